Context: an optimization exercise on an open-source flow, tuned for small area, a short achievable clock period and few clock cycles. The choices shown serve that exercise and are no tape-out recipe. RTL that was checked went through simulation tests only; none was proved equivalent to the original. Runs are listed by start time; runs that overlapped did not see each other's results, and the first one shown may already differ from the original design. Some runs may be left out. An edit can pass the tests and still lose a function that they never use. No functional check of the RTL was part of runs 4 to 9, 17, 18, 20 and 27. Power and IR drop assume default switching activity.

## flow/run.sh

```bash
#!/bin/bash
# synth_recipe.tcl (not shown) runs the flow's synth.tcl, then flattens the netlist and writes it again
# the make line also repeats each setting of config.mk as NAME=value (left out here)
make -C /OpenROAD-flow-scripts/flow DESIGN_CONFIG=/design/flow/config.mk WORK_HOME=/design/flow/orfs CLKGATE_MAP_FILE= SYNTH_SCRIPT=/design/flow/synth_recipe.tcl finish
```

## flow/config.mk

```make
export PLATFORM = sky130hd
export DESIGN_NAME = cpu
export DESIGN_NICKNAME = cpu
export VERILOG_FILES = /design/flow/design.v
export SDC_FILE = /design/flow/constraint.sdc
export NUM_CORES = 4
export LEC_CHECK = 0
export CAP_MARGIN = 20
export CORE_MARGIN = 2
export CORE_UTILIZATION = 40
export PLACE_DENSITY = 0.6
export SLEW_MARGIN = 20
```

## flow/constraint.sdc

```tcl
create_clock -name core_clock -period 8.0 [get_ports {CLK}]
set_input_delay 1.6000 -clock core_clock [delete_from_list [all_inputs] [get_ports {CLK}]]
set_output_delay 1.6000 -clock core_clock [all_outputs]
set_load 0.01 [all_outputs]
```

## flow/design.v

```verilog
module sm(
  output reg [3:0] q,
  input start,
  input stop,
  input CLK,
  input RSTN
  );
  always @(posedge CLK or negedge RSTN)
  begin
    if (!RSTN) begin
      q <= 4'b0000;
    end
    else begin
      casex ({q,start,stop})
      6'b0000_1_x: q <= 4'b0001;
      6'b0001_x_x: q <= 4'b0010;
      6'b0010_x_x: q <= 4'b0100;
      6'b0100_x_x: q <= 4'b1000;
      6'b1000_x_0: q <= 4'b0001;
      6'b1000_x_1: q <= 4'b0000;
      endcase
    end
  end
endmodule
module count16rle(
  output reg [15:0] q,
  input [15:0] d,
  input load,
  input inc,
  input CLK,
  input RSTN
  );
  always @(posedge CLK or negedge RSTN)
  begin
    if (!RSTN) begin
      q <= 0;
    end
    else begin
      if (load) begin
        q <= d;
      end
      else if (inc) begin
        q <= q+1;
      end
    end
  end
endmodule
module reg16(
  output reg [15:0] q,
  input [15:0] d,
  input load,
  input CLK,
  input RSTN
  );
  always @(posedge CLK or negedge RSTN)
  begin
    if (!RSTN) begin
      q <= 0;
    end
    else begin
      if (load) begin
        q <= d;
      end
    end
  end
endmodule
module regfile (
  output reg [15:0] q0,
  output reg [15:0] q1,
  output reg [15:0] q2,
  output reg [15:0] q3,
  output reg [15:0] q4,
  output reg [15:0] q5,
  output reg [15:0] q6,
  output reg [15:0] q7,
  input [15:0] d,
  input load,
  input [2:0] wsel,
  input CLK,
  input RSTN
  );
  always @(posedge CLK or negedge RSTN)
  begin
    if (!RSTN) begin
      {q0,q1,q2,q3,q4,q5,q6,q7} <= 128'b0;
    end
    else if (load) begin
      case (wsel)
      3'b000 : q0 <= d;
      3'b001 : q1 <= d;
      3'b010 : q2 <= d;
      3'b011 : q3 <= d;
      3'b100 : q4 <= d;
      3'b101 : q5 <= d;
      3'b110 : q6 <= d;
      3'b111 : q7 <= d;
      endcase
    end
  end
endmodule
module muxreg16 (
  output reg [15:0] q,
  input [15:0] d0,
  input [15:0] d1,
  input [15:0] d2,
  input [15:0] d3,
  input [15:0] d4,
  input [15:0] d5,
  input [15:0] d6,
  input [15:0] d7,
  input load,
  input [2:0] sel,
  input CLK,
  input RSTN
  );
  always @(posedge CLK or negedge RSTN)
  begin
    if (!RSTN) begin
      q <= 0;
    end
    else if (load) begin
      case (sel)
      3'b000 : q <= d0;
      3'b001 : q <= d1;
      3'b010 : q <= d2;
      3'b011 : q <= d3;
      3'b100 : q <= d4;
      3'b101 : q <= d5;
      3'b110 : q <= d6;
      3'b111 : q <= d7;
      endcase
    end	
  end
endmodule
module alu (
  output reg [15:0] q,
  input [15:0] sr1,
  input [15:0] sr2,
  input [15:0] pc,
  input [15:0] ir,
  input [3:0] ph,
  input CLK,
  input RSTN
  );
  wire [15:0] imm8 = {{8{ir[7]}},ir[7:0]};
  always @(posedge CLK or negedge RSTN)
  begin
    if (!RSTN)
    begin
      q <= 0;
    end
    else
    begin
      casex ({ph,ir})
      {4'bx1xx,16'b00_xxx_xxx_xxx_00010}: q <= sr1 + sr2;
      {4'bx1xx,16'b01_xxx_000_xxxxxxxx}:  q <= imm8;
      {4'bx1xx,16'b10_000_000_xxxxxxxx}:   q <= pc + imm8;
      {4'bx1xx,16'b10_001_xxx_xxxxxxxx}: q <= sr1 != 0 ? pc + imm8 : pc;
      {4'bx1xx,16'b10_010_xxx_xxxxxxxx}:  q <= sr1 == 0 ? pc + imm8 : pc;
      {4'bx1xx,16'b00_xxx_xxx_xxx_00100}: q <= sr1 > sr2 ? 'hffff : 'h0000;
      {4'bx1xx,16'b00_xxx_xxx_xxx_00101}: q <= sr1 * sr2;
      endcase
    end
  end
endmodule
module cpu (
  output [15:0] imem_addr,
  input  [15:0] imem_rdata,
  output [15:0] dmem_addr,
  input  [15:0] dmem_rdata,
  output [15:0] dmem_wdata,
  output reg    dmem_write,
  input         start,
  input         stop,
  input         CLK,
  input         RSTN
  );
  wire [3:0] ph;
  wire [15:0] w_pc, w_ir, w_sr1, w_sr2, w_alu, w_dr;
  wire [15:0] r0, r1, r2, r3, r4, r5, r6, r7;
  reg [15:0] regfile_wdata;
  reg pc_write, dr_write, regfile_write;
  assign imem_addr = w_pc;
  assign dmem_addr = w_sr1;
  assign dmem_wdata = w_sr2;
  always @*
  begin
    casex ({ph,w_ir})
    {4'b1xxx,16'b10_000_000_xxxxxxxx}:   pc_write = 1'b1;  
    {4'b1xxx,16'b10_001_xxx_xxxxxxxx}: pc_write = 1'b1;  
    {4'b1xxx,16'b10_010_xxx_xxxxxxxx}:  pc_write = 1'b1;  
    default:     pc_write = 1'b0;
    endcase
  end
  always @*
  begin
    casex ({ph,w_ir})
    {4'b1xxx,16'b00_xxx_xxx_000_00001}:  regfile_write = 1'b1;
    {4'b1xxx,16'b00_xxx_xxx_xxx_00010}: regfile_write = 1'b1;
    {4'b1xxx,16'b01_xxx_000_xxxxxxxx}:  regfile_write = 1'b1;
    {4'b1xxx,16'b00_xxx_xxx_xxx_00101}: regfile_write = 1'b1;
    {4'b1xxx,16'b00_xxx_xxx_xxx_00100}: regfile_write = 1'b1;
    default:     regfile_write = 1'b0;
    endcase
  end
  always @*
  begin
    casex ({ph,w_ir})
    {4'bx1xx,16'b00_000_xxx_xxx_00000}:  dmem_write = 1'b1;
    default:    dmem_write = 1'b0;
    endcase
  end
  always @*
  begin
    casex ({ph,w_ir})
    {4'bx1xx,16'b00_xxx_xxx_000_00001}: dr_write = 1'b1;
    default:    dr_write = 1'b0;
    endcase
  end
  always @*
  begin
    casex (w_ir)
    16'b00_xxx_xxx_000_00001:     regfile_wdata = w_dr;
    default: regfile_wdata = w_alu;
    endcase
  end
  sm sm (
    .q(ph),
    .start(start),
    .stop(stop),
    .CLK(CLK),
    .RSTN(RSTN)
  );
  count16rle pc (
    .q(w_pc),
    .load(pc_write),
    .inc(ph[0]),
    .d(w_alu),
    .CLK(CLK),
    .RSTN(RSTN)
  );
  reg16 ir (
    .q(w_ir),
    .load(ph[0]),
    .d(imem_rdata),
    .CLK(CLK),
    .RSTN(RSTN)
  );
  regfile regfile (
    .q0(r0),
    .q1(r1),
    .q2(r2),
    .q3(r3),
    .q4(r4),
    .q5(r5),
    .q6(r6),
    .q7(r7),
    .load(regfile_write),
    .wsel(w_ir[13:11]),
    .d(regfile_wdata),
    .CLK(CLK),
    .RSTN(RSTN)
  );
  muxreg16 sr1 (
    .q(w_sr1),
    .load(ph[1]),
    .d0(r0),
    .d1(r1),
    .d2(r2),
    .d3(r3),
    .d4(r4),
    .d5(r5),
    .d6(r6),
    .d7(r7),
    .sel(w_ir[10:8]),
    .CLK(CLK),
    .RSTN(RSTN)
  );
  muxreg16 sr2 (
    .q(w_sr2),
    .load(ph[1]),
    .d0(r0),
    .d1(r1),
    .d2(r2),
    .d3(r3),
    .d4(r4),
    .d5(r5),
    .d6(r6),
    .d7(r7),
    .sel(w_ir[7:5]),
    .CLK(CLK),
    .RSTN(RSTN)
  );
  alu alu (
    .q(w_alu),
    .sr1(w_sr1),
    .sr2(w_sr2),
    .pc(w_pc),
    .ir(w_ir),
    .ph(ph),
    .CLK(CLK),
    .RSTN(RSTN)
  );
  reg16 dr (
    .q(w_dr),
    .load(dr_write),
    .d(dmem_rdata),
    .CLK(CLK),
    .RSTN(RSTN)
  );
endmodule
```

==> impl_metrics.py, run 1 <==
metrics = {
    "power_and_ir_drop": {
        "combPwrFrac_pct": 54.9,
        "p_clk_share_pct": 15.7,
        "seq_power_share_pct": 29.4,
        "power_switching_mw": 3.64,
        "p_int_mw": 3.98,
        "p_leak_nw": 8.25,
        "p_per_area_nw_per_um2": 402,
        "switching_share_pct": 47.8,
        "peakVddDrop_v": 0.000241,
    },
    "final_layout": {
        "final_common_cell": "nand2_1",
        "layout.nets": 2087,
        "final_cell_mix": "271 x nand2_1, 224 x dfrtp_1, 171 x inv_1",
        "instances_no_fill": 2430,
        "nFillCells": 4079,
        "fin_util_pct": 45.4,
        "area_delta_synth_final_pct": 12.5,
        "diodes": 0,
        "drive_gt1_share_pct": 8.83,
    },
    "detailed_routing": {
        "vias_per_cell": 5.63,
        "wl_um": 53000,
        "final_antenna_net_count": 0,
        "drt_iter0_drc": 1017,
        "wl_per_cell_um": 21.8,
        "via_count": 13700,
        "first_pass_iters": 5,
        "drc": 0,
    },
    "logic_synthesis": {
        "synth-seq-cells": 228,
        "syn-mean-instance-area_um2": 9.20,
        "synth_warnings": 7,
        "synth_xor_area_share_pct": 4.18,
        "synth_adder_area_share_pct": 16.9,
        "synth_compound_area_share_pct": 17.0,
        "ys.flop_type": "dfrtp_1",
        "syn_area_um2": 16900,
        "yosys.area_share.simple_pct": 13.8,
        "synthMuxAreaShare_pct": 8.03,
        "synthesis.nets": 2047,
        "synth_enable_flop_cells": 0,
        "seq_area_frac_synth_pct": 33.8,
        "synth_cell_types": 82,
        "async_flop_share_pct": 100,
        "synth_top_family_by_area": "compound AO/OA/AOI/OAI gates",
        "syn_inst": 1833,
    },
    "clock_tree": {
        "htree_levels": 1,
        "cts.repair.resized": 0,
        "insertion_delay_ns": 0.55,
        "cts.path.max_buffers": 3,
        "numCtsBuffers": 26,
        "cts-root-buf": "clkbuf_16",
        "holdBufCountCts": 0,
        "clock_sinks": 228,
        "cts_tree": "built",
        "postCtsSetupBuffers": 0,
        "clkTransAtPathRegs_ns": 0.06,
    },
    "worst_hold_path": {
        "min_path_type": "flop to flop",
    },
    "timing": {
        "finalHoldViolCount": 0,
        "fin_crit_ns": 6.09,
        "fmax_mhz": 164,
        "setup_tns_ns": 0,
        "rsz0062_at_grt": "no",
        "tightest_slew_ns": 1.12,
        "slew_viol_final": 0,
        "skew_ns": 0.0111,
        "period_share_pct": 76.1,
        "setup_viol": 0,
        "slew_headroom_pct": 23.1,
    },
    "critical_path": {
        "worst_ep_required_time_ns": 8.40,
        "end_kind": "flop",
        "worst_ep_arrival_time_ns": 6.49,
        "cp_max_fo": 11,
        "path_class": "flop to flop",
        "startpoint_type": "flop",
        "reg2reg_setup_slack_ns": 1.91,
    },
    "floorplan": {
        "pin_count": 85,
        "die_w_um": 209,
        "rows": 75,
        "die_area_um2": 43800,
        "initial_core_util_pct": 40.4,
        "die_y_um": 209,
        "core_um2": 41800,
    },
    "grt": {
        "grt_max_degree": 127,
        "grt_usage_pct": 24.5,
        "overflow": 0,
        "grt_pass1_wl_um": 83100,
        "first_global_vias": 13800,
        "antenna_found_initial": 1,
    },
    "place": {
        "port_buffers": 84,
        "place_inst": 2383,
        "gp_congestion": 0.921,
        "dpl.hpwl_um": 38800,
    },
    "run": {
        "cap_violations": 0,
    },
    "outcome": {
        "outcome": "no timing/DRC/antenna violations",
    },
}
## cell type report
type	instances	area (um2)	share of cell area (%)
Tap cell	539	674	3.55
Sequential cell	228	5710	30.1
Timing Repair Buffer	104	996	5.25
Clock buffer	37	732	3.86
Multi-Input combinational cell	1339	10100	53.2
Inverter	174	653	3.44
Clock inverter	9	111	0.587
## worst max-delay path, cell delays in order (launching register included)
cell and delay (ns):
dfrtp_1 0.64, clkinv_1 0.49, nor2_1 0.25, fa_1 0.44
ha_1 0.20, fa_1 0.48, inv_1 0.05, fa_1 0.52
inv_1 0.05, fa_1 0.47, inv_1 0.05, fa_1 0.49
inv_1 0.05, ha_1 0.32, a21o_1 0.19, a21o_1 0.19
a21oi_1 0.16, o21ai_0 0.16, xor2_1 0.18, a221o_2 0.34
a21oi_1 0.13, a211oi_1 0.06
## routing by layer
metal / vias up / share of wire, % / GRT usage [%]
met4: 2 / 3.3 / 8.08
met1: 6784 / 43 / 33.0
met5: - / 0.025 / 0
li1: 6367 / - / -
met2: 433 / 47 / 40.7
met3: 90 / 6.1 / 3.70
## cells in the mapped netlist (all sizes together), types with 3 or more instances
cell    count  area share (%)
xor2       29             1.5
nand3      17            0.58
xnor2      49             2.5
mux4       17             2.3
a21oi      88             2.6
inv       172             3.8
nand2b      8            0.30
a22oi       9            0.40
o21a        3            0.13
o31ai       6            0.27
clkbuf     42            0.93
a31oi      11            0.41
nor4        6            0.26
o41ai       3            0.31
fa         82             9.7
nand4       8            0.30
dfrtp     228              34
nor3       15            0.51
buf        50             1.6
a22o        6            0.31
nor2      129             3.2
nor2b      15            0.56
o211ai     22             1.0
ha         96             7.1
a211oi     14            0.68
nand2     272             6.1
o21ai     205             6.1
o221ai     15            0.78
and3       12            0.44
a221oi     18             1.0
o22ai      12            0.44
mux2i      42             2.5
a221o       8            0.50
and2       19            0.71
nor3b       5            0.25
a222oi      4            0.24
a211o       8            0.42
a21o       11            0.49
mux2       49             3.3
or3         3            0.11
## cells by family after synthesis
kind of cell	Yosys count
AOI/OAI and AO/OA	455
adders and majority gates	178
buffers and inverters	266
xor gates and xnor gates	79
DFF	228
muxes	108
and+or+nand+nor	519
## path summary, 6_finish.rpt
| kind | cells after the start | to | startpoint |
|---|---|---|---|
| worst max-delay path | 21 | alu.q[13] | sr1.q[1] |
| worst min-delay path | 2 | regfile.q2[6] | regfile.q2[6] |
| worst max register to register | 21 | alu.q[13] | sr1.q[1] |
| worst min register to register | 2 | regfile.q2[6] | regfile.q2[6] |
| max in group asynchronous | 2 | ir.q[7] | RSTN |
| min in group asynchronous | 1 | regfile.q3[7] | RSTN |
## stage by stage
stage / hold slack (ns) / worst slack [ns] / cell area [um2] / total power [mW]
CTS: 0.487 / 1.86 / 19000 / 7.65
detailed placement: 0.475 / 1.88 / 18100 / 6.42
floorplan: 0.450 / 2.34 / 16900 / 4.90
global route: 0.513 / 1.59 / 19000 / 8.21
global placement: 0.467 / 2.03 / 18100 / 6.34
finish: 0.486 / 1.91 / 19000 / 7.62
## power groups by stage
stage	clock, mW	sequential, mW	combinational (mW)
finish	1.20	2.24	4.18
global route	1.28	2.31	4.62
CTS	1.22	2.23	4.20
detailed placement	0	2.25	4.18
global placement	0	2.23	4.11
floorplan	0	1.99	2.91
Testbench counts, summed over its fixed seeds: cycles 105,216.
==> run 2: changes to the inputs <==
==> flow/design.v (replaced) <==
module cpu (
  output [15:0] imem_addr,
  input  [15:0] imem_rdata,
  output [15:0] dmem_addr,
  input  [15:0] dmem_rdata,
  output [15:0] dmem_wdata,
  output        dmem_write,
  input         start,
  input         stop,
  input         CLK,
  input         RSTN
  );
  reg  [15:0] pc;         
  reg         run;        
  reg  [15:0] ir;         
  reg         rv;         
  reg  [15:0] ra, rb;     
  reg         e_st;       
  reg         e_wen;      
  reg         e_mlt;      
  reg         e_ld, e_sgt, e_li;
  reg  [2:0]  e_dst;
  reg  [1:0]  mcnt;       
  reg         bprev;      
  reg  [15:0] acc;        
  reg  [127:0] rf;        
  wire [1:0] op = ir[15:14];
  wire [2:0] fd = ir[13:11];
  wire [2:0] fs = ir[10:8];
  wire [2:0] ft = ir[7:5];
  wire [4:0] fn = ir[4:0];
  wire [15:0] imm = {{8{ir[7]}}, ir[7:0]};
  wire op0   = (op == 2'b00);
  wire d_st  = op0 & (fd == 3'b000) & (fn == 5'b00000);
  wire d_ld  = op0 & (ft == 3'b000) & (fn == 5'b00001);
  wire d_add = op0 & (fn == 5'b00010);
  wire d_sgt = op0 & (fn == 5'b00100);
  wire d_mlt = op0 & (fn == 5'b00101);
  wire d_li  = (op == 2'b01) & (fs == 3'b000);
  wire d_b   = (op == 2'b10) & (fd == 3'b000) & (fs == 3'b000);
  wire d_bnz = (op == 2'b10) & (fd == 3'b001);
  wire d_bz  = (op == 2'b10) & (fd == 3'b010);
  wire last  = (mcnt == 2'd3);
  wire mbusy = e_mlt & ~last;
  wire wen   = e_wen | (e_mlt & last);
  wire one0 = e_mlt ? (rb[0] ^ bprev) : 1'b1;
  wire two0 = e_mlt & ((rb[1] & ~rb[0] & ~bprev) | (~rb[1] & rb[0] & bprev));
  wire neg0 = e_mlt & rb[1];
  wire one1 = e_mlt & (rb[2] ^ rb[1]);
  wire two1 = e_mlt & ((rb[3] & ~rb[2] & ~rb[1]) | (~rb[3] & rb[2] & rb[1]));
  wire neg1 = e_mlt & rb[3];
  wire [15:0] ra1 = {ra[14:0], 1'b0};
  wire [15:0] pp0 = ({16{one0}} & ra | {16{two0}} & ra1) ^ {16{neg0}};
  wire [15:0] pp1 = {(({14{one1}} & ra[13:0] | {14{two1}} & ra1[13:0]) ^ {14{neg1}}), {2{neg1}}};
  wire [15:0] x0  = e_mlt ? (mcnt == 2'd0 ? 16'h0000 : acc) : rb;
  wire [15:0] cs_s = x0 ^ pp0 ^ pp1;
  wire [15:0] cs_c = {(x0[14:0] & pp0[14:0]) | (x0[14:0] & pp1[14:0]) | (pp0[14:0] & pp1[14:0]), neg0};
  wire [16:0] sum17 = {cs_s, neg1} + {cs_c, neg1};
  wire [15:0] sum = sum17[16:1];
  wire gt = ra > rb;
  wire [15:0] res = e_ld  ? dmem_rdata :
                    e_sgt ? {16{gt}} :
                    e_li  ? rb : sum;
  wire [15:0] zx = ra ^ rb;
  wire [15:0] zo = {ra[14:0] | rb[14:0], 1'b0};
  wire z_add = (zx == zo);
  wire z_ex  = e_sgt ? ~gt : e_li ? (rb == 16'h0000) : z_add;
  wire [15:0] rf_s = rf[{fs, 4'b0000} +: 16];
  wire [15:0] rf_t = rf[{ft, 4'b0000} +: 16];
  wire fwd_s = wen & (e_dst == fs);
  wire fwd_t = wen & (e_dst == ft);
  wire [15:0] vs = fwd_s ? res : rf_s;
  wire [15:0] vt = fwd_t ? res : rf_t;
  wire zs = fwd_s ? z_ex : (rf_s == 16'h0000);
  wire is_bc  = d_bnz | d_bz;
  wire hazard = is_bc & (e_dst == fs) & ((e_wen & e_ld) | e_mlt);
  wire taken  = d_b | (d_bnz & ~zs) | (d_bz & zs);
  wire issue  = rv & run & ~mbusy & ~hazard;
  wire fetch  = ~rv | issue;
  always @(posedge CLK or negedge RSTN) begin
    if (!RSTN) begin
      pc    <= 16'h0000;
      run   <= 1'b0;
      rv    <= 1'b0;
      e_st  <= 1'b0;
      e_wen <= 1'b0;
      e_mlt <= 1'b0;
      mcnt  <= 2'd0;
    end else begin
      if (start)
        run <= 1'b1;
      else if (stop)
        run <= 1'b0;
      if (issue & taken) begin
        pc <= pc + imm;
        rv <= 1'b0;
      end else if (fetch) begin
        pc <= pc + 16'd1;
        rv <= 1'b1;
      end
      e_st  <= issue & d_st;
      e_wen <= issue & (d_ld | d_add | d_sgt | d_li);
      e_mlt <= mbusy | (issue & d_mlt);
      mcnt  <= mbusy ? mcnt + 2'd1 : 2'd0;
    end
  end
  always @(posedge CLK) begin
    if (fetch)
      ir <= imem_rdata;
    if (mbusy) begin
      ra    <= {ra[11:0], 4'b0000};
      rb    <= {4'b0000, rb[15:4]};
      bprev <= rb[3];
    end else begin
      ra    <= vs;
      rb    <= d_li ? imm : vt;
      bprev <= 1'b0;
      e_ld  <= d_ld;
      e_sgt <= d_sgt;
      e_li  <= d_li;
      e_dst <= fd;
    end
    acc <= sum;
  end
  genvar i;
  generate
    for (i = 0; i < 8; i = i + 1) begin : g_rf
      always @(posedge CLK or negedge RSTN) begin
        if (!RSTN)
          rf[16*i +: 16] <= 16'h0000;
        else if (wen && e_dst == i)
          rf[16*i +: 16] <= res;
      end
    end
  endgenerate
  assign imem_addr  = pc;
  assign dmem_addr  = ra;
  assign dmem_wdata = rb;
  assign dmem_write = e_st;
endmodule
==> run 2 against run 1 <==
  * Largest cell class unchanged
  * Via count down 6.4%
  * Die area down 12%
  * Count of clock-buffer cells in the layout up 2
  * Synthesized cell count down 13%
  * Critical endpoint is now ra[10]
  * Core utilization up 0.95 points
  * Still clean
  * Setup slack worse by 0.015 ns
==> impl_metrics.py, run 2 <==
metrics = {
    "run": {
        "cap_violations": 0,
    },
    "critical_path": {
        "end_kind": "flop",
        "worst_ep_arrival_time_ns": 6.54,
        "worst_ep_required_time_ns": 8.44,
        "cp_max_fo": 25,
        "startpoint_type": "flop",
        "path_class": "flop to flop",
    },
    "final_layout": {
        "fin_util_pct": 46.4,
        "diodes": 0,
        "layout.nets": 1741,
        "area_delta_synth_final_pct": 14.4,
        "final_common_cell": "nand2_1",
        "instances_no_fill": 2113,
        "nFillCells": 3415,
        "largest_reg_flops": 128,
        "final_cell_mix": "258 x nand2_1, 151 x dfrtp_1, 106 x o21ai_0",
        "drive_gt1_share_pct": 11.2,
        "largest_register": "rf",
    },
    "timing": {
        "finalHoldViolCount": 0,
        "period_share_pct": 76.3,
        "slew_headroom_pct": 22.4,
        "holdWs_ns": 0.473,
        "fmax_mhz": 164,
        "skew_ns": 0.0281,
        "setup_viol": 0,
        "setup_tns_ns": 0,
        "slew_viol_final": 0,
        "fin_crit_ns": 6.10,
        "tightest_slew_ns": 1.16,
        "rsz0062_at_grt": "no",
    },
    "place": {
        "dpl.hpwl_um": 35500,
        "place_inst": 2065,
        "port_buffers": 84,
        "gp_congestion": 0.923,
    },
    "logic_synthesis": {
        "ys.flop_type": "dfrtp_1",
        "syn-mean-instance-area_um2": 9.30,
        "yosysTopAreaCellShare_pct": 25.5,
        "synthTopCellsByCount": "258 x nand2_1, 151 x dfrtp_1, 106 x o21ai_0",
        "synth_warnings": 1,
        "seq_area_frac_synth_pct": 36.6,
        "synthesis.nets": 1708,
        "synth-seq-cells": 222,
        "synth.most_common_cell": "nand2_1",
        "syn_area_um2": 14800,
        "yosysTopAreaCell": "dfrtp_1",
        "synth_area_leaders": "dfrtp_1 26%, mux4_2 8.7%, dfxtp_1 6.6%",
        "synth_cell_types": 80,
        "syn_inst": 1592,
        "synth_enable_flop_cells": 22,
        "async_flop_share_pct": 68.0,
    },
    "clock_tree": {
        "numCtsBuffers": 26,
        "postCtsSetupBuffers": 0,
        "cts.path.max_buffers": 3,
        "cts.repair.resized": 0,
        "insertion_delay_ns": 0.55,
        "cts_tree": "built",
        "clock_sinks": 222,
        "clkTransAtPathRegs_ns": 0.06,
        "cts-root-buf": "clkbuf_16",
        "htree_levels": 1,
        "holdBufCountCts": 0,
    },
    "floorplan": {
        "die_y_um": 196,
        "die_area_um2": 38600,
        "rows": 70,
        "initial_core_util_pct": 40.6,
        "core_um2": 36500,
        "die_w_um": 196,
        "pin_count": 85,
    },
    "detailed_routing": {
        "drt_iter0_drc": 1258,
        "wl_um": 49600,
        "final_antenna_net_count": 0,
        "vias_per_cell": 6.06,
        "first_pass_iters": 7,
        "drc": 0,
        "wl_per_cell_um": 23.5,
        "via_count": 12800,
    },
    "outcome": {
        "outcome": "no timing/DRC/antenna violations",
    },
    "worst_hold_path": {
        "min_path_type": "flop to flop",
    },
    "grt": {
        "first_global_vias": 12300,
        "antenna_found_initial": 1,
        "grt_pass1_wl_um": 75100,
        "grt_max_degree": 91,
        "grt_usage_pct": 25.5,
        "overflow": 0,
    },
}
[run 2: cell count changes after synthesis, sizes merged, moves of 35 or more]
cell and change:
o21ai -95, inv -84, dfrtp -77, fa -66, dfxtp +49, clkbuf +45, mux4 +40, nor2 -35
[run 2: layer usage]
metal / GRT usage [%] / part of all wire, %
met5: 0 / 0.020
met2: 41.0 / 47
met3: 2.94 / 5.9
met4: 11.3 / 4.5
met1: 34.7 / 43
[run 2: cell type report]
type	count	area (um2)	area share [%]
well taps	468	586	3.46
clock inverters	9	141	0.834
multi-input cells	1170	8600	50.8
inverters	91	342	2.02
flip-flops and latches	222	5420	32.0
repair buffers	114	1070	6.34
clock buffers	39	781	4.61
[run 2: worst paths after layout]
check | startpoint | end | depth (start not counted) | slack (ns)
setup / recovery | rb[2] | ra[10] | 16 | 1.90
hold / removal | mcnt[0] | mcnt[0] | 1 | 0.47
setup reg to reg | rb[2] | ra[10] | 16 | 1.90
hold reg to reg | mcnt[0] | mcnt[0] | 1 | 0.47
max in group asynchronous | RSTN | rf[30] | 2 | 5.50
min in group asynchronous | RSTN | rf[32] | 1 | 1.17
[run 2: worst max-delay path, cell delays in order, from the launching register on]
cell and delay [ns]:
dfxtp_1 0.88, inv_2 0.34, nor2_1 0.62, a211oi_1 0.18, o22ai_1 0.36, nand2_1 0.16, fa_1 0.55, inv_1 0.04
ha_1 0.20, or4_1 0.53, nor3_1 0.31, o31ai_2 0.15, xor2_1 0.24, nor2_1 0.11, a2111oi_4 0.76, o21ai_0 0.36
o21ai_0 0.20
[run 2: cell families (layout without fill, tap and decap cells)]
| family | count (synthesis) | in the layout | share of synthesized area (%) |
|---|---|---|---|
| simple gates | 502 | 502 | 15.3 |
| compound gates | 409 | 409 | 18.4 |
| flops | 222 | 222 | 36.6 |
| buf+inv | 200 | 253 | 5.37 |
| mux | 123 | 123 | 13.4 |
| fa+ha+maj | 88 | 88 | 8.11 |
| xor+xnor | 48 | 48 | 2.84 |
[run 2: metrics by stage]
stage / worst slack (ns) / area [um2]
floorplan: 2.87 / 14800
global placement: 2.16 / 16000
detailed placement: 2.04 / 16000
CTS: 2.02 / 16900
global route: 1.42 / 16900
finish: 1.90 / 16900
Testbench counts for the RTL of run 2, summed over its fixed seeds: cycles 35,342.
Power of run 2 is not shown: the default activity estimate is doubtful for this run.
==> run 3: changes to the inputs <==
--- a/flow/config.mk
+++ b/flow/config.mk
@@ -6,7 +6,9 @@
 export NUM_CORES = 4
 export LEC_CHECK = 0
+export ABC_CLOCK_PERIOD_IN_PS = 2500
 export CAP_MARGIN = 20
 export CORE_MARGIN = 2
 export CORE_UTILIZATION = 40
 export PLACE_DENSITY = 0.6
+export SETUP_SLACK_MARGIN = 5
 export SLEW_MARGIN = 20
==> run 3 against run 2 <==
  * Still clean on timing, DRC and antenna
  * Wire length rose by 17%
  * Register-to-register slack improved by 1.4 ns
  * Synthesized area unchanged
  * Via count increased by 9.4%
  * Count of clock-buffer cells in the layout is the same
  * Fmax increased by 30%
  * Sequential cell count did not move
  * Non-clock buffer count increased by 144
  * Final cell count grew 7.0%
  * First-iteration DRC count up 9.4%
  * Clock skew increased by 0.0095 ns
  * Largest cell class unchanged
==> impl_metrics.py, run 3 <==
metrics = {
    "outcome": {
        "outcome": "no timing/DRC/antenna violations",
    },
    "detailed_routing": {
        "wl_per_cell_um": 25.8,
        "first_pass_iters": 6,
        "via_count": 14000,
        "wl_um": 58200,
        "final_antenna_net_count": 0,
        "drc": 0,
        "drt_iter0_drc": 1376,
        "vias_per_cell": 6.19,
    },
    "grt": {
        "antenna_found_initial": 1,
        "first_global_vias": 13500,
        "grt_pass1_wl_um": 85500,
        "grt_usage_pct": 29.3,
        "grt_max_degree": 101,
        "overflow": 0,
    },
    "timing": {
        "skew_ns": 0.0376,
        "rsz0062_at_grt": "yes",
        "period_share_pct": 58.8,
        "setup_viol": 0,
        "slew_headroom_pct": 17.5,
        "finalHoldViolCount": 0,
        "fin_crit_ns": 4.70,
        "tightest_slew_ns": 1.23,
        "slew_viol_final": 0,
        "setup_tns_ns": 0,
        "fmax_mhz": 213,
    },
    "clock_tree": {
        "clkTransAtPathRegs_ns": 0.06,
        "insertion_delay_ns": 0.58,
        "htree_levels": 1,
        "clock_sinks": 222,
        "cts_tree": "built",
        "cts.path.max_buffers": 3,
        "holdBufCountCts": 0,
        "cts-root-buf": "clkbuf_16",
        "numCtsBuffers": 26,
    },
    "final_layout": {
        "final_cell_mix": "229 x nand2_1, 144 x dfrtp_1, 96 x buf_4",
        "nFillCells": 3072,
        "area_delta_synth_final_pct": 38.7,
        "drive_gt1_share_pct": 36.8,
        "final_common_cell": "nand2_1",
        "layout.nets": 1888,
        "largest_reg_flops": 128,
        "largest_register": "rf",
    },
    "critical_path": {
        "end_kind": "flop",
        "cp_max_fo": 4,
        "crit_slowest_cell": "or4_1",
        "path_class": "flop to flop",
        "critPathMaxStageDelay_ns": 0.48,
        "path_cells": "inv_2, ha_4, or4_1, o221ai_1, a32oi_1, buf_4, a32oi_4, mux2i_1, nand2_1, or3_4, ha_4, inv_2, fa_2, nor2b_2, o21ai_2, a21boi_2, o21ai_2, a21oi_2, o2111ai_2, a311oi_2, or3_1, nand3_1",
        "startpoint_type": "flop",
        "cp_top_family": "compound AO/OA/AOI/OAI gates",
        "worst_ep_arrival_time_ns": 5.19,
        "cp_num_buf_inv": 3,
        "worst_ep_required_time_ns": 8.49,
    },
    "logic_synthesis": {
        "yosysTopAreaCell": "dfrtp_1",
        "seq_area_frac_synth_pct": 36.6,
        "yosysTopAreaCellShare_pct": 25.5,
        "synth_cell_types": 80,
        "syn_area_um2": 14800,
        "synth-seq-cells": 222,
        "synthTopCellsByCount": "258 x nand2_1, 151 x dfrtp_1, 106 x o21ai_0",
        "synth_area_leaders": "dfrtp_1 26%, mux4_2 8.7%, dfxtp_1 6.6%",
        "synth_warnings": 1,
        "ys.flop_type": "dfrtp_1",
        "synthesis.nets": 1708,
        "syn_inst": 1592,
        "synth_enable_flop_cells": 22,
        "syn-mean-instance-area_um2": 9.30,
        "async_flop_share_pct": 68.0,
        "synth.most_common_cell": "nand2_1",
    },
    "floorplan": {
        "rows": 70,
        "initial_core_util_pct": 40.6,
        "die_area_um2": 38600,
        "pin_count": 85,
        "core_um2": 36500,
        "die_w_um": 196,
        "die_y_um": 196,
    },
    "run": {
        "cap_violations": 0,
    },
    "place": {
        "dpl.hpwl_um": 36900,
        "gp_congestion": 0.941,
        "port_buffers": 84,
    },
    "worst_hold_path": {
        "min_path_type": "flop to flop",
    },
}
==> run 3: through the flow <==
step	std cells	area, um2	setup WS (ns)	util [%]	hold slack (ns)
2_1_floorplan	1592	15400	3.64	-	0.432
6_report	2260	20500	3.30	56.2	0.474
5_1_grt	2259	20500	3.14	56.2	0.492
4_1_cts	2216	19300	3.29	52.8	0.479
3_3_place_gp	2061	16400	2.35	44.8	0.458
3_5_place_dp	2061	16400	2.21	44.8	0.474
==> run 3: logic make-up (layout without fill, tap and decap cells) <==
kind of cell	Yosys count	count (layout)	share of synthesized area [%]
AND/OR/NAND/NOR	502	502	15.3
AO/OA/AOI/OAI	409	412	18.4
flip-flops	222	222	36.6
buffers and inverters	200	396	5.37
multiplexers	123	123	13.4
adder cells (fa/ha/maj)	88	88	8.11
XOR/XNOR	48	48	2.84
other	0	1	0
==> run 3: area by class of cell <==
class | instances | area (um2) | area share (%)
Antenna cell | 1 | 2.50 | 0.0122
Clock buffer | 39 | 719 | 3.50
Clock inverter | 8 | 114 | 0.554
Inverter | 91 | 362 | 1.76
Multi-Input combinational cell | 1173 | 10600 | 51.5
Sequential cell | 222 | 5530 | 26.9
Tap cell | 468 | 586 | 2.85
Timing Repair Buffer | 258 | 2640 | 12.8
==> run 3: path summary, 6_finish.rpt <==
check | cells after the start | from | endpoint | slack, ns
worst min-delay path | 1 | mcnt[0] | mcnt[0] | 0.47
worst min register to register | 1 | mcnt[0] | mcnt[0] | 0.47
min in group asynchronous | 1 | RSTN | rf[50] | 1.13
max in group asynchronous | 2 | RSTN | pc[8] | 5.46
worst max register to register | 22 | rb[7] | pc[14] | 3.30
worst max-delay path | 22 | rb[7] | pc[14] | 3.30
==> run 3: per-layer routing <==
| metal | global-route usage (%) | wire length (um) | vias to the layer above |
|---|---|---|---|
| met4 | 14.8 | 3400 | 0 |
| met3 | 4.12 | 4240 | 159 |
| met2 | 46.4 | 26800 | 645 |
| met5 | 0 | 0 | - |
| li1 | - | - | 6178 |
| met1 | 39.3 | 23800 | 7013 |
==> run 3: repair_timing <==
item	in CTS	in global routing
pin swaps	77	76
setup buffers	104	37
gates cloned	4	5
gates resized for setup	360	205
endpoints found under the setup margin	257	217
==> run 3: worst register-to-register path: stages (launching register included) <==
cell and delay, ns:
dfxtp_2 0.41, inv_2 0.13, ha_4 0.26, or4_1 0.48
o221ai_1 0.22, a32oi_1 0.11, buf_4 0.18, a32oi_4 0.24
mux2i_1 0.26, nand2_1 0.13, or3_4 0.39, ha_4 0.17
inv_2 0.05, fa_2 0.21, nor2b_2 0.05, o21ai_2 0.16
a21boi_2 0.10, o21ai_2 0.15, a21oi_2 0.09, o2111ai_2 0.24
a311oi_2 0.18, or3_1 0.34, nand3_1 0.08
Power of run 3 is left out: the tool's default activity adds up to more than one toggle a clock period on the data nets, which glitch-free logic cannot reach.
==> run 4: changes to the inputs <==
==> flow/design.v (replaced) <==
module cpu (
  output [15:0] imem_addr,
  input  [15:0] imem_rdata,
  output [15:0] dmem_addr,
  input  [15:0] dmem_rdata,
  output [15:0] dmem_wdata,
  output        dmem_write,
  input         start,
  input         stop,
  input         CLK,
  input         RSTN
  );
  reg  [15:0] pc;         
  reg         run;        
  reg  [15:0] ir;         
  reg         rv;         
  reg  [15:0] ra, rb;     
  reg         e_st;       
  reg         e_wen;      
  reg         e_mlt;      
  reg         e_ld, e_sgt;
  reg  [2:0]  e_dst;
  reg  [1:0]  mcnt;       
  reg         bprev;      
  reg  [15:0] acc_s, acc_c;   
  reg  [127:0] rf;        
  reg  [7:0]  rvld;       
  wire [1:0] op = ir[15:14];
  wire [2:0] fd = ir[13:11];
  wire [2:0] fs = ir[10:8];
  wire [2:0] ft = ir[7:5];
  wire [4:0] fn = ir[4:0];
  wire [15:0] imm = {{8{ir[7]}}, ir[7:0]};
  wire op0   = (op == 2'b00);
  wire d_st  = op0 & (fd == 3'b000) & (fn == 5'b00000);
  wire d_ld  = op0 & (ft == 3'b000) & (fn == 5'b00001);
  wire d_add = op0 & (fn == 5'b00010);
  wire d_sgt = op0 & (fn == 5'b00100);
  wire d_mlt = op0 & (fn == 5'b00101);
  wire d_li  = (op == 2'b01) & (fs == 3'b000);
  wire d_b   = (op == 2'b10) & (fd == 3'b000) & (fs == 3'b000);
  wire d_bnz = (op == 2'b10) & (fd == 3'b001);
  wire d_bz  = (op == 2'b10) & (fd == 3'b010);
  wire last = (mcnt == 2'd3);
  wire [15:0] sum = ra + rb;
  wire gt = ra > rb;
  wire [15:0] res = e_ld  ? dmem_rdata :
                    e_sgt ? {16{gt}} : sum;
  wire z_add = ((ra ^ rb) == {ra[14:0] | rb[14:0], 1'b0});
  wire z_ex  = e_sgt ? ~gt : z_add;
  wire one0 = rb[0] ^ bprev;
  wire two0 = (rb[1] & ~rb[0] & ~bprev) | (~rb[1] & rb[0] & bprev);
  wire neg0 = rb[1];
  wire one1 = rb[2] ^ rb[1];
  wire two1 = (rb[3] & ~rb[2] & ~rb[1]) | (~rb[3] & rb[2] & rb[1]);
  wire neg1 = rb[3];
  wire [15:0] ra1 = {ra[14:0], 1'b0};
  wire [15:0] pp0 = ({16{one0}} & ra | {16{two0}} & ra1) ^ {16{neg0}};
  wire [15:0] pp1 = {(({14{one1}} & ra[13:0] | {14{two1}} & ra1[13:0]) ^ {14{neg1}}), {2{neg1}}};
  wire first = (mcnt == 2'd0);
  wire [15:0] as = acc_s & {16{~first}};
  wire [15:0] ac = acc_c & {16{~first}};
  wire [15:0] s1 = as ^ ac ^ pp0;
  wire [15:0] c1 = {(as[14:0] & ac[14:0]) | (as[14:0] & pp0[14:0]) | (ac[14:0] & pp0[14:0]), neg0};
  wire [15:0] s2 = s1 ^ c1 ^ pp1;
  wire [15:0] c2 = {(s1[14:0] & c1[14:0]) | (s1[14:0] & pp1[14:0]) | (c1[14:0] & pp1[14:0]), neg1};
  wire [15:0] rf_s = rf[{fs, 4'b0000} +: 16] & {16{rvld[fs]}};
  wire [15:0] rf_t = rf[{ft, 4'b0000} +: 16] & {16{rvld[ft]}};
  wire fwd_s = e_wen & (e_dst == fs);
  wire fwd_t = e_wen & (e_dst == ft);
  wire [15:0] vs = fwd_s ? res : rf_s;
  wire [15:0] vt = fwd_t ? res : rf_t;
  wire zs = fwd_s ? z_ex : (rf_s == 16'h0000);
  wire hazard = (d_bnz | d_bz) & e_wen & e_ld & (e_dst == fs);
  wire taken  = d_b | (d_bnz & ~zs) | (d_bz & zs);
  wire issue  = rv & run & ~e_mlt & ~hazard;
  wire fetch  = ~rv | issue;
  wire [8:0]  lo_t   = {1'b0, pc[7:0]} + {1'b0, ir[7:0]};
  wire [8:0]  lo_i   = {1'b0, pc[7:0]} + 9'd1;
  wire [7:0]  hi_inc = pc[15:8] + 8'd1;
  wire [7:0]  hi_dec = pc[15:8] - 8'd1;
  wire [15:0] pc_inc = {lo_i[8] ? hi_inc : pc[15:8], lo_i[7:0]};
  wire [15:0] target = {(lo_t[8] & ~ir[7]) ? hi_inc :
                        (~lo_t[8] & ir[7]) ? hi_dec : pc[15:8], lo_t[7:0]};
  always @(posedge CLK or negedge RSTN) begin
    if (!RSTN) begin
      pc    <= 16'h0000;
      run   <= 1'b0;
      rv    <= 1'b0;
      e_st  <= 1'b0;
      e_wen <= 1'b0;
      e_mlt <= 1'b0;
      mcnt  <= 2'd0;
      rvld  <= 8'h00;
    end else begin
      if (start)
        run <= 1'b1;
      else if (stop)
        run <= 1'b0;
      if (issue & taken) begin
        pc <= target;
        rv <= 1'b0;
      end else if (fetch) begin
        pc <= pc_inc;
        rv <= 1'b1;
      end
      e_st  <= issue & d_st;
      e_wen <= (issue & (d_ld | d_add | d_sgt | d_li)) | (e_mlt & last);
      e_mlt <= (e_mlt & ~last) | (issue & d_mlt);
      mcnt  <= e_mlt ? mcnt + 2'd1 : 2'd0;
      if (e_wen)
        rvld[e_dst] <= 1'b1;
    end
  end
  always @(posedge CLK) begin
    if (fetch)
      ir <= imem_rdata;
    if (e_mlt) begin
      if (last) begin
        ra <= s2;
        rb <= c2;
      end else begin
        ra <= {ra[11:0], 4'b0000};
        rb <= {4'b0000, rb[15:4]};
      end
      bprev <= rb[3];
      e_ld  <= 1'b0;
      e_sgt <= 1'b0;
    end else begin
      ra    <= d_li ? 16'h0000 : vs;
      rb    <= d_li ? imm : vt;
      bprev <= 1'b0;
      e_ld  <= d_ld;
      e_sgt <= d_sgt;
      e_dst <= fd;
    end
    acc_s <= s2;
    acc_c <= c2;
  end
  genvar i;
  generate
    for (i = 0; i < 8; i = i + 1) begin : g_rf
      always @(posedge CLK) begin
        if (e_wen && e_dst == i)
          rf[16*i +: 16] <= res;
      end
    end
  endgenerate
  assign imem_addr  = pc;
  assign dmem_addr  = ra;
  assign dmem_wdata = rb;
  assign dmem_write = e_st;
endmodule
--- a/flow/config.mk
+++ b/flow/config.mk
@@ -6,5 +6,4 @@
 export NUM_CORES = 4
 export LEC_CHECK = 0
-export ABC_CLOCK_PERIOD_IN_PS = 2500
 export CAP_MARGIN = 20
 export CORE_MARGIN = 2
==> run 4 against run 3 <==
  * Sequential share of layout area grew 6.3 points
  * Still clean on timing, DRC and antenna
  * Sequential cell count rose by 23
  * Global-route usage is 3.0 points lower
  * Non-clock buffer count down 16
  * Critical path depth is 10 lower
  * Synthesized cell count fell by 11%
  * Core utilization shrank 3.1 points
  * Clock skew down 0.023 ns
  * Worst hold slack lost 0.023 ns
  * Final cell count shrank 6.2%
==> impl_metrics.py, run 4 <==
metrics = {
    "outcome": {
        "outcome": "no timing/DRC/antenna violations",
    },
    "logic_synthesis": {
        "synth_compound_area_share_pct": 14.7,
        "synthTopCellsByCount": "147 x edfxtp_1, 139 x a21oi_1, 113 x nand2_1",
        "synth_enable_flop_cells": 147,
        "syn_area_um2": 15100,
        "yosys.area_share.simple_pct": 10.9,
        "ys.flop_type": "edfxtp_1",
        "synthMuxAreaShare_pct": 13.3,
        "yosysTopAreaCell": "edfxtp_1",
        "synth_top_family_by_area": "compound AO/OA/AOI/OAI gates",
        "syn-mean-instance-area_um2": 10.7,
        "seq_area_frac_synth_pct": 43.2,
        "synth_warnings": 1,
        "synth_adder_area_share_pct": 9.78,
        "synth_area_leaders": "edfxtp_1 29%, mux4_2 9.7%, dfxtp_1 8.9%",
        "synthesis.nets": 1545,
        "synth.most_common_cell": "edfxtp_1",
        "yosysTopAreaCellShare_pct": 29.2,
        "async_flop_share_pct": 12.7,
        "synth_cell_types": 75,
        "syn_inst": 1410,
        "synth_xor_area_share_pct": 3.30,
        "synth-seq-cells": 245,
    },
    "place": {
        "place_inst": 1922,
        "gp_congestion": 0.887,
        "placed_area_um2": 16500,
        "dpl.hpwl_um": 32400,
        "port_buffers": 84,
    },
    "critical_path": {
        "path_cells": "buf_6, buf_12, mux4_2, nor4_4, nand4_1, nand2_2, a41oi_4, nand2_8, mux2i_4, mux2_4, o21ai_2, xnor2_1",
        "worst_ep_arrival_time_ns": 3.67,
        "startpoint_type": "flop",
        "crit_slowest_cell": "mux4_2",
        "cp_max_fo": 6,
        "end_kind": "flop",
        "cp_top_family": "multiplexers",
        "cp_num_buf_inv": 2,
        "worst_ep_required_time_ns": 8.48,
        "critPathMaxStageDelay_ns": 0.58,
        "path_class": "flop to flop",
    },
    "clock_tree": {
        "cts.path.max_buffers": 3,
        "cts-root-buf": "clkbuf_16",
        "holdBufCountCts": 0,
        "cts_tree": "built",
        "numCtsBuffers": 28,
        "htree_levels": 1,
        "clkTransAtPathRegs_ns": 0.07,
        "clock_sinks": 245,
        "insertion_delay_ns": 0.56,
    },
    "detailed_routing": {
        "wl_per_cell_um": 24.8,
        "wl_um": 52500,
        "first_pass_iters": 10,
        "drc": 0,
        "via_count": 12700,
        "final_antenna_net_count": 0,
        "drt_iter0_drc": 1222,
        "vias_per_cell": 6.00,
    },
    "timing": {
        "skew_ns": 0.0145,
        "slew_viol_final": 0,
        "setup_viol": 0,
        "setup_tns_ns": 0,
        "fin_crit_ns": 3.19,
        "slew_headroom_pct": 26.1,
        "period_share_pct": 39.8,
        "fmax_mhz": 314,
        "finalHoldViolCount": 0,
        "tightest_slew_ns": 1.11,
        "rsz0062_at_grt": "yes",
    },
    "final_layout": {
        "drive_gt1_share_pct": 29.8,
        "area_delta_synth_final_pct": 31.7,
        "fin_util_pct": 53.2,
        "largest_register": "rf",
        "largest_reg_flops": 128,
        "final_cell_mix": "147 x edfxtp_1, 117 x a21oi_1, 113 x buf_4",
        "fin_area_um2": 19900,
        "layout.nets": 1721,
        "final_common_cell": "edfxtp_1",
        "nFillCells": 3216,
        "instances_no_fill": 2120,
    },
    "grt": {
        "first_global_vias": 12400,
        "gr-usage-met2_pct": 43.6,
        "grt_max_degree": 46,
        "overflow": 0,
        "antenna_found_initial": 0,
        "grt.met3_usage_pct": 3.58,
        "grt_pass1_wl_um": 77800,
        "use_met1_pct": 34.3,
        "grt_usage_pct": 26.3,
        "busiest_layer": "met2",
    },
    "floorplan": {
        "die_area_um2": 39400,
        "rows": 71,
        "die_y_um": 198,
        "core_um2": 37500,
        "initial_core_util_pct": 40.4,
        "pin_count": 85,
        "die_w_um": 198,
    },
    "run": {
        "cap_violations": 0,
    },
    "power_and_ir_drop": {
        "power.total_mw": 8.01,
        "peakVddDrop_v": 0.000199,
        "p_leak_nw": 7.53,
        "p_per_area_nw_per_um2": 402,
    },
    "worst_hold_path": {
        "min_path_type": "flop to flop",
    },
}
[run 4: power by group]
group / internal, mW / leakage (nW) / switching, mW / total [mW]
Clock: 0.809 / 0.485 / 0.550 / 1.36
Sequential: 1.76 / 2.31 / 0.246 / 2.01
Combinational: 2.06 / 4.73 / 2.59 / 4.65
[run 4: timing repair]
item                                    4_1_cts  5_1_grt
setup buffers                                90       39
cloned                                       15        1
pin swaps                                    22       47
resized for setup                           253      104
endpoints found under the hold margin         0        0
endpoints found under the setup margin      264      130
[run 4: routing by layer]
| metal | routed length, um | vias to the layer above |
|---|---|---|
| li1 | - | 5587 |
| met1 | 20300 | 6246 |
| met5 | 0 | - |
| met3 | 4280 | 197 |
| met4 | 3090 | 0 |
| met2 | 24900 | 691 |
[run 4: final cells by class]
type                    instances  area [um2]  area share (%)
well taps                     511         639            3.21
clock inverters                23         278            1.39
diodes                          1        2.50          0.0126
multi-input cells             986        8790            44.1
flip-flops and latches        245        6630            33.3
repair buffers                242        2440            12.3
repair inverters                1        11.3          0.0565
inverters                      82         430            2.16
clock buffers                  29         704            3.53
[run 4: through the flow]
stage,setup WS (ns),hold WS (ns)
4_1_cts,4.82,0.453
3_3_place_gp,3.56,0.440
2_1_floorplan,4.89,0.386
5_1_grt,4.69,0.513
6_report,4.81,0.452
3_5_place_dp,3.38,0.445
[run 4: path summary, 6_finish.rpt]
path,startpoint,slack [ns],endpoint,depth (start not counted)
worst max-delay path,ir[8],4.81,pc[14],12
worst min-delay path,mcnt[0],0.45,mcnt[0],1
worst max register to register,ir[8],4.81,pc[14],12
worst min register to register,mcnt[0],0.45,mcnt[0],1
max in group asynchronous,RSTN,6.22,pc[4],2
min in group asynchronous,RSTN,1.45,pc[14],2
[run 4: kinds of logic (layout without fill, tap and decap cells)]
logic type,count (synthesis),in the layout
AND/OR/NAND/NOR,337,338
flip-flops,245,245
other,0,1
XOR/XNOR,57,57
adder cells (fa/ha/maj),99,99
multiplexers,118,119
AO/OA/AOI/OAI,372,373
buffers and inverters,182,377
==> run 5: changes to the inputs <==
--- a/flow/design.v
+++ b/flow/design.v
@@ -21,7 +21,4 @@
   reg         e_ld, e_sgt;
   reg  [2:0]  e_dst;
-  reg  [1:0]  mcnt;       
-  reg         bprev;      
-  reg  [15:0] acc_s, acc_c;   
   reg  [127:0] rf;        
   reg  [7:0]  rvld;       
@@ -42,5 +39,4 @@
   wire d_bnz = (op == 2'b10) & (fd == 3'b001);
   wire d_bz  = (op == 2'b10) & (fd == 3'b010);
-  wire last = (mcnt == 2'd3);
   wire [15:0] sum = ra + rb;
   wire gt = ra > rb;
@@ -49,20 +45,36 @@
   wire z_add = ((ra ^ rb) == {ra[14:0] | rb[14:0], 1'b0});
   wire z_ex  = e_sgt ? ~gt : z_add;
-  wire one0 = rb[0] ^ bprev;
-  wire two0 = (rb[1] & ~rb[0] & ~bprev) | (~rb[1] & rb[0] & bprev);
-  wire neg0 = rb[1];
-  wire one1 = rb[2] ^ rb[1];
-  wire two1 = (rb[3] & ~rb[2] & ~rb[1]) | (~rb[3] & rb[2] & rb[1]);
-  wire neg1 = rb[3];
+  wire [16:0] bx = {rb, 1'b0};
   wire [15:0] ra1 = {ra[14:0], 1'b0};
-  wire [15:0] pp0 = ({16{one0}} & ra | {16{two0}} & ra1) ^ {16{neg0}};
-  wire [15:0] pp1 = {(({14{one1}} & ra[13:0] | {14{two1}} & ra1[13:0]) ^ {14{neg1}}), {2{neg1}}};
-  wire first = (mcnt == 2'd0);
-  wire [15:0] as = acc_s & {16{~first}};
-  wire [15:0] ac = acc_c & {16{~first}};
-  wire [15:0] s1 = as ^ ac ^ pp0;
-  wire [15:0] c1 = {(as[14:0] & ac[14:0]) | (as[14:0] & pp0[14:0]) | (ac[14:0] & pp0[14:0]), neg0};
-  wire [15:0] s2 = s1 ^ c1 ^ pp1;
-  wire [15:0] c2 = {(s1[14:0] & c1[14:0]) | (s1[14:0] & pp1[14:0]) | (c1[14:0] & pp1[14:0]), neg1};
+  reg  [15:0] pp [0:7];
+  reg  [15:0] nb;
+  reg  [15:0] row;
+  reg         one, two, neg;
+  integer j;
+  always @* begin
+    nb = 16'h0000;
+    for (j = 0; j < 8; j = j + 1) begin
+      one = bx[2*j+1] ^ bx[2*j];
+      two = (bx[2*j+2] & ~bx[2*j+1] & ~bx[2*j]) | (~bx[2*j+2] & bx[2*j+1] & bx[2*j]);
+      neg = bx[2*j+2];
+      row = ({16{one}} & ra | {16{two}} & ra1) ^ {16{neg}};
+      pp[j] = row << (2*j);
+      nb[2*j] = neg;
+    end
+  end
+  function [31:0] csa;    
+    input [15:0] x, y, z;
+    begin
+      csa[15:0]  = x ^ y ^ z;
+      csa[31:16] = {(x[14:0] & y[14:0]) | (x[14:0] & z[14:0]) | (y[14:0] & z[14:0]), 1'b0};
+    end
+  endfunction
+  wire [31:0] l1a = csa(pp[0], pp[1], pp[2]);
+  wire [31:0] l1b = csa(pp[3], pp[4], pp[5]);
+  wire [31:0] l1c = csa(pp[6], pp[7], nb);
+  wire [31:0] l2a = csa(l1a[15:0], l1a[31:16], l1b[15:0]);
+  wire [31:0] l2b = csa(l1b[31:16], l1c[15:0], l1c[31:16]);
+  wire [31:0] l3  = csa(l2a[15:0], l2a[31:16], l2b[15:0]);
+  wire [31:0] l4  = csa(l3[15:0], l3[31:16], l2b[31:16]);
   wire [15:0] rf_s = rf[{fs, 4'b0000} +: 16] & {16{rvld[fs]}};
   wire [15:0] rf_t = rf[{ft, 4'b0000} +: 16] & {16{rvld[ft]}};
@@ -91,5 +103,4 @@
       e_wen <= 1'b0;
       e_mlt <= 1'b0;
-      mcnt  <= 2'd0;
       rvld  <= 8'h00;
     end else begin
@@ -106,7 +117,6 @@
       end
       e_st  <= issue & d_st;
-      e_wen <= (issue & (d_ld | d_add | d_sgt | d_li)) | (e_mlt & last);
-      e_mlt <= (e_mlt & ~last) | (issue & d_mlt);
-      mcnt  <= e_mlt ? mcnt + 2'd1 : 2'd0;
+      e_wen <= (issue & (d_ld | d_add | d_sgt | d_li)) | e_mlt;
+      e_mlt <= issue & d_mlt;
       if (e_wen)
         rvld[e_dst] <= 1'b1;
@@ -117,12 +127,6 @@
       ir <= imem_rdata;
     if (e_mlt) begin
-      if (last) begin
-        ra <= s2;
-        rb <= c2;
-      end else begin
-        ra <= {ra[11:0], 4'b0000};
-        rb <= {4'b0000, rb[15:4]};
-      end
-      bprev <= rb[3];
+      ra    <= l4[15:0];
+      rb    <= l4[31:16];
       e_ld  <= 1'b0;
       e_sgt <= 1'b0;
@@ -130,11 +134,8 @@
       ra    <= d_li ? 16'h0000 : vs;
       rb    <= d_li ? imm : vt;
-      bprev <= 1'b0;
       e_ld  <= d_ld;
       e_sgt <= d_sgt;
       e_dst <= fd;
     end
-    acc_s <= s2;
-    acc_c <= c2;
   end
   genvar i;
==> run 5 against run 4 <==
  * Fmax decreased by 17%
  * Clock skew is 0.0016 ns lower
  * Count of clock-buffer cells in the layout fell by 2
  * Setup slack worse by 0.66 ns
  * Combinational power fell by 9.9%
  * Non-clock buffer count grew 137
  * Design area is 13% higher
  * Die area increased by 6.7%
  * Clock power shrank 27%
  * Via count rose by 23%
  * Total power down 16%
  * Largest cell class unchanged
  * Largest power group unchanged
==> impl_metrics.py, run 5 <==
metrics = {
    "final_layout": {
        "fin_util_pct": 56.6,
        "instances_no_fill": 2479,
        "largest_reg_flops": 128,
        "largest_register": "rf",
        "final_cell_mix": "177 x buf_4, 147 x edfxtp_1, 124 x nand2_1",
        "fin_area_um2": 22600,
        "final_common_cell": "buf_4",
        "drive_gt1_share_pct": 37.9,
        "area_delta_synth_final_pct": 39.5,
        "layout.nets": 2098,
    },
    "timing": {
        "finalHoldViolCount": 0,
        "rsz0062_at_grt": "yes",
        "slew_viol_final": 0,
        "period_share_pct": 48.1,
        "holdWs_ns": 0.486,
        "fin_crit_ns": 3.85,
        "skew_ns": 0.0128,
        "slew_headroom_pct": 29.0,
        "tightest_slew_ns": 1.07,
        "setup_tns_ns": 0,
        "fmax_mhz": 260,
        "setup_viol": 0,
    },
    "worst_hold_path": {
        "hold_path_startpoint": "pc[15]",
        "hold_depth": 1,
        "min_to": "pc[15]",
        "min_path_type": "flop to flop",
    },
    "detailed_routing": {
        "wl_um": 65400,
        "via_count": 15700,
        "drt_iter0_drc": 2070,
        "vias_per_cell": 6.31,
        "first_pass_iters": 9,
        "wl_per_cell_um": 26.4,
        "final_antenna_net_count": 0,
        "drc": 0,
    },
    "critical_path": {
        "cpMostUsedCell": "xnor2_1",
        "cp_top_family": "adder cells",
        "reg2reg_setup_slack_ns": 4.15,
        "critPathMaxStageDelay_ns": 0.44,
        "r2r_cells": 16,
        "path_class": "flop to flop",
        "cp_max_fo": 6,
        "startpoint_type": "flop",
        "r2r-start": "rb[4]",
        "cp_num_buf_inv": 2,
        "worst_ep_arrival_time_ns": 4.21,
        "worst_ep_required_time_ns": 8.37,
        "crit_slowest_cell": "fa_1",
        "path_cells": "clkinvlp_4, o311ai_1, o21ai_1, o21ai_2, fa_1, inv_2, fa_1, fa_2, xnor2_2, xnor2_2, xnor2_1, xnor2_1, xnor2_1, xnor2_1, nand2_1, o221ai_1",
        "startpoint": "rb[4]",
        "r2r-end": "ra[15]",
        "end_kind": "flop",
    },
    "power_and_ir_drop": {
        "peakVddDrop_v": 0.000144,
        "p_per_area_nw_per_um2": 298,
        "p_leak_nw": 8.73,
    },
    "logic_synthesis": {
        "yosysTopAreaCell": "edfxtp_1",
        "synth-seq-cells": 210,
        "seq_area_frac_synth_pct": 36.0,
        "synth_area_leaders": "edfxtp_1 27%, mux4_2 9.2%, ha_1 6.8%",
        "syn_inst": 1662,
        "synth.most_common_cell": "a21oi_1",
        "async_flop_share_pct": 13.8,
        "syn-mean-instance-area_um2": 9.73,
        "synth_cell_types": 73,
        "synthTopCellsByCount": "182 x a21oi_1, 147 x edfxtp_1, 132 x nand2_1",
        "syn_area_um2": 16200,
        "synth_enable_flop_cells": 147,
        "yosysTopAreaCellShare_pct": 27.3,
        "synthesis.nets": 1826,
        "ys.flop_type": "edfxtp_1",
        "synth_warnings": 2,
    },
    "clock_tree": {
        "htree_levels": 1,
        "insertion_delay_ns": 0.51,
        "holdBufCountCts": 0,
        "cts.path.max_buffers": 3,
        "clock_sinks": 210,
        "clkTransAtPathRegs_ns": 0.07,
        "cts-root-buf": "clkbuf_16",
        "cts_tree": "built",
        "numCtsBuffers": 23,
    },
    "grt": {
        "grt_max_degree": 40,
        "first_global_vias": 14700,
        "antenna_found_initial": 2,
        "grt_usage_pct": 29.3,
        "grt_pass1_wl_um": 92200,
        "overflow": 0,
    },
    "place": {
        "place_inst": 2155,
        "port_buffers": 84,
        "placed_area_um2": 17400,
        "dpl.hpwl_um": 35600,
        "gp_congestion": 0.895,
    },
    "run": {
        "cap_violations": 0,
    },
    "floorplan": {
        "die_area_um2": 42000,
        "initial_core_util_pct": 40.6,
        "core_um2": 39800,
        "die_w_um": 205,
        "pin_count": 85,
        "rows": 73,
        "die_y_um": 205,
    },
    "outcome": {
        "outcome": "no timing/DRC/antenna violations",
    },
}
-- run 5: cell types whose count changed after synthesis, moves of 21 or more --
cell	previous run	this run
a21oi_1	139	182
clkbuf_1	67	96
dfxtp_1	67	34
nor2b_1	34	7
xor2_1	8	36
inv_1	77	112
nand3_1	35	63
o21ai_0	98	124
nor2_1	55	102
ha_1	67	88
-- run 5: cell families after synthesis --
| logic type | after synthesis | share of synthesized area, % |
|---|---|---|
| buffers and inverters | 251 | 6.09 |
| DFF | 210 | 36.0 |
| AOI/OAI and AO/OA | 478 | 17.8 |
| adders and majority gates | 128 | 11.8 |
| muxes | 116 | 12.5 |
| and+or+nand+nor | 385 | 10.8 |
| xor gates and xnor gates | 94 | 5.09 |
-- run 5: layout make-up --
| cell class | count | area [um2] |
|---|---|---|
| Inverter | 119 | 563 |
| Clock inverter | 14 | 97.6 |
| Antenna cell | 4 | 10.0 |
| Multi-Input combinational cell | 1201 | 10700 |
| Sequential cell | 210 | 5950 |
| Tap cell | 525 | 657 |
| Clock buffer | 27 | 591 |
| Fill cell | 3257 | 17300 |
| Timing Repair Buffer | 379 | 3970 |
-- run 5: stage by stage --
step | setup WS, ns | power, mW
5_1_grt | 4.02 | 7.03
4_1_cts | 4.36 | 6.12
6_report | 4.15 | 6.73
2_1_floorplan | 4.45 | 3.44
3_5_place_dp | 3.35 | 4.24
3_3_place_gp | 3.42 | 4.22
-- run 5: timing repair --
action / in CTS / in global routing
setup endpoints to repair: 241 / 210
cloned: 9 / 2
resized for setup: 410 / 202
buffers inserted: 206 / 60
pin swaps: 82 / 89
-- run 5: worst max path at each step --
stage | endpoint | slack, ns | cells past startpoint
floorplan | ra[15] | 4.45 | 17
global placement | pc[10] | 3.42 | 11
detailed placement | pc[14] | 3.35 | 11
CTS | ra[15] | 4.36 | 16
global route | ra[15] | 4.02 | 16
finish | ra[15] | 4.15 | 16
-- run 5: where the power goes --
group | switching [mW] | internal [mW]
logic | 2.30 | 1.89
registers | 0.179 | 1.36
clock network | 0.434 | 0.560
total | 2.91 | 3.81
-- run 5: layer usage --
layer  vias to the layer above  wire length [um]  part of all wire, %  track usage [%]
li1                       6660                 -                    -                -
met1                      7569             24200                   37             37.4
met2                      1078             29000                   44             45.6
met3                       344              7240                   11             6.12
met4                         2              5030                  7.7             17.6
met5                         -                10                0.015                0
==> run 6: changes to the inputs <==
--- a/flow/design.v
+++ b/flow/design.v
@@ -23,4 +23,6 @@
   reg  [127:0] rf;        
   reg  [7:0]  rvld;       
+  reg  [7:0]  zf;         
+  reg         e_add;      
   wire [1:0] op = ir[15:14];
   wire [2:0] fd = ir[13:11];
@@ -41,47 +43,234 @@
   wire [15:0] sum = ra + rb;
   wire gt = ra > rb;
-  wire [15:0] res = e_ld  ? dmem_rdata :
-                    e_sgt ? {16{gt}} : sum;
+  wire [15:0] res = ({16{e_ld}} & dmem_rdata) | {16{e_sgt & gt}} | ({16{e_add}} & sum);
   wire z_add = ((ra ^ rb) == {ra[14:0] | rb[14:0], 1'b0});
   wire z_ex  = e_sgt ? ~gt : z_add;
   wire [16:0] bx = {rb, 1'b0};
-  wire [15:0] ra1 = {ra[14:0], 1'b0};
-  reg  [15:0] pp [0:7];
-  reg  [15:0] nb;
-  reg  [15:0] row;
-  reg         one, two, neg;
-  integer j;
-  always @* begin
-    nb = 16'h0000;
-    for (j = 0; j < 8; j = j + 1) begin
-      one = bx[2*j+1] ^ bx[2*j];
-      two = (bx[2*j+2] & ~bx[2*j+1] & ~bx[2*j]) | (~bx[2*j+2] & bx[2*j+1] & bx[2*j]);
-      neg = bx[2*j+2];
-      row = ({16{one}} & ra | {16{two}} & ra1) ^ {16{neg}};
-      pp[j] = row << (2*j);
-      nb[2*j] = neg;
-    end
-  end
-  function [31:0] csa;    
-    input [15:0] x, y, z;
-    begin
-      csa[15:0]  = x ^ y ^ z;
-      csa[31:16] = {(x[14:0] & y[14:0]) | (x[14:0] & z[14:0]) | (y[14:0] & z[14:0]), 1'b0};
-    end
-  endfunction
-  wire [31:0] l1a = csa(pp[0], pp[1], pp[2]);
-  wire [31:0] l1b = csa(pp[3], pp[4], pp[5]);
-  wire [31:0] l1c = csa(pp[6], pp[7], nb);
-  wire [31:0] l2a = csa(l1a[15:0], l1a[31:16], l1b[15:0]);
-  wire [31:0] l2b = csa(l1b[31:16], l1c[15:0], l1c[31:16]);
-  wire [31:0] l3  = csa(l2a[15:0], l2a[31:16], l2b[15:0]);
-  wire [31:0] l4  = csa(l3[15:0], l3[31:16], l2b[31:16]);
-  wire [15:0] rf_s = rf[{fs, 4'b0000} +: 16] & {16{rvld[fs]}};
-  wire [15:0] rf_t = rf[{ft, 4'b0000} +: 16] & {16{rvld[ft]}};
+  wire [15:0] mul_s, mul_c;
+  wire s1 = (rb[0] & ra[13]) ^ (rb[1] & ra[12]);
+  wire c2 = (rb[0] & ra[13]) & (rb[1] & ra[12]);
+  wire s3 = (rb[0] & ra[14]) ^ (rb[1] & ra[13]) ^ (rb[2] & ra[12]);
+  wire c4 = ((rb[0] & ra[14]) & (rb[1] & ra[13])) | ((rb[0] & ra[14]) & (rb[2] & ra[12])) | ((rb[1] & ra[13]) & (rb[2] & ra[12]));
+  wire s5 = (rb[3] & ra[11]) ^ (rb[4] & ra[10]);
+  wire c6 = (rb[3] & ra[11]) & (rb[4] & ra[10]);
+  wire s7 = (rb[0] & ra[15]) ^ (rb[1] & ra[14]) ^ (rb[2] & ra[13]);
+  wire c8 = ((rb[0] & ra[15]) & (rb[1] & ra[14])) | ((rb[0] & ra[15]) & (rb[2] & ra[13])) | ((rb[1] & ra[14]) & (rb[2] & ra[13]));
+  wire s9 = (rb[3] & ra[12]) ^ (rb[4] & ra[11]) ^ (rb[5] & ra[10]);
+  wire c10 = ((rb[3] & ra[12]) & (rb[4] & ra[11])) | ((rb[3] & ra[12]) & (rb[5] & ra[10])) | ((rb[4] & ra[11]) & (rb[5] & ra[10]));
+  wire s11 = (rb[6] & ra[9]) ^ (rb[7] & ra[8]);
+  wire c12 = (rb[6] & ra[9]) & (rb[7] & ra[8]);
+  wire s13 = (rb[0] & ra[9]) ^ (rb[1] & ra[8]);
+  wire c14 = (rb[0] & ra[9]) & (rb[1] & ra[8]);
+  wire s15 = (rb[0] & ra[10]) ^ (rb[1] & ra[9]) ^ (rb[2] & ra[8]);
+  wire c16 = ((rb[0] & ra[10]) & (rb[1] & ra[9])) | ((rb[0] & ra[10]) & (rb[2] & ra[8])) | ((rb[1] & ra[9]) & (rb[2] & ra[8]));
+  wire s17 = (rb[3] & ra[7]) ^ (rb[4] & ra[6]);
+  wire c18 = (rb[3] & ra[7]) & (rb[4] & ra[6]);
+  wire s19 = (rb[0] & ra[11]) ^ (rb[1] & ra[10]) ^ (rb[2] & ra[9]);
+  wire c20 = ((rb[0] & ra[11]) & (rb[1] & ra[10])) | ((rb[0] & ra[11]) & (rb[2] & ra[9])) | ((rb[1] & ra[10]) & (rb[2] & ra[9]));
+  wire s21 = (rb[3] & ra[8]) ^ (rb[4] & ra[7]) ^ (rb[5] & ra[6]);
+  wire c22 = ((rb[3] & ra[8]) & (rb[4] & ra[7])) | ((rb[3] & ra[8]) & (rb[5] & ra[6])) | ((rb[4] & ra[7]) & (rb[5] & ra[6]));
+  wire s23 = (rb[6] & ra[5]) ^ (rb[7] & ra[4]);
+  wire c24 = (rb[6] & ra[5]) & (rb[7] & ra[4]);
+  wire s25 = (rb[0] & ra[12]) ^ (rb[1] & ra[11]) ^ (rb[2] & ra[10]);
+  wire c26 = ((rb[0] & ra[12]) & (rb[1] & ra[11])) | ((rb[0] & ra[12]) & (rb[2] & ra[10])) | ((rb[1] & ra[11]) & (rb[2] & ra[10]));
+  wire s27 = (rb[3] & ra[9]) ^ (rb[4] & ra[8]) ^ (rb[5] & ra[7]);
+  wire c28 = ((rb[3] & ra[9]) & (rb[4] & ra[8])) | ((rb[3] & ra[9]) & (rb[5] & ra[7])) | ((rb[4] & ra[8]) & (rb[5] & ra[7]));
+  wire s29 = (rb[6] & ra[6]) ^ (rb[7] & ra[5]) ^ (rb[8] & ra[4]);
+  wire c30 = ((rb[6] & ra[6]) & (rb[7] & ra[5])) | ((rb[6] & ra[6]) & (rb[8] & ra[4])) | ((rb[7] & ra[5]) & (rb[8] & ra[4]));
+  wire s31 = (rb[9] & ra[3]) ^ (rb[10] & ra[2]);
+  wire c32 = (rb[9] & ra[3]) & (rb[10] & ra[2]);
+  wire s33 = (rb[2] & ra[11]) ^ (rb[3] & ra[10]) ^ (rb[4] & ra[9]);
+  wire c34 = ((rb[2] & ra[11]) & (rb[3] & ra[10])) | ((rb[2] & ra[11]) & (rb[4] & ra[9])) | ((rb[3] & ra[10]) & (rb[4] & ra[9]));
+  wire s35 = (rb[5] & ra[8]) ^ (rb[6] & ra[7]) ^ (rb[7] & ra[6]);
+  wire c36 = ((rb[5] & ra[8]) & (rb[6] & ra[7])) | ((rb[5] & ra[8]) & (rb[7] & ra[6])) | ((rb[6] & ra[7]) & (rb[7] & ra[6]));
+  wire s37 = (rb[8] & ra[5]) ^ (rb[9] & ra[4]) ^ (rb[10] & ra[3]);
+  wire c38 = ((rb[8] & ra[5]) & (rb[9] & ra[4])) | ((rb[8] & ra[5]) & (rb[10] & ra[3])) | ((rb[9] & ra[4]) & (rb[10] & ra[3]));
+  wire s39 = (rb[11] & ra[2]) ^ (rb[12] & ra[1]) ^ (rb[13] & ra[0]);
+  wire c40 = ((rb[11] & ra[2]) & (rb[12] & ra[1])) | ((rb[11] & ra[2]) & (rb[13] & ra[0])) | ((rb[12] & ra[1]) & (rb[13] & ra[0]));
+  wire s41 = (rb[5] & ra[9]) ^ (rb[6] & ra[8]) ^ (rb[7] & ra[7]);
+  wire c42 = ((rb[5] & ra[9]) & (rb[6] & ra[8])) | ((rb[5] & ra[9]) & (rb[7] & ra[7])) | ((rb[6] & ra[8]) & (rb[7] & ra[7]));
+  wire s43 = (rb[8] & ra[6]) ^ (rb[9] & ra[5]) ^ (rb[10] & ra[4]);
+  wire c44 = ((rb[8] & ra[6]) & (rb[9] & ra[5])) | ((rb[8] & ra[6]) & (rb[10] & ra[4])) | ((rb[9] & ra[5]) & (rb[10] & ra[4]));
+  wire s45 = (rb[11] & ra[3]) ^ (rb[12] & ra[2]) ^ (rb[13] & ra[1]);
+  wire c46 = ((rb[11] & ra[3]) & (rb[12] & ra[2])) | ((rb[11] & ra[3]) & (rb[13] & ra[1])) | ((rb[12] & ra[2]) & (rb[13] & ra[1]));
+  wire s47 = (rb[14] & ra[0]) ^ s3 ^ s5;
+  wire c48 = ((rb[14] & ra[0]) & s3) | ((rb[14] & ra[0]) & s5) | (s3 & s5);
+  wire s49 = (rb[8] & ra[7]) ^ (rb[9] & ra[6]) ^ (rb[10] & ra[5]);
+  wire c50 = ((rb[8] & ra[7]) & (rb[9] & ra[6])) | ((rb[8] & ra[7]) & (rb[10] & ra[5])) | ((rb[9] & ra[6]) & (rb[10] & ra[5]));
+  wire s51 = (rb[11] & ra[4]) ^ (rb[12] & ra[3]) ^ (rb[13] & ra[2]);
+  wire c52 = ((rb[11] & ra[4]) & (rb[12] & ra[3])) | ((rb[11] & ra[4]) & (rb[13] & ra[2])) | ((rb[12] & ra[3]) & (rb[13] & ra[2]));
+  wire s53 = (rb[14] & ra[1]) ^ (rb[15] & ra[0]) ^ s7;
+  wire c54 = ((rb[14] & ra[1]) & (rb[15] & ra[0])) | ((rb[14] & ra[1]) & s7) | ((rb[15] & ra[0]) & s7);
+  wire s55 = s9 ^ s11 ^ c4;
+  wire c56 = (s9 & s11) | (s9 & c4) | (s11 & c4);
+  wire s57 = (rb[0] & ra[6]) ^ (rb[1] & ra[5]);
+  wire c58 = (rb[0] & ra[6]) & (rb[1] & ra[5]);
+  wire s59 = (rb[0] & ra[7]) ^ (rb[1] & ra[6]) ^ (rb[2] & ra[5]);
+  wire c60 = ((rb[0] & ra[7]) & (rb[1] & ra[6])) | ((rb[0] & ra[7]) & (rb[2] & ra[5])) | ((rb[1] & ra[6]) & (rb[2] & ra[5]));
+  wire s61 = (rb[3] & ra[4]) ^ (rb[4] & ra[3]);
+  wire c62 = (rb[3] & ra[4]) & (rb[4] & ra[3]);
+  wire s63 = (rb[0] & ra[8]) ^ (rb[1] & ra[7]) ^ (rb[2] & ra[6]);
+  wire c64 = ((rb[0] & ra[8]) & (rb[1] & ra[7])) | ((rb[0] & ra[8]) & (rb[2] & ra[6])) | ((rb[1] & ra[7]) & (rb[2] & ra[6]));
+  wire s65 = (rb[3] & ra[5]) ^ (rb[4] & ra[4]) ^ (rb[5] & ra[3]);
+  wire c66 = ((rb[3] & ra[5]) & (rb[4] & ra[4])) | ((rb[3] & ra[5]) & (rb[5] & ra[3])) | ((rb[4] & ra[4]) & (rb[5] & ra[3]));
+  wire s67 = (rb[6] & ra[2]) ^ (rb[7] & ra[1]);
+  wire c68 = (rb[6] & ra[2]) & (rb[7] & ra[1]);
+  wire s69 = (rb[2] & ra[7]) ^ (rb[3] & ra[6]) ^ (rb[4] & ra[5]);
+  wire c70 = ((rb[2] & ra[7]) & (rb[3] & ra[6])) | ((rb[2] & ra[7]) & (rb[4] & ra[5])) | ((rb[3] & ra[6]) & (rb[4] & ra[5]));
+  wire s71 = (rb[5] & ra[4]) ^ (rb[6] & ra[3]) ^ (rb[7] & ra[2]);
+  wire c72 = ((rb[5] & ra[4]) & (rb[6] & ra[3])) | ((rb[5] & ra[4]) & (rb[7] & ra[2])) | ((rb[6] & ra[3]) & (rb[7] & ra[2]));
+  wire s73 = (rb[8] & ra[1]) ^ (rb[9] & ra[0]) ^ s13;
+  wire c74 = ((rb[8] & ra[1]) & (rb[9] & ra[0])) | ((rb[8] & ra[1]) & s13) | ((rb[9] & ra[0]) & s13);
+  wire s75 = (rb[5] & ra[5]) ^ (rb[6] & ra[4]) ^ (rb[7] & ra[3]);
+  wire c76 = ((rb[5] & ra[5]) & (rb[6] & ra[4])) | ((rb[5] & ra[5]) & (rb[7] & ra[3])) | ((rb[6] & ra[4]) & (rb[7] & ra[3]));
+  wire s77 = (rb[8] & ra[2]) ^ (rb[9] & ra[1]) ^ (rb[10] & ra[0]);
+  wire c78 = ((rb[8] & ra[2]) & (rb[9] & ra[1])) | ((rb[8] & ra[2]) & (rb[10] & ra[0])) | ((rb[9] & ra[1]) & (rb[10] & ra[0]));
+  wire s79 = s15 ^ s17 ^ c14;
+  wire c80 = (s15 & s17) | (s15 & c14) | (s17 & c14);
+  wire s81 = (rb[8] & ra[3]) ^ (rb[9] & ra[2]) ^ (rb[10] & ra[1]);
+  wire c82 = ((rb[8] & ra[3]) & (rb[9] & ra[2])) | ((rb[8] & ra[3]) & (rb[10] & ra[1])) | ((rb[9] & ra[2]) & (rb[10] & ra[1]));
+  wire s83 = (rb[11] & ra[0]) ^ s19 ^ s21;
+  wire c84 = ((rb[11] & ra[0]) & s19) | ((rb[11] & ra[0]) & s21) | (s19 & s21);
+  wire s85 = s23 ^ c16 ^ c18;
+  wire c86 = (s23 & c16) | (s23 & c18) | (c16 & c18);
+  wire s87 = (rb[11] & ra[1]) ^ (rb[12] & ra[0]) ^ s25;
+  wire c88 = ((rb[11] & ra[1]) & (rb[12] & ra[0])) | ((rb[11] & ra[1]) & s25) | ((rb[12] & ra[0]) & s25);
+  wire s89 = s27 ^ s29 ^ s31;
+  wire c90 = (s27 & s29) | (s27 & s31) | (s29 & s31);
+  wire s91 = c20 ^ c22 ^ c24;
+  wire c92 = (c20 & c22) | (c20 & c24) | (c22 & c24);
+  wire s93 = s1 ^ s33 ^ s35;
+  wire c94 = (s1 & s33) | (s1 & s35) | (s33 & s35);
+  wire s95 = s37 ^ s39 ^ c26;
+  wire c96 = (s37 & s39) | (s37 & c26) | (s39 & c26);
+  wire s97 = c28 ^ c30 ^ c32;
+  wire c98 = (c28 & c30) | (c28 & c32) | (c30 & c32);
+  wire s99 = c2 ^ s41 ^ s43;
+  wire c100 = (c2 & s41) | (c2 & s43) | (s41 & s43);
+  wire s101 = s45 ^ s47 ^ c34;
+  wire c102 = (s45 & s47) | (s45 & c34) | (s47 & c34);
+  wire s103 = c36 ^ c38 ^ c40;
+  wire c104 = (c36 & c38) | (c36 & c40) | (c38 & c40);
+  wire s105 = c6 ^ s49 ^ s51;
+  wire c106 = (c6 & s49) | (c6 & s51) | (s49 & s51);
+  wire s107 = s53 ^ s55 ^ c42;
+  wire c108 = (s53 & s55) | (s53 & c42) | (s55 & c42);
+  wire s109 = c44 ^ c46 ^ c48;
+  wire c110 = (c44 & c46) | (c44 & c48) | (c46 & c48);
+  wire s111 = (rb[0] & ra[4]) ^ (rb[1] & ra[3]);
+  wire c112 = (rb[0] & ra[4]) & (rb[1] & ra[3]);
+  wire s113 = (rb[0] & ra[5]) ^ (rb[1] & ra[4]) ^ (rb[2] & ra[3]);
+  wire c114 = ((rb[0] & ra[5]) & (rb[1] & ra[4])) | ((rb[0] & ra[5]) & (rb[2] & ra[3])) | ((rb[1] & ra[4]) & (rb[2] & ra[3]));
+  wire s115 = (rb[3] & ra[2]) ^ (rb[4] & ra[1]);
+  wire c116 = (rb[3] & ra[2]) & (rb[4] & ra[1]);
+  wire s117 = (rb[2] & ra[4]) ^ (rb[3] & ra[3]) ^ (rb[4] & ra[2]);
+  wire c118 = ((rb[2] & ra[4]) & (rb[3] & ra[3])) | ((rb[2] & ra[4]) & (rb[4] & ra[2])) | ((rb[3] & ra[3]) & (rb[4] & ra[2]));
+  wire s119 = (rb[5] & ra[1]) ^ (rb[6] & ra[0]) ^ s57;
+  wire c120 = ((rb[5] & ra[1]) & (rb[6] & ra[0])) | ((rb[5] & ra[1]) & s57) | ((rb[6] & ra[0]) & s57);
+  wire s121 = (rb[5] & ra[2]) ^ (rb[6] & ra[1]) ^ (rb[7] & ra[0]);
+  wire c122 = ((rb[5] & ra[2]) & (rb[6] & ra[1])) | ((rb[5] & ra[2]) & (rb[7] & ra[0])) | ((rb[6] & ra[1]) & (rb[7] & ra[0]));
+  wire s123 = s59 ^ s61 ^ c58;
+  wire c124 = (s59 & s61) | (s59 & c58) | (s61 & c58);
+  wire s125 = (rb[8] & ra[0]) ^ s63 ^ s65;
+  wire c126 = ((rb[8] & ra[0]) & s63) | ((rb[8] & ra[0]) & s65) | (s63 & s65);
+  wire s127 = s67 ^ c60 ^ c62;
+  wire c128 = (s67 & c60) | (s67 & c62) | (c60 & c62);
+  wire s129 = s69 ^ s71 ^ s73;
+  wire c130 = (s69 & s71) | (s69 & s73) | (s71 & s73);
+  wire s131 = c64 ^ c66 ^ c68;
+  wire c132 = (c64 & c66) | (c64 & c68) | (c66 & c68);
+  wire s133 = s75 ^ s77 ^ s79;
+  wire c134 = (s75 & s77) | (s75 & s79) | (s77 & s79);
+  wire s135 = c70 ^ c72 ^ c74;
+  wire c136 = (c70 & c72) | (c70 & c74) | (c72 & c74);
+  wire s137 = s81 ^ s83 ^ s85;
+  wire c138 = (s81 & s83) | (s81 & s85) | (s83 & s85);
+  wire s139 = c76 ^ c78 ^ c80;
+  wire c140 = (c76 & c78) | (c76 & c80) | (c78 & c80);
+  wire s141 = s87 ^ s89 ^ s91;
+  wire c142 = (s87 & s89) | (s87 & s91) | (s89 & s91);
+  wire s143 = c82 ^ c84 ^ c86;
+  wire c144 = (c82 & c84) | (c82 & c86) | (c84 & c86);
+  wire s145 = s93 ^ s95 ^ s97;
+  wire c146 = (s93 & s95) | (s93 & s97) | (s95 & s97);
+  wire s147 = c88 ^ c90 ^ c92;
+  wire c148 = (c88 & c90) | (c88 & c92) | (c90 & c92);
+  wire s149 = s99 ^ s101 ^ s103;
+  wire c150 = (s99 & s101) | (s99 & s103) | (s101 & s103);
+  wire s151 = c94 ^ c96 ^ c98;
+  wire c152 = (c94 & c96) | (c94 & c98) | (c96 & c98);
+  wire s153 = s105 ^ s107 ^ s109;
+  wire c154 = (s105 & s107) | (s105 & s109) | (s107 & s109);
+  wire s155 = c100 ^ c102 ^ c104;
+  wire c156 = (c100 & c102) | (c100 & c104) | (c102 & c104);
+  wire s157 = (rb[0] & ra[3]) ^ (rb[1] & ra[2]);
+  wire c158 = (rb[0] & ra[3]) & (rb[1] & ra[2]);
+  wire s159 = (rb[2] & ra[2]) ^ (rb[3] & ra[1]) ^ (rb[4] & ra[0]);
+  wire c160 = ((rb[2] & ra[2]) & (rb[3] & ra[1])) | ((rb[2] & ra[2]) & (rb[4] & ra[0])) | ((rb[3] & ra[1]) & (rb[4] & ra[0]));
+  wire s161 = (rb[5] & ra[0]) ^ s113 ^ s115;
+  wire c162 = ((rb[5] & ra[0]) & s113) | ((rb[5] & ra[0]) & s115) | (s113 & s115);
+  wire s163 = s117 ^ s119 ^ c114;
+  wire c164 = (s117 & s119) | (s117 & c114) | (s119 & c114);
+  wire s165 = s121 ^ s123 ^ c118;
+  wire c166 = (s121 & s123) | (s121 & c118) | (s123 & c118);
+  wire s167 = s125 ^ s127 ^ c122;
+  wire c168 = (s125 & s127) | (s125 & c122) | (s127 & c122);
+  wire s169 = s129 ^ s131 ^ c126;
+  wire c170 = (s129 & s131) | (s129 & c126) | (s131 & c126);
+  wire s171 = s133 ^ s135 ^ c130;
+  wire c172 = (s133 & s135) | (s133 & c130) | (s135 & c130);
+  wire s173 = s137 ^ s139 ^ c134;
+  wire c174 = (s137 & s139) | (s137 & c134) | (s139 & c134);
+  wire s175 = s141 ^ s143 ^ c138;
+  wire c176 = (s141 & s143) | (s141 & c138) | (s143 & c138);
+  wire s177 = s145 ^ s147 ^ c142;
+  wire c178 = (s145 & s147) | (s145 & c142) | (s147 & c142);
+  wire s179 = s149 ^ s151 ^ c146;
+  wire c180 = (s149 & s151) | (s149 & c146) | (s151 & c146);
+  wire s181 = s153 ^ s155 ^ c150;
+  wire c182 = (s153 & s155) | (s153 & c150) | (s155 & c150);
+  wire s183 = (rb[0] & ra[2]) ^ (rb[1] & ra[1]);
+  wire c184 = (rb[0] & ra[2]) & (rb[1] & ra[1]);
+  wire s185 = (rb[2] & ra[1]) ^ (rb[3] & ra[0]) ^ s157;
+  wire c186 = ((rb[2] & ra[1]) & (rb[3] & ra[0])) | ((rb[2] & ra[1]) & s157) | ((rb[3] & ra[0]) & s157);
+  wire s187 = s111 ^ s159 ^ c158;
+  wire c188 = (s111 & s159) | (s111 & c158) | (s159 & c158);
+  wire s189 = c112 ^ s161 ^ c160;
+  wire c190 = (c112 & s161) | (c112 & c160) | (s161 & c160);
+  wire s191 = c116 ^ s163 ^ c162;
+  wire c192 = (c116 & s163) | (c116 & c162) | (s163 & c162);
+  wire s193 = c120 ^ s165 ^ c164;
+  wire c194 = (c120 & s165) | (c120 & c164) | (s165 & c164);
+  wire s195 = c124 ^ s167 ^ c166;
+  wire c196 = (c124 & s167) | (c124 & c166) | (s167 & c166);
+  wire s197 = c128 ^ s169 ^ c168;
+  wire c198 = (c128 & s169) | (c128 & c168) | (s169 & c168);
+  wire s199 = c132 ^ s171 ^ c170;
+  wire c200 = (c132 & s171) | (c132 & c170) | (s171 & c170);
+  wire s201 = c136 ^ s173 ^ c172;
+  wire c202 = (c136 & s173) | (c136 & c172) | (s173 & c172);
+  wire s203 = c140 ^ s175 ^ c174;
+  wire c204 = (c140 & s175) | (c140 & c174) | (s175 & c174);
+  wire s205 = c144 ^ s177 ^ c176;
+  wire c206 = (c144 & s177) | (c144 & c176) | (s177 & c176);
+  wire s207 = c148 ^ s179 ^ c178;
+  wire c208 = (c148 & s179) | (c148 & c178) | (s179 & c178);
+  wire s209 = c152 ^ s181 ^ c180;
+  wire c210 = (c152 & s181) | (c152 & c180) | (s181 & c180);
+  assign mul_s = {s209, s207, s205, s203, s201, s199, s197, s195, s193, s191, s189, s187, s185, (rb[2] & ra[0]), (rb[0] & ra[1]), (rb[0] & ra[0])};
+  assign mul_c = {c208, c206, c204, c202, c200, c198, c196, c194, c192, c190, c188, c186, c184, s183, (rb[1] & ra[0]), 1'b0};
+  wire [15:0] rf_s = rf[{fs, 4'b0000} +: 16];
+  wire [15:0] rf_t = rf[{ft, 4'b0000} +: 16];
   wire fwd_s = e_wen & (e_dst == fs);
   wire fwd_t = e_wen & (e_dst == ft);
-  wire [15:0] vs = fwd_s ? res : rf_s;
-  wire [15:0] vt = fwd_t ? res : rf_t;
-  wire zs = fwd_s ? z_ex : (rf_s == 16'h0000);
+  wire sa_f = ~e_mlt & ~d_li & fwd_s;
+  wire sa_r = ~e_mlt & ~d_li & ~fwd_s & rvld[fs];
+  wire sb_i = ~e_mlt & d_li;
+  wire sb_f = ~e_mlt & ~d_li & fwd_t;
+  wire sb_r = ~e_mlt & ~d_li & ~fwd_t & rvld[ft];
+  wire [15:0] ra_d = ({16{e_mlt}} & mul_s) | ({16{sa_f}} & res) | ({16{sa_r}} & rf_s);
+  wire [15:0] rb_d = ({16{e_mlt}} & mul_c) | ({16{sb_f}} & res) | ({16{sb_r}} & rf_t) |
+                     ({16{sb_i}} & imm);
+  wire zs = fwd_s ? z_ex : zf[fs];
   wire hazard = (d_bnz | d_bz) & e_wen & e_ld & (e_dst == fs);
   wire taken  = d_b | (d_bnz & ~zs) | (d_bz & zs);
@@ -104,4 +293,5 @@
       e_mlt <= 1'b0;
       rvld  <= 8'h00;
+      zf    <= 8'hff;
     end else begin
       if (start)
@@ -119,6 +309,8 @@
       e_wen <= (issue & (d_ld | d_add | d_sgt | d_li)) | e_mlt;
       e_mlt <= issue & d_mlt;
-      if (e_wen)
+      if (e_wen) begin
         rvld[e_dst] <= 1'b1;
+        zf[e_dst]   <= e_ld ? (dmem_rdata == 16'h0000) : z_ex;
+      end
     end
   end
@@ -126,14 +318,14 @@
     if (fetch)
       ir <= imem_rdata;
+    ra <= ra_d;
+    rb <= rb_d;
     if (e_mlt) begin
-      ra    <= l4[15:0];
-      rb    <= l4[31:16];
       e_ld  <= 1'b0;
       e_sgt <= 1'b0;
+      e_add <= 1'b1;
     end else begin
-      ra    <= d_li ? 16'h0000 : vs;
-      rb    <= d_li ? imm : vt;
       e_ld  <= d_ld;
       e_sgt <= d_sgt;
+      e_add <= ~d_ld & ~d_sgt;
       e_dst <= fd;
     end
==> run 6 against run 5 <==
  * Clock skew shrank 0.0018 ns
  * Wire length shrank 27%
  * Design area shrank 16%
  * Total power shrank 37%
  * Die area shrank 9.1%
  * Critical path type unchanged
  * Worst hold slack lost 0.010 ns
  * Sequential power is essentially flat
  * Synthesized area shrank 9.2%
  * Global-route usage shrank 4.6 points
  * Non-clock buffer count shrank 150
  * Synthesized cell count shrank 25%
  * Count of clock-buffer cells in the layout is the same
  * Still clean on timing, DRC and antenna
==> impl_metrics.py, run 6 <==
metrics = {
    "outcome": {
        "outcome": "no timing/DRC/antenna violations",
    },
    "timing": {
        "skew_ns": 0.0110,
        "setup_viol": 0,
        "setup_tns_ns": 0,
        "fmax_mhz": 252,
        "finalHoldViolCount": 0,
        "slew_headroom_pct": 30.1,
        "period_share_pct": 49.6,
        "tightest_slew_ns": 1.05,
        "slew_viol_final": 0,
        "rsz0062_at_grt": "yes",
        "fin_crit_ns": 3.97,
    },
    "final_layout": {
        "largest_reg_flops": 128,
        "final_cell_mix": "147 x edfxtp_1, 112 x nand2_1, 109 x buf_4",
        "area_delta_synth_final_pct": 29.5,
        "layout.nets": 1628,
        "diodes": 0,
        "drive_gt1_share_pct": 35.5,
        "largest_register": "rf",
        "final_common_cell": "edfxtp_1",
        "nFillCells": 3061,
    },
    "detailed_routing": {
        "wl_met2_um": 22800,
        "wl_um": 47900,
        "wl_per_cell_um": 25.0,
        "met1Wirelength_um": 18800,
        "drc": 0,
        "final_antenna_net_count": 0,
        "drt_iter0_drc": 1048,
        "vias_per_cell": 5.87,
        "wl_met3_um": 3700,
        "first_pass_iters": 5,
        "via_count": 11200,
        "top_layer": "met4",
    },
    "clock_tree": {
        "clock_sinks": 219,
        "insertion_delay_ns": 0.51,
        "cts.path.max_buffers": 3,
        "cts_tree": "built",
        "numCtsBuffers": 23,
        "cts-root-buf": "clkbuf_16",
        "holdBufCountCts": 0,
        "clkTransAtPathRegs_ns": 0.06,
        "htree_levels": 1,
    },
    "place": {
        "gp_congestion": 0.989,
        "port_buffers": 84,
        "dpl.hpwl_um": 31400,
    },
    "logic_synthesis": {
        "synth_area_leaders": "edfxtp_1 30%, fa_1 11%, mux4_2 11%",
        "synthTopCellsByCount": "147 x edfxtp_1, 139 x inv_1, 119 x nand2_1",
        "yosysTopAreaCellShare_pct": 30.1,
        "async_flop_share_pct": 16.9,
        "syn_area_um2": 14700,
        "synth.most_common_cell": "edfxtp_1",
        "synth_enable_flop_cells": 147,
        "seq_area_frac_synth_pct": 41.2,
        "synth_warnings": 1,
        "syn_inst": 1239,
        "synth_cell_types": 70,
        "synthesis.nets": 1432,
        "yosysTopAreaCell": "edfxtp_1",
        "synth-seq-cells": 219,
        "syn-mean-instance-area_um2": 11.8,
        "ys.flop_type": "edfxtp_1",
    },
    "floorplan": {
        "die_w_um": 196,
        "initial_core_util_pct": 40.4,
        "die_y_um": 196,
        "rows": 70,
        "core_um2": 36300,
        "die_area_um2": 38200,
        "pin_count": 85,
    },
    "grt": {
        "grt_pass1_wl_um": 70400,
        "overflow": 0,
        "grt_usage_pct": 24.6,
        "antenna_found_initial": 0,
        "grt_max_degree": 39,
        "first_global_vias": 11200,
    },
    "critical_path": {
        "path_cells": "inv_8, nor2_4, fa_1, inv_1, fa_1, fa_1, fa_1, fa_2, xnor2_2, xnor2_1, xnor2_1, xnor2_1, xnor2_1, a21oi_1, o21ai_1",
        "crit_slowest_cell": "fa_1",
        "worst_ep_arrival_time_ns": 4.34,
        "cp_max_fo": 2,
        "path_class": "flop to flop",
        "critPathMaxStageDelay_ns": 0.53,
        "end_kind": "flop",
        "r2r_cells": 15,
        "worst_ep_required_time_ns": 8.38,
        "r2r-start": "rb[2]",
        "startpoint_type": "flop",
        "startpoint": "rb[2]",
    },
    "power_and_ir_drop": {
        "p_per_area_nw_per_um2": 224,
        "power.total_mw": 4.26,
        "p_leak_nw": 7.17,
        "peakVddDrop_v": 0.000134,
    },
    "worst_hold_path": {
        "hold_depth": 2,
        "hold_path_startpoint": "zf[5]",
        "min_path_type": "flop to flop",
    },
    "run": {
        "cap_violations": 0,
    },
}
==> run 6: what timing repair did <==
item                                    4_1_cts  5_1_grt
gates resized for setup                     268      129
cloned                                        1        3
endpoints found under the setup margin      250      205
buffers inserted                            103       32
pin swaps                                    37       53
==> run 6: worst max-delay path: cells and delay by family (launching register included) <==
family | cells | cell delay (ns)
adder cells (fa/ha/maj) | 5 | 2.32
XOR/XNOR | 5 | 0.80
flip-flops | 1 | 0.38
AO/OA/AOI/OAI | 2 | 0.20
buffers and inverters | 2 | 0.11
AND/OR/NAND/NOR | 1 | 0.03
==> run 6: final timing paths <==
check,end,slack (ns)
worst max-delay path,ra[15],4.03
min in group asynchronous,rvld[7],1.23
worst min-delay path,zf[5],0.48
worst min register to register,zf[5],0.48
worst max register to register,ra[15],4.03
max in group asynchronous,e_mlt,6.14
==> run 6: through the flow <==
stage                     utilization (%)  setup slack (ns)  instance area [um2]  hold slack [ns]  instances
after detailed placement             44.3              3.79                16100            0.470       1739
after CTS                            50.3              4.05                18300            0.485       1882
final                                52.3              4.03                19000            0.476       1917
after global routing                 52.3              3.90                19000            0.493       1917
after floorplan                         -              4.15                15000            0.446       1239
after global placement               44.3              3.83                16100            0.465       1739
==> run 6: kinds of logic after synthesis <==
logic type	after synthesis	synth area share (%)
buf+inv	203	5.29
compound gates	170	8.00
fa+ha+maj	157	17.5
xor+xnor	74	4.42
flops	219	41.2
simple gates	303	9.63
mux	113	13.9
==> run 6: cell type report <==
class                   instances  area, um2  area share, %
inverters                     143        639           3.37
flip-flops and latches        219       6170           32.5
clock inverters                12        121          0.639
clock buffers                  27        591           3.11
repair buffers                229       2030           10.7
well taps                     468        586           3.08
multi-input cells             819       8860           46.6
==> run 6: where the power goes <==
part | leakage (nW) | internal [mW] | switching, mW | total, mW
logic | 4.72 | 0.752 | 0.959 | 1.71
registers | 2.12 | 1.39 | 0.137 | 1.52
clock network | 0.336 | 0.591 | 0.429 | 1.02
total | 7.17 | 2.73 | 1.53 | 4.26
==> run 6: metal layers <==
layer | vias to the layer above | GRT usage (%)
li1 | 4802 | -
met5 | - | 0
met3 | 157 | 4.25
met4 | 0 | 10.9
met1 | 5720 | 32.1
met2 | 569 | 40.5
==> run 7: changes to the inputs <==
==> flow/design.v (replaced) <==
module cpu (
  output [15:0] imem_addr,
  input  [15:0] imem_rdata,
  output [15:0] dmem_addr,
  input  [15:0] dmem_rdata,
  output [15:0] dmem_wdata,
  output        dmem_write,
  input         start,
  input         stop,
  input         CLK,
  input         RSTN
  );
  reg  [15:0] pc;         
  reg         run;        
  reg  [15:0] ir;         
  reg         rv;         
  reg  [15:0] ra, rb;     
  reg         e_st;       
  reg         e_wen;      
  reg         e_mlt;      
  reg         e_ml2;      
  reg  [15:0] mq;         
  reg         e_ld, e_sgt;
  reg  [2:0]  e_dst;
  reg  [127:0] rf;        
  reg  [7:0]  rvld;       
  reg  [7:0]  zf;         
  reg         e_add;      
  wire [1:0] op = ir[15:14];
  wire [2:0] fd = ir[13:11];
  wire [2:0] fs = ir[10:8];
  wire [2:0] ft = ir[7:5];
  wire [4:0] fn = ir[4:0];
  wire [15:0] imm = {{8{ir[7]}}, ir[7:0]};
  wire op0   = (op == 2'b00);
  wire d_st  = op0 & (fd == 3'b000) & (fn == 5'b00000);
  wire d_ld  = op0 & (ft == 3'b000) & (fn == 5'b00001);
  wire d_add = op0 & (fn == 5'b00010);
  wire d_sgt = op0 & (fn == 5'b00100);
  wire d_mlt = op0 & (fn == 5'b00101);
  wire d_li  = (op == 2'b01) & (fs == 3'b000);
  wire d_b   = (op == 2'b10) & (fd == 3'b000) & (fs == 3'b000);
  wire d_bnz = (op == 2'b10) & (fd == 3'b001);
  wire d_bz  = (op == 2'b10) & (fd == 3'b010);
  wire [15:0] sum = ra + rb;
  wire gt = ra > rb;
  wire [15:0] res = ({16{e_ld}} & dmem_rdata) | {16{e_sgt & gt}} | ({16{e_add}} & sum);
  wire z_add = ((ra ^ rb) == {ra[14:0] | rb[14:0], 1'b0});
  wire z_ex  = e_sgt ? ~gt : z_add;
  wire [15:0] m1_s, m1_c, m2_s, m2_c;
  wire as1 = (rb[0] & ra[6]) ^ (rb[1] & ra[5]);
  wire ac2 = (rb[0] & ra[6]) & (rb[1] & ra[5]);
  wire as3 = (rb[0] & ra[7]) ^ (rb[1] & ra[6]) ^ (rb[2] & ra[5]);
  wire ac4 = ((rb[0] & ra[7]) & (rb[1] & ra[6])) | ((rb[0] & ra[7]) & (rb[2] & ra[5])) | ((rb[1] & ra[6]) & (rb[2] & ra[5]));
  wire as5 = (rb[3] & ra[4]) ^ (rb[4] & ra[3]);
  wire ac6 = (rb[3] & ra[4]) & (rb[4] & ra[3]);
  wire as7 = (rb[0] & ra[8]) ^ (rb[1] & ra[7]) ^ (rb[2] & ra[6]);
  wire ac8 = ((rb[0] & ra[8]) & (rb[1] & ra[7])) | ((rb[0] & ra[8]) & (rb[2] & ra[6])) | ((rb[1] & ra[7]) & (rb[2] & ra[6]));
  wire as9 = (rb[3] & ra[5]) ^ (rb[4] & ra[4]) ^ (rb[5] & ra[3]);
  wire ac10 = ((rb[3] & ra[5]) & (rb[4] & ra[4])) | ((rb[3] & ra[5]) & (rb[5] & ra[3])) | ((rb[4] & ra[4]) & (rb[5] & ra[3]));
  wire as11 = (rb[0] & ra[9]) ^ (rb[1] & ra[8]) ^ (rb[2] & ra[7]);
  wire ac12 = ((rb[0] & ra[9]) & (rb[1] & ra[8])) | ((rb[0] & ra[9]) & (rb[2] & ra[7])) | ((rb[1] & ra[8]) & (rb[2] & ra[7]));
  wire as13 = (rb[3] & ra[6]) ^ (rb[4] & ra[5]) ^ (rb[5] & ra[4]);
  wire ac14 = ((rb[3] & ra[6]) & (rb[4] & ra[5])) | ((rb[3] & ra[6]) & (rb[5] & ra[4])) | ((rb[4] & ra[5]) & (rb[5] & ra[4]));
  wire as15 = (rb[0] & ra[10]) ^ (rb[1] & ra[9]) ^ (rb[2] & ra[8]);
  wire ac16 = ((rb[0] & ra[10]) & (rb[1] & ra[9])) | ((rb[0] & ra[10]) & (rb[2] & ra[8])) | ((rb[1] & ra[9]) & (rb[2] & ra[8]));
  wire as17 = (rb[3] & ra[7]) ^ (rb[4] & ra[6]) ^ (rb[5] & ra[5]);
  wire ac18 = ((rb[3] & ra[7]) & (rb[4] & ra[6])) | ((rb[3] & ra[7]) & (rb[5] & ra[5])) | ((rb[4] & ra[6]) & (rb[5] & ra[5]));
  wire as19 = (rb[0] & ra[11]) ^ (rb[1] & ra[10]) ^ (rb[2] & ra[9]);
  wire ac20 = ((rb[0] & ra[11]) & (rb[1] & ra[10])) | ((rb[0] & ra[11]) & (rb[2] & ra[9])) | ((rb[1] & ra[10]) & (rb[2] & ra[9]));
  wire as21 = (rb[3] & ra[8]) ^ (rb[4] & ra[7]) ^ (rb[5] & ra[6]);
  wire ac22 = ((rb[3] & ra[8]) & (rb[4] & ra[7])) | ((rb[3] & ra[8]) & (rb[5] & ra[6])) | ((rb[4] & ra[7]) & (rb[5] & ra[6]));
  wire as23 = (rb[0] & ra[12]) ^ (rb[1] & ra[11]) ^ (rb[2] & ra[10]);
  wire ac24 = ((rb[0] & ra[12]) & (rb[1] & ra[11])) | ((rb[0] & ra[12]) & (rb[2] & ra[10])) | ((rb[1] & ra[11]) & (rb[2] & ra[10]));
  wire as25 = (rb[3] & ra[9]) ^ (rb[4] & ra[8]) ^ (rb[5] & ra[7]);
  wire ac26 = ((rb[3] & ra[9]) & (rb[4] & ra[8])) | ((rb[3] & ra[9]) & (rb[5] & ra[7])) | ((rb[4] & ra[8]) & (rb[5] & ra[7]));
  wire as27 = (rb[0] & ra[13]) ^ (rb[1] & ra[12]) ^ (rb[2] & ra[11]);
  wire ac28 = ((rb[0] & ra[13]) & (rb[1] & ra[12])) | ((rb[0] & ra[13]) & (rb[2] & ra[11])) | ((rb[1] & ra[12]) & (rb[2] & ra[11]));
  wire as29 = (rb[3] & ra[10]) ^ (rb[4] & ra[9]) ^ (rb[5] & ra[8]);
  wire ac30 = ((rb[3] & ra[10]) & (rb[4] & ra[9])) | ((rb[3] & ra[10]) & (rb[5] & ra[8])) | ((rb[4] & ra[9]) & (rb[5] & ra[8]));
  wire as31 = (rb[0] & ra[14]) ^ (rb[1] & ra[13]) ^ (rb[2] & ra[12]);
  wire ac32 = ((rb[0] & ra[14]) & (rb[1] & ra[13])) | ((rb[0] & ra[14]) & (rb[2] & ra[12])) | ((rb[1] & ra[13]) & (rb[2] & ra[12]));
  wire as33 = (rb[3] & ra[11]) ^ (rb[4] & ra[10]) ^ (rb[5] & ra[9]);
  wire ac34 = ((rb[3] & ra[11]) & (rb[4] & ra[10])) | ((rb[3] & ra[11]) & (rb[5] & ra[9])) | ((rb[4] & ra[10]) & (rb[5] & ra[9]));
  wire as35 = (rb[0] & ra[15]) ^ (rb[1] & ra[14]) ^ (rb[2] & ra[13]);
  wire as37 = (rb[3] & ra[12]) ^ (rb[4] & ra[11]) ^ (rb[5] & ra[10]);
  wire as39 = (rb[0] & ra[4]) ^ (rb[1] & ra[3]);
  wire ac40 = (rb[0] & ra[4]) & (rb[1] & ra[3]);
  wire as41 = (rb[0] & ra[5]) ^ (rb[1] & ra[4]) ^ (rb[2] & ra[3]);
  wire ac42 = ((rb[0] & ra[5]) & (rb[1] & ra[4])) | ((rb[0] & ra[5]) & (rb[2] & ra[3])) | ((rb[1] & ra[4]) & (rb[2] & ra[3]));
  wire as43 = (rb[3] & ra[2]) ^ (rb[4] & ra[1]);
  wire ac44 = (rb[3] & ra[2]) & (rb[4] & ra[1]);
  wire as45 = (rb[2] & ra[4]) ^ (rb[3] & ra[3]) ^ (rb[4] & ra[2]);
  wire ac46 = ((rb[2] & ra[4]) & (rb[3] & ra[3])) | ((rb[2] & ra[4]) & (rb[4] & ra[2])) | ((rb[3] & ra[3]) & (rb[4] & ra[2]));
  wire as47 = (rb[5] & ra[1]) ^ (rb[6] & ra[0]) ^ as1;
  wire ac48 = ((rb[5] & ra[1]) & (rb[6] & ra[0])) | ((rb[5] & ra[1]) & as1) | ((rb[6] & ra[0]) & as1);
  wire as49 = (rb[5] & ra[2]) ^ (rb[6] & ra[1]) ^ (rb[7] & ra[0]);
  wire ac50 = ((rb[5] & ra[2]) & (rb[6] & ra[1])) | ((rb[5] & ra[2]) & (rb[7] & ra[0])) | ((rb[6] & ra[1]) & (rb[7] & ra[0]));
  wire as51 = as3 ^ as5 ^ ac2;
  wire ac52 = (as3 & as5) | (as3 & ac2) | (as5 & ac2);
  wire as53 = (rb[6] & ra[2]) ^ (rb[7] & ra[1]) ^ as7;
  wire ac54 = ((rb[6] & ra[2]) & (rb[7] & ra[1])) | ((rb[6] & ra[2]) & as7) | ((rb[7] & ra[1]) & as7);
  wire as55 = as9 ^ ac4 ^ ac6;
  wire ac56 = (as9 & ac4) | (as9 & ac6) | (ac4 & ac6);
  wire as57 = (rb[6] & ra[3]) ^ (rb[7] & ra[2]) ^ as11;
  wire ac58 = ((rb[6] & ra[3]) & (rb[7] & ra[2])) | ((rb[6] & ra[3]) & as11) | ((rb[7] & ra[2]) & as11);
  wire as59 = as13 ^ ac8 ^ ac10;
  wire ac60 = (as13 & ac8) | (as13 & ac10) | (ac8 & ac10);
  wire as61 = (rb[6] & ra[4]) ^ (rb[7] & ra[3]) ^ as15;
  wire ac62 = ((rb[6] & ra[4]) & (rb[7] & ra[3])) | ((rb[6] & ra[4]) & as15) | ((rb[7] & ra[3]) & as15);
  wire as63 = as17 ^ ac12 ^ ac14;
  wire ac64 = (as17 & ac12) | (as17 & ac14) | (ac12 & ac14);
  wire as65 = (rb[6] & ra[5]) ^ (rb[7] & ra[4]) ^ as19;
  wire ac66 = ((rb[6] & ra[5]) & (rb[7] & ra[4])) | ((rb[6] & ra[5]) & as19) | ((rb[7] & ra[4]) & as19);
  wire as67 = as21 ^ ac16 ^ ac18;
  wire ac68 = (as21 & ac16) | (as21 & ac18) | (ac16 & ac18);
  wire as69 = (rb[6] & ra[6]) ^ (rb[7] & ra[5]) ^ as23;
  wire ac70 = ((rb[6] & ra[6]) & (rb[7] & ra[5])) | ((rb[6] & ra[6]) & as23) | ((rb[7] & ra[5]) & as23);
  wire as71 = as25 ^ ac20 ^ ac22;
  wire ac72 = (as25 & ac20) | (as25 & ac22) | (ac20 & ac22);
  wire as73 = (rb[6] & ra[7]) ^ (rb[7] & ra[6]) ^ as27;
  wire ac74 = ((rb[6] & ra[7]) & (rb[7] & ra[6])) | ((rb[6] & ra[7]) & as27) | ((rb[7] & ra[6]) & as27);
  wire as75 = as29 ^ ac24 ^ ac26;
  wire ac76 = (as29 & ac24) | (as29 & ac26) | (ac24 & ac26);
  wire as77 = (rb[6] & ra[8]) ^ (rb[7] & ra[7]) ^ as31;
  wire ac78 = ((rb[6] & ra[8]) & (rb[7] & ra[7])) | ((rb[6] & ra[8]) & as31) | ((rb[7] & ra[7]) & as31);
  wire as79 = as33 ^ ac28 ^ ac30;
  wire ac80 = (as33 & ac28) | (as33 & ac30) | (ac28 & ac30);
  wire as81 = (rb[6] & ra[9]) ^ (rb[7] & ra[8]) ^ as35;
  wire as83 = as37 ^ ac32 ^ ac34;
  wire as85 = (rb[0] & ra[3]) ^ (rb[1] & ra[2]);
  wire ac86 = (rb[0] & ra[3]) & (rb[1] & ra[2]);
  wire as87 = (rb[2] & ra[2]) ^ (rb[3] & ra[1]) ^ (rb[4] & ra[0]);
  wire ac88 = ((rb[2] & ra[2]) & (rb[3] & ra[1])) | ((rb[2] & ra[2]) & (rb[4] & ra[0])) | ((rb[3] & ra[1]) & (rb[4] & ra[0]));
  wire as89 = (rb[5] & ra[0]) ^ as41 ^ as43;
  wire ac90 = ((rb[5] & ra[0]) & as41) | ((rb[5] & ra[0]) & as43) | (as41 & as43);
  wire as91 = as45 ^ as47 ^ ac42;
  wire ac92 = (as45 & as47) | (as45 & ac42) | (as47 & ac42);
  wire as93 = as49 ^ as51 ^ ac46;
  wire ac94 = (as49 & as51) | (as49 & ac46) | (as51 & ac46);
  wire as95 = as53 ^ as55 ^ ac50;
  wire ac96 = (as53 & as55) | (as53 & ac50) | (as55 & ac50);
  wire as97 = as57 ^ as59 ^ ac54;
  wire ac98 = (as57 & as59) | (as57 & ac54) | (as59 & ac54);
  wire as99 = as61 ^ as63 ^ ac58;
  wire ac100 = (as61 & as63) | (as61 & ac58) | (as63 & ac58);
  wire as101 = as65 ^ as67 ^ ac62;
  wire ac102 = (as65 & as67) | (as65 & ac62) | (as67 & ac62);
  wire as103 = as69 ^ as71 ^ ac66;
  wire ac104 = (as69 & as71) | (as69 & ac66) | (as71 & ac66);
  wire as105 = as73 ^ as75 ^ ac70;
  wire ac106 = (as73 & as75) | (as73 & ac70) | (as75 & ac70);
  wire as107 = as77 ^ as79 ^ ac74;
  wire ac108 = (as77 & as79) | (as77 & ac74) | (as79 & ac74);
  wire as109 = as81 ^ as83 ^ ac78;
  wire as111 = (rb[0] & ra[2]) ^ (rb[1] & ra[1]);
  wire ac112 = (rb[0] & ra[2]) & (rb[1] & ra[1]);
  wire as113 = (rb[2] & ra[1]) ^ (rb[3] & ra[0]) ^ as85;
  wire ac114 = ((rb[2] & ra[1]) & (rb[3] & ra[0])) | ((rb[2] & ra[1]) & as85) | ((rb[3] & ra[0]) & as85);
  wire as115 = as39 ^ as87 ^ ac86;
  wire ac116 = (as39 & as87) | (as39 & ac86) | (as87 & ac86);
  wire as117 = ac40 ^ as89 ^ ac88;
  wire ac118 = (ac40 & as89) | (ac40 & ac88) | (as89 & ac88);
  wire as119 = ac44 ^ as91 ^ ac90;
  wire ac120 = (ac44 & as91) | (ac44 & ac90) | (as91 & ac90);
  wire as121 = ac48 ^ as93 ^ ac92;
  wire ac122 = (ac48 & as93) | (ac48 & ac92) | (as93 & ac92);
  wire as123 = ac52 ^ as95 ^ ac94;
  wire ac124 = (ac52 & as95) | (ac52 & ac94) | (as95 & ac94);
  wire as125 = ac56 ^ as97 ^ ac96;
  wire ac126 = (ac56 & as97) | (ac56 & ac96) | (as97 & ac96);
  wire as127 = ac60 ^ as99 ^ ac98;
  wire ac128 = (ac60 & as99) | (ac60 & ac98) | (as99 & ac98);
  wire as129 = ac64 ^ as101 ^ ac100;
  wire ac130 = (ac64 & as101) | (ac64 & ac100) | (as101 & ac100);
  wire as131 = ac68 ^ as103 ^ ac102;
  wire ac132 = (ac68 & as103) | (ac68 & ac102) | (as103 & ac102);
  wire as133 = ac72 ^ as105 ^ ac104;
  wire ac134 = (ac72 & as105) | (ac72 & ac104) | (as105 & ac104);
  wire as135 = ac76 ^ as107 ^ ac106;
  wire ac136 = (ac76 & as107) | (ac76 & ac106) | (as107 & ac106);
  wire as137 = ac80 ^ as109 ^ ac108;
  assign m1_s = {as137, as135, as133, as131, as129, as127, as125, as123, as121, as119, as117, as115, as113, (rb[2] & ra[0]), (rb[0] & ra[1]), (rb[0] & ra[0])};
  assign m1_c = {ac136, ac134, ac132, ac130, ac128, ac126, ac124, ac122, ac120, ac118, ac116, ac114, ac112, as111, (rb[1] & ra[0]), 1'b0};
  wire bs139 = ra[15] ^ rb[15];
  wire bs141 = ra[12] ^ rb[12];
  wire bc142 = ra[12] & rb[12];
  wire bs143 = ra[13] ^ rb[13] ^ (mq[0] & mq[13]);
  wire bc144 = (ra[13] & rb[13]) | (ra[13] & (mq[0] & mq[13])) | (rb[13] & (mq[0] & mq[13]));
  wire bs145 = (mq[1] & mq[12]) ^ (mq[2] & mq[11]);
  wire bc146 = (mq[1] & mq[12]) & (mq[2] & mq[11]);
  wire bs147 = ra[14] ^ rb[14] ^ (mq[0] & mq[14]);
  wire bc148 = (ra[14] & rb[14]) | (ra[14] & (mq[0] & mq[14])) | (rb[14] & (mq[0] & mq[14]));
  wire bs149 = (mq[1] & mq[13]) ^ (mq[2] & mq[12]) ^ (mq[3] & mq[11]);
  wire bc150 = ((mq[1] & mq[13]) & (mq[2] & mq[12])) | ((mq[1] & mq[13]) & (mq[3] & mq[11])) | ((mq[2] & mq[12]) & (mq[3] & mq[11]));
  wire bs151 = (mq[4] & mq[10]) ^ (mq[5] & mq[9]);
  wire bc152 = (mq[4] & mq[10]) & (mq[5] & mq[9]);
  wire bs153 = (mq[0] & mq[15]) ^ (mq[1] & mq[14]) ^ (mq[2] & mq[13]);
  wire bs155 = (mq[3] & mq[12]) ^ (mq[4] & mq[11]) ^ (mq[5] & mq[10]);
  wire bs157 = (mq[6] & mq[9]) ^ (mq[7] & mq[8]) ^ bs139;
  wire bs159 = ra[10] ^ rb[10];
  wire bc160 = ra[10] & rb[10];
  wire bs161 = ra[11] ^ rb[11] ^ (mq[0] & mq[11]);
  wire bc162 = (ra[11] & rb[11]) | (ra[11] & (mq[0] & mq[11])) | (rb[11] & (mq[0] & mq[11]));
  wire bs163 = (mq[1] & mq[10]) ^ (mq[2] & mq[9]);
  wire bc164 = (mq[1] & mq[10]) & (mq[2] & mq[9]);
  wire bs165 = (mq[0] & mq[12]) ^ (mq[1] & mq[11]) ^ (mq[2] & mq[10]);
  wire bc166 = ((mq[0] & mq[12]) & (mq[1] & mq[11])) | ((mq[0] & mq[12]) & (mq[2] & mq[10])) | ((mq[1] & mq[11]) & (mq[2] & mq[10]));
  wire bs167 = (mq[3] & mq[9]) ^ (mq[4] & mq[8]) ^ bs141;
  wire bc168 = ((mq[3] & mq[9]) & (mq[4] & mq[8])) | ((mq[3] & mq[9]) & bs141) | ((mq[4] & mq[8]) & bs141);
  wire bs169 = (mq[3] & mq[10]) ^ (mq[4] & mq[9]) ^ (mq[5] & mq[8]);
  wire bc170 = ((mq[3] & mq[10]) & (mq[4] & mq[9])) | ((mq[3] & mq[10]) & (mq[5] & mq[8])) | ((mq[4] & mq[9]) & (mq[5] & mq[8]));
  wire bs171 = bs143 ^ bs145 ^ bc142;
  wire bc172 = (bs143 & bs145) | (bs143 & bc142) | (bs145 & bc142);
  wire bs173 = (mq[6] & mq[8]) ^ bs147 ^ bs149;
  wire bc174 = ((mq[6] & mq[8]) & bs147) | ((mq[6] & mq[8]) & bs149) | (bs147 & bs149);
  wire bs175 = bs151 ^ bc144 ^ bc146;
  wire bc176 = (bs151 & bc144) | (bs151 & bc146) | (bc144 & bc146);
  wire bs177 = bs153 ^ bs155 ^ bs157;
  wire bs179 = bc148 ^ bc150 ^ bc152;
  wire bs181 = ra[9] ^ rb[9];
  wire bc182 = ra[9] & rb[9];
  wire bs183 = (mq[0] & mq[10]) ^ (mq[1] & mq[9]) ^ (mq[2] & mq[8]);
  wire bc184 = ((mq[0] & mq[10]) & (mq[1] & mq[9])) | ((mq[0] & mq[10]) & (mq[2] & mq[8])) | ((mq[1] & mq[9]) & (mq[2] & mq[8]));
  wire bs185 = (mq[3] & mq[8]) ^ bs161 ^ bs163;
  wire bc186 = ((mq[3] & mq[8]) & bs161) | ((mq[3] & mq[8]) & bs163) | (bs161 & bs163);
  wire bs187 = bs165 ^ bs167 ^ bc162;
  wire bc188 = (bs165 & bs167) | (bs165 & bc162) | (bs167 & bc162);
  wire bs189 = bs169 ^ bs171 ^ bc166;
  wire bc190 = (bs169 & bs171) | (bs169 & bc166) | (bs171 & bc166);
  wire bs191 = bs173 ^ bs175 ^ bc170;
  wire bc192 = (bs173 & bs175) | (bs173 & bc170) | (bs175 & bc170);
  wire bs193 = bs177 ^ bs179 ^ bc174;
  wire bs195 = ra[8] ^ rb[8];
  wire bc196 = ra[8] & rb[8];
  wire bs197 = (mq[0] & mq[9]) ^ (mq[1] & mq[8]) ^ bs181;
  wire bc198 = ((mq[0] & mq[9]) & (mq[1] & mq[8])) | ((mq[0] & mq[9]) & bs181) | ((mq[1] & mq[8]) & bs181);
  wire bs199 = bs159 ^ bs183 ^ bc182;
  wire bc200 = (bs159 & bs183) | (bs159 & bc182) | (bs183 & bc182);
  wire bs201 = bc160 ^ bs185 ^ bc184;
  wire bc202 = (bc160 & bs185) | (bc160 & bc184) | (bs185 & bc184);
  wire bs203 = bc164 ^ bs187 ^ bc186;
  wire bc204 = (bc164 & bs187) | (bc164 & bc186) | (bs187 & bc186);
  wire bs205 = bc168 ^ bs189 ^ bc188;
  wire bc206 = (bc168 & bs189) | (bc168 & bc188) | (bs189 & bc188);
  wire bs207 = bc172 ^ bs191 ^ bc190;
  wire bc208 = (bc172 & bs191) | (bc172 & bc190) | (bs191 & bc190);
  wire bs209 = bc176 ^ bs193 ^ bc192;
  assign m2_s = {bs209, bs207, bs205, bs203, bs201, bs199, bs197, (mq[0] & mq[8]), ra[7], ra[6], ra[5], ra[4], ra[3], ra[2], ra[1], ra[0]};
  assign m2_c = {bc208, bc206, bc204, bc202, bc200, bc198, bc196, bs195, rb[7], rb[6], rb[5], rb[4], rb[3], rb[2], rb[1], rb[0]};
  wire [15:0] rf_s = rf[{fs, 4'b0000} +: 16];
  wire [15:0] rf_t = rf[{ft, 4'b0000} +: 16];
  wire fwd_s = e_wen & (e_dst == fs);
  wire fwd_t = e_wen & (e_dst == ft);
  wire busy = e_mlt | e_ml2;
  wire sa_f = ~busy & ~d_li & fwd_s;
  wire sa_r = ~busy & ~d_li & ~fwd_s & rvld[fs];
  wire sb_i = ~busy & d_li;
  wire sb_f = ~busy & ~d_li & fwd_t;
  wire sb_r = ~busy & ~d_li & ~fwd_t & rvld[ft];
  wire [15:0] ra_d = ({16{e_mlt}} & m1_s) | ({16{e_ml2}} & m2_s) |
                     ({16{sa_f}} & res) | ({16{sa_r}} & rf_s);
  wire [15:0] rb_d = ({16{e_mlt}} & m1_c) | ({16{e_ml2}} & m2_c) |
                     ({16{sb_f}} & res) | ({16{sb_r}} & rf_t) | ({16{sb_i}} & imm);
  wire zs = fwd_s ? z_ex : zf[fs];
  wire hazard = (d_bnz | d_bz) & e_wen & e_ld & (e_dst == fs);
  wire taken  = d_b | (d_bnz & ~zs) | (d_bz & zs);
  wire issue  = rv & run & ~busy & ~hazard;
  wire fetch  = ~rv | issue;
  wire [8:0]  lo_t   = {1'b0, pc[7:0]} + {1'b0, ir[7:0]};
  wire [8:0]  lo_i   = {1'b0, pc[7:0]} + 9'd1;
  wire [7:0]  hi_inc = pc[15:8] + 8'd1;
  wire [7:0]  hi_dec = pc[15:8] - 8'd1;
  wire [15:0] pc_inc = {lo_i[8] ? hi_inc : pc[15:8], lo_i[7:0]};
  wire [15:0] target = {(lo_t[8] & ~ir[7]) ? hi_inc :
                        (~lo_t[8] & ir[7]) ? hi_dec : pc[15:8], lo_t[7:0]};
  always @(posedge CLK or negedge RSTN) begin
    if (!RSTN) begin
      pc    <= 16'h0000;
      run   <= 1'b0;
      rv    <= 1'b0;
      e_st  <= 1'b0;
      e_wen <= 1'b0;
      e_mlt <= 1'b0;
      e_ml2 <= 1'b0;
      rvld  <= 8'h00;
      zf    <= 8'hff;
    end else begin
      if (start)
        run <= 1'b1;
      else if (stop)
        run <= 1'b0;
      if (issue & taken) begin
        pc <= target;
        rv <= 1'b0;
      end else if (fetch) begin
        pc <= pc_inc;
        rv <= 1'b1;
      end
      e_st  <= issue & d_st;
      e_wen <= (issue & (d_ld | d_add | d_sgt | d_li)) | e_ml2;
      e_mlt <= issue & d_mlt;
      e_ml2 <= e_mlt;
      if (e_wen) begin
        rvld[e_dst] <= 1'b1;
        zf[e_dst]   <= e_ld ? (dmem_rdata == 16'h0000) : z_ex;
      end
    end
  end
  always @(posedge CLK) begin
    if (fetch)
      ir <= imem_rdata;
    ra <= ra_d;
    rb <= rb_d;
    mq <= {ra[7:0], rb[15:8]};
    if (busy) begin
      e_ld  <= 1'b0;
      e_sgt <= 1'b0;
      e_add <= 1'b1;
    end else begin
      e_ld  <= d_ld;
      e_sgt <= d_sgt;
      e_add <= ~d_ld & ~d_sgt;
      e_dst <= fd;
    end
  end
  genvar i;
  generate
    for (i = 0; i < 8; i = i + 1) begin : g_rf
      always @(posedge CLK) begin
        if (e_wen && e_dst == i)
          rf[16*i +: 16] <= res;
      end
    end
  endgenerate
  assign imem_addr  = pc;
  assign dmem_addr  = ra;
  assign dmem_wdata = rb;
  assign dmem_write = e_st;
endmodule
==> run 7 against run 6 <==
  * Sequential cell count is 17 higher
  * Critical path depth increased by 2
  * Setup slack gained 0.58 ns
  * Non-clock buffer count increased by 27
  * Critical path type unchanged
  * Clock skew increased by 0.011 ns
  * Highest routed layer unchanged
  * Register-to-register slack improved by 0.58 ns
  * Synthesized cell count increased by 4.0%
  * Sequential power increased by 12%
  * Combinational power is about 20% higher
  * First-iteration DRC count decreased by 4.7%
  * Core utilization increased by 1.8 points
==> impl_metrics.py, run 7 <==
metrics = {
    "floorplan": {
        "initial_core_util_pct": 40.4,
        "core_um2": 37500,
        "pin_count": 85,
        "die_w_um": 198,
        "rows": 71,
        "die_y_um": 198,
        "die_area_um2": 39400,
    },
    "logic_synthesis": {
        "synth-seq-cells": 236,
        "syn_inst": 1288,
        "yosysTopAreaCell": "edfxtp_1",
        "synth_warnings": 1,
        "ys.flop_type": "edfxtp_1",
        "syn-mean-instance-area_um2": 11.7,
        "synth_adder_area_share_pct": 16.6,
        "synth_cell_types": 73,
        "synth_enable_flop_cells": 147,
        "seq_area_frac_synth_pct": 42.3,
        "yosysTopAreaCellShare_pct": 29.2,
        "yosys.area_share.simple_pct": 10.8,
        "synth_xor_area_share_pct": 4.34,
        "synthesis.nets": 1477,
        "synthTopCellsByCount": "147 x edfxtp_1, 142 x nand2_1, 126 x inv_1",
        "synth_compound_area_share_pct": 8.66,
        "synth_top_family_by_area": "adder cells",
        "synthMuxAreaShare_pct": 12.4,
        "synth.most_common_cell": "edfxtp_1",
        "async_flop_share_pct": 16.1,
        "synth_area_leaders": "edfxtp_1 29%, fa_1 11%, mux4_2 10%",
        "syn_area_um2": 15100,
    },
    "detailed_routing": {
        "via_count": 11500,
        "wl_um": 47100,
        "final_antenna_net_count": 0,
        "drt_iter0_drc": 999,
        "drc": 0,
        "wl_per_cell_um": 23.1,
        "first_pass_iters": 5,
        "vias_per_cell": 5.66,
    },
    "clock_tree": {
        "cts-root-buf": "clkbuf_16",
        "holdBufCountCts": 0,
        "cts_tree": "built",
        "numCtsBuffers": 25,
        "htree_levels": 1,
        "clock_sinks": 236,
        "clkTransAtPathRegs_ns": 0.06,
        "insertion_delay_ns": 0.54,
        "cts.path.max_buffers": 3,
    },
    "critical_path": {
        "worst_ep_required_time_ns": 8.46,
        "cp_max_fo": 4,
        "startpoint_type": "flop",
        "end_kind": "flop",
        "reg2reg_setup_slack_ns": 4.61,
        "path_class": "flop to flop",
        "worst_ep_arrival_time_ns": 3.84,
    },
    "place": {
        "gp_congestion": 0.921,
        "port_buffers": 84,
        "dpl.hpwl_um": 30300,
    },
    "timing": {
        "finalHoldViolCount": 0,
        "fmax_mhz": 295,
        "period_share_pct": 42.3,
        "setup_viol": 0,
        "tightest_slew_ns": 1.19,
        "skew_ns": 0.0216,
        "slew_headroom_pct": 20.0,
        "rsz0062_at_grt": "yes",
        "setup_tns_ns": 0,
        "slew_viol_final": 0,
        "fin_crit_ns": 3.39,
    },
    "final_layout": {
        "fin_util_pct": 54.1,
        "final_common_cell": "edfxtp_1",
        "nFillCells": 3095,
        "drive_gt1_share_pct": 38.1,
        "final_cell_mix": "147 x edfxtp_1, 126 x nand2_1, 125 x buf_4",
        "area_delta_synth_final_pct": 34.0,
        "largest_register": "rf",
        "layout.nets": 1701,
        "diodes": 0,
        "largest_reg_flops": 128,
    },
    "outcome": {
        "outcome": "no timing/DRC/antenna violations",
    },
    "run": {
        "cap_violations": 0,
    },
    "grt": {
        "grt_usage_pct": 23.2,
        "grt_max_degree": 39,
        "overflow": 0,
        "grt_pass1_wl_um": 68700,
        "antenna_found_initial": 0,
        "first_global_vias": 11400,
    },
    "power_and_ir_drop": {
        "peakVddDrop_v": 0.000159,
        "p_per_area_nw_per_um2": 245,
        "p_leak_nw": 7.62,
    },
    "worst_hold_path": {
        "min_path_type": "flop to flop",
    },
}
-- run 7: final timing paths --
check | cells after the start | startpoint | endpoint
worst max register to register | 17 | ir[0] | pc[11]
min in group asynchronous | 1 | RSTN | pc[14]
worst min-delay path | 0 | rb[15] | mq[7]
worst max-delay path | 17 | ir[0] | pc[11]
worst min register to register | 0 | rb[15] | mq[7]
max in group asynchronous | 1 | RSTN | pc[1]
-- run 7: area by class of cell --
type,instances,area [um2],share of cell area (%)
clock buffer,31,668,3.30
clock inverter,14,174,0.858
inverter,129,552,2.72
multi-input combinational,864,9320,46.0
sequential,236,6540,32.3
tap,511,639,3.16
timing repair buffer,256,2380,11.7
-- run 7: per-layer routing --
layer	vias up	GRT usage [%]	wire length [um]
met5	-	0	0
met4	0	6.69	1420
met3	91	4.19	3740
met2	506	37.3	22400
met1	5868	32.2	19500
li1	5077	-	-
-- run 7: critical path, stage by stage, from the launching register on --
cell,delay [ns]
edfxtp_1,0.40
ha_2,0.20
inv_2,0.05
fa_2,0.19
inv_2,0.04
a21oi_2,0.12
o21ai_2,0.08
a21o_1,0.16
a21o_1,0.16
a21o_1,0.18
a21o_1,0.21
ha_4,0.19
nor4_4,0.32
mux2i_4,0.14
buf_4,0.15
or4_4,0.41
a21oi_2,0.14
xor2_1,0.17
-- run 7: power breakdown --
part	internal, mW	switching [mW]	total [mW]
sequential	1.52	0.180	1.70
clock	0.720	0.483	1.20
combinational	0.966	1.09	2.06
total	3.21	1.76	4.96
-- run 7: logic make-up (layout without fill, tap and decap cells) --
| group | Yosys count | count (layout) |
|---|---|---|
| xor gates and xnor gates | 75 | 75 |
| muxes | 99 | 102 |
| adders and majority gates | 153 | 153 |
| and+or+nand+nor | 339 | 339 |
| DFF | 236 | 236 |
| AOI/OAI and AO/OA | 195 | 195 |
| buffers and inverters | 191 | 430 |
-- run 7: through the flow --
step	power, mW	std cells	hold WS, ns	setup slack (ns)	instance area, um2
after floorplan	2.66	1288	0.352	4.81	15500
after global placement	3.14	1833	0.366	4.26	16700
after detailed placement	3.16	1833	0.375	4.17	16700
after CTS	4.70	1986	0.379	4.62	19200
after global routing	5.19	2041	0.397	4.49	20300
final	4.96	2041	0.375	4.61	20300
-- run 7: what timing repair did --
item | 4_1_cts | 5_1_grt
gates cloned | 3 | 2
endpoints found under the setup margin | 234 | 180
resized for setup | 251 | 168
setup buffers | 105 | 53
pin swaps | 54 | 101
==> run 8: changes to the inputs <==
--- a/flow/design.v
+++ b/flow/design.v
@@ -44,5 +44,17 @@
   wire d_bz  = (op == 2'b10) & (fd == 3'b010);
   wire [15:0] sum = ra + rb;
-  wire gt = ra > rb;
+  reg [15:0] cg, cl;
+  integer q, r;
+  always @* begin
+    cg = ra & ~rb;
+    cl = ~ra & rb;
+    for (q = 1; q < 16; q = q * 2)
+      for (r = 15; r >= 0; r = r - 1)
+        if ((r % (2 * q)) == (2 * q - 1)) begin
+          cg[r] = cg[r] | (~cl[r] & cg[r - q]);
+          cl[r] = cl[r] | (~cg[r] & cl[r - q]);
+        end
+  end
+  wire gt = cg[15];
   wire [15:0] res = ({16{e_ld}} & dmem_rdata) | {16{e_sgt & gt}} | ({16{e_add}} & sum);
   wire z_add = ((ra ^ rb) == {ra[14:0] | rb[14:0], 1'b0});
@@ -263,9 +275,9 @@
   wire [15:0] rb_d = ({16{e_mlt}} & m1_c) | ({16{e_ml2}} & m2_c) |
                      ({16{sb_f}} & res) | ({16{sb_r}} & rf_t) | ({16{sb_i}} & imm);
-  wire zs = fwd_s ? z_ex : zf[fs];
   wire hazard = (d_bnz | d_bz) & e_wen & e_ld & (e_dst == fs);
-  wire taken  = d_b | (d_bnz & ~zs) | (d_bz & zs);
   wire issue  = rv & run & ~busy & ~hazard;
   wire fetch  = ~rv | issue;
+  wire tk1 = issue & (d_b | d_bz);
+  wire tk0 = issue & (d_b | d_bnz);
   wire [8:0]  lo_t   = {1'b0, pc[7:0]} + {1'b0, ir[7:0]};
   wire [8:0]  lo_i   = {1'b0, pc[7:0]} + 9'd1;
@@ -275,4 +287,13 @@
   wire [15:0] target = {(lo_t[8] & ~ir[7]) ? hi_inc :
                         (~lo_t[8] & ir[7]) ? hi_dec : pc[15:8], lo_t[7:0]};
+  wire [15:0] pc_n  = fetch ? pc_inc : pc;
+  wire [15:0] pc_z1 = tk1 ? target : pc_n;
+  wire [15:0] pc_z0 = tk0 ? target : pc_n;
+  wire        rv_z1 = ~tk1 & (rv | fetch);
+  wire        rv_z0 = ~tk0 & (rv | fetch);
+  wire [15:0] pc_r  = zf[fs] ? pc_z1 : pc_z0;
+  wire        rv_r  = zf[fs] ? rv_z1 : rv_z0;
+  wire [15:0] pc_d  = ~fwd_s ? pc_r : z_ex ? pc_z1 : pc_z0;
+  wire        rv_d  = ~fwd_s ? rv_r : z_ex ? rv_z1 : rv_z0;
   always @(posedge CLK or negedge RSTN) begin
     if (!RSTN) begin
@@ -291,11 +312,6 @@
       else if (stop)
         run <= 1'b0;
-      if (issue & taken) begin
-        pc <= target;
-        rv <= 1'b0;
-      end else if (fetch) begin
-        pc <= pc_inc;
-        rv <= 1'b1;
-      end
+      pc <= pc_d;
+      rv <= rv_d;
       e_st  <= issue & d_st;
       e_wen <= (issue & (d_ld | d_add | d_sgt | d_li)) | e_ml2;
==> run 8 against run 7 <==
  * Combinational power fell by 17%
  * First-iteration DRC count is 8.5% higher
  * Non-clock buffer count decreased by 53
  * Setup slack better by 0.035 ns
  * Die area rose by 2.7%
  * Critical path type unchanged
  * Critical endpoint is now rb[12]
==> impl_metrics.py, run 8 <==
metrics = {
    "final_layout": {
        "layout.nets": 1687,
        "final_cell_mix": "147 x edfxtp_1, 98 x inv_1, 90 x buf_4",
        "final_common_cell": "edfxtp_1",
        "fin_util_pct": 51.1,
        "fin_area_um2": 19600,
        "largest_register": "rf",
        "diodes": 0,
        "nFillCells": 3341,
        "area_delta_synth_final_pct": 26.4,
        "largest_reg_flops": 128,
        "drive_gt1_share_pct": 30.3,
    },
    "grt": {
        "grt_pass1_wl_um": 72800,
        "overflow": 0,
        "first_global_vias": 11800,
        "grt_usage_pct": 23.6,
        "grt_max_degree": 39,
        "antenna_found_initial": 0,
    },
    "logic_synthesis": {
        "synth_warnings": 1,
        "yosysTopAreaCell": "edfxtp_1",
        "synth-seq-cells": 236,
        "async_flop_share_pct": 16.1,
        "syn_inst": 1311,
        "yosysTopAreaCellShare_pct": 28.4,
        "synth_cell_types": 70,
        "seq_area_frac_synth_pct": 41.1,
        "synth_area_leaders": "edfxtp_1 28%, fa_1 10%, mux4_2 10%",
        "synthesis.nets": 1515,
        "syn_area_um2": 15500,
        "ys.flop_type": "edfxtp_1",
        "synth_enable_flop_cells": 147,
        "synth.most_common_cell": "edfxtp_1",
        "synthTopCellsByCount": "147 x edfxtp_1, 137 x inv_1, 101 x nor2_1",
        "syn-mean-instance-area_um2": 11.9,
    },
    "detailed_routing": {
        "vias_per_cell": 5.67,
        "via_count": 11500,
        "final_antenna_net_count": 0,
        "first_pass_iters": 5,
        "wl_per_cell_um": 23.6,
        "wl_um": 47600,
        "drc": 0,
        "drt_iter0_drc": 1084,
    },
    "timing": {
        "slew_headroom_pct": 18.0,
        "setup_tns_ns": 0,
        "tightest_slew_ns": 1.23,
        "setup_ws_ns": 4.65,
        "finalHoldViolCount": 0,
        "setup_viol": 0,
        "slew_viol_final": 0,
        "fin_crit_ns": 3.35,
        "period_share_pct": 41.9,
        "rsz0062_at_grt": "yes",
        "skew_ns": 0.0254,
        "fmax_mhz": 298,
    },
    "clock_tree": {
        "insertion_delay_ns": 0.56,
        "clock_sinks": 236,
        "cts_tree": "built",
        "htree_levels": 1,
        "cts.path.max_buffers": 3,
        "cts-root-buf": "clkbuf_16",
        "numCtsBuffers": 27,
        "clkTransAtPathRegs_ns": 0.08,
    },
    "critical_path": {
        "startpoint_type": "flop",
        "worst_ep_arrival_time_ns": 3.68,
        "worst_ep_required_time_ns": 8.33,
        "end_kind": "flop",
        "r2r-start": "ra[6]",
        "path_class": "flop to flop",
        "startpoint": "ra[6]",
        "cp_max_fo": 7,
    },
    "place": {
        "port_buffers": 84,
        "post-place-ws_ns": 3.84,
        "placed_area_um2": 17000,
        "dpl.hpwl_um": 32500,
        "gp_congestion": 0.963,
    },
    "power_and_ir_drop": {
        "p_per_area_nw_per_um2": 234,
        "p_leak_nw": 7.63,
        "power.total_mw": 4.60,
        "peakVddDrop_v": 0.000133,
    },
    "floorplan": {
        "pin_count": 85,
        "die_w_um": 201,
        "initial_core_util_pct": 40.4,
        "rows": 72,
        "die_area_um2": 40500,
        "core_um2": 38500,
        "die_y_um": 201,
    },
    "run": {
        "cap_violations": 0,
    },
    "outcome": {
        "outcome": "no timing/DRC/antenna violations",
    },
    "worst_hold_path": {
        "hold_path_startpoint": "rb[12]",
        "min_path_type": "flop to flop",
    },
}
[run 8: changes by cell type after synthesis, sizes merged, moves of 10 or more]
cell	before	now
o21ai	51	25
inv	127	137
and2	22	32
nor2	68	101
mux2i	22	35
ha	73	88
nand2	142	92
[run 8: path summary, 6_finish.rpt]
path	cells after the start	end	slack (ns)
worst max-delay path	10	rb[12]	4.65
worst min-delay path	0	mq[4]	0.39
worst max register to register	10	rb[12]	4.65
worst min register to register	0	mq[4]	0.39
max in group asynchronous	1	pc[10]	6.12
min in group asynchronous	1	rvld[3]	1.21
[run 8: layout make-up]
cell class | instances | area [um2] | area share, %
sequential | 236 | 6520 | 33.2
tap | 518 | 648 | 3.30
inverter | 139 | 612 | 3.11
clock inverter | 13 | 154 | 0.783
clock buffer | 36 | 719 | 3.66
multi-input combinational | 876 | 9090 | 46.3
timing repair buffer | 203 | 1910 | 9.72
[run 8: repair_timing]
action	in CTS	in global routing
hold endpoints to repair	0	0
endpoints found under the setup margin	234	166
hold buffers	0	0
resized for setup	229	81
setup buffers	78	26
pin swaps	38	33
cloned	1	1
[run 8: cells by family (layout without fill, tap and decap cells)]
logic type               after synthesis  count (layout)  synth area share, %
adder cells (fa/ha/maj)              168             168                 17.4
multiplexers                         118             118                 13.3
flip-flops                           236             236                 41.1
AND/OR/NAND/NOR                      330             330                 10.3
XOR/XNOR                              77              77                 4.34
buffers and inverters                200             391                 4.95
AO/OA/AOI/OAI                        182             183                 8.59
[run 8: stage by stage]
stage / hold WS (ns) / std cells
5_1_grt: 0.400 / 2021
3_3_place_gp: 0.390 / 1866
6_report: 0.388 / 2021
4_1_cts: 0.399 / 1994
3_5_place_dp: 0.406 / 1866
2_1_floorplan: 0.352 / 1311
[run 8: worst max-delay path: stages, from the launching register on]
cell and delay [ns]:
dfxtp_4 0.39, clkinvlp_4 0.24, nor2_4 0.18, fa_1 0.41, fa_1 0.50, inv_1 0.06
fa_2 0.54, fa_2 0.22, inv_2 0.03, a222oi_1 0.29, o211ai_1 0.28
[run 8: power by group]
part           internal [mW]  total, mW  switching, mW  leakage (nW)
logic                  0.734       1.71          0.975          4.96
clock network          0.730       1.25          0.517         0.411
registers               1.49       1.65          0.155          2.26
total                   2.96       4.60           1.65          7.63
[run 8: metal layers]
metal	track usage [%]	vias to the layer above	wire length [um]	share of wire (%)
li1	-	5035	-	-
met1	33.1	5848	20800	44
met2	37.4	489	21800	46
met3	3.29	92	3260	6.8
met4	9.21	0	1830	3.8
met5	0	-	0	0
==> run 9: changes to the inputs <==
--- a/flow/design.v
+++ b/flow/design.v
@@ -44,17 +44,5 @@
   wire d_bz  = (op == 2'b10) & (fd == 3'b010);
   wire [15:0] sum = ra + rb;
-  reg [15:0] cg, cl;
-  integer q, r;
-  always @* begin
-    cg = ra & ~rb;
-    cl = ~ra & rb;
-    for (q = 1; q < 16; q = q * 2)
-      for (r = 15; r >= 0; r = r - 1)
-        if ((r % (2 * q)) == (2 * q - 1)) begin
-          cg[r] = cg[r] | (~cl[r] & cg[r - q]);
-          cl[r] = cl[r] | (~cg[r] & cl[r - q]);
-        end
-  end
-  wire gt = cg[15];
+  wire gt = ra > rb;
   wire [15:0] res = ({16{e_ld}} & dmem_rdata) | {16{e_sgt & gt}} | ({16{e_add}} & sum);
   wire z_add = ((ra ^ rb) == {ra[14:0] | rb[14:0], 1'b0});
@@ -275,9 +263,9 @@
   wire [15:0] rb_d = ({16{e_mlt}} & m1_c) | ({16{e_ml2}} & m2_c) |
                      ({16{sb_f}} & res) | ({16{sb_r}} & rf_t) | ({16{sb_i}} & imm);
+  wire zs = fwd_s ? z_ex : zf[fs];
   wire hazard = (d_bnz | d_bz) & e_wen & e_ld & (e_dst == fs);
+  wire taken  = d_b | (d_bnz & ~zs) | (d_bz & zs);
   wire issue  = rv & run & ~busy & ~hazard;
   wire fetch  = ~rv | issue;
-  wire tk1 = issue & (d_b | d_bz);
-  wire tk0 = issue & (d_b | d_bnz);
   wire [8:0]  lo_t   = {1'b0, pc[7:0]} + {1'b0, ir[7:0]};
   wire [8:0]  lo_i   = {1'b0, pc[7:0]} + 9'd1;
@@ -287,13 +275,4 @@
   wire [15:0] target = {(lo_t[8] & ~ir[7]) ? hi_inc :
                         (~lo_t[8] & ir[7]) ? hi_dec : pc[15:8], lo_t[7:0]};
-  wire [15:0] pc_n  = fetch ? pc_inc : pc;
-  wire [15:0] pc_z1 = tk1 ? target : pc_n;
-  wire [15:0] pc_z0 = tk0 ? target : pc_n;
-  wire        rv_z1 = ~tk1 & (rv | fetch);
-  wire        rv_z0 = ~tk0 & (rv | fetch);
-  wire [15:0] pc_r  = zf[fs] ? pc_z1 : pc_z0;
-  wire        rv_r  = zf[fs] ? rv_z1 : rv_z0;
-  wire [15:0] pc_d  = ~fwd_s ? pc_r : z_ex ? pc_z1 : pc_z0;
-  wire        rv_d  = ~fwd_s ? rv_r : z_ex ? rv_z1 : rv_z0;
   always @(posedge CLK or negedge RSTN) begin
     if (!RSTN) begin
@@ -312,6 +291,11 @@
       else if (stop)
         run <= 1'b0;
-      pc <= pc_d;
-      rv <= rv_d;
+      if (issue & taken) begin
+        pc <= target;
+        rv <= 1'b0;
+      end else if (fetch) begin
+        pc <= pc_inc;
+        rv <= 1'b1;
+      end
       e_st  <= issue & d_st;
       e_wen <= (issue & (d_ld | d_add | d_sgt | d_li)) | e_ml2;
--- a/flow/config.mk
+++ b/flow/config.mk
@@ -10,4 +10,4 @@
 export CORE_UTILIZATION = 40
 export PLACE_DENSITY = 0.6
-export SETUP_SLACK_MARGIN = 5
+export SETUP_SLACK_MARGIN = 4.4
 export SLEW_MARGIN = 20
==> run 9 against run 8 <==
  * Still clean on timing, DRC and antenna
  * Sequential power rose by 4%
  * Synthesized area is 2.7% lower
  * First-iteration DRC count is 36% lower
  * Fmax shrank 5.2%
  * Die area down 2.7%
  * Sequential cell count unchanged
  * Wire length shrank 8.2%
  * Critical endpoint is now pc[15]
==> impl_metrics.py, run 9 <==
metrics = {
    "logic_synthesis": {
        "yosysTopAreaCellShare_pct": 29.2,
        "synth_warnings": 1,
        "synth.most_common_cell": "edfxtp_1",
        "syn_inst": 1288,
        "synth_cell_types": 73,
        "synthTopCellsByCount": "147 x edfxtp_1, 142 x nand2_1, 126 x inv_1",
        "synth_enable_flop_cells": 147,
        "syn-mean-instance-area_um2": 11.7,
        "synth_area_leaders": "edfxtp_1 29%, fa_1 11%, mux4_2 10%",
        "synth-seq-cells": 236,
        "seq_area_frac_synth_pct": 42.3,
        "ys.flop_type": "edfxtp_1",
        "async_flop_share_pct": 16.1,
        "yosysTopAreaCell": "edfxtp_1",
        "synthesis.nets": 1477,
        "syn_area_um2": 15100,
    },
    "grt": {
        "first_global_vias": 10500,
        "antenna_found_initial": 1,
        "grt_max_degree": 39,
        "grt_pass1_wl_um": 65300,
        "grt_usage_pct": 22.3,
        "overflow": 0,
    },
    "clock_tree": {
        "holdBufCountCts": 0,
        "clock_sinks": 236,
        "htree_levels": 1,
        "cts.path.max_buffers": 3,
        "numCtsBuffers": 26,
        "clkTransAtPathRegs_ns": 0.06,
        "cts-root-buf": "clkbuf_16",
        "insertion_delay_ns": 0.55,
        "cts_tree": "built",
    },
    "floorplan": {
        "initial_core_util_pct": 40.4,
        "core_um2": 37500,
        "die_w_um": 198,
        "rows": 71,
        "die_area_um2": 39400,
        "pin_count": 85,
        "die_y_um": 198,
    },
    "final_layout": {
        "diodes": 0,
        "layout.nets": 1573,
        "instances_no_fill": 1915,
        "final-seq-area_um2": 6470,
        "largest_register": "rf",
        "fin_area_um2": 18100,
        "drive_gt1_share_pct": 19.5,
        "multi_input_area_um2": 8330,
        "final_common_cell": "edfxtp_1",
        "area_delta_synth_final_pct": 19.7,
        "fin_util_pct": 48.3,
        "largest_reg_flops": 128,
        "final_cell_mix": "147 x edfxtp_1, 142 x nand2_1, 118 x inv_1",
        "nFillCells": 3378,
    },
    "place": {
        "gp_congestion": 0.924,
        "place_inst": 1835,
        "placed_area_um2": 16500,
        "dpl.hpwl_um": 31100,
        "port_buffers": 84,
        "post-place-ws_ns": 3.63,
    },
    "detailed_routing": {
        "via_count": 10700,
        "vias_per_cell": 5.58,
        "wl_um": 43700,
        "drc": 0,
        "first_pass_iters": 5,
        "drt_iter0_drc": 697,
        "final_antenna_net_count": 0,
        "wl_per_cell_um": 22.8,
    },
    "timing": {
        "finalHoldViolCount": 0,
        "fin_crit_ns": 3.54,
        "setup_viol": 0,
        "period_share_pct": 44.2,
        "slew_headroom_pct": 26.0,
        "setup_tns_ns": 0,
        "slew_viol_final": 0,
        "setup_ws_ns": 4.46,
        "skew_ns": 0.0176,
        "fmax_mhz": 283,
        "tightest_slew_ns": 1.11,
        "rsz0062_at_grt": "no",
        "holdWs_ns": 0.412,
    },
    "outcome": {
        "outcome": "no timing/DRC/antenna violations",
    },
    "critical_path": {
        "end_kind": "flop",
        "critPathMaxStageDelay_ns": 0.53,
        "r2r-start": "ra[6]",
        "path_class": "flop to flop",
        "reg2reg_setup_slack_ns": 4.46,
        "path_cells": "inv_2, ha_2, xnor2_1, or4_4, nor4_4, o31a_1, o21a_4, mux2i_2, buf_6, mux2_4, a21oi_1, xor2_1",
        "cp_max_fo": 9,
        "startpoint_type": "flop",
        "startpoint": "ra[6]",
        "setup.worst_path.end": "pc[15]",
        "crit_slowest_cell": "or4_4",
        "r2r-end": "pc[15]",
        "worst_ep_required_time_ns": 8.46,
        "worst_ep_arrival_time_ns": 4.00,
        "r2r_cells": 12,
    },
    "run": {
        "cap_violations": 0,
    },
    "worst_hold_path": {
        "min_path_type": "flop to flop",
    },
    "power_and_ir_drop": {
        "power.total_mw": 4.60,
        "peakVddDrop_v": 0.000146,
        "p_per_area_nw_per_um2": 254,
        "p_leak_nw": 6.54,
    },
}
==> run 9: cell types whose count changed after synthesis, moves of 7 or more <==
| cell | change |
|---|---|
| a221oi_1 | -8 |
| and2_1 | -10 |
| o211ai_1 | -7 |
| mux2i_1 | -13 |
| a21oi_1 | +7 |
| nand3_1 | +9 |
| nand2_1 | +50 |
| ha_1 | -15 |
| o21ai_0 | +22 |
| nor2_1 | -34 |
| inv_1 | -11 |
==> run 9: what timing repair did <==
item / in CTS / in global routing
pin swaps: 2 / 12
setup endpoints to repair: 155 / 85
setup buffers: 8 / 23
cloned: 1 / 0
gates resized for setup: 65 / 54
==> run 9: power breakdown <==
group	switching, mW	total (mW)	internal [mW]
registers	0.206	1.72	1.51
clock network	0.517	1.36	0.845
logic	0.846	1.52	0.672
==> run 9: worst min-delay path by stage <==
stage | start | slack, ns | depth (start not counted) | to
2_1_floorplan | e_mlt | 0.35 | 0 | e_ml2
5_1_grt | rb[13] | 0.42 | 0 | mq[5]
3_3_place_gp | rb[13] | 0.39 | 0 | mq[5]
6_report | rb[13] | 0.41 | 0 | mq[5]
3_5_place_dp | rb[13] | 0.40 | 0 | mq[5]
4_1_cts | rb[13] | 0.40 | 0 | mq[5]
==> run 9: worst max-delay path, delay by kind of cell (launching register included) <==
family	cells	cell delay, ns
AOI/OAI and AO/OA	3	0.61
xor gates and xnor gates	2	0.31
adders and majority gates	1	0.33
and+or+nand+nor	2	0.95
buffers and inverters	2	0.21
DFF	1	0.41
muxes	2	0.62
==> run 9: metal layers <==
metal | global-route usage (%) | part of all wire, % | vias to the layer above
met5 | 0 | 0.018 | -
met4 | 7.27 | 3.2 | 2
met3 | 3.59 | 7.3 | 80
met2 | 35.6 | 47 | 373
met1 | 31.3 | 43 | 5425
li1 | - | - | 4808
==> run 9: cells by family after synthesis <==
group | share of synthesized area (%)
AO/OA/AOI/OAI | 8.66
buffers and inverters | 4.87
flip-flops | 42.3
AND/OR/NAND/NOR | 10.8
multiplexers | 12.4
adder cells (fa/ha/maj) | 16.6
XOR/XNOR | 4.34
==> run 9: area by class of cell <==
| class | count | area share (%) |
|---|---|---|
| Clock inverter | 19 | 1.60 |
| Tap cell | 511 | 3.53 |
| Timing Repair Buffer | 130 | 6.56 |
| Clock buffer | 29 | 3.77 |
| Sequential cell | 236 | 35.7 |
| Multi-Input combinational cell | 861 | 46.0 |
| Inverter | 129 | 2.78 |
==> run 10: changes to the inputs <==
--- a/flow/design.v
+++ b/flow/design.v
@@ -24,5 +24,4 @@
   reg  [2:0]  e_dst;
   reg  [127:0] rf;        
-  reg  [7:0]  rvld;       
   reg  [7:0]  zf;         
   reg         e_add;      
@@ -44,5 +43,17 @@
   wire d_bz  = (op == 2'b10) & (fd == 3'b010);
   wire [15:0] sum = ra + rb;
-  wire gt = ra > rb;
+  reg [15:0] cg, cl;
+  integer q, r;
+  always @* begin
+    cg = ra & ~rb;
+    cl = ~ra & rb;
+    for (q = 1; q < 16; q = q * 2)
+      for (r = 15; r >= 0; r = r - 1)
+        if ((r % (2 * q)) == (2 * q - 1)) begin
+          cg[r] = cg[r] | (~cl[r] & cg[r - q]);
+          cl[r] = cl[r] | (~cg[r] & cl[r - q]);
+        end
+  end
+  wire gt = cg[15];
   wire [15:0] res = ({16{e_ld}} & dmem_rdata) | {16{e_sgt & gt}} | ({16{e_add}} & sum);
   wire z_add = ((ra ^ rb) == {ra[14:0] | rb[14:0], 1'b0});
@@ -255,17 +266,17 @@
   wire busy = e_mlt | e_ml2;
   wire sa_f = ~busy & ~d_li & fwd_s;
-  wire sa_r = ~busy & ~d_li & ~fwd_s & rvld[fs];
+  wire sa_r = ~busy & ~d_li & ~fwd_s & ~zf[fs];
   wire sb_i = ~busy & d_li;
   wire sb_f = ~busy & ~d_li & fwd_t;
-  wire sb_r = ~busy & ~d_li & ~fwd_t & rvld[ft];
+  wire sb_r = ~busy & ~d_li & ~fwd_t & ~zf[ft];
   wire [15:0] ra_d = ({16{e_mlt}} & m1_s) | ({16{e_ml2}} & m2_s) |
                      ({16{sa_f}} & res) | ({16{sa_r}} & rf_s);
   wire [15:0] rb_d = ({16{e_mlt}} & m1_c) | ({16{e_ml2}} & m2_c) |
                      ({16{sb_f}} & res) | ({16{sb_r}} & rf_t) | ({16{sb_i}} & imm);
-  wire zs = fwd_s ? z_ex : zf[fs];
   wire hazard = (d_bnz | d_bz) & e_wen & e_ld & (e_dst == fs);
-  wire taken  = d_b | (d_bnz & ~zs) | (d_bz & zs);
   wire issue  = rv & run & ~busy & ~hazard;
   wire fetch  = ~rv | issue;
+  wire tk1 = issue & (d_b | d_bz);
+  wire tk0 = issue & (d_b | d_bnz);
   wire [8:0]  lo_t   = {1'b0, pc[7:0]} + {1'b0, ir[7:0]};
   wire [8:0]  lo_i   = {1'b0, pc[7:0]} + 9'd1;
@@ -275,4 +286,13 @@
   wire [15:0] target = {(lo_t[8] & ~ir[7]) ? hi_inc :
                         (~lo_t[8] & ir[7]) ? hi_dec : pc[15:8], lo_t[7:0]};
+  wire [15:0] pc_n  = fetch ? pc_inc : pc;
+  wire [15:0] pc_z1 = tk1 ? target : pc_n;
+  wire [15:0] pc_z0 = tk0 ? target : pc_n;
+  wire        rv_z1 = ~tk1 & (rv | fetch);
+  wire        rv_z0 = ~tk0 & (rv | fetch);
+  wire [15:0] pc_r  = zf[fs] ? pc_z1 : pc_z0;
+  wire        rv_r  = zf[fs] ? rv_z1 : rv_z0;
+  wire [15:0] pc_d  = ~fwd_s ? pc_r : z_ex ? pc_z1 : pc_z0;
+  wire        rv_d  = ~fwd_s ? rv_r : z_ex ? rv_z1 : rv_z0;
   always @(posedge CLK or negedge RSTN) begin
     if (!RSTN) begin
@@ -284,5 +304,4 @@
       e_mlt <= 1'b0;
       e_ml2 <= 1'b0;
-      rvld  <= 8'h00;
       zf    <= 8'hff;
     end else begin
@@ -291,11 +310,6 @@
       else if (stop)
         run <= 1'b0;
-      if (issue & taken) begin
-        pc <= target;
-        rv <= 1'b0;
-      end else if (fetch) begin
-        pc <= pc_inc;
-        rv <= 1'b1;
-      end
+      pc <= pc_d;
+      rv <= rv_d;
       e_st  <= issue & d_st;
       e_wen <= (issue & (d_ld | d_add | d_sgt | d_li)) | e_ml2;
@@ -303,5 +317,4 @@
       e_ml2 <= e_mlt;
       if (e_wen) begin
-        rvld[e_dst] <= 1'b1;
         zf[e_dst]   <= e_ld ? (dmem_rdata == 16'h0000) : z_ex;
       end
--- a/flow/config.mk
+++ b/flow/config.mk
@@ -10,4 +10,4 @@
 export CORE_UTILIZATION = 40
 export PLACE_DENSITY = 0.6
-export SETUP_SLACK_MARGIN = 4.4
+export SETUP_SLACK_MARGIN = 5
 export SLEW_MARGIN = 20
==> run 10 against run 9 <==
  * Synthesized cell count is 1.1% lower
  * Fmax is 6.7% higher
  * Critical endpoint is now ra[9]
  * Count of clock-buffer cells in the layout is 3 lower
  * Total power is 1.0% lower
  * Synthesized area is 0.55% lower
  * Critical path type unchanged
==> impl_metrics.py, run 10 <==
metrics = {
    "outcome": {
        "outcome": "no timing/DRC/antenna violations",
    },
    "place": {
        "post-place-ws_ns": 4.02,
        "place_inst": 1789,
        "gp_congestion": 0.897,
        "port_buffers": 84,
        "dpl.hpwl_um": 30600,
    },
    "detailed_routing": {
        "wl_um": 45100,
        "met1Wirelength_um": 19000,
        "top_layer": "met4",
        "final_antenna_net_count": 0,
        "wl_per_cell_um": 23.3,
        "vias_per_cell": 5.69,
        "first_pass_iters": 5,
        "drc": 0,
        "wl_met2_um": 21500,
        "via_count": 11000,
        "drt_iter0_drc": 963,
        "wl_met3_um": 2760,
    },
    "power_and_ir_drop": {
        "p_leak_nw": 7.40,
        "p_per_area_nw_per_um2": 235,
        "peakVddDrop_v": 0.000125,
    },
    "timing": {
        "slew_viol_final": 0,
        "setup_ws_ns": 4.69,
        "rsz0062_at_grt": "yes",
        "setup_tns_ns": 0,
        "skew_ns": 0.0137,
        "fmax_mhz": 302,
        "finalHoldViolCount": 0,
        "slew_headroom_pct": 25.6,
        "fin_crit_ns": 3.31,
        "tightest_slew_ns": 1.12,
        "setup_viol": 0,
        "period_share_pct": 41.4,
    },
    "clock_tree": {
        "clock_sinks": 228,
        "cts_tree": "built",
        "numCtsBuffers": 25,
        "insertion_delay_ns": 0.53,
        "cts-root-buf": "clkbuf_16",
        "htree_levels": 1,
        "holdBufCountCts": 0,
        "clkTransAtPathRegs_ns": 0.06,
        "cts.path.max_buffers": 3,
    },
    "critical_path": {
        "worst_ep_arrival_time_ns": 3.70,
        "path_class": "flop to flop",
        "cp_max_fo": 7,
        "worst_ep_required_time_ns": 8.39,
        "end_kind": "flop",
        "startpoint_type": "flop",
    },
    "logic_synthesis": {
        "synth_enable_flop_cells": 147,
        "seq_area_frac_synth_pct": 41.2,
        "yosysTopAreaCell": "edfxtp_1",
        "syn-mean-instance-area_um2": 11.8,
        "synth.most_common_cell": "edfxtp_1",
        "syn_area_um2": 15000,
        "synthTopCellsByCount": "147 x edfxtp_1, 118 x inv_1, 112 x nand2_1",
        "syn_inst": 1274,
        "synth-seq-cells": 228,
        "synthesis.nets": 1477,
        "yosysTopAreaCellShare_pct": 29.3,
        "synth_warnings": 1,
        "async_flop_share_pct": 13.2,
        "ys.flop_type": "edfxtp_1",
        "synth_cell_types": 74,
        "synth_area_leaders": "edfxtp_1 29%, fa_1 11%, mux4_2 10%",
    },
    "floorplan": {
        "die_w_um": 198,
        "initial_core_util_pct": 40.3,
        "die_y_um": 198,
        "core_um2": 37300,
        "pin_count": 85,
        "die_area_um2": 39200,
        "rows": 71,
    },
    "final_layout": {
        "final_cell_mix": "147 x edfxtp_1, 106 x nand2_1, 88 x buf_4",
        "diodes": 0,
        "final_common_cell": "edfxtp_1",
        "largest_reg_flops": 128,
        "drive_gt1_share_pct": 32.7,
        "instances_no_fill": 1938,
        "layout.nets": 1651,
        "area_delta_synth_final_pct": 28.8,
        "nFillCells": 3161,
        "largest_register": "rf",
    },
    "grt": {
        "grt_usage_pct": 22.9,
        "overflow": 0,
        "grt_pass1_wl_um": 67200,
        "antenna_found_initial": 0,
        "first_global_vias": 11200,
        "grt_max_degree": 39,
    },
    "run": {
        "cap_violations": 0,
    },
    "worst_hold_path": {
        "min_path_type": "flop to flop",
    },
}
run 10: cell count changes after synthesis, sizes merged, moves of 11 or more:
cell and change:
o21ai -17, nand2 -29, nor2 +43, a21oi -12, clkbuf -11, ha +14
run 10: metal layers:
layer,global-route usage (%),up-vias
met1,31.5,5590
li1,-,4919
met3,2.45,109
met2,37.7,409
met5,0,-
met4,8.44,0
run 10: cells by family after synthesis:
logic type | Yosys count | share of synthesized area (%)
and+or+nand+nor | 336 | 10.3
DFF | 228 | 41.2
AOI/OAI and AO/OA | 183 | 8.80
buffers and inverters | 178 | 4.66
adders and majority gates | 167 | 17.9
muxes | 101 | 12.4
xor gates and xnor gates | 81 | 4.77
run 10: final timing paths:
path | from | to | slack, ns | depth (start not counted)
hold reg to reg | rb[15] | mq[7] | 0.40 | 0
setup reg to reg | ra[6] | ra[9] | 4.69 | 9
min in group asynchronous | RSTN | e_wen | 1.50 | 2
hold / removal | rb[15] | mq[7] | 0.40 | 0
max in group asynchronous | RSTN | pc[6] | 6.16 | 2
setup / recovery | ra[6] | ra[9] | 4.69 | 9
run 10: report_power, final:
group / leakage [nW] / internal [mW] / switching [mW]
Combinational: 4.88 / 0.821 / 1.02
Clock: 0.374 / 0.632 / 0.472
Sequential: 2.14 / 1.44 / 0.157
run 10: layout make-up:
class                           instances  area (um2)  area share, %
Inverter                              123         558           2.88
Clock inverter                         17         136          0.704
Tap cell                              474         593           3.06
Timing Repair Buffer                  200        1850           9.56
Multi-Input combinational cell        870        9290           48.0
Sequential cell                       228        6310           32.6
Clock buffer                           26         629           3.25
run 10: worst max-delay path: stages, from the launching register on:
cell,delay [ns]
dfxtp_4,0.39
clkinvlp_4,0.22
nor2_4,0.18
fa_1,0.42
fa_1,0.56
inv_2,0.04
fa_2,0.45
fa_2,0.65
o221a_4,0.20
o21ai_0,0.07
run 10: stage by stage:
step                      total power [mW]  util (%)  hold slack, ns  instance area [um2]
final                                 4.55      51.9           0.398                19400
after global placement                3.04      44.1           0.411                16500
after detailed placement              3.05      44.1           0.416                16500
after global routing                  4.79      51.9           0.405                19400
after CTS                             4.33      48.9           0.400                18200
after floorplan                       2.52         -           0.349                15200
run 10: timing repair:
item | CTS | global route
gates resized for setup | 195 | 175
buffers inserted | 68 | 34
pin swaps | 23 | 47
cloned | 0 | 3
endpoints found under the setup margin | 230 | 174
Testbench counts for the RTL of run 10, summed over its fixed seeds: cycles 33,795.
==> run 11: changes to the inputs <==
--- a/flow/config.mk
+++ b/flow/config.mk
@@ -8,6 +8,7 @@
 export CAP_MARGIN = 20
 export CORE_MARGIN = 2
-export CORE_UTILIZATION = 40
-export PLACE_DENSITY = 0.6
+export CORE_UTILIZATION = 60
+export PLACE_DENSITY = 0.75
 export SETUP_SLACK_MARGIN = 5
 export SLEW_MARGIN = 20
+export TNS_END_PERCENT = 0
==> run 11 against run 10 <==
  * Still clean on timing, DRC and antenna
  * First-iteration DRC count increased by 50%
  * Final cell count fell by 12%
  * Sequential cell count unchanged
  * Clock skew is 0.0021 ns lower
  * Critical endpoint is now rb[12]
==> impl_metrics.py, run 11 <==
metrics = {
    "final_layout": {
        "largest_reg_flops": 128,
        "layout.nets": 1576,
        "area_delta_synth_final_pct": 17.0,
        "final_cell_mix": "147 x edfxtp_1, 112 x nand2_1, 103 x nor2_1",
        "largest_register": "rf",
        "final_common_cell": "edfxtp_1",
        "nFillCells": 1677,
        "drive_gt1_share_pct": 18.6,
        "diodes": 0,
        "fin_util_pct": 72.0,
    },
    "outcome": {
        "outcome": "no timing/DRC/antenna violations",
    },
    "logic_synthesis": {
        "ys.flop_type": "edfxtp_1",
        "synth_cell_types": 74,
        "synth_area_leaders": "edfxtp_1 29%, fa_1 11%, mux4_2 10%",
        "synth_compound_area_share_pct": 8.80,
        "synth_adder_area_share_pct": 17.9,
        "synth-seq-cells": 228,
        "yosysTopAreaCell": "edfxtp_1",
        "synth_warnings": 1,
        "async_flop_share_pct": 13.2,
        "synthesis.nets": 1477,
        "synth_enable_flop_cells": 147,
        "syn_inst": 1274,
        "seq_area_frac_synth_pct": 41.2,
        "yosysTopAreaCellShare_pct": 29.3,
        "yosys.area_share.simple_pct": 10.3,
        "synth_xor_area_share_pct": 4.77,
        "synthMuxAreaShare_pct": 12.4,
        "synth_top_family_by_area": "adder cells",
        "syn-mean-instance-area_um2": 11.8,
        "synthTopCellsByCount": "147 x edfxtp_1, 118 x inv_1, 112 x nand2_1",
        "synth.most_common_cell": "edfxtp_1",
        "syn_area_um2": 15000,
    },
    "grt": {
        "first_global_vias": 10800,
        "antenna_found_initial": 1,
        "overflow": 0,
        "grt_pass1_wl_um": 63500,
        "grt_usage_pct": 32.0,
        "grt_max_degree": 39,
    },
    "detailed_routing": {
        "via_count": 11000,
        "first_pass_iters": 7,
        "vias_per_cell": 6.39,
        "final_antenna_net_count": 0,
        "drt_iter0_drc": 1445,
        "wl_per_cell_um": 24.2,
        "wl_um": 41400,
        "drc": 0,
    },
    "floorplan": {
        "pin_count": 85,
        "die_w_um": 162,
        "rows": 57,
        "initial_core_util_pct": 61.5,
        "die_area_um2": 26400,
        "core_um2": 24500,
        "die_y_um": 162,
    },
    "timing": {
        "fmax_mhz": 298,
        "fin_crit_ns": 3.36,
        "slew_headroom_pct": 26.0,
        "period_share_pct": 42.0,
        "slew_viol_final": 0,
        "rsz0062_at_grt": "yes",
        "setup_viol": 0,
        "skew_ns": 0.0116,
        "setup_tns_ns": 0,
        "tightest_slew_ns": 1.11,
        "finalHoldViolCount": 0,
    },
    "critical_path": {
        "cpMostUsedCell": "fa_1",
        "path_class": "flop to flop",
        "end_kind": "flop",
        "critPathMaxStageDelay_ns": 0.50,
        "startpoint_type": "flop",
        "worst_ep_arrival_time_ns": 3.83,
        "worst_ep_required_time_ns": 8.47,
        "cp_num_buf_inv": 2,
        "cp_top_family": "adder cells",
        "crit_cells": 10,
        "crit_slowest_cell": "fa_1",
        "path_cells": "inv_2, nor2_1, fa_1, fa_1, inv_1, fa_1, fa_1, o21ai_1, a311oi_1, o21ai_0",
        "cp_max_fo": 8,
        "r2r_cells": 10,
    },
    "power_and_ir_drop": {
        "p_leak_nw": 6.73,
        "peakVddDrop_v": 0.000207,
        "p_per_area_nw_per_um2": 245,
    },
    "place": {
        "dpl.hpwl_um": 28600,
        "gp_congestion": 0.986,
        "port_buffers": 84,
    },
    "worst_hold_path": {
        "hold_depth": 0,
        "min_path_type": "flop to flop",
    },
    "clock_tree": {
        "htree_levels": 1,
        "clock_sinks": 228,
        "numCtsBuffers": 25,
        "cts.path.max_buffers": 3,
        "cts_tree": "built",
        "holdBufCountCts": 0,
        "clkTransAtPathRegs_ns": 0.07,
        "cts-root-buf": "clkbuf_16",
        "insertion_delay_ns": 0.55,
    },
    "run": {
        "cap_violations": 0,
    },
}
-- run 11: cell counts after synthesis --
No cell type changed its count.
-- run 11: routing by layer --
metal | share of wire, % | vias to the layer above | track usage (%)
li1 | - | 4769 | -
met5 | 0 | - | 0
met4 | 3.8 | 0 | 11.5
met1 | 41 | 5499 | 45.6
met3 | 9.2 | 106 | 5.17
met2 | 46 | 581 | 50.3
-- run 11: worst paths after layout --
| path | start | endpoint | slack (ns) |
|---|---|---|---|
| worst min register to register | rb[15] | mq[7] | 0.39 |
| min in group asynchronous | RSTN | e_st | 1.48 |
| max in group asynchronous | RSTN | zf[0] | 6.18 |
| worst min-delay path | rb[15] | mq[7] | 0.39 |
| worst max register to register | ra[8] | rb[12] | 4.64 |
| worst max-delay path | ra[8] | rb[12] | 4.64 |
-- run 11: timing repair --
item	CTS	global route
setup endpoints to repair	246	234
gates resized for setup	74	14
setup buffers	32	0
pin swaps	11	4
-- run 11: cell families (layout without fill, tap and decap cells) --
| kind of cell | after synthesis | in the layout |
|---|---|---|
| buffers and inverters | 178 | 294 |
| muxes | 101 | 101 |
| and+or+nand+nor | 336 | 336 |
| xor gates and xnor gates | 81 | 81 |
| DFF | 228 | 228 |
| adders and majority gates | 167 | 167 |
| AOI/OAI and AO/OA | 183 | 183 |
-- run 11: final cells by class --
type / count / area [um2] / share of cell area [%]
inverters: 123 / 529 / 3.01
clock inverters: 16 / 193 / 1.09
clock buffers: 28 / 637 / 3.62
well taps: 324 / 405 / 2.30
repair buffers: 127 / 1200 / 6.84
multi-input cells: 868 / 8370 / 47.5
flip-flops and latches: 228 / 6270 / 35.6
-- run 11: where the power goes --
| part | switching (mW) | total, mW | internal (mW) |
|---|---|---|---|
| clock | 0.485 | 1.19 | 0.702 |
| combinational | 0.853 | 1.52 | 0.666 |
| sequential | 0.177 | 1.62 | 1.44 |
-- run 11: per-stage QoR --
stage	area, um2	worst slack (ns)	power [mW]	hold WS (ns)	cells
6_report	17600	4.64	4.32	0.393	1714
5_1_grt	17600	4.52	4.53	0.424	1714
4_1_cts	17500	4.71	4.29	0.402	1714
3_5_place_dp	16200	4.06	3.02	0.399	1638
3_3_place_gp	16200	4.11	2.99	0.401	1638
2_1_floorplan	15100	4.90	2.52	0.349	1274
-- run 11: worst register-to-register path: cells and delay by family (launching register included) --
family	cells	cell delay [ns]
AO/OA/AOI/OAI	3	0.62
adder cells (fa/ha/maj)	4	1.83
buffers and inverters	2	0.21
flip-flops	1	0.49
AND/OR/NAND/NOR	1	0.14
==> run 12: changes to the inputs <==
--- a/flow/config.mk
+++ b/flow/config.mk
@@ -8,7 +8,7 @@
 export CAP_MARGIN = 20
 export CORE_MARGIN = 2
-export CORE_UTILIZATION = 60
-export PLACE_DENSITY = 0.75
-export SETUP_SLACK_MARGIN = 5
+export CORE_UTILIZATION = 40
+export PLACE_DENSITY = 0.6
+export SETUP_SLACK_MARGIN = 4.6
 export SLEW_MARGIN = 20
 export TNS_END_PERCENT = 0
==> run 12 against run 11 <==
  * Setup slack lost 0.28 ns
  * Design area shrank 0.97%
  * Fmax shrank 7.7%
  * Global-route usage shrank 9.6 points
  * Still clean
  * Count of clock-buffer cells in the layout grew 5
  * Combinational power shrank 4%
  * Wire length grew 4.8%
  * Total power shrank 1.1%
  * Synthesized area is the same
  * Die area grew 49%
  * Register-to-register slack lost 0.21 ns
  * Highest routed layer unchanged
==> impl_metrics.py, run 12 <==
metrics = {
    "grt": {
        "antenna_found_initial": 0,
        "overflow": 0,
        "first_global_vias": 10800,
        "grt_pass1_wl_um": 66100,
        "grt_max_degree": 39,
        "grt_usage_pct": 22.4,
    },
    "logic_synthesis": {
        "synthTopCellsByCount": "147 x edfxtp_1, 118 x inv_1, 112 x nand2_1",
        "synth_warnings": 1,
        "yosysTopAreaCell": "edfxtp_1",
        "async_flop_share_pct": 13.2,
        "synth_enable_flop_cells": 147,
        "synth_cell_types": 74,
        "synthesis.nets": 1477,
        "syn-mean-instance-area_um2": 11.8,
        "seq_area_frac_synth_pct": 41.2,
        "yosysTopAreaCellShare_pct": 29.3,
        "synth.most_common_cell": "edfxtp_1",
        "synth_area_leaders": "edfxtp_1 29%, fa_1 11%, mux4_2 10%",
        "syn_inst": 1274,
        "syn_area_um2": 15000,
        "ys.flop_type": "edfxtp_1",
        "synth-seq-cells": 228,
    },
    "clock_tree": {
        "holdBufCountCts": 0,
        "cts-root-buf": "clkbuf_16",
        "htree_levels": 1,
        "cts_tree": "built",
        "insertion_delay_ns": 0.54,
        "numCtsBuffers": 26,
        "clock_sinks": 228,
        "clkTransAtPathRegs_ns": 0.07,
        "cts.path.max_buffers": 3,
    },
    "final_layout": {
        "fin_util_pct": 46.7,
        "area_delta_synth_final_pct": 15.9,
        "layout.nets": 1556,
        "diodes": 0,
        "fin_area_um2": 17400,
        "final_common_cell": "edfxtp_1",
        "largest_reg_flops": 128,
        "largest_register": "rf",
        "final_cell_mix": "147 x edfxtp_1, 112 x nand2_1, 110 x inv_1",
        "instances_no_fill": 1846,
        "drive_gt1_share_pct": 14.9,
    },
    "outcome": {
        "outcome": "no timing/DRC/antenna violations",
    },
    "timing": {
        "fmax_mhz": 275,
        "slew_viol_final": 0,
        "setup_tns_ns": 0,
        "slew_headroom_pct": 26.1,
        "tightest_slew_ns": 1.11,
        "setup_ws_ns": 4.36,
        "skew_ns": 0.0143,
        "rsz0062_at_grt": "yes",
        "fin_crit_ns": 3.64,
        "finalHoldViolCount": 0,
        "holdWs_ns": 0.455,
        "period_share_pct": 45.5,
        "setup_viol": 0,
    },
    "place": {
        "dpl.hpwl_um": 31100,
        "placed_area_um2": 16300,
        "port_buffers": 84,
        "place_inst": 1788,
        "gp_congestion": 0.928,
        "post-place-ws_ns": 3.58,
    },
    "critical_path": {
        "end_kind": "flop",
        "startpoint_type": "input port",
        "startpoint": "dmem_rdata[5]",
        "worst_ep_required_time_ns": 8.45,
        "r2r-start": "ra[4]",
        "worst_ep_arrival_time_ns": 4.08,
        "cp_max_fo": 5,
        "path_class": "input port to flop",
    },
    "detailed_routing": {
        "wl_um": 43400,
        "drc": 0,
        "vias_per_cell": 5.72,
        "drt_iter0_drc": 1043,
        "via_count": 10600,
        "final_antenna_net_count": 0,
        "first_pass_iters": 5,
        "wl_per_cell_um": 23.5,
    },
    "power_and_ir_drop": {
        "switching_share_pct": 35.4,
        "seq_power_share_pct": 37.9,
        "peakVddDrop_v": 0.000165,
        "power.total_mw": 4.28,
        "combPwrFrac_pct": 34.1,
        "p_int_mw": 2.76,
        "p_leak_nw": 6.58,
        "p_clk_share_pct": 28.0,
        "power_switching_mw": 1.51,
        "p_per_area_nw_per_um2": 245,
    },
    "floorplan": {
        "rows": 71,
        "die_area_um2": 39200,
        "die_w_um": 198,
        "die_y_um": 198,
        "core_um2": 37300,
        "initial_core_util_pct": 40.3,
        "pin_count": 85,
    },
    "run": {
        "cap_violations": 0,
    },
    "worst_hold_path": {
        "min_path_type": "flop to flop",
        "hold_path_startpoint": "ra[5]",
    },
}
## run 12: cell count changes in the layout (fill, tap and decap cells not counted), moves of 6 or more
cell / previous run / this run
a221oi_1: 5 / 11
inv_1: 101 / 110
dfxtp_1: 25 / 33
buf_4: 39 / 19
nor2_1: 103 / 109
a221oi_2: 14 / 8
dfxtp_4: 17 / 7
## run 12: worst paths after layout
check / slack, ns / depth (start not counted) / to
max in group asynchronous: 6.20 / 2 / zf[6]
worst min-delay path: 0.46 / 0 / mq[13]
worst min register to register: 0.46 / 0 / mq[13]
worst max register to register: 4.43 / 10 / rb[11]
worst max-delay path: 4.36 / 6 / zf[3]
min in group asynchronous: 1.48 / 2 / e_wen
## run 12: timing repair
action,4_1_cts,5_1_grt
pin swaps,6,3
setup endpoints to repair,182,152
setup buffers,8,3
gates resized for setup,48,12
hold endpoints to repair,0,0
## run 12: routing by layer
layer	GRT usage, %	vias to the layer above	wire, um
li1	-	4718	-
met1	31.0	5423	18900
met2	36.4	334	20400
met3	3.19	82	2640
met4	7.46	0	1470
met5	0	-	0
## run 12: final cells by class
| class | count | area [um2] |
|---|---|---|
| clock inverter | 14 | 126 |
| timing repair buffer | 106 | 1020 |
| sequential | 228 | 6240 |
| clock buffer | 33 | 718 |
| tap | 474 | 593 |
| inverter | 123 | 482 |
| multi-input combinational | 868 | 8260 |
| fill | 3354 | 19900 |
## run 12: worst max-delay path, cell delays in order
cell and delay, ns:
clkdlybuf4s50_1 0.54, nor4_1 0.65, a41oi_1 0.40, a31oi_2 0.44, nand2_1 0.18, o31ai_1 0.27
## run 12: kinds of logic after synthesis
family / Yosys count / share of synthesized area (%)
DFF: 228 / 41.2
muxes: 101 / 12.4
AOI/OAI and AO/OA: 183 / 8.80
and+or+nand+nor: 336 / 10.3
xor gates and xnor gates: 81 / 4.77
buffers and inverters: 178 / 4.66
adders and majority gates: 167 / 17.9
## run 12: power by group through the flow
stage                     clock, mW  sequential [mW]  combinational, mW
final                          1.20             1.62               1.46
after global routing           1.26             1.64               1.61
after CTS                      1.21             1.62               1.44
after detailed placement          0             1.64               1.40
after global placement            0             1.64               1.38
after floorplan                   0             1.59              0.915
==> run 13: changes to the inputs <==
--- a/flow/config.mk
+++ b/flow/config.mk
@@ -10,5 +10,5 @@
 export CORE_UTILIZATION = 40
 export PLACE_DENSITY = 0.6
-export SETUP_SLACK_MARGIN = 4.6
+export SETUP_SLACK_MARGIN = 5
 export SLEW_MARGIN = 20
 export TNS_END_PERCENT = 0
==> run 13 against run 12 <==
  * Still clean on timing, DRC and antenna
  * Die area unchanged
  * Via count increased by 0.63%
  * Sequential cell count unchanged
  * Register-to-register slack improved by 0.25 ns
  * Clock power increased by 6%
  * Sequential share of layout area decreased by 1.2 points
  * Sequential power about the same
  * Clock skew increased by 0.0093 ns
  * Total power increased by 4.8%
  * Final cell count increased by 1.8%
  * Setup slack improved by 0.31 ns
  * Critical path type is now flop to flop
  * Largest cell class unchanged
  * Highest routed layer unchanged
==> impl_metrics.py, run 13 <==
metrics = {
    "outcome": {
        "outcome": "no timing/DRC/antenna violations",
    },
    "final_layout": {
        "area_delta_synth_final_pct": 20.8,
        "final_cell_mix": "147 x edfxtp_1, 112 x nand2_1, 98 x nor2_1",
        "fin_util_pct": 48.7,
        "final_common_cell": "edfxtp_1",
        "diodes": 0,
        "largest_register": "rf",
        "layout.nets": 1590,
        "nFillCells": 3256,
        "largest_reg_flops": 128,
        "instances_no_fill": 1880,
        "drive_gt1_share_pct": 22.3,
        "fin_area_um2": 18200,
    },
    "logic_synthesis": {
        "synthTopCellsByCount": "147 x edfxtp_1, 118 x inv_1, 112 x nand2_1",
        "yosysTopAreaCell": "edfxtp_1",
        "syn-mean-instance-area_um2": 11.8,
        "ys.flop_type": "edfxtp_1",
        "synth-seq-cells": 228,
        "seq_area_frac_synth_pct": 41.2,
        "async_flop_share_pct": 13.2,
        "syn_inst": 1274,
        "synth_cell_types": 74,
        "synth_enable_flop_cells": 147,
        "synth_area_leaders": "edfxtp_1 29%, fa_1 11%, mux4_2 10%",
        "syn_area_um2": 15000,
        "synth_warnings": 1,
        "yosysTopAreaCellShare_pct": 29.3,
        "synthesis.nets": 1477,
        "synth.most_common_cell": "edfxtp_1",
    },
    "place": {
        "place_inst": 1790,
        "post-place-ws_ns": 4.10,
        "gp_congestion": 0.895,
        "placed_area_um2": 16400,
        "dpl.hpwl_um": 30700,
        "port_buffers": 84,
    },
    "critical_path": {
        "end_kind": "flop",
        "worst_ep_arrival_time_ns": 3.71,
        "worst_ep_required_time_ns": 8.38,
        "cp_max_fo": 8,
        "startpoint_type": "flop",
        "path_class": "flop to flop",
    },
    "detailed_routing": {
        "drc": 0,
        "wl_um": 43400,
        "vias_per_cell": 5.65,
        "final_antenna_net_count": 0,
        "drt_iter0_drc": 802,
        "first_pass_iters": 5,
        "wl_per_cell_um": 23.1,
        "via_count": 10600,
    },
    "grt": {
        "first_global_vias": 10800,
        "antenna_found_initial": 0,
        "overflow": 0,
        "grt_pass1_wl_um": 66000,
        "grt_usage_pct": 22.5,
        "grt_max_degree": 39,
    },
    "timing": {
        "skew_ns": 0.0236,
        "fmax_mhz": 301,
        "slew_headroom_pct": 21.2,
        "period_share_pct": 41.5,
        "fin_crit_ns": 3.32,
        "finalHoldViolCount": 0,
        "setup_tns_ns": 0,
        "tightest_slew_ns": 1.18,
        "setup_ws_ns": 4.68,
        "rsz0062_at_grt": "yes",
        "setup_viol": 0,
        "slew_viol_final": 0,
    },
    "clock_tree": {
        "insertion_delay_ns": 0.54,
        "cts-root-buf": "clkbuf_16",
        "clkTransAtPathRegs_ns": 0.07,
        "clock_sinks": 228,
        "cts.path.max_buffers": 3,
        "cts_tree": "built",
        "numCtsBuffers": 25,
        "htree_levels": 1,
    },
    "floorplan": {
        "die_y_um": 198,
        "die_area_um2": 39200,
        "core_um2": 37300,
        "initial_core_util_pct": 40.3,
        "pin_count": 85,
        "die_w_um": 198,
        "rows": 71,
    },
    "worst_hold_path": {
        "min_path_type": "flop to flop",
    },
    "power_and_ir_drop": {
        "p_per_area_nw_per_um2": 247,
        "peakVddDrop_v": 0.000142,
        "p_leak_nw": 6.86,
    },
    "run": {
        "cap_violations": 0,
    },
}
-- run 13: cell counts after synthesis --
Identical to the previous run, type by type.
-- run 13: power breakdown --
| group | internal, mW | leakage [nW] | switching [mW] |
|---|---|---|---|
| Combinational | 0.704 | 4.28 | 0.890 |
| Clock | 0.769 | 0.435 | 0.500 |
| Sequential | 1.44 | 2.14 | 0.178 |
-- run 13: worst paths after layout --
check                      cells past startpoint  startpoint  slack, ns     to
max reg2reg                                    8       ra[4]       4.68  ra[9]
max                                            8       ra[4]       4.68  ra[9]
min reg2reg                                    0      rb[15]       0.40  mq[7]
min in group asynchronous                      2        RSTN       1.49    run
max in group asynchronous                      2        RSTN       6.16  zf[0]
min                                            0      rb[15]       0.40  mq[7]
-- run 13: layout make-up --
cell class              count  area, um2  area share (%)
repair inverters            1       6.26          0.0344
clock inverters            21        274            1.51
clock buffers              25        626            3.44
repair buffers            140       1330            7.32
flip-flops and latches    228       6280            34.6
multi-input cells         868       8530            46.9
inverters                 123        532            2.93
well taps                 474        593            3.26
-- run 13: timing repair --
item                                    4_1_cts  5_1_grt
endpoints found under the setup margin      233      233
hold buffers                                  0        0
gates resized for setup                     105       34
buffers inserted                             43        0
pin swaps                                    24       13
gates cloned                                  1        0
-- run 13: logic make-up after synthesis --
family	after synthesis	synth area share, %
adder cells (fa/ha/maj)	167	17.9
AND/OR/NAND/NOR	336	10.3
XOR/XNOR	81	4.77
AO/OA/AOI/OAI	183	8.80
flip-flops	228	41.2
multiplexers	101	12.4
buffers and inverters	178	4.66
-- run 13: stage by stage --
| step | hold slack (ns) | power (mW) |
|---|---|---|
| finish | 0.399 | 4.48 |
| global route | 0.413 | 4.72 |
| CTS | 0.398 | 4.45 |
| detailed placement | 0.407 | 3.05 |
| global placement | 0.407 | 3.04 |
| floorplan | 0.349 | 2.52 |
-- run 13: critical path, stage by stage, from the launching register on --
cell and delay [ns]:
dfxtp_2 0.44, ha_1 0.38, fa_1 0.47, inv_1 0.07, fa_1 0.43, fa_1 0.44, fa_1 0.66, o221a_2 0.21
o21ai_0 0.07
-- run 13: metal layers --
metal	up-vias	GRT usage (%)	share of wire [%]
li1	4800	-	-
met1	5367	29.7	41
met4	0	9.05	3.9
met3	86	3.56	6.8
met2	371	37.3	48
met5	-	0	0
==> run 14: changes to the inputs <==
==> flow/flow/run.sh (new file) <==
#!/bin/bash
# Standard layout, with plain buf_1 cells as the port buffers.
cp standard.sh standard_sh_copy.txt
export BUFFER_PORTS_ARGS="-buffer_cell sky130_fd_sc_hd__buf_1"
bash standard.sh > standard.log 2>&1
==> flow/standard.sh (new file) <==
#!/bin/bash
# synth_recipe.tcl (not shown) runs the flow's synth.tcl, then flattens the netlist and writes it again
# the make line also repeats each setting of config.mk as NAME=value (left out here)
make -C /OpenROAD-flow-scripts/flow DESIGN_CONFIG=/design/flow/config.mk WORK_HOME=/design/flow/orfs CLKGATE_MAP_FILE= SYNTH_SCRIPT=/design/flow/synth_recipe.tcl "${@:-finish}"
removed: flow/run.sh
==> run 14 against run 13 <==
  * Still clean
  * Die area did not move
  * Core utilization is 0.99 points lower
  * Combinational power decreased by 4%
  * Worst hold slack better by 0.0026 ns
  * First-iteration DRC count grew 7.2%
  * Wire length about the same
  * Register-to-register slack gained 0.02 ns
  * Critical path depth rose by 2
  * Clock power about the same
  * Count of clock-buffer cells in the layout up 8
==> impl_metrics.py, run 14 <==
metrics = {
    "logic_synthesis": {
        "synth_warnings": 1,
        "syn-mean-instance-area_um2": 11.8,
        "seq_area_frac_synth_pct": 41.2,
        "async_flop_share_pct": 13.2,
        "synth_enable_flop_cells": 147,
        "yosysTopAreaCellShare_pct": 29.3,
        "synthesis.nets": 1477,
        "synth-seq-cells": 228,
        "synth_cell_types": 74,
        "synth_area_leaders": "edfxtp_1 29%, fa_1 11%, mux4_2 10%",
        "syn_inst": 1274,
        "syn_area_um2": 15000,
        "synthTopCellsByCount": "147 x edfxtp_1, 118 x inv_1, 112 x nand2_1",
        "yosysTopAreaCell": "edfxtp_1",
        "ys.flop_type": "edfxtp_1",
        "synth.most_common_cell": "edfxtp_1",
    },
    "timing": {
        "skew_ns": 0.0165,
        "period_share_pct": 41.3,
        "setup_tns_ns": 0,
        "slew_viol_final": 0,
        "rsz0062_at_grt": "yes",
        "setup_viol": 0,
        "setup_ws_ns": 4.70,
        "finalHoldViolCount": 0,
        "tightest_slew_ns": 1.27,
        "fin_crit_ns": 3.30,
        "slew_headroom_pct": 15.4,
        "fmax_mhz": 303,
    },
    "critical_path": {
        "cp_top_family": "adder cells",
        "worst_ep_required_time_ns": 8.42,
        "startpoint_type": "flop",
        "cpMostUsedCell": "fa_1",
        "path_cells": "buf_6, nand2_1, fa_2, inv_1, fa_1, inv_1, fa_1, fa_1, o22ai_1, or3_1",
        "cp_num_buf_inv": 3,
        "crit_cells": 10,
        "cp_max_fo": 7,
        "end_kind": "flop",
        "r2r-start": "rb[3]",
        "critPathMaxStageDelay_ns": 0.52,
        "path_class": "flop to flop",
        "r2r_cells": 10,
        "worst_ep_arrival_time_ns": 3.72,
        "r2r-end": "ra[13]",
        "crit_slowest_cell": "fa_2",
        "reg2reg_setup_slack_ns": 4.70,
    },
    "clock_tree": {
        "numCtsBuffers": 26,
        "clkTransAtPathRegs_ns": 0.07,
        "htree_levels": 1,
        "clock_sinks": 228,
        "insertion_delay_ns": 0.54,
        "cts.path.max_buffers": 3,
        "cts-root-buf": "clkbuf_16",
        "cts_tree": "built",
    },
    "power_and_ir_drop": {
        "power_switching_mw": 1.57,
        "p_leak_nw": 6.72,
        "p_clk_share_pct": 28.9,
        "peakVddDrop_v": 0.000125,
        "switching_share_pct": 35.6,
        "combPwrFrac_pct": 34.4,
        "p_int_mw": 2.84,
        "power.total_mw": 4.41,
        "seq_power_share_pct": 36.7,
        "p_per_area_nw_per_um2": 247,
    },
    "final_layout": {
        "drive_gt1_share_pct": 22.9,
        "nFillCells": 3338,
        "final_common_cell": "edfxtp_1",
        "layout.nets": 1605,
        "area_delta_synth_final_pct": 18.3,
        "largest_reg_flops": 128,
        "final_cell_mix": "147 x edfxtp_1, 111 x nand2_1, 99 x nor2_1",
        "instances_no_fill": 1896,
        "diodes": 0,
        "final-seq-area_um2": 6280,
        "multi_input_area_um2": 8590,
        "fin_util_pct": 47.7,
        "largest_register": "rf",
    },
    "place": {
        "dpl.hpwl_um": 30400,
        "post-place-ws_ns": 3.83,
        "place_inst": 1788,
        "port_buffers": 84,
        "gp_congestion": 0.911,
    },
    "grt": {
        "first_global_vias": 10900,
        "grt_max_degree": 39,
        "overflow": 0,
        "antenna_found_initial": 0,
        "grt_usage_pct": 22.1,
        "grt_pass1_wl_um": 65500,
    },
    "detailed_routing": {
        "drt_iter0_drc": 860,
        "drc": 0,
        "first_pass_iters": 5,
        "vias_per_cell": 5.70,
        "wl_um": 43400,
        "wl_per_cell_um": 22.9,
        "final_antenna_net_count": 0,
        "via_count": 10800,
    },
    "run": {
        "cap_violations": 0,
    },
    "floorplan": {
        "die_area_um2": 39200,
        "die_y_um": 198,
        "die_w_um": 198,
        "initial_core_util_pct": 40.3,
        "pin_count": 85,
        "core_um2": 37300,
        "rows": 71,
    },
    "outcome": {
        "outcome": "no timing/DRC/antenna violations",
    },
    "worst_hold_path": {
        "min_to": "mq[7]",
        "hold_path_startpoint": "rb[15]",
        "hold_depth": 0,
        "min_path_type": "flop to flop",
    },
}
run 14: cell type report:
class                   instances  share of cell area (%)
multi-input cells             869                    48.2
flip-flops and latches        228                    35.3
repair buffers                154                    4.94
clock buffers                  33                    4.03
well taps                     474                    3.33
inverters                     123                    3.12
clock inverters                15                    1.07
run 14: worst max path at each step:
| stage | start | endpoint | slack, ns |
|---|---|---|---|
| floorplan | rb[0] | ra[13] | 4.90 |
| global placement | dmem_rdata[4] | zf[3] | 3.82 |
| detailed placement | dmem_rdata[4] | zf[3] | 3.83 |
| CTS | rb[3] | ra[15] | 4.70 |
| global route | ra[1] | rf[9] | 4.60 |
| finish | rb[3] | ra[13] | 4.70 |
run 14: metrics by stage:
step / hold slack, ns / area, um2
after floorplan: 0.349 / 15100
after global placement: 0.397 / 15900
after detailed placement: 0.405 / 15900
after CTS: 0.405 / 17400
after global routing: 0.417 / 17800
final: 0.402 / 17800
run 14: power by group through the flow:
stage	clock, mW	combinational [mW]	sequential (mW)
3_3_place_gp	0	1.29	1.64
2_1_floorplan	0	0.925	1.59
4_1_cts	1.29	1.43	1.61
5_1_grt	1.34	1.66	1.63
6_report	1.27	1.52	1.62
3_5_place_dp	0	1.31	1.64
run 14: cell families after synthesis:
| logic type | Yosys count | share of synthesized area (%) |
|---|---|---|
| and+or+nand+nor | 336 | 10.3 |
| xor gates and xnor gates | 81 | 4.77 |
| adders and majority gates | 167 | 17.9 |
| AOI/OAI and AO/OA | 183 | 8.80 |
| muxes | 101 | 12.4 |
| buffers and inverters | 178 | 4.66 |
| DFF | 228 | 41.2 |
run 14: per-layer routing:
metal / GRT usage [%] / vias up / routed length (um) / share of wire [%]
li1: - / 4833 / - / -
met1: 29.7 / 5484 / 18300 / 42
met2: 36.4 / 406 / 20600 / 48
met3: 3.27 / 93 / 2740 / 6.3
met4: 8.38 / 0 / 1720 / 4.0
met5: 0 / - / 0 / 0
run 14: what timing repair did:
item                                    4_1_cts  5_1_grt
buffers inserted                             39       20
resized for setup                            85       59
gates cloned                                  0        1
endpoints found under the setup margin      187      184
hold buffers                                  0        0
pin swaps                                    16       24
==> run 15: changes to the inputs <==
--- a/flow/config.mk
+++ b/flow/config.mk
@@ -9,4 +9,5 @@
 export CORE_MARGIN = 2
 export CORE_UTILIZATION = 40
+export CTS_BUF_LIST = sky130_fd_sc_hd__clkbuf_4 sky130_fd_sc_hd__clkbuf_8
 export PLACE_DENSITY = 0.6
 export SETUP_SLACK_MARGIN = 5
==> run 15 against run 14 <==
  * Still clean on timing, DRC and antenna
  * Sequential cell count unchanged
  * Die area unchanged
  * Synthesized cell count unchanged
  * Design area decreased by 2.4%
  * Sequential power about the same
  * Register-to-register slack about the same
  * Clock power decreased by 11%
  * Non-clock buffer count decreased by 24
==> impl_metrics.py, run 15 <==
metrics = {
    "outcome": {
        "outcome": "no timing/DRC/antenna violations",
    },
    "worst_hold_path": {
        "hold_depth": 0,
        "min_path_type": "flop to flop",
        "min_to": "mq[0]",
        "hold_path_startpoint": "rb[8]",
    },
    "logic_synthesis": {
        "async_flop_share_pct": 13.2,
        "synthesis.nets": 1477,
        "yosysTopAreaCell": "edfxtp_1",
        "synth_cell_types": 74,
        "syn_inst": 1274,
        "synth-seq-cells": 228,
        "syn_area_um2": 15000,
        "yosysTopAreaCellShare_pct": 29.3,
        "synth_enable_flop_cells": 147,
        "synth_area_leaders": "edfxtp_1 29%, fa_1 11%, mux4_2 10%",
        "seq_area_frac_synth_pct": 41.2,
        "syn-mean-instance-area_um2": 11.8,
        "synth_warnings": 1,
        "ys.flop_type": "edfxtp_1",
        "synth.most_common_cell": "edfxtp_1",
        "synthTopCellsByCount": "147 x edfxtp_1, 118 x inv_1, 112 x nand2_1",
    },
    "detailed_routing": {
        "final_antenna_net_count": 0,
        "wl_per_cell_um": 22.5,
        "wl_um": 42600,
        "drc": 0,
        "drt_iter0_drc": 847,
        "first_pass_iters": 5,
        "vias_per_cell": 5.64,
        "via_count": 10700,
    },
    "critical_path": {
        "cp_max_fo": 11,
        "critPathMaxStageDelay_ns": 0.51,
        "startpoint_type": "flop",
        "cp_top_family": "adder cells",
        "path_cells": "inv_6, nor2_2, fa_1, inv_1, fa_1, fa_2, xor2_2, xnor2_2, xnor2_1, xnor2_1, xnor2_1, a221oi_2, o21ai_1",
        "path_class": "flop to flop",
        "crit_cells": 13,
        "reg2reg_setup_slack_ns": 4.70,
        "end_kind": "flop",
        "worst_ep_required_time_ns": 8.44,
        "worst_ep_arrival_time_ns": 3.75,
        "r2r-end": "ra[15]",
        "cp_num_buf_inv": 2,
        "crit_slowest_cell": "fa_1",
        "cpMostUsedCell": "xnor2_1",
        "r2r_cells": 13,
        "r2r-start": "rb[4]",
    },
    "place": {
        "dpl.hpwl_um": 30400,
        "gp_congestion": 0.911,
        "place_inst": 1788,
        "post-place-ws_ns": 3.83,
        "port_buffers": 84,
    },
    "floorplan": {
        "core_um2": 37300,
        "initial_core_util_pct": 40.3,
        "die_w_um": 198,
        "die_y_um": 198,
        "rows": 71,
        "die_area_um2": 39200,
        "pin_count": 85,
    },
    "timing": {
        "rsz0062_at_grt": "yes",
        "skew_ns": 0.0445,
        "fmax_mhz": 303,
        "slew_viol_final": 0,
        "tightest_slew_ns": 1.11,
        "finalHoldViolCount": 0,
        "setup_ws_ns": 4.70,
        "period_share_pct": 41.3,
        "slew_headroom_pct": 25.9,
        "setup_tns_ns": 0,
        "setup_viol": 0,
        "fin_crit_ns": 3.30,
    },
    "clock_tree": {
        "htree_levels": 2,
        "insertion_delay_ns": 0.58,
        "numCtsBuffers": 40,
        "cts-root-buf": "clkbuf_8",
        "cts_tree": "built",
        "clkTransAtPathRegs_ns": 0.06,
        "clock_sinks": 228,
        "cts.path.max_buffers": 3,
        "holdBufCountCts": 0,
    },
    "power_and_ir_drop": {
        "p_leak_nw": 6.54,
        "p_per_area_nw_per_um2": 241,
        "power.total_mw": 4.19,
        "peakVddDrop_v": 0.000106,
    },
    "grt": {
        "antenna_found_initial": 0,
        "overflow": 0,
        "grt_max_degree": 39,
        "first_global_vias": 10900,
        "grt_usage_pct": 22.2,
        "grt_pass1_wl_um": 65200,
    },
    "final_layout": {
        "final-seq-area_um2": 6280,
        "final_cell_mix": "147 x edfxtp_1, 112 x nand2_1, 102 x nor2_1",
        "area_delta_synth_final_pct": 15.5,
        "multi_input_area_um2": 8450,
        "largest_reg_flops": 128,
        "diodes": 0,
        "layout.nets": 1594,
        "instances_no_fill": 1894,
        "final_common_cell": "edfxtp_1",
        "fin_util_pct": 46.6,
        "largest_register": "rf",
        "drive_gt1_share_pct": 21.7,
        "nFillCells": 3409,
    },
    "run": {
        "cap_violations": 0,
    },
}
-- run 15: cell count changes in the layout (fill, tap and decap cells not counted), sizes merged --
cell,before,now
mux2,8,7
clkinvlp,3,10
clkinv,14,13
buf,153,129
bufinv,4,3
clkbuf,34,52
-- run 15: power breakdown --
group          leakage (nW)  total (mW)  internal, mW  switching, mW
Clock                 0.421        1.13         0.632          0.498
Combinational          3.97        1.44         0.587          0.855
Sequential             2.14        1.62          1.44          0.176
-- run 15: worst max-delay path by stage --
stage	startpoint	to	slack, ns
floorplan	rb[0]	ra[13]	4.90
global placement	dmem_rdata[4]	zf[3]	3.82
detailed placement	dmem_rdata[4]	zf[3]	3.83
CTS	rb[5]	ra[15]	4.71
global route	rb[4]	ra[15]	4.61
finish	rb[4]	ra[15]	4.70
-- run 15: cell type report --
class                           count  share of cell area (%)
Clock buffer                       51                    3.71
Clock inverter                     20                    1.08
Inverter                          123                    3.04
Multi-Input combinational cell    868                    48.6
Sequential cell                   228                    36.1
Tap cell                          474                    3.41
Timing Repair Buffer              130                    4.02
-- run 15: timing repair --
item,CTS,global route
pin swaps,11,5
resized for setup,80,29
setup buffers,29,6
endpoints found under the setup margin,189,185
-- run 15: metal layers --
layer  share of wire (%)  routed length, um  GRT usage [%]  vias up
met1                  43              18200           29.7     5453
met3                 5.9               2510           3.51       88
met4                 3.4               1470           8.58        0
met2                  48              20500           36.6      322
li1                    -                  -              -     4818
met5                   0                  0              0        -
-- run 15: worst register-to-register path, cell delays in order, from the launching register on --
cell      delay, ns
dfxtp_4        0.39
inv_6          0.13
nor2_2         0.06
fa_1           0.51
inv_1          0.06
fa_1           0.47
fa_2           0.40
xor2_2         0.20
xnor2_2        0.14
xnor2_1        0.18
xnor2_1        0.16
xnor2_1        0.11
a221oi_2       0.29
o21ai_1        0.10
-- run 15: kinds of logic after synthesis --
logic type      count (synthesis)  synth area share (%)
simple gates                  336                  10.3
flops                         228                  41.2
compound gates                183                  8.80
buf+inv                       178                  4.66
fa+ha+maj                     167                  17.9
mux                           101                  12.4
xor+xnor                       81                  4.77
-- run 15: metrics by stage --
| stage | instance area [um2] | hold slack, ns |
|---|---|---|
| 2_1_floorplan | 15100 | 0.349 |
| 3_3_place_gp | 15900 | 0.397 |
| 3_5_place_dp | 15900 | 0.405 |
| 4_1_cts | 17200 | 0.417 |
| 5_1_grt | 17400 | 0.421 |
| 6_report | 17400 | 0.413 |
==> run 16: changes to the inputs <==
--- a/flow/config.mk
+++ b/flow/config.mk
@@ -8,7 +8,7 @@
 export CAP_MARGIN = 20
 export CORE_MARGIN = 2
-export CORE_UTILIZATION = 40
+export CORE_UTILIZATION = 60
 export CTS_BUF_LIST = sky130_fd_sc_hd__clkbuf_4 sky130_fd_sc_hd__clkbuf_8
-export PLACE_DENSITY = 0.6
+export PLACE_DENSITY = 0.75
 export SETUP_SLACK_MARGIN = 5
 export SLEW_MARGIN = 20
==> run 16 against run 15 <==
  * Sequential cell count did not move
  * Worst hold slack improved by 0.018 ns
  * Count of clock-buffer cells in the layout grew 2
  * Largest cell class unchanged
  * Clock power shrank 9.7%
==> impl_metrics.py, run 16 <==
metrics = {
    "power_and_ir_drop": {
        "p_clk_share_pct": 24.9,
        "power.total_mw": 4.11,
        "switching_share_pct": 37.4,
        "p_leak_nw": 6.50,
        "peakVddDrop_v": 0.000160,
        "combPwrFrac_pct": 35.7,
        "p_int_mw": 2.57,
        "power_switching_mw": 1.54,
        "seq_power_share_pct": 39.4,
        "p_per_area_nw_per_um2": 240,
    },
    "final_layout": {
        "largest_register": "rf",
        "final_common_cell": "edfxtp_1",
        "drive_gt1_share_pct": 21.2,
        "area_delta_synth_final_pct": 13.5,
        "largest_reg_flops": 128,
        "layout.nets": 1591,
        "final_cell_mix": "147 x edfxtp_1, 112 x nand2_1, 102 x nor2_1",
        "diodes": 0,
        "fin_util_pct": 69.8,
    },
    "place": {
        "dpl.hpwl_um": 28500,
        "post-place-ws_ns": 3.99,
        "port_buffers": 84,
        "gp_congestion": 1.01,
    },
    "critical_path": {
        "worst_ep_arrival_time_ns": 3.84,
        "path_class": "input port to flop",
        "startpoint_type": "input port",
        "path_cells": "buf_1, nor4_1, a41oi_1, a31oi_2, nand2_1, o31ai_1",
        "worst_ep_required_time_ns": 8.47,
        "end_kind": "flop",
        "critPathMaxStageDelay_ns": 0.67,
        "crit_slowest_cell": "nor4_1",
        "cp_max_fo": 5,
    },
    "grt": {
        "grt_usage_pct": 31.7,
        "grt_pass1_wl_um": 62300,
        "antenna_found_initial": 0,
        "first_global_vias": 10800,
        "grt_max_degree": 39,
        "overflow": 0,
    },
    "timing": {
        "finalHoldViolCount": 0,
        "setup_tns_ns": 0,
        "setup_viol": 0,
        "setup_ws_ns": 4.62,
        "slew_headroom_pct": 26.9,
        "slew_viol_final": 0,
        "tightest_slew_ns": 1.10,
        "fin_crit_ns": 3.38,
        "fmax_mhz": 296,
        "skew_ns": 0.0211,
        "rsz0062_at_grt": "yes",
        "period_share_pct": 42.2,
    },
    "clock_tree": {
        "insertion_delay_ns": 0.56,
        "cts.path.max_buffers": 3,
        "clock_sinks": 228,
        "clkTransAtPathRegs_ns": 0.06,
        "holdBufCountCts": 0,
        "numCtsBuffers": 40,
        "htree_levels": 2,
        "cts_tree": "built",
        "cts-root-buf": "clkbuf_8",
    },
    "worst_hold_path": {
        "min_path_type": "flop to flop",
    },
    "floorplan": {
        "rows": 57,
        "initial_core_util_pct": 61.5,
        "die_w_um": 162,
        "die_area_um2": 26400,
        "core_um2": 24500,
        "pin_count": 85,
        "die_y_um": 162,
    },
    "detailed_routing": {
        "wl_um": 41000,
        "wl_per_cell_um": 23.6,
        "drt_iter0_drc": 1449,
        "vias_per_cell": 6.32,
        "drc": 0,
        "first_pass_iters": 6,
        "final_antenna_net_count": 0,
        "via_count": 11000,
    },
    "logic_synthesis": {
        "synth-seq-cells": 228,
        "synth_warnings": 1,
        "syn_area_um2": 15000,
        "synth_cell_types": 74,
        "synthesis.nets": 1477,
        "syn_inst": 1274,
        "seq_area_frac_synth_pct": 41.2,
        "async_flop_share_pct": 13.2,
        "synth_area_leaders": "edfxtp_1 29%, fa_1 11%, mux4_2 10%",
        "synth_enable_flop_cells": 147,
        "syn-mean-instance-area_um2": 11.8,
        "synthTopCellsByCount": "147 x edfxtp_1, 118 x inv_1, 112 x nand2_1",
        "ys.flop_type": "edfxtp_1",
        "yosysTopAreaCellShare_pct": 29.3,
        "synth.most_common_cell": "edfxtp_1",
        "yosysTopAreaCell": "edfxtp_1",
    },
    "run": {
        "cap_violations": 0,
    },
    "outcome": {
        "outcome": "no timing/DRC/antenna violations",
    },
}
run 16: worst max-delay path, delay by kind of cell:
kind	cells	cell delay, ns
AND/OR/NAND/NOR	2	0.86
AO/OA/AOI/OAI	3	1.20
buffers and inverters	1	0.16
run 16: stage by stage:
| step | area [um2] | cells | hold WS (ns) |
|---|---|---|---|
| finish | 17100 | 1739 | 0.431 |
| global route | 17100 | 1739 | 0.439 |
| CTS | 16900 | 1735 | 0.435 |
| detailed placement | 15700 | 1637 | 0.407 |
| global placement | 15700 | 1637 | 0.401 |
| floorplan | 15100 | 1274 | 0.349 |
run 16: power by group through the flow:
| stage | logic [mW] | clock network, mW | registers, mW |
|---|---|---|---|
| floorplan | 0.925 | 0 | 1.59 |
| global placement | 1.29 | 0 | 1.63 |
| detailed placement | 1.31 | 0 | 1.64 |
| CTS | 1.41 | 1.03 | 1.61 |
| global route | 1.61 | 1.09 | 1.63 |
| finish | 1.47 | 1.02 | 1.62 |
run 16: final timing paths:
check | cells past startpoint | slack, ns | to | start
min reg2reg | 0 | 0.43 | mq[6] | rb[14]
min | 0 | 0.43 | mq[6] | rb[14]
max reg2reg | 10 | 4.67 | ra[13] | rb[2]
max in group asynchronous | 1 | 6.34 | e_ml2 | RSTN
min in group asynchronous | 1 | 1.13 | e_wen | RSTN
max | 6 | 4.62 | zf[3] | dmem_rdata[6]
run 16: timing repair:
item	4_1_cts	5_1_grt
gates resized for setup	64	40
pin swaps	14	8
setup endpoints to repair	187	181
buffers inserted	29	4
run 16: cell families after synthesis:
group           after synthesis  share of synthesized area, %
compound gates              183                          8.80
buf+inv                     178                          4.66
xor+xnor                     81                          4.77
flops                       228                          41.2
mux                         101                          12.4
simple gates                336                          10.3
fa+ha+maj                   167                          17.9
run 16: final cells by class:
type / count / area, um2
clock buffer: 53 / 648
timing repair buffer: 127 / 691
tap: 324 / 405
inverter: 123 / 527
fill: 1759 / 7380
clock inverter: 16 / 95.1
multi-input combinational: 868 / 8440
sequential: 228 / 6270
run 16: per-layer routing:
layer	GRT usage [%]	routed length, um
met1	45.0	16600
met2	50.3	19300
met3	5.02	3530
met4	11.0	1570
met5	0	0
==> run 17: changes to the inputs <==
--- a/flow/design.v
+++ b/flow/design.v
@@ -15,4 +15,5 @@
   reg  [15:0] ir;         
   reg         rv;         
+  reg         ir_pred;    
   reg  [15:0] ra, rb;     
   reg         e_st;       
@@ -58,5 +59,6 @@
   wire [15:0] res = ({16{e_ld}} & dmem_rdata) | {16{e_sgt & gt}} | ({16{e_add}} & sum);
   wire z_add = ((ra ^ rb) == {ra[14:0] | rb[14:0], 1'b0});
-  wire z_ex  = e_sgt ? ~gt : z_add;
+  wire z_ld  = (dmem_rdata == 16'h0000);
+  wire z_ex  = e_ld ? z_ld : e_sgt ? ~gt : z_add;
   wire [15:0] m1_s, m1_c, m2_s, m2_c;
   wire as1 = (rb[0] & ra[6]) ^ (rb[1] & ra[5]);
@@ -274,10 +276,12 @@
   wire [15:0] rb_d = ({16{e_mlt}} & m1_c) | ({16{e_ml2}} & m2_c) |
                      ({16{sb_f}} & res) | ({16{sb_r}} & rf_t) | ({16{sb_i}} & imm);
-  wire hazard = (d_bnz | d_bz) & e_wen & e_ld & (e_dst == fs);
-  wire issue  = rv & run & ~busy & ~hazard;
+  wire issue  = rv & run & ~busy;
   wire fetch  = ~rv | issue;
-  wire tk1 = issue & (d_b | d_bz);
-  wire tk0 = issue & (d_b | d_bnz);
+  wire tk1 = d_b | d_bz;
+  wire tk0 = d_b | d_bnz;
+  wire rd1 = issue & (ir_pred ? ~tk1 : tk1);
+  wire rd0 = issue & (ir_pred ? ~tk0 : tk0);
   wire [8:0]  lo_t   = {1'b0, pc[7:0]} + {1'b0, ir[7:0]};
+  wire [8:0]  lo_f   = {1'b0, pc[7:0]} - {1'b0, ir[7:0]};
   wire [8:0]  lo_i   = {1'b0, pc[7:0]} + 9'd1;
   wire [7:0]  hi_inc = pc[15:8] + 8'd1;
@@ -286,13 +290,17 @@
   wire [15:0] target = {(lo_t[8] & ~ir[7]) ? hi_inc :
                         (~lo_t[8] & ir[7]) ? hi_dec : pc[15:8], lo_t[7:0]};
-  wire [15:0] pc_n  = fetch ? pc_inc : pc;
-  wire [15:0] pc_z1 = tk1 ? target : pc_n;
-  wire [15:0] pc_z0 = tk0 ? target : pc_n;
-  wire        rv_z1 = ~tk1 & (rv | fetch);
-  wire        rv_z0 = ~tk0 & (rv | fetch);
-  wire [15:0] pc_r  = zf[fs] ? pc_z1 : pc_z0;
-  wire        rv_r  = zf[fs] ? rv_z1 : rv_z0;
-  wire [15:0] pc_d  = ~fwd_s ? pc_r : z_ex ? pc_z1 : pc_z0;
-  wire        rv_d  = ~fwd_s ? rv_r : z_ex ? rv_z1 : rv_z0;
+  wire [15:0] fall   = {(~lo_f[8] & ir[7]) ? hi_inc :
+                        (lo_f[8] & ~ir[7]) ? hi_dec : pc[15:8], lo_f[7:0]};
+  wire [15:0] raddr  = ir_pred ? fall : target;
+  wire [15:0] iw     = imem_rdata;
+  wire        i_pred = (iw[15:14] == 2'b10) & ((iw[13:8] == 6'b000000) |
+                       (iw[7] & ((iw[13:11] == 3'b001) | (iw[13:11] == 3'b010))));
+  wire [8:0]  lo_p   = {1'b0, pc[7:0]} + {1'b0, iw[7:0]} + 9'd1;
+  wire [15:0] ptgt   = {(lo_p[8] & ~iw[7]) ? hi_inc :
+                        (~lo_p[8] & iw[7]) ? hi_dec : pc[15:8], lo_p[7:0]};
+  wire [15:0] pc_n  = ~fetch ? pc : i_pred ? ptgt : pc_inc;
+  wire        redir = ~fwd_s ? (zf[fs] ? rd1 : rd0) : (z_ex ? rd1 : rd0);
+  wire [15:0] pc_d  = redir ? raddr : pc_n;
+  wire        rv_d  = ~redir & (rv | fetch);
   always @(posedge CLK or negedge RSTN) begin
     if (!RSTN) begin
@@ -317,11 +325,13 @@
       e_ml2 <= e_mlt;
       if (e_wen) begin
-        zf[e_dst]   <= e_ld ? (dmem_rdata == 16'h0000) : z_ex;
+        zf[e_dst] <= z_ex;
       end
     end
   end
   always @(posedge CLK) begin
-    if (fetch)
-      ir <= imem_rdata;
+    if (fetch) begin
+      ir      <= imem_rdata;
+      ir_pred <= i_pred;
+    end
     ra <= ra_d;
     rb <= rb_d;
--- a/flow/config.mk
+++ b/flow/config.mk
@@ -8,7 +8,7 @@
 export CAP_MARGIN = 20
 export CORE_MARGIN = 2
-export CORE_UTILIZATION = 60
+export CORE_UTILIZATION = 40
 export CTS_BUF_LIST = sky130_fd_sc_hd__clkbuf_4 sky130_fd_sc_hd__clkbuf_8
-export PLACE_DENSITY = 0.75
+export PLACE_DENSITY = 0.6
 export SETUP_SLACK_MARGIN = 5
 export SLEW_MARGIN = 20
==> run 17 against run 16 <==
  * First-iteration DRC count shrank 23%
  * Via count grew 3.9%
  * Worst hold slack gained 0.020 ns
  * Die area grew 55%
  * Fmax shrank 12%
  * Still clean
  * Critical path depth grew 6
  * Global-route usage shrank 9.2 points
  * Non-clock buffer count shrank 12
  * Total power grew 13%
  * Setup slack lost 0.46 ns
==> impl_metrics.py, run 17 <==
metrics = {
    "outcome": {
        "outcome": "no timing/DRC/antenna violations",
    },
    "final_layout": {
        "final_cell_mix": "148 x edfxtp_1, 119 x inv_1, 115 x nand2_1",
        "layout.nets": 1709,
        "largest_reg_flops": 128,
        "diodes": 0,
        "final_common_cell": "edfxtp_1",
        "largest_register": "rf",
        "instances_no_fill": 2036,
        "drive_gt1_share_pct": 18.1,
        "area_delta_synth_final_pct": 13.8,
    },
    "clock_tree": {
        "clock_sinks": 229,
        "insertion_delay_ns": 0.56,
        "cts.path.max_buffers": 3,
        "htree_levels": 2,
        "cts-root-buf": "clkbuf_8",
        "numCtsBuffers": 41,
        "cts_tree": "built",
        "clkTransAtPathRegs_ns": 0.06,
        "holdBufCountCts": 0,
    },
    "power_and_ir_drop": {
        "p_clk_share_pct": 24.8,
        "power_switching_mw": 1.81,
        "combPwrFrac_pct": 38.5,
        "seq_power_share_pct": 36.7,
        "p_per_area_nw_per_um2": 259,
        "switching_share_pct": 38.8,
        "p_int_mw": 2.85,
        "peakVddDrop_v": 0.000100,
        "p_leak_nw": 6.78,
    },
    "timing": {
        "skew_ns": 0.0200,
        "holdWs_ns": 0.451,
        "period_share_pct": 47.9,
        "setup_viol": 0,
        "slew_viol_final": 0,
        "tightest_slew_ns": 1.11,
        "slew_headroom_pct": 26.0,
        "setup_tns_ns": 0,
        "fmax_mhz": 261,
        "finalHoldViolCount": 0,
        "fin_crit_ns": 3.83,
        "rsz0062_at_grt": "yes",
    },
    "critical_path": {
        "startpoint_type": "input port",
        "reg2reg_setup_slack_ns": 4.21,
        "end_kind": "flop",
        "r2r_cells": 13,
        "r2r-end": "pc[10]",
        "worst_ep_arrival_time_ns": 4.32,
        "r2r-start": "ra[0]",
        "cp_max_fo": 9,
        "path_class": "input port to flop",
        "worst_ep_required_time_ns": 8.49,
    },
    "grt": {
        "antenna_found_initial": 0,
        "grt_usage_pct": 22.5,
        "grt_pass1_wl_um": 70100,
        "overflow": 0,
        "first_global_vias": 11700,
        "grt_max_degree": 40,
    },
    "detailed_routing": {
        "drt_iter0_drc": 1114,
        "wl_per_cell_um": 22.5,
        "first_pass_iters": 7,
        "final_antenna_net_count": 0,
        "vias_per_cell": 5.61,
        "wl_um": 45800,
        "via_count": 11400,
        "drc": 0,
    },
    "place": {
        "port_buffers": 84,
        "gp_congestion": 0.957,
        "dpl.hpwl_um": 32900,
        "place_inst": 1940,
    },
    "logic_synthesis": {
        "syn_area_um2": 15800,
        "synth_enable_flop_cells": 148,
        "syn-mean-instance-area_um2": 11.4,
        "syn_inst": 1385,
        "synth_area_leaders": "edfxtp_1 28%, fa_1 10%, mux4_2 9.7%",
        "synthesis.nets": 1609,
        "async_flop_share_pct": 13.1,
        "seq_area_frac_synth_pct": 39.5,
        "synth_cell_types": 68,
        "synth-seq-cells": 229,
        "synthTopCellsByCount": "148 x edfxtp_1, 131 x inv_1, 115 x nand2_1",
        "yosysTopAreaCell": "edfxtp_1",
        "synth_warnings": 1,
        "ys.flop_type": "edfxtp_1",
        "yosysTopAreaCellShare_pct": 28.2,
        "synth.most_common_cell": "edfxtp_1",
    },
    "floorplan": {
        "die_y_um": 202,
        "pin_count": 85,
        "rows": 72,
        "die_w_um": 202,
        "initial_core_util_pct": 40.7,
        "core_um2": 38700,
        "die_area_um2": 41000,
    },
    "worst_hold_path": {
        "hold_path_startpoint": "rb[15]",
        "min_to": "mq[7]",
        "min_path_type": "flop to flop",
        "hold_depth": 0,
    },
    "run": {
        "cap_violations": 0,
    },
}
==> run 17: power by group through the flow <==
stage               sequential [mW]  combinational, mW  clock (mW)
finish                         1.71               1.79        1.15
global route                   1.72               1.99        1.23
CTS                            1.70               1.72        1.18
detailed placement             1.71               1.68           0
global placement               1.71               1.67           0
floorplan                      1.63               1.18           0
==> run 17: worst max-delay path by stage <==
stage                   startpoint  endpoint  slack (ns)
floorplan            imem_rdata[0]    pc[13]        3.87
finish               dmem_rdata[7]    pc[10]        4.17
global route         imem_rdata[0]    pc[15]        4.08
CTS                  imem_rdata[0]    pc[15]        4.11
detailed placement  dmem_rdata[11]     pc[0]        2.89
global placement     dmem_rdata[7]     pc[0]        3.06
==> run 17: area by class of cell <==
cell class                      count  area [um2]
Fill cell                        3589       20800
Clock buffer                       58         717
Sequential cell                   229        6280
Timing Repair Buffer              115         561
Tap cell                          518         648
Inverter                          136         547
Multi-Input combinational cell    962        9030
Clock inverter                     18         145
==> run 17: cells by family (layout without fill, tap and decap cells) <==
logic type	after synthesis	in the layout	synth area share (%)
fa+ha+maj	188	188	18.8
simple gates	373	373	11.0
buf+inv	194	327	4.69
compound gates	218	218	9.53
xor+xnor	86	86	4.78
flops	229	229	39.5
mux	97	97	11.6
==> run 17: through the flow <==
stage          total power, mW  utilization [%]  area (um2)  worst slack [ns]
6_report                  4.65             46.3       17900              4.17
5_1_grt                   4.94             46.3       17900              4.08
4_1_cts                   4.59             45.5       17600              4.11
3_5_place_dp              3.39             42.8       16600              2.89
3_3_place_gp              3.38             42.8       16600              3.06
2_1_floorplan             2.81                -       15800              3.87
==> run 17: worst max-delay path: stages <==
cell	delay, ns
buf_1	0.21
nor4_4	0.38
nand3_1	0.17
nor4_4	0.25
buf_4	0.19
or3_1	0.12
mux2i_2	0.10
or3_4	0.42
and3_4	0.22
or3b_1	0.36
a21oi_2	0.14
xor2_1	0.14
==> run 17: layer usage <==
layer	track usage, %	vias up	routed length [um]	share of wire [%]
met1	30.5	5731	19100	42
met2	35.8	457	21300	47
met5	0	-	0	0
li1	-	5147	-	-
met4	8.63	0	1620	3.5
met3	4.32	89	3720	8.1
==> run 17: what timing repair did <==
action	4_1_cts	5_1_grt
resized for setup	42	54
setup buffers	5	15
pin swaps	3	16
setup endpoints to repair	193	189
==> run 18: changes to the inputs <==
--- a/flow/design.v
+++ b/flow/design.v
@@ -15,5 +15,4 @@
   reg  [15:0] ir;         
   reg         rv;         
-  reg         ir_pred;    
   reg  [15:0] ra, rb;     
   reg         e_st;       
@@ -278,10 +277,7 @@
   wire issue  = rv & run & ~busy;
   wire fetch  = ~rv | issue;
-  wire tk1 = d_b | d_bz;
-  wire tk0 = d_b | d_bnz;
-  wire rd1 = issue & (ir_pred ? ~tk1 : tk1);
-  wire rd0 = issue & (ir_pred ? ~tk0 : tk0);
+  wire tk1 = issue & (d_b | d_bz);
+  wire tk0 = issue & (d_b | d_bnz);
   wire [8:0]  lo_t   = {1'b0, pc[7:0]} + {1'b0, ir[7:0]};
-  wire [8:0]  lo_f   = {1'b0, pc[7:0]} - {1'b0, ir[7:0]};
   wire [8:0]  lo_i   = {1'b0, pc[7:0]} + 9'd1;
   wire [7:0]  hi_inc = pc[15:8] + 8'd1;
@@ -290,16 +286,7 @@
   wire [15:0] target = {(lo_t[8] & ~ir[7]) ? hi_inc :
                         (~lo_t[8] & ir[7]) ? hi_dec : pc[15:8], lo_t[7:0]};
-  wire [15:0] fall   = {(~lo_f[8] & ir[7]) ? hi_inc :
-                        (lo_f[8] & ~ir[7]) ? hi_dec : pc[15:8], lo_f[7:0]};
-  wire [15:0] raddr  = ir_pred ? fall : target;
-  wire [15:0] iw     = imem_rdata;
-  wire        i_pred = (iw[15:14] == 2'b10) & ((iw[13:8] == 6'b000000) |
-                       (iw[7] & ((iw[13:11] == 3'b001) | (iw[13:11] == 3'b010))));
-  wire [8:0]  lo_p   = {1'b0, pc[7:0]} + {1'b0, iw[7:0]} + 9'd1;
-  wire [15:0] ptgt   = {(lo_p[8] & ~iw[7]) ? hi_inc :
-                        (~lo_p[8] & iw[7]) ? hi_dec : pc[15:8], lo_p[7:0]};
-  wire [15:0] pc_n  = ~fetch ? pc : i_pred ? ptgt : pc_inc;
-  wire        redir = ~fwd_s ? (zf[fs] ? rd1 : rd0) : (z_ex ? rd1 : rd0);
-  wire [15:0] pc_d  = redir ? raddr : pc_n;
+  wire [15:0] pc_n  = fetch ? pc_inc : pc;
+  wire        redir = ~fwd_s ? (zf[fs] ? tk1 : tk0) : (z_ex ? tk1 : tk0);
+  wire [15:0] pc_d  = redir ? target : pc_n;
   wire        rv_d  = ~redir & (rv | fetch);
   always @(posedge CLK or negedge RSTN) begin
@@ -330,8 +317,6 @@
   end
   always @(posedge CLK) begin
-    if (fetch) begin
-      ir      <= imem_rdata;
-      ir_pred <= i_pred;
-    end
+    if (fetch)
+      ir <= imem_rdata;
     ra <= ra_d;
     rb <= rb_d;
==> run 18 against run 17 <==
  * Critical path depth unchanged
  * Setup slack improved by 0.35 ns
  * Core utilization rose by 1.2 points
  * Register-to-register slack improved by 0.32 ns
  * Wire length shrank 2.3%
  * Clock power down 3%
  * Fmax rose by 10%
  * Total power decreased by 8.5%
  * Design area fell by 1.2%
  * Sequential power down 4%
  * Clock skew increased by 0.0017 ns
  * Sequential share of layout area rose by 0.35 points
  * Critical endpoint unchanged
  * Largest cell class unchanged
  * Largest power group is now sequential cells
  * Highest routed layer is now met5
==> impl_metrics.py, run 18 <==
metrics = {
    "logic_synthesis": {
        "ys.flop_type": "edfxtp_1",
        "seq_area_frac_synth_pct": 41.2,
        "synthesis.nets": 1485,
        "async_flop_share_pct": 13.2,
        "synth_warnings": 1,
        "synth.most_common_cell": "edfxtp_1",
        "synth_area_leaders": "edfxtp_1 29%, fa_1 11%, mux4_2 10%",
        "synthTopCellsByCount": "147 x edfxtp_1, 117 x inv_1, 110 x nor2_1",
        "syn_inst": 1282,
        "synth_cell_types": 75,
        "yosysTopAreaCell": "edfxtp_1",
        "syn_area_um2": 15000,
        "yosysTopAreaCellShare_pct": 29.4,
        "syn-mean-instance-area_um2": 11.7,
        "synth_enable_flop_cells": 147,
        "synth-seq-cells": 228,
    },
    "place": {
        "post-place-ws_ns": 3.55,
        "port_buffers": 84,
        "gp_congestion": 0.981,
        "placed_area_um2": 15900,
        "dpl.hpwl_um": 31400,
    },
    "power_and_ir_drop": {
        "peakVddDrop_v": 0.000114,
        "seq_power_share_pct": 38.5,
        "combPwrFrac_pct": 35.4,
        "p_leak_nw": 6.60,
        "p_clk_share_pct": 26.1,
        "p_int_mw": 2.68,
        "power_switching_mw": 1.58,
        "p_per_area_nw_per_um2": 240,
        "switching_share_pct": 37.1,
    },
    "clock_tree": {
        "holdBufCountCts": 0,
        "insertion_delay_ns": 0.57,
        "cts-root-buf": "clkbuf_8",
        "numCtsBuffers": 38,
        "clock_sinks": 228,
        "cts.path.max_buffers": 3,
        "cts_tree": "built",
        "htree_levels": 2,
        "clkTransAtPathRegs_ns": 0.07,
    },
    "detailed_routing": {
        "wl_met3_um": 3640,
        "wl_um": 44700,
        "drt_iter0_drc": 988,
        "vias_per_cell": 5.77,
        "wl_met2_um": 20700,
        "wl_per_cell_um": 23.3,
        "top_layer": "met5",
        "first_pass_iters": 5,
        "via_count": 11100,
        "final_antenna_net_count": 0,
        "drc": 0,
        "met1Wirelength_um": 17700,
    },
    "worst_hold_path": {
        "hold_depth": 0,
        "min_to": "mq[5]",
        "hold_path_startpoint": "rb[13]",
        "min_path_type": "flop to flop",
    },
    "critical_path": {
        "cp_num_buf_inv": 4,
        "cpMostUsedCell": "buf_8",
        "r2r-start": "rb[2]",
        "path_cells": "buf_8, nor4b_4, nand4_1, o41ai_4, a221oi_2, a31o_1, buf_12, buf_8, buf_4, nor3b_1, o21bai_1, xnor2_1",
        "path_class": "input port to flop",
        "worst_ep_required_time_ns": 8.45,
        "cp_top_family": "compound AO/OA/AOI/OAI gates",
        "crit_slowest_cell": "nor4b_4",
        "reg2reg_setup_slack_ns": 4.53,
        "cp_max_fo": 7,
        "end_kind": "flop",
        "r2r_cells": 11,
        "r2r-end": "ra[9]",
        "worst_ep_arrival_time_ns": 3.94,
        "critPathMaxStageDelay_ns": 0.40,
        "startpoint_type": "input port",
    },
    "grt": {
        "first_global_vias": 11200,
        "antenna_found_initial": 1,
        "grt_usage_pct": 23.3,
        "grt_pass1_wl_um": 68100,
        "overflow": 0,
        "grt_max_degree": 39,
    },
    "final_layout": {
        "layout.nets": 1620,
        "final_common_cell": "edfxtp_1",
        "diodes": 0,
        "fin_area_um2": 17700,
        "area_delta_synth_final_pct": 17.8,
        "drive_gt1_share_pct": 22.8,
        "largest_reg_flops": 128,
        "fin_util_pct": 47.5,
        "final_cell_mix": "147 x edfxtp_1, 103 x inv_1, 98 x nor2_1",
        "largest_register": "rf",
        "nFillCells": 3332,
    },
    "floorplan": {
        "initial_core_util_pct": 40.3,
        "rows": 71,
        "core_um2": 37300,
        "die_y_um": 198,
        "pin_count": 85,
        "die_w_um": 198,
        "die_area_um2": 39200,
    },
    "timing": {
        "finalHoldViolCount": 0,
        "holdWs_ns": 0.434,
        "slew_viol_final": 0,
        "setup_viol": 0,
        "skew_ns": 0.0217,
        "tightest_slew_ns": 1.05,
        "fmax_mhz": 287,
        "setup_ws_ns": 4.52,
        "setup_tns_ns": 0,
        "period_share_pct": 43.5,
        "rsz0062_at_grt": "yes",
        "slew_headroom_pct": 30.3,
        "fin_crit_ns": 3.48,
    },
    "run": {
        "cap_violations": 0,
    },
    "outcome": {
        "outcome": "no timing/DRC/antenna violations",
    },
}
## run 18: how the worst max path moves through the flow
| stage | endpoint | depth (start not counted) | from |
|---|---|---|---|
| after detailed placement | pc[11] | 10 | dmem_rdata[14] |
| after floorplan | pc[10] | 9 | dmem_rdata[7] |
| after global placement | pc[11] | 10 | dmem_rdata[14] |
| after CTS | pc[11] | 10 | dmem_rdata[14] |
| final | pc[10] | 12 | dmem_rdata[14] |
| after global routing | ra[13] | 11 | rb[1] |
## run 18: layer usage
metal	track usage, %	vias to the layer above
met1	30.1	5506
met5	0	-
met2	36.6	522
li1	-	4886
met3	4.84	155
met4	13.6	2
## run 18: cells by family after synthesis
family / after synthesis / share of synthesized area, %
simple gates: 352 / 11.2
compound gates: 196 / 9.18
buf+inv: 177 / 4.55
mux: 90 / 11.7
xor+xnor: 72 / 4.19
flops: 228 / 41.2
fa+ha+maj: 167 / 17.9
## run 18: per-stage QoR
stage / power, mW / cells
6_report: 4.26 / 1920
5_1_grt: 4.48 / 1920
4_1_cts: 4.20 / 1912
3_5_place_dp: 2.93 / 1797
3_3_place_gp: 2.92 / 1797
2_1_floorplan: 2.48 / 1282
## run 18: repair_timing
item	CTS	global route
gates cloned	1	0
pin swaps	22	22
buffers inserted	45	8
setup endpoints to repair	194	182
gates resized for setup	121	46
## run 18: final cells by class
type / count / area (um2) / share of cell area, %
Clock buffer: 50 / 632 / 3.57
Clock inverter: 19 / 179 / 1.01
Inverter: 122 / 515 / 2.91
Multi-Input combinational cell: 877 / 8610 / 48.6
Sequential cell: 228 / 6270 / 35.4
Tap cell: 474 / 593 / 3.35
Timing Repair Buffer: 150 / 923 / 5.21
## run 18: power groups by stage
stage / registers (mW) / clock network (mW) / logic [mW]
6_report: 1.64 / 1.11 / 1.50
5_1_grt: 1.65 / 1.19 / 1.64
4_1_cts: 1.63 / 1.14 / 1.43
3_5_place_dp: 1.65 / 0 / 1.29
3_3_place_gp: 1.64 / 0 / 1.27
2_1_floorplan: 1.59 / 0 / 0.885
## run 18: worst reg2reg max path, stage by stage, from the launching register on
cell and delay (ns):
dfxtp_4 0.38, clkinvlp_4 0.12, buf_4 0.14, buf_4 0.11, nor2_2 0.04, fa_1 0.53
inv_1 0.06, fa_1 0.47, fa_1 0.55, fa_1 0.55, a2bb2oi_2 0.22, o221ai_1 0.15
==> run 19: changes to the inputs <==
--- a/flow/design.v
+++ b/flow/design.v
@@ -58,6 +58,5 @@
   wire [15:0] res = ({16{e_ld}} & dmem_rdata) | {16{e_sgt & gt}} | ({16{e_add}} & sum);
   wire z_add = ((ra ^ rb) == {ra[14:0] | rb[14:0], 1'b0});
-  wire z_ld  = (dmem_rdata == 16'h0000);
-  wire z_ex  = e_ld ? z_ld : e_sgt ? ~gt : z_add;
+  wire z_ex  = e_sgt ? ~gt : z_add;
   wire [15:0] m1_s, m1_c, m2_s, m2_c;
   wire as1 = (rb[0] & ra[6]) ^ (rb[1] & ra[5]);
@@ -275,5 +274,6 @@
   wire [15:0] rb_d = ({16{e_mlt}} & m1_c) | ({16{e_ml2}} & m2_c) |
                      ({16{sb_f}} & res) | ({16{sb_r}} & rf_t) | ({16{sb_i}} & imm);
-  wire issue  = rv & run & ~busy;
+  wire hazard = (d_bnz | d_bz) & e_wen & e_ld & (e_dst == fs);
+  wire issue  = rv & run & ~busy & ~hazard;
   wire fetch  = ~rv | issue;
   wire tk1 = issue & (d_b | d_bz);
@@ -287,7 +287,12 @@
                         (~lo_t[8] & ir[7]) ? hi_dec : pc[15:8], lo_t[7:0]};
   wire [15:0] pc_n  = fetch ? pc_inc : pc;
-  wire        redir = ~fwd_s ? (zf[fs] ? tk1 : tk0) : (z_ex ? tk1 : tk0);
-  wire [15:0] pc_d  = redir ? target : pc_n;
-  wire        rv_d  = ~redir & (rv | fetch);
+  wire [15:0] pc_z1 = tk1 ? target : pc_n;
+  wire [15:0] pc_z0 = tk0 ? target : pc_n;
+  wire        rv_z1 = ~tk1 & (rv | fetch);
+  wire        rv_z0 = ~tk0 & (rv | fetch);
+  wire [15:0] pc_r  = zf[fs] ? pc_z1 : pc_z0;
+  wire        rv_r  = zf[fs] ? rv_z1 : rv_z0;
+  wire [15:0] pc_d  = ~fwd_s ? pc_r : z_ex ? pc_z1 : pc_z0;
+  wire        rv_d  = ~fwd_s ? rv_r : z_ex ? rv_z1 : rv_z0;
   always @(posedge CLK or negedge RSTN) begin
     if (!RSTN) begin
@@ -312,5 +317,5 @@
       e_ml2 <= e_mlt;
       if (e_wen) begin
-        zf[e_dst] <= z_ex;
+        zf[e_dst]   <= e_ld ? (dmem_rdata == 16'h0000) : z_ex;
       end
     end
==> flow/flow/run.sh (replaced) <==
#!/bin/bash
# The standard layout (standard.sh), except that the port buffers are
# plain buf_1 cells rather than the delay buffers buffer_ports picks itself.
set -euo pipefail
export BUFFER_PORTS_ARGS="-buffer_cell sky130_fd_sc_hd__buf_1"
bash standard.sh > standard.log 2>&1
==> run 19 against run 18 <==
  * Sequential power about the same
  * Combinational power down 4%
  * Sequential cell count unchanged
  * Setup slack better by 0.18 ns
  * Wire length shrank 4.7%
  * Worst hold slack got worse by 0.021 ns
  * Non-clock buffer count fell by 20
  * Design area is 1.9% lower
  * Clock skew is 0.023 ns higher
  * Fmax grew 5.4%
==> impl_metrics.py, run 19 <==
metrics = {
    "outcome": {
        "outcome": "no timing/DRC/antenna violations",
    },
    "place": {
        "port_buffers": 84,
        "gp_congestion": 0.911,
        "dpl.hpwl_um": 30400,
    },
    "logic_synthesis": {
        "syn_inst": 1274,
        "ys.flop_type": "edfxtp_1",
        "synth_cell_types": 74,
        "synth_area_leaders": "edfxtp_1 29%, fa_1 11%, mux4_2 10%",
        "syn-mean-instance-area_um2": 11.8,
        "yosysTopAreaCellShare_pct": 29.3,
        "syn_area_um2": 15000,
        "synth_warnings": 1,
        "yosysTopAreaCell": "edfxtp_1",
        "synthesis.nets": 1477,
        "synth.most_common_cell": "edfxtp_1",
        "async_flop_share_pct": 13.2,
        "seq_area_frac_synth_pct": 41.2,
        "synthTopCellsByCount": "147 x edfxtp_1, 118 x inv_1, 112 x nand2_1",
        "synth_enable_flop_cells": 147,
        "synth-seq-cells": 228,
    },
    "grt": {
        "grt_pass1_wl_um": 65200,
        "grt_max_degree": 39,
        "first_global_vias": 10900,
        "grt_usage_pct": 22.2,
        "overflow": 0,
        "antenna_found_initial": 0,
    },
    "final_layout": {
        "final_cell_mix": "147 x edfxtp_1, 112 x nand2_1, 102 x nor2_1",
        "final_common_cell": "edfxtp_1",
        "largest_register": "rf",
        "final-seq-area_um2": 6280,
        "multi_input_area_um2": 8450,
        "layout.nets": 1594,
        "drive_gt1_share_pct": 21.7,
        "fin_util_pct": 46.6,
        "diodes": 0,
        "largest_reg_flops": 128,
        "area_delta_synth_final_pct": 15.5,
        "nFillCells": 3409,
    },
    "critical_path": {
        "worst_ep_arrival_time_ns": 3.75,
        "crit_slowest_cell": "fa_1",
        "cp_max_fo": 11,
        "path_cells": "inv_6, nor2_2, fa_1, inv_1, fa_1, fa_2, xor2_2, xnor2_2, xnor2_1, xnor2_1, xnor2_1, a221oi_2, o21ai_1",
        "critPathMaxStageDelay_ns": 0.51,
        "cpMostUsedCell": "xnor2_1",
        "cp_num_buf_inv": 2,
        "cp_top_family": "adder cells",
        "path_class": "flop to flop",
        "worst_ep_required_time_ns": 8.44,
        "end_kind": "flop",
        "startpoint_type": "flop",
    },
    "clock_tree": {
        "holdBufCountCts": 0,
        "clock_sinks": 228,
        "insertion_delay_ns": 0.58,
        "cts_tree": "built",
        "clkTransAtPathRegs_ns": 0.06,
        "numCtsBuffers": 40,
        "htree_levels": 2,
        "cts-root-buf": "clkbuf_8",
        "cts.path.max_buffers": 3,
    },
    "power_and_ir_drop": {
        "p_per_area_nw_per_um2": 241,
        "p_leak_nw": 6.54,
        "peakVddDrop_v": 0.000106,
        "p_int_mw": 2.66,
        "p_clk_share_pct": 27.0,
        "power_switching_mw": 1.53,
        "switching_share_pct": 36.5,
        "seq_power_share_pct": 38.6,
        "power.total_mw": 4.19,
        "combPwrFrac_pct": 34.4,
    },
    "timing": {
        "setup_tns_ns": 0,
        "setup_viol": 0,
        "slew_viol_final": 0,
        "finalHoldViolCount": 0,
        "tightest_slew_ns": 1.11,
        "fin_crit_ns": 3.30,
        "slew_headroom_pct": 25.9,
        "fmax_mhz": 303,
        "period_share_pct": 41.3,
        "skew_ns": 0.0445,
        "rsz0062_at_grt": "yes",
        "holdWs_ns": 0.413,
    },
    "floorplan": {
        "die_w_um": 198,
        "die_area_um2": 39200,
        "die_y_um": 198,
        "pin_count": 85,
        "core_um2": 37300,
        "rows": 71,
        "initial_core_util_pct": 40.3,
    },
    "detailed_routing": {
        "final_antenna_net_count": 0,
        "via_count": 10700,
        "wl_per_cell_um": 22.5,
        "drt_iter0_drc": 847,
        "vias_per_cell": 5.64,
        "first_pass_iters": 5,
        "wl_um": 42600,
        "drc": 0,
    },
    "run": {
        "cap_violations": 0,
    },
    "worst_hold_path": {
        "min_path_type": "flop to flop",
    },
}
==> run 19: changes by cell type in the layout (fill, tap and decap cells not counted), moves of 5 or more <==
cell     change
and3_1       -6
o21a_1       -5
or3_1        -5
nand2_1     +15
buf_6        -6
mux2i_1      +8
xor2_1       +8
buf_4       -13
==> run 19: area by class of cell <==
class	instances	share of cell area (%)
repair buffers	130	4.02
inverters	123	3.04
flip-flops and latches	228	36.1
well taps	474	3.41
clock buffers	51	3.71
clock inverters	20	1.08
multi-input cells	868	48.6
==> run 19: worst paths after layout <==
path,startpoint,to,slack (ns),depth (start not counted)
max in group asynchronous,RSTN,pc[15],6.32,1
min,rb[8],mq[0],0.41,0
min reg2reg,rb[8],mq[0],0.41,0
min in group asynchronous,RSTN,e_st,1.15,1
max reg2reg,rb[4],ra[15],4.70,13
max,rb[4],ra[15],4.70,13
==> run 19: per-stage QoR <==
stage               cells  instance area (um2)  setup slack [ns]
finish               1894                17400              4.70
global route         1894                17400              4.61
CTS                  1888                17200              4.71
global placement     1788                15900              3.82
floorplan            1274                15100              4.90
detailed placement   1788                15900              3.83
==> run 19: repair_timing <==
action	4_1_cts	5_1_grt
endpoints found under the hold margin	0	0
setup buffers	29	6
gates resized for setup	80	29
pin swaps	11	5
endpoints found under the setup margin	189	185
==> run 19: power by group through the flow <==
| stage | Clock (mW) | Combinational [mW] | Sequential [mW] |
|---|---|---|---|
| 2_1_floorplan | 0 | 0.925 | 1.59 |
| 3_3_place_gp | 0 | 1.29 | 1.64 |
| 3_5_place_dp | 0 | 1.31 | 1.64 |
| 4_1_cts | 1.16 | 1.41 | 1.62 |
| 5_1_grt | 1.21 | 1.59 | 1.63 |
| 6_report | 1.13 | 1.44 | 1.62 |
==> run 19: kinds of logic after synthesis <==
group / share of synthesized area [%]
XOR/XNOR: 4.77
AO/OA/AOI/OAI: 8.80
AND/OR/NAND/NOR: 10.3
multiplexers: 12.4
flip-flops: 41.2
adder cells (fa/ha/maj): 17.9
buffers and inverters: 4.66
==> run 19: routing by layer <==
layer  up-vias  wire length, um  global-route usage, %  share of wire [%]
met5         -                0                      0                  0
met4         0             1470                   8.58                3.4
met3        88             2510                   3.51                5.9
met2       322            20500                   36.6                 48
met1      5453            18200                   29.7                 43
li1       4818                -                      -                  -
==> run 19: worst reg2reg max path: stages (launching register included) <==
cell and delay (ns):
dfxtp_4 0.39, inv_6 0.13, nor2_2 0.06, fa_1 0.51, inv_1 0.06, fa_1 0.47, fa_2 0.40, xor2_2 0.20
xnor2_2 0.14, xnor2_1 0.18, xnor2_1 0.16, xnor2_1 0.11, a221oi_2 0.29, o21ai_1 0.10
Testbench counts for the RTL of run 19, summed over its fixed seeds: cycles 33,795.
==> run 20: changes to the inputs <==
--- a/flow/design.v
+++ b/flow/design.v
@@ -15,4 +15,7 @@
   reg  [15:0] ir;         
   reg         rv;         
+  reg  [15:0] tgt;        
+  reg         ir_pred;    
+  reg         use_tgt;    
   reg  [15:0] ra, rb;     
   reg         e_st;       
@@ -277,18 +280,25 @@
   wire issue  = rv & run & ~busy & ~hazard;
   wire fetch  = ~rv | issue;
-  wire tk1 = issue & (d_b | d_bz);
-  wire tk0 = issue & (d_b | d_bnz);
-  wire [8:0]  lo_t   = {1'b0, pc[7:0]} + {1'b0, ir[7:0]};
-  wire [8:0]  lo_i   = {1'b0, pc[7:0]} + 9'd1;
-  wire [7:0]  hi_inc = pc[15:8] + 8'd1;
-  wire [7:0]  hi_dec = pc[15:8] - 8'd1;
-  wire [15:0] pc_inc = {lo_i[8] ? hi_inc : pc[15:8], lo_i[7:0]};
-  wire [15:0] target = {(lo_t[8] & ~ir[7]) ? hi_inc :
-                        (~lo_t[8] & ir[7]) ? hi_dec : pc[15:8], lo_t[7:0]};
-  wire [15:0] pc_n  = fetch ? pc_inc : pc;
-  wire [15:0] pc_z1 = tk1 ? target : pc_n;
-  wire [15:0] pc_z0 = tk0 ? target : pc_n;
-  wire        rv_z1 = ~tk1 & (rv | fetch);
-  wire        rv_z0 = ~tk0 & (rv | fetch);
+  wire tk1 = d_b | d_bz;
+  wire tk0 = d_b | d_bnz;
+  wire rd1 = issue & (ir_pred ? ~tk1 : tk1);
+  wire rd0 = issue & (ir_pred ? ~tk0 : tk0);
+  wire [15:0] fa     = use_tgt ? tgt : pc;
+  wire [15:0] iw     = imem_rdata;
+  wire        i_pred = (iw[15:14] == 2'b10) & ((iw[13:8] == 6'b000000) |
+                       (iw[7] & ((iw[13:11] == 3'b001) | (iw[13:11] == 3'b010))));
+  wire [8:0]  lo_i   = {1'b0, fa[7:0]} + 9'd1;
+  wire [8:0]  lo_t   = {1'b0, fa[7:0]} + {1'b0, iw[7:0]} + 9'd1;
+  wire [7:0]  hi_inc = fa[15:8] + 8'd1;
+  wire [7:0]  hi_dec = fa[15:8] - 8'd1;
+  wire [15:0] fa_inc = {lo_i[8] ? hi_inc : fa[15:8], lo_i[7:0]};
+  wire [15:0] i_tgt  = {(lo_t[8] & ~iw[7]) ? hi_inc :
+                        (~lo_t[8] & iw[7]) ? hi_dec : fa[15:8], lo_t[7:0]};
+  wire [15:0] raddr = ir_pred ? pc : tgt;
+  wire [15:0] pc_n  = fetch ? fa_inc : pc;
+  wire [15:0] pc_z1 = rd1 ? raddr : pc_n;
+  wire [15:0] pc_z0 = rd0 ? raddr : pc_n;
+  wire        rv_z1 = ~rd1 & (rv | fetch);
+  wire        rv_z0 = ~rd0 & (rv | fetch);
   wire [15:0] pc_r  = zf[fs] ? pc_z1 : pc_z0;
   wire        rv_r  = zf[fs] ? rv_z1 : rv_z0;
@@ -300,4 +310,5 @@
       run   <= 1'b0;
       rv    <= 1'b0;
+      use_tgt <= 1'b0;
       e_st  <= 1'b0;
       e_wen <= 1'b0;
@@ -312,4 +323,5 @@
       pc <= pc_d;
       rv <= rv_d;
+      use_tgt <= rv_d & (fetch ? i_pred : ir_pred);
       e_st  <= issue & d_st;
       e_wen <= (issue & (d_ld | d_add | d_sgt | d_li)) | e_ml2;
@@ -322,6 +334,9 @@
   end
   always @(posedge CLK) begin
-    if (fetch)
-      ir <= imem_rdata;
+    if (fetch) begin
+      ir      <= iw;
+      ir_pred <= i_pred;
+      tgt     <= i_tgt;
+    end
     ra <= ra_d;
     rb <= rb_d;
@@ -347,5 +362,5 @@
     end
   endgenerate
-  assign imem_addr  = pc;
+  assign imem_addr  = fa;
   assign dmem_addr  = ra;
   assign dmem_wdata = rb;
==> run 20 against run 19 <==
  * Count of clock-buffer cells in the layout grew 6
  * Wire length grew 12%
  * Global-route usage grew 0.58 points
  * Sequential cell count grew 18
  * Combinational power grew 85%
  * Worst hold slack gained 0.026 ns
  * Clock power is essentially flat
  * Sequential power grew 19%
  * Total power grew 36%
  * Critical endpoint is now tgt[15]
==> impl_metrics.py, run 20 <==
metrics = {
    "clock_tree": {
        "htree_levels": 2,
        "holdBufCountCts": 0,
        "cts.path.max_buffers": 3,
        "numCtsBuffers": 43,
        "insertion_delay_ns": 0.57,
        "clkTransAtPathRegs_ns": 0.06,
        "cts_tree": "built",
        "cts-root-buf": "clkbuf_8",
        "clock_sinks": 246,
    },
    "timing": {
        "slew_viol_final": 0,
        "period_share_pct": 44.0,
        "skew_ns": 0.0304,
        "finalHoldViolCount": 0,
        "fin_crit_ns": 3.52,
        "slew_headroom_pct": 24.6,
        "fmax_mhz": 284,
        "holdWs_ns": 0.438,
        "setup_tns_ns": 0,
        "rsz0062_at_grt": "yes",
        "setup_viol": 0,
        "tightest_slew_ns": 1.13,
    },
    "place": {
        "gp_congestion": 0.933,
        "port_buffers": 84,
        "dpl.hpwl_um": 33600,
    },
    "detailed_routing": {
        "wl_um": 47800,
        "vias_per_cell": 5.72,
        "drc": 0,
        "wl_per_cell_um": 22.8,
        "first_pass_iters": 6,
        "drt_iter0_drc": 978,
        "final_antenna_net_count": 0,
        "via_count": 12000,
    },
    "grt": {
        "grt.met3_usage_pct": 4.45,
        "antenna_found_initial": 1,
        "first_global_vias": 12100,
        "grt_max_degree": 39,
        "grt_usage_pct": 22.8,
        "busiest_layer": "met2",
        "gr-usage-met2_pct": 37.9,
        "use_met1_pct": 29.8,
        "overflow": 0,
        "grt_pass1_wl_um": 72500,
    },
    "final_layout": {
        "final_cell_mix": "163 x edfxtp_1, 123 x inv_1, 112 x nand2_1",
        "diodes": 0,
        "largest_reg_flops": 128,
        "area_delta_synth_final_pct": 16.7,
        "final_common_cell": "edfxtp_1",
        "drive_gt1_share_pct": 21.5,
        "largest_register": "rf",
        "layout.nets": 1745,
    },
    "logic_synthesis": {
        "seq_area_frac_synth_pct": 41.4,
        "synth_cell_types": 78,
        "syn-mean-instance-area_um2": 11.7,
        "yosysTopAreaCell": "edfxtp_1",
        "synthesis.nets": 1595,
        "yosysTopAreaCellShare_pct": 30.2,
        "synth.most_common_cell": "edfxtp_1",
        "syn_inst": 1391,
        "async_flop_share_pct": 12.6,
        "synth_area_leaders": "edfxtp_1 30%, fa_1 9.9%, mux4_2 9.4%",
        "synthTopCellsByCount": "163 x edfxtp_1, 142 x inv_1, 113 x nand2_1",
        "synth_warnings": 1,
        "ys.flop_type": "edfxtp_1",
        "synth-seq-cells": 246,
        "synth_enable_flop_cells": 163,
        "syn_area_um2": 16200,
    },
    "power_and_ir_drop": {
        "p_clk_share_pct": 19.6,
        "p_int_mw": 3.44,
        "p_leak_nw": 7.17,
        "peakVddDrop_v": 0.000103,
        "combPwrFrac_pct": 46.6,
        "power_switching_mw": 2.27,
        "seq_power_share_pct": 33.8,
        "switching_share_pct": 39.8,
        "p_per_area_nw_per_um2": 302,
    },
    "critical_path": {
        "crit_slowest_cell": "fa_2",
        "end_kind": "flop",
        "startpoint_type": "input port",
        "worst_ep_required_time_ns": 8.33,
        "critPathMaxStageDelay_ns": 0.38,
        "path_cells": "buf_8, inv_12, ha_4, inv_2, fa_2, a21o_1, a21oi_2, nor2b_1, o21a_1, o41ai_4, buf_4, nand2_4, o41ai_4, xnor2_1",
        "r2r_cells": 11,
        "reg2reg_setup_slack_ns": 4.54,
        "cp_max_fo": 4,
        "r2r-end": "rf[84]",
        "cpMostUsedCell": "o41ai_4",
        "worst_ep_arrival_time_ns": 3.85,
        "r2r-start": "rb[7]",
        "startpoint": "imem_rdata[0]",
        "path_class": "input port to flop",
    },
    "worst_hold_path": {
        "hold_depth": 0,
        "min_path_type": "flop to flop",
        "min_to": "mq[7]",
        "hold_path_startpoint": "rb[15]",
    },
    "floorplan": {
        "die_area_um2": 42200,
        "die_y_um": 205,
        "pin_count": 85,
        "initial_core_util_pct": 40.7,
        "die_w_um": 205,
        "rows": 73,
        "core_um2": 39900,
    },
    "run": {
        "cap_violations": 0,
    },
    "outcome": {
        "outcome": "no timing/DRC/antenna violations",
    },
}
[run 20: cell types whose count changed after synthesis, moves of 7 or more]
cell      change
inv_1        +24
edfxtp_1     +16
clkbuf_1      +7
a221oi_2     +11
xor2_1       -11
nor2b_1       +7
nor3_1       +16
o21ai_0       +9
xnor2_1      +17
nor2_1        -9
[run 20: critical path, delay by kind of cell]
kind            cells  cell delay (ns)
compound gates      5             1.11
fa+ha+maj           2             0.50
buf+inv             4             0.39
simple gates        2             0.15
xor+xnor            1             0.11
[run 20: routing by layer]
layer	vias up	routed length, um	part of all wire [%]
met4	0	1610	3.4
met3	99	3650	7.6
met5	-	0	0
li1	5312	-	-
met1	6129	19600	41
met2	454	23000	48
[run 20: worst max path at each step]
stage	to	slack, ns	cells past startpoint
after floorplan	tgt[15]	4.10	12
after global placement	tgt[15]	3.64	13
after detailed placement	tgt[15]	3.56	13
after CTS	tgt[15]	4.57	14
after global routing	tgt[15]	4.41	14
final	tgt[15]	4.48	14
[run 20: metrics by stage]
stage	setup WS (ns)	util, %	total power, mW	std cells	area (um2)
global placement	3.64	42.9	4.21	1956	17100
finish	4.48	47.4	5.71	2096	18900
CTS	4.57	47.2	5.68	2087	18800
floorplan	4.10	-	3.53	1391	16300
detailed placement	3.56	42.9	4.24	1956	17100
global route	4.41	47.4	6.08	2096	18900
[run 20: what timing repair did]
action,4_1_cts,5_1_grt
cloned,2,0
pin swaps,17,1
resized for setup,121,10
setup endpoints to repair,220,211
buffers inserted,54,9
hold endpoints to repair,0,0
[run 20: cell families after synthesis]
group                      share of synthesized area, %
DFF                                                41.4
adders and majority gates                          16.8
and+or+nand+nor                                    10.4
xor gates and xnor gates                           4.64
muxes                                              11.4
AOI/OAI and AO/OA                                  10.5
buffers and inverters                              4.90
[run 20: final cells by class]
class | count | area [um2]
clock buffer | 57 | 734
clock inverter | 18 | 85.1
fill | 3584 | 21000
inverter | 146 | 601
multi-input combinational | 940 | 9050
sequential | 246 | 6780
tap | 525 | 657
timing repair buffer | 163 | 1020
timing repair inverter | 1 | 5.00
[run 20: power groups by stage]
stage,logic (mW),clock network (mW),registers [mW]
6_report,2.66,1.12,1.93
5_1_grt,2.94,1.20,1.94
4_1_cts,2.61,1.14,1.92
3_5_place_dp,2.32,0,1.92
3_3_place_gp,2.29,0,1.92
2_1_floorplan,1.71,0,1.83
==> run 21: changes to the inputs <==
==> flow/design.v: back to that of run 10 <==
--- a/flow/config.mk
+++ b/flow/config.mk
@@ -8,7 +8,7 @@
 export CAP_MARGIN = 20
 export CORE_MARGIN = 2
-export CORE_UTILIZATION = 40
+export CORE_UTILIZATION = 55
 export CTS_BUF_LIST = sky130_fd_sc_hd__clkbuf_4 sky130_fd_sc_hd__clkbuf_8
-export PLACE_DENSITY = 0.6
+export PLACE_DENSITY = 0.7
 export SETUP_SLACK_MARGIN = 5
 export SLEW_MARGIN = 20
==> run 21 against run 20 <==
  * Still clean
  * Setup slack improved by 0.18 ns
  * Wire length down 12%
  * Via count shrank 8.0%
  * Global-route usage is 7.0 points higher
  * Synthesized cell count is 8.4% lower
  * Critical path type is now flop to flop
  * Largest cell class unchanged
  * Highest routed layer unchanged
==> impl_metrics.py, run 21 <==
metrics = {
    "outcome": {
        "outcome": "no timing/DRC/antenna violations",
    },
    "logic_synthesis": {
        "synthMuxAreaShare_pct": 12.4,
        "syn_inst": 1274,
        "syn-mean-instance-area_um2": 11.8,
        "yosysTopAreaCellShare_pct": 29.3,
        "synth_adder_area_share_pct": 17.9,
        "async_flop_share_pct": 13.2,
        "synth.most_common_cell": "edfxtp_1",
        "synth-seq-cells": 228,
        "synth_xor_area_share_pct": 4.77,
        "synthesis.nets": 1477,
        "syn_area_um2": 15000,
        "synth_cell_types": 74,
        "seq_area_frac_synth_pct": 41.2,
        "synthTopCellsByCount": "147 x edfxtp_1, 118 x inv_1, 112 x nand2_1",
        "yosys.area_share.simple_pct": 10.3,
        "synth_compound_area_share_pct": 8.80,
        "yosysTopAreaCell": "edfxtp_1",
        "synth_enable_flop_cells": 147,
        "synth_area_leaders": "edfxtp_1 29%, fa_1 11%, mux4_2 10%",
        "synth_warnings": 1,
        "synth_top_family_by_area": "adder cells",
        "ys.flop_type": "edfxtp_1",
    },
    "detailed_routing": {
        "via_count": 11000,
        "final_antenna_net_count": 0,
        "vias_per_cell": 6.23,
        "drc": 0,
        "first_pass_iters": 7,
        "wl_um": 42000,
        "drt_iter0_drc": 1371,
        "wl_per_cell_um": 23.7,
    },
    "grt": {
        "antenna_found_initial": 0,
        "grt_max_degree": 39,
        "first_global_vias": 11000,
        "grt_usage_pct": 29.9,
        "overflow": 0,
        "grt_pass1_wl_um": 64800,
    },
    "floorplan": {
        "rows": 60,
        "initial_core_util_pct": 56.0,
        "core_um2": 26900,
        "die_area_um2": 28700,
        "die_w_um": 169,
        "pin_count": 85,
        "die_y_um": 169,
    },
    "timing": {
        "setup_ws_ns": 4.66,
        "holdWs_ns": 0.402,
        "setup_tns_ns": 0,
        "slew_headroom_pct": 28.0,
        "fin_crit_ns": 3.34,
        "fmax_mhz": 299,
        "finalHoldViolCount": 0,
        "rsz0062_at_grt": "yes",
        "skew_ns": 0.0179,
        "setup_viol": 0,
        "slew_viol_final": 0,
        "period_share_pct": 41.8,
        "tightest_slew_ns": 1.08,
    },
    "place": {
        "dpl.hpwl_um": 28900,
        "placed_area_um2": 15700,
        "gp_congestion": 0.940,
        "place_inst": 1653,
        "post-place-ws_ns": 3.88,
        "port_buffers": 84,
    },
    "worst_hold_path": {
        "min_to": "mq[6]",
        "hold_depth": 0,
        "hold_path_startpoint": "rb[14]",
        "min_path_type": "flop to flop",
    },
    "critical_path": {
        "end_kind": "flop",
        "r2r_cells": 10,
        "reg2reg_setup_slack_ns": 4.66,
        "r2r-end": "pc[14]",
        "startpoint_type": "flop",
        "r2r-start": "ra[7]",
        "path_class": "flop to flop",
        "worst_ep_required_time_ns": 8.41,
        "cp_max_fo": 7,
        "worst_ep_arrival_time_ns": 3.75,
    },
    "final_layout": {
        "instances_no_fill": 1772,
        "diodes": 0,
        "fin_util_pct": 64.1,
        "final_common_cell": "edfxtp_1",
        "largest_register": "rf",
        "final_cell_mix": "147 x edfxtp_1, 112 x nand2_1, 100 x inv_1",
        "area_delta_synth_final_pct": 14.6,
        "largest_reg_flops": 128,
        "nFillCells": 2038,
        "layout.nets": 1603,
        "drive_gt1_share_pct": 22.1,
        "fin_area_um2": 17200,
    },
    "clock_tree": {
        "insertion_delay_ns": 0.56,
        "holdBufCountCts": 0,
        "cts_tree": "built",
        "clkTransAtPathRegs_ns": 0.06,
        "cts.path.max_buffers": 3,
        "cts-root-buf": "clkbuf_8",
        "numCtsBuffers": 40,
        "clock_sinks": 228,
        "htree_levels": 2,
    },
    "run": {
        "cap_violations": 0,
    },
    "power_and_ir_drop": {
        "p_leak_nw": 6.60,
        "power.total_mw": 4.23,
        "p_per_area_nw_per_um2": 245,
        "peakVddDrop_v": 0.000111,
    },
}
## run 21: metal layers
metal	wire length [um]	vias to the layer above	part of all wire, %	global-route usage [%]
met5	0	-	0	0
met4	1440	0	3.4	10.7
met3	3640	115	8.7	5.74
met2	19700	558	47	47.3
met1	17200	5530	41	41.5
li1	-	4836	-	-
## run 21: power breakdown
part,total (mW),switching (mW),internal (mW)
sequential,1.61,0.174,1.44
clock,1.16,0.512,0.652
combinational,1.45,0.860,0.591
total,4.23,1.55,2.68
## run 21: repair_timing
item | 4_1_cts | 5_1_grt
cloned | 1 | 0
gates resized for setup | 100 | 8
pin swaps | 18 | 0
endpoints found under the setup margin | 189 | 185
buffers inserted | 45 | 0
## run 21: cell families (layout without fill, tap and decap cells)
kind of cell / count (synthesis) / in the layout
AND/OR/NAND/NOR: 336 / 336
flip-flops: 228 / 228
AO/OA/AOI/OAI: 183 / 183
buffers and inverters: 178 / 335
adder cells (fa/ha/maj): 167 / 167
multiplexers: 101 / 101
XOR/XNOR: 81 / 81
## run 21: worst max path at each step
stage                   from     end  slack, ns  depth (start not counted)
6_report               ra[7]  pc[14]       4.66                         10
5_1_grt                rb[3]  ra[15]       4.56                         13
4_1_cts                rb[2]  ra[15]       4.75                         13
3_5_place_dp   dmem_rdata[4]   zf[3]       3.88                          6
3_3_place_gp   dmem_rdata[4]   zf[3]       3.93                          6
2_1_floorplan          rb[0]  ra[13]       4.90                         10
## run 21: critical path, stage by stage (launching register included)
cell and delay, ns:
dfxtp_4 0.40, clkinvlp_4 0.22, ha_2 0.46, xor2_1 0.19
nand4_1 0.14, or4_1 0.62, mux2i_1 0.28, nor3b_1 0.13
o31ai_1 0.38, a2bb2oi_1 0.25, o21ai_0 0.12
## run 21: layout make-up
cell class,instances,area (um2),area share [%]
well taps,341,427,2.48
repair buffers,138,753,4.37
multi-input cells,868,8390,48.7
clock buffers,48,623,3.61
flip-flops and latches,228,6280,36.4
clock inverters,25,230,1.34
repair inverters,1,6.26,0.0363
inverters,123,532,3.08
Testbench counts for the RTL of run 21, summed over its fixed seeds: cycles 33,795.
==> run 22: changes to the inputs <==
--- a/flow/config.mk
+++ b/flow/config.mk
@@ -8,7 +8,8 @@
 export CAP_MARGIN = 20
 export CORE_MARGIN = 2
-export CORE_UTILIZATION = 55
+export CORE_UTILIZATION = 40
 export CTS_BUF_LIST = sky130_fd_sc_hd__clkbuf_4 sky130_fd_sc_hd__clkbuf_8
-export PLACE_DENSITY = 0.7
+export CTS_CLUSTER_SIZE = 30
+export PLACE_DENSITY = 0.6
 export SETUP_SLACK_MARGIN = 5
 export SLEW_MARGIN = 20
==> run 22 against run 21 <==
  * Still clean on timing, DRC and antenna
  * Sequential share of layout area decreased by 0.29 points
  * Count of clock-buffer cells in the layout increased by 3
  * Sequential power about the same
  * Worst hold slack improved by 0.010 ns
  * Setup slack improved by 0.037 ns
  * Clock power about the same
  * Fmax increased by 1.1%
  * Clock skew increased by 0.027 ns
  * Critical path depth increased by 3
  * Sequential cell count unchanged
  * Synthesized cell count unchanged
  * Non-clock buffer count decreased by 8
  * Critical path type unchanged
  * Highest routed layer unchanged
==> impl_metrics.py, run 22 <==
metrics = {
    "critical_path": {
        "r2r-end": "ra[15]",
        "reg2reg_setup_slack_ns": 4.70,
        "end_kind": "flop",
        "startpoint_type": "flop",
        "worst_ep_required_time_ns": 8.44,
        "r2r_cells": 13,
        "r2r-start": "rb[4]",
        "cp_max_fo": 11,
        "worst_ep_arrival_time_ns": 3.75,
        "path_class": "flop to flop",
    },
    "logic_synthesis": {
        "synth_xor_area_share_pct": 4.77,
        "synthMuxAreaShare_pct": 12.4,
        "synth_area_leaders": "edfxtp_1 29%, fa_1 11%, mux4_2 10%",
        "syn-mean-instance-area_um2": 11.8,
        "synth_adder_area_share_pct": 17.9,
        "synth.most_common_cell": "edfxtp_1",
        "synth-seq-cells": 228,
        "synthTopCellsByCount": "147 x edfxtp_1, 118 x inv_1, 112 x nand2_1",
        "synthesis.nets": 1477,
        "synth_cell_types": 74,
        "seq_area_frac_synth_pct": 41.2,
        "synth_top_family_by_area": "adder cells",
        "synth_enable_flop_cells": 147,
        "syn_inst": 1274,
        "yosys.area_share.simple_pct": 10.3,
        "syn_area_um2": 15000,
        "yosysTopAreaCell": "edfxtp_1",
        "yosysTopAreaCellShare_pct": 29.3,
        "ys.flop_type": "edfxtp_1",
        "synth_compound_area_share_pct": 8.80,
        "async_flop_share_pct": 13.2,
        "synth_warnings": 1,
    },
    "grt": {
        "grt_usage_pct": 22.2,
        "grt_pass1_wl_um": 65200,
        "overflow": 0,
        "grt_max_degree": 39,
        "antenna_found_initial": 0,
        "first_global_vias": 10900,
    },
    "clock_tree": {
        "insertion_delay_ns": 0.58,
        "cts.path.max_buffers": 3,
        "htree_levels": 2,
        "cts-root-buf": "clkbuf_8",
        "numCtsBuffers": 40,
        "clock_sinks": 228,
        "cts_tree": "built",
        "holdBufCountCts": 0,
        "clkTransAtPathRegs_ns": 0.06,
    },
    "worst_hold_path": {
        "min_path_type": "flop to flop",
        "hold_path_startpoint": "rb[8]",
        "min_to": "mq[0]",
        "hold_depth": 0,
    },
    "place": {
        "gp_congestion": 0.911,
        "place_inst": 1788,
        "port_buffers": 84,
        "dpl.hpwl_um": 30400,
    },
    "power_and_ir_drop": {
        "p_per_area_nw_per_um2": 241,
        "p_leak_nw": 6.54,
        "peakVddDrop_v": 0.000106,
        "power.total_mw": 4.19,
    },
    "floorplan": {
        "rows": 71,
        "core_um2": 37300,
        "die_y_um": 198,
        "pin_count": 85,
        "die_area_um2": 39200,
        "die_w_um": 198,
        "initial_core_util_pct": 40.3,
    },
    "timing": {
        "slew_headroom_pct": 25.9,
        "fmax_mhz": 303,
        "period_share_pct": 41.3,
        "tightest_slew_ns": 1.11,
        "slew_viol_final": 0,
        "setup_viol": 0,
        "holdWs_ns": 0.413,
        "rsz0062_at_grt": "yes",
        "setup_tns_ns": 0,
        "finalHoldViolCount": 0,
        "fin_crit_ns": 3.30,
        "skew_ns": 0.0445,
    },
    "final_layout": {
        "layout.nets": 1594,
        "instances_no_fill": 1894,
        "final_cell_mix": "147 x edfxtp_1, 112 x nand2_1, 102 x nor2_1",
        "area_delta_synth_final_pct": 15.5,
        "diodes": 0,
        "largest_register": "rf",
        "final_common_cell": "edfxtp_1",
        "drive_gt1_share_pct": 21.7,
        "largest_reg_flops": 128,
    },
    "detailed_routing": {
        "wl_um": 42600,
        "drt_iter0_drc": 847,
        "via_count": 10700,
        "drc": 0,
        "vias_per_cell": 5.64,
        "first_pass_iters": 5,
        "final_antenna_net_count": 0,
        "wl_per_cell_um": 22.5,
    },
    "run": {
        "cap_violations": 0,
    },
    "outcome": {
        "outcome": "no timing/DRC/antenna violations",
    },
}
[run 22: cell counts after synthesis]
Identical to the previous run, type by type.
[run 22: cells by family (layout without fill, tap and decap cells)]
family | after synthesis | in the layout
compound gates | 183 | 183
xor+xnor | 81 | 81
fa+ha+maj | 167 | 167
buf+inv | 178 | 324
flops | 228 | 228
mux | 101 | 101
simple gates | 336 | 336
[run 22: routing by layer]
layer | GRT usage, % | vias to the layer above | routed length (um)
met5 | 0 | - | 0
met4 | 8.58 | 0 | 1470
met3 | 3.51 | 88 | 2510
met2 | 36.6 | 322 | 20500
met1 | 29.7 | 5453 | 18200
li1 | - | 4818 | -
[run 22: how the worst max path moves through the flow]
stage	end	slack, ns	startpoint
after detailed placement	zf[3]	3.83	dmem_rdata[4]
after CTS	ra[15]	4.71	rb[5]
after global routing	ra[15]	4.61	rb[4]
after floorplan	ra[13]	4.90	rb[0]
after global placement	zf[3]	3.82	dmem_rdata[4]
final	ra[15]	4.70	rb[4]
[run 22: cell type report]
class	instances	area, um2
Fill cell	3409	19900
Multi-Input combinational cell	868	8450
Sequential cell	228	6280
Timing Repair Buffer	130	698
Clock buffer	51	646
Tap cell	474	593
Inverter	123	528
Clock inverter	20	188
[run 22: critical path, cell delays in order, from the launching register on]
cell and delay (ns):
dfxtp_4 0.39, inv_6 0.13, nor2_2 0.06, fa_1 0.51, inv_1 0.06, fa_1 0.47
fa_2 0.40, xor2_2 0.20, xnor2_2 0.14, xnor2_1 0.18, xnor2_1 0.16, xnor2_1 0.11
a221oi_2 0.29, o21ai_1 0.10
[run 22: timing repair]
item | CTS | global route
setup endpoints to repair | 189 | 185
buffers inserted | 29 | 6
pin swaps | 11 | 5
gates resized for setup | 80 | 29
cloned | 0 | 0
[run 22: per-stage QoR]
stage	utilization, %	area [um2]	setup slack, ns
6_report	46.6	17400	4.70
3_5_place_dp	42.6	15900	3.83
2_1_floorplan	-	15100	4.90
4_1_cts	46.2	17200	4.71
3_3_place_gp	42.6	15900	3.82
5_1_grt	46.6	17400	4.61
[run 22: report_power, final]
part           switching (mW)  internal (mW)  total (mW)
Combinational           0.855          0.587        1.44
Clock                   0.498          0.632        1.13
Sequential              0.176           1.44        1.62
Total                    1.53           2.66        4.19
==> run 23: changes to the inputs <==
--- a/flow/config.mk
+++ b/flow/config.mk
@@ -9,6 +9,6 @@
 export CORE_MARGIN = 2
 export CORE_UTILIZATION = 40
-export CTS_BUF_LIST = sky130_fd_sc_hd__clkbuf_4 sky130_fd_sc_hd__clkbuf_8
-export CTS_CLUSTER_SIZE = 30
+export CTS_BUF_LIST = sky130_fd_sc_hd__clkbuf_8
+export CTS_CLUSTER_SIZE = 40
 export PLACE_DENSITY = 0.6
 export SETUP_SLACK_MARGIN = 5
==> run 23 against run 22 <==
  * Still clean on timing, DRC and antenna
  * Clock skew up 0.0042 ns
  * Die area unchanged
  * Count of clock-buffer cells in the layout is 9 lower
  * Core utilization down 0.084 points
  * Synthesized area did not move
  * Setup slack got worse by 0.0027 ns
  * Critical path depth unchanged
  * Sequential share of layout area up 0.080 points
==> impl_metrics.py, run 23 <==
metrics = {
    "power_and_ir_drop": {
        "p_per_area_nw_per_um2": 239,
        "p_leak_nw": 6.54,
        "peakVddDrop_v": 0.000106,
        "power.total_mw": 4.15,
    },
    "grt": {
        "grt_usage_pct": 22.2,
        "antenna_found_initial": 0,
        "grt_pass1_wl_um": 65200,
        "grt_max_degree": 39,
        "overflow": 0,
        "first_global_vias": 10900,
    },
    "clock_tree": {
        "insertion_delay_ns": 0.58,
        "clock_sinks": 228,
        "cts-root-buf": "clkbuf_8",
        "numCtsBuffers": 40,
        "cts.path.max_buffers": 3,
        "clkTransAtPathRegs_ns": 0.06,
        "holdBufCountCts": 0,
        "cts_tree": "built",
        "htree_levels": 2,
    },
    "final_layout": {
        "largest_reg_flops": 128,
        "final_cell_mix": "147 x edfxtp_1, 112 x nand2_1, 108 x inv_1",
        "instances_no_fill": 1894,
        "largest_register": "rf",
        "fin_area_um2": 17300,
        "diodes": 0,
        "final_common_cell": "edfxtp_1",
        "drive_gt1_share_pct": 21.1,
        "area_delta_synth_final_pct": 15.3,
        "layout.nets": 1594,
        "fin_util_pct": 46.5,
        "nFillCells": 3417,
    },
    "timing": {
        "fmax_mhz": 302,
        "tightest_slew_ns": 1.12,
        "slew_headroom_pct": 25.0,
        "slew_viol_final": 0,
        "finalHoldViolCount": 0,
        "setup_ws_ns": 4.69,
        "rsz0062_at_grt": "yes",
        "period_share_pct": 41.3,
        "setup_viol": 0,
        "holdWs_ns": 0.410,
        "fin_crit_ns": 3.31,
        "setup_tns_ns": 0,
        "skew_ns": 0.0487,
    },
    "logic_synthesis": {
        "yosysTopAreaCellShare_pct": 29.3,
        "seq_area_frac_synth_pct": 41.2,
        "synth.most_common_cell": "edfxtp_1",
        "syn_area_um2": 15000,
        "syn_inst": 1274,
        "synth-seq-cells": 228,
        "yosysTopAreaCell": "edfxtp_1",
        "synth_cell_types": 74,
        "synthesis.nets": 1477,
        "synth_area_leaders": "edfxtp_1 29%, fa_1 11%, mux4_2 10%",
        "ys.flop_type": "edfxtp_1",
        "synth_warnings": 1,
        "async_flop_share_pct": 13.2,
        "synthTopCellsByCount": "147 x edfxtp_1, 118 x inv_1, 112 x nand2_1",
        "syn-mean-instance-area_um2": 11.8,
        "synth_enable_flop_cells": 147,
    },
    "floorplan": {
        "rows": 71,
        "die_w_um": 198,
        "die_y_um": 198,
        "pin_count": 85,
        "die_area_um2": 39200,
        "core_um2": 37300,
        "initial_core_util_pct": 40.3,
    },
    "critical_path": {
        "worst_ep_required_time_ns": 8.44,
        "end_kind": "flop",
        "r2r-start": "rb[4]",
        "r2r_cells": 13,
        "crit_slowest_cell": "fa_1",
        "reg2reg_setup_slack_ns": 4.69,
        "cp_top_family": "adder cells",
        "startpoint_type": "flop",
        "path_cells": "inv_6, nor2_2, fa_1, inv_1, fa_1, fa_2, xor2_2, xnor2_2, xnor2_1, xnor2_1, xnor2_1, a221oi_2, o21ai_1",
        "path_class": "flop to flop",
        "cp_max_fo": 11,
        "cpMostUsedCell": "xnor2_1",
        "cp_num_buf_inv": 2,
        "critPathMaxStageDelay_ns": 0.51,
        "r2r-end": "ra[15]",
        "worst_ep_arrival_time_ns": 3.75,
    },
    "place": {
        "dpl.hpwl_um": 30400,
        "placed_area_um2": 15900,
        "post-place-ws_ns": 3.83,
        "gp_congestion": 0.911,
        "port_buffers": 84,
        "place_inst": 1788,
    },
    "run": {
        "cap_violations": 0,
    },
    "worst_hold_path": {
        "min_path_type": "flop to flop",
        "hold_path_startpoint": "rb[8]",
        "min_to": "mq[0]",
        "hold_depth": 0,
    },
    "detailed_routing": {
        "drc": 0,
        "wl_um": 42600,
        "first_pass_iters": 5,
        "vias_per_cell": 5.63,
        "wl_per_cell_um": 22.5,
        "drt_iter0_drc": 839,
        "via_count": 10700,
        "final_antenna_net_count": 0,
    },
    "outcome": {
        "outcome": "no timing/DRC/antenna violations",
    },
}
run 23: how the worst max path moves through the flow:
stage             startpoint      to  depth (start not counted)
5_1_grt                rb[4]  ra[15]                         13
3_5_place_dp   dmem_rdata[4]   zf[3]                          6
3_3_place_gp   dmem_rdata[4]   zf[3]                          6
4_1_cts                rb[5]  ra[15]                         13
2_1_floorplan          rb[0]  ra[13]                         10
6_report               rb[4]  ra[15]                         13
run 23: cell families (layout without fill, tap and decap cells):
logic type / after synthesis / in the layout / share of synthesized area (%)
compound gates: 183 / 183 / 8.80
flops: 228 / 228 / 41.2
fa+ha+maj: 167 / 167 / 17.9
xor+xnor: 81 / 81 / 4.77
buf+inv: 178 / 324 / 4.66
mux: 101 / 101 / 12.4
simple gates: 336 / 336 / 10.3
run 23: timing repair:
action                                  CTS  global route
hold endpoints to repair                  0             0
buffers inserted                         29             6
resized for setup                        81            29
pin swaps                                11             5
endpoints found under the setup margin  189           185
run 23: area by class of cell:
cell class | instances | area (um2) | share of cell area (%)
clock buffer | 42 | 578 | 3.33
multi-input combinational | 868 | 8450 | 48.7
clock inverter | 29 | 221 | 1.28
inverter | 123 | 528 | 3.04
tap | 474 | 593 | 3.42
timing repair buffer | 130 | 698 | 4.02
sequential | 228 | 6280 | 36.2
run 23: power breakdown:
group          total (mW)  internal (mW)  switching, mW  leakage [nW]
Sequential           1.62           1.44          0.177          2.14
Combinational        1.44          0.587          0.856          3.97
Clock                1.09          0.590          0.499         0.427
Total                4.15           2.62           1.53          6.54
run 23: metal layers:
metal	global-route usage (%)	vias up	share of wire, %
met1	29.7	5433	43
met5	0	-	0
met3	3.51	84	5.6
met2	36.6	336	48
met4	8.58	0	3.4
li1	-	4818	-
==> run 24: changes to the inputs <==
==> flow/flow/run.sh (replaced) <==
#!/bin/bash
# The standard layout (standard.sh) with two changes:
#  - the port buffers are plain buf_1 cells rather than the delay buffers
#    buffer_ports picks itself;
#  - synthesis leaves adders to ABC instead of first extracting full and
#    half adder cells (ADDER_MAP_FILE empty), which maps the multiplier trees
#    and adders both smaller and faster. Registers are untouched by this.
set -euo pipefail
export BUFFER_PORTS_ARGS="-buffer_cell sky130_fd_sc_hd__buf_1"
bash standard.sh ADDER_MAP_FILE= finish > standard.log 2>&1
--- a/flow/config.mk
+++ b/flow/config.mk
@@ -9,6 +9,5 @@
 export CORE_MARGIN = 2
 export CORE_UTILIZATION = 40
-export CTS_BUF_LIST = sky130_fd_sc_hd__clkbuf_8
-export CTS_CLUSTER_SIZE = 40
+export CTS_BUF_LIST = sky130_fd_sc_hd__clkbuf_4 sky130_fd_sc_hd__clkbuf_8
 export PLACE_DENSITY = 0.6
 export SETUP_SLACK_MARGIN = 5
==> run 24 against run 23 <==
  * Critical path type unchanged
  * Largest power group is now combinational logic
  * Sequential cell count stayed put
  * Still clean
  * Setup slack better by 0.093 ns
  * Die area is 0.74% lower
  * Design area is 1.7% higher
  * First-iteration DRC count is 60% higher
  * Sequential power is 4% higher
  * Non-clock buffer count is 33 higher
==> impl_metrics.py, run 24 <==
metrics = {
    "outcome": {
        "outcome": "no timing/DRC/antenna violations",
    },
    "logic_synthesis": {
        "syn-mean-instance-area_um2": 10.7,
        "async_flop_share_pct": 13.2,
        "syn_area_um2": 14900,
        "synth_enable_flop_cells": 147,
        "synth-seq-cells": 228,
        "synth_area_leaders": "edfxtp_1 30%, mux4_2 10%, xnor2_1 10%",
        "yosysTopAreaCellShare_pct": 29.6,
        "yosysTopAreaCell": "edfxtp_1",
        "synth.most_common_cell": "nand2_1",
        "syn_inst": 1393,
        "synth_cell_types": 80,
        "synth_warnings": 1,
        "synthesis.nets": 1429,
        "synthTopCellsByCount": "179 x nand2_1, 170 x xnor2_1, 147 x edfxtp_1",
        "seq_area_frac_synth_pct": 41.5,
        "ys.flop_type": "edfxtp_1",
    },
    "critical_path": {
        "r2r-end": "pc[10]",
        "end_kind": "flop",
        "worst_ep_required_time_ns": 8.49,
        "path_class": "flop to flop",
        "startpoint_type": "flop",
        "startpoint": "rb[8]",
        "r2r-start": "rb[8]",
        "worst_ep_arrival_time_ns": 3.70,
        "cp_max_fo": 11,
        "reg2reg_setup_slack_ns": 4.79,
        "r2r_cells": 8,
    },
    "timing": {
        "setup_tns_ns": 0,
        "rsz0062_at_grt": "yes",
        "skew_ns": 0.0328,
        "fmax_mhz": 311,
        "finalHoldViolCount": 0,
        "slew_viol_final": 0,
        "holdWs_ns": 0.442,
        "period_share_pct": 40.2,
        "setup_ws_ns": 4.79,
        "setup_viol": 0,
        "fin_crit_ns": 3.21,
        "slew_headroom_pct": 32.7,
        "tightest_slew_ns": 1.00,
    },
    "clock_tree": {
        "htree_levels": 2,
        "clock_sinks": 228,
        "cts_tree": "built",
        "cts.path.max_buffers": 3,
        "clkTransAtPathRegs_ns": 0.06,
        "cts-root-buf": "clkbuf_8",
        "numCtsBuffers": 41,
        "insertion_delay_ns": 0.58,
    },
    "final_layout": {
        "diodes": 0,
        "final_common_cell": "nand2_1",
        "largest_register": "rf",
        "final_cell_mix": "177 x nand2_1, 162 x xnor2_1, 147 x edfxtp_1",
        "drive_gt1_share_pct": 23.9,
        "largest_reg_flops": 128,
        "layout.nets": 1542,
        "area_delta_synth_final_pct": 18.2,
    },
    "power_and_ir_drop": {
        "p_per_area_nw_per_um2": 307,
        "power.total_mw": 5.42,
        "peakVddDrop_v": 0.000130,
        "combPwrFrac_pct": 47.6,
        "seq_power_share_pct": 31.2,
        "p_int_mw": 3.21,
        "p_clk_share_pct": 21.3,
        "switching_share_pct": 40.8,
        "p_leak_nw": 6.16,
        "power_switching_mw": 2.21,
    },
    "floorplan": {
        "die_y_um": 197,
        "pin_count": 85,
        "die_area_um2": 38900,
        "core_um2": 36700,
        "rows": 70,
        "die_w_um": 197,
        "initial_core_util_pct": 40.7,
    },
    "detailed_routing": {
        "drt_iter0_drc": 1345,
        "drc": 0,
        "wl_um": 46300,
        "via_count": 12000,
        "first_pass_iters": 8,
        "wl_per_cell_um": 23.1,
        "final_antenna_net_count": 0,
        "vias_per_cell": 5.98,
    },
    "worst_hold_path": {
        "hold_depth": 0,
        "hold_path_startpoint": "rb[12]",
        "min_to": "mq[4]",
        "min_path_type": "flop to flop",
    },
    "grt": {
        "antenna_found_initial": 0,
        "grt_pass1_wl_um": 69600,
        "overflow": 0,
        "grt_usage_pct": 23.6,
        "first_global_vias": 11500,
        "grt_max_degree": 42,
    },
    "place": {
        "gp_congestion": 0.947,
        "port_buffers": 84,
        "post-place-ws_ns": 3.81,
        "dpl.hpwl_um": 30700,
    },
    "run": {
        "cap_violations": 0,
    },
}
[run 24: cell types whose count changed after synthesis, moves of 45 or more]
cell	delta
fa_1	-80
ha_1	-87
inv_1	-75
maj3_1	+71
nand2_1	+67
nor2_1	-45
xnor2_1	+127
[run 24: power groups by stage]
stage | combinational [mW] | sequential, mW | clock [mW]
floorplan | 1.70 | 1.61 | 0
global placement | 2.28 | 1.70 | 0
detailed placement | 2.30 | 1.70 | 0
CTS | 2.49 | 1.68 | 1.17
global route | 2.75 | 1.70 | 1.22
finish | 2.58 | 1.69 | 1.15
[run 24: cell families after synthesis]
logic type | share of synthesized area (%)
DFF | 41.5
muxes | 13.8
adders and majority gates | 4.83
buffers and inverters | 3.55
xor gates and xnor gates | 14.0
AOI/OAI and AO/OA | 10.8
and+or+nand+nor | 11.4
[run 24: worst max-delay path, stage by stage, from the launching register on]
cell and delay (ns):
dfxtp_1 0.71, a2111oi_0 0.21, or4_1 0.53, or4_4 0.46, o211a_2 0.19, a211oi_4 0.37
nor3_4 0.12, or2_4 0.28, a221oi_2 0.25
[run 24: layer usage]
layer / global-route usage [%] / up-vias / share of wire, %
li1: - / 5367 / -
met3: 4.46 / 110 / 8.8
met5: 0 / - / 0
met2: 37.9 / 588 / 47
met1: 31.8 / 5932 / 41
met4: 8.80 / 0 / 3.5
[run 24: area by class of cell]
cell class | instances | area (um2)
flip-flops and latches | 228 | 6270
clock buffers | 64 | 762
multi-input cells | 1027 | 8630
well taps | 468 | 586
inverters | 45 | 181
clock inverters | 11 | 93.8
repair buffers | 163 | 1120
fillers | 3326 | 19000
[run 24: worst max path at each step]
stage and end:
2_1_floorplan rf[111], 3_3_place_gp pc[0], 3_5_place_dp pc[0], 4_1_cts rf[111], 5_1_grt rf[46], 6_report pc[10]
[run 24: stage by stage]
| stage | instances | cell area, um2 | util [%] |
|---|---|---|---|
| global route | 2006 | 17700 | 48.1 |
| finish | 2006 | 17700 | 48.1 |
| global placement | 1880 | 15700 | 42.9 |
| CTS | 1993 | 17400 | 47.4 |
| detailed placement | 1880 | 15700 | 42.9 |
| floorplan | 1393 | 15000 | - |
[run 24: repair_timing]
| action | CTS | global route |
|---|---|---|
| hold buffers | 0 | 0 |
| buffers inserted | 35 | 13 |
| gates cloned | 3 | 0 |
| resized for setup | 118 | 33 |
| setup endpoints to repair | 221 | 188 |
| pin swaps | 16 | 13 |
==> run 25: changes to the inputs <==
==> flow/design.v (replaced) <==
module cpu (
  output [15:0] imem_addr,
  input  [15:0] imem_rdata,
  output [15:0] dmem_addr,
  input  [15:0] dmem_rdata,
  output [15:0] dmem_wdata,
  output        dmem_write,
  input         start,
  input         stop,
  input         CLK,
  input         RSTN
  );
  reg  [15:0] pc;         
  reg         run;        
  reg  [15:0] ir;         
  reg         rv;         
  reg  [15:0] ra, rb;     
  reg         e_st;       
  reg         e_wen;      
  reg         e_mlt;      
  reg         e_ld, e_sgt;
  reg  [2:0]  e_dst;
  reg  [127:0] rf;        
  reg  [7:0]  zf;         
  reg         e_add;      
  wire [1:0] op = ir[15:14];
  wire [2:0] fd = ir[13:11];
  wire [2:0] fs = ir[10:8];
  wire [2:0] ft = ir[7:5];
  wire [4:0] fn = ir[4:0];
  wire [15:0] imm = {{8{ir[7]}}, ir[7:0]};
  wire op0   = (op == 2'b00);
  wire d_st  = op0 & (fd == 3'b000) & (fn == 5'b00000);
  wire d_ld  = op0 & (ft == 3'b000) & (fn == 5'b00001);
  wire d_add = op0 & (fn == 5'b00010);
  wire d_sgt = op0 & (fn == 5'b00100);
  wire d_mlt = op0 & (fn == 5'b00101);
  wire d_li  = (op == 2'b01) & (fs == 3'b000);
  wire d_b   = (op == 2'b10) & (fd == 3'b000) & (fs == 3'b000);
  wire d_bnz = (op == 2'b10) & (fd == 3'b001);
  wire d_bz  = (op == 2'b10) & (fd == 3'b010);
  wire [15:0] sum = ra + rb;
  reg [15:0] cg, cl;
  integer q, r;
  always @* begin
    cg = ra & ~rb;
    cl = ~ra & rb;
    for (q = 1; q < 16; q = q * 2)
      for (r = 15; r >= 0; r = r - 1)
        if ((r % (2 * q)) == (2 * q - 1)) begin
          cg[r] = cg[r] | (~cl[r] & cg[r - q]);
          cl[r] = cl[r] | (~cg[r] & cl[r - q]);
        end
  end
  wire gt = cg[15];
  wire [15:0] res = ({16{e_ld}} & dmem_rdata) | {16{e_sgt & gt}} | ({16{e_add}} & sum);
  wire z_add = ((ra ^ rb) == {ra[14:0] | rb[14:0], 1'b0});
  wire z_ex  = e_sgt ? ~gt : z_add;
  wire [15:0] mul_s, mul_c;
  wire s1 = (rb[0] & ra[13]) ^ (rb[1] & ra[12]);
  wire c2 = (rb[0] & ra[13]) & (rb[1] & ra[12]);
  wire s3 = (rb[0] & ra[14]) ^ (rb[1] & ra[13]) ^ (rb[2] & ra[12]);
  wire c4 = ((rb[0] & ra[14]) & (rb[1] & ra[13])) | ((rb[0] & ra[14]) & (rb[2] & ra[12])) | ((rb[1] & ra[13]) & (rb[2] & ra[12]));
  wire s5 = (rb[3] & ra[11]) ^ (rb[4] & ra[10]);
  wire c6 = (rb[3] & ra[11]) & (rb[4] & ra[10]);
  wire s7 = (rb[0] & ra[15]) ^ (rb[1] & ra[14]) ^ (rb[2] & ra[13]);
  wire c8 = ((rb[0] & ra[15]) & (rb[1] & ra[14])) | ((rb[0] & ra[15]) & (rb[2] & ra[13])) | ((rb[1] & ra[14]) & (rb[2] & ra[13]));
  wire s9 = (rb[3] & ra[12]) ^ (rb[4] & ra[11]) ^ (rb[5] & ra[10]);
  wire c10 = ((rb[3] & ra[12]) & (rb[4] & ra[11])) | ((rb[3] & ra[12]) & (rb[5] & ra[10])) | ((rb[4] & ra[11]) & (rb[5] & ra[10]));
  wire s11 = (rb[6] & ra[9]) ^ (rb[7] & ra[8]);
  wire c12 = (rb[6] & ra[9]) & (rb[7] & ra[8]);
  wire s13 = (rb[0] & ra[9]) ^ (rb[1] & ra[8]);
  wire c14 = (rb[0] & ra[9]) & (rb[1] & ra[8]);
  wire s15 = (rb[0] & ra[10]) ^ (rb[1] & ra[9]) ^ (rb[2] & ra[8]);
  wire c16 = ((rb[0] & ra[10]) & (rb[1] & ra[9])) | ((rb[0] & ra[10]) & (rb[2] & ra[8])) | ((rb[1] & ra[9]) & (rb[2] & ra[8]));
  wire s17 = (rb[3] & ra[7]) ^ (rb[4] & ra[6]);
  wire c18 = (rb[3] & ra[7]) & (rb[4] & ra[6]);
  wire s19 = (rb[0] & ra[11]) ^ (rb[1] & ra[10]) ^ (rb[2] & ra[9]);
  wire c20 = ((rb[0] & ra[11]) & (rb[1] & ra[10])) | ((rb[0] & ra[11]) & (rb[2] & ra[9])) | ((rb[1] & ra[10]) & (rb[2] & ra[9]));
  wire s21 = (rb[3] & ra[8]) ^ (rb[4] & ra[7]) ^ (rb[5] & ra[6]);
  wire c22 = ((rb[3] & ra[8]) & (rb[4] & ra[7])) | ((rb[3] & ra[8]) & (rb[5] & ra[6])) | ((rb[4] & ra[7]) & (rb[5] & ra[6]));
  wire s23 = (rb[6] & ra[5]) ^ (rb[7] & ra[4]);
  wire c24 = (rb[6] & ra[5]) & (rb[7] & ra[4]);
  wire s25 = (rb[0] & ra[12]) ^ (rb[1] & ra[11]) ^ (rb[2] & ra[10]);
  wire c26 = ((rb[0] & ra[12]) & (rb[1] & ra[11])) | ((rb[0] & ra[12]) & (rb[2] & ra[10])) | ((rb[1] & ra[11]) & (rb[2] & ra[10]));
  wire s27 = (rb[3] & ra[9]) ^ (rb[4] & ra[8]) ^ (rb[5] & ra[7]);
  wire c28 = ((rb[3] & ra[9]) & (rb[4] & ra[8])) | ((rb[3] & ra[9]) & (rb[5] & ra[7])) | ((rb[4] & ra[8]) & (rb[5] & ra[7]));
  wire s29 = (rb[6] & ra[6]) ^ (rb[7] & ra[5]) ^ (rb[8] & ra[4]);
  wire c30 = ((rb[6] & ra[6]) & (rb[7] & ra[5])) | ((rb[6] & ra[6]) & (rb[8] & ra[4])) | ((rb[7] & ra[5]) & (rb[8] & ra[4]));
  wire s31 = (rb[9] & ra[3]) ^ (rb[10] & ra[2]);
  wire c32 = (rb[9] & ra[3]) & (rb[10] & ra[2]);
  wire s33 = (rb[2] & ra[11]) ^ (rb[3] & ra[10]) ^ (rb[4] & ra[9]);
  wire c34 = ((rb[2] & ra[11]) & (rb[3] & ra[10])) | ((rb[2] & ra[11]) & (rb[4] & ra[9])) | ((rb[3] & ra[10]) & (rb[4] & ra[9]));
  wire s35 = (rb[5] & ra[8]) ^ (rb[6] & ra[7]) ^ (rb[7] & ra[6]);
  wire c36 = ((rb[5] & ra[8]) & (rb[6] & ra[7])) | ((rb[5] & ra[8]) & (rb[7] & ra[6])) | ((rb[6] & ra[7]) & (rb[7] & ra[6]));
  wire s37 = (rb[8] & ra[5]) ^ (rb[9] & ra[4]) ^ (rb[10] & ra[3]);
  wire c38 = ((rb[8] & ra[5]) & (rb[9] & ra[4])) | ((rb[8] & ra[5]) & (rb[10] & ra[3])) | ((rb[9] & ra[4]) & (rb[10] & ra[3]));
  wire s39 = (rb[11] & ra[2]) ^ (rb[12] & ra[1]) ^ (rb[13] & ra[0]);
  wire c40 = ((rb[11] & ra[2]) & (rb[12] & ra[1])) | ((rb[11] & ra[2]) & (rb[13] & ra[0])) | ((rb[12] & ra[1]) & (rb[13] & ra[0]));
  wire s41 = (rb[5] & ra[9]) ^ (rb[6] & ra[8]) ^ (rb[7] & ra[7]);
  wire c42 = ((rb[5] & ra[9]) & (rb[6] & ra[8])) | ((rb[5] & ra[9]) & (rb[7] & ra[7])) | ((rb[6] & ra[8]) & (rb[7] & ra[7]));
  wire s43 = (rb[8] & ra[6]) ^ (rb[9] & ra[5]) ^ (rb[10] & ra[4]);
  wire c44 = ((rb[8] & ra[6]) & (rb[9] & ra[5])) | ((rb[8] & ra[6]) & (rb[10] & ra[4])) | ((rb[9] & ra[5]) & (rb[10] & ra[4]));
  wire s45 = (rb[11] & ra[3]) ^ (rb[12] & ra[2]) ^ (rb[13] & ra[1]);
  wire c46 = ((rb[11] & ra[3]) & (rb[12] & ra[2])) | ((rb[11] & ra[3]) & (rb[13] & ra[1])) | ((rb[12] & ra[2]) & (rb[13] & ra[1]));
  wire s47 = (rb[14] & ra[0]) ^ s3 ^ s5;
  wire c48 = ((rb[14] & ra[0]) & s3) | ((rb[14] & ra[0]) & s5) | (s3 & s5);
  wire s49 = (rb[8] & ra[7]) ^ (rb[9] & ra[6]) ^ (rb[10] & ra[5]);
  wire c50 = ((rb[8] & ra[7]) & (rb[9] & ra[6])) | ((rb[8] & ra[7]) & (rb[10] & ra[5])) | ((rb[9] & ra[6]) & (rb[10] & ra[5]));
  wire s51 = (rb[11] & ra[4]) ^ (rb[12] & ra[3]) ^ (rb[13] & ra[2]);
  wire c52 = ((rb[11] & ra[4]) & (rb[12] & ra[3])) | ((rb[11] & ra[4]) & (rb[13] & ra[2])) | ((rb[12] & ra[3]) & (rb[13] & ra[2]));
  wire s53 = (rb[14] & ra[1]) ^ (rb[15] & ra[0]) ^ s7;
  wire c54 = ((rb[14] & ra[1]) & (rb[15] & ra[0])) | ((rb[14] & ra[1]) & s7) | ((rb[15] & ra[0]) & s7);
  wire s55 = s9 ^ s11 ^ c4;
  wire c56 = (s9 & s11) | (s9 & c4) | (s11 & c4);
  wire s57 = (rb[0] & ra[6]) ^ (rb[1] & ra[5]);
  wire c58 = (rb[0] & ra[6]) & (rb[1] & ra[5]);
  wire s59 = (rb[0] & ra[7]) ^ (rb[1] & ra[6]) ^ (rb[2] & ra[5]);
  wire c60 = ((rb[0] & ra[7]) & (rb[1] & ra[6])) | ((rb[0] & ra[7]) & (rb[2] & ra[5])) | ((rb[1] & ra[6]) & (rb[2] & ra[5]));
  wire s61 = (rb[3] & ra[4]) ^ (rb[4] & ra[3]);
  wire c62 = (rb[3] & ra[4]) & (rb[4] & ra[3]);
  wire s63 = (rb[0] & ra[8]) ^ (rb[1] & ra[7]) ^ (rb[2] & ra[6]);
  wire c64 = ((rb[0] & ra[8]) & (rb[1] & ra[7])) | ((rb[0] & ra[8]) & (rb[2] & ra[6])) | ((rb[1] & ra[7]) & (rb[2] & ra[6]));
  wire s65 = (rb[3] & ra[5]) ^ (rb[4] & ra[4]) ^ (rb[5] & ra[3]);
  wire c66 = ((rb[3] & ra[5]) & (rb[4] & ra[4])) | ((rb[3] & ra[5]) & (rb[5] & ra[3])) | ((rb[4] & ra[4]) & (rb[5] & ra[3]));
  wire s67 = (rb[6] & ra[2]) ^ (rb[7] & ra[1]);
  wire c68 = (rb[6] & ra[2]) & (rb[7] & ra[1]);
  wire s69 = (rb[2] & ra[7]) ^ (rb[3] & ra[6]) ^ (rb[4] & ra[5]);
  wire c70 = ((rb[2] & ra[7]) & (rb[3] & ra[6])) | ((rb[2] & ra[7]) & (rb[4] & ra[5])) | ((rb[3] & ra[6]) & (rb[4] & ra[5]));
  wire s71 = (rb[5] & ra[4]) ^ (rb[6] & ra[3]) ^ (rb[7] & ra[2]);
  wire c72 = ((rb[5] & ra[4]) & (rb[6] & ra[3])) | ((rb[5] & ra[4]) & (rb[7] & ra[2])) | ((rb[6] & ra[3]) & (rb[7] & ra[2]));
  wire s73 = (rb[8] & ra[1]) ^ (rb[9] & ra[0]) ^ s13;
  wire c74 = ((rb[8] & ra[1]) & (rb[9] & ra[0])) | ((rb[8] & ra[1]) & s13) | ((rb[9] & ra[0]) & s13);
  wire s75 = (rb[5] & ra[5]) ^ (rb[6] & ra[4]) ^ (rb[7] & ra[3]);
  wire c76 = ((rb[5] & ra[5]) & (rb[6] & ra[4])) | ((rb[5] & ra[5]) & (rb[7] & ra[3])) | ((rb[6] & ra[4]) & (rb[7] & ra[3]));
  wire s77 = (rb[8] & ra[2]) ^ (rb[9] & ra[1]) ^ (rb[10] & ra[0]);
  wire c78 = ((rb[8] & ra[2]) & (rb[9] & ra[1])) | ((rb[8] & ra[2]) & (rb[10] & ra[0])) | ((rb[9] & ra[1]) & (rb[10] & ra[0]));
  wire s79 = s15 ^ s17 ^ c14;
  wire c80 = (s15 & s17) | (s15 & c14) | (s17 & c14);
  wire s81 = (rb[8] & ra[3]) ^ (rb[9] & ra[2]) ^ (rb[10] & ra[1]);
  wire c82 = ((rb[8] & ra[3]) & (rb[9] & ra[2])) | ((rb[8] & ra[3]) & (rb[10] & ra[1])) | ((rb[9] & ra[2]) & (rb[10] & ra[1]));
  wire s83 = (rb[11] & ra[0]) ^ s19 ^ s21;
  wire c84 = ((rb[11] & ra[0]) & s19) | ((rb[11] & ra[0]) & s21) | (s19 & s21);
  wire s85 = s23 ^ c16 ^ c18;
  wire c86 = (s23 & c16) | (s23 & c18) | (c16 & c18);
  wire s87 = (rb[11] & ra[1]) ^ (rb[12] & ra[0]) ^ s25;
  wire c88 = ((rb[11] & ra[1]) & (rb[12] & ra[0])) | ((rb[11] & ra[1]) & s25) | ((rb[12] & ra[0]) & s25);
  wire s89 = s27 ^ s29 ^ s31;
  wire c90 = (s27 & s29) | (s27 & s31) | (s29 & s31);
  wire s91 = c20 ^ c22 ^ c24;
  wire c92 = (c20 & c22) | (c20 & c24) | (c22 & c24);
  wire s93 = s1 ^ s33 ^ s35;
  wire c94 = (s1 & s33) | (s1 & s35) | (s33 & s35);
  wire s95 = s37 ^ s39 ^ c26;
  wire c96 = (s37 & s39) | (s37 & c26) | (s39 & c26);
  wire s97 = c28 ^ c30 ^ c32;
  wire c98 = (c28 & c30) | (c28 & c32) | (c30 & c32);
  wire s99 = c2 ^ s41 ^ s43;
  wire c100 = (c2 & s41) | (c2 & s43) | (s41 & s43);
  wire s101 = s45 ^ s47 ^ c34;
  wire c102 = (s45 & s47) | (s45 & c34) | (s47 & c34);
  wire s103 = c36 ^ c38 ^ c40;
  wire c104 = (c36 & c38) | (c36 & c40) | (c38 & c40);
  wire s105 = c6 ^ s49 ^ s51;
  wire c106 = (c6 & s49) | (c6 & s51) | (s49 & s51);
  wire s107 = s53 ^ s55 ^ c42;
  wire c108 = (s53 & s55) | (s53 & c42) | (s55 & c42);
  wire s109 = c44 ^ c46 ^ c48;
  wire c110 = (c44 & c46) | (c44 & c48) | (c46 & c48);
  wire s111 = (rb[0] & ra[4]) ^ (rb[1] & ra[3]);
  wire c112 = (rb[0] & ra[4]) & (rb[1] & ra[3]);
  wire s113 = (rb[0] & ra[5]) ^ (rb[1] & ra[4]) ^ (rb[2] & ra[3]);
  wire c114 = ((rb[0] & ra[5]) & (rb[1] & ra[4])) | ((rb[0] & ra[5]) & (rb[2] & ra[3])) | ((rb[1] & ra[4]) & (rb[2] & ra[3]));
  wire s115 = (rb[3] & ra[2]) ^ (rb[4] & ra[1]);
  wire c116 = (rb[3] & ra[2]) & (rb[4] & ra[1]);
  wire s117 = (rb[2] & ra[4]) ^ (rb[3] & ra[3]) ^ (rb[4] & ra[2]);
  wire c118 = ((rb[2] & ra[4]) & (rb[3] & ra[3])) | ((rb[2] & ra[4]) & (rb[4] & ra[2])) | ((rb[3] & ra[3]) & (rb[4] & ra[2]));
  wire s119 = (rb[5] & ra[1]) ^ (rb[6] & ra[0]) ^ s57;
  wire c120 = ((rb[5] & ra[1]) & (rb[6] & ra[0])) | ((rb[5] & ra[1]) & s57) | ((rb[6] & ra[0]) & s57);
  wire s121 = (rb[5] & ra[2]) ^ (rb[6] & ra[1]) ^ (rb[7] & ra[0]);
  wire c122 = ((rb[5] & ra[2]) & (rb[6] & ra[1])) | ((rb[5] & ra[2]) & (rb[7] & ra[0])) | ((rb[6] & ra[1]) & (rb[7] & ra[0]));
  wire s123 = s59 ^ s61 ^ c58;
  wire c124 = (s59 & s61) | (s59 & c58) | (s61 & c58);
  wire s125 = (rb[8] & ra[0]) ^ s63 ^ s65;
  wire c126 = ((rb[8] & ra[0]) & s63) | ((rb[8] & ra[0]) & s65) | (s63 & s65);
  wire s127 = s67 ^ c60 ^ c62;
  wire c128 = (s67 & c60) | (s67 & c62) | (c60 & c62);
  wire s129 = s69 ^ s71 ^ s73;
  wire c130 = (s69 & s71) | (s69 & s73) | (s71 & s73);
  wire s131 = c64 ^ c66 ^ c68;
  wire c132 = (c64 & c66) | (c64 & c68) | (c66 & c68);
  wire s133 = s75 ^ s77 ^ s79;
  wire c134 = (s75 & s77) | (s75 & s79) | (s77 & s79);
  wire s135 = c70 ^ c72 ^ c74;
  wire c136 = (c70 & c72) | (c70 & c74) | (c72 & c74);
  wire s137 = s81 ^ s83 ^ s85;
  wire c138 = (s81 & s83) | (s81 & s85) | (s83 & s85);
  wire s139 = c76 ^ c78 ^ c80;
  wire c140 = (c76 & c78) | (c76 & c80) | (c78 & c80);
  wire s141 = s87 ^ s89 ^ s91;
  wire c142 = (s87 & s89) | (s87 & s91) | (s89 & s91);
  wire s143 = c82 ^ c84 ^ c86;
  wire c144 = (c82 & c84) | (c82 & c86) | (c84 & c86);
  wire s145 = s93 ^ s95 ^ s97;
  wire c146 = (s93 & s95) | (s93 & s97) | (s95 & s97);
  wire s147 = c88 ^ c90 ^ c92;
  wire c148 = (c88 & c90) | (c88 & c92) | (c90 & c92);
  wire s149 = s99 ^ s101 ^ s103;
  wire c150 = (s99 & s101) | (s99 & s103) | (s101 & s103);
  wire s151 = c94 ^ c96 ^ c98;
  wire c152 = (c94 & c96) | (c94 & c98) | (c96 & c98);
  wire s153 = s105 ^ s107 ^ s109;
  wire c154 = (s105 & s107) | (s105 & s109) | (s107 & s109);
  wire s155 = c100 ^ c102 ^ c104;
  wire c156 = (c100 & c102) | (c100 & c104) | (c102 & c104);
  wire s157 = (rb[0] & ra[3]) ^ (rb[1] & ra[2]);
  wire c158 = (rb[0] & ra[3]) & (rb[1] & ra[2]);
  wire s159 = (rb[2] & ra[2]) ^ (rb[3] & ra[1]) ^ (rb[4] & ra[0]);
  wire c160 = ((rb[2] & ra[2]) & (rb[3] & ra[1])) | ((rb[2] & ra[2]) & (rb[4] & ra[0])) | ((rb[3] & ra[1]) & (rb[4] & ra[0]));
  wire s161 = (rb[5] & ra[0]) ^ s113 ^ s115;
  wire c162 = ((rb[5] & ra[0]) & s113) | ((rb[5] & ra[0]) & s115) | (s113 & s115);
  wire s163 = s117 ^ s119 ^ c114;
  wire c164 = (s117 & s119) | (s117 & c114) | (s119 & c114);
  wire s165 = s121 ^ s123 ^ c118;
  wire c166 = (s121 & s123) | (s121 & c118) | (s123 & c118);
  wire s167 = s125 ^ s127 ^ c122;
  wire c168 = (s125 & s127) | (s125 & c122) | (s127 & c122);
  wire s169 = s129 ^ s131 ^ c126;
  wire c170 = (s129 & s131) | (s129 & c126) | (s131 & c126);
  wire s171 = s133 ^ s135 ^ c130;
  wire c172 = (s133 & s135) | (s133 & c130) | (s135 & c130);
  wire s173 = s137 ^ s139 ^ c134;
  wire c174 = (s137 & s139) | (s137 & c134) | (s139 & c134);
  wire s175 = s141 ^ s143 ^ c138;
  wire c176 = (s141 & s143) | (s141 & c138) | (s143 & c138);
  wire s177 = s145 ^ s147 ^ c142;
  wire c178 = (s145 & s147) | (s145 & c142) | (s147 & c142);
  wire s179 = s149 ^ s151 ^ c146;
  wire c180 = (s149 & s151) | (s149 & c146) | (s151 & c146);
  wire s181 = s153 ^ s155 ^ c150;
  wire c182 = (s153 & s155) | (s153 & c150) | (s155 & c150);
  wire s183 = (rb[0] & ra[2]) ^ (rb[1] & ra[1]);
  wire c184 = (rb[0] & ra[2]) & (rb[1] & ra[1]);
  wire s185 = (rb[2] & ra[1]) ^ (rb[3] & ra[0]) ^ s157;
  wire c186 = ((rb[2] & ra[1]) & (rb[3] & ra[0])) | ((rb[2] & ra[1]) & s157) | ((rb[3] & ra[0]) & s157);
  wire s187 = s111 ^ s159 ^ c158;
  wire c188 = (s111 & s159) | (s111 & c158) | (s159 & c158);
  wire s189 = c112 ^ s161 ^ c160;
  wire c190 = (c112 & s161) | (c112 & c160) | (s161 & c160);
  wire s191 = c116 ^ s163 ^ c162;
  wire c192 = (c116 & s163) | (c116 & c162) | (s163 & c162);
  wire s193 = c120 ^ s165 ^ c164;
  wire c194 = (c120 & s165) | (c120 & c164) | (s165 & c164);
  wire s195 = c124 ^ s167 ^ c166;
  wire c196 = (c124 & s167) | (c124 & c166) | (s167 & c166);
  wire s197 = c128 ^ s169 ^ c168;
  wire c198 = (c128 & s169) | (c128 & c168) | (s169 & c168);
  wire s199 = c132 ^ s171 ^ c170;
  wire c200 = (c132 & s171) | (c132 & c170) | (s171 & c170);
  wire s201 = c136 ^ s173 ^ c172;
  wire c202 = (c136 & s173) | (c136 & c172) | (s173 & c172);
  wire s203 = c140 ^ s175 ^ c174;
  wire c204 = (c140 & s175) | (c140 & c174) | (s175 & c174);
  wire s205 = c144 ^ s177 ^ c176;
  wire c206 = (c144 & s177) | (c144 & c176) | (s177 & c176);
  wire s207 = c148 ^ s179 ^ c178;
  wire c208 = (c148 & s179) | (c148 & c178) | (s179 & c178);
  wire s209 = c152 ^ s181 ^ c180;
  wire c210 = (c152 & s181) | (c152 & c180) | (s181 & c180);
  assign mul_s = {s209, s207, s205, s203, s201, s199, s197, s195, s193, s191, s189, s187, s185, (rb[2] & ra[0]), (rb[0] & ra[1]), (rb[0] & ra[0])};
  assign mul_c = {c208, c206, c204, c202, c200, c198, c196, c194, c192, c190, c188, c186, c184, s183, (rb[1] & ra[0]), 1'b0};
  wire [15:0] rf_s = rf[{fs, 4'b0000} +: 16];
  wire [15:0] rf_t = rf[{ft, 4'b0000} +: 16];
  wire fwd_s = e_wen & (e_dst == fs);
  wire fwd_t = e_wen & (e_dst == ft);
  wire busy = e_mlt;
  wire sa_f = ~busy & ~d_li & fwd_s;
  wire sa_r = ~busy & ~d_li & ~fwd_s & ~zf[fs];
  wire sb_i = ~busy & d_li;
  wire sb_f = ~busy & ~d_li & fwd_t;
  wire sb_r = ~busy & ~d_li & ~fwd_t & ~zf[ft];
  wire [15:0] ra_d = ({16{e_mlt}} & mul_s) |
                     ({16{sa_f}} & res) | ({16{sa_r}} & rf_s);
  wire [15:0] rb_d = ({16{e_mlt}} & mul_c) |
                     ({16{sb_f}} & res) | ({16{sb_r}} & rf_t) | ({16{sb_i}} & imm);
  wire hazard = (d_bnz | d_bz) & e_wen & e_ld & (e_dst == fs);
  wire issue  = rv & run & ~busy & ~hazard;
  wire fetch  = ~rv | issue;
  wire tk1 = issue & (d_b | d_bz);
  wire tk0 = issue & (d_b | d_bnz);
  wire [8:0]  lo_t   = {1'b0, pc[7:0]} + {1'b0, ir[7:0]};
  wire [8:0]  lo_i   = {1'b0, pc[7:0]} + 9'd1;
  wire [7:0]  hi_inc = pc[15:8] + 8'd1;
  wire [7:0]  hi_dec = pc[15:8] - 8'd1;
  wire [15:0] pc_inc = {lo_i[8] ? hi_inc : pc[15:8], lo_i[7:0]};
  wire [15:0] target = {(lo_t[8] & ~ir[7]) ? hi_inc :
                        (~lo_t[8] & ir[7]) ? hi_dec : pc[15:8], lo_t[7:0]};
  wire [15:0] pc_n  = fetch ? pc_inc : pc;
  wire [15:0] pc_z1 = tk1 ? target : pc_n;
  wire [15:0] pc_z0 = tk0 ? target : pc_n;
  wire        rv_z1 = ~tk1 & (rv | fetch);
  wire        rv_z0 = ~tk0 & (rv | fetch);
  wire [15:0] pc_r  = zf[fs] ? pc_z1 : pc_z0;
  wire        rv_r  = zf[fs] ? rv_z1 : rv_z0;
  wire [15:0] pc_d  = ~fwd_s ? pc_r : z_ex ? pc_z1 : pc_z0;
  wire        rv_d  = ~fwd_s ? rv_r : z_ex ? rv_z1 : rv_z0;
  always @(posedge CLK or negedge RSTN) begin
    if (!RSTN) begin
      pc    <= 16'h0000;
      run   <= 1'b0;
      rv    <= 1'b0;
      e_st  <= 1'b0;
      e_wen <= 1'b0;
      e_mlt <= 1'b0;
      zf    <= 8'hff;
    end else begin
      if (start)
        run <= 1'b1;
      else if (stop)
        run <= 1'b0;
      pc <= pc_d;
      rv <= rv_d;
      e_st  <= issue & d_st;
      e_wen <= (issue & (d_ld | d_add | d_sgt | d_li)) | e_mlt;
      e_mlt <= issue & d_mlt;
      if (e_wen) begin
        zf[e_dst]   <= e_ld ? (dmem_rdata == 16'h0000) : z_ex;
      end
    end
  end
  always @(posedge CLK) begin
    if (fetch)
      ir <= imem_rdata;
    ra <= ra_d;
    rb <= rb_d;
    if (busy) begin
      e_ld  <= 1'b0;
      e_sgt <= 1'b0;
      e_add <= 1'b1;
    end else begin
      e_ld  <= d_ld;
      e_sgt <= d_sgt;
      e_add <= ~d_ld & ~d_sgt;
      e_dst <= fd;
    end
  end
  genvar i;
  generate
    for (i = 0; i < 8; i = i + 1) begin : g_rf
      always @(posedge CLK) begin
        if (e_wen && e_dst == i)
          rf[16*i +: 16] <= res;
      end
    end
  endgenerate
  assign imem_addr  = pc;
  assign dmem_addr  = ra;
  assign dmem_wdata = rb;
  assign dmem_write = e_st;
endmodule
==> run 25 against run 24 <==
  * Clock power down 15%
  * Worst hold slack better by 0.13 ns
  * Sequential share of layout area down 1.5 points
  * First-iteration DRC count down 20%
  * Count of clock-buffer cells in the layout down 14
  * Wire length about the same
  * Synthesized area down 1.7%
  * Critical path depth down 5
  * Register-to-register slack better by 0.10 ns
  * Design area down 1.6%
  * Combinational power up about 10%
  * Die area down 1.7%
  * Critical endpoint is now dmem_wdata[2]
==> impl_metrics.py, run 25 <==
metrics = {
    "outcome": {
        "outcome": "no timing/DRC/antenna violations",
    },
    "place": {
        "port_buffers": 84,
        "post-place-ws_ns": 3.84,
        "dpl.hpwl_um": 28900,
        "gp_congestion": 0.903,
    },
    "logic_synthesis": {
        "synthTopCellsByCount": "172 x nand2_1, 154 x xnor2_1, 147 x edfxtp_1",
        "synth.most_common_cell": "nand2_1",
        "yosysTopAreaCellShare_pct": 30.1,
        "seq_area_frac_synth_pct": 39.9,
        "synth_warnings": 1,
        "async_flop_share_pct": 13.7,
        "syn-mean-instance-area_um2": 10.8,
        "synth_area_leaders": "edfxtp_1 30%, mux4_2 10%, xnor2_1 9.2%",
        "synth_enable_flop_cells": 147,
        "syn_inst": 1353,
        "ys.flop_type": "edfxtp_1",
        "syn_area_um2": 14700,
        "synthesis.nets": 1389,
        "synth_cell_types": 81,
        "synth-seq-cells": 211,
        "yosysTopAreaCell": "edfxtp_1",
    },
    "critical_path": {
        "cp_max_fo": 10,
        "path_class": "flop to primary output",
        "worst_ep_required_time_ns": 6.40,
        "startpoint_type": "flop",
        "worst_ep_arrival_time_ns": 1.52,
        "r2r-start": "rb[0]",
        "startpoint": "rb[2]",
        "end_kind": "primary output",
    },
    "grt": {
        "first_global_vias": 11600,
        "grt_usage_pct": 24.1,
        "grt_max_degree": 42,
        "grt_pass1_wl_um": 69500,
        "antenna_found_initial": 2,
        "overflow": 0,
    },
    "timing": {
        "setup_tns_ns": 0,
        "holdWs_ns": 0.570,
        "fin_crit_ns": 3.12,
        "fmax_mhz": 321,
        "slew_viol_final": 0,
        "setup_viol": 0,
        "setup_ws_ns": 4.88,
        "rsz0062_at_grt": "yes",
        "finalHoldViolCount": 0,
        "slew_headroom_pct": 26.0,
        "tightest_slew_ns": 1.10,
        "skew_ns": 0.0323,
        "period_share_pct": 38.9,
    },
    "detailed_routing": {
        "wl_per_cell_um": 23.6,
        "final_antenna_net_count": 0,
        "via_count": 11800,
        "vias_per_cell": 5.99,
        "drt_iter0_drc": 1076,
        "first_pass_iters": 5,
        "drc": 0,
        "wl_um": 46300,
    },
    "floorplan": {
        "rows": 70,
        "die_w_um": 196,
        "initial_core_util_pct": 40.4,
        "core_um2": 36300,
        "die_y_um": 196,
        "die_area_um2": 38200,
        "pin_count": 85,
    },
    "clock_tree": {
        "cts-root-buf": "clkbuf_8",
        "htree_levels": 2,
        "clkTransAtPathRegs_ns": 0.06,
        "cts_tree": "built",
        "numCtsBuffers": 37,
        "clock_sinks": 211,
        "cts.path.max_buffers": 3,
        "insertion_delay_ns": 0.55,
    },
    "power_and_ir_drop": {
        "switching_share_pct": 40.4,
        "peakVddDrop_v": 0.000242,
        "p_per_area_nw_per_um2": 306,
        "seq_power_share_pct": 28.0,
        "p_leak_nw": 6.27,
        "p_int_mw": 3.17,
        "power_switching_mw": 2.15,
        "combPwrFrac_pct": 53.7,
        "p_clk_share_pct": 18.3,
    },
    "final_layout": {
        "largest_register": "rf",
        "largest_reg_flops": 128,
        "final_common_cell": "nand2_1",
        "final-seq-area_um2": 5910,
        "drive_gt1_share_pct": 22.4,
        "area_delta_synth_final_pct": 18.4,
        "layout.nets": 1500,
        "final_cell_mix": "171 x nand2_1, 148 x xnor2_1, 147 x edfxtp_1",
        "nFillCells": 3260,
        "multi_input_area_um2": 8640,
    },
    "worst_hold_path": {
        "hold_path_startpoint": "run",
        "min_path_type": "flop to flop",
    },
    "run": {
        "cap_violations": 0,
    },
}
-- run 25: cell count changes in the layout (fill, tap and decap cells not counted), moves of 9 or more --
cell,before,now
a221o_1,1,11
clkbuf_4,19,10
mux2i_1,22,36
nor3_1,10,19
o21ai_0,48,35
dfxtp_1,23,14
a21oi_1,39,57
mux2_2,28,15
xnor2_1,162,148
a222oi_1,17,2
-- run 25: routing by layer --
metal | routed length, um | GRT usage (%)
met5 | 0 | 0
met4 | 1970 | 10.9
met3 | 4260 | 4.92
met2 | 21000 | 38.0
met1 | 19000 | 32.2
-- run 25: area by class of cell --
type	instances	area share [%]
multi-input combinational	1007	49.8
sequential	211	34.0
timing repair buffer	168	7.76
clock buffer	50	3.60
tap	468	3.37
inverter	39	0.864
clock inverter	18	0.605
antenna	2	0.0288
-- run 25: per-stage QoR --
stage | cell area [um2] | utilization [%] | total power, mW | std cells
after global placement | 15500 | 42.5 | 4.00 | 1842
after CTS | 17200 | 47.3 | 5.25 | 1955
after floorplan | 14700 | - | 3.36 | 1353
final | 17400 | 47.8 | 5.31 | 1963
after global routing | 17400 | 47.8 | 5.60 | 1963
after detailed placement | 15500 | 42.5 | 4.03 | 1842
-- run 25: cells by family after synthesis --
logic type                 Yosys count  synth area share [%]
muxes                              121                  14.2
buffers and inverters              135                  3.70
AOI/OAI and AO/OA                  206                  9.77
adders and majority gates           76                  5.20
and+or+nand+nor                    371                  11.7
xor gates and xnor gates           233                  15.6
DFF                                211                  39.9
-- run 25: repair_timing --
item | 4_1_cts | 5_1_grt
cloned | 7 | 0
pin swaps | 22 | 6
hold buffers | 0 | 0
gates resized for setup | 128 | 21
buffers inserted | 38 | 6
endpoints found under the setup margin | 201 | 181
-- run 25: worst paths after layout --
kind                       slack (ns)  cells after the start       endpoint
min                              0.57                      1            run
max in group asynchronous        6.60                      2          zf[7]
min reg2reg                      0.57                      1            run
max                              4.88                      3  dmem_wdata[2]
max reg2reg                      4.89                     13          pc[3]
min in group asynchronous        1.07                      2          pc[0]
-- run 25: critical path: stages, from the launching register on --
cell,delay (ns)
dfxtp_2,0.39
buf_12,0.16
buf_4,0.19
buf_1,0.25
-- run 25: power groups by stage --
stage	clock network [mW]	logic (mW)	registers, mW
after floorplan	0	1.92	1.44
after global placement	0	2.51	1.49
after detailed placement	0	2.54	1.49
final	0.973	2.85	1.49
after CTS	0.992	2.78	1.48
after global routing	1.04	3.06	1.49
Testbench counts for the RTL of run 25, summed over its fixed seeds: cycles 32,251.
==> run 26: changes to the inputs <==
--- a/flow/design.v
+++ b/flow/design.v
@@ -56,5 +56,6 @@
   wire [15:0] res = ({16{e_ld}} & dmem_rdata) | {16{e_sgt & gt}} | ({16{e_add}} & sum);
   wire z_add = ((ra ^ rb) == {ra[14:0] | rb[14:0], 1'b0});
-  wire z_ex  = e_sgt ? ~gt : z_add;
+  wire z_ld  = (dmem_rdata == 16'h0000);
+  wire z_ex  = e_ld ? z_ld : e_sgt ? ~gt : z_add;
   wire [15:0] mul_s, mul_c;
   wire s1 = (rb[0] & ra[13]) ^ (rb[1] & ra[12]);
@@ -284,6 +285,5 @@
   wire [15:0] rb_d = ({16{e_mlt}} & mul_c) |
                      ({16{sb_f}} & res) | ({16{sb_r}} & rf_t) | ({16{sb_i}} & imm);
-  wire hazard = (d_bnz | d_bz) & e_wen & e_ld & (e_dst == fs);
-  wire issue  = rv & run & ~busy & ~hazard;
+  wire issue  = rv & run & ~busy;
   wire fetch  = ~rv | issue;
   wire tk1 = issue & (d_b | d_bz);
@@ -325,5 +325,5 @@
       e_mlt <= issue & d_mlt;
       if (e_wen) begin
-        zf[e_dst]   <= e_ld ? (dmem_rdata == 16'h0000) : z_ex;
+        zf[e_dst] <= z_ex;
       end
     end
==> run 26 against run 25 <==
  * Still clean on timing, DRC and antenna
  * Total power shrank 25%
  * Register-to-register slack lost 0.14 ns
  * Die area shrank 0.75%
  * Sequential cell count is the same
  * Fmax shrank 4.7%
  * Critical path type is now input port to flop
  * Critical endpoint is now pc[11]
  * Highest routed layer unchanged
==> impl_metrics.py, run 26 <==
metrics = {
    "power_and_ir_drop": {
        "power.total_mw": 3.96,
        "p_clk_share_pct": 23.3,
        "seq_power_share_pct": 38.8,
        "p_int_mw": 2.46,
        "p_leak_nw": 5.51,
        "peakVddDrop_v": 0.0000892,
        "switching_share_pct": 38.0,
        "power_switching_mw": 1.50,
        "combPwrFrac_pct": 37.8,
        "p_per_area_nw_per_um2": 239,
    },
    "timing": {
        "slew_headroom_pct": 24.2,
        "setup_tns_ns": 0,
        "rsz0062_at_grt": "yes",
        "slew_viol_final": 0,
        "skew_ns": 0.0190,
        "fmax_mhz": 306,
        "holdWs_ns": 0.507,
        "setup_ws_ns": 4.73,
        "setup_viol": 0,
        "finalHoldViolCount": 0,
        "fin_crit_ns": 3.27,
        "period_share_pct": 40.9,
        "tightest_slew_ns": 1.13,
    },
    "floorplan": {
        "die_y_um": 195,
        "core_um2": 35700,
        "die_w_um": 195,
        "die_area_um2": 38000,
        "rows": 69,
        "pin_count": 85,
        "initial_core_util_pct": 40.8,
    },
    "place": {
        "port_buffers": 84,
        "dpl.hpwl_um": 29300,
        "place_inst": 1829,
        "post-place-ws_ns": 3.34,
        "placed_area_um2": 15300,
        "gp_congestion": 0.867,
    },
    "detailed_routing": {
        "drc": 0,
        "wl_per_cell_um": 22.7,
        "drt_iter0_drc": 921,
        "wl_um": 43400,
        "first_pass_iters": 5,
        "final_antenna_net_count": 0,
        "vias_per_cell": 5.80,
        "via_count": 11100,
    },
    "grt": {
        "overflow": 0,
        "grt_usage_pct": 22.8,
        "antenna_found_initial": 0,
        "grt_pass1_wl_um": 66700,
        "grt_max_degree": 41,
        "first_global_vias": 11000,
    },
    "run": {
        "cap_violations": 0,
    },
    "worst_hold_path": {
        "min_to": "zf[5]",
        "hold_path_startpoint": "zf[5]",
        "min_path_type": "flop to flop",
        "hold_depth": 2,
    },
    "outcome": {
        "outcome": "no timing/DRC/antenna violations",
    },
    "final_layout": {
        "drive_gt1_share_pct": 20.7,
        "fin_util_pct": 46.3,
        "final_common_cell": "nand2_1",
        "largest_register": "rf",
        "diodes": 0,
        "fin_area_um2": 16600,
        "layout.nets": 1465,
        "largest_reg_flops": 128,
        "instances_no_fill": 1914,
        "area_delta_synth_final_pct": 13.7,
        "final_cell_mix": "178 x nand2_1, 158 x xnor2_1, 147 x edfxtp_1",
    },
    "logic_synthesis": {
        "syn_inst": 1347,
        "syn-mean-instance-area_um2": 10.8,
        "yosysTopAreaCell": "edfxtp_1",
        "syn_area_um2": 14600,
        "async_flop_share_pct": 13.7,
        "synth-seq-cells": 211,
        "yosysTopAreaCellShare_pct": 30.3,
        "synthTopCellsByCount": "183 x nand2_1, 160 x xnor2_1, 147 x edfxtp_1",
        "synth.most_common_cell": "nand2_1",
        "ys.flop_type": "edfxtp_1",
        "synthesis.nets": 1383,
        "synth_cell_types": 90,
        "synth_enable_flop_cells": 147,
        "seq_area_frac_synth_pct": 40.2,
        "synth_area_leaders": "edfxtp_1 30%, mux4_2 11%, xnor2_1 9.6%",
        "synth_warnings": 1,
    },
    "clock_tree": {
        "insertion_delay_ns": 0.54,
        "cts_tree": "built",
        "clock_sinks": 211,
        "numCtsBuffers": 34,
        "clkTransAtPathRegs_ns": 0.07,
        "cts.path.max_buffers": 3,
        "cts-root-buf": "clkbuf_8",
        "htree_levels": 2,
    },
    "critical_path": {
        "startpoint": "dmem_rdata[7]",
        "path_class": "input port to flop",
        "r2r_cells": 13,
        "worst_ep_required_time_ns": 8.42,
        "startpoint_type": "input port",
        "r2r-end": "rf[45]",
        "r2r-start": "ra[3]",
        "worst_ep_arrival_time_ns": 3.69,
        "end_kind": "flop",
        "reg2reg_setup_slack_ns": 4.75,
        "cp_max_fo": 5,
    },
}
## run 26: cell count changes after synthesis, moves of 10 or more
cell | previous run | this run
buf_2 | 16 | 27
clkbuf_1 | 54 | 43
maj3_1 | 74 | 63
nand2_1 | 172 | 183
nand4_1 | 17 | 6
buf_1 | 22 | 12
## run 26: cells by family after synthesis
kind of cell | count (synthesis) | share of synthesized area [%]
AND/OR/NAND/NOR | 382 | 12.4
XOR/XNOR | 236 | 15.5
AO/OA/AOI/OAI | 214 | 9.81
flip-flops | 211 | 40.2
buffers and inverters | 125 | 3.75
multiplexers | 108 | 13.4
adder cells (fa/ha/maj) | 71 | 4.98
## run 26: layout make-up
cell class                      count  area, um2
Fill cell                        3307      19200
Multi-Input combinational cell   1012       8460
Sequential cell                   211       5910
Timing Repair Buffer              137        822
Tap cell                          461        577
Clock buffer                       44        562
Inverter                           33        128
Clock inverter                     16       98.8
## run 26: worst max path at each step
stage	to	slack, ns
2_1_floorplan	pc[11]	4.60
3_3_place_gp	pc[11]	3.40
3_5_place_dp	pc[11]	3.34
4_1_cts	pc[11]	4.74
5_1_grt	pc[9]	4.62
6_report	pc[11]	4.73
## run 26: worst max-delay path, cell delays in order
cell	delay (ns)
buf_8	0.10
nor4b_4	0.38
nand3_1	0.14
o32ai_2	0.17
a31oi_4	0.09
a31oi_4	0.18
buf_12	0.15
mux2i_4	0.30
nor4b_1	0.36
a41oi_2	0.07
xnor2_1	0.15
## run 26: metal layers
metal	global-route usage, %	wire length [um]	vias up	part of all wire (%)
met3	2.71	2320	85	5.3
li1	-	-	5074	-
met5	0	0	-	0
met1	30.0	18300	5537	42
met2	38.7	21200	401	49
met4	8.68	1500	0	3.4
## run 26: power by group through the flow
stage	clock network, mW	registers (mW)	logic, mW
2_1_floorplan	0	1.45	1.07
3_3_place_gp	0	1.54	1.37
3_5_place_dp	0	1.55	1.39
4_1_cts	0.947	1.53	1.45
5_1_grt	0.990	1.55	1.62
6_report	0.924	1.54	1.50
## run 26: repair_timing
action                                 CTS  global route
setup endpoints to repair              201           181
setup buffers                           14            10
hold buffers                             0             0
resized for setup                       60            42
endpoints found under the hold margin    0             0
pin swaps                               11            15
gates cloned                             1             0
Testbench counts for the RTL of run 26, summed over its fixed seeds: cycles 31,856.
==> run 27: changes to the inputs <==
--- a/flow/design.v
+++ b/flow/design.v
@@ -15,4 +15,7 @@
   reg  [15:0] ir;         
   reg         rv;         
+  reg  [15:0] tgt;        
+  reg         ir_pred;    
+  reg         use_tgt;    
   reg  [15:0] ra, rb;     
   reg         e_st;       
@@ -287,18 +290,25 @@
   wire issue  = rv & run & ~busy;
   wire fetch  = ~rv | issue;
-  wire tk1 = issue & (d_b | d_bz);
-  wire tk0 = issue & (d_b | d_bnz);
-  wire [8:0]  lo_t   = {1'b0, pc[7:0]} + {1'b0, ir[7:0]};
-  wire [8:0]  lo_i   = {1'b0, pc[7:0]} + 9'd1;
-  wire [7:0]  hi_inc = pc[15:8] + 8'd1;
-  wire [7:0]  hi_dec = pc[15:8] - 8'd1;
-  wire [15:0] pc_inc = {lo_i[8] ? hi_inc : pc[15:8], lo_i[7:0]};
-  wire [15:0] target = {(lo_t[8] & ~ir[7]) ? hi_inc :
-                        (~lo_t[8] & ir[7]) ? hi_dec : pc[15:8], lo_t[7:0]};
-  wire [15:0] pc_n  = fetch ? pc_inc : pc;
-  wire [15:0] pc_z1 = tk1 ? target : pc_n;
-  wire [15:0] pc_z0 = tk0 ? target : pc_n;
-  wire        rv_z1 = ~tk1 & (rv | fetch);
-  wire        rv_z0 = ~tk0 & (rv | fetch);
+  wire tk1 = d_b | d_bz;
+  wire tk0 = d_b | d_bnz;
+  wire rd1 = issue & (ir_pred ? ~tk1 : tk1);
+  wire rd0 = issue & (ir_pred ? ~tk0 : tk0);
+  wire [15:0] fa     = use_tgt ? tgt : pc;
+  wire [15:0] iw     = imem_rdata;
+  wire        i_pred = (iw[15:14] == 2'b10) & ((iw[13:8] == 6'b000000) |
+                       (iw[7] & ((iw[13:11] == 3'b001) | (iw[13:11] == 3'b010))));
+  wire [8:0]  lo_i   = {1'b0, fa[7:0]} + 9'd1;
+  wire [8:0]  lo_t   = {1'b0, fa[7:0]} + {1'b0, iw[7:0]} + 9'd1;
+  wire [7:0]  hi_inc = fa[15:8] + 8'd1;
+  wire [7:0]  hi_dec = fa[15:8] - 8'd1;
+  wire [15:0] fa_inc = {lo_i[8] ? hi_inc : fa[15:8], lo_i[7:0]};
+  wire [15:0] i_tgt  = {(lo_t[8] & ~iw[7]) ? hi_inc :
+                        (~lo_t[8] & iw[7]) ? hi_dec : fa[15:8], lo_t[7:0]};
+  wire [15:0] raddr = ir_pred ? pc : tgt;
+  wire [15:0] pc_n  = fetch ? fa_inc : pc;
+  wire [15:0] pc_z1 = rd1 ? raddr : pc_n;
+  wire [15:0] pc_z0 = rd0 ? raddr : pc_n;
+  wire        rv_z1 = ~rd1 & (rv | fetch);
+  wire        rv_z0 = ~rd0 & (rv | fetch);
   wire [15:0] pc_r  = zf[fs] ? pc_z1 : pc_z0;
   wire        rv_r  = zf[fs] ? rv_z1 : rv_z0;
@@ -310,4 +320,5 @@
       run   <= 1'b0;
       rv    <= 1'b0;
+      use_tgt <= 1'b0;
       e_st  <= 1'b0;
       e_wen <= 1'b0;
@@ -321,4 +332,5 @@
       pc <= pc_d;
       rv <= rv_d;
+      use_tgt <= rv_d & (fetch ? i_pred : ir_pred);
       e_st  <= issue & d_st;
       e_wen <= (issue & (d_ld | d_add | d_sgt | d_li)) | e_mlt;
@@ -330,6 +342,9 @@
   end
   always @(posedge CLK) begin
-    if (fetch)
-      ir <= imem_rdata;
+    if (fetch) begin
+      ir      <= iw;
+      ir_pred <= i_pred;
+      tgt     <= i_tgt;
+    end
     ra <= ra_d;
     rb <= rb_d;
@@ -354,5 +369,5 @@
     end
   endgenerate
-  assign imem_addr  = pc;
+  assign imem_addr  = fa;
   assign dmem_addr  = ra;
   assign dmem_wdata = rb;
==> run 27 against run 26 <==
  * Synthesized area is 7.5% higher
  * Largest power group is now combinational logic
  * Setup slack worse by 0.43 ns
  * Clock power is 15% higher
  * Register-to-register slack worse by 0.45 ns
  * Sequential share of layout area is 0.87 points higher
  * Final cell count is 7.4% higher
==> impl_metrics.py, run 27 <==
metrics = {
    "timing": {
        "setup_viol": 0,
        "holdWs_ns": 0.495,
        "finalHoldViolCount": 0,
        "skew_ns": 0.0263,
        "setup_tns_ns": 0,
        "period_share_pct": 46.2,
        "fin_crit_ns": 3.70,
        "slew_viol_final": 0,
        "fmax_mhz": 270,
        "slew_headroom_pct": 31.5,
        "rsz0062_at_grt": "yes",
        "setup_ws_ns": 4.30,
        "tightest_slew_ns": 1.03,
    },
    "grt": {
        "gr-usage-met2_pct": 37.8,
        "antenna_found_initial": 1,
        "grt_pass1_wl_um": 69800,
        "grt_usage_pct": 22.3,
        "use_met1_pct": 29.7,
        "grt.met3_usage_pct": 2.31,
        "busiest_layer": "met2",
        "grt_max_degree": 40,
        "first_global_vias": 11700,
        "overflow": 0,
    },
    "detailed_routing": {
        "drc": 0,
        "via_count": 11900,
        "first_pass_iters": 7,
        "drt_iter0_drc": 1158,
        "wl_per_cell_um": 22.2,
        "final_antenna_net_count": 0,
        "wl_um": 45600,
        "vias_per_cell": 5.81,
    },
    "outcome": {
        "outcome": "no timing/DRC/antenna violations",
    },
    "final_layout": {
        "area_delta_synth_final_pct": 11.7,
        "nFillCells": 3571,
        "drive_gt1_share_pct": 16.4,
        "largest_reg_flops": 128,
        "largest_register": "rf",
        "fin_area_um2": 17500,
        "final_cell_mix": "180 x nand2_1, 164 x xnor2_1, 163 x edfxtp_1",
        "final_common_cell": "nand2_1",
        "diodes": 0,
        "layout.nets": 1549,
    },
    "critical_path": {
        "r2r-start": "rb[3]",
        "crit_slowest_cell": "a221o_1",
        "worst_ep_arrival_time_ns": 4.13,
        "cp_top_family": "compound AO/OA/AOI/OAI gates",
        "path_class": "flop to flop",
        "critPathMaxStageDelay_ns": 0.49,
        "worst_ep_required_time_ns": 8.43,
        "startpoint": "rb[3]",
        "reg2reg_setup_slack_ns": 4.30,
        "cp_num_buf_inv": 1,
        "startpoint_type": "flop",
        "end_kind": "flop",
        "path_cells": "buf_4, a31oi_1, o41ai_4, nand3_1, a21oi_1, maj3_1, maj3_2, maj3_2, xor2_1, a221o_1, a221o_1",
        "cp_max_fo": 14,
    },
    "clock_tree": {
        "cts.path.max_buffers": 3,
        "numCtsBuffers": 36,
        "clkTransAtPathRegs_ns": 0.07,
        "insertion_delay_ns": 0.55,
        "holdBufCountCts": 0,
        "clock_sinks": 229,
        "cts-root-buf": "clkbuf_8",
        "cts_tree": "built",
        "htree_levels": 2,
    },
    "floorplan": {
        "die_w_um": 202,
        "die_area_um2": 40800,
        "pin_count": 85,
        "initial_core_util_pct": 40.5,
        "die_y_um": 202,
        "rows": 72,
        "core_um2": 38600,
    },
    "logic_synthesis": {
        "ys.flop_type": "edfxtp_1",
        "synth_warnings": 1,
        "synth_area_leaders": "edfxtp_1 31%, mux4_2 9.8%, xnor2_1 9.2%",
        "synth.most_common_cell": "nand2_1",
        "syn-mean-instance-area_um2": 10.8,
        "yosysTopAreaCellShare_pct": 31.2,
        "synthesis.nets": 1487,
        "synthTopCellsByCount": "181 x nand2_1, 164 x xnor2_1, 163 x edfxtp_1",
        "seq_area_frac_synth_pct": 40.7,
        "synth_enable_flop_cells": 163,
        "synth_cell_types": 79,
        "yosysTopAreaCell": "edfxtp_1",
        "syn_area_um2": 15700,
        "async_flop_share_pct": 13.1,
        "syn_inst": 1451,
        "synth-seq-cells": 229,
    },
    "place": {
        "placed_area_um2": 16500,
        "port_buffers": 84,
        "dpl.hpwl_um": 30800,
        "post-place-ws_ns": 2.94,
        "gp_congestion": 0.850,
    },
    "power_and_ir_drop": {
        "peakVddDrop_v": 0.000240,
        "combPwrFrac_pct": 52.5,
        "p_per_area_nw_per_um2": 327,
        "power_switching_mw": 2.31,
        "seq_power_share_pct": 28.9,
        "power.total_mw": 5.72,
        "p_leak_nw": 6.12,
        "p_clk_share_pct": 18.6,
        "p_int_mw": 3.40,
        "switching_share_pct": 40.5,
    },
    "worst_hold_path": {
        "hold_path_startpoint": "ir[13]",
        "min_path_type": "flop to flop",
    },
    "run": {
        "cap_violations": 0,
    },
}
[run 27: cell families (layout without fill, tap and decap cells)]
| group | after synthesis | after routing | synth area share (%) |
|---|---|---|---|
| buf+inv | 169 | 255 | 4.27 |
| mux | 117 | 117 | 13.1 |
| flops | 229 | 229 | 40.7 |
| fa+ha+maj | 73 | 73 | 4.69 |
| xor+xnor | 247 | 247 | 15.8 |
| compound gates | 216 | 216 | 9.75 |
| simple gates | 400 | 400 | 11.6 |
[run 27: final timing paths]
path                            endpoint  cells after the start
min in group asynchronous           e_st                      1
worst max register to register    ra[13]                     11
max in group asynchronous        use_tgt                      1
worst max-delay path              ra[13]                     11
worst min register to register  e_dst[2]                      0
worst min-delay path            e_dst[2]                      0
[run 27: timing repair]
| item | in CTS | in global routing |
|---|---|---|
| resized for setup | 29 | 13 |
| endpoints found under the setup margin | 233 | 229 |
| buffers inserted | 4 | 0 |
| pin swaps | 5 | 3 |
[run 27: metal layers]
metal	wire length (um)	part of all wire (%)
met3	2610	5.7
met4	1270	2.8
met2	22500	49
met1	19200	42
met5	13	0.028
[run 27: area by class of cell]
class | instances | area (um2) | area share (%)
flip-flops and latches | 229 | 6390 | 36.5
inverters | 72 | 270 | 1.54
multi-input cells | 1053 | 8820 | 50.4
clock buffers | 50 | 626 | 3.58
well taps | 518 | 648 | 3.70
repair buffers | 121 | 597 | 3.41
clock inverters | 12 | 136 | 0.780
[run 27: power by group through the flow]
stage | combinational, mW | clock [mW] | sequential [mW]
after global routing | 3.24 | 1.14 | 1.66
after detailed placement | 2.95 | 0 | 1.66
final | 3.00 | 1.06 | 1.65
after floorplan | 2.25 | 0 | 1.60
after global placement | 2.92 | 0 | 1.66
after CTS | 3.00 | 1.09 | 1.65
[run 27: per-stage QoR]
stage / instances / utilization (%)
floorplan: 1451 / -
global placement: 1989 / 42.8
detailed placement: 1989 / 42.8
CTS: 2055 / 45.1
global route: 2055 / 45.3
finish: 2055 / 45.3
[run 27: worst reg2reg max path, delay by kind of cell, from the launching register on]
| family | cells | cell delay [ns] |
|---|---|---|
| AND/OR/NAND/NOR | 1 | 0.13 |
| XOR/XNOR | 1 | 0.15 |
| AO/OA/AOI/OAI | 5 | 1.37 |
| flip-flops | 1 | 0.48 |
| adder cells (fa/ha/maj) | 3 | 1.15 |
| buffers and inverters | 1 | 0.31 |
==> run 28: changes to the inputs <==
==> flow/design.v: back to that of run 26 <==
--- a/flow/config.mk
+++ b/flow/config.mk
@@ -8,7 +8,7 @@
 export CAP_MARGIN = 20
 export CORE_MARGIN = 2
-export CORE_UTILIZATION = 40
+export CORE_UTILIZATION = 45
 export CTS_BUF_LIST = sky130_fd_sc_hd__clkbuf_4 sky130_fd_sc_hd__clkbuf_8
-export PLACE_DENSITY = 0.6
+export PLACE_DENSITY = 0.65
 export SETUP_SLACK_MARGIN = 5
 export SLEW_MARGIN = 20
==> run 28 against run 27 <==
  * Still clean on timing, DRC and antenna
  * Setup slack better by 0.35 ns
  * Wire length is 8.2% lower
  * Core utilization up 6.3 points
  * Clock power fell by 4%
  * Non-clock buffer count rose by 12
  * Critical path type is now input port to flop
  * Highest routed layer unchanged
==> impl_metrics.py, run 28 <==
metrics = {
    "run": {
        "cap_violations": 0,
    },
    "place": {
        "gp_congestion": 0.869,
        "dpl.hpwl_um": 28300,
        "port_buffers": 84,
    },
    "logic_synthesis": {
        "syn-mean-instance-area_um2": 10.8,
        "syn_area_um2": 14600,
        "yosysTopAreaCellShare_pct": 30.3,
        "seq_area_frac_synth_pct": 40.2,
        "synth_warnings": 1,
        "async_flop_share_pct": 13.7,
        "synthesis.nets": 1383,
        "synth-seq-cells": 211,
        "synth_cell_types": 90,
        "yosysTopAreaCell": "edfxtp_1",
        "synthTopCellsByCount": "183 x nand2_1, 160 x xnor2_1, 147 x edfxtp_1",
        "syn_inst": 1347,
        "synth_area_leaders": "edfxtp_1 30%, mux4_2 11%, xnor2_1 9.6%",
        "ys.flop_type": "edfxtp_1",
        "synth.most_common_cell": "nand2_1",
        "synth_enable_flop_cells": 147,
    },
    "final_layout": {
        "multi_input_area_um2": 8360,
        "nFillCells": 2765,
        "drive_gt1_share_pct": 19.5,
        "largest_reg_flops": 128,
        "final-seq-area_um2": 5880,
        "area_delta_synth_final_pct": 12.2,
        "largest_register": "rf",
        "final_cell_mix": "180 x nand2_1, 160 x xnor2_1, 147 x edfxtp_1",
        "layout.nets": 1462,
        "final_common_cell": "nand2_1",
        "diodes": 0,
        "fin_util_pct": 51.5,
    },
    "power_and_ir_drop": {
        "power_switching_mw": 1.49,
        "seq_power_share_pct": 38.6,
        "p_clk_share_pct": 25.4,
        "switching_share_pct": 37.4,
        "power.total_mw": 3.99,
        "combPwrFrac_pct": 36.0,
        "p_per_area_nw_per_um2": 244,
        "peakVddDrop_v": 0.000106,
        "p_leak_nw": 5.47,
        "p_int_mw": 2.50,
    },
    "timing": {
        "rsz0062_at_grt": "yes",
        "setup_viol": 0,
        "setup_tns_ns": 0,
        "tightest_slew_ns": 1.04,
        "holdWs_ns": 0.511,
        "slew_viol_final": 0,
        "slew_headroom_pct": 30.3,
        "finalHoldViolCount": 0,
        "fin_crit_ns": 3.35,
        "skew_ns": 0.0217,
        "fmax_mhz": 298,
        "period_share_pct": 41.9,
    },
    "clock_tree": {
        "clkTransAtPathRegs_ns": 0.06,
        "htree_levels": 2,
        "insertion_delay_ns": 0.53,
        "cts-root-buf": "clkbuf_8",
        "holdBufCountCts": 0,
        "numCtsBuffers": 35,
        "clock_sinks": 211,
        "cts_tree": "built",
        "cts.path.max_buffers": 3,
    },
    "floorplan": {
        "initial_core_util_pct": 45.9,
        "die_area_um2": 33800,
        "pin_count": 85,
        "die_y_um": 184,
        "core_um2": 31700,
        "die_w_um": 184,
        "rows": 65,
    },
    "detailed_routing": {
        "wl_per_cell_um": 22.6,
        "first_pass_iters": 6,
        "vias_per_cell": 6.05,
        "via_count": 11200,
        "wl_um": 41900,
        "drc": 0,
        "drt_iter0_drc": 916,
        "final_antenna_net_count": 0,
    },
    "grt": {
        "grt_max_degree": 41,
        "first_global_vias": 10800,
        "overflow": 0,
        "grt_pass1_wl_um": 63800,
        "grt_usage_pct": 24.8,
        "antenna_found_initial": 1,
    },
    "critical_path": {
        "worst_ep_arrival_time_ns": 3.76,
        "cp_max_fo": 7,
        "path_class": "input port to flop",
        "worst_ep_required_time_ns": 8.40,
        "end_kind": "flop",
        "startpoint_type": "input port",
    },
    "worst_hold_path": {
        "min_path_type": "flop to flop",
    },
    "outcome": {
        "outcome": "no timing/DRC/antenna violations",
    },
}
[run 28: cell count changes after synthesis, sizes merged, moves of 10 or more]
cell	delta
a21oi	+26
a221oi	-10
clkbuf	-10
edfxtp	-16
inv	-40
nor3	-11
[run 28: power groups by stage]
stage / clock network, mW / registers (mW) / logic [mW]
2_1_floorplan: 0 / 1.45 / 1.07
3_3_place_gp: 0 / 1.54 / 1.35
3_5_place_dp: 0 / 1.55 / 1.37
4_1_cts: 1.04 / 1.53 / 1.41
5_1_grt: 1.08 / 1.55 / 1.55
6_report: 1.02 / 1.54 / 1.44
[run 28: cells by family after synthesis]
family          share of synthesized area, %
xor+xnor                                15.5
flops                                   40.2
mux                                     13.4
simple gates                            12.4
compound gates                          9.81
fa+ha+maj                               4.98
buf+inv                                 3.75
[run 28: layout make-up]
cell class | count | share of cell area [%]
Clock buffer | 43 | 3.43
Clock inverter | 21 | 1.14
Inverter | 33 | 0.781
Multi-Input combinational cell | 1012 | 51.1
Sequential cell | 211 | 36.0
Tap cell | 402 | 3.08
Timing Repair Buffer | 133 | 4.44
[run 28: timing repair]
action / in CTS / in global routing
setup buffers: 11 / 9
gates resized for setup: 36 / 22
endpoints found under the setup margin: 199 / 150
pin swaps: 4 / 8
gates cloned: 1 / 0
endpoints found under the hold margin: 0 / 0
[run 28: per-layer routing]
metal | wire length, um | global-route usage [%] | share of wire, %
met1 | 17200 | 33.3 | 41
met2 | 20300 | 41.3 | 48
met3 | 2930 | 3.13 | 7.0
met4 | 1460 | 9.22 | 3.5
met5 | 8 | 0 | 0.019
[run 28: through the flow]
step	cell area, um2	std cells	setup slack [ns]
after floorplan	14600	1347	4.60
after global placement	15300	1770	3.48
after detailed placement	15300	1770	3.37
after global routing	16300	1855	4.54
final	16300	1855	4.65
after CTS	16200	1846	4.68
[run 28: final timing paths]
kind | slack (ns) | startpoint | end | cells after the start
hold reg to reg | 0.51 | ra[0] | ra[0] | 2
setup reg to reg | 4.66 | ra[1] | rf[93] | 13
max in group asynchronous | 6.37 | RSTN | pc[15] | 1
min in group asynchronous | 1.14 | RSTN | rv | 1
hold / removal | 0.51 | ra[0] | ra[0] | 2
setup / recovery | 4.65 | dmem_rdata[4] | pc[11] | 10
[run 28: critical path: stages]
cell,delay (ns)
buf_6,0.10
nor4b_4,0.36
nand3_1,0.16
o32ai_2,0.20
a31oi_4,0.12
a31oi_4,0.25
mux2i_4,0.37
mux2i_1,0.27
a41oi_1,0.16
xnor2_1,0.15
Testbench counts for the RTL of run 28, summed over its fixed seeds: cycles 31,856.
==> run 29: changes to the inputs <==
--- a/flow/config.mk
+++ b/flow/config.mk
@@ -8,7 +8,8 @@
 export CAP_MARGIN = 20
 export CORE_MARGIN = 2
-export CORE_UTILIZATION = 45
+export CORE_UTILIZATION = 40
 export CTS_BUF_LIST = sky130_fd_sc_hd__clkbuf_4 sky130_fd_sc_hd__clkbuf_8
-export PLACE_DENSITY = 0.65
+export GPL_ROUTABILITY_DRIVEN = 0
+export PLACE_DENSITY = 0.6
 export SETUP_SLACK_MARGIN = 5
 export SLEW_MARGIN = 20
==> run 29 against run 28 <==
  * Synthesized cell count stayed put
  * Core utilization is 5.2 points lower
  * Die area is 12% higher
  * Final cell count is 3.2% higher
  * Highest routed layer is now met4
  * Design area is 1.3% higher
  * Setup slack better by 0.083 ns
  * First-iteration DRC count is 0.55% higher
  * Critical path depth is 1 higher
  * Count of clock-buffer cells in the layout is 1 higher
  * Largest power group unchanged
==> impl_metrics.py, run 29 <==
metrics = {
    "grt": {
        "first_global_vias": 11000,
        "grt.met3_usage_pct": 2.71,
        "overflow": 0,
        "gr-usage-met2_pct": 38.7,
        "busiest_layer": "met2",
        "grt_usage_pct": 22.8,
        "grt_pass1_wl_um": 66700,
        "grt_max_degree": 41,
        "antenna_found_initial": 0,
        "use_met1_pct": 30.0,
    },
    "timing": {
        "fmax_mhz": 306,
        "skew_ns": 0.0190,
        "slew_viol_final": 0,
        "fin_crit_ns": 3.27,
        "period_share_pct": 40.9,
        "tightest_slew_ns": 1.13,
        "slew_headroom_pct": 24.2,
        "setup_tns_ns": 0,
        "finalHoldViolCount": 0,
        "setup_ws_ns": 4.73,
        "holdWs_ns": 0.507,
        "rsz0062_at_grt": "yes",
        "setup_viol": 0,
    },
    "logic_synthesis": {
        "syn_inst": 1347,
        "synth_enable_flop_cells": 147,
        "synth-seq-cells": 211,
        "synth_cell_types": 90,
        "ys.flop_type": "edfxtp_1",
        "syn-mean-instance-area_um2": 10.8,
        "synth_area_leaders": "edfxtp_1 30%, mux4_2 11%, xnor2_1 9.6%",
        "yosysTopAreaCellShare_pct": 30.3,
        "seq_area_frac_synth_pct": 40.2,
        "async_flop_share_pct": 13.7,
        "yosysTopAreaCell": "edfxtp_1",
        "synth.most_common_cell": "nand2_1",
        "synth_warnings": 1,
        "synthesis.nets": 1383,
        "synthTopCellsByCount": "183 x nand2_1, 160 x xnor2_1, 147 x edfxtp_1",
        "syn_area_um2": 14600,
    },
    "clock_tree": {
        "htree_levels": 2,
        "insertion_delay_ns": 0.54,
        "clkTransAtPathRegs_ns": 0.07,
        "cts.path.max_buffers": 3,
        "cts-root-buf": "clkbuf_8",
        "cts_tree": "built",
        "numCtsBuffers": 34,
        "clock_sinks": 211,
    },
    "place": {
        "port_buffers": 84,
        "post-place-ws_ns": 3.34,
        "placed_area_um2": 15300,
        "dpl.hpwl_um": 29300,
    },
    "final_layout": {
        "multi_input_area_um2": 8460,
        "area_delta_synth_final_pct": 13.7,
        "drive_gt1_share_pct": 20.7,
        "final_common_cell": "nand2_1",
        "largest_reg_flops": 128,
        "final_cell_mix": "178 x nand2_1, 158 x xnor2_1, 147 x edfxtp_1",
        "final-seq-area_um2": 5910,
        "nFillCells": 3307,
        "diodes": 0,
        "largest_register": "rf",
        "fin_area_um2": 16600,
        "layout.nets": 1465,
    },
    "detailed_routing": {
        "wl_per_cell_um": 22.7,
        "drc": 0,
        "first_pass_iters": 5,
        "final_antenna_net_count": 0,
        "vias_per_cell": 5.80,
        "drt_iter0_drc": 921,
        "via_count": 11100,
        "wl_um": 43400,
    },
    "critical_path": {
        "cp_top_family": "simple AND/OR/NAND/NOR gates",
        "worst_ep_required_time_ns": 8.42,
        "startpoint_type": "input port",
        "cp_num_buf_inv": 2,
        "cp_max_fo": 5,
        "worst_ep_arrival_time_ns": 3.69,
        "cpMostUsedCell": "a31oi_4",
        "path_class": "input port to flop",
        "end_kind": "flop",
        "critPathMaxStageDelay_ns": 0.38,
        "path_cells": "buf_8, nor4b_4, nand3_1, o32ai_2, a31oi_4, a31oi_4, buf_12, mux2i_4, nor4b_1, a41oi_2, xnor2_1",
        "crit_slowest_cell": "nor4b_4",
    },
    "power_and_ir_drop": {
        "p_per_area_nw_per_um2": 239,
        "peakVddDrop_v": 0.0000892,
        "power.total_mw": 3.96,
        "p_leak_nw": 5.51,
    },
    "floorplan": {
        "rows": 69,
        "die_y_um": 195,
        "pin_count": 85,
        "initial_core_util_pct": 40.8,
        "core_um2": 35700,
        "die_w_um": 195,
        "die_area_um2": 38000,
    },
    "outcome": {
        "outcome": "no timing/DRC/antenna violations",
    },
    "worst_hold_path": {
        "min_path_type": "flop to flop",
    },
    "run": {
        "cap_violations": 0,
    },
}
## run 29: cell count changes in the layout (fill, tap and decap cells not counted), moves of 3 or more
cell     change
dfxtp_4      +8
buf_12       +4
dfxtp_1      -4
dfxtp_2      -4
buf_8        +3
## run 29: power breakdown
part,total [mW],leakage [nW],internal (mW),switching (mW)
registers,1.54,1.99,1.34,0.202
clock network,0.924,0.351,0.493,0.431
logic,1.50,3.17,0.628,0.872
total,3.96,5.51,2.46,1.50
## run 29: final cells by class
class	count	share of cell area (%)
clock buffers	44	3.39
clock inverters	16	0.597
inverters	33	0.771
multi-input cells	1012	51.1
flip-flops and latches	211	35.7
well taps	461	3.48
repair buffers	137	4.96
## run 29: worst register-to-register path, stage by stage (launching register included)
cell and delay, ns:
dfxtp_4 0.40, buf_8 0.18, nand2_4 0.13, nand2_1 0.09, o21ai_2 0.20, o21ai_2 0.10, maj3_4 0.37, a22o_4 0.28
maj3_4 0.37, o21ai_1 0.14, o31ai_1 0.10, a311oi_2 0.27, buf_4 0.18, clkinvlp_4 0.16
## run 29: stage by stage
step | cells | utilization, %
after global placement | 1829 | 42.9
after global routing | 1914 | 46.3
final | 1914 | 46.3
after CTS | 1904 | 45.7
after detailed placement | 1829 | 42.9
after floorplan | 1347 | -
## run 29: what timing repair did
action                     in CTS  in global routing
setup endpoints to repair     201                181
gates cloned                    1                  0
gates resized for setup        60                 42
pin swaps                      11                 15
hold buffers                    0                  0
buffers inserted               14                 10
## run 29: logic make-up (layout without fill, tap and decap cells)
kind of cell	count (synthesis)	in the layout	synth area share, %
DFF	211	211	40.2
muxes	108	109	13.4
AOI/OAI and AO/OA	214	214	9.81
buffers and inverters	125	230	3.75
adders and majority gates	71	71	4.98
xor gates and xnor gates	236	236	15.5
and+or+nand+nor	382	382	12.4
## run 29: metal layers
metal / wire length [um] / share of wire, %
met5: 0 / 0
met4: 1500 / 3.4
met3: 2320 / 5.3
met2: 21200 / 49
met1: 18300 / 42
## run 29: final timing paths
path                            endpoint  cells after the start     startpoint  slack [ns]
worst max-delay path              pc[11]                     11  dmem_rdata[7]        4.73
worst min-delay path               zf[5]                      2          zf[5]        0.51
worst max register to register    rf[45]                     13          ra[3]        4.75
worst min register to register     zf[5]                      2          zf[5]        0.51
max in group asynchronous          pc[6]                      1           RSTN        6.35
min in group asynchronous          pc[2]                      1           RSTN        1.14
==> run 30: changes to the inputs <==
==> flow/flow/run.sh (replaced) <==
#!/bin/bash
# The standard layout (standard.sh) with three changes:
#  - the port buffers are plain buf_1 cells rather than the delay buffers
#    buffer_ports picks itself;
#  - synthesis leaves adders to ABC instead of first extracting full and
#    half adder cells (ADDER_MAP_FILE empty), which maps the multiplier tree
#    and adders both smaller and faster. Registers are untouched by this;
#  - clock tree synthesis adds no dummy loads to balance the tree.
set -euo pipefail
export BUFFER_PORTS_ARGS="-buffer_cell sky130_fd_sc_hd__buf_1"
export CTS_ARGS="-sink_clustering_enable -repair_clock_nets -buf_list {sky130_fd_sc_hd__clkbuf_4 sky130_fd_sc_hd__clkbuf_8} -dont_use_dummy_load"
bash standard.sh ADDER_MAP_FILE= finish > standard.log 2>&1
--- a/flow/config.mk
+++ b/flow/config.mk
@@ -10,5 +10,4 @@
 export CORE_UTILIZATION = 40
 export CTS_BUF_LIST = sky130_fd_sc_hd__clkbuf_4 sky130_fd_sc_hd__clkbuf_8
-export GPL_ROUTABILITY_DRIVEN = 0
 export PLACE_DENSITY = 0.6
 export SETUP_SLACK_MARGIN = 5
==> run 30 against run 29 <==
  * Largest power group unchanged
  * Clock skew is 0.0079 ns higher
  * Clock power is 17% lower
  * Register-to-register slack hardly changed
  * Final cell count is 1.4% lower
  * Core utilization is 0.54 points lower
  * Sequential power hardly changed
  * Wire length is 0.27% lower
  * Via count hardly changed
  * Die area stayed put
  * Highest routed layer unchanged
==> impl_metrics.py, run 30 <==
metrics = {
    "timing": {
        "tightest_slew_ns": 1.12,
        "setup_tns_ns": 0,
        "setup_viol": 0,
        "slew_viol_final": 0,
        "fmax_mhz": 305,
        "holdWs_ns": 0.507,
        "fin_crit_ns": 3.28,
        "finalHoldViolCount": 0,
        "rsz0062_at_grt": "yes",
        "setup_ws_ns": 4.72,
        "slew_headroom_pct": 24.7,
        "period_share_pct": 41.0,
        "skew_ns": 0.0269,
    },
    "grt": {
        "grt_max_degree": 41,
        "first_global_vias": 11000,
        "antenna_found_initial": 0,
        "grt_pass1_wl_um": 66400,
        "grt_usage_pct": 22.8,
        "overflow": 0,
    },
    "power_and_ir_drop": {
        "power.total_mw": 3.80,
        "power_switching_mw": 1.46,
        "switching_share_pct": 38.4,
        "peakVddDrop_v": 0.0000728,
        "p_clk_share_pct": 20.1,
        "p_per_area_nw_per_um2": 232,
        "seq_power_share_pct": 40.6,
        "p_int_mw": 2.34,
        "p_leak_nw": 5.39,
        "combPwrFrac_pct": 39.3,
    },
    "final_layout": {
        "largest_reg_flops": 128,
        "diodes": 0,
        "instances_no_fill": 1888,
        "nFillCells": 3298,
        "largest_register": "rf",
        "area_delta_synth_final_pct": 12.4,
        "final_cell_mix": "176 x nand2_1, 155 x xnor2_1, 147 x edfxtp_1",
        "final_common_cell": "nand2_1",
        "drive_gt1_share_pct": 20.0,
        "layout.nets": 1465,
    },
    "logic_synthesis": {
        "synth_warnings": 1,
        "ys.flop_type": "edfxtp_1",
        "synthTopCellsByCount": "183 x nand2_1, 160 x xnor2_1, 147 x edfxtp_1",
        "syn-mean-instance-area_um2": 10.8,
        "syn_area_um2": 14600,
        "synth_cell_types": 90,
        "yosysTopAreaCell": "edfxtp_1",
        "synth.most_common_cell": "nand2_1",
        "yosysTopAreaCellShare_pct": 30.3,
        "seq_area_frac_synth_pct": 40.2,
        "synth-seq-cells": 211,
        "async_flop_share_pct": 13.7,
        "synth_enable_flop_cells": 147,
        "synth_area_leaders": "edfxtp_1 30%, mux4_2 11%, xnor2_1 9.6%",
        "synthesis.nets": 1383,
        "syn_inst": 1347,
    },
    "floorplan": {
        "pin_count": 85,
        "die_w_um": 195,
        "rows": 69,
        "core_um2": 35700,
        "initial_core_util_pct": 40.8,
        "die_area_um2": 38000,
        "die_y_um": 195,
    },
    "critical_path": {
        "end_kind": "flop",
        "worst_ep_arrival_time_ns": 3.73,
        "startpoint_type": "input port",
        "worst_ep_required_time_ns": 8.45,
        "cp_max_fo": 11,
        "path_class": "input port to flop",
        "startpoint": "dmem_rdata[7]",
        "r2r-start": "ra[1]",
    },
    "detailed_routing": {
        "wl_um": 43300,
        "wl_per_cell_um": 22.9,
        "first_pass_iters": 7,
        "via_count": 11100,
        "vias_per_cell": 5.87,
        "drc": 0,
        "drt_iter0_drc": 1004,
        "final_antenna_net_count": 0,
    },
    "clock_tree": {
        "holdBufCountCts": 0,
        "clkTransAtPathRegs_ns": 0.06,
        "cts.path.max_buffers": 3,
        "numCtsBuffers": 34,
        "cts-root-buf": "clkbuf_8",
        "htree_levels": 2,
        "clock_sinks": 211,
        "insertion_delay_ns": 0.53,
        "cts_tree": "built",
    },
    "place": {
        "dpl.hpwl_um": 29300,
        "port_buffers": 84,
        "post-place-ws_ns": 3.34,
        "place_inst": 1829,
        "gp_congestion": 0.867,
    },
    "outcome": {
        "outcome": "no timing/DRC/antenna violations",
    },
    "worst_hold_path": {
        "hold_path_startpoint": "zf[5]",
        "min_path_type": "flop to flop",
    },
    "run": {
        "cap_violations": 0,
    },
}
## run 30: cell counts after synthesis
Identical to the previous run, type by type.
## run 30: cell type report
| class | count | area [um2] | share of cell area (%) |
|---|---|---|---|
| timing repair buffer | 137 | 817 | 4.99 |
| inverter | 33 | 128 | 0.780 |
| sequential | 211 | 5900 | 36.0 |
| tap | 461 | 577 | 3.52 |
| multi-input combinational | 1012 | 8480 | 51.8 |
| clock buffer | 34 | 468 | 2.86 |
## run 30: per-stage QoR
stage	util (%)	cell area, um2
after floorplan	-	14600
after global placement	42.9	15300
after detailed placement	42.9	15300
after CTS	45.0	16100
after global routing	45.8	16400
final	45.8	16400
## run 30: timing repair
action | CTS | global route
pin swaps | 12 | 11
setup endpoints to repair | 201 | 188
gates resized for setup | 47 | 51
cloned | 1 | 0
setup buffers | 11 | 13
## run 30: worst paths after layout
kind / end / slack, ns / cells past startpoint
worst max-delay path: pc[14] / 4.72 / 13
worst min-delay path: zf[5] / 0.51 / 2
worst max register to register: rf[125] / 4.76 / 13
worst min register to register: zf[5] / 0.51 / 2
max in group asynchronous: pc[0] / 6.29 / 1
min in group asynchronous: pc[2] / 1.16 / 1
## run 30: logic make-up (layout without fill, tap and decap cells)
family / Yosys count / count (layout) / synth area share, %
simple gates: 382 / 382 / 12.4
xor+xnor: 236 / 236 / 15.5
compound gates: 214 / 214 / 9.81
flops: 211 / 211 / 40.2
buf+inv: 125 / 204 / 3.75
mux: 108 / 109 / 13.4
fa+ha+maj: 71 / 71 / 4.98
## run 30: power by group through the flow
stage	registers [mW]	clock network, mW	logic (mW)
after floorplan	1.45	0	1.07
after global placement	1.54	0	1.37
after detailed placement	1.55	0	1.39
after CTS	1.53	0.782	1.44
after global routing	1.56	0.822	1.61
final	1.54	0.765	1.49
## run 30: critical path, stage by stage
cell	delay [ns]
buf_8	0.10
nor4b_4	0.38
nand3_1	0.14
o32ai_2	0.16
a31oi_4	0.09
a31oi_4	0.27
buf_6	0.15
buf_12	0.10
mux2i_4	0.24
buf_12	0.16
nor3_1	0.05
a21oi_1	0.16
xnor2_1	0.13
## run 30: layer usage
| layer | global-route usage [%] | vias to the layer above | share of wire (%) |
|---|---|---|---|
| li1 | - | 5063 | - |
| met1 | 29.9 | 5518 | 42 |
| met2 | 38.4 | 416 | 49 |
| met3 | 3.12 | 91 | 6.3 |
| met4 | 8.76 | 0 | 3.5 |
| met5 | 0 | - | 0 |
==> run 31: changes to the inputs <==
--- a/flow/config.mk
+++ b/flow/config.mk
@@ -8,7 +8,7 @@
 export CAP_MARGIN = 20
 export CORE_MARGIN = 2
-export CORE_UTILIZATION = 40
+export CORE_UTILIZATION = 50
 export CTS_BUF_LIST = sky130_fd_sc_hd__clkbuf_4 sky130_fd_sc_hd__clkbuf_8
-export PLACE_DENSITY = 0.6
+export PLACE_DENSITY = 0.65
 export SETUP_SLACK_MARGIN = 5
 export SLEW_MARGIN = 20
==> run 31 against run 30 <==
  * Still clean on timing, DRC and antenna
  * Total power is 1.6% lower
  * Count of clock-buffer cells in the layout is the same
  * Sequential share of layout area grew 0.46 points
  * Global-route usage is 4.2 points higher
  * Critical endpoint is now pc[11]
==> impl_metrics.py, run 31 <==
metrics = {
    "clock_tree": {
        "insertion_delay_ns": 0.52,
        "numCtsBuffers": 34,
        "htree_levels": 2,
        "clock_sinks": 211,
        "clkTransAtPathRegs_ns": 0.06,
        "holdBufCountCts": 0,
        "cts.path.max_buffers": 3,
        "cts_tree": "built",
        "cts-root-buf": "clkbuf_8",
    },
    "timing": {
        "period_share_pct": 41.5,
        "holdWs_ns": 0.509,
        "slew_headroom_pct": 30.5,
        "skew_ns": 0.0470,
        "slew_viol_final": 0,
        "setup_tns_ns": 0,
        "setup_viol": 0,
        "fmax_mhz": 301,
        "fin_crit_ns": 3.32,
        "rsz0062_at_grt": "yes",
        "tightest_slew_ns": 1.03,
        "finalHoldViolCount": 0,
    },
    "detailed_routing": {
        "final_antenna_net_count": 0,
        "first_pass_iters": 5,
        "wl_um": 41300,
        "vias_per_cell": 6.10,
        "drc": 0,
        "drt_iter0_drc": 1117,
        "wl_per_cell_um": 22.9,
        "via_count": 11000,
    },
    "logic_synthesis": {
        "synth-seq-cells": 211,
        "syn-mean-instance-area_um2": 10.8,
        "synth_warnings": 1,
        "ys.flop_type": "edfxtp_1",
        "synth_area_leaders": "edfxtp_1 30%, mux4_2 11%, xnor2_1 9.6%",
        "async_flop_share_pct": 13.7,
        "synth.most_common_cell": "nand2_1",
        "syn_area_um2": 14600,
        "seq_area_frac_synth_pct": 40.2,
        "syn_inst": 1347,
        "synth_enable_flop_cells": 147,
        "synth_cell_types": 90,
        "yosysTopAreaCell": "edfxtp_1",
        "yosysTopAreaCellShare_pct": 30.3,
        "synthTopCellsByCount": "183 x nand2_1, 160 x xnor2_1, 147 x edfxtp_1",
        "synthesis.nets": 1383,
    },
    "power_and_ir_drop": {
        "peakVddDrop_v": 0.000127,
        "p_per_area_nw_per_um2": 231,
        "p_leak_nw": 5.33,
    },
    "final_layout": {
        "final_cell_mix": "179 x nand2_1, 159 x xnor2_1, 147 x edfxtp_1",
        "drive_gt1_share_pct": 19.4,
        "largest_register": "rf",
        "instances_no_fill": 1801,
        "final-seq-area_um2": 5900,
        "layout.nets": 1455,
        "final_common_cell": "nand2_1",
        "diodes": 0,
        "multi_input_area_um2": 8450,
        "fin_area_um2": 16200,
        "area_delta_synth_final_pct": 11.0,
        "largest_reg_flops": 128,
        "nFillCells": 2466,
    },
    "worst_hold_path": {
        "hold_path_startpoint": "zf[0]",
        "hold_depth": 2,
        "min_path_type": "flop to flop",
        "min_to": "zf[0]",
    },
    "critical_path": {
        "cp_max_fo": 6,
        "r2r-end": "pc[11]",
        "r2r-start": "rb[11]",
        "end_kind": "flop",
        "crit_slowest_cell": "mux2i_4",
        "path_class": "input port to flop",
        "r2r_cells": 11,
        "startpoint_type": "input port",
        "worst_ep_required_time_ns": 8.37,
        "path_cells": "buf_8, nor4_4, nand3_2, o32ai_4, a31oi_4, a31oi_4, mux2i_4, mux2i_2, a41oi_2, xnor2_1",
        "reg2reg_setup_slack_ns": 4.70,
        "cpMostUsedCell": "a31oi_4",
        "worst_ep_arrival_time_ns": 3.69,
        "critPathMaxStageDelay_ns": 0.39,
    },
    "floorplan": {
        "initial_core_util_pct": 50.7,
        "pin_count": 85,
        "die_w_um": 175,
        "die_area_um2": 30500,
        "rows": 62,
        "core_um2": 28700,
        "die_y_um": 175,
    },
    "place": {
        "port_buffers": 84,
        "place_inst": 1749,
        "dpl.hpwl_um": 28000,
        "gp_congestion": 0.881,
        "placed_area_um2": 15200,
    },
    "grt": {
        "overflow": 0,
        "antenna_found_initial": 0,
        "first_global_vias": 10700,
        "grt_pass1_wl_um": 63300,
        "grt_max_degree": 40,
        "grt_usage_pct": 27.0,
    },
    "outcome": {
        "outcome": "no timing/DRC/antenna violations",
    },
    "run": {
        "cap_violations": 0,
    },
}
==> run 31: changes by cell type in the layout (fill, tap and decap cells not counted), moves of 3 or more <==
cell     change
xnor2_1      +4
o21ai_0      +3
buf_1        -5
xnor2_2      -4
nand2_1      +3
buf_4        -4
buf_12       -3
o21ai_1      -3
nand2_2      -3
==> run 31: how the worst max path moves through the flow <==
| stage | start | to |
|---|---|---|
| 3_3_place_gp | dmem_rdata[8] | pc[11] |
| 5_1_grt | dmem_rdata[6] | pc[11] |
| 3_5_place_dp | dmem_rdata[8] | pc[11] |
| 6_report | dmem_rdata[13] | pc[11] |
| 4_1_cts | dmem_rdata[13] | pc[11] |
| 2_1_floorplan | dmem_rdata[8] | pc[11] |
==> run 31: kinds of logic after synthesis <==
logic type	count (synthesis)	synth area share, %
flops	211	40.2
compound gates	214	9.81
simple gates	382	12.4
mux	108	13.4
fa+ha+maj	71	4.98
xor+xnor	236	15.5
buf+inv	125	3.75
==> run 31: worst max-delay path, delay by kind of cell <==
kind,cells,cell delay (ns)
AOI/OAI and AO/OA,4,0.70
muxes,2,0.69
and+or+nand+nor,2,0.43
xor gates and xnor gates,1,0.16
buffers and inverters,1,0.10
==> run 31: routing by layer <==
metal	GRT usage, %	routed length, um	vias to the layer above
met5	0	0	-
met4	10.6	1490	0
met3	2.96	2700	85
met2	45.0	20000	414
met1	36.4	17000	5453
li1	-	-	5039
==> run 31: area by class of cell <==
type | count | area share (%)
repair buffers | 127 | 4.57
well taps | 384 | 2.97
flip-flops and latches | 211 | 36.5
inverters | 33 | 0.766
multi-input cells | 1012 | 52.3
clock buffers | 34 | 2.89
==> run 31: through the flow <==
stage	power [mW]	setup slack (ns)	utilization, %
final	3.74	4.68	56.3
after floorplan	2.52	4.60	-
after detailed placement	2.91	3.47	53.0
after CTS	3.71	4.70	55.6
after global routing	3.94	4.58	56.3
after global placement	2.90	3.50	53.0
==> run 31: what timing repair did <==
action,4_1_cts,5_1_grt
cloned,1,1
setup endpoints to repair,184,142
resized for setup,62,36
buffers inserted,9,7
pin swaps,11,10
==> run 31: power breakdown <==
group | switching [mW] | internal, mW | leakage (nW)
sequential | 0.209 | 1.34 | 1.99
clock | 0.373 | 0.376 | 0.244
combinational | 0.842 | 0.604 | 3.10
total | 1.42 | 2.32 | 5.33
==> run 32: changes to the inputs <==
==> flow/config.mk (replaced) <==
export PLATFORM = sky130hd
export DESIGN_NAME = cpu
export DESIGN_NICKNAME = cpu
export VERILOG_FILES = /design/flow/design.v
export SDC_FILE = /design/flow/constraint.sdc
export NUM_CORES = 4
export LEC_CHECK = 0
export CAP_MARGIN = 0
export CORE_MARGIN = 2
export CORE_UTILIZATION = 40
export CTS_BUF_LIST = sky130_fd_sc_hd__clkbuf_4 sky130_fd_sc_hd__clkbuf_8
export PLACE_DENSITY = 0.6
export SETUP_SLACK_MARGIN = 5
export SLEW_MARGIN = 0
export TNS_END_PERCENT = 0
==> run 32 against run 31 <==
  * Sequential share of layout area decreased by 0.46 points
  * Setup slack improved by 0.037 ns
  * Combinational power increased by 3%
  * Critical path depth increased by 3
  * Synthesized cell count unchanged
  * Highest routed layer unchanged
==> impl_metrics.py, run 32 <==
metrics = {
    "final_layout": {
        "final_common_cell": "nand2_1",
        "drive_gt1_share_pct": 20.0,
        "area_delta_synth_final_pct": 12.4,
        "final_cell_mix": "176 x nand2_1, 155 x xnor2_1, 147 x edfxtp_1",
        "nFillCells": 3298,
        "layout.nets": 1465,
        "fin_area_um2": 16400,
        "largest_register": "rf",
        "diodes": 0,
        "largest_reg_flops": 128,
    },
    "floorplan": {
        "core_um2": 35700,
        "initial_core_util_pct": 40.8,
        "pin_count": 85,
        "die_area_um2": 38000,
        "rows": 69,
        "die_y_um": 195,
        "die_w_um": 195,
    },
    "timing": {
        "slew_viol_final": 0,
        "slew_headroom_pct": 24.7,
        "fmax_mhz": 305,
        "setup_viol": 0,
        "tightest_slew_ns": 1.12,
        "rsz0062_at_grt": "yes",
        "finalHoldViolCount": 0,
        "fin_crit_ns": 3.28,
        "skew_ns": 0.0269,
        "period_share_pct": 41.0,
        "setup_tns_ns": 0,
    },
    "logic_synthesis": {
        "synth_warnings": 1,
        "synth_compound_area_share_pct": 9.81,
        "synth_cell_types": 90,
        "syn-mean-instance-area_um2": 10.8,
        "synth.most_common_cell": "nand2_1",
        "synth_adder_area_share_pct": 4.98,
        "synth_area_leaders": "edfxtp_1 30%, mux4_2 11%, xnor2_1 9.6%",
        "ys.flop_type": "edfxtp_1",
        "async_flop_share_pct": 13.7,
        "syn_inst": 1347,
        "yosysTopAreaCellShare_pct": 30.3,
        "synth_xor_area_share_pct": 15.5,
        "synth_top_family_by_area": "XOR/XNOR gates",
        "yosysTopAreaCell": "edfxtp_1",
        "synth-seq-cells": 211,
        "seq_area_frac_synth_pct": 40.2,
        "syn_area_um2": 14600,
        "yosys.area_share.simple_pct": 12.4,
        "synthMuxAreaShare_pct": 13.4,
        "synth_enable_flop_cells": 147,
        "synthesis.nets": 1383,
        "synthTopCellsByCount": "183 x nand2_1, 160 x xnor2_1, 147 x edfxtp_1",
    },
    "outcome": {
        "outcome": "no timing/DRC/antenna violations",
    },
    "detailed_routing": {
        "via_count": 11100,
        "final_antenna_net_count": 0,
        "drt_iter0_drc": 1004,
        "drc": 0,
        "first_pass_iters": 7,
        "vias_per_cell": 5.87,
        "wl_per_cell_um": 22.9,
        "wl_um": 43300,
    },
    "power_and_ir_drop": {
        "p_leak_nw": 5.39,
        "p_per_area_nw_per_um2": 232,
        "peakVddDrop_v": 0.0000728,
    },
    "critical_path": {
        "crit_slowest_cell": "nor4b_4",
        "cp_max_fo": 11,
        "path_cells": "buf_8, nor4b_4, nand3_1, o32ai_2, a31oi_4, a31oi_4, buf_6, buf_12, mux2i_4, buf_12, nor3_1, a21oi_1, xnor2_1",
        "worst_ep_required_time_ns": 8.45,
        "critPathMaxStageDelay_ns": 0.38,
        "worst_ep_arrival_time_ns": 3.73,
        "startpoint_type": "input port",
        "path_class": "input port to flop",
        "reg2reg_setup_slack_ns": 4.76,
        "end_kind": "flop",
    },
    "grt": {
        "gr-usage-met2_pct": 38.4,
        "grt_max_degree": 41,
        "busiest_layer": "met2",
        "overflow": 0,
        "first_global_vias": 11000,
        "use_met1_pct": 29.9,
        "grt_pass1_wl_um": 66400,
        "grt_usage_pct": 22.8,
        "grt.met3_usage_pct": 3.12,
        "antenna_found_initial": 0,
    },
    "run": {
        "cap_violations": 0,
    },
    "clock_tree": {
        "insertion_delay_ns": 0.53,
        "cts_tree": "built",
        "htree_levels": 2,
        "cts-root-buf": "clkbuf_8",
        "numCtsBuffers": 34,
        "clock_sinks": 211,
        "clkTransAtPathRegs_ns": 0.06,
        "holdBufCountCts": 0,
        "cts.path.max_buffers": 3,
    },
    "place": {
        "dpl.hpwl_um": 29300,
        "placed_area_um2": 15300,
        "gp_congestion": 0.867,
        "port_buffers": 84,
    },
    "worst_hold_path": {
        "min_path_type": "flop to flop",
    },
}
==> run 32: cell counts after synthesis <==
No cell type changed its count.
==> run 32: cells by family (layout without fill, tap and decap cells) <==
group / count (synthesis) / in the layout
AND/OR/NAND/NOR: 382 / 382
XOR/XNOR: 236 / 236
AO/OA/AOI/OAI: 214 / 214
flip-flops: 211 / 211
buffers and inverters: 125 / 204
multiplexers: 108 / 109
adder cells (fa/ha/maj): 71 / 71
==> run 32: worst paths after layout <==
kind	cells after the start	startpoint	end
setup / recovery	13	dmem_rdata[7]	pc[14]
hold / removal	2	zf[5]	zf[5]
setup reg to reg	13	ra[1]	rf[125]
hold reg to reg	2	zf[5]	zf[5]
max in group asynchronous	1	RSTN	pc[0]
min in group asynchronous	1	RSTN	pc[2]
==> run 32: what timing repair did <==
action	CTS	global route
gates cloned	1	0
endpoints found under the setup margin	201	188
setup buffers	11	13
pin swaps	12	11
gates resized for setup	47	51
==> run 32: layout make-up <==
cell class	instances	area [um2]	share of cell area, %
sequential	211	5900	36.0
clock buffer	34	468	2.86
inverter	33	128	0.780
timing repair buffer	137	817	4.99
tap	461	577	3.52
multi-input combinational	1012	8480	51.8
==> run 32: report_power, final <==
part	leakage (nW)	internal (mW)	switching, mW
clock network	0.244	0.376	0.389
logic	3.16	0.626	0.867
registers	1.99	1.34	0.205
total	5.39	2.34	1.46
==> run 32: stage by stage <==
stage                     cells  hold WS [ns]  power (mW)  util [%]  setup slack [ns]
after floorplan            1347         0.468        2.52         -              4.60
after global placement     1829         0.491        2.92      42.9              3.40
after detailed placement   1829         0.496        2.93      42.9              3.34
after CTS                  1875         0.504        3.76      45.0              4.69
after global routing       1888         0.538        3.99      45.8              4.64
final                      1888         0.507        3.80      45.8              4.72
==> run 32: worst max-delay path: cells and delay by family <==
family | cells | cell delay [ns]
AO/OA/AOI/OAI | 4 | 0.68
XOR/XNOR | 1 | 0.13
buffers and inverters | 4 | 0.51
multiplexers | 1 | 0.24
AND/OR/NAND/NOR | 3 | 0.57
==> run 32: per-layer routing <==
layer / wire (um) / share of wire [%]
met4: 1520 / 3.5
met5: 0 / 0
met3: 2740 / 6.3
met2: 21000 / 49
met1: 18000 / 42
==> run 33: changes to the inputs <==
--- a/flow/config.mk
+++ b/flow/config.mk
@@ -6,10 +6,10 @@
 export NUM_CORES = 4
 export LEC_CHECK = 0
-export CAP_MARGIN = 0
+export CAP_MARGIN = 20
 export CORE_MARGIN = 2
 export CORE_UTILIZATION = 40
 export CTS_BUF_LIST = sky130_fd_sc_hd__clkbuf_4 sky130_fd_sc_hd__clkbuf_8
-export PLACE_DENSITY = 0.6
+export PLACE_DENSITY = 0.5
 export SETUP_SLACK_MARGIN = 5
-export SLEW_MARGIN = 0
+export SLEW_MARGIN = 20
 export TNS_END_PERCENT = 0
==> run 33 against run 32 <==
  * Sequential cell count is the same
  * Sequential power about the same
  * Synthesized cell count unchanged
  * First-iteration DRC count is 25% lower
  * Design area rose by 2.8%
  * Global-route usage is 1.1 points higher
  * Clock skew rose by 0.0023 ns
  * Still clean on timing, DRC and antenna
==> impl_metrics.py, run 33 <==
metrics = {
    "final_layout": {
        "layout.nets": 1488,
        "largest_register": "rf",
        "fin_area_um2": 16800,
        "final-seq-area_um2": 5900,
        "final_cell_mix": "176 x nand2_1, 157 x xnor2_1, 147 x edfxtp_1",
        "nFillCells": 3333,
        "final_common_cell": "nand2_1",
        "multi_input_area_um2": 8550,
        "diodes": 0,
        "largest_reg_flops": 128,
        "area_delta_synth_final_pct": 15.5,
        "drive_gt1_share_pct": 21.9,
    },
    "place": {
        "post-place-ws_ns": 3.47,
        "dpl.hpwl_um": 30300,
        "gp_congestion": 0.832,
        "port_buffers": 84,
        "placed_area_um2": 15400,
    },
    "detailed_routing": {
        "via_count": 11100,
        "drt_iter0_drc": 749,
        "final_antenna_net_count": 0,
        "drc": 0,
        "wl_um": 46200,
        "first_pass_iters": 5,
        "vias_per_cell": 5.81,
        "wl_per_cell_um": 24.2,
    },
    "clock_tree": {
        "clkTransAtPathRegs_ns": 0.06,
        "holdBufCountCts": 0,
        "cts-root-buf": "clkbuf_8",
        "cts.path.max_buffers": 3,
        "cts_tree": "built",
        "numCtsBuffers": 36,
        "clock_sinks": 211,
        "insertion_delay_ns": 0.53,
        "htree_levels": 2,
    },
    "timing": {
        "finalHoldViolCount": 0,
        "setup_tns_ns": 0,
        "period_share_pct": 39.6,
        "skew_ns": 0.0292,
        "setup_viol": 0,
        "setup_ws_ns": 4.83,
        "rsz0062_at_grt": "yes",
        "fmax_mhz": 316,
        "slew_headroom_pct": 22.5,
        "slew_viol_final": 0,
        "fin_crit_ns": 3.17,
        "tightest_slew_ns": 1.16,
    },
    "logic_synthesis": {
        "yosysTopAreaCell": "edfxtp_1",
        "synthesis.nets": 1383,
        "synth.most_common_cell": "nand2_1",
        "seq_area_frac_synth_pct": 40.2,
        "syn_inst": 1347,
        "async_flop_share_pct": 13.7,
        "synth-seq-cells": 211,
        "synth_area_leaders": "edfxtp_1 30%, mux4_2 11%, xnor2_1 9.6%",
        "synthTopCellsByCount": "183 x nand2_1, 160 x xnor2_1, 147 x edfxtp_1",
        "ys.flop_type": "edfxtp_1",
        "syn-mean-instance-area_um2": 10.8,
        "synth_warnings": 1,
        "syn_area_um2": 14600,
        "synth_cell_types": 90,
        "yosysTopAreaCellShare_pct": 30.3,
        "synth_enable_flop_cells": 147,
    },
    "worst_hold_path": {
        "hold_depth": 2,
        "hold_path_startpoint": "zf[1]",
        "min_path_type": "flop to flop",
        "min_to": "zf[1]",
    },
    "floorplan": {
        "rows": 69,
        "die_area_um2": 38000,
        "die_y_um": 195,
        "pin_count": 85,
        "core_um2": 35700,
        "die_w_um": 195,
        "initial_core_util_pct": 40.8,
    },
    "critical_path": {
        "cp_num_buf_inv": 1,
        "path_class": "input port to flop",
        "r2r_cells": 13,
        "path_cells": "buf_6, nor4b_4, nand3_2, o32ai_4, a31oi_4, a31oi_4, mux2i_4, mux2i_1, a41oi_1, xnor2_1",
        "startpoint_type": "input port",
        "startpoint": "dmem_rdata[4]",
        "critPathMaxStageDelay_ns": 0.36,
        "worst_ep_arrival_time_ns": 3.58,
        "cp_top_family": "compound AO/OA/AOI/OAI gates",
        "cpMostUsedCell": "a31oi_4",
        "reg2reg_setup_slack_ns": 4.85,
        "cp_max_fo": 6,
        "r2r-start": "rb[1]",
        "r2r-end": "rf[61]",
        "crit_slowest_cell": "mux2i_4",
        "worst_ep_required_time_ns": 8.42,
        "end_kind": "flop",
    },
    "power_and_ir_drop": {
        "power_switching_mw": 1.51,
        "p_leak_nw": 5.58,
        "power.total_mw": 3.92,
        "p_int_mw": 2.41,
        "p_clk_share_pct": 20.2,
        "switching_share_pct": 38.5,
        "seq_power_share_pct": 38.7,
        "p_per_area_nw_per_um2": 233,
        "combPwrFrac_pct": 41.1,
        "peakVddDrop_v": 0.000113,
    },
    "grt": {
        "antenna_found_initial": 0,
        "grt_usage_pct": 23.9,
        "grt_max_degree": 41,
        "overflow": 0,
        "grt_pass1_wl_um": 68200,
        "first_global_vias": 11000,
    },
    "run": {
        "cap_violations": 0,
    },
    "outcome": {
        "outcome": "no timing/DRC/antenna violations",
    },
}
## run 33: changes by cell type in the layout (fill, tap and decap cells not counted), sizes merged
cell / before / now
bufbuf: 0 / 1
inv: 31 / 32
clkbuf: 35 / 43
buf: 136 / 150
clkinvlp: 1 / 0
## run 33: layout make-up
| class | count | area share (%) |
|---|---|---|
| Clock buffer | 36 | 2.95 |
| Inverter | 33 | 0.751 |
| Multi-Input combinational cell | 1012 | 50.8 |
| Sequential cell | 211 | 35.1 |
| Tap cell | 461 | 3.43 |
| Timing Repair Buffer | 158 | 6.95 |
## run 33: power by group through the flow
stage	registers (mW)	clock network (mW)	logic [mW]
2_1_floorplan	1.45	0	1.07
3_3_place_gp	1.52	0	1.45
3_5_place_dp	1.52	0	1.45
4_1_cts	1.50	0.813	1.53
5_1_grt	1.53	0.858	1.74
6_report	1.52	0.790	1.61
## run 33: kinds of logic after synthesis
family	share of synthesized area, %
AND/OR/NAND/NOR	12.4
multiplexers	13.4
AO/OA/AOI/OAI	9.81
flip-flops	40.2
adder cells (fa/ha/maj)	4.98
XOR/XNOR	15.5
buffers and inverters	3.75
## run 33: how the worst max path moves through the flow
| stage | slack (ns) | depth (start not counted) | to |
|---|---|---|---|
| global placement | 3.51 | 10 | pc[11] |
| global route | 4.75 | 13 | rf[77] |
| floorplan | 4.60 | 9 | pc[11] |
| detailed placement | 3.47 | 10 | pc[11] |
| CTS | 4.81 | 10 | pc[11] |
| finish | 4.83 | 10 | pc[11] |
## run 33: stage by stage
step                hold slack (ns)  util [%]  instances
detailed placement            0.498      43.0       1833
finish                        0.507      47.1       1911
floorplan                     0.468         -       1347
CTS                           0.506      45.9       1890
global placement              0.493      43.0       1833
global route                  0.530      47.1       1911
## run 33: layer usage
metal  up-vias  wire [um]  track usage [%]
li1       5111          -                -
met1      5549      20000             31.8
met2       376      22100             39.2
met3        76       2720             4.44
met4         0       1390             8.45
met5         -          0                0
## run 33: worst register-to-register path: stages (launching register included)
cell and delay [ns]:
dfxtp_4 0.36, buf_12 0.16, nor2_4 0.15, a21oi_2 0.08, o21ai_2 0.22, o21ai_2 0.09
maj3_4 0.36, a22o_4 0.27, maj3_4 0.38, mux2i_1 0.17, nand2b_1 0.11, a311oi_4 0.31
buf_6 0.17, inv_4 0.06
## run 33: repair_timing
action | 4_1_cts | 5_1_grt
setup endpoints to repair | 194 | 123
buffers inserted | 19 | 16
gates resized for setup | 81 | 58
gates cloned | 2 | 5
pin swaps | 12 | 21
==> run 34: changes to the inputs <==
--- a/flow/design.v
+++ b/flow/design.v
@@ -56,6 +56,5 @@
   wire [15:0] res = ({16{e_ld}} & dmem_rdata) | {16{e_sgt & gt}} | ({16{e_add}} & sum);
   wire z_add = ((ra ^ rb) == {ra[14:0] | rb[14:0], 1'b0});
-  wire z_ld  = (dmem_rdata == 16'h0000);
-  wire z_ex  = e_ld ? z_ld : e_sgt ? ~gt : z_add;
+  wire z_ex  = e_sgt ? ~gt : z_add;
   wire [15:0] mul_s, mul_c;
   wire s1 = (rb[0] & ra[13]) ^ (rb[1] & ra[12]);
@@ -285,5 +284,6 @@
   wire [15:0] rb_d = ({16{e_mlt}} & mul_c) |
                      ({16{sb_f}} & res) | ({16{sb_r}} & rf_t) | ({16{sb_i}} & imm);
-  wire issue  = rv & run & ~busy;
+  wire hazard = (d_bnz | d_bz) & e_wen & e_ld & (e_dst == fs);
+  wire issue  = rv & run & ~busy & ~hazard;
   wire fetch  = ~rv | issue;
   wire tk1 = issue & (d_b | d_bz);
@@ -325,5 +325,5 @@
       e_mlt <= issue & d_mlt;
       if (e_wen) begin
-        zf[e_dst] <= z_ex;
+        zf[e_dst]   <= e_ld ? (dmem_rdata == 16'h0000) : z_ex;
       end
     end
--- a/flow/config.mk
+++ b/flow/config.mk
@@ -10,5 +10,5 @@
 export CORE_UTILIZATION = 40
 export CTS_BUF_LIST = sky130_fd_sc_hd__clkbuf_4 sky130_fd_sc_hd__clkbuf_8
-export PLACE_DENSITY = 0.5
+export PLACE_DENSITY = 0.7
 export SETUP_SLACK_MARGIN = 5
 export SLEW_MARGIN = 20
==> run 34 against run 33 <==
  * Register-to-register slack lost 0.05 ns
  * Clock power is essentially flat
  * Setup slack lost 0.030 ns
  * Sequential cell count is the same
  * Synthesized cell count grew 0.45%
  * Combinational power grew about 70%
  * Fmax shrank 0.93%
  * Sequential share of layout area shrank 0.14 points
  * Wire length shrank 4.2%
  * Core utilization shrank 0.48 points
  * Critical path depth shrank 1
  * Final cell count grew 0.37%
  * Largest cell class unchanged
==> impl_metrics.py, run 34 <==
metrics = {
    "outcome": {
        "outcome": "no timing/DRC/antenna violations",
    },
    "critical_path": {
        "cp_max_fo": 23,
        "worst_ep_arrival_time_ns": 3.55,
        "critPathMaxStageDelay_ns": 0.49,
        "startpoint": "rb[4]",
        "startpoint_type": "flop",
        "worst_ep_required_time_ns": 8.36,
        "crit_slowest_cell": "xnor3_1",
        "path_class": "flop to flop",
        "path_cells": "buf_8, and2_1, maj3_1, xnor2_1, xnor2_1, xnor3_1, maj3_1, maj3_2, a221o_1",
        "r2r-start": "rb[4]",
        "end_kind": "flop",
    },
    "grt": {
        "first_global_vias": 11100,
        "grt_pass1_wl_um": 64400,
        "antenna_found_initial": 0,
        "grt_max_degree": 42,
        "overflow": 0,
        "grt_usage_pct": 21.8,
    },
    "timing": {
        "skew_ns": 0.0643,
        "setup_viol": 0,
        "fin_crit_ns": 3.20,
        "slew_headroom_pct": 34.3,
        "slew_viol_final": 0,
        "setup_tns_ns": 0,
        "rsz0062_at_grt": "yes",
        "tightest_slew_ns": 0.973,
        "period_share_pct": 40.0,
        "fmax_mhz": 313,
        "finalHoldViolCount": 0,
        "setup_ws_ns": 4.80,
    },
    "logic_synthesis": {
        "async_flop_share_pct": 13.7,
        "synth_warnings": 1,
        "yosysTopAreaCell": "edfxtp_1",
        "synth.most_common_cell": "nand2_1",
        "syn_area_um2": 14700,
        "syn_inst": 1353,
        "ys.flop_type": "edfxtp_1",
        "synthesis.nets": 1389,
        "syn-mean-instance-area_um2": 10.8,
        "seq_area_frac_synth_pct": 39.9,
        "synth_area_leaders": "edfxtp_1 30%, mux4_2 10%, xnor2_1 9.2%",
        "yosysTopAreaCellShare_pct": 30.1,
        "synthTopCellsByCount": "172 x nand2_1, 154 x xnor2_1, 147 x edfxtp_1",
        "synth_enable_flop_cells": 147,
        "synth_cell_types": 81,
        "synth-seq-cells": 211,
    },
    "floorplan": {
        "rows": 70,
        "die_w_um": 196,
        "die_area_um2": 38200,
        "die_y_um": 196,
        "pin_count": 85,
        "core_um2": 36300,
        "initial_core_util_pct": 40.4,
    },
    "detailed_routing": {
        "drc": 0,
        "wl_per_cell_um": 23.1,
        "vias_per_cell": 6.14,
        "first_pass_iters": 6,
        "wl_met3_um": 4430,
        "final_antenna_net_count": 0,
        "via_count": 11800,
        "drt_iter0_drc": 1466,
        "top_layer": "met4",
        "wl_um": 44300,
        "met1Wirelength_um": 18300,
        "wl_met2_um": 19900,
    },
    "clock_tree": {
        "cts.path.max_buffers": 3,
        "clock_sinks": 211,
        "numCtsBuffers": 36,
        "htree_levels": 2,
        "holdBufCountCts": 0,
        "cts_tree": "built",
        "insertion_delay_ns": 0.53,
        "clkTransAtPathRegs_ns": 0.05,
        "cts-root-buf": "clkbuf_8",
    },
    "final_layout": {
        "diodes": 0,
        "instances_no_fill": 1918,
        "final_common_cell": "nand2_1",
        "area_delta_synth_final_pct": 15.4,
        "largest_register": "rf",
        "largest_reg_flops": 128,
        "final_cell_mix": "172 x nand2_1, 147 x xnor2_1, 147 x edfxtp_1",
        "layout.nets": 1488,
        "drive_gt1_share_pct": 19.9,
        "fin_area_um2": 16900,
    },
    "run": {
        "cap_violations": 0,
    },
    "worst_hold_path": {
        "hold_path_startpoint": "ir[13]",
        "min_path_type": "flop to flop",
    },
    "place": {
        "place_inst": 1840,
        "port_buffers": 84,
        "gp_congestion": 0.922,
        "post-place-ws_ns": 3.88,
        "dpl.hpwl_um": 28300,
        "placed_area_um2": 15400,
    },
    "power_and_ir_drop": {
        "peakVddDrop_v": 0.000263,
        "p_leak_nw": 6.04,
        "p_per_area_nw_per_um2": 297,
    },
}
run 34: cell count changes after synthesis, sizes merged, moves of 8 or more:
| cell | previous run | this run |
|---|---|---|
| nor2b | 17 | 8 |
| a31oi | 15 | 4 |
| nand2 | 184 | 173 |
| a21oi | 69 | 60 |
| xnor2 | 162 | 154 |
| o21ai | 50 | 38 |
| a221o | 11 | 19 |
| clkbuf | 44 | 55 |
| nand4 | 6 | 17 |
run 34: repair_timing:
item | CTS | global route
resized for setup | 43 | 94
endpoints found under the setup margin | 203 | 188
endpoints found under the hold margin | 0 | 0
cloned | 0 | 7
pin swaps | 3 | 20
setup buffers | 3 | 32
run 34: kinds of logic after synthesis:
group | count (synthesis) | synth area share [%]
and+or+nand+nor | 371 | 11.7
xor gates and xnor gates | 233 | 15.6
DFF | 211 | 39.9
AOI/OAI and AO/OA | 206 | 9.77
buffers and inverters | 135 | 3.70
muxes | 121 | 14.2
adders and majority gates | 76 | 5.20
run 34: power breakdown:
group | switching (mW) | internal, mW | leakage (nW)
sequential | 0.156 | 1.34 | 1.99
clock | 0.391 | 0.397 | 0.259
combinational | 1.48 | 1.25 | 3.80
total | 2.03 | 2.99 | 6.04
run 34: metal layers:
metal	up-vias	GRT usage, %
met1	5812	30.9
met3	122	3.54
li1	5153	-
met4	0	8.17
met5	-	0
met2	689	33.6
run 34: worst paths after layout:
kind	endpoint	slack, ns	depth (start not counted)
worst max-delay path	rb[15]	4.80	9
worst min-delay path	e_dst[2]	0.54	0
worst max register to register	rb[15]	4.80	9
worst min register to register	e_dst[2]	0.54	0
max in group asynchronous	zf[1]	6.57	2
min in group asynchronous	e_wen	1.10	2
run 34: stage by stage:
step	utilization [%]	hold slack, ns	total power [mW]
after floorplan	-	0.449	3.36
after global placement	42.4	0.496	3.93
after detailed placement	42.4	0.500	3.97
after CTS	44.3	0.511	4.80
after global routing	46.6	0.573	5.26
final	46.6	0.537	5.02
run 34: final cells by class:
type / count / area (um2)
Multi-Input combinational cell: 1007 / 8600
Sequential cell: 211 / 5920
Timing Repair Buffer: 157 / 1180
Tap cell: 468 / 586
Inverter: 39 / 150
Clock buffer: 36 / 495
Fill cell: 3279 / 19400
run 34: worst max-delay path: cells and delay by family, from the launching register on:
kind	cells	cell delay, ns
adders and majority gates	3	1.18
DFF	1	0.32
buffers and inverters	1	0.17
xor gates and xnor gates	3	0.85
AOI/OAI and AO/OA	1	0.30
and+or+nand+nor	1	0.18
Testbench counts for the RTL of run 34, summed over its fixed seeds: cycles 32,251.

## re-timing with driven ports
The results above use ideal ports. As a check the final layouts listed here were re-extracted and re-timed, cells and wires unchanged. Step 1 assumes that a clkbuf_16 drives the clock port and a buf_2 every other input. Step 2 times the ports against the registers' clock, not the clock port: input delays grow and output delays shrink by t, the midpoint of the rising clock arrivals with the driver on. a / b / c = ideal / step 1 / step 2; a / b = the first two.
| run | shift t [ns] | setup WS [ns] | worst setup path at the end |
|---|---|---|---|
| run 1 | 0.599 | 1.911 / 1.911 / 1.911 | register to register |
| run 2 | 0.589 | 1.896 / 1.896 / 1.896 | register to register |
| run 3 | 0.614 | 3.296 / 3.296 / 3.296 | register to register |
| run 4 | 0.613 | 4.815 / 4.815 / 4.815 | register to register |
| run 5 | 0.562 | 4.154 / 4.154 / 4.154 | register to register |
| run 6 | 0.556 | 4.033 / 4.033 / 4.033 | register to register |
| run 7 | 0.579 | 4.613 / 4.613 / 4.463 | input to register |
| run 8 | 0.598 | 4.648 / 4.648 / 4.477 | input to register |
| run 9 | 0.599 | 4.465 / 4.465 / 3.902 | input to register |
| run 10 | 0.575 | 4.687 / 4.687 / 4.511 | input to register |
| run 11 | 0.593 | 4.640 / 4.640 / 4.113 | input to register |
| run 12 | 0.590 | 4.362 / 4.390 / 3.800 | input to register |
| run 13 | 0.586 | 4.676 / 4.676 / 4.232 | input to register |
| run 14 | 0.592 | 4.696 / 4.696 / 4.237 | input to register |
| run 15 | 0.611 | 4.696 / 4.696 / 4.205 | input to register |
| run 16 | 0.592 | 4.625 / 4.645 / 4.053 | input to register |
| run 17 | 0.603 | 4.165 / 4.179 / 3.576 | input to register |
| run 18 | 0.606 | 4.517 / 4.521 / 3.915 | input to register |
| run 19 | 0.611 | 4.696 / 4.696 / 4.205 | input to register |
| run 20 | 0.612 | 4.476 / 4.484 / 3.872 | input to register |
| run 21 | 0.597 | 4.660 / 4.660 / 4.268 | input to register |
| run 22 | 0.611 | 4.696 / 4.696 / 4.205 | input to register |
| run 23 | 0.611 | 4.694 / 4.694 / 4.221 | input to register |
| run 24 | 0.617 | 4.786 / 4.786 / 4.515 | input to register |
| run 25 | 0.583 | 4.884 / 4.837 / 4.772 | input to register |
| run 26 | 0.575 | 4.732 / 4.741 / 4.166 | input to register |
| run 27 | 0.579 | 4.301 / 4.301 / 3.780 | input to register |
| run 28 | 0.567 | 4.649 / 4.654 / 4.088 | input to register |
| run 29 | 0.575 | 4.732 / 4.741 / 4.166 | input to register |
| run 30 | 0.565 | 4.720 / 4.729 / 4.165 | input to register |
| run 31 | 0.541 | 4.683 / 4.681 / 4.139 | input to register |
| run 32 | 0.565 | 4.720 / 4.729 / 4.165 | input to register |
| run 33 | 0.568 | 4.833 / 4.848 / 4.280 | input to register |
| run 34 | 0.536 | 4.804 / 4.804 / 4.740 | input to register |
After both steps setup and hold are still met in every run listed. For run 20, which loses most, drivers alone change the setup slack by +0.008 ns; drivers and shift together by -0.604 ns.
